From an optimization exercise on the open Yosys and OpenROAD flow, aimed at small area; shortcuts taken in it are not production practice. The RTL was checked by simulation tests, not by an equivalence proof against the original design. Runs are listed by start time; runs that overlapped did not see each other's results, and the first one shown may already differ from the original design. Not every run is shown, and edits may drop behaviour that the tests do not exercise. Power and IR drop assume default switching activity.

[design/flow/design.v]
module LMC #(parameter pipe_width_gen1 = 8,
parameter pipe_width_gen2 = 16,
parameter pipe_width_gen3 = 16,
parameter pipe_width_gen4 = 32,
parameter pipe_width_gen5 = 32,
parameter number_of_lanes= 16
) (reset_n, pclk, generation, data_valid, data, d_k_in, MUXSyncHeader, PIPEWIDTH, data_valid_out_1, data_valid_out_2, data_valid_out_3, data_valid_out_4, data_valid_out_5, data_valid_out_6, data_valid_out_7, data_valid_out_8, data_valid_out_9, data_valid_out_10, data_valid_out_11, data_valid_out_12, data_valid_out_13, data_valid_out_14, data_valid_out_15, data_valid_out_16, d_k_out_1, d_k_out_2, d_k_out_3, d_k_out_4, d_k_out_5, d_k_out_6, d_k_out_7, d_k_out_8, d_k_out_9, d_k_out_10, d_k_out_11, d_k_out_12, d_k_out_13, d_k_out_14, d_k_out_15, d_k_out_16, dataout_1, dataout_2, dataout_3, dataout_4, dataout_5, dataout_6, dataout_7, dataout_8, dataout_9, dataout_10, dataout_11, dataout_12, dataout_13, dataout_14, dataout_15, dataout_16, LMCSyncHeader_1, LMCSyncHeader_2, LMCSyncHeader_3, LMCSyncHeader_4, LMCSyncHeader_5, LMCSyncHeader_6, LMCSyncHeader_7, LMCSyncHeader_8, LMCSyncHeader_9, LMCSyncHeader_10, LMCSyncHeader_11, LMCSyncHeader_12, LMCSyncHeader_13, LMCSyncHeader_14, LMCSyncHeader_15, LMCSyncHeader_16);
input reset_n, pclk;
input [2:0] generation;
input [63:0] data_valid;
input [511 : 0] data;
input [63:0] d_k_in;
input MUXSyncHeader;
output reg data_valid_out_1, data_valid_out_2, data_valid_out_3, data_valid_out_4, data_valid_out_5, data_valid_out_6, data_valid_out_7, data_valid_out_8, data_valid_out_9, data_valid_out_10, data_valid_out_11, data_valid_out_12, data_valid_out_13, data_valid_out_14, data_valid_out_15, data_valid_out_16;
output reg [31 : 0] dataout_1, dataout_2, dataout_3, dataout_4, dataout_5, dataout_6, dataout_7, dataout_8, dataout_9, dataout_10, dataout_11, dataout_12, dataout_13, dataout_14, dataout_15, dataout_16;
output reg [3 : 0] d_k_out_1, d_k_out_2, d_k_out_3, d_k_out_4, d_k_out_5, d_k_out_6, d_k_out_7, d_k_out_8, d_k_out_9, d_k_out_10, d_k_out_11, d_k_out_12, d_k_out_13, d_k_out_14, d_k_out_15, d_k_out_16;
output reg [5:0] PIPEWIDTH;
output reg [1:0] LMCSyncHeader_1, LMCSyncHeader_2, LMCSyncHeader_3, LMCSyncHeader_4, LMCSyncHeader_5, LMCSyncHeader_6, LMCSyncHeader_7, LMCSyncHeader_8, LMCSyncHeader_9, LMCSyncHeader_10, LMCSyncHeader_11, LMCSyncHeader_12, LMCSyncHeader_13, LMCSyncHeader_14, LMCSyncHeader_15, LMCSyncHeader_16;
reg [5:0] pipe_width;
reg [4:0] count;
always@(generation) begin
    pipe_width = pipe_width_gen1;
    if(generation==1)
        pipe_width = pipe_width_gen1; 
    else if (generation==2)
        pipe_width = pipe_width_gen2; 
    else if (generation==3)
        pipe_width = pipe_width_gen3; 
    else if (generation==4)
        pipe_width = pipe_width_gen4;                 
    else if (generation==5)
        pipe_width = pipe_width_gen5;
    PIPEWIDTH= pipe_width; 
end
always @(posedge pclk or negedge reset_n) begin
  if (~reset_n) begin
    dataout_1=0;
    dataout_2=0; 
    dataout_3=0;
    dataout_4=0; 
    dataout_5=0;
    dataout_6=0;
    dataout_7=0;
    dataout_8=0;
    dataout_9=0;
    dataout_10=0;
    dataout_11=0;
    dataout_12=0;
    dataout_13=0;
    dataout_14=0;
    dataout_15=0;
    dataout_16=0;
    d_k_out_1=0;
    d_k_out_2=0;
    d_k_out_3=0;
    d_k_out_4=0;
    d_k_out_5=0;
    d_k_out_6=0;
    d_k_out_7=0;
    d_k_out_8=0;
    d_k_out_9=0;
    d_k_out_10=0;
    d_k_out_11=0;
    d_k_out_12=0;
    d_k_out_13=0;
    d_k_out_14=0;
    d_k_out_15=0;
    d_k_out_16=0;
    data_valid_out_1=0;
    data_valid_out_2=0;
    data_valid_out_3=0;
    data_valid_out_4=0;
    data_valid_out_5=0;
    data_valid_out_6=0;
    data_valid_out_7=0;
    data_valid_out_8=0;
    data_valid_out_9=0;
    data_valid_out_10=0;
    data_valid_out_11=0;
    data_valid_out_12=0;
    data_valid_out_13=0;
    data_valid_out_14=0;
    data_valid_out_15=0;
    data_valid_out_16=0;
    LMCSyncHeader_1 =0;
    LMCSyncHeader_2 =0;
    LMCSyncHeader_3 =0;
    LMCSyncHeader_4 =0;
    LMCSyncHeader_5 =0;
    LMCSyncHeader_6 =0;
    LMCSyncHeader_7 =0;
    LMCSyncHeader_8 =0;
    LMCSyncHeader_9 =0;
    LMCSyncHeader_10 =0;
    LMCSyncHeader_11 =0;
    LMCSyncHeader_12 =0;
    LMCSyncHeader_13 =0;
    LMCSyncHeader_14 =0;
    LMCSyncHeader_15 =0;
    LMCSyncHeader_16 =0;
    count =0;
    end
  else begin
  if(generation >= 3) begin
    if(MUXSyncHeader==1 && count==0) begin   
        LMCSyncHeader_1 =10;
        LMCSyncHeader_2 =10;
        LMCSyncHeader_3 =10;
        LMCSyncHeader_4 =10;
        LMCSyncHeader_5 =10;
        LMCSyncHeader_6 =10;
        LMCSyncHeader_7 =10;
        LMCSyncHeader_8 =10;
        LMCSyncHeader_9 =10;
        LMCSyncHeader_10 =10;
        LMCSyncHeader_11 =10;
        LMCSyncHeader_12 =10;
        LMCSyncHeader_13 =10;
        LMCSyncHeader_14 =10;
        LMCSyncHeader_15 =10;
        LMCSyncHeader_16 =10;
        count = count + 1;
    end
    else if(PIPEWIDTH==6'b001000 && MUXSyncHeader==1 && count>0) begin
            if(MUXSyncHeader==1 && count==16) begin
                LMCSyncHeader_1 =10;
                LMCSyncHeader_2 =10;
                LMCSyncHeader_3 =10;
                LMCSyncHeader_4 =10;
                LMCSyncHeader_5 =10;
                LMCSyncHeader_6 =10;
                LMCSyncHeader_7 =10;
                LMCSyncHeader_8 =10;
                LMCSyncHeader_9 =10;
                LMCSyncHeader_10 =10;
                LMCSyncHeader_11 =10;
                LMCSyncHeader_12 =10;
                LMCSyncHeader_13 =10;
                LMCSyncHeader_14 =10;
                LMCSyncHeader_15 =10;
                LMCSyncHeader_16 =10;
                count=1;
            end
            else begin
                LMCSyncHeader_1 =0;
                LMCSyncHeader_2 =0;
                LMCSyncHeader_3 =0;
                LMCSyncHeader_4 =0;
                LMCSyncHeader_5 =0;
                LMCSyncHeader_6 =0;
                LMCSyncHeader_7 =0;
                LMCSyncHeader_8 =0;
                LMCSyncHeader_9 =0;
                LMCSyncHeader_10 =0;
                LMCSyncHeader_11 =0;
                LMCSyncHeader_12 =0;
                LMCSyncHeader_13 =0;
                LMCSyncHeader_14 =0;
                LMCSyncHeader_15 =0;
                LMCSyncHeader_16 =0;
                count = count + 1;
            end
        end
    else if(PIPEWIDTH==6'b010000 && MUXSyncHeader==1 && count>0) begin
            if(MUXSyncHeader==1 && count==8) begin
                LMCSyncHeader_1 =10;
                LMCSyncHeader_2 =10;
                LMCSyncHeader_3 =10;
                LMCSyncHeader_4 =10;
                LMCSyncHeader_5 =10;
                LMCSyncHeader_6 =10;
                LMCSyncHeader_7 =10;
                LMCSyncHeader_8 =10;
                LMCSyncHeader_9 =10;
                LMCSyncHeader_10 =10;
                LMCSyncHeader_11 =10;
                LMCSyncHeader_12 =10;
                LMCSyncHeader_13 =10;
                LMCSyncHeader_14 =10;
                LMCSyncHeader_15 =10;
                LMCSyncHeader_16 =10;
                count=1;
            end
            else begin
                LMCSyncHeader_1 =0;
                LMCSyncHeader_2 =0;
                LMCSyncHeader_3 =0;
                LMCSyncHeader_4 =0;
                LMCSyncHeader_5 =0;
                LMCSyncHeader_6 =0;
                LMCSyncHeader_7 =0;
                LMCSyncHeader_8 =0;
                LMCSyncHeader_9 =0;
                LMCSyncHeader_10 =0;
                LMCSyncHeader_11 =0;
                LMCSyncHeader_12 =0;
                LMCSyncHeader_13 =0;
                LMCSyncHeader_14 =0;
                LMCSyncHeader_15 =0;
                LMCSyncHeader_16 =0;   
                count = count + 1;
            end
        end
    else if(PIPEWIDTH==6'b100000 && MUXSyncHeader==1 && count>0) begin
            if(MUXSyncHeader==1 && count==4) begin
                LMCSyncHeader_1 =10;
                LMCSyncHeader_2 =10;
                LMCSyncHeader_3 =10;
                LMCSyncHeader_4 =10;
                LMCSyncHeader_5 =10;
                LMCSyncHeader_6 =10;
                LMCSyncHeader_7 =10;
                LMCSyncHeader_8 =10;
                LMCSyncHeader_9 =10;
                LMCSyncHeader_10 =10;
                LMCSyncHeader_11 =10;
                LMCSyncHeader_12 =10;
                LMCSyncHeader_13 =10;
                LMCSyncHeader_14 =10;
                LMCSyncHeader_15 =10;
                LMCSyncHeader_16 =10;
                count=1;
            end
            else begin
                LMCSyncHeader_1 =0;
                LMCSyncHeader_2 =0;
                LMCSyncHeader_3 =0;
                LMCSyncHeader_4 =0;
                LMCSyncHeader_5 =0;
                LMCSyncHeader_6 =0;
                LMCSyncHeader_7 =0;
                LMCSyncHeader_8 =0;
                LMCSyncHeader_9 =0;
                LMCSyncHeader_10 =0;
                LMCSyncHeader_11 =0;
                LMCSyncHeader_12 =0;
                LMCSyncHeader_13 =0;
                LMCSyncHeader_14 =0;
                LMCSyncHeader_15 =0;
                LMCSyncHeader_16 =0;
                count = count + 1;
            end 
    end
    else if(MUXSyncHeader==0 && count==0) begin     
        LMCSyncHeader_1 =01;
        LMCSyncHeader_2 =01;
        LMCSyncHeader_3 =01;
        LMCSyncHeader_4 =01;
        LMCSyncHeader_5 =01;
        LMCSyncHeader_6 =01;
        LMCSyncHeader_7 =01;
        LMCSyncHeader_8 =01;
        LMCSyncHeader_9 =01;
        LMCSyncHeader_10 =01;
        LMCSyncHeader_11 =01;
        LMCSyncHeader_12 =01;
        LMCSyncHeader_13 =01;
        LMCSyncHeader_14 =01;
        LMCSyncHeader_15 =01;
        LMCSyncHeader_16 =01;
        count = count + 1;     
    end 
    else if(PIPEWIDTH==6'b001000 && MUXSyncHeader==0 && count>0) begin
            if(MUXSyncHeader==0 && count==16) begin
                LMCSyncHeader_1 =01;
                LMCSyncHeader_2 =01;
                LMCSyncHeader_3 =01;
                LMCSyncHeader_4 =01;
                LMCSyncHeader_5 =01;
                LMCSyncHeader_6 =01;
                LMCSyncHeader_7 =01;
                LMCSyncHeader_8 =01;
                LMCSyncHeader_9 =01;
                LMCSyncHeader_10 =01;
                LMCSyncHeader_11 =01;
                LMCSyncHeader_12 =01;
                LMCSyncHeader_13 =01;
                LMCSyncHeader_14 =01;
                LMCSyncHeader_15 =01;
                LMCSyncHeader_16 =01;
                count=1;
            end
            else begin
                LMCSyncHeader_1 =0;
                LMCSyncHeader_2 =0;
                LMCSyncHeader_3 =0;
                LMCSyncHeader_4 =0;
                LMCSyncHeader_5 =0;
                LMCSyncHeader_6 =0;
                LMCSyncHeader_7 =0;
                LMCSyncHeader_8 =0;
                LMCSyncHeader_9 =0;
                LMCSyncHeader_10 =0;
                LMCSyncHeader_11 =0;
                LMCSyncHeader_12 =0;
                LMCSyncHeader_13 =0;
                LMCSyncHeader_14 =0;
                LMCSyncHeader_15 =0;
                LMCSyncHeader_16 =0;
                count = count + 1;
            end
        end
        else if(PIPEWIDTH==6'b010000 && MUXSyncHeader==0 && count>0) begin
            if(MUXSyncHeader==0 && count==8) begin
                LMCSyncHeader_1 =01;
                LMCSyncHeader_2 =01;
                LMCSyncHeader_3 =01;
                LMCSyncHeader_4 =01;
                LMCSyncHeader_5 =01;
                LMCSyncHeader_6 =01;
                LMCSyncHeader_7 =01;
                LMCSyncHeader_8 =01;
                LMCSyncHeader_9 =01;
                LMCSyncHeader_10 =01;
                LMCSyncHeader_11 =01;
                LMCSyncHeader_12 =01;
                LMCSyncHeader_13 =01;
                LMCSyncHeader_14 =01;
                LMCSyncHeader_15 =01;
                LMCSyncHeader_16 =01;
                count=1;
            end
            else begin
                LMCSyncHeader_1 =0;
                LMCSyncHeader_2 =0;
                LMCSyncHeader_3 =0;
                LMCSyncHeader_4 =0;
                LMCSyncHeader_5 =0;
                LMCSyncHeader_6 =0;
                LMCSyncHeader_7 =0;
                LMCSyncHeader_8 =0;
                LMCSyncHeader_9 =0;
                LMCSyncHeader_10 =0;
                LMCSyncHeader_11 =0;
                LMCSyncHeader_12 =0;
                LMCSyncHeader_13 =0;
                LMCSyncHeader_14 =0;
                LMCSyncHeader_15 =0;
                LMCSyncHeader_16 =0;    
                count = count + 1;
            end
        end
        else if(PIPEWIDTH==6'b100000 && MUXSyncHeader==0 && count>0) begin
            if(MUXSyncHeader==1 && count==4) begin
                LMCSyncHeader_1 =01;
                LMCSyncHeader_2 =01;
                LMCSyncHeader_3 =01;
                LMCSyncHeader_4 =01;
                LMCSyncHeader_5 =01;
                LMCSyncHeader_6 =01;
                LMCSyncHeader_7 =01;
                LMCSyncHeader_8 =01;
                LMCSyncHeader_9 =01;
                LMCSyncHeader_10 =01;
                LMCSyncHeader_11 =01;
                LMCSyncHeader_12 =01;
                LMCSyncHeader_13 =01;
                LMCSyncHeader_14 =01;
                LMCSyncHeader_15 =01;
                LMCSyncHeader_16 =01;
                count=1;
            end
            else begin
                LMCSyncHeader_1 =0;
                LMCSyncHeader_2 =0;
                LMCSyncHeader_3 =0;
                LMCSyncHeader_4 =0;
                LMCSyncHeader_5 =0;
                LMCSyncHeader_6 =0;
                LMCSyncHeader_7 =0;
                LMCSyncHeader_8 =0;
                LMCSyncHeader_9 =0;
                LMCSyncHeader_10 =0;
                LMCSyncHeader_11 =0;
                LMCSyncHeader_12 =0;
                LMCSyncHeader_13 =0;
                LMCSyncHeader_14 =0;
                LMCSyncHeader_15 =0;
                LMCSyncHeader_16 =0;
                count = count + 1;
            end  
        end
        else
            count =0;
  end
  if (data_valid[0] == 0) begin
    dataout_1=0;
    dataout_2=0; 
    dataout_3=0;
    dataout_4=0; 
    dataout_5=0;
    dataout_6=0;
    dataout_7=0;
    dataout_8=0;
    dataout_9=0;
    dataout_10=0;
    dataout_11=0;
    dataout_12=0;
    dataout_13=0;
    dataout_14=0;
    dataout_15=0;
    dataout_16=0;
    d_k_out_1=0;
    d_k_out_2=0;
    d_k_out_3=0;
    d_k_out_4=0;
    d_k_out_5=0;
    d_k_out_6=0;
    d_k_out_7=0;
    d_k_out_8=0;
    d_k_out_9=0;
    d_k_out_10=0;
    d_k_out_11=0;
    d_k_out_12=0;
    d_k_out_13=0;
    d_k_out_14=0;
    d_k_out_15=0;
    d_k_out_16=0;
    data_valid_out_1=0;
    data_valid_out_2=0;
    data_valid_out_3=0;
    data_valid_out_4=0;
    data_valid_out_5=0;
    data_valid_out_6=0;
    data_valid_out_7=0;
    data_valid_out_8=0;
    data_valid_out_9=0;
    data_valid_out_10=0;
    data_valid_out_11=0;
    data_valid_out_12=0;
    data_valid_out_13=0;
    data_valid_out_14=0;
    data_valid_out_15=0;
    data_valid_out_16=0;
    LMCSyncHeader_1 =0;
    LMCSyncHeader_2 =0;
    LMCSyncHeader_3 =0;
    LMCSyncHeader_4 =0;
    LMCSyncHeader_5 =0;
    LMCSyncHeader_6 =0;
    LMCSyncHeader_7 =0;
    LMCSyncHeader_8 =0;
    LMCSyncHeader_9 =0;
    LMCSyncHeader_10 =0;
    LMCSyncHeader_11 =0;
    LMCSyncHeader_12 =0;
    LMCSyncHeader_13 =0;
    LMCSyncHeader_14 =0;
    LMCSyncHeader_15 =0;
    LMCSyncHeader_16 =0;
    count =0;
  end
  else if (pipe_width == 8 && number_of_lanes == 1) begin
            if (data_valid[0] == 1) begin
                dataout_1= data[7:0];
                d_k_out_1= d_k_in;
                data_valid_out_1= 1'b1;
            end
  end
  else if (pipe_width == 16 && number_of_lanes == 1) begin
            if (data_valid[1] == 1 && data_valid[0] == 1) begin
                dataout_1= {data[7:0] , data[15:8]};
                d_k_out_1= {d_k_in[0] , d_k_in[1]};
                data_valid_out_1= 1'b1;                
            end
  end
  else if (pipe_width == 32 && number_of_lanes == 1) begin
            data_valid_out_1= 1'b1; 
            if(data_valid[3] == 1 && data_valid[0] == 1) begin
                dataout_1= {data[7:0] , data[15:8] , data[23:16] , data[31:24]};
                d_k_out_1= {d_k_in[0] , d_k_in[1] , d_k_in[2] , d_k_in[3]};                               
            end
            else if (data_valid[1] == 0 && data_valid[0] == 1) begin
                 if(generation >= 3)
                     dataout_1= {data[7:0] , 24'b0};
                 else
                     dataout_1= {data[7:0] , 24'hf7f7f7};
                d_k_out_1= {d_k_in[0] , 3'b111 };
            end
            else if (data_valid[2] == 0 && data_valid[0] == 1) begin
                  if(generation >= 3)
                      dataout_1= {data[7:0] , data[15:8] , 16'b0};
                  else
                      dataout_1= {data[7:0] , data[15:8] , 16'hf7f7};
                d_k_out_1= {d_k_in[0] , d_k_in[1] , 2'b11};
            end
            else if (data_valid[3] == 0 && data_valid[0] == 1) begin
                    if(generation >= 3)
                      dataout_1= {data[7:0] , data[15:8] , data[23:16] , 8'b0};
                    else 
                      dataout_1= {data[7:0] , data[15:8] , data[23:16] , 8'hf7};
                d_k_out_1= {d_k_in[0] , d_k_in[1] , d_k_in[2] , 1'b1};
            end
  end    
  else if (pipe_width == 8 && number_of_lanes == 4) begin
                data_valid_out_1= 1'b1;
                data_valid_out_2= 1'b1;
                data_valid_out_3= 1'b1;
                data_valid_out_4= 1'b1;
            if( data_valid[3] == 1 && data_valid[0] == 1) begin
                dataout_1= data[7:0];
                dataout_2= data[15:8]; 
                dataout_3= data[23:16];
                dataout_4= data[32:24];
                d_k_out_1= d_k_in[0];
                d_k_out_2= d_k_in[1];
                d_k_out_3= d_k_in[2];
                d_k_out_4= d_k_in[3];
            end            
  end
  else if (pipe_width == 16 && number_of_lanes == 4) begin
                data_valid_out_1= 1'b1;
                data_valid_out_2= 1'b1;
                data_valid_out_3= 1'b1;
                data_valid_out_4= 1'b1;
            if( data_valid[7] == 1 && data_valid[0] == 1) begin
                dataout_1= {data[7:0] , data[39:32]};
                dataout_2= {data[15:8] , data[47:40]}; 
                dataout_3= {data[23:16] , data[55:48]};
                dataout_4= {data[31:24] , data[63:56]};
                d_k_out_1= {d_k_in[0] , d_k_in[4]};
                d_k_out_2= {d_k_in[1] , d_k_in[5]};
                d_k_out_3= {d_k_in[2] , d_k_in[6]};
                d_k_out_4= {d_k_in[3] , d_k_in[7]};
            end
            else if( data_valid[4] == 0 && data_valid[0] == 1) begin
                if (generation>=3) begin
                        dataout_1= {data[7:0] , 8'b0};
                        dataout_2= {data[15:8] , 8'b0}; 
                        dataout_3= {data[23:16] , 8'b0};
                        dataout_4= {data[31:24] , 8'b0};
                end
                else begin
                        dataout_1= {data[7:0] , 8'hf7};
                        dataout_2= {data[15:8] , 8'hf7}; 
                        dataout_3= {data[23:16] , 8'hf7};
                        dataout_4= {data[31:24] , 8'hf7};
                end
                d_k_out_1= {d_k_in[0] , 1'b1};
                d_k_out_2= {d_k_in[1] , 1'b1};
                d_k_out_3= {d_k_in[2] , 1'b1};
                d_k_out_4= {d_k_in[3] , 1'b1};
            end
  end
  else if (pipe_width == 32 && number_of_lanes == 4) begin
                data_valid_out_1= 1'b1;
                data_valid_out_2= 1'b1;
                data_valid_out_3= 1'b1;
                data_valid_out_4= 1'b1;
            if( data_valid[15] == 1 && data_valid[0] == 1) begin
                dataout_1= {data[7:0] , data[39:32] , data[71:64] , data[103:96]};
                dataout_2= {data[15:8] , data[47:40] , data[79:72] , data[111:104]}; 
                dataout_3= {data[23:16] , data[55:48] , data[87:80] , data[119:112]};
                dataout_4= {data[31:24] , data[63:56] , data[95:88] , data[127:120]};
                d_k_out_1= {d_k_in[0] , d_k_in[4] , d_k_in[8] , d_k_in[12]};
                d_k_out_2= {d_k_in[1] , d_k_in[5] , d_k_in[9] , d_k_in[13]};
                d_k_out_3= {d_k_in[2] , d_k_in[6] , d_k_in[10] , d_k_in[14]};
                d_k_out_4= {d_k_in[3] , d_k_in[7] , d_k_in[11] , d_k_in[15]};
            end      
            else if( data_valid[4] == 0 && data_valid[0] == 1) begin
                    if(generation>=3) begin
                        dataout_1= {data[7:0] , 24'b0};
                        dataout_2= {data[15:8] , 24'b0}; 
                        dataout_3= {data[23:16] , 24'b0};
                        dataout_4= {data[31:24] , 24'b0};                         
                    end
                    else begin
                        dataout_1= {data[7:0] , 24'hf7f7f7};
                        dataout_2= {data[15:8] , 24'hf7f7f7}; 
                        dataout_3= {data[23:16] , 24'hf7f7f7};
                        dataout_4= {data[31:24] , 24'hf7f7f7}; 
                    end
                d_k_out_1= {d_k_in[0] , 3'b111};
                d_k_out_2= {d_k_in[1] , 3'b111};
                d_k_out_3= {d_k_in[2] , 3'b111};
                d_k_out_4= {d_k_in[3] , 3'b111};
            end 
            else if( data_valid[8] == 0 && data_valid[0] == 1) begin
                    if(generation>=3) begin
                        dataout_1= {data[7:0] , data[39:32] , 16'b0};
                        dataout_2= {data[15:8] , data[47:40] , 16'b0}; 
                        dataout_3= {data[23:16] , data[55:48] , 16'b0};
                        dataout_4= {data[31:24] , data[63:56] , 16'b0};
                    end
                    else begin
                        dataout_1= {data[7:0] , data[39:32] , 16'hf7f7};
                        dataout_2= {data[15:8] , data[47:40] , 16'hf7f7}; 
                        dataout_3= {data[23:16] , data[55:48] , 16'hf7f7};
                        dataout_4= {data[31:24] , data[63:56] , 16'hf7f7};                        
                    end
                d_k_out_1= {d_k_in[0] , d_k_in[4] , 2'b11};
                d_k_out_2= {d_k_in[1] , d_k_in[5] , 2'b11};
                d_k_out_3= {d_k_in[2] , d_k_in[6] , 2'b11};
                d_k_out_4= {d_k_in[3] , d_k_in[7] , 2'b11};
            end 
            else if( data_valid[12] == 0 && data_valid[0] == 1) begin
                    if(generation>=3) begin
                        dataout_1= {data[7:0] , data[39:32] , data[71:64] , 8'b0};
                        dataout_2= {data[15:8] , data[47:40] , data[79:72] , 8'b0}; 
                        dataout_3= {data[23:16] , data[55:48] , data[87:80] , 8'b0};
                        dataout_4= {data[31:24] , data[63:56] , data[95:88] , 8'b0};
                    end
                    else begin
                        dataout_1= {data[7:0] , data[39:32] , data[71:64] , 8'hf7};
                        dataout_2= {data[15:8] , data[47:40] , data[79:72] , 8'hf7}; 
                        dataout_3= {data[23:16] , data[55:48] , data[87:80] , 8'hf7};
                        dataout_4= {data[31:24] , data[63:56] , data[95:88] , 8'hf7};                        
                    end
                d_k_out_1= {d_k_in[0] , d_k_in[4] , d_k_in[8] , 1'b1};
                d_k_out_2= {d_k_in[1] , d_k_in[5] , d_k_in[9] , 1'b1};
                d_k_out_3= {d_k_in[2] , d_k_in[6] , d_k_in[10] , 1'b1};
                d_k_out_4= {d_k_in[3] , d_k_in[7] , d_k_in[11] , 1'b1};
            end     
  end
  else if (pipe_width == 8 && number_of_lanes == 8) begin
                data_valid_out_1= 1'b1;
                data_valid_out_2= 1'b1;
                data_valid_out_3= 1'b1;
                data_valid_out_4= 1'b1;
                data_valid_out_5= 1'b1;
                data_valid_out_6= 1'b1;
                data_valid_out_7= 1'b1;
                data_valid_out_8= 1'b1;
            if(data_valid[7] == 1 && data_valid[0] == 1) begin
                dataout_1= data[7:0];
                dataout_2= data[15:8]; 
                dataout_3= data[23:16];
                dataout_4= data[31:24];
                dataout_5= data[39:32];
                dataout_6= data[47:40]; 
                dataout_7= data[55:48];
                dataout_8= data[63:56];
                d_k_out_1= d_k_in[0];
                d_k_out_2= d_k_in[1];
                d_k_out_3= d_k_in[2];
                d_k_out_4= d_k_in[3];
                d_k_out_5= d_k_in[4];
                d_k_out_6= d_k_in[5];
                d_k_out_7= d_k_in[6];
                d_k_out_8= d_k_in[7]; 
            end
            else if(data_valid[4] == 0 && data_valid[0] == 1) begin
                    if(generation>=3) begin
                        dataout_1= data[7:0];
                        dataout_2= data[15:8]; 
                        dataout_3= data[23:16];
                        dataout_4= data[31:24];
                        dataout_5= 8'b0;
                        dataout_6= 8'b0; 
                        dataout_7= 8'b0;
                        dataout_8= 8'b0;  
                    end
                    else begin
                        dataout_1= data[7:0];
                        dataout_2= data[15:8]; 
                        dataout_3= data[23:16];
                        dataout_4= data[31:24];
                        dataout_5= 8'hf7;
                        dataout_6= 8'hf7; 
                        dataout_7= 8'hf7;
                        dataout_8= 8'hf7;                        
                    end
                d_k_out_1= d_k_in[0];
                d_k_out_2= d_k_in[1];
                d_k_out_3= d_k_in[2];
                d_k_out_4= d_k_in[3];
                d_k_out_5= 1;
                d_k_out_6= 1;
                d_k_out_7= 1;
                d_k_out_8= 1; 
            end
  end
  else if (pipe_width == 16 && number_of_lanes == 8) begin
                data_valid_out_1= 1'b1;
                data_valid_out_2= 1'b1;
                data_valid_out_3= 1'b1;
                data_valid_out_4= 1'b1;
                data_valid_out_5= 1'b1;
                data_valid_out_6= 1'b1;
                data_valid_out_7= 1'b1;
                data_valid_out_8= 1'b1;  
            if(data_valid[15] == 1 && data_valid[0] == 1) begin
                dataout_1= {data[7:0] , data[71:64]};
                dataout_2= {data[15:8] , data[79:72]}; 
                dataout_3= {data[23:16] , data[87:80]};
                dataout_4= {data[31:24] , data[95:88]};
                dataout_5= {data[39:32] , data[103:96]};
                dataout_6= {data[47:40] , data[111:104]}; 
                dataout_7= {data[55:48] , data[119:112]};
                dataout_8= {data[63:56] , data[127:120]};
                d_k_out_1= {d_k_in[0] , d_k_in[8]};
                d_k_out_2= {d_k_in[1] , d_k_in[9]};
                d_k_out_3= {d_k_in[2] , d_k_in[10]};
                d_k_out_4= {d_k_in[3] , d_k_in[11]};
                d_k_out_5= {d_k_in[4] , d_k_in[12]};
                d_k_out_6= {d_k_in[5] , d_k_in[13]};
                d_k_out_7= {d_k_in[6] , d_k_in[14]};
                d_k_out_8= {d_k_in[7] , d_k_in[15]};                
            end
            else if(data_valid[4] == 0 && data_valid[0] == 1) begin
                    if(generation>=3) begin
                        dataout_1= {data[7:0] , 8'b0};
                        dataout_2= {data[15:8] , 8'b0}; 
                        dataout_3= {data[23:16] , 8'b0};
                        dataout_4= {data[31:24] , 8'b0};
                        dataout_5= {16'b0};
                        dataout_6= {16'b0}; 
                        dataout_7= {16'b0};
                        dataout_8= {16'b0};             
                    end
                    else begin
                        dataout_1= {data[7:0] , 8'hf7};
                        dataout_2= {data[15:8] , 8'hf7}; 
                        dataout_3= {data[23:16] , 8'hf7};
                        dataout_4= {data[31:24] , 8'hf7};
                        dataout_5= {16'hf7f7};
                        dataout_6= {16'hf7f7}; 
                        dataout_7= {16'hf7f7};
                        dataout_8= {16'hf7f7};                        
                    end
                d_k_out_1= {d_k_in[0] , 1'b1};
                d_k_out_2= {d_k_in[1] , 1'b1};
                d_k_out_3= {d_k_in[2] , 1'b1};
                d_k_out_4= {d_k_in[3] , 1'b1};
                d_k_out_5= 2'b11;
                d_k_out_6= 2'b11;
                d_k_out_7= 2'b11;
                d_k_out_8= 2'b11;                
            end
            else if(data_valid[8] == 0 && data_valid[0] == 1) begin
                    if(generation>=3) begin
                        dataout_1= {data[7:0] , 8'b0};
                        dataout_2= {data[15:8] , 8'b0}; 
                        dataout_3= {data[23:16] , 8'b0};
                        dataout_4= {data[31:24] , 8'b0};
                        dataout_5= {data[39:32] , 8'b0};
                        dataout_6= {data[47:40] , 8'b0}; 
                        dataout_7= {data[55:48] , 8'b0};
                        dataout_8= {data[63:56] , 8'b0};
                    end
                    else begin
                        dataout_1= {data[7:0] , 8'hf7};
                        dataout_2= {data[15:8] , 8'hf7}; 
                        dataout_3= {data[23:16] , 8'hf7};
                        dataout_4= {data[31:24] , 8'hf7};
                        dataout_5= {data[39:32] , 8'hf7};
                        dataout_6= {data[47:40] , 8'hf7}; 
                        dataout_7= {data[55:48] , 8'hf7};
                        dataout_8= {data[63:56] , 8'hf7};                        
                    end
                d_k_out_1= {d_k_in[0] , 1'b1};
                d_k_out_2= {d_k_in[1] , 1'b1};
                d_k_out_3= {d_k_in[2] , 1'b1};
                d_k_out_4= {d_k_in[3] , 1'b1};
                d_k_out_5= {d_k_in[4] , 1'b1};
                d_k_out_6= {d_k_in[5] , 1'b1};
                d_k_out_7= {d_k_in[6] , 1'b1};
                d_k_out_8= {d_k_in[7] , 1'b1};                
            end
            else if(data_valid[12] == 0 && data_valid[0] == 1) begin
                    if(generation>=3) begin
                        dataout_1= {data[7:0] , data[71:64]};
                        dataout_2= {data[15:8] , data[79:72]}; 
                        dataout_3= {data[23:16] , data[87:80]};
                        dataout_4= {data[31:24] , data[95:88]};
                        dataout_5= {data[39:32] , 8'b0};
                        dataout_6= {data[47:40] , 8'b0}; 
                        dataout_7= {data[55:48] , 8'b0};
                        dataout_8= {data[63:56] , 8'b0};
                    end
                    else begin
                        dataout_1= {data[7:0] , data[71:64]};
                        dataout_2= {data[15:8] , data[79:72]}; 
                        dataout_3= {data[23:16] , data[87:80]};
                        dataout_4= {data[31:24] , data[95:88]};
                        dataout_5= {data[39:32] , 8'hf7};
                        dataout_6= {data[47:40] , 8'hf7}; 
                        dataout_7= {data[55:48] , 8'hf7};
                        dataout_8= {data[63:56] , 8'hf7};                        
                    end
                d_k_out_1= {d_k_in[0] , d_k_in[8]};
                d_k_out_2= {d_k_in[1] , d_k_in[9]};
                d_k_out_3= {d_k_in[2] , d_k_in[10]};
                d_k_out_4= {d_k_in[3] , d_k_in[11]};
                d_k_out_5= {d_k_in[4] , 1'b1};
                d_k_out_6= {d_k_in[5] , 1'b1};
                d_k_out_7= {d_k_in[6] , 1'b1};
                d_k_out_8= {d_k_in[7] , 1'b1};                
            end            
  end
  else if (pipe_width == 32 && number_of_lanes == 8) begin
                data_valid_out_1= 1'b1;
                data_valid_out_2= 1'b1;
                data_valid_out_3= 1'b1;
                data_valid_out_4= 1'b1;
                data_valid_out_5= 1'b1;
                data_valid_out_6= 1'b1;
                data_valid_out_7= 1'b1;
                data_valid_out_8= 1'b1;   
            if(data_valid[31] == 1 && data_valid[0] == 1) begin
                dataout_1= {data[7:0], data[71:64], data[135:128], data[199:192]};
                dataout_2= {data[15:8], data[79:72] , data[143:136] , data[207:200]}; 
                dataout_3= {data[23:16] , data[87:80] , data[151:144] , data[215:208]};
                dataout_4= {data[31:24] , data[95:88] , data[159:152] , data[223:216]};
                dataout_5= {data[39:32] , data[103:96] , data[167:160] , data[231:224]};
                dataout_6= {data[47:40] , data[111:104] , data[175:168] , data[239:232]}; 
                dataout_7= {data[55:48] , data[119:112] , data[183:176] , data[247:240]};
                dataout_8= {data[63:56] , data[127:120] , data[191:184] , data[255:248]};
                d_k_out_1= {d_k_in[0] , d_k_in[8] , d_k_in[16] , d_k_in[24]};
                d_k_out_2= {d_k_in[1] , d_k_in[9] , d_k_in[17] , d_k_in[25]};
                d_k_out_3= {d_k_in[2] , d_k_in[10] , d_k_in[18] , d_k_in[26]};
                d_k_out_4= {d_k_in[3] , d_k_in[11] , d_k_in[19] , d_k_in[27]};
                d_k_out_5= {d_k_in[4] , d_k_in[12] , d_k_in[20] , d_k_in[28]};
                d_k_out_6= {d_k_in[5] , d_k_in[13] , d_k_in[21] , d_k_in[29]};
                d_k_out_7= {d_k_in[6] , d_k_in[14] , d_k_in[22] , d_k_in[30]};
                d_k_out_8= {d_k_in[7] , d_k_in[15] , d_k_in[23] , d_k_in[31]};                 
            end
            else if(data_valid[4] == 0 && data_valid[0] == 1) begin
                    if(generation>=3) begin
                        dataout_1= {data[7:0] , 24'b0};
                        dataout_2= {data[15:8] , 24'b0}; 
                        dataout_3= {data[23:16] , 24'b0};
                        dataout_4= {data[31:24] , 24'b0};
                        dataout_5= {32'b0};
                        dataout_6= {32'b0}; 
                        dataout_7= {32'b0};
                        dataout_8= {32'b0}; 
                    end
                    else begin
                        dataout_1= {data[7:0] , 24'hf7f7f7};
                        dataout_2= {data[15:8] , 24'hf7f7f7}; 
                        dataout_3= {data[23:16] , 24'hf7f7f7};
                        dataout_4= {data[31:24] , 24'hf7f7f7};
                        dataout_5= {32'hf7f7f7f7};
                        dataout_6= {32'hf7f7f7f7}; 
                        dataout_7= {32'hf7f7f7f7};
                        dataout_8= {32'hf7f7f7f7};                        
                    end
                d_k_out_1= {d_k_in[0] , 3'b111};
                d_k_out_2= {d_k_in[1] , 3'b111};
                d_k_out_3= {d_k_in[2] , 3'b111};
                d_k_out_4= {d_k_in[3] , 3'b111};
                d_k_out_5= 4'b1111; 
                d_k_out_6= 4'b1111;
                d_k_out_7= 4'b1111;
                d_k_out_8= 4'b1111;                 
            end             
            else if(data_valid[8] == 0 && data_valid[0] == 1) begin
                    if(generation>=3) begin
                        dataout_1= {data[7:0] , 24'b0};
                        dataout_2= {data[15:8] , 24'b0}; 
                        dataout_3= {data[23:16] , 24'b0};
                        dataout_4= {data[31:24] , 24'b0};
                        dataout_5= {data[39:32] , 24'b0};
                        dataout_6= {data[47:40] , 24'b0}; 
                        dataout_7= {data[55:48] , 24'b0};
                        dataout_8= {data[63:56] , 24'b0}; 
                    end
                    else begin
                        dataout_1= {data[7:0] , 24'hf7f7f7};
                        dataout_2= {data[15:8] , 24'hf7f7f7}; 
                        dataout_3= {data[23:16] , 24'hf7f7f7};
                        dataout_4= {data[31:24] , 24'hf7f7f7};
                        dataout_5= {data[39:32] , 24'hf7f7f7};
                        dataout_6= {data[47:40] , 24'hf7f7f7}; 
                        dataout_7= {data[55:48] , 24'hf7f7f7};
                        dataout_8= {data[63:56] , 24'hf7f7f7};                        
                    end
                d_k_out_1= {d_k_in[0] , 3'b111};
                d_k_out_2= {d_k_in[1] , 3'b111};
                d_k_out_3= {d_k_in[2] , 3'b111};
                d_k_out_4= {d_k_in[3] , 3'b111};
                d_k_out_5= {d_k_in[4] , 3'b111};
                d_k_out_6= {d_k_in[5] , 3'b111};
                d_k_out_7= {d_k_in[6] , 3'b111};
                d_k_out_8= {d_k_in[7] , 3'b111};                 
            end
            else if(data_valid[12] == 0 && data_valid[0] == 1) begin
                    if(generation>=3) begin
                        dataout_1= {data[7:0] , data[71:64] , 16'b0};
                        dataout_2= {data[15:8] , data[79:72] , 16'b0}; 
                        dataout_3= {data[23:16] , data[87:80] , 16'b0};
                        dataout_4= {data[31:24] , data[95:88] , 16'b0};
                        dataout_5= {data[39:32] , 24'b0};
                        dataout_6= {data[47:40] , 24'b0}; 
                        dataout_7= {data[55:48] , 24'b0};
                        dataout_8= {data[63:56] , 24'b0};       
                    end
                    else begin
                        dataout_1= {data[7:0] , data[71:64] , 16'hf7f7};
                        dataout_2= {data[15:8] , data[79:72] , 16'hf7f7}; 
                        dataout_3= {data[23:16] , data[87:80] , 16'hf7f7};
                        dataout_4= {data[31:24] , data[95:88] , 16'hf7f7};
                        dataout_5= {data[39:32] , 24'hf7f7f7};
                        dataout_6= {data[47:40] , 24'hf7f7f7}; 
                        dataout_7= {data[55:48] , 24'hf7f7f7};
                        dataout_8= {data[63:56] , 24'hf7f7f7};                        
                    end
                d_k_out_1= {d_k_in[0] , d_k_in[8] , 2'b11};
                d_k_out_2= {d_k_in[1] , d_k_in[9] , 2'b11};
                d_k_out_3= {d_k_in[2] , d_k_in[10] , 2'b11};
                d_k_out_4= {d_k_in[3] , d_k_in[11] , 2'b11};
                d_k_out_5= {d_k_in[4] , 3'b111};
                d_k_out_6= {d_k_in[5] , 3'b111};
                d_k_out_7= {d_k_in[6] , 3'b111};
                d_k_out_8= {d_k_in[7] , 3'b111};                 
            end              
            else if(data_valid[16] == 0 && data_valid[0] == 1) begin
                        if(generation>=3) begin
                            dataout_1= {data[7:0] , data[71:64] , 16'b0};
                            dataout_2= {data[15:8] , data[79:72] , 16'b0}; 
                            dataout_3= {data[23:16] , data[87:80] , 16'b0};
                            dataout_4= {data[31:24] , data[95:88] , 16'b0};
                            dataout_5= {data[39:32] , data[103:96] , 16'b0};
                            dataout_6= {data[47:40] , data[111:104] , 16'b0}; 
                            dataout_7= {data[55:48] , data[119:112] , 16'b0};
                            dataout_8= {data[63:56] , data[127:120] , 16'b0};
                        end
                        else begin
                            dataout_1= {data[7:0] , data[71:64] , 16'hf7f7};
                            dataout_2= {data[15:8] , data[79:72] , 16'hf7f7}; 
                            dataout_3= {data[23:16] , data[87:80] , 16'hf7f7};
                            dataout_4= {data[31:24] , data[95:88] , 16'hf7f7};
                            dataout_5= {data[39:32] , data[103:96] , 16'hf7f7};
                            dataout_6= {data[47:40] , data[111:104] , 16'hf7f7}; 
                            dataout_7= {data[55:48] , data[119:112] , 16'hf7f7};
                            dataout_8= {data[63:56] , data[127:120] , 16'hf7f7};                            
                        end
                d_k_out_1= {d_k_in[0] , d_k_in[8] , 2'b11};
                d_k_out_2= {d_k_in[1] , d_k_in[9] , 2'b11};
                d_k_out_3= {d_k_in[2] , d_k_in[10] , 2'b11};
                d_k_out_4= {d_k_in[3] , d_k_in[11] , 2'b11};
                d_k_out_5= {d_k_in[4] , d_k_in[12] , 2'b11};
                d_k_out_6= {d_k_in[5] , d_k_in[13] , 2'b11};
                d_k_out_7= {d_k_in[6] , d_k_in[14] , 2'b11};
                d_k_out_8= {d_k_in[7] , d_k_in[15] , 2'b11};                 
            end
            else if(data_valid[20] == 0 && data_valid[0] == 1) begin
                    if(generation>=3) begin
                        dataout_1= {data[7:0] , data[71:64] , data[135:128] , 8'b0};
                        dataout_2= {data[15:8] , data[79:72] , data[143:136] , 8'b0}; 
                        dataout_3= {data[23:16] , data[87:80] , data[151:144] , 8'b0};
                        dataout_4= {data[31:24] , data[95:88] , data[159:152] , 8'b0};
                        dataout_5= {data[39:32] , data[103:96] , 16'b0};
                        dataout_6= {data[47:40] , data[111:104] , 16'b0}; 
                        dataout_7= {data[55:48] , data[119:112] , 16'b0};
                        dataout_8= {data[63:56] , data[127:120] , 16'b0};        
                    end
                    else begin
                        dataout_1= {data[7:0] , data[71:64] , data[135:128] , 8'hf7};
                        dataout_2= {data[15:8] , data[79:72] , data[143:136] , 8'hf7}; 
                        dataout_3= {data[23:16] , data[87:80] , data[151:144] , 8'hf7};
                        dataout_4= {data[31:24] , data[95:88] , data[159:152] , 8'hf7};
                        dataout_5= {data[39:32] , data[103:96] , 16'hf7f7};
                        dataout_6= {data[47:40] , data[111:104] , 16'hf7f7}; 
                        dataout_7= {data[55:48] , data[119:112] , 16'hf7f7};
                        dataout_8= {data[63:56] , data[127:120] , 16'hf7f7};                        
                    end
                d_k_out_1= {d_k_in[0] , d_k_in[8] , d_k_in[16] , 1'b1};
                d_k_out_2= {d_k_in[1] , d_k_in[9] , d_k_in[17] , 1'b1};
                d_k_out_3= {d_k_in[2] , d_k_in[10] , d_k_in[18] , 1'b1};
                d_k_out_4= {d_k_in[3] , d_k_in[11] , d_k_in[19] , 1'b1};
                d_k_out_5= {d_k_in[4] , d_k_in[12] , 2'b11};
                d_k_out_6= {d_k_in[5] , d_k_in[13] , 2'b11};
                d_k_out_7= {d_k_in[6] , d_k_in[14] , 2'b11};
                d_k_out_8= {d_k_in[7] , d_k_in[15] , 2'b11};                 
            end               
            else if(data_valid[24] == 0 && data_valid[0] == 1) begin
                    if(generation>=3) begin
                        dataout_1= {data[7:0] , data[71:64] , data[135:128] , 8'b0};
                        dataout_2= {data[15:8] , data[79:72] , data[143:136] , 8'b0}; 
                        dataout_3= {data[23:16] , data[87:80] , data[151:144] , 8'b0};
                        dataout_4= {data[31:24] , data[95:88] , data[159:152] , 8'b0};
                        dataout_5= {data[39:32] , data[103:96] , data[167:160] , 8'b0};
                        dataout_6= {data[47:40] , data[111:104] , data[175:168] , 8'b0}; 
                        dataout_7= {data[55:48] , data[119:112] , data[183:176] , 8'b0};
                        dataout_8= {data[63:56] , data[127:120] , data[191:184] , 8'b0};                       
                    end
                    else begin
                        dataout_1= {data[7:0] , data[71:64] , data[135:128] , 8'hf7};
                        dataout_2= {data[15:8] , data[79:72] , data[143:136] , 8'hf7}; 
                        dataout_3= {data[23:16] , data[87:80] , data[151:144] , 8'hf7};
                        dataout_4= {data[31:24] , data[95:88] , data[159:152] , 8'hf7};
                        dataout_5= {data[39:32] , data[103:96] , data[167:160] , 8'hf7};
                        dataout_6= {data[47:40] , data[111:104] , data[175:168] , 8'hf7}; 
                        dataout_7= {data[55:48] , data[119:112] , data[183:176] , 8'hf7};
                        dataout_8= {data[63:56] , data[127:120] , data[191:184] , 8'hf7};                        
                    end
                d_k_out_1= {d_k_in[0] , d_k_in[8] , d_k_in[16] , 1'b1};
                d_k_out_2= {d_k_in[1] , d_k_in[9] , d_k_in[17] , 1'b1};
                d_k_out_3= {d_k_in[2] , d_k_in[10] , d_k_in[18] , 1'b1};
                d_k_out_4= {d_k_in[3] , d_k_in[11] , d_k_in[19] , 1'b1};
                d_k_out_5= {d_k_in[4] , d_k_in[12] , d_k_in[20] , 1'b1};
                d_k_out_6= {d_k_in[5] , d_k_in[13] , d_k_in[21] , 1'b1};
                d_k_out_7= {d_k_in[6] , d_k_in[14] , d_k_in[22] , 1'b1};
                d_k_out_8= {d_k_in[7] , d_k_in[15] , d_k_in[23] , 1'b1};                 
            end 
            else if(data_valid[28] == 0 && data_valid[0] == 1) begin
                    if(generation>=3) begin
                        dataout_1= {data[7:0] , data[71:64] , data[135:128] , data[199:192]};
                        dataout_2= {data[15:8] , data[79:72] , data[143:136] , data[207:200]}; 
                        dataout_3= {data[23:16] , data[87:80] , data[151:144] , data[215:208]};
                        dataout_4= {data[31:24] , data[95:88] , data[159:152] , data[223:216]};
                        dataout_5= {data[39:32] , data[103:96] , data[167:160] , 8'b0};
                        dataout_6= {data[47:40] , data[111:104] , data[175:168] , 8'b0}; 
                        dataout_7= {data[55:48] , data[119:112] , data[183:176] , 8'b0};
                        dataout_8= {data[63:56] , data[127:120] , data[191:184] , 8'b0};             
                    end
                    else begin
                        dataout_1= {data[7:0] , data[71:64] , data[135:128] , data[199:192]};
                        dataout_2= {data[15:8] , data[79:72] , data[143:136] , data[207:200]}; 
                        dataout_3= {data[23:16] , data[87:80] , data[151:144] , data[215:208]};
                        dataout_4= {data[31:24] , data[95:88] , data[159:152] , data[223:216]};
                        dataout_5= {data[39:32] , data[103:96] , data[167:160] , 8'hf7};
                        dataout_6= {data[47:40] , data[111:104] , data[175:168] , 8'hf7}; 
                        dataout_7= {data[55:48] , data[119:112] , data[183:176] , 8'hf7};
                        dataout_8= {data[63:56] , data[127:120] , data[191:184] , 8'hf7};                        
                    end
                d_k_out_1= {d_k_in[0] , d_k_in[8] , d_k_in[16] , d_k_in[24]};
                d_k_out_2= {d_k_in[1] , d_k_in[9] , d_k_in[17] , d_k_in[25]};
                d_k_out_3= {d_k_in[2] , d_k_in[10] , d_k_in[18] , d_k_in[26]};
                d_k_out_4= {d_k_in[3] , d_k_in[11] , d_k_in[19] , d_k_in[27]};
                d_k_out_5= {d_k_in[4] , d_k_in[12] , d_k_in[20] , 1'b1};
                d_k_out_6= {d_k_in[5] , d_k_in[13] , d_k_in[21] , 1'b1};
                d_k_out_7= {d_k_in[6] , d_k_in[14] , d_k_in[22] , 1'b1};
                d_k_out_8= {d_k_in[7] , d_k_in[15] , d_k_in[23] , 1'b1};                 
            end 
  end
  else if (pipe_width == 8 && number_of_lanes == 16) begin
                data_valid_out_1= 1'b1;
                data_valid_out_2= 1'b1;
                data_valid_out_3= 1'b1;
                data_valid_out_4= 1'b1;
                data_valid_out_5= 1'b1;
                data_valid_out_6= 1'b1;
                data_valid_out_7= 1'b1;
                data_valid_out_8= 1'b1;
                data_valid_out_9= 1'b1;
                data_valid_out_10= 1'b1;
                data_valid_out_11= 1'b1;
                data_valid_out_12= 1'b1;
                data_valid_out_13= 1'b1;
                data_valid_out_14= 1'b1;
                data_valid_out_15= 1'b1;
                data_valid_out_16= 1'b1;
            if(data_valid[15] == 1 && data_valid[0] == 1) begin
                dataout_1= data[7:0];
                dataout_2= data[15:8]; 
                dataout_3= data[23:16];
                dataout_4= data[31:24];
                dataout_5= data[39:32];
                dataout_6= data[47:40]; 
                dataout_7= data[55:48];
                dataout_8= data[63:56];
                dataout_9= data[71:64];
                dataout_10= data[79:72]; 
                dataout_11= data[87:80];
                dataout_12= data[95:88];
                dataout_13= data[103:96];
                dataout_14= data[111:104]; 
                dataout_15= data[119:112];
                dataout_16= data[127:120];
                d_k_out_1= d_k_in[0];
                d_k_out_2= d_k_in[1];
                d_k_out_3= d_k_in[2];
                d_k_out_4= d_k_in[3];
                d_k_out_5= d_k_in[4];
                d_k_out_6= d_k_in[5];
                d_k_out_7= d_k_in[6];
                d_k_out_8= d_k_in[7];
                d_k_out_9= d_k_in[8];
                d_k_out_10= d_k_in[9];
                d_k_out_11= d_k_in[10];
                d_k_out_12= d_k_in[11];
                d_k_out_13= d_k_in[12];
                d_k_out_14= d_k_in[13];
                d_k_out_15= d_k_in[14];
                d_k_out_16= d_k_in[15];   
            end
            else if(data_valid[4] == 0 && data_valid[0] == 1) begin
                    if(generation>=3) begin
                        dataout_1= data[7:0];
                        dataout_2= data[15:8]; 
                        dataout_3= data[23:16];
                        dataout_4= data[31:24];
                        dataout_5= 8'b0;
                        dataout_6= 8'b0; 
                        dataout_7= 8'b0;
                        dataout_8= 8'b0;
                        dataout_9= 8'b0;
                        dataout_10= 8'b0; 
                        dataout_11= 8'b0;
                        dataout_12= 8'b0;
                        dataout_13= 8'b0;
                        dataout_14= 8'b0; 
                        dataout_15= 8'b0;
                        dataout_16= 8'b0;     
                    end
                    else begin
                        dataout_1= data[7:0];
                        dataout_2= data[15:8]; 
                        dataout_3= data[23:16];
                        dataout_4= data[31:24];
                        dataout_5= 8'hf7;
                        dataout_6= 8'hf7; 
                        dataout_7= 8'hf7;
                        dataout_8= 8'hf7;
                        dataout_9= 8'hf7;
                        dataout_10= 8'hf7; 
                        dataout_11= 8'hf7;
                        dataout_12= 8'hf7;
                        dataout_13= 8'hf7;
                        dataout_14= 8'hf7; 
                        dataout_15= 8'hf7;
                        dataout_16= 8'hf7;                        
                    end
                d_k_out_1= d_k_in[0];
                d_k_out_2= d_k_in[1];
                d_k_out_3= d_k_in[2];
                d_k_out_4= d_k_in[3];
                d_k_out_5= 1;
                d_k_out_6= 1;
                d_k_out_7= 1;
                d_k_out_8= 1;
                d_k_out_9= 1;
                d_k_out_10= 1;
                d_k_out_11= 1;
                d_k_out_12= 1;
                d_k_out_13= 1;
                d_k_out_14= 1;
                d_k_out_15= 1;
                d_k_out_16= 1;   
            end            
            else if(data_valid[8] == 0 && data_valid[0] == 1) begin
                    if(generation>=3) begin
                        dataout_1= data[7:0];
                        dataout_2= data[15:8]; 
                        dataout_3= data[23:16];
                        dataout_4= data[31:24];
                        dataout_5= data[39:32];
                        dataout_6= data[47:40]; 
                        dataout_7= data[55:48];
                        dataout_8= data[63:56];
                        dataout_9= 8'b0;
                        dataout_10= 8'b0; 
                        dataout_11= 8'b0;
                        dataout_12= 8'b0;
                        dataout_13= 8'b0;
                        dataout_14= 8'b0; 
                        dataout_15= 8'b0;
                        dataout_16= 8'b0;          
                    end
                    else begin
                        dataout_1= data[7:0];
                        dataout_2= data[15:8]; 
                        dataout_3= data[23:16];
                        dataout_4= data[31:24];
                        dataout_5= data[39:32];
                        dataout_6= data[47:40]; 
                        dataout_7= data[55:48];
                        dataout_8= data[63:56];
                        dataout_9= 8'hf7;
                        dataout_10= 8'hf7; 
                        dataout_11= 8'hf7;
                        dataout_12= 8'hf7;
                        dataout_13= 8'hf7;
                        dataout_14= 8'hf7; 
                        dataout_15= 8'hf7;
                        dataout_16= 8'hf7;                        
                    end
                d_k_out_1= d_k_in[0];
                d_k_out_2= d_k_in[1];
                d_k_out_3= d_k_in[2];
                d_k_out_4= d_k_in[3];
                d_k_out_5= d_k_in[4];
                d_k_out_6= d_k_in[5];
                d_k_out_7= d_k_in[6];
                d_k_out_8= d_k_in[7];
                d_k_out_9= 1;
                d_k_out_10= 1;
                d_k_out_11= 1;
                d_k_out_12= 1;
                d_k_out_13= 1;
                d_k_out_14= 1;
                d_k_out_15= 1;
                d_k_out_16= 1;   
            end
            else if(data_valid[12] == 0 && data_valid[0] == 1) begin
                    if(generation>=3) begin
                        dataout_1= data[7:0];
                        dataout_2= data[15:8]; 
                        dataout_3= data[23:16];
                        dataout_4= data[31:24];
                        dataout_5= data[39:32];
                        dataout_6= data[47:40]; 
                        dataout_7= data[55:48];
                        dataout_8= data[63:56];
                        dataout_9= data[71:64];
                        dataout_10= data[79:72]; 
                        dataout_11= data[87:80];
                        dataout_12= data[95:88];
                        dataout_13= 8'b0;
                        dataout_14= 8'b0; 
                        dataout_15= 8'b0;
                        dataout_16= 8'b0;       
                    end
                    else begin
                        dataout_1= data[7:0];
                        dataout_2= data[15:8]; 
                        dataout_3= data[23:16];
                        dataout_4= data[31:24];
                        dataout_5= data[39:32];
                        dataout_6= data[47:40]; 
                        dataout_7= data[55:48];
                        dataout_8= data[63:56];
                        dataout_9= data[71:64];
                        dataout_10= data[79:72]; 
                        dataout_11= data[87:80];
                        dataout_12= data[95:88];
                        dataout_13= 8'hf7;
                        dataout_14= 8'hf7; 
                        dataout_15= 8'hf7;
                        dataout_16= 8'hf7;                        
                    end
                d_k_out_1= d_k_in[0];
                d_k_out_2= d_k_in[1];
                d_k_out_3= d_k_in[2];
                d_k_out_4= d_k_in[3];
                d_k_out_5= d_k_in[4];
                d_k_out_6= d_k_in[5];
                d_k_out_7= d_k_in[6];
                d_k_out_8= d_k_in[7];
                d_k_out_9= d_k_in[8];
                d_k_out_10= d_k_in[9];
                d_k_out_11= d_k_in[10];
                d_k_out_12= d_k_in[11];
                d_k_out_13= 1;
                d_k_out_14= 1;
                d_k_out_15= 1;
                d_k_out_16= 1;   
            end
  end
  else if (pipe_width == 16 && number_of_lanes == 16) begin
                data_valid_out_1= 1'b1;
                data_valid_out_2= 1'b1;
                data_valid_out_3= 1'b1;
                data_valid_out_4= 1'b1;
                data_valid_out_5= 1'b1;
                data_valid_out_6= 1'b1;
                data_valid_out_7= 1'b1;
                data_valid_out_8= 1'b1;
                data_valid_out_9= 1'b1;
                data_valid_out_10= 1'b1;
                data_valid_out_11= 1'b1;
                data_valid_out_12= 1'b1;
                data_valid_out_13= 1'b1;
                data_valid_out_14= 1'b1;
                data_valid_out_15= 1'b1;
                data_valid_out_16= 1'b1; 
            if(data_valid[31] == 1 && data_valid[0] == 1) begin
                dataout_1= {data[7:0] , data[135:128]};
                dataout_2= {data[15:8] , data[143:136]}; 
                dataout_3= {data[23:16] , data[151:144]};
                dataout_4= {data[31:24] , data[159:152]};
                dataout_5= {data[39:32] , data[167:160]};
                dataout_6= {data[47:40] , data[175:168]}; 
                dataout_7= {data[55:48] , data[183:176]};
                dataout_8= {data[63:56] , data[191:184]};
                dataout_9= {data[71:64] , data[199:192]};
                dataout_10= {data[79:72] , data[207:200]}; 
                dataout_11= {data[87:80] , data[215:208]};
                dataout_12= {data[95:88] , data[223:216]};
                dataout_13= {data[103:96] , data[231:224]};
                dataout_14= {data[111:104] , data[239:232]};
                dataout_15= {data[119:112] , data[247:240]};
                dataout_16= {data[127:120] , data[255:248]};
                d_k_out_1= {d_k_in[0] , d_k_in[16]};
                d_k_out_2= {d_k_in[1] , d_k_in[17]};
                d_k_out_3= {d_k_in[2] , d_k_in[18]};
                d_k_out_4= {d_k_in[3] , d_k_in[19]};
                d_k_out_5= {d_k_in[4] , d_k_in[20]};
                d_k_out_6= {d_k_in[5] , d_k_in[21]};
                d_k_out_7= {d_k_in[6] , d_k_in[22]};
                d_k_out_8= {d_k_in[7] , d_k_in[23]};
                d_k_out_9= {d_k_in[8] , d_k_in[24]};
                d_k_out_10= {d_k_in[9] , d_k_in[25]};
                d_k_out_11= {d_k_in[10] , d_k_in[26]};
                d_k_out_12= {d_k_in[11] , d_k_in[27]};
                d_k_out_13= {d_k_in[12] , d_k_in[28]};
                d_k_out_14= {d_k_in[13] , d_k_in[29]};
                d_k_out_15= {d_k_in[14] , d_k_in[30]};
                d_k_out_16= {d_k_in[15] , d_k_in[31]};                
            end
           else if(data_valid[4] == 0 && data_valid[0] == 1) begin
                if(generation>=3) begin
                        dataout_1= {data[7:0] , 8'b0};
                        dataout_2= {data[15:8] , 8'b0}; 
                        dataout_3= {data[23:16] , 8'b0};
                        dataout_4= {data[31:24] , 8'b0};
                        dataout_5= {16'b0};
                        dataout_6= {16'b0}; 
                        dataout_7= {16'b0};
                        dataout_8= {16'b0};
                        dataout_9= {16'b0};
                        dataout_10= {16'b0}; 
                        dataout_11= {16'b0};
                        dataout_12= {16'b0};
                        dataout_13= {16'b0};
                        dataout_14= {16'b0};
                        dataout_15= {16'b0};
                        dataout_16= {16'b0};               
                end
                else begin
                        dataout_1= {data[7:0] , 8'hf7};
                        dataout_2= {data[15:8] , 8'hf7}; 
                        dataout_3= {data[23:16] , 8'hf7};
                        dataout_4= {data[31:24] , 8'hf7};
                        dataout_5= {16'hf7f7};
                        dataout_6= {16'hf7f7}; 
                        dataout_7= {16'hf7f7};
                        dataout_8= {16'hf7f7};
                        dataout_9= {16'hf7f7};
                        dataout_10= {16'hf7f7}; 
                        dataout_11= {16'hf7f7};
                        dataout_12= {16'hf7f7};
                        dataout_13= {16'hf7f7};
                        dataout_14= {16'hf7f7};
                        dataout_15= {16'hf7f7};
                        dataout_16= {16'hf7f7};                    
                end
                d_k_out_1= {d_k_in[0] , 1'b1};
                d_k_out_2= {d_k_in[1] , 1'b1};
                d_k_out_3= {d_k_in[2] , 1'b1};
                d_k_out_4= {d_k_in[3] , 1'b1};
                d_k_out_5= 2'b11;
                d_k_out_6= 2'b11;
                d_k_out_7= 2'b11;
                d_k_out_8= 2'b11;
                d_k_out_9= 2'b11;
                d_k_out_10= 2'b11;
                d_k_out_11= 2'b11;
                d_k_out_12= 2'b11;
                d_k_out_13= 2'b11;
                d_k_out_14= 2'b11;
                d_k_out_15= 2'b11;
                d_k_out_16= 2'b11;                
            end             
            else if(data_valid[8] == 0 && data_valid[0] == 1) begin
                    if(generation>=3) begin
                        dataout_1= {data[7:0] , 8'b0};
                        dataout_2= {data[15:8] , 8'b0}; 
                        dataout_3= {data[23:16] , 8'b0};
                        dataout_4= {data[31:24] , 8'b0};
                        dataout_5= {data[39:32] , 8'b0};
                        dataout_6= {data[47:40] , 8'b0}; 
                        dataout_7= {data[55:48] , 8'b0};
                        dataout_8= {data[63:56] , 8'b0};
                        dataout_9= {16'b0};
                        dataout_10=  {16'b0}; 
                        dataout_11=  {16'b0};
                        dataout_12=  {16'b0};
                        dataout_13=  {16'b0};
                        dataout_14=  {16'b0};
                        dataout_15=  {16'b0};
                        dataout_16=  {16'b0};     
                    end
                    else begin
                        dataout_1= {data[7:0] , 8'hf7};
                        dataout_2= {data[15:8] , 8'hf7}; 
                        dataout_3= {data[23:16] , 8'hf7};
                        dataout_4= {data[31:24] , 8'hf7};
                        dataout_5= {data[39:32] , 8'hf7};
                        dataout_6= {data[47:40] , 8'hf7}; 
                        dataout_7= {data[55:48] , 8'hf7};
                        dataout_8= {data[63:56] , 8'hf7};
                        dataout_9= {16'hf7f7};
                        dataout_10=  {16'hf7f7}; 
                        dataout_11=  {16'hf7f7};
                        dataout_12=  {16'hf7f7};
                        dataout_13=  {16'hf7f7};
                        dataout_14=  {16'hf7f7};
                        dataout_15=  {16'hf7f7};
                        dataout_16=  {16'hf7f7};                        
                    end
                d_k_out_1= {d_k_in[0] , 1'b1};
                d_k_out_2= {d_k_in[1] , 1'b1};
                d_k_out_3= {d_k_in[2] , 1'b1};
                d_k_out_4= {d_k_in[3] , 1'b1};
                d_k_out_5= {d_k_in[4] , 1'b1};
                d_k_out_6= {d_k_in[5] , 1'b1};
                d_k_out_7= {d_k_in[6] , 1'b1};
                d_k_out_8= {d_k_in[7] , 1'b1};
                d_k_out_9=  2'b11;
                d_k_out_10=  2'b11;
                d_k_out_11=  2'b11;
                d_k_out_12=  2'b11;
                d_k_out_13=  2'b11;
                d_k_out_14=  2'b11;
                d_k_out_15=  2'b11;
                d_k_out_16=  2'b11;                
            end             
            else if(data_valid[12] == 0 && data_valid[0] == 1) begin
                    if(generation>=3) begin
                        dataout_1= {data[7:0] , 8'b0};
                        dataout_2= {data[15:8] , 8'b0}; 
                        dataout_3= {data[23:16] , 8'b0};
                        dataout_4= {data[31:24] , 8'b0};
                        dataout_5= {data[39:32] , 8'b0};
                        dataout_6= {data[47:40] , 8'b0}; 
                        dataout_7= {data[55:48] , 8'b0};
                        dataout_8= {data[63:56] , 8'b0};
                        dataout_9= {data[71:64] , 8'b0};
                        dataout_10= {data[79:72] , 8'b0}; 
                        dataout_11= {data[87:80] , 8'b0};
                        dataout_12= {data[95:88] , 8'b0};
                        dataout_13=  {16'b0};
                        dataout_14=  {16'b0};
                        dataout_15=  {16'b0};
                        dataout_16=  {16'b0};   
                    end
                    else begin
                        dataout_1= {data[7:0] , 8'hf7};
                        dataout_2= {data[15:8] , 8'hf7}; 
                        dataout_3= {data[23:16] , 8'hf7};
                        dataout_4= {data[31:24] , 8'hf7};
                        dataout_5= {data[39:32] , 8'hf7};
                        dataout_6= {data[47:40] , 8'hf7}; 
                        dataout_7= {data[55:48] , 8'hf7};
                        dataout_8= {data[63:56] , 8'hf7};
                        dataout_9= {data[71:64] , 8'hf7};
                        dataout_10= {data[79:72] , 8'hf7}; 
                        dataout_11= {data[87:80] , 8'hf7};
                        dataout_12= {data[95:88] , 8'hf7};
                        dataout_13=  {16'hf7f7};
                        dataout_14=  {16'hf7f7};
                        dataout_15=  {16'hf7f7};
                        dataout_16=  {16'hf7f7};                        
                    end
                d_k_out_1= {d_k_in[0] , 1'b1};
                d_k_out_2= {d_k_in[1] , 1'b1};
                d_k_out_3= {d_k_in[2] , 1'b1};
                d_k_out_4= {d_k_in[3] , 1'b1};
                d_k_out_5= {d_k_in[4] , 1'b1};
                d_k_out_6= {d_k_in[5] , 1'b1};
                d_k_out_7= {d_k_in[6] , 1'b1};
                d_k_out_8= {d_k_in[7] , 1'b1};
                d_k_out_9= {d_k_in[8] , 1'b1};
                d_k_out_10= {d_k_in[9] , 1'b1};
                d_k_out_11= {d_k_in[10] , 1'b1};
                d_k_out_12= {d_k_in[11] , 1'b1};
                d_k_out_13=  2'b11;
                d_k_out_14=  2'b11;
                d_k_out_15=  2'b11;
                d_k_out_16=  2'b11;                
            end                        
            else if(data_valid[16] == 0 && data_valid[0] == 1) begin
                    if(generation>=3) begin
                        dataout_1= {data[7:0] , 8'b0};
                        dataout_2= {data[15:8] , 8'b0}; 
                        dataout_3= {data[23:16] ,8'b0};
                        dataout_4= {data[31:24] , 8'b0};
                        dataout_5= {data[39:32] , 8'b0};
                        dataout_6= {data[47:40] , 8'b0}; 
                        dataout_7= {data[55:48] , 8'b0};
                        dataout_8= {data[63:56] , 8'b0};
                        dataout_9= {data[71:64] , 8'b0};
                        dataout_10= {data[79:72] , 8'b0}; 
                        dataout_11= {data[87:80] , 8'b0};
                        dataout_12= {data[95:88] , 8'b0};
                        dataout_13= {data[103:96] , 8'b0};
                        dataout_14= {data[111:104] , 8'b0};
                        dataout_15= {data[119:112] , 8'b0};
                        dataout_16= {data[127:120] , 8'b0};
                    end
                    else begin
                        dataout_1= {data[7:0] , 8'hf7};
                        dataout_2= {data[15:8] , 8'hf7}; 
                        dataout_3= {data[23:16] ,8'hf7};
                        dataout_4= {data[31:24] , 8'hf7};
                        dataout_5= {data[39:32] , 8'hf7};
                        dataout_6= {data[47:40] , 8'hf7}; 
                        dataout_7= {data[55:48] , 8'hf7};
                        dataout_8= {data[63:56] , 8'hf7};
                        dataout_9= {data[71:64] , 8'hf7};
                        dataout_10= {data[79:72] , 8'hf7}; 
                        dataout_11= {data[87:80] , 8'hf7};
                        dataout_12= {data[95:88] , 8'hf7};
                        dataout_13= {data[103:96] , 8'hf7};
                        dataout_14= {data[111:104] , 8'hf7};
                        dataout_15= {data[119:112] , 8'hf7};
                        dataout_16= {data[127:120] , 8'hf7};                        
                    end
                d_k_out_1= {d_k_in[0] , 1'b1};
                d_k_out_2= {d_k_in[1] , 1'b1};
                d_k_out_3= {d_k_in[2] , 1'b1};
                d_k_out_4= {d_k_in[3] , 1'b1};
                d_k_out_5= {d_k_in[4] , 1'b1};
                d_k_out_6= {d_k_in[5] , 1'b1};
                d_k_out_7= {d_k_in[6] , 1'b1};
                d_k_out_8= {d_k_in[7] , 1'b1};
                d_k_out_9= {d_k_in[8] , 1'b1};
                d_k_out_10= {d_k_in[9] , 1'b1};
                d_k_out_11= {d_k_in[10] , 1'b1};
                d_k_out_12= {d_k_in[11] , 1'b1};
                d_k_out_13= {d_k_in[12] , 1'b1};
                d_k_out_14= {d_k_in[13] , 1'b1};
                d_k_out_15= {d_k_in[14] , 1'b1};
                d_k_out_16= {d_k_in[15] , 1'b1};                
            end            
            else if(data_valid[20] == 0 && data_valid[0] == 1) begin
                    if(generation>=3) begin
                        dataout_1= {data[7:0] , data[135:128]};
                        dataout_2= {data[15:8] , data[143:136]}; 
                        dataout_3= {data[23:16] , data[151:144]};
                        dataout_4= {data[31:24] , data[159:152]};
                        dataout_5= {data[39:32] , 8'b0};
                        dataout_6= {data[47:40] , 8'b0}; 
                        dataout_7= {data[55:48] , 8'b0};
                        dataout_8= {data[63:56] , 8'b0};
                        dataout_9= {data[71:64] , 8'b0};
                        dataout_10= {data[79:72] , 8'b0}; 
                        dataout_11= {data[87:80] , 8'b0};
                        dataout_12= {data[95:88] , 8'b0};
                        dataout_13= {data[103:96] , 8'b0};
                        dataout_14= {data[111:104] , 8'b0};
                        dataout_15= {data[119:112] , 8'b0};
                        dataout_16= {data[127:120] , 8'b0};         
                    end
                    else begin
                        dataout_1= {data[7:0] , data[135:128]};
                        dataout_2= {data[15:8] , data[143:136]}; 
                        dataout_3= {data[23:16] , data[151:144]};
                        dataout_4= {data[31:24] , data[159:152]};
                        dataout_5= {data[39:32] , 8'hf7};
                        dataout_6= {data[47:40] , 8'hf7}; 
                        dataout_7= {data[55:48] , 8'hf7};
                        dataout_8= {data[63:56] , 8'hf7};
                        dataout_9= {data[71:64] , 8'hf7};
                        dataout_10= {data[79:72] , 8'hf7}; 
                        dataout_11= {data[87:80] , 8'hf7};
                        dataout_12= {data[95:88] , 8'hf7};
                        dataout_13= {data[103:96] , 8'hf7};
                        dataout_14= {data[111:104] , 8'hf7};
                        dataout_15= {data[119:112] , 8'hf7};
                        dataout_16= {data[127:120] , 8'hf7};                        
                    end
                d_k_out_1= {d_k_in[0] , d_k_in[16]};
                d_k_out_2= {d_k_in[1] , d_k_in[17]};
                d_k_out_3= {d_k_in[2] , d_k_in[18]};
                d_k_out_4= {d_k_in[3] , d_k_in[19]};
                d_k_out_5= {d_k_in[4] , 1'b1};
                d_k_out_6= {d_k_in[5] , 1'b1};
                d_k_out_7= {d_k_in[6] , 1'b1};
                d_k_out_8= {d_k_in[7] , 1'b1};
                d_k_out_9= {d_k_in[8] , 1'b1};
                d_k_out_10= {d_k_in[9] , 1'b1};
                d_k_out_11= {d_k_in[10] , 1'b1};
                d_k_out_12= {d_k_in[11] , 1'b1};
                d_k_out_13= {d_k_in[12] , 1'b1};
                d_k_out_14= {d_k_in[13] , 1'b1};
                d_k_out_15= {d_k_in[14] , 1'b1};
                d_k_out_16= {d_k_in[15] , 1'b1};                
            end                        
            else if(data_valid[24] == 0 && data_valid[0] == 1) begin
                    if(generation>=3) begin
                        dataout_1= {data[7:0] , data[135:128]};
                        dataout_2= {data[15:8] , data[143:136]}; 
                        dataout_3= {data[23:16] , data[151:144]};
                        dataout_4= {data[31:24] , data[159:152]};
                        dataout_5= {data[39:32] , data[167:160]};
                        dataout_6= {data[47:40] , data[175:168]}; 
                        dataout_7= {data[55:48] , data[183:176]};
                        dataout_8= {data[63:56] , data[191:184]};
                        dataout_9= {data[71:64] , 8'b0};
                        dataout_10= {data[79:72] , 8'b0}; 
                        dataout_11= {data[87:80] , 8'b0};
                        dataout_12= {data[95:88] , 8'b0};
                        dataout_13= {data[103:96] , 8'b0};
                        dataout_14= {data[111:104] , 8'b0};
                        dataout_15= {data[119:112] , 8'b0};
                        dataout_16= {data[127:120] , 8'b0};
                    end
                    else begin
                        dataout_1= {data[7:0] , data[135:128]};
                        dataout_2= {data[15:8] , data[143:136]}; 
                        dataout_3= {data[23:16] , data[151:144]};
                        dataout_4= {data[31:24] , data[159:152]};
                        dataout_5= {data[39:32] , data[167:160]};
                        dataout_6= {data[47:40] , data[175:168]}; 
                        dataout_7= {data[55:48] , data[183:176]};
                        dataout_8= {data[63:56] , data[191:184]};
                        dataout_9= {data[71:64] , 8'hf7};
                        dataout_10= {data[79:72] , 8'hf7}; 
                        dataout_11= {data[87:80] , 8'hf7};
                        dataout_12= {data[95:88] , 8'hf7};
                        dataout_13= {data[103:96] , 8'hf7};
                        dataout_14= {data[111:104] , 8'hf7};
                        dataout_15= {data[119:112] , 8'hf7};
                        dataout_16= {data[127:120] , 8'hf7};                        
                    end
                d_k_out_1= {d_k_in[0] , d_k_in[16]};
                d_k_out_2= {d_k_in[1] , d_k_in[17]};
                d_k_out_3= {d_k_in[2] , d_k_in[18]};
                d_k_out_4= {d_k_in[3] , d_k_in[19]};
                d_k_out_5= {d_k_in[4] , d_k_in[20]};
                d_k_out_6= {d_k_in[5] , d_k_in[21]};
                d_k_out_7= {d_k_in[6] , d_k_in[22]};
                d_k_out_8= {d_k_in[7] , d_k_in[23]};
                d_k_out_9= {d_k_in[8] , 1'b1};
                d_k_out_10= {d_k_in[9] , 1'b1};
                d_k_out_11= {d_k_in[10] , 1'b1};
                d_k_out_12= {d_k_in[11] , 1'b1};
                d_k_out_13= {d_k_in[12] , 1'b1};
                d_k_out_14= {d_k_in[13] , 1'b1};
                d_k_out_15= {d_k_in[14] , 1'b1};
                d_k_out_16= {d_k_in[15] , 1'b1};                
            end            
            else if(data_valid[28] == 0 && data_valid[0] == 1) begin
                    if(generation>=3) begin
                        dataout_1= {data[7:0] , data[135:128]};
                        dataout_2= {data[15:8] , data[143:136]}; 
                        dataout_3= {data[23:16] , data[151:144]};
                        dataout_4= {data[31:24] , data[159:152]};
                        dataout_5= {data[39:32] , data[167:160]};
                        dataout_6= {data[47:40] , data[175:168]}; 
                        dataout_7= {data[55:48] , data[183:176]};
                        dataout_8= {data[63:56] , data[191:184]};
                        dataout_9= {data[71:64] , data[199:192]};
                        dataout_10= {data[79:72] , data[207:200]}; 
                        dataout_11= {data[87:80] , data[215:208]};
                        dataout_12= {data[95:88] , data[223:216]};
                        dataout_13= {data[103:96] , 8'b0};
                        dataout_14= {data[111:104] , 8'b0};
                        dataout_15= {data[119:112] , 8'b0};
                        dataout_16= {data[127:120] , 8'b0};
                    end
                    else begin
                        dataout_1= {data[7:0] , data[135:128]};
                        dataout_2= {data[15:8] , data[143:136]}; 
                        dataout_3= {data[23:16] , data[151:144]};
                        dataout_4= {data[31:24] , data[159:152]};
                        dataout_5= {data[39:32] , data[167:160]};
                        dataout_6= {data[47:40] , data[175:168]}; 
                        dataout_7= {data[55:48] , data[183:176]};
                        dataout_8= {data[63:56] , data[191:184]};
                        dataout_9= {data[71:64] , data[199:192]};
                        dataout_10= {data[79:72] , data[207:200]}; 
                        dataout_11= {data[87:80] , data[215:208]};
                        dataout_12= {data[95:88] , data[223:216]};
                        dataout_13= {data[103:96] , 8'hf7};
                        dataout_14= {data[111:104] , 8'hf7};
                        dataout_15= {data[119:112] , 8'hf7};
                        dataout_16= {data[127:120] , 8'hf7};                        
                    end
                d_k_out_1= {d_k_in[0] , d_k_in[16]};
                d_k_out_2= {d_k_in[1] , d_k_in[17]};
                d_k_out_3= {d_k_in[2] , d_k_in[18]};
                d_k_out_4= {d_k_in[3] , d_k_in[19]};
                d_k_out_5= {d_k_in[4] , d_k_in[20]};
                d_k_out_6= {d_k_in[5] , d_k_in[21]};
                d_k_out_7= {d_k_in[6] , d_k_in[22]};
                d_k_out_8= {d_k_in[7] , d_k_in[23]};
                d_k_out_9= {d_k_in[8] , d_k_in[24]};
                d_k_out_10= {d_k_in[9] , d_k_in[25]};
                d_k_out_11= {d_k_in[10] , d_k_in[26]};
                d_k_out_12= {d_k_in[11] , d_k_in[27]};
                d_k_out_13= {d_k_in[12] , 1'b1};
                d_k_out_14= {d_k_in[13] , 1'b1};
                d_k_out_15= {d_k_in[14] , 1'b1};
                d_k_out_16= {d_k_in[15] , 1'b1};                
            end
  end
  else if (pipe_width == 32 && number_of_lanes == 16) begin
                data_valid_out_1= 1'b1;
                data_valid_out_2= 1'b1;
                data_valid_out_3= 1'b1;
                data_valid_out_4= 1'b1;
                data_valid_out_5= 1'b1;
                data_valid_out_6= 1'b1;
                data_valid_out_7= 1'b1;
                data_valid_out_8= 1'b1;
                data_valid_out_9= 1'b1;
                data_valid_out_10= 1'b1;
                data_valid_out_11= 1'b1;
                data_valid_out_12= 1'b1;
                data_valid_out_13= 1'b1;
                data_valid_out_14= 1'b1;
                data_valid_out_15= 1'b1;
                data_valid_out_16= 1'b1;
            if(data_valid[63] == 1 && data_valid[0] == 1) begin
                dataout_1= {data[7:0] , data[135:128] , data[263:256] , data[391:384]};
                dataout_2= {data[15:8] , data[143:136] , data[271:264] , data[399:392]}; 
                dataout_3= {data[23:16] , data[151:144] , data[279:272] , data[407:400]};
                dataout_4= {data[31:24] , data[159:152] , data[287:280] , data[415:408]};
                dataout_5= {data[39:32] , data[167:160] , data[295:288] , data[423:416]};
                dataout_6= {data[47:40] , data[175:168] , data[303:296] , data[431:424]}; 
                dataout_7= {data[55:48] , data[183:176] , data[311:304] , data[439:432]};
                dataout_8= {data[63:56] , data[191:184] , data[319:312] , data[447:440]};
                dataout_9= {data[71:64] , data[199:192] , data[327:320] , data[455:448]};
                dataout_10= {data[79:72] , data[207:200] , data[335:328] , data[463:456]}; 
                dataout_11= {data[87:80] , data[215:208] , data[343:336] , data[471:464]};
                dataout_12= {data[95:88] , data[223:216] , data[351:344] , data[479:472]};
                dataout_13= {data[103:96] , data[231:224] , data[359:352] , data[487:480]};
                dataout_14= {data[111:104] , data[239:232] , data[367:360] , data[495:488]}; 
                dataout_15= {data[119:112] , data[247:240] , data[375:368] , data[503:496]};
                dataout_16= {data[127:120] , data[255:248] , data[383:376] , data[511:504]};
                d_k_out_1= {d_k_in[0] , d_k_in[16] , d_k_in[32] , d_k_in[48]};
                d_k_out_2= {d_k_in[1] , d_k_in[17] , d_k_in[33] , d_k_in[49]};
                d_k_out_3= {d_k_in[2] , d_k_in[18] , d_k_in[34] , d_k_in[50]};
                d_k_out_4= {d_k_in[3] , d_k_in[19] , d_k_in[35] , d_k_in[51]};
                d_k_out_5= {d_k_in[4] , d_k_in[20] , d_k_in[36] , d_k_in[52]};
                d_k_out_6= {d_k_in[5] , d_k_in[21] , d_k_in[37] , d_k_in[53]};
                d_k_out_7= {d_k_in[6] , d_k_in[22] , d_k_in[38] , d_k_in[54]};
                d_k_out_8= {d_k_in[7] , d_k_in[23] , d_k_in[39] , d_k_in[55]};
                d_k_out_9= {d_k_in[8] , d_k_in[24] , d_k_in[40] , d_k_in[56]};
                d_k_out_10= {d_k_in[9] , d_k_in[25] , d_k_in[41] , d_k_in[57]};
                d_k_out_11= {d_k_in[10] , d_k_in[26] , d_k_in[42] , d_k_in[58]};
                d_k_out_12= {d_k_in[11] , d_k_in[27] , d_k_in[43] , d_k_in[59]};
                d_k_out_13= {d_k_in[12] , d_k_in[28] , d_k_in[44] , d_k_in[60]};
                d_k_out_14= {d_k_in[13] , d_k_in[29] , d_k_in[45] , d_k_in[61]};
                d_k_out_15= {d_k_in[14] , d_k_in[30] , d_k_in[46] , d_k_in[62]};
                d_k_out_16= {d_k_in[15] , d_k_in[31] , d_k_in[47] , d_k_in[63]};
            end
            else if(data_valid[4] == 0 && data_valid[0] == 1) begin
                    if(generation>=3) begin
                        dataout_1= {data[7:0] , 24'b0};
                        dataout_2= {data[15:8] , 24'b0}; 
                        dataout_3= {data[23:16] , 24'b0};
                        dataout_4= {data[31:24] , 24'b0};
                        dataout_5= {32'b0};
                        dataout_6= {32'b0}; 
                        dataout_7= {32'b0};
                        dataout_8= {32'b0};
                        dataout_9= {32'b0};
                        dataout_10= {32'b0};
                        dataout_11= {32'b0};
                        dataout_12= {32'b0};
                        dataout_13= {32'b0};
                        dataout_14= {32'b0};
                        dataout_15= {32'b0};
                        dataout_16= {32'b0};
                    end
                    else begin
                        dataout_1= {data[7:0] , 24'hf7f7f7};
                        dataout_2= {data[15:8] , 24'hf7f7f7}; 
                        dataout_3= {data[23:16] , 24'hf7f7f7};
                        dataout_4= {data[31:24] , 24'hf7f7f7};
                        dataout_5= {32'hf7f7f7f7};
                        dataout_6= {32'hf7f7f7f7}; 
                        dataout_7= {32'hf7f7f7f7};
                        dataout_8= {32'hf7f7f7f7};
                        dataout_9= {32'hf7f7f7f7};
                        dataout_10= {32'hf7f7f7f7};
                        dataout_11= {32'hf7f7f7f7};
                        dataout_12= {32'hf7f7f7f7};
                        dataout_13= {32'hf7f7f7f7};
                        dataout_14= {32'hf7f7f7f7};
                        dataout_15= {32'hf7f7f7f7};
                        dataout_16= {32'hf7f7f7f7};                        
                    end
                d_k_out_1= {d_k_in[0] , 3'b111};
                d_k_out_2= {d_k_in[1] , 3'b111};
                d_k_out_3= {d_k_in[2] , 3'b111};
                d_k_out_4= {d_k_in[3] , 3'b111};
                d_k_out_5=  4'b1111;
                d_k_out_6=  4'b1111;
                d_k_out_7=  4'b1111;
                d_k_out_8=  4'b1111;
                d_k_out_9=  4'b1111;
                d_k_out_10=  4'b1111;
                d_k_out_11=  4'b1111;
                d_k_out_12=  4'b1111;
                d_k_out_13=  4'b1111;
                d_k_out_14=  4'b1111;
                d_k_out_15=  4'b1111;
                d_k_out_16=  4'b1111;
            end
            else if(data_valid[8] == 0 && data_valid[0] == 1) begin
                    if(generation>=3) begin
                        dataout_1= {data[7:0] , 24'b0};
                        dataout_2= {data[15:8] , 24'b0}; 
                        dataout_3= {data[23:16] , 24'b0};
                        dataout_4= {data[31:24] , 24'b0};
                        dataout_5= {data[39:32] , 24'b0};
                        dataout_6= {data[47:40] , 24'b0}; 
                        dataout_7= {data[55:48] , 24'b0};
                        dataout_8= {data[63:56] , 24'b0};
                        dataout_9= {32'b0};
                        dataout_10=  {32'b0}; 
                        dataout_11=  {32'b0};
                        dataout_12=  {32'b0};
                        dataout_13=  {32'b0};
                        dataout_14=  {32'b0}; 
                        dataout_15=  {32'b0};
                        dataout_16=  {32'b0};            
                    end
                    else begin
                        dataout_1= {data[7:0] , 24'hf7f7f7};
                        dataout_2= {data[15:8] , 24'hf7f7f7}; 
                        dataout_3= {data[23:16] , 24'hf7f7f7};
                        dataout_4= {data[31:24] , 24'hf7f7f7};
                        dataout_5= {data[39:32] , 24'hf7f7f7};
                        dataout_6= {data[47:40] , 24'hf7f7f7}; 
                        dataout_7= {data[55:48] , 24'hf7f7f7};
                        dataout_8= {data[63:56] , 24'hf7f7f7};
                        dataout_9= {32'hf7f7f7f7};
                        dataout_10=  {32'hf7f7f7f7}; 
                        dataout_11=  {32'hf7f7f7f7};
                        dataout_12=  {32'hf7f7f7f7};
                        dataout_13=  {32'hf7f7f7f7};
                        dataout_14=  {32'hf7f7f7f7}; 
                        dataout_15=  {32'hf7f7f7f7};
                        dataout_16=  {32'hf7f7f7f7};                        
                    end
                d_k_out_1= {d_k_in[0] , 3'b111};
                d_k_out_2= {d_k_in[1] , 3'b111};
                d_k_out_3= {d_k_in[2] , 3'b111};
                d_k_out_4= {d_k_in[3] , 3'b111};
                d_k_out_5= {d_k_in[4] , 3'b111};
                d_k_out_6= {d_k_in[5] , 3'b111};
                d_k_out_7= {d_k_in[6] , 3'b111};
                d_k_out_8= {d_k_in[7] , 3'b111};
                d_k_out_9=  4'b1111;
                d_k_out_10=  4'b1111;
                d_k_out_11=  4'b1111;
                d_k_out_12=  4'b1111;
                d_k_out_13=  4'b1111;
                d_k_out_14=  4'b1111;
                d_k_out_15=  4'b1111;
                d_k_out_16=  4'b1111;
            end
            else if(data_valid[12] == 0 && data_valid[0] == 1) begin
                    if(generation>=3) begin
                        dataout_1= {data[7:0] , 24'b0};
                        dataout_2= {data[15:8] , 24'b0}; 
                        dataout_3= {data[23:16] , 24'b0};
                        dataout_4= {data[31:24] , 24'b0};
                        dataout_5= {data[39:32] , 24'b0};
                        dataout_6= {data[47:40] , 24'b0}; 
                        dataout_7= {data[55:48] , 24'b0};
                        dataout_8= {data[63:56] , 24'b0};
                        dataout_9= {data[71:64] , 24'b0};
                        dataout_10= {data[79:72] , 24'b0}; 
                        dataout_11= {data[87:80] , 24'b0};
                        dataout_12= {data[95:88] , 24'b0};
                        dataout_13= {32'b0};
                        dataout_14= {32'b0}; 
                        dataout_15= {32'b0};
                        dataout_16= {32'b0}; 
                    end
                    else begin
                        dataout_1= {data[7:0] , 24'hf7f7f7};
                        dataout_2= {data[15:8] , 24'hf7f7f7}; 
                        dataout_3= {data[23:16] , 24'hf7f7f7};
                        dataout_4= {data[31:24] , 24'hf7f7f7};
                        dataout_5= {data[39:32] , 24'hf7f7f7};
                        dataout_6= {data[47:40] , 24'hf7f7f7}; 
                        dataout_7= {data[55:48] , 24'hf7f7f7};
                        dataout_8= {data[63:56] , 24'hf7f7f7};
                        dataout_9= {data[71:64] , 24'hf7f7f7};
                        dataout_10= {data[79:72] , 24'hf7f7f7}; 
                        dataout_11= {data[87:80] , 24'hf7f7f7};
                        dataout_12= {data[95:88] , 24'hf7f7f7};
                        dataout_13= {32'hf7f7f7f7};
                        dataout_14= {32'hf7f7f7f7}; 
                        dataout_15= {32'hf7f7f7f7};
                        dataout_16= {32'hf7f7f7f7};                        
                    end
                d_k_out_1= {d_k_in[0] , 3'b111};
                d_k_out_2= {d_k_in[1] , 3'b111};
                d_k_out_3= {d_k_in[2] , 3'b111};
                d_k_out_4= {d_k_in[3] , 3'b111};
                d_k_out_5= {d_k_in[4] , 3'b111};
                d_k_out_6= {d_k_in[5] , 3'b111};
                d_k_out_7= {d_k_in[6] , 3'b111};
                d_k_out_8= {d_k_in[7] , 3'b111};
                d_k_out_9= {d_k_in[8] , 3'b111};
                d_k_out_10= {d_k_in[9] , 3'b111};
                d_k_out_11= {d_k_in[10] , 3'b111};
                d_k_out_12= {d_k_in[11] , 3'b111};
                d_k_out_13=  4'b1111;
                d_k_out_14=  4'b1111;
                d_k_out_15=  4'b1111;
                d_k_out_16=  4'b1111;
            end
            else if(data_valid[16] == 0 && data_valid[0] == 1) begin
                    if(generation>=3) begin
                        dataout_1= {data[7:0] , 24'b0};
                        dataout_2= {data[15:8] , 24'b0}; 
                        dataout_3= {data[23:16] , 24'b0};
                        dataout_4= {data[31:24] , 24'b0};
                        dataout_5= {data[39:32] , 24'b0};
                        dataout_6= {data[47:40] , 24'b0}; 
                        dataout_7= {data[55:48] , 24'b0};
                        dataout_8= {data[63:56] , 24'b0};
                        dataout_9= {data[71:64] , 24'b0};
                        dataout_10= {data[79:72] , 24'b0}; 
                        dataout_11= {data[87:80] , 24'b0};
                        dataout_12= {data[95:88] , 24'b0};
                        dataout_13= {data[103:96] , 24'b0};
                        dataout_14= {data[111:104] ,24'b0}; 
                        dataout_15= {data[119:112] , 24'b0};
                        dataout_16= {data[127:120] , 24'b0};
                    end
                    else begin
                        dataout_1= {data[7:0] , 24'hf7f7f7};
                        dataout_2= {data[15:8] , 24'hf7f7f7}; 
                        dataout_3= {data[23:16] , 24'hf7f7f7};
                        dataout_4= {data[31:24] , 24'hf7f7f7};
                        dataout_5= {data[39:32] , 24'hf7f7f7};
                        dataout_6= {data[47:40] , 24'hf7f7f7}; 
                        dataout_7= {data[55:48] , 24'hf7f7f7};
                        dataout_8= {data[63:56] , 24'hf7f7f7};
                        dataout_9= {data[71:64] , 24'hf7f7f7};
                        dataout_10= {data[79:72] , 24'hf7f7f7}; 
                        dataout_11= {data[87:80] , 24'hf7f7f7};
                        dataout_12= {data[95:88] , 24'hf7f7f7};
                        dataout_13= {data[103:96] , 24'hf7f7f7};
                        dataout_14= {data[111:104] , 24'hf7f7f7}; 
                        dataout_15= {data[119:112] , 24'hf7f7f7};
                        dataout_16= {data[127:120] , 24'hf7f7f7};                        
                    end
                d_k_out_1= {d_k_in[0] , 3'b111};
                d_k_out_2= {d_k_in[1] , 3'b111};
                d_k_out_3= {d_k_in[2] , 3'b111};
                d_k_out_4= {d_k_in[3] , 3'b111};
                d_k_out_5= {d_k_in[4] , 3'b111};
                d_k_out_6= {d_k_in[5] , 3'b111};
                d_k_out_7= {d_k_in[6] , 3'b111};
                d_k_out_8= {d_k_in[7] , 3'b111};
                d_k_out_9= {d_k_in[8] , 3'b111};
                d_k_out_10= {d_k_in[9] , 3'b111};
                d_k_out_11= {d_k_in[10] , 3'b111};
                d_k_out_12= {d_k_in[11] , 3'b111};
                d_k_out_13= {d_k_in[12] , 3'b111};
                d_k_out_14= {d_k_in[13] , 3'b111};
                d_k_out_15= {d_k_in[14] , 3'b111};
                d_k_out_16= {d_k_in[15] , 3'b111};
            end
            else if(data_valid[20] == 0 && data_valid[0] == 1) begin
                    if(generation>=3) begin
                        dataout_1= {data[7:0] , data[135:128] , 16'b0};
                        dataout_2= {data[15:8] , data[143:136] ,16'b0}; 
                        dataout_3= {data[23:16] , data[151:144] , 16'b0};
                        dataout_4= {data[31:24] , data[159:152] , 16'b0};
                        dataout_5= {data[39:32] , 24'b0};
                        dataout_6= {data[47:40] , 24'b0}; 
                        dataout_7= {data[55:48] , 24'b0};
                        dataout_8= {data[63:56] , 24'b0};
                        dataout_9= {data[71:64] , 24'b0};
                        dataout_10= {data[79:72] , 24'b0}; 
                        dataout_11= {data[87:80] , 24'b0};
                        dataout_12= {data[95:88] , 24'b0};
                        dataout_13= {data[103:96] , 24'b0};
                        dataout_14= {data[111:104] , 24'b0}; 
                        dataout_15= {data[119:112] , 24'b0};
                        dataout_16= {data[127:120] , 24'b0};
                    end
                    else begin
                        dataout_1= {data[7:0] , data[135:128] , 16'hf7f7};
                        dataout_2= {data[15:8] , data[143:136] ,16'hf7f7}; 
                        dataout_3= {data[23:16] , data[151:144] , 16'hf7f7};
                        dataout_4= {data[31:24] , data[159:152] , 16'hf7f7};
                        dataout_5= {data[39:32] , 24'hf7f7f7};
                        dataout_6= {data[47:40] , 24'hf7f7f7}; 
                        dataout_7= {data[55:48] , 24'hf7f7f7};
                        dataout_8= {data[63:56] , 24'hf7f7f7};
                        dataout_9= {data[71:64] , 24'hf7f7f7};
                        dataout_10= {data[79:72] , 24'hf7f7f7}; 
                        dataout_11= {data[87:80] , 24'hf7f7f7};
                        dataout_12= {data[95:88] , 24'hf7f7f7};
                        dataout_13= {data[103:96] , 24'hf7f7f7};
                        dataout_14= {data[111:104] , 24'hf7f7f7}; 
                        dataout_15= {data[119:112] , 24'hf7f7f7};
                        dataout_16= {data[127:120] , 24'hf7f7f7};                        
                    end
                d_k_out_1= {d_k_in[0] , d_k_in[16] , 2'b11};
                d_k_out_2= {d_k_in[1] , d_k_in[17] , 2'b11};
                d_k_out_3= {d_k_in[2] , d_k_in[18] , 2'b11};
                d_k_out_4= {d_k_in[3] , d_k_in[19] , 2'b11};
                d_k_out_5= {d_k_in[4] , 3'b111};
                d_k_out_6= {d_k_in[5] , 3'b111};
                d_k_out_7= {d_k_in[6] , 3'b111};
                d_k_out_8= {d_k_in[7] , 3'b111};
                d_k_out_9= {d_k_in[8] , 3'b111};
                d_k_out_10= {d_k_in[9] , 3'b111};
                d_k_out_11= {d_k_in[10] , 3'b111};
                d_k_out_12= {d_k_in[11] , 3'b111};
                d_k_out_13= {d_k_in[12] , 3'b111};
                d_k_out_14= {d_k_in[13] , 3'b111};
                d_k_out_15= {d_k_in[14] , 3'b111};
                d_k_out_16= {d_k_in[15] , 3'b111};
            end
            else if(data_valid[24] == 0 && data_valid[0] == 1) begin
                    if(generation>=3) begin
                        dataout_1= {data[7:0] , data[135:128] , 16'b0};
                        dataout_2= {data[15:8] , data[143:136] , 16'b0}; 
                        dataout_3= {data[23:16] , data[151:144] , 16'b0};
                        dataout_4= {data[31:24] , data[159:152] , 16'b0};
                        dataout_5= {data[39:32] , data[167:160] , 16'b0};
                        dataout_6= {data[47:40] , data[175:168] , 16'b0}; 
                        dataout_7= {data[55:48] , data[183:176] , 16'b0};
                        dataout_8= {data[63:56] , data[191:184] , 16'b0};
                        dataout_9= {data[71:64] , 24'b0};
                        dataout_10= {data[79:72] , 24'b0}; 
                        dataout_11= {data[87:80] , 24'b0};
                        dataout_12= {data[95:88] , 24'b0};
                        dataout_13= {data[103:96] , 24'b0};
                        dataout_14= {data[111:104] , 24'b0}; 
                        dataout_15= {data[119:112] , 24'b0};
                        dataout_16= {data[127:120] , 24'b0};
                    end
                    else begin
                        dataout_1= {data[7:0] , data[135:128] , 16'hf7f7};
                        dataout_2= {data[15:8] , data[143:136] , 16'hf7f7}; 
                        dataout_3= {data[23:16] , data[151:144] , 16'hf7f7};
                        dataout_4= {data[31:24] , data[159:152] , 16'hf7f7};
                        dataout_5= {data[39:32] , data[167:160] , 16'hf7f7};
                        dataout_6= {data[47:40] , data[175:168] , 16'hf7f7}; 
                        dataout_7= {data[55:48] , data[183:176] , 16'hf7f7};
                        dataout_8= {data[63:56] , data[191:184] , 16'hf7f7};
                        dataout_9= {data[71:64] , 24'hf7f7f7};
                        dataout_10= {data[79:72] , 24'hf7f7f7}; 
                        dataout_11= {data[87:80] , 24'hf7f7f7};
                        dataout_12= {data[95:88] , 24'hf7f7f7};
                        dataout_13= {data[103:96] , 24'hf7f7f7};
                        dataout_14= {data[111:104] , 24'hf7f7f7}; 
                        dataout_15= {data[119:112] , 24'hf7f7f7};
                        dataout_16= {data[127:120] , 24'hf7f7f7};                        
                    end
                d_k_out_1= {d_k_in[0] , d_k_in[16] , 2'b11};
                d_k_out_2= {d_k_in[1] , d_k_in[17] , 2'b11};
                d_k_out_3= {d_k_in[2] , d_k_in[18] , 2'b11};
                d_k_out_4= {d_k_in[3] , d_k_in[19] , 2'b11};
                d_k_out_5= {d_k_in[4] , d_k_in[20] , 2'b11};
                d_k_out_6= {d_k_in[5] , d_k_in[21] , 2'b11};
                d_k_out_7= {d_k_in[6] , d_k_in[22] , 2'b11};
                d_k_out_8= {d_k_in[7] , d_k_in[23] , 2'b11};
                d_k_out_9= {d_k_in[8] , 3'b111};
                d_k_out_10= {d_k_in[9] , 3'b111};
                d_k_out_11= {d_k_in[10] , 3'b111};
                d_k_out_12= {d_k_in[11] , 3'b111};
                d_k_out_13= {d_k_in[12] , 3'b111};
                d_k_out_14= {d_k_in[13] , 3'b111};
                d_k_out_15= {d_k_in[14] , 3'b111};
                d_k_out_16= {d_k_in[15] , 3'b111};
            end
            else if(data_valid[28] == 0 && data_valid[0] == 1) begin
                    if(generation>=3) begin
                        dataout_1= {data[7:0] , data[135:128] , 16'b0};
                        dataout_2= {data[15:8] , data[143:136] , 16'b0}; 
                        dataout_3= {data[23:16] , data[151:144] , 16'b0};
                        dataout_4= {data[31:24] , data[159:152] , 16'b0};
                        dataout_5= {data[39:32] , data[167:160] , 16'b0};
                        dataout_6= {data[47:40] , data[175:168] , 16'b0}; 
                        dataout_7= {data[55:48] , data[183:176] , 16'b0};
                        dataout_8= {data[63:56] , data[191:184] , 16'b0};
                        dataout_9= {data[71:64] , data[199:192] , 16'b0};
                        dataout_10= {data[79:72] , data[207:200] , 16'b0}; 
                        dataout_11= {data[87:80] , data[215:208] , 16'b0};
                        dataout_12= {data[95:88] , data[223:216] , 16'b0};
                        dataout_13= {data[103:96] , 24'b0};
                        dataout_14= {data[111:104] , 24'b0}; 
                        dataout_15= {data[119:112] , 24'b0};
                        dataout_16= {data[127:120] , 24'b0};  
                    end
                    else begin
                        dataout_1= {data[7:0] , data[135:128] , 16'hf7f7};
                        dataout_2= {data[15:8] , data[143:136] , 16'hf7f7}; 
                        dataout_3= {data[23:16] , data[151:144] , 16'hf7f7};
                        dataout_4= {data[31:24] , data[159:152] , 16'hf7f7};
                        dataout_5= {data[39:32] , data[167:160] , 16'hf7f7};
                        dataout_6= {data[47:40] , data[175:168] , 16'hf7f7}; 
                        dataout_7= {data[55:48] , data[183:176] , 16'hf7f7};
                        dataout_8= {data[63:56] , data[191:184] , 16'hf7f7};
                        dataout_9= {data[71:64] , data[199:192] , 16'hf7f7};
                        dataout_10= {data[79:72] , data[207:200] , 16'hf7f7}; 
                        dataout_11= {data[87:80] , data[215:208] , 16'hf7f7};
                        dataout_12= {data[95:88] , data[223:216] , 16'hf7f7};
                        dataout_13= {data[103:96] , 24'hf7f7f7};
                        dataout_14= {data[111:104] , 24'hf7f7f7}; 
                        dataout_15= {data[119:112] , 24'hf7f7f7};
                        dataout_16= {data[127:120] , 24'hf7f7f7};                        
                    end
                d_k_out_1= {d_k_in[0] , d_k_in[16] , 2'b11};
                d_k_out_2= {d_k_in[1] , d_k_in[17] , 2'b11};
                d_k_out_3= {d_k_in[2] , d_k_in[18] , 2'b11};
                d_k_out_4= {d_k_in[3] , d_k_in[19] , 2'b11};
                d_k_out_5= {d_k_in[4] , d_k_in[20] , 2'b11};
                d_k_out_6= {d_k_in[5] , d_k_in[21] , 2'b11};
                d_k_out_7= {d_k_in[6] , d_k_in[22] , 2'b11};
                d_k_out_8= {d_k_in[7] , d_k_in[23] , 2'b11};
                d_k_out_9= {d_k_in[8] , d_k_in[24] , 2'b11};
                d_k_out_10= {d_k_in[9] , d_k_in[25] , 2'b11};
                d_k_out_11= {d_k_in[10] , d_k_in[26] , 2'b11};
                d_k_out_12= {d_k_in[11] , d_k_in[27] , 2'b11};
                d_k_out_13= {d_k_in[12] , 3'b111};
                d_k_out_14= {d_k_in[13] , 3'b111};
                d_k_out_15= {d_k_in[14] , 3'b111};
                d_k_out_16= {d_k_in[15] , 3'b111};
            end
            else if(data_valid[32] == 0 && data_valid[0] == 1) begin
                    if(generation>=3) begin
                        dataout_1= {data[7:0] , data[135:128] , 16'b0};
                        dataout_2= {data[15:8] , data[143:136] , 16'b0}; 
                        dataout_3= {data[23:16] , data[151:144] , 16'b0};
                        dataout_4= {data[31:24] , data[159:152] , 16'b0};
                        dataout_5= {data[39:32] , data[167:160] , 16'b0};
                        dataout_6= {data[47:40] , data[175:168] , 16'b0}; 
                        dataout_7= {data[55:48] , data[183:176] , 16'b0};
                        dataout_8= {data[63:56] , data[191:184] , 16'b0};
                        dataout_9= {data[71:64] , data[199:192] , 16'b0};
                        dataout_10= {data[79:72] , data[207:200] , 16'b0}; 
                        dataout_11= {data[87:80] , data[215:208] , 16'b0};
                        dataout_12= {data[95:88] , data[223:216] , 16'b0};
                        dataout_13= {data[103:96] , data[231:224] , 16'b0};
                        dataout_14= {data[111:104] , data[239:232] , 16'b0}; 
                        dataout_15= {data[119:112] , data[247:240] , 16'b0};
                        dataout_16= {data[127:120] , data[255:248] , 16'b0};
                    end
                    else begin
                        dataout_1= {data[7:0] , data[135:128] , 16'hf7f7};
                        dataout_2= {data[15:8] , data[143:136] , 16'hf7f7}; 
                        dataout_3= {data[23:16] , data[151:144] , 16'hf7f7};
                        dataout_4= {data[31:24] , data[159:152] , 16'hf7f7};
                        dataout_5= {data[39:32] , data[167:160] , 16'hf7f7};
                        dataout_6= {data[47:40] , data[175:168] , 16'hf7f7}; 
                        dataout_7= {data[55:48] , data[183:176] , 16'hf7f7};
                        dataout_8= {data[63:56] , data[191:184] , 16'hf7f7};
                        dataout_9= {data[71:64] , data[199:192] , 16'hf7f7};
                        dataout_10= {data[79:72] , data[207:200] , 16'hf7f7}; 
                        dataout_11= {data[87:80] , data[215:208] , 16'hf7f7};
                        dataout_12= {data[95:88] , data[223:216] , 16'hf7f7};
                        dataout_13= {data[103:96] , data[231:224] , 16'hf7f7};
                        dataout_14= {data[111:104] , data[239:232] , 16'hf7f7}; 
                        dataout_15= {data[119:112] , data[247:240] , 16'hf7f7};
                        dataout_16= {data[127:120] , data[255:248] , 16'hf7f7};                        
                    end
                d_k_out_1= {d_k_in[0] , d_k_in[16] , 2'b11};
                d_k_out_2= {d_k_in[1] , d_k_in[17] , 2'b11};
                d_k_out_3= {d_k_in[2] , d_k_in[18] , 2'b11};
                d_k_out_4= {d_k_in[3] , d_k_in[19] , 2'b11};
                d_k_out_5= {d_k_in[4] , d_k_in[20] , 2'b11};
                d_k_out_6= {d_k_in[5] , d_k_in[21] , 2'b11};
                d_k_out_7= {d_k_in[6] , d_k_in[22] , 2'b11};
                d_k_out_8= {d_k_in[7] , d_k_in[23] , 2'b11};
                d_k_out_9= {d_k_in[8] , d_k_in[24] , 2'b11};
                d_k_out_10= {d_k_in[9] , d_k_in[25] , 2'b11};
                d_k_out_11= {d_k_in[10] , d_k_in[26] , 2'b11};
                d_k_out_12= {d_k_in[11] , d_k_in[27] , 2'b11};
                d_k_out_13= {d_k_in[12] , d_k_in[28] , 2'b11};
                d_k_out_14= {d_k_in[13] , d_k_in[29] , 2'b11};
                d_k_out_15= {d_k_in[14] , d_k_in[30] , 2'b11};
                d_k_out_16= {d_k_in[15] , d_k_in[31] , 2'b11};
            end 
            else if(data_valid[36] == 0 && data_valid[0] == 1) begin
                    if(generation>=3) begin
                        dataout_1= {data[7:0] , data[135:128] , data[263:256] , 8'b0};
                        dataout_2= {data[15:8] , data[143:136] , data[271:264] , 8'b0}; 
                        dataout_3= {data[23:16] , data[151:144] , data[279:272] , 8'b0};
                        dataout_4= {data[31:24] , data[159:152] , data[287:280] , 8'b0};
                        dataout_5= {data[39:32] , data[167:160] , 16'b0};
                        dataout_6= {data[47:40] , data[175:168] , 16'b0}; 
                        dataout_7= {data[55:48] , data[183:176] , 16'b0};
                        dataout_8= {data[63:56] , data[191:184] , 16'b0};
                        dataout_9= {data[71:64] , data[199:192] , 16'b0};
                        dataout_10= {data[79:72] , data[207:200] , 16'b0}; 
                        dataout_11= {data[87:80] , data[215:208] , 16'b0};
                        dataout_12= {data[95:88] , data[223:216] , 16'b0};
                        dataout_13= {data[103:96] , data[231:224] , 16'b0};
                        dataout_14= {data[111:104] , data[239:232] , 16'b0}; 
                        dataout_15= {data[119:112] , data[247:240] , 16'b0};
                        dataout_16= {data[127:120] , data[255:248] , 16'b0};
                    end
                    else begin
                        dataout_1= {data[7:0] , data[135:128] , data[263:256] , 8'hf7};
                        dataout_2= {data[15:8] , data[143:136] , data[271:264] , 8'hf7}; 
                        dataout_3= {data[23:16] , data[151:144] , data[279:272] , 8'hf7};
                        dataout_4= {data[31:24] , data[159:152] , data[287:280] , 8'hf7};
                        dataout_5= {data[39:32] , data[167:160] , 16'hf7f7};
                        dataout_6= {data[47:40] , data[175:168] , 16'hf7f7}; 
                        dataout_7= {data[55:48] , data[183:176] , 16'hf7f7};
                        dataout_8= {data[63:56] , data[191:184] , 16'hf7f7};
                        dataout_9= {data[71:64] , data[199:192] , 16'hf7f7};
                        dataout_10= {data[79:72] , data[207:200] , 16'hf7f7}; 
                        dataout_11= {data[87:80] , data[215:208] , 16'hf7f7};
                        dataout_12= {data[95:88] , data[223:216] , 16'hf7f7};
                        dataout_13= {data[103:96] , data[231:224] , 16'hf7f7};
                        dataout_14= {data[111:104] , data[239:232] , 16'hf7f7}; 
                        dataout_15= {data[119:112] , data[247:240] , 16'hf7f7};
                        dataout_16= {data[127:120] , data[255:248] , 16'hf7f7};                        
                    end
                d_k_out_1= {d_k_in[0] , d_k_in[16] , d_k_in[32] , 1'b1};
                d_k_out_2= {d_k_in[1] , d_k_in[17] , d_k_in[33] , 1'b1};
                d_k_out_3= {d_k_in[2] , d_k_in[18] , d_k_in[34] , 1'b1};
                d_k_out_4= {d_k_in[3] , d_k_in[19] , d_k_in[35] , 1'b1};
                d_k_out_5= {d_k_in[4] , d_k_in[20] , 2'b11};
                d_k_out_6= {d_k_in[5] , d_k_in[21] , 2'b11};
                d_k_out_7= {d_k_in[6] , d_k_in[22] , 2'b11};
                d_k_out_8= {d_k_in[7] , d_k_in[23] , 2'b11};
                d_k_out_9= {d_k_in[8] , d_k_in[24] , 2'b11};
                d_k_out_10= {d_k_in[9] , d_k_in[25] , 2'b11};
                d_k_out_11= {d_k_in[10] , d_k_in[26] , 2'b11};
                d_k_out_12= {d_k_in[11] , d_k_in[27] , 2'b11};
                d_k_out_13= {d_k_in[12] , d_k_in[28] , 2'b11};
                d_k_out_14= {d_k_in[13] , d_k_in[29] , 2'b11};
                d_k_out_15= {d_k_in[14] , d_k_in[30] , 2'b11};
                d_k_out_16= {d_k_in[15] , d_k_in[31] , 2'b11};
            end            
            else if(data_valid[40] == 0 && data_valid[0] == 1) begin
                    if(generation>=3) begin
                        dataout_1= {data[7:0] , data[135:128] , data[263:256] , 8'b0};
                        dataout_2= {data[15:8] , data[143:136] , data[271:264] , 8'b0}; 
                        dataout_3= {data[23:16] , data[151:144] , data[279:272] , 8'b0};
                        dataout_4= {data[31:24] , data[159:152] , data[287:280] , 8'b0};
                        dataout_5= {data[39:32] , data[167:160] , data[295:288] , 8'b0};
                        dataout_6= {data[47:40] , data[175:168] , data[303:296] , 8'b0}; 
                        dataout_7= {data[55:48] , data[183:176] , data[311:304] , 8'b0};
                        dataout_8= {data[63:56] , data[191:184] , data[319:312] , 8'b0};
                        dataout_9= {data[71:64] , data[199:192] , 16'b0};
                        dataout_10= {data[79:72] , data[207:200] , 16'b0}; 
                        dataout_11= {data[87:80] , data[215:208] , 16'b0};
                        dataout_12= {data[95:88] , data[223:216] , 16'b0};
                        dataout_13= {data[103:96] , data[231:224] , 16'b0};
                        dataout_14= {data[111:104] , data[239:232] , 16'b0}; 
                        dataout_15= {data[119:112] , data[247:240] , 16'b0};
                        dataout_16= {data[127:120] , data[255:248] , 16'b0};
                    end
                    else begin
                        dataout_1= {data[7:0] , data[135:128] , data[263:256] , 8'hf7};
                        dataout_2= {data[15:8] , data[143:136] , data[271:264] , 8'hf7}; 
                        dataout_3= {data[23:16] , data[151:144] , data[279:272] , 8'hf7};
                        dataout_4= {data[31:24] , data[159:152] , data[287:280] , 8'hf7};
                        dataout_5= {data[39:32] , data[167:160] , data[295:288] , 8'hf7};
                        dataout_6= {data[47:40] , data[175:168] , data[303:296] , 8'hf7}; 
                        dataout_7= {data[55:48] , data[183:176] , data[311:304] , 8'hf7};
                        dataout_8= {data[63:56] , data[191:184] , data[319:312] , 8'hf7};
                        dataout_9= {data[71:64] , data[199:192] , 16'hf7f7};
                        dataout_10= {data[79:72] , data[207:200] , 16'hf7f7}; 
                        dataout_11= {data[87:80] , data[215:208] , 16'hf7f7};
                        dataout_12= {data[95:88] , data[223:216] , 16'hf7f7};
                        dataout_13= {data[103:96] , data[231:224] , 16'hf7f7};
                        dataout_14= {data[111:104] , data[239:232] , 16'hf7f7}; 
                        dataout_15= {data[119:112] , data[247:240] , 16'hf7f7};
                        dataout_16= {data[127:120] , data[255:248] , 16'hf7f7};                        
                    end
                d_k_out_1= {d_k_in[0] , d_k_in[16] , d_k_in[32] , 1'b1};
                d_k_out_2= {d_k_in[1] , d_k_in[17] , d_k_in[33] , 1'b1};
                d_k_out_3= {d_k_in[2] , d_k_in[18] , d_k_in[34] , 1'b1};
                d_k_out_4= {d_k_in[3] , d_k_in[19] , d_k_in[35] , 1'b1};
                d_k_out_5= {d_k_in[4] , d_k_in[20] , d_k_in[36] , 1'b1};
                d_k_out_6= {d_k_in[5] , d_k_in[21] , d_k_in[37] , 1'b1};
                d_k_out_7= {d_k_in[6] , d_k_in[22] , d_k_in[38] , 1'b1};
                d_k_out_8= {d_k_in[7] , d_k_in[23] , d_k_in[39] , 1'b1};
                d_k_out_9= {d_k_in[8] , d_k_in[24] , 2'b11};
                d_k_out_10= {d_k_in[9] , d_k_in[25] , 2'b11};
                d_k_out_11= {d_k_in[10] , d_k_in[26] , 2'b11};
                d_k_out_12= {d_k_in[11] , d_k_in[27] , 2'b11};
                d_k_out_13= {d_k_in[12] , d_k_in[28] , 2'b11};
                d_k_out_14= {d_k_in[13] , d_k_in[29] , 2'b11};
                d_k_out_15= {d_k_in[14] , d_k_in[30] , 2'b11};
                d_k_out_16= {d_k_in[15] , d_k_in[31] , 2'b11};
            end
            else if(data_valid[44] == 0 && data_valid[0] == 1) begin
                    if(generation>=3) begin
                        dataout_1= {data[7:0] , data[135:128] , data[263:256] , 8'b0};
                        dataout_2= {data[15:8] , data[143:136] , data[271:264] , 8'b0}; 
                        dataout_3= {data[23:16] , data[151:144] , data[279:272] , 8'b0};
                        dataout_4= {data[31:24] , data[159:152] , data[287:280] , 8'b0};
                        dataout_5= {data[39:32] , data[167:160] , data[295:288] , 8'b0};
                        dataout_6= {data[47:40] , data[175:168] , data[303:296] , 8'b0}; 
                        dataout_7= {data[55:48] , data[183:176] , data[311:304] , 8'b0};
                        dataout_8= {data[63:56] , data[191:184] , data[319:312] , 8'b0};
                        dataout_9= {data[71:64] , data[199:192] , data[327:320] , 8'b0};
                        dataout_10= {data[79:72] , data[207:200] , data[335:328] , 8'b0}; 
                        dataout_11= {data[87:80] , data[215:208] , data[343:336] , 8'b0};
                        dataout_12= {data[95:88] , data[223:216] , data[351:344] , 8'b0};
                        dataout_13= {data[103:96] , data[231:224] , 16'b0};
                        dataout_14= {data[111:104] , data[239:232] , 16'b0}; 
                        dataout_15= {data[119:112] , data[247:240] , 16'b0};
                        dataout_16= {data[127:120] , data[255:248] , 16'b0};
                    end
                    else begin
                        dataout_1= {data[7:0] , data[135:128] , data[263:256] , 8'hf7};
                        dataout_2= {data[15:8] , data[143:136] , data[271:264] , 8'hf7}; 
                        dataout_3= {data[23:16] , data[151:144] , data[279:272] , 8'hf7};
                        dataout_4= {data[31:24] , data[159:152] , data[287:280] , 8'hf7};
                        dataout_5= {data[39:32] , data[167:160] , data[295:288] , 8'hf7};
                        dataout_6= {data[47:40] , data[175:168] , data[303:296] , 8'hf7}; 
                        dataout_7= {data[55:48] , data[183:176] , data[311:304] , 8'hf7};
                        dataout_8= {data[63:56] , data[191:184] , data[319:312] , 8'hf7};
                        dataout_9= {data[71:64] , data[199:192] , data[327:320] , 8'hf7};
                        dataout_10= {data[79:72] , data[207:200] , data[335:328] , 8'hf7}; 
                        dataout_11= {data[87:80] , data[215:208] , data[343:336] , 8'hf7};
                        dataout_12= {data[95:88] , data[223:216] , data[351:344] , 8'hf7};
                        dataout_13= {data[103:96] , data[231:224] , 16'hf7f7};
                        dataout_14= {data[111:104] , data[239:232] , 16'hf7f7}; 
                        dataout_15= {data[119:112] , data[247:240] , 16'hf7f7};
                        dataout_16= {data[127:120] , data[255:248] , 16'hf7f7};                        
                    end
                d_k_out_1= {d_k_in[0] , d_k_in[16] , d_k_in[32] , 1'b1};
                d_k_out_2= {d_k_in[1] , d_k_in[17] , d_k_in[33] , 1'b1};
                d_k_out_3= {d_k_in[2] , d_k_in[18] , d_k_in[34] , 1'b1};
                d_k_out_4= {d_k_in[3] , d_k_in[19] , d_k_in[35] , 1'b1};
                d_k_out_5= {d_k_in[4] , d_k_in[20] , d_k_in[36] , 1'b1};
                d_k_out_6= {d_k_in[5] , d_k_in[21] , d_k_in[37] , 1'b1};
                d_k_out_7= {d_k_in[6] , d_k_in[22] , d_k_in[38] , 1'b1};
                d_k_out_8= {d_k_in[7] , d_k_in[23] , d_k_in[39] , 1'b1};
                d_k_out_9= {d_k_in[8] , d_k_in[24] , d_k_in[40] , 1'b1};
                d_k_out_10= {d_k_in[9] , d_k_in[25] , d_k_in[41] , 1'b1};
                d_k_out_11= {d_k_in[10] , d_k_in[26] , d_k_in[42] , 1'b1};
                d_k_out_12= {d_k_in[11] , d_k_in[27] , d_k_in[43] , 1'b1};
                d_k_out_13= {d_k_in[12] , d_k_in[28] , 2'b11};
                d_k_out_14= {d_k_in[13] , d_k_in[29] , 2'b11};
                d_k_out_15= {d_k_in[14] , d_k_in[30] , 2'b11};
                d_k_out_16= {d_k_in[15] , d_k_in[31] , 2'b11};
            end
            else if(data_valid[48] == 0 && data_valid[0] == 1) begin
                    if(generation>=3) begin
                        dataout_1= {data[7:0] , data[135:128] , data[263:256] , 8'b0};
                        dataout_2= {data[15:8] , data[143:136] , data[271:264] , 8'b0}; 
                        dataout_3= {data[23:16] , data[151:144] , data[279:272] , 8'b0};
                        dataout_4= {data[31:24] , data[159:152] , data[287:280] , 8'b0};
                        dataout_5= {data[39:32] , data[167:160] , data[295:288] , 8'b0};
                        dataout_6= {data[47:40] , data[175:168] , data[303:296] , 8'b0}; 
                        dataout_7= {data[55:48] , data[183:176] , data[311:304] , 8'b0};
                        dataout_8= {data[63:56] , data[191:184] , data[319:312] , 8'b0};
                        dataout_9= {data[71:64] , data[199:192] , data[327:320] , 8'b0};
                        dataout_10= {data[79:72] , data[207:200] , data[335:328] , 8'b0}; 
                        dataout_11= {data[87:80] , data[215:208] , data[343:336] , 8'b0};
                        dataout_12= {data[95:88] , data[223:216] , data[351:344] , 8'b0};
                        dataout_13= {data[103:96] , data[231:224] , data[359:352] , 8'b0};
                        dataout_14= {data[111:104] , data[239:232] , data[367:360] , 8'b0}; 
                        dataout_15= {data[119:112] , data[247:240] , data[375:368] , 8'b0};
                        dataout_16= {data[127:120] , data[255:248] , data[383:376] , 8'b0};   
                    end
                    else begin
                        dataout_1= {data[7:0] , data[135:128] , data[263:256] , 8'hf7};
                        dataout_2= {data[15:8] , data[143:136] , data[271:264] , 8'hf7}; 
                        dataout_3= {data[23:16] , data[151:144] , data[279:272] , 8'hf7};
                        dataout_4= {data[31:24] , data[159:152] , data[287:280] , 8'hf7};
                        dataout_5= {data[39:32] , data[167:160] , data[295:288] , 8'hf7};
                        dataout_6= {data[47:40] , data[175:168] , data[303:296] , 8'hf7}; 
                        dataout_7= {data[55:48] , data[183:176] , data[311:304] , 8'hf7};
                        dataout_8= {data[63:56] , data[191:184] , data[319:312] , 8'hf7};
                        dataout_9= {data[71:64] , data[199:192] , data[327:320] , 8'hf7};
                        dataout_10= {data[79:72] , data[207:200] , data[335:328] , 8'hf7}; 
                        dataout_11= {data[87:80] , data[215:208] , data[343:336] , 8'hf7};
                        dataout_12= {data[95:88] , data[223:216] , data[351:344] , 8'hf7};
                        dataout_13= {data[103:96] , data[231:224] , data[359:352] , 8'hf7};
                        dataout_14= {data[111:104] , data[239:232] , data[367:360] , 8'hf7}; 
                        dataout_15= {data[119:112] , data[247:240] , data[375:368] , 8'hf7};
                        dataout_16= {data[127:120] , data[255:248] , data[383:376] , 8'hf7};                        
                    end
                d_k_out_1= {d_k_in[0] , d_k_in[16] , d_k_in[32] , 1'b1};
                d_k_out_2= {d_k_in[1] , d_k_in[17] , d_k_in[33] , 1'b1};
                d_k_out_3= {d_k_in[2] , d_k_in[18] , d_k_in[34] , 1'b1};
                d_k_out_4= {d_k_in[3] , d_k_in[19] , d_k_in[35] , 1'b1};
                d_k_out_5= {d_k_in[4] , d_k_in[20] , d_k_in[36] , 1'b1};
                d_k_out_6= {d_k_in[5] , d_k_in[21] , d_k_in[37] , 1'b1};
                d_k_out_7= {d_k_in[6] , d_k_in[22] , d_k_in[38] , 1'b1};
                d_k_out_8= {d_k_in[7] , d_k_in[23] , d_k_in[39] , 1'b1};
                d_k_out_9= {d_k_in[8] , d_k_in[24] , d_k_in[40] , 1'b1};
                d_k_out_10= {d_k_in[9] , d_k_in[25] , d_k_in[41] , 1'b1};
                d_k_out_11= {d_k_in[10] , d_k_in[26] , d_k_in[42] , 1'b1};
                d_k_out_12= {d_k_in[11] , d_k_in[27] , d_k_in[43] , 1'b1};
                d_k_out_13= {d_k_in[12] , d_k_in[28] , d_k_in[44] , 1'b1};
                d_k_out_14= {d_k_in[13] , d_k_in[29] , d_k_in[45] , 1'b1};
                d_k_out_15= {d_k_in[14] , d_k_in[30] , d_k_in[46] , 1'b1};
                d_k_out_16= {d_k_in[15] , d_k_in[31] , d_k_in[47] , 1'b1};
            end            
            else if(data_valid[52] == 0 && data_valid[0] == 1) begin
                    if(generation>=3) begin
                        dataout_1= {data[7:0] , data[135:128] , data[263:256] , data[391:384]};
                        dataout_2= {data[15:8] , data[143:136] , data[271:264] , data[399:392]}; 
                        dataout_3= {data[23:16] , data[151:144] , data[279:272] , data[407:400]};
                        dataout_4= {data[31:24] , data[159:152] , data[287:280] , data[415:408]};
                        dataout_5= {data[39:32] , data[167:160] , data[295:288] , 8'b0};
                        dataout_6= {data[47:40] , data[175:168] , data[303:296] , 8'b0}; 
                        dataout_7= {data[55:48] , data[183:176] , data[311:304] , 8'b0};
                        dataout_8= {data[63:56] , data[191:184] , data[319:312] , 8'b0};
                        dataout_9= {data[71:64] , data[199:192] , data[327:320] , 8'b0};
                        dataout_10= {data[79:72] , data[207:200] , data[335:328] , 8'b0}; 
                        dataout_11= {data[87:80] , data[215:208] , data[343:336] , 8'b0};
                        dataout_12= {data[95:88] , data[223:216] , data[351:344] , 8'b0};
                        dataout_13= {data[103:96] , data[231:224] , data[359:352] , 8'b0};
                        dataout_14= {data[111:104] , data[239:232] , data[367:360] , 8'b0}; 
                        dataout_15= {data[119:112] , data[247:240] , data[375:368] , 8'b0};
                        dataout_16= {data[127:120] , data[255:248] , data[383:376] , 8'b0};
                    end
                    else begin
                        dataout_1= {data[7:0] , data[135:128] , data[263:256] , data[391:384]};
                        dataout_2= {data[15:8] , data[143:136] , data[271:264] , data[399:392]}; 
                        dataout_3= {data[23:16] , data[151:144] , data[279:272] , data[407:400]};
                        dataout_4= {data[31:24] , data[159:152] , data[287:280] , data[415:408]};
                        dataout_5= {data[39:32] , data[167:160] , data[295:288] , 8'hf7};
                        dataout_6= {data[47:40] , data[175:168] , data[303:296] , 8'hf7}; 
                        dataout_7= {data[55:48] , data[183:176] , data[311:304] , 8'hf7};
                        dataout_8= {data[63:56] , data[191:184] , data[319:312] , 8'hf7};
                        dataout_9= {data[71:64] , data[199:192] , data[327:320] , 8'hf7};
                        dataout_10= {data[79:72] , data[207:200] , data[335:328] , 8'hf7}; 
                        dataout_11= {data[87:80] , data[215:208] , data[343:336] , 8'hf7};
                        dataout_12= {data[95:88] , data[223:216] , data[351:344] , 8'hf7};
                        dataout_13= {data[103:96] , data[231:224] , data[359:352] , 8'hf7};
                        dataout_14= {data[111:104] , data[239:232] , data[367:360] , 8'hf7}; 
                        dataout_15= {data[119:112] , data[247:240] , data[375:368] , 8'hf7};
                        dataout_16= {data[127:120] , data[255:248] , data[383:376] , 8'hf7};                        
                    end
                d_k_out_1= {d_k_in[0] , d_k_in[16] , d_k_in[32] , d_k_in[48]};
                d_k_out_2= {d_k_in[1] , d_k_in[17] , d_k_in[33] , d_k_in[49]};
                d_k_out_3= {d_k_in[2] , d_k_in[18] , d_k_in[34] , d_k_in[50]};
                d_k_out_4= {d_k_in[3] , d_k_in[19] , d_k_in[35] , d_k_in[51]};
                d_k_out_5= {d_k_in[4] , d_k_in[20] , d_k_in[36] , 1'b1};
                d_k_out_6= {d_k_in[5] , d_k_in[21] , d_k_in[37] , 1'b1};
                d_k_out_7= {d_k_in[6] , d_k_in[22] , d_k_in[38] , 1'b1};
                d_k_out_8= {d_k_in[7] , d_k_in[23] , d_k_in[39] , 1'b1};
                d_k_out_9= {d_k_in[8] , d_k_in[24] , d_k_in[40] , 1'b1};
                d_k_out_10= {d_k_in[9] , d_k_in[25] , d_k_in[41] , 1'b1};
                d_k_out_11= {d_k_in[10] , d_k_in[26] , d_k_in[42] , 1'b1};
                d_k_out_12= {d_k_in[11] , d_k_in[27] , d_k_in[43] , 1'b1};
                d_k_out_13= {d_k_in[12] , d_k_in[28] , d_k_in[44] , 1'b1};
                d_k_out_14= {d_k_in[13] , d_k_in[29] , d_k_in[45] , 1'b1};
                d_k_out_15= {d_k_in[14] , d_k_in[30] , d_k_in[46] , 1'b1};
                d_k_out_16= {d_k_in[15] , d_k_in[31] , d_k_in[47] , 1'b1};
            end                          
            else if(data_valid[56] == 0 && data_valid[0] == 1) begin
                    if(generation>=3) begin
                        dataout_1= {data[7:0] , data[135:128] , data[263:256] , data[391:384]};
                        dataout_2= {data[15:8] , data[143:136] , data[271:264] , data[399:392]}; 
                        dataout_3= {data[23:16] , data[151:144] , data[279:272] , data[407:400]};
                        dataout_4= {data[31:24] , data[159:152] , data[287:280] , data[415:408]};
                        dataout_5= {data[39:32] , data[167:160] , data[295:288] , data[423:416]};
                        dataout_6= {data[47:40] , data[175:168] , data[303:296] , data[431:424]}; 
                        dataout_7= {data[55:48] , data[183:176] , data[311:304] , data[439:432]};
                        dataout_8= {data[63:56] , data[191:184] , data[319:312] , data[447:440]};
                        dataout_9= {data[71:64] , data[199:192] , data[327:320] , 8'b0};
                        dataout_10= {data[79:72] , data[207:200] , data[335:328] , 8'b0}; 
                        dataout_11= {data[87:80] , data[215:208] , data[343:336] , 8'b0};
                        dataout_12= {data[95:88] , data[223:216] , data[351:344] , 8'b0};
                        dataout_13= {data[103:96] , data[231:224] , data[359:352] , 8'b0};
                        dataout_14= {data[111:104] , data[239:232] , data[367:360] , 8'b0}; 
                        dataout_15= {data[119:112] , data[247:240] , data[375:368] , 8'b0};
                        dataout_16= {data[127:120] , data[255:248] , data[383:376] , 8'b0}; 
                    end
                    else begin
                        dataout_1= {data[7:0] , data[135:128] , data[263:256] , data[391:384]};
                        dataout_2= {data[15:8] , data[143:136] , data[271:264] , data[399:392]}; 
                        dataout_3= {data[23:16] , data[151:144] , data[279:272] , data[407:400]};
                        dataout_4= {data[31:24] , data[159:152] , data[287:280] , data[415:408]};
                        dataout_5= {data[39:32] , data[167:160] , data[295:288] , data[423:416]};
                        dataout_6= {data[47:40] , data[175:168] , data[303:296] , data[431:424]}; 
                        dataout_7= {data[55:48] , data[183:176] , data[311:304] , data[439:432]};
                        dataout_8= {data[63:56] , data[191:184] , data[319:312] , data[447:440]};
                        dataout_9= {data[71:64] , data[199:192] , data[327:320] , 8'hf7};
                        dataout_10= {data[79:72] , data[207:200] , data[335:328] , 8'hf7}; 
                        dataout_11= {data[87:80] , data[215:208] , data[343:336] , 8'hf7};
                        dataout_12= {data[95:88] , data[223:216] , data[351:344] , 8'hf7};
                        dataout_13= {data[103:96] , data[231:224] , data[359:352] , 8'hf7};
                        dataout_14= {data[111:104] , data[239:232] , data[367:360] , 8'hf7}; 
                        dataout_15= {data[119:112] , data[247:240] , data[375:368] , 8'hf7};
                        dataout_16= {data[127:120] , data[255:248] , data[383:376] , 8'hf7};                        
                    end
                d_k_out_1= {d_k_in[0] , d_k_in[16] , d_k_in[32] , d_k_in[48]};
                d_k_out_2= {d_k_in[1] , d_k_in[17] , d_k_in[33] , d_k_in[49]};
                d_k_out_3= {d_k_in[2] , d_k_in[18] , d_k_in[34] , d_k_in[50]};
                d_k_out_4= {d_k_in[3] , d_k_in[19] , d_k_in[35] , d_k_in[51]};
                d_k_out_5= {d_k_in[4] , d_k_in[20] , d_k_in[36] , d_k_in[52]};
                d_k_out_6= {d_k_in[5] , d_k_in[21] , d_k_in[37] , d_k_in[53]};
                d_k_out_7= {d_k_in[6] , d_k_in[22] , d_k_in[38] , d_k_in[54]};
                d_k_out_8= {d_k_in[7] , d_k_in[23] , d_k_in[39] , d_k_in[55]};
                d_k_out_9= {d_k_in[8] , d_k_in[24] , d_k_in[40] , 1'b1};
                d_k_out_10= {d_k_in[9] , d_k_in[25] , d_k_in[41] , 1'b1};
                d_k_out_11= {d_k_in[10] , d_k_in[26] , d_k_in[42] , 1'b1};
                d_k_out_12= {d_k_in[11] , d_k_in[27] , d_k_in[43] , 1'b1};
                d_k_out_13= {d_k_in[12] , d_k_in[28] , d_k_in[44] , 1'b1};
                d_k_out_14= {d_k_in[13] , d_k_in[29] , d_k_in[45] , 1'b1};
                d_k_out_15= {d_k_in[14] , d_k_in[30] , d_k_in[46] , 1'b1};
                d_k_out_16= {d_k_in[15] , d_k_in[31] , d_k_in[47] , 1'b1};
            end              
            else if(data_valid[60] == 0 && data_valid[0] == 1) begin
                    if(generation>=3) begin
                        dataout_1= {data[7:0] , data[135:128] , data[263:256] , data[391:384]};
                        dataout_2= {data[15:8] , data[143:136] , data[271:264] , data[399:392]}; 
                        dataout_3= {data[23:16] , data[151:144] , data[279:272] , data[407:400]};
                        dataout_4= {data[31:24] , data[159:152] , data[287:280] , data[415:408]};
                        dataout_5= {data[39:32] , data[167:160] , data[295:288] , data[423:416]};
                        dataout_6= {data[47:40] , data[175:168] , data[303:296] , data[431:424]}; 
                        dataout_7= {data[55:48] , data[183:176] , data[311:304] , data[439:432]};
                        dataout_8= {data[63:56] , data[191:184] , data[319:312] , data[447:440]};
                        dataout_9= {data[71:64] , data[199:192] , data[327:320] , data[455:448]};
                        dataout_10= {data[79:72] , data[207:200] , data[335:328] , data[463:456]}; 
                        dataout_11= {data[87:80] , data[215:208] , data[343:336] , data[471:464]};
                        dataout_12= {data[95:88] , data[223:216] , data[351:344] , data[479:472]};
                        dataout_13= {data[103:96] , data[231:224] , data[359:352] , 8'b0};
                        dataout_14= {data[111:104] , data[239:232] , data[367:360] , 8'b0}; 
                        dataout_15= {data[119:112] , data[247:240] , data[375:368] , 8'b0};
                        dataout_16= {data[127:120] , data[255:248] , data[383:376] , 8'b0};
                    end
                    else begin
                        dataout_1= {data[7:0] , data[135:128] , data[263:256] , data[391:384]};
                        dataout_2= {data[15:8] , data[143:136] , data[271:264] , data[399:392]}; 
                        dataout_3= {data[23:16] , data[151:144] , data[279:272] , data[407:400]};
                        dataout_4= {data[31:24] , data[159:152] , data[287:280] , data[415:408]};
                        dataout_5= {data[39:32] , data[167:160] , data[295:288] , data[423:416]};
                        dataout_6= {data[47:40] , data[175:168] , data[303:296] , data[431:424]}; 
                        dataout_7= {data[55:48] , data[183:176] , data[311:304] , data[439:432]};
                        dataout_8= {data[63:56] , data[191:184] , data[319:312] , data[447:440]};
                        dataout_9= {data[71:64] , data[199:192] , data[327:320] , data[455:448]};
                        dataout_10= {data[79:72] , data[207:200] , data[335:328] , data[463:456]}; 
                        dataout_11= {data[87:80] , data[215:208] , data[343:336] , data[471:464]};
                        dataout_12= {data[95:88] , data[223:216] , data[351:344] , data[479:472]};
                        dataout_13= {data[103:96] , data[231:224] , data[359:352] , 8'hf7};
                        dataout_14= {data[111:104] , data[239:232] , data[367:360] , 8'hf7}; 
                        dataout_15= {data[119:112] , data[247:240] , data[375:368] , 8'hf7};
                        dataout_16= {data[127:120] , data[255:248] , data[383:376] , 8'hf7};                        
                    end
                d_k_out_1= {d_k_in[0] , d_k_in[16] , d_k_in[32] , d_k_in[48]};
                d_k_out_2= {d_k_in[1] , d_k_in[17] , d_k_in[33] , d_k_in[49]};
                d_k_out_3= {d_k_in[2] , d_k_in[18] , d_k_in[34] , d_k_in[50]};
                d_k_out_4= {d_k_in[3] , d_k_in[19] , d_k_in[35] , d_k_in[51]};
                d_k_out_5= {d_k_in[4] , d_k_in[20] , d_k_in[36] , d_k_in[52]};
                d_k_out_6= {d_k_in[5] , d_k_in[21] , d_k_in[37] , d_k_in[53]};
                d_k_out_7= {d_k_in[6] , d_k_in[22] , d_k_in[38] , d_k_in[54]};
                d_k_out_8= {d_k_in[7] , d_k_in[23] , d_k_in[39] , d_k_in[55]};
                d_k_out_9= {d_k_in[8] , d_k_in[24] , d_k_in[40] , d_k_in[56]};
                d_k_out_10= {d_k_in[9] , d_k_in[25] , d_k_in[41] , d_k_in[57]};
                d_k_out_11= {d_k_in[10] , d_k_in[26] , d_k_in[42] , d_k_in[58]};
                d_k_out_12= {d_k_in[11] , d_k_in[27] , d_k_in[43] , d_k_in[59]};
                d_k_out_13= {d_k_in[12] , d_k_in[28] , d_k_in[44] , 1'b1};
                d_k_out_14= {d_k_in[13] , d_k_in[29] , d_k_in[45] , 1'b1};
                d_k_out_15= {d_k_in[14] , d_k_in[30] , d_k_in[46] , 1'b1};
                d_k_out_16= {d_k_in[15] , d_k_in[31] , d_k_in[47] , 1'b1};
            end            
  end
  end
end
endmodule
[design/flow/run.sh]
#!/bin/bash
# synth_recipe.tcl (not shown) runs the flow's synth.tcl, then flattens the netlist and writes it again
# the make line also repeats each setting of config.mk as NAME=value (left out here)
make -C /OpenROAD-flow-scripts/flow DESIGN_CONFIG=/design/flow/config.mk WORK_HOME=/design/flow/orfs CLKGATE_MAP_FILE= SYNTH_SCRIPT=/design/flow/synth_recipe.tcl finish
[design/flow/config.mk]
export PLATFORM = sky130hd
export DESIGN_NAME = LMC
export DESIGN_NICKNAME = LMC
export VERILOG_FILES = /design/flow/design.v
export SDC_FILE = /design/flow/constraint.sdc
export NUM_CORES = 4
export LEC_CHECK = 0
export CAP_MARGIN = 20
export CORE_AREA = 10 10 440 440
export DIE_AREA = 0 0 450 450
export SLEW_MARGIN = 20
[design/flow/constraint.sdc]
create_clock -name core_clock -period 5.0 [get_ports {pclk}]
set_input_delay 1.0000 -clock core_clock [delete_from_list [all_inputs] [get_ports {pclk}]]
set_output_delay 1.0000 -clock core_clock [all_outputs]
set_load 0.01 [all_outputs]
==> results of run 1 <==
[per-layer routing]
layer,global-route usage [%],part of all wire (%),wire length (um)
met5,0,0.018,45
met4,13.95,7.0,17820
met3,7.705,9.4,24100
met2,38.69,46,118400
met1,27.42,37,94760
[power groups by stage]
stage | sequential [mW] | combinational, mW | clock (mW)
floorplan | 5.31 | 0.930 | 0
global placement | 5.24 | 3.19 | 0
detailed placement | 5.25 | 3.20 | 0
global route | 5.20 | 3.37 | 6.38
finish | 5.17 | 3.22 | 6.09
CTS | 5.17 | 3.21 | 6.21
[critical path, delay by kind of cell]
kind	cells	cell delay (ns)
buf+inv	4	1.59
simple gates	1	0.25
[state kept, by name (all words and copies together) (netlist names), 5 cells and up]
signal and flops:
count 5, dataout_1 32, dataout_10 32, dataout_11 32, dataout_12 32, dataout_13 32
dataout_14 32, dataout_15 32, dataout_16 32, dataout_2 32, dataout_3 32, dataout_4 32
dataout_5 32, dataout_6 32, dataout_7 32, dataout_8 32, dataout_9 32
[worst min path at each step]
stage / slack [ns] / end / startpoint / cells after the start
finish: 0.33 / dataout_15[30] / reset_n / 1
global route: 0.34 / dataout_15[30] / reset_n / 1
CTS: 0.32 / dataout_15[30] / reset_n / 1
detailed placement: 0.46 / d_k_out_8[3] / d_k_out_8[3] / 2
global placement: 0.45 / d_k_out_9[3] / d_k_out_9[3] / 2
floorplan: 0.48 / count[0] / count[0] / 1
[placed cells by master, fill, tap and decap left out, types with 10 or more instances in the layout]
cell type / synthesis / final
clkdlybuf4s50_1: 0 / 1221
nand2_1: 676 / 668
dfrtp_1: 584 / 584
a21oi_1: 471 / 466
o21ai_0: 434 / 430
nor2_1: 284 / 278
buf_4: 60 / 158
a22o_1: 106 / 106
o22ai_1: 86 / 86
clkbuf_16: 0 / 77
nand3_1: 71 / 70
o221ai_1: 49 / 49
o211ai_1: 48 / 48
o31ai_1: 48 / 47
nor3_1: 39 / 37
a221o_1: 35 / 35
diode_2: 0 / 34
a31oi_1: 34 / 33
a22oi_1: 25 / 25
a211oi_1: 25 / 25
buf_12: 0 / 25
o21a_1: 20 / 20
a221oi_1: 17 / 17
clkbuf_8: 0 / 15
and3_1: 14 / 14
clkinv_2: 0 / 14
inv_1: 14 / 13
o21ai_1: 14 / 12
nand4_1: 11 / 11
a21o_1: 12 / 11
clkbuf_1: 182 / 10
[area by class of cell]
cell class              count  area (sq um)  share of cell area, %
repair buffers           1408         13940                  28.49
well taps                2464          3083                  6.301
multi-input cells        2676         14440                  29.50
flip-flops and latches    584         14610                  29.87
diodes                     34         85.08                 0.1739
clock inverters            34         545.5                  1.115
clock buffers             102          2171                  4.436
inverters                  15         58.81                 0.1202
[kinds of logic after synthesis]
group / after synthesis / synth area share (%)
simple gates: 1164 / 15.73
other cells: 1 / 0.01226
fa+ha+maj: 2 / 0.08181
mux: 1 / 0.03273
compound gates: 1506 / 30.41
buf+inv: 382 / 5.953
flops: 584 / 47.78
[per-stage QoR]
step / power, mW / hold slack (ns)
3_5_place_dp: 8.447 / 0.4553
2_1_floorplan: 6.242 / 0.4823
6_report: 14.48 / 0.3306
3_3_place_gp: 8.433 / 0.4517
5_1_grt: 14.95 / 0.3365
4_1_cts: 14.59 / 0.3236
==> results.sh, run 1 <==
export IMPL_place_area_sq_um=46130
export IMPL_hpwl_um=203100
export IMPL_cts_sinks=584
export IMPL_drcViolationCount=0
export IMPL_finalHoldViolations=0
export IMPL_synth_edff_count=0
export IMPL_fillers=19850
export IMPL_cp_end_kind="output pin"
export IMPL_core_sq_um=183500
export IMPL_min_period_over_period_pct=77.35
export IMPL_cts_hold_buf=0
export IMPL_synth_top_area_share_pct=47.78
export IMPL_yosysWarnings=1
export IMPL_switching_share_pct=32.16
export IMPL_dp_cells=7147
export IMPL_fin_util_pct=26.67
export IMPL_grt_ovfl_total=0
export IMPL_crit_end="PIPEWIDTH[5]"
export IMPL_cts_setup_buffers=0
export IMPL_cts_root_buf="clkbuf_16"
export IMPL_drive_above_1_share_pct=7.968
export IMPL_clk_latency_ns=0.71
export IMPL_fmax_ghz=0.2586
export IMPL_cp_arrival_ns=2.87
export IMPL_setup_viol=0
export IMPL_p_int_mw=9.820
export IMPL_vdd_drop_max_uv=273.9
export IMPL_worst_slack_ns=1.132
export IMPL_yosys_top_cells_count="nand2_1 (676), dfrtp_1 (584), a21oi_1 (471), o21ai_0 (434), nor2_1 (284)"
export IMPL_fin_nets=5410
export IMPL_synth_top_area_cell="dfrtp_1"
export IMPL_ys_flop_type="dfrtp_1"
export IMPL_fin_area_sq_um=48930
export IMPL_clockBufferDepth=3
export IMPL_routed_via_count=36350
export IMPL_timing_rr_start="count[4]"
export IMPL_r2r_end="count[4]"
export IMPL_antenna_left=0
export IMPL_place_congestion=0.9647
export IMPL_die_x_um=450
export IMPL_netlist_area_sq_um=30580
export IMPL_clkTransAtPathRegs_ns=0.06
export IMPL_synth_top_cells_by_area="dfrtp_1 (48%), nand2_1 (8.3%), a21oi_1 (7.7%)"
export IMPL_track_usage_pct=23.84
export IMPL_tightest_slew_ns=1.093
export IMPL_synth_seq_cells=584
export IMPL_synth_area_per_cell_sq_um=8.402
export IMPL_cts_resized_gates=0
export IMPL_drtPass1Iterations=6
export IMPL_die_area_sq_um=202500
export IMPL_io_buffers=1227
export IMPL_grt_pass1_wl_um=336300
export IMPL_setup_worst_path_start="generation[2]"
export IMPL_grt_pass1_vias=35750
export IMPL_synth_most_common_cell="nand2_1"
export IMPL_initial_core_util_pct=16.67
export IMPL_layout_min_cycle_time_ns=3.868
export IMPL_pwr_share_seq_pct=35.7
export IMPL_power_density_nw_per_um2=295.8
export IMPL_r2r_slack_ns=3.07
export IMPL_cts_buffers=77
export IMPL_areaGrowthSynthToFinish_pct=60.00
export IMPL_p_leak_nw=19.62
export IMPL_cp_start_kind="input pin"
export IMPL_htreeDepth=3
export IMPL_async_flop_share_pct=100.0
export IMPL_cts_tree="built"
export IMPL_hold_class="in -> async"
export IMPL_power_switching_mw=4.655
export IMPL_slowest_stage="clkdlybuf4s50_1"
export IMPL_path_cells="buf_2, nand2b_1, inv_1, buf_4, clkdlybuf4s50_1"
export IMPL_die_h_um=450
export IMPL_skew_ns=0.01317
export IMPL_fp_row_count=157
export IMPL_cp_max_fo=10
export IMPL_yosysSeqAreaShare_pct=47.78
export IMPL_drt_iter0_markers=4061
export IMPL_ys_types=77
export IMPL_wl_per_cell_um=34.87
export IMPL_grt_setup_unrepaired="no"
export IMPL_tns_ns=0
export IMPL_combPwrFrac_pct=22.2
export IMPL_grt_max_degree=110
export IMPL_power_frac_clock_pct=42.0
export IMPL_status="complete, no violations"
export IMPL_reg2regPathDepth=6
export IMPL_io_pins=1276
export IMPL_syn_inst=3640
export IMPL_finalNonFillerCells=7317
export IMPL_critPathRequiredTime_ns=4.00
export IMPL_worstSetupPathType="in -> out"
export IMPL_antenna_found_initial=73
export IMPL_wirelength_um=255100
export IMPL_drv_cap=0
export IMPL_place_ws_ns=0.5183
export IMPL_slew_violations=0
export IMPL_viasPerCell=4.968
export IMPL_max_slew_margin_pct=26.38
export IMPL_critPathMaxStageDelay_ns=0.65
==> inputs of run 2 (changes only) <==
==> design/flow/design.v (replaced) <==
module LMC (reset_n, pclk, generation, data_valid, data, d_k_in, MUXSyncHeader, PIPEWIDTH, data_valid_out_1, data_valid_out_2, data_valid_out_3, data_valid_out_4, data_valid_out_5, data_valid_out_6, data_valid_out_7, data_valid_out_8, data_valid_out_9, data_valid_out_10, data_valid_out_11, data_valid_out_12, data_valid_out_13, data_valid_out_14, data_valid_out_15, data_valid_out_16, d_k_out_1, d_k_out_2, d_k_out_3, d_k_out_4, d_k_out_5, d_k_out_6, d_k_out_7, d_k_out_8, d_k_out_9, d_k_out_10, d_k_out_11, d_k_out_12, d_k_out_13, d_k_out_14, d_k_out_15, d_k_out_16, dataout_1, dataout_2, dataout_3, dataout_4, dataout_5, dataout_6, dataout_7, dataout_8, dataout_9, dataout_10, dataout_11, dataout_12, dataout_13, dataout_14, dataout_15, dataout_16, LMCSyncHeader_1, LMCSyncHeader_2, LMCSyncHeader_3, LMCSyncHeader_4, LMCSyncHeader_5, LMCSyncHeader_6, LMCSyncHeader_7, LMCSyncHeader_8, LMCSyncHeader_9, LMCSyncHeader_10, LMCSyncHeader_11, LMCSyncHeader_12, LMCSyncHeader_13, LMCSyncHeader_14, LMCSyncHeader_15, LMCSyncHeader_16);
input reset_n, pclk;
input [2:0] generation;
input [63:0] data_valid;
input [511:0] data;
input [63:0] d_k_in;
input MUXSyncHeader;
output data_valid_out_1, data_valid_out_2, data_valid_out_3, data_valid_out_4, data_valid_out_5, data_valid_out_6, data_valid_out_7, data_valid_out_8, data_valid_out_9, data_valid_out_10, data_valid_out_11, data_valid_out_12, data_valid_out_13, data_valid_out_14, data_valid_out_15, data_valid_out_16;
output [31:0] dataout_1, dataout_2, dataout_3, dataout_4, dataout_5, dataout_6, dataout_7, dataout_8, dataout_9, dataout_10, dataout_11, dataout_12, dataout_13, dataout_14, dataout_15, dataout_16;
output [3:0] d_k_out_1, d_k_out_2, d_k_out_3, d_k_out_4, d_k_out_5, d_k_out_6, d_k_out_7, d_k_out_8, d_k_out_9, d_k_out_10, d_k_out_11, d_k_out_12, d_k_out_13, d_k_out_14, d_k_out_15, d_k_out_16;
output [5:0] PIPEWIDTH;
output [1:0] LMCSyncHeader_1, LMCSyncHeader_2, LMCSyncHeader_3, LMCSyncHeader_4, LMCSyncHeader_5, LMCSyncHeader_6, LMCSyncHeader_7, LMCSyncHeader_8, LMCSyncHeader_9, LMCSyncHeader_10, LMCSyncHeader_11, LMCSyncHeader_12, LMCSyncHeader_13, LMCSyncHeader_14, LMCSyncHeader_15, LMCSyncHeader_16;
wire w16 = ~generation[2] & generation[1];
wire w32 = generation[2] & ~generation[1];
wire w8  = ~w16 & ~w32;
assign PIPEWIDTH = {w32, w16, w8, 3'b000};
wire g3 = generation[2] | (generation[1] & generation[0]);
wire dv0 = data_valid[0];
wire [15:0] pre;
assign pre[0] = 1'b1;
genvar g;
generate
  for (g = 1; g < 16; g = g + 1) begin : gpre
    assign pre[g] = pre[g-1] & data_valid[4*g];
  end
endgenerate
wire full = w8 ? data_valid[15] : w16 ? data_valid[31] : data_valid[63];
wire part = w8 ? ~pre[3] : w16 ? ~pre[7] : ~pre[15];
wire load = dv0 & (full | part);
wire hold = dv0 & ~load;
wire [15:0] vg = pre | {16{full}};
reg [4:0] count;
reg [1:0] hdr;
wire [4:0] lim = w8 ? 5'd16 : w16 ? 5'd8 : 5'd4;
wire wrap = (count == 5'd0) | ((count == lim) & (MUXSyncHeader | ~w32));
always @(posedge pclk or negedge reset_n) begin
  if (~reset_n) begin
    count <= 5'd0;
    hdr <= 2'b00;
  end else if (~dv0) begin
    count <= 5'd0;
    hdr <= 2'b00;
  end else if (g3) begin
    if (wrap) begin
      count <= 5'd1;
      hdr <= {MUXSyncHeader, ~MUXSyncHeader};
    end else begin
      count <= count + 5'd1;
      hdr <= 2'b00;
    end
  end
end
reg dvo;
always @(posedge pclk or negedge reset_n) begin
  if (~reset_n) dvo <= 1'b0;
  else dvo <= dv0;
end
wire [7:0] pad = g3 ? 8'h00 : 8'hF7;
reg [511:0] dout;
reg [63:0] dk;
genvar n, p;
generate
  for (n = 0; n < 16; n = n + 1) begin : glane
    for (p = 0; p < 4; p = p + 1) begin : gpos
      localparam integer J8  = (p == 0) ? n : -1;
      localparam integer J16 = (p == 0) ? n + 16 : (p == 1) ? n : -1;
      localparam integer J32 = n + 16 * (3 - p);
      wire [7:0] nd;
      wire nk;
      if (p == 0) begin : gp0
        assign nd = w8  ? (vg[J8/4]  ? data[8*J8  +: 8] : pad) :
                    w16 ? (vg[J16/4] ? data[8*J16 +: 8] : pad) :
                          (vg[J32/4] ? data[8*J32 +: 8] : pad);
        assign nk = w8  ? (vg[J8/4]  ? d_k_in[J8]  : 1'b1) :
                    w16 ? (vg[J16/4] ? d_k_in[J16] : 1'b1) :
                          (vg[J32/4] ? d_k_in[J32] : 1'b1);
      end else if (p == 1) begin : gp1
        assign nd = w8  ? 8'h00 :
                    w16 ? (vg[J16/4] ? data[8*J16 +: 8] : pad) :
                          (vg[J32/4] ? data[8*J32 +: 8] : pad);
        assign nk = w8  ? 1'b0 :
                    w16 ? (vg[J16/4] ? d_k_in[J16] : 1'b1) :
                          (vg[J32/4] ? d_k_in[J32] : 1'b1);
      end else begin : gp23
        assign nd = ~w32 ? 8'h00 : (vg[J32/4] ? data[8*J32 +: 8] : pad);
        assign nk = ~w32 ? 1'b0 : (vg[J32/4] ? d_k_in[J32] : 1'b1);
      end
      always @(posedge pclk or negedge reset_n) begin
        if (~reset_n) begin
          dout[32*n + 8*p +: 8] <= 8'h00;
          dk[4*n + p] <= 1'b0;
        end else if (~dv0) begin
          dout[32*n + 8*p +: 8] <= 8'h00;
          dk[4*n + p] <= 1'b0;
        end else if (load) begin
          dout[32*n + 8*p +: 8] <= nd;
          dk[4*n + p] <= nk;
        end
      end
    end
  end
endgenerate
assign dataout_1 = dout[31:0];
assign dataout_2 = dout[63:32];
assign dataout_3 = dout[95:64];
assign dataout_4 = dout[127:96];
assign dataout_5 = dout[159:128];
assign dataout_6 = dout[191:160];
assign dataout_7 = dout[223:192];
assign dataout_8 = dout[255:224];
assign dataout_9 = dout[287:256];
assign dataout_10 = dout[319:288];
assign dataout_11 = dout[351:320];
assign dataout_12 = dout[383:352];
assign dataout_13 = dout[415:384];
assign dataout_14 = dout[447:416];
assign dataout_15 = dout[479:448];
assign dataout_16 = dout[511:480];
assign d_k_out_1 = dk[3:0];
assign d_k_out_2 = dk[7:4];
assign d_k_out_3 = dk[11:8];
assign d_k_out_4 = dk[15:12];
assign d_k_out_5 = dk[19:16];
assign d_k_out_6 = dk[23:20];
assign d_k_out_7 = dk[27:24];
assign d_k_out_8 = dk[31:28];
assign d_k_out_9 = dk[35:32];
assign d_k_out_10 = dk[39:36];
assign d_k_out_11 = dk[43:40];
assign d_k_out_12 = dk[47:44];
assign d_k_out_13 = dk[51:48];
assign d_k_out_14 = dk[55:52];
assign d_k_out_15 = dk[59:56];
assign d_k_out_16 = dk[63:60];
assign data_valid_out_1 = dvo;
assign data_valid_out_2 = dvo;
assign data_valid_out_3 = dvo;
assign data_valid_out_4 = dvo;
assign data_valid_out_5 = dvo;
assign data_valid_out_6 = dvo;
assign data_valid_out_7 = dvo;
assign data_valid_out_8 = dvo;
assign data_valid_out_9 = dvo;
assign data_valid_out_10 = dvo;
assign data_valid_out_11 = dvo;
assign data_valid_out_12 = dvo;
assign data_valid_out_13 = dvo;
assign data_valid_out_14 = dvo;
assign data_valid_out_15 = dvo;
assign data_valid_out_16 = dvo;
assign LMCSyncHeader_1 = hdr;
assign LMCSyncHeader_2 = hdr;
assign LMCSyncHeader_3 = hdr;
assign LMCSyncHeader_4 = hdr;
assign LMCSyncHeader_5 = hdr;
assign LMCSyncHeader_6 = hdr;
assign LMCSyncHeader_7 = hdr;
assign LMCSyncHeader_8 = hdr;
assign LMCSyncHeader_9 = hdr;
assign LMCSyncHeader_10 = hdr;
assign LMCSyncHeader_11 = hdr;
assign LMCSyncHeader_12 = hdr;
assign LMCSyncHeader_13 = hdr;
assign LMCSyncHeader_14 = hdr;
assign LMCSyncHeader_15 = hdr;
assign LMCSyncHeader_16 = hdr;
endmodule
==> results.sh, run 2 <==
export IMPL_cp_max_fo=13
export IMPL_grt_ovfl_total=0
export IMPL_synth_top_cells_by_area="dfrtp_1 (51%), o21ai_0 (6.9%), nand2_1 (6.8%)"
export IMPL_yosysSeqAreaShare_pct=50.78
export IMPL_synth_top_area_share_pct=50.78
export IMPL_cts_buffers=80
export IMPL_initial_core_util_pct=15.68
export IMPL_total_power_mw=15.50
export IMPL_synth_top_area_cell="dfrtp_1"
export IMPL_cts_resized_gates=0
export IMPL_drive_above_1_share_pct=8.906
export IMPL_p_leak_nw=18.35
export IMPL_place_congestion=0.9633
export IMPL_largest_reg_flops=512
export IMPL_syn_inst=3073
export IMPL_fp_row_count=157
export IMPL_fmax_ghz=0.2402
export IMPL_worstSetupPathType="in -> out"
export IMPL_ys_flop_type="dfrtp_1"
export IMPL_synth_seq_cells=584
export IMPL_drv_cap=0
export IMPL_layout_common_cells="clkdlybuf4s50_1 (1225), dfrtp_1 (584), nand2_1 (522)"
export IMPL_status="complete, no violations"
export IMPL_cts_tree="built"
export IMPL_grt_pass1_vias=31730
export IMPL_hold_class="in -> async"
export IMPL_die_h_um=450
export IMPL_setup_viol=0
export IMPL_skew_ns=0.008769
export IMPL_cts_setup_buffers=0
export IMPL_tightest_slew_ns=1.113
export IMPL_viasPerCell=4.740
export IMPL_io_buffers=1227
export IMPL_grt_setup_unrepaired="no"
export IMPL_grt_max_degree=95
export IMPL_hpwl_um=199500
export IMPL_largest_register="dout"
export IMPL_die_x_um=450
export IMPL_antenna_left=0
export IMPL_antenna_found_initial=82
export IMPL_reg2regPathDepth=5
export IMPL_max_slew_margin_pct=25.83
export IMPL_layout_min_cycle_time_ns=4.164
export IMPL_drtPass1Iterations=6
export IMPL_io_pins=1276
export IMPL_grt_pass1_wl_um=321600
export IMPL_die_area_sq_um=202500
export IMPL_cts_hold_buf=0
export IMPL_min_period_over_period_pct=83.28
export IMPL_synth_most_common_cell="dfrtp_1"
export IMPL_routed_via_count=31840
export IMPL_clockBufferDepth=3
export IMPL_synth_area_per_cell_sq_um=9.364
export IMPL_drt_iter0_markers=3275
export IMPL_cts_sinks=584
export IMPL_slew_violations=0
export IMPL_synth_edff_count=0
export IMPL_track_usage_pct=23.25
export IMPL_cp_end_kind="output pin"
export IMPL_reg_top3="dout (512), dk (64), count (5)"
export IMPL_clk_latency_ns=0.70
export IMPL_finalHoldViolations=0
export IMPL_power_density_nw_per_um2=331.3
export IMPL_core_sq_um=183500
export IMPL_fillers=19830
export IMPL_final_common_cell="clkdlybuf4s50_1"
export IMPL_fin_nets=4813
export IMPL_areaGrowthSynthToFinish_pct=62.56
export IMPL_tns_ns=0
export IMPL_clkTransAtPathRegs_ns=0.06
export IMPL_drcViolationCount=0
export IMPL_netlist_area_sq_um=28780
export IMPL_vdd_drop_max_uv=228.3
export IMPL_yosys_top_cells_count="dfrtp_1 (584), nand2_1 (525), o21ai_0 (397), a21oi_1 (259), clkbuf_1 (172)"
export IMPL_wl_per_cell_um=36.91
export IMPL_htreeDepth=3
export IMPL_async_flop_share_pct=100.0
export IMPL_ys_types=67
export IMPL_critPathRequiredTime_ns=4.00
export IMPL_cp_start_kind="input pin"
export IMPL_wirelength_um=247900
export IMPL_cts_root_buf="clkbuf_16"
export IMPL_yosysWarnings=1
export IMPL_cp_arrival_ns=3.16
## run 2: final cells by class
| class | instances | area [sq um] | share of cell area (%) |
|---|---|---|---|
| Inverter | 27 | 106.4 | 0.2273 |
| Tap cell | 2464 | 3083 | 6.590 |
| Multi-Input combinational cell | 2109 | 12580 | 26.90 |
| Sequential cell | 584 | 14610 | 31.24 |
| Clock buffer | 108 | 2291 | 4.897 |
| Clock inverter | 33 | 420.4 | 0.8987 |
| Timing Repair Buffer | 1361 | 13600 | 29.07 |
| Antenna cell | 32 | 80.08 | 0.1712 |
## run 2: kinds of logic (layout without fill, tap and decap cells)
| logic type | count (synthesis) | count (layout) | share of synthesized area, % |
|---|---|---|---|
| buf+inv | 382 | 1529 | 6.622 |
| fa+ha+maj | 4 | 4 | 0.1739 |
| mux | 37 | 37 | 1.339 |
| flops | 584 | 584 | 50.78 |
| other cells | 1 | 35 | 0.01303 |
| simple gates | 794 | 794 | 11.97 |
| xor+xnor | 2 | 2 | 0.06088 |
| compound gates | 1269 | 1269 | 29.04 |
## run 2: metrics by stage
step / std cells / util, % / cell area [sq um] / hold WS, ns / setup slack, ns
global route: 6711 / 25.49 / 46760 / 0.3626 / 0.7784
finish: 6718 / 25.50 / 46780 / 0.3551 / 0.8362
detailed placement: 6545 / 23.97 / 43980 / 0.4547 / 0.4207
CTS: 6686 / 25.45 / 46690 / 0.3303 / 0.8369
floorplan: 3075 / - / 28780 / 0.4924 / 1.661
global placement: 6545 / 23.97 / 43980 / 0.4537 / 0.4298
## run 2: worst max-delay path, cell delays in order
cell and delay, ns:
clkdlybuf4s50_1 0.64, inv_1 0.13, ha_4 0.38, buf_4 0.37
clkdlybuf4s50_1 0.63
## run 2: where the power goes
part	total [mW]	switching (mW)	internal, mW
logic	4.06	2.42	1.64
clock network	6.14	2.51	3.62
registers	5.30	0.237	5.06
## run 2: path summary, 6_finish.rpt
path | start | to | slack [ns]
max reg2reg | count[2] | hdr[0] | 3.14
min reg2reg | dout[30] | dout[30] | 0.47
min | reset_n | dout[266] | 0.36
max in group asynchronous | reset_n | dout[476] | 3.39
min in group core_clock | dout[30] | dout[30] | 0.47
max | generation[1] | PIPEWIDTH[3] | 0.84
## run 2: routing by layer
metal	global-route usage, %	vias to the layer above	part of all wire (%)
met5	0	-	0.066
met4	8.658	24	4.0
met3	7.572	317	8.5
met2	38.65	1684	48
met1	27.84	16360	40
li1	-	13460	-
==> inputs of run 3 (changes only) <==
--- a/design/flow/design.v
+++ b/design/flow/design.v
@@ -28,7 +28,19 @@
 wire part = w8 ? ~pre[3] : w16 ? ~pre[7] : ~pre[15];
 wire load = dv0 & (full | part);
 wire hold = dv0 & ~load;
+wire l8 = load & w8;
+wire l16 = load & w16;
+wire l32 = load & w32;
 wire [15:0] vg = pre | {16{full}};
+wire [15:0] iv8 = {16{l8}} & vg;
+wire [15:0] ip8 = {16{l8}} & ~vg;
+wire [15:0] iv16 = {16{l16}} & vg;
+wire [15:0] ip16 = {16{l16}} & ~vg;
+wire [15:0] iv32 = {16{l32}} & vg;
+wire [15:0] ip32 = {16{l32}} & ~vg;
+wire [15:0] dp8 = ip8 & {16{~g3}};
+wire [15:0] dp16 = ip16 & {16{~g3}};
+wire [15:0] dp32 = ip32 & {16{~g3}};
 reg [4:0] count;
 reg [1:0] hdr;
 wire [4:0] lim = w8 ? 5'd16 : w16 ? 5'd8 : 5'd4;
@@ -55,51 +67,595 @@
   if (~reset_n) dvo <= 1'b0;
   else dvo <= dv0;
 end
-wire [7:0] pad = g3 ? 8'h00 : 8'hF7;
 reg [511:0] dout;
 reg [63:0] dk;
-genvar n, p;
-generate
-  for (n = 0; n < 16; n = n + 1) begin : glane
-    for (p = 0; p < 4; p = p + 1) begin : gpos
-      localparam integer J8  = (p == 0) ? n : -1;
-      localparam integer J16 = (p == 0) ? n + 16 : (p == 1) ? n : -1;
-      localparam integer J32 = n + 16 * (3 - p);
-      wire [7:0] nd;
-      wire nk;
-      if (p == 0) begin : gp0
-        assign nd = w8  ? (vg[J8/4]  ? data[8*J8  +: 8] : pad) :
-                    w16 ? (vg[J16/4] ? data[8*J16 +: 8] : pad) :
-                          (vg[J32/4] ? data[8*J32 +: 8] : pad);
-        assign nk = w8  ? (vg[J8/4]  ? d_k_in[J8]  : 1'b1) :
-                    w16 ? (vg[J16/4] ? d_k_in[J16] : 1'b1) :
-                          (vg[J32/4] ? d_k_in[J32] : 1'b1);
-      end else if (p == 1) begin : gp1
-        assign nd = w8  ? 8'h00 :
-                    w16 ? (vg[J16/4] ? data[8*J16 +: 8] : pad) :
-                          (vg[J32/4] ? data[8*J32 +: 8] : pad);
-        assign nk = w8  ? 1'b0 :
-                    w16 ? (vg[J16/4] ? d_k_in[J16] : 1'b1) :
-                          (vg[J32/4] ? d_k_in[J32] : 1'b1);
-      end else begin : gp23
-        assign nd = ~w32 ? 8'h00 : (vg[J32/4] ? data[8*J32 +: 8] : pad);
-        assign nk = ~w32 ? 1'b0 : (vg[J32/4] ? d_k_in[J32] : 1'b1);
-      end
-      always @(posedge pclk or negedge reset_n) begin
-        if (~reset_n) begin
-          dout[32*n + 8*p +: 8] <= 8'h00;
-          dk[4*n + p] <= 1'b0;
-        end else if (~dv0) begin
-          dout[32*n + 8*p +: 8] <= 8'h00;
-          dk[4*n + p] <= 1'b0;
-        end else if (load) begin
-          dout[32*n + 8*p +: 8] <= nd;
-          dk[4*n + p] <= nk;
-        end
-      end
-    end
+wire [511:0] dout_n;
+wire [63:0] dk_n;
+always @(posedge pclk or negedge reset_n) begin
+  if (~reset_n) begin
+    dout <= 512'd0;
+    dk <= 64'd0;
+  end else begin
+    dout <= dout_n;
+    dk <= dk_n;
   end
-endgenerate
+end
+sel3p u0_0_0 (dout_n[0], hold, dout[0], iv8[0], data[0], iv16[4], data[128], iv32[12], data[384], (dp8[0] | dp16[4] | dp32[12]));
+sel3p u0_0_1 (dout_n[1], hold, dout[1], iv8[0], data[1], iv16[4], data[129], iv32[12], data[385], (dp8[0] | dp16[4] | dp32[12]));
+sel3p u0_0_2 (dout_n[2], hold, dout[2], iv8[0], data[2], iv16[4], data[130], iv32[12], data[386], (dp8[0] | dp16[4] | dp32[12]));
+sel3 u0_0_3 (dout_n[3], hold, dout[3], iv8[0], data[3], iv16[4], data[131], iv32[12], data[387]);
+sel3p u0_0_4 (dout_n[4], hold, dout[4], iv8[0], data[4], iv16[4], data[132], iv32[12], data[388], (dp8[0] | dp16[4] | dp32[12]));
+sel3p u0_0_5 (dout_n[5], hold, dout[5], iv8[0], data[5], iv16[4], data[133], iv32[12], data[389], (dp8[0] | dp16[4] | dp32[12]));
+sel3p u0_0_6 (dout_n[6], hold, dout[6], iv8[0], data[6], iv16[4], data[134], iv32[12], data[390], (dp8[0] | dp16[4] | dp32[12]));
+sel3p u0_0_7 (dout_n[7], hold, dout[7], iv8[0], data[7], iv16[4], data[135], iv32[12], data[391], (dp8[0] | dp16[4] | dp32[12]));
+sel3p u0_0_8 (dk_n[0], hold, dk[0], iv8[0], d_k_in[0], iv16[4], d_k_in[16], iv32[12], d_k_in[48], (ip8[0] | ip16[4] | ip32[12]));
+sel2p u0_1_0 (dout_n[8], hold, dout[8], iv16[0], data[0], iv32[8], data[256], ~(dp16[0] | dp32[8]));
+sel2p u0_1_1 (dout_n[9], hold, dout[9], iv16[0], data[1], iv32[8], data[257], ~(dp16[0] | dp32[8]));
+sel2p u0_1_2 (dout_n[10], hold, dout[10], iv16[0], data[2], iv32[8], data[258], ~(dp16[0] | dp32[8]));
+sel2 u0_1_3 (dout_n[11], hold, dout[11], iv16[0], data[3], iv32[8], data[259]);
+sel2p u0_1_4 (dout_n[12], hold, dout[12], iv16[0], data[4], iv32[8], data[260], ~(dp16[0] | dp32[8]));
+sel2p u0_1_5 (dout_n[13], hold, dout[13], iv16[0], data[5], iv32[8], data[261], ~(dp16[0] | dp32[8]));
+sel2p u0_1_6 (dout_n[14], hold, dout[14], iv16[0], data[6], iv32[8], data[262], ~(dp16[0] | dp32[8]));
+sel2p u0_1_7 (dout_n[15], hold, dout[15], iv16[0], data[7], iv32[8], data[263], ~(dp16[0] | dp32[8]));
+sel2p u0_1_8 (dk_n[1], hold, dk[1], iv16[0], d_k_in[0], iv32[8], d_k_in[32], ~(ip16[0] | ip32[8]));
+sel1p u0_2_0 (dout_n[16], hold, dout[16], iv32[4], data[128], dp32[4]);
+sel1p u0_2_1 (dout_n[17], hold, dout[17], iv32[4], data[129], dp32[4]);
+sel1p u0_2_2 (dout_n[18], hold, dout[18], iv32[4], data[130], dp32[4]);
+sel1 u0_2_3 (dout_n[19], hold, dout[19], iv32[4], data[131]);
+sel1p u0_2_4 (dout_n[20], hold, dout[20], iv32[4], data[132], dp32[4]);
+sel1p u0_2_5 (dout_n[21], hold, dout[21], iv32[4], data[133], dp32[4]);
+sel1p u0_2_6 (dout_n[22], hold, dout[22], iv32[4], data[134], dp32[4]);
+sel1p u0_2_7 (dout_n[23], hold, dout[23], iv32[4], data[135], dp32[4]);
+sel1p u0_2_8 (dk_n[2], hold, dk[2], iv32[4], d_k_in[16], ip32[4]);
+sel1p u0_3_0 (dout_n[24], hold, dout[24], iv32[0], data[0], dp32[0]);
+sel1p u0_3_1 (dout_n[25], hold, dout[25], iv32[0], data[1], dp32[0]);
+sel1p u0_3_2 (dout_n[26], hold, dout[26], iv32[0], data[2], dp32[0]);
+sel1 u0_3_3 (dout_n[27], hold, dout[27], iv32[0], data[3]);
+sel1p u0_3_4 (dout_n[28], hold, dout[28], iv32[0], data[4], dp32[0]);
+sel1p u0_3_5 (dout_n[29], hold, dout[29], iv32[0], data[5], dp32[0]);
+sel1p u0_3_6 (dout_n[30], hold, dout[30], iv32[0], data[6], dp32[0]);
+sel1p u0_3_7 (dout_n[31], hold, dout[31], iv32[0], data[7], dp32[0]);
+sel1p u0_3_8 (dk_n[3], hold, dk[3], iv32[0], d_k_in[0], ip32[0]);
+sel3p u1_0_0 (dout_n[32], hold, dout[32], iv8[0], data[8], iv16[4], data[136], iv32[12], data[392], (dp8[0] | dp16[4] | dp32[12]));
+sel3p u1_0_1 (dout_n[33], hold, dout[33], iv8[0], data[9], iv16[4], data[137], iv32[12], data[393], (dp8[0] | dp16[4] | dp32[12]));
+sel3p u1_0_2 (dout_n[34], hold, dout[34], iv8[0], data[10], iv16[4], data[138], iv32[12], data[394], (dp8[0] | dp16[4] | dp32[12]));
+sel3 u1_0_3 (dout_n[35], hold, dout[35], iv8[0], data[11], iv16[4], data[139], iv32[12], data[395]);
+sel3p u1_0_4 (dout_n[36], hold, dout[36], iv8[0], data[12], iv16[4], data[140], iv32[12], data[396], (dp8[0] | dp16[4] | dp32[12]));
+sel3p u1_0_5 (dout_n[37], hold, dout[37], iv8[0], data[13], iv16[4], data[141], iv32[12], data[397], (dp8[0] | dp16[4] | dp32[12]));
+sel3p u1_0_6 (dout_n[38], hold, dout[38], iv8[0], data[14], iv16[4], data[142], iv32[12], data[398], (dp8[0] | dp16[4] | dp32[12]));
+sel3p u1_0_7 (dout_n[39], hold, dout[39], iv8[0], data[15], iv16[4], data[143], iv32[12], data[399], (dp8[0] | dp16[4] | dp32[12]));
+sel3p u1_0_8 (dk_n[4], hold, dk[4], iv8[0], d_k_in[1], iv16[4], d_k_in[17], iv32[12], d_k_in[49], (ip8[0] | ip16[4] | ip32[12]));
+sel2p u1_1_0 (dout_n[40], hold, dout[40], iv16[0], data[8], iv32[8], data[264], ~(dp16[0] | dp32[8]));
+sel2p u1_1_1 (dout_n[41], hold, dout[41], iv16[0], data[9], iv32[8], data[265], ~(dp16[0] | dp32[8]));
+sel2p u1_1_2 (dout_n[42], hold, dout[42], iv16[0], data[10], iv32[8], data[266], ~(dp16[0] | dp32[8]));
+sel2 u1_1_3 (dout_n[43], hold, dout[43], iv16[0], data[11], iv32[8], data[267]);
+sel2p u1_1_4 (dout_n[44], hold, dout[44], iv16[0], data[12], iv32[8], data[268], ~(dp16[0] | dp32[8]));
+sel2p u1_1_5 (dout_n[45], hold, dout[45], iv16[0], data[13], iv32[8], data[269], ~(dp16[0] | dp32[8]));
+sel2p u1_1_6 (dout_n[46], hold, dout[46], iv16[0], data[14], iv32[8], data[270], ~(dp16[0] | dp32[8]));
+sel2p u1_1_7 (dout_n[47], hold, dout[47], iv16[0], data[15], iv32[8], data[271], ~(dp16[0] | dp32[8]));
+sel2p u1_1_8 (dk_n[5], hold, dk[5], iv16[0], d_k_in[1], iv32[8], d_k_in[33], ~(ip16[0] | ip32[8]));
+sel1p u1_2_0 (dout_n[48], hold, dout[48], iv32[4], data[136], dp32[4]);
+sel1p u1_2_1 (dout_n[49], hold, dout[49], iv32[4], data[137], dp32[4]);
+sel1p u1_2_2 (dout_n[50], hold, dout[50], iv32[4], data[138], dp32[4]);
+sel1 u1_2_3 (dout_n[51], hold, dout[51], iv32[4], data[139]);
+sel1p u1_2_4 (dout_n[52], hold, dout[52], iv32[4], data[140], dp32[4]);
+sel1p u1_2_5 (dout_n[53], hold, dout[53], iv32[4], data[141], dp32[4]);
+sel1p u1_2_6 (dout_n[54], hold, dout[54], iv32[4], data[142], dp32[4]);
+sel1p u1_2_7 (dout_n[55], hold, dout[55], iv32[4], data[143], dp32[4]);
+sel1p u1_2_8 (dk_n[6], hold, dk[6], iv32[4], d_k_in[17], ip32[4]);
+sel1p u1_3_0 (dout_n[56], hold, dout[56], iv32[0], data[8], dp32[0]);
+sel1p u1_3_1 (dout_n[57], hold, dout[57], iv32[0], data[9], dp32[0]);
+sel1p u1_3_2 (dout_n[58], hold, dout[58], iv32[0], data[10], dp32[0]);
+sel1 u1_3_3 (dout_n[59], hold, dout[59], iv32[0], data[11]);
+sel1p u1_3_4 (dout_n[60], hold, dout[60], iv32[0], data[12], dp32[0]);
+sel1p u1_3_5 (dout_n[61], hold, dout[61], iv32[0], data[13], dp32[0]);
+sel1p u1_3_6 (dout_n[62], hold, dout[62], iv32[0], data[14], dp32[0]);
+sel1p u1_3_7 (dout_n[63], hold, dout[63], iv32[0], data[15], dp32[0]);
+sel1p u1_3_8 (dk_n[7], hold, dk[7], iv32[0], d_k_in[1], ip32[0]);
+sel3p u2_0_0 (dout_n[64], hold, dout[64], iv8[0], data[16], iv16[4], data[144], iv32[12], data[400], (dp8[0] | dp16[4] | dp32[12]));
+sel3p u2_0_1 (dout_n[65], hold, dout[65], iv8[0], data[17], iv16[4], data[145], iv32[12], data[401], (dp8[0] | dp16[4] | dp32[12]));
+sel3p u2_0_2 (dout_n[66], hold, dout[66], iv8[0], data[18], iv16[4], data[146], iv32[12], data[402], (dp8[0] | dp16[4] | dp32[12]));
+sel3 u2_0_3 (dout_n[67], hold, dout[67], iv8[0], data[19], iv16[4], data[147], iv32[12], data[403]);
+sel3p u2_0_4 (dout_n[68], hold, dout[68], iv8[0], data[20], iv16[4], data[148], iv32[12], data[404], (dp8[0] | dp16[4] | dp32[12]));
+sel3p u2_0_5 (dout_n[69], hold, dout[69], iv8[0], data[21], iv16[4], data[149], iv32[12], data[405], (dp8[0] | dp16[4] | dp32[12]));
+sel3p u2_0_6 (dout_n[70], hold, dout[70], iv8[0], data[22], iv16[4], data[150], iv32[12], data[406], (dp8[0] | dp16[4] | dp32[12]));
+sel3p u2_0_7 (dout_n[71], hold, dout[71], iv8[0], data[23], iv16[4], data[151], iv32[12], data[407], (dp8[0] | dp16[4] | dp32[12]));
+sel3p u2_0_8 (dk_n[8], hold, dk[8], iv8[0], d_k_in[2], iv16[4], d_k_in[18], iv32[12], d_k_in[50], (ip8[0] | ip16[4] | ip32[12]));
+sel2p u2_1_0 (dout_n[72], hold, dout[72], iv16[0], data[16], iv32[8], data[272], ~(dp16[0] | dp32[8]));
+sel2p u2_1_1 (dout_n[73], hold, dout[73], iv16[0], data[17], iv32[8], data[273], ~(dp16[0] | dp32[8]));
+sel2p u2_1_2 (dout_n[74], hold, dout[74], iv16[0], data[18], iv32[8], data[274], ~(dp16[0] | dp32[8]));
+sel2 u2_1_3 (dout_n[75], hold, dout[75], iv16[0], data[19], iv32[8], data[275]);
+sel2p u2_1_4 (dout_n[76], hold, dout[76], iv16[0], data[20], iv32[8], data[276], ~(dp16[0] | dp32[8]));
+sel2p u2_1_5 (dout_n[77], hold, dout[77], iv16[0], data[21], iv32[8], data[277], ~(dp16[0] | dp32[8]));
+sel2p u2_1_6 (dout_n[78], hold, dout[78], iv16[0], data[22], iv32[8], data[278], ~(dp16[0] | dp32[8]));
+sel2p u2_1_7 (dout_n[79], hold, dout[79], iv16[0], data[23], iv32[8], data[279], ~(dp16[0] | dp32[8]));
+sel2p u2_1_8 (dk_n[9], hold, dk[9], iv16[0], d_k_in[2], iv32[8], d_k_in[34], ~(ip16[0] | ip32[8]));
+sel1p u2_2_0 (dout_n[80], hold, dout[80], iv32[4], data[144], dp32[4]);
+sel1p u2_2_1 (dout_n[81], hold, dout[81], iv32[4], data[145], dp32[4]);
+sel1p u2_2_2 (dout_n[82], hold, dout[82], iv32[4], data[146], dp32[4]);
+sel1 u2_2_3 (dout_n[83], hold, dout[83], iv32[4], data[147]);
+sel1p u2_2_4 (dout_n[84], hold, dout[84], iv32[4], data[148], dp32[4]);
+sel1p u2_2_5 (dout_n[85], hold, dout[85], iv32[4], data[149], dp32[4]);
+sel1p u2_2_6 (dout_n[86], hold, dout[86], iv32[4], data[150], dp32[4]);
+sel1p u2_2_7 (dout_n[87], hold, dout[87], iv32[4], data[151], dp32[4]);
+sel1p u2_2_8 (dk_n[10], hold, dk[10], iv32[4], d_k_in[18], ip32[4]);
+sel1p u2_3_0 (dout_n[88], hold, dout[88], iv32[0], data[16], dp32[0]);
+sel1p u2_3_1 (dout_n[89], hold, dout[89], iv32[0], data[17], dp32[0]);
+sel1p u2_3_2 (dout_n[90], hold, dout[90], iv32[0], data[18], dp32[0]);
+sel1 u2_3_3 (dout_n[91], hold, dout[91], iv32[0], data[19]);
+sel1p u2_3_4 (dout_n[92], hold, dout[92], iv32[0], data[20], dp32[0]);
+sel1p u2_3_5 (dout_n[93], hold, dout[93], iv32[0], data[21], dp32[0]);
+sel1p u2_3_6 (dout_n[94], hold, dout[94], iv32[0], data[22], dp32[0]);
+sel1p u2_3_7 (dout_n[95], hold, dout[95], iv32[0], data[23], dp32[0]);
+sel1p u2_3_8 (dk_n[11], hold, dk[11], iv32[0], d_k_in[2], ip32[0]);
+sel3p u3_0_0 (dout_n[96], hold, dout[96], iv8[0], data[24], iv16[4], data[152], iv32[12], data[408], (dp8[0] | dp16[4] | dp32[12]));
+sel3p u3_0_1 (dout_n[97], hold, dout[97], iv8[0], data[25], iv16[4], data[153], iv32[12], data[409], (dp8[0] | dp16[4] | dp32[12]));
+sel3p u3_0_2 (dout_n[98], hold, dout[98], iv8[0], data[26], iv16[4], data[154], iv32[12], data[410], (dp8[0] | dp16[4] | dp32[12]));
+sel3 u3_0_3 (dout_n[99], hold, dout[99], iv8[0], data[27], iv16[4], data[155], iv32[12], data[411]);
+sel3p u3_0_4 (dout_n[100], hold, dout[100], iv8[0], data[28], iv16[4], data[156], iv32[12], data[412], (dp8[0] | dp16[4] | dp32[12]));
+sel3p u3_0_5 (dout_n[101], hold, dout[101], iv8[0], data[29], iv16[4], data[157], iv32[12], data[413], (dp8[0] | dp16[4] | dp32[12]));
+sel3p u3_0_6 (dout_n[102], hold, dout[102], iv8[0], data[30], iv16[4], data[158], iv32[12], data[414], (dp8[0] | dp16[4] | dp32[12]));
+sel3p u3_0_7 (dout_n[103], hold, dout[103], iv8[0], data[31], iv16[4], data[159], iv32[12], data[415], (dp8[0] | dp16[4] | dp32[12]));
+sel3p u3_0_8 (dk_n[12], hold, dk[12], iv8[0], d_k_in[3], iv16[4], d_k_in[19], iv32[12], d_k_in[51], (ip8[0] | ip16[4] | ip32[12]));
+sel2p u3_1_0 (dout_n[104], hold, dout[104], iv16[0], data[24], iv32[8], data[280], ~(dp16[0] | dp32[8]));
+sel2p u3_1_1 (dout_n[105], hold, dout[105], iv16[0], data[25], iv32[8], data[281], ~(dp16[0] | dp32[8]));
+sel2p u3_1_2 (dout_n[106], hold, dout[106], iv16[0], data[26], iv32[8], data[282], ~(dp16[0] | dp32[8]));
+sel2 u3_1_3 (dout_n[107], hold, dout[107], iv16[0], data[27], iv32[8], data[283]);
+sel2p u3_1_4 (dout_n[108], hold, dout[108], iv16[0], data[28], iv32[8], data[284], ~(dp16[0] | dp32[8]));
+sel2p u3_1_5 (dout_n[109], hold, dout[109], iv16[0], data[29], iv32[8], data[285], ~(dp16[0] | dp32[8]));
+sel2p u3_1_6 (dout_n[110], hold, dout[110], iv16[0], data[30], iv32[8], data[286], ~(dp16[0] | dp32[8]));
+sel2p u3_1_7 (dout_n[111], hold, dout[111], iv16[0], data[31], iv32[8], data[287], ~(dp16[0] | dp32[8]));
+sel2p u3_1_8 (dk_n[13], hold, dk[13], iv16[0], d_k_in[3], iv32[8], d_k_in[35], ~(ip16[0] | ip32[8]));
+sel1p u3_2_0 (dout_n[112], hold, dout[112], iv32[4], data[152], dp32[4]);
+sel1p u3_2_1 (dout_n[113], hold, dout[113], iv32[4], data[153], dp32[4]);
+sel1p u3_2_2 (dout_n[114], hold, dout[114], iv32[4], data[154], dp32[4]);
+sel1 u3_2_3 (dout_n[115], hold, dout[115], iv32[4], data[155]);
+sel1p u3_2_4 (dout_n[116], hold, dout[116], iv32[4], data[156], dp32[4]);
+sel1p u3_2_5 (dout_n[117], hold, dout[117], iv32[4], data[157], dp32[4]);
+sel1p u3_2_6 (dout_n[118], hold, dout[118], iv32[4], data[158], dp32[4]);
+sel1p u3_2_7 (dout_n[119], hold, dout[119], iv32[4], data[159], dp32[4]);
+sel1p u3_2_8 (dk_n[14], hold, dk[14], iv32[4], d_k_in[19], ip32[4]);
+sel1p u3_3_0 (dout_n[120], hold, dout[120], iv32[0], data[24], dp32[0]);
+sel1p u3_3_1 (dout_n[121], hold, dout[121], iv32[0], data[25], dp32[0]);
+sel1p u3_3_2 (dout_n[122], hold, dout[122], iv32[0], data[26], dp32[0]);
+sel1 u3_3_3 (dout_n[123], hold, dout[123], iv32[0], data[27]);
+sel1p u3_3_4 (dout_n[124], hold, dout[124], iv32[0], data[28], dp32[0]);
+sel1p u3_3_5 (dout_n[125], hold, dout[125], iv32[0], data[29], dp32[0]);
+sel1p u3_3_6 (dout_n[126], hold, dout[126], iv32[0], data[30], dp32[0]);
+sel1p u3_3_7 (dout_n[127], hold, dout[127], iv32[0], data[31], dp32[0]);
+sel1p u3_3_8 (dk_n[15], hold, dk[15], iv32[0], d_k_in[3], ip32[0]);
+sel3p u4_0_0 (dout_n[128], hold, dout[128], iv8[1], data[32], iv16[5], data[160], iv32[13], data[416], (dp8[1] | dp16[5] | dp32[13]));
+sel3p u4_0_1 (dout_n[129], hold, dout[129], iv8[1], data[33], iv16[5], data[161], iv32[13], data[417], (dp8[1] | dp16[5] | dp32[13]));
+sel3p u4_0_2 (dout_n[130], hold, dout[130], iv8[1], data[34], iv16[5], data[162], iv32[13], data[418], (dp8[1] | dp16[5] | dp32[13]));
+sel3 u4_0_3 (dout_n[131], hold, dout[131], iv8[1], data[35], iv16[5], data[163], iv32[13], data[419]);
+sel3p u4_0_4 (dout_n[132], hold, dout[132], iv8[1], data[36], iv16[5], data[164], iv32[13], data[420], (dp8[1] | dp16[5] | dp32[13]));
+sel3p u4_0_5 (dout_n[133], hold, dout[133], iv8[1], data[37], iv16[5], data[165], iv32[13], data[421], (dp8[1] | dp16[5] | dp32[13]));
+sel3p u4_0_6 (dout_n[134], hold, dout[134], iv8[1], data[38], iv16[5], data[166], iv32[13], data[422], (dp8[1] | dp16[5] | dp32[13]));
+sel3p u4_0_7 (dout_n[135], hold, dout[135], iv8[1], data[39], iv16[5], data[167], iv32[13], data[423], (dp8[1] | dp16[5] | dp32[13]));
+sel3p u4_0_8 (dk_n[16], hold, dk[16], iv8[1], d_k_in[4], iv16[5], d_k_in[20], iv32[13], d_k_in[52], (ip8[1] | ip16[5] | ip32[13]));
+sel2p u4_1_0 (dout_n[136], hold, dout[136], iv16[1], data[32], iv32[9], data[288], ~(dp16[1] | dp32[9]));
+sel2p u4_1_1 (dout_n[137], hold, dout[137], iv16[1], data[33], iv32[9], data[289], ~(dp16[1] | dp32[9]));
+sel2p u4_1_2 (dout_n[138], hold, dout[138], iv16[1], data[34], iv32[9], data[290], ~(dp16[1] | dp32[9]));
+sel2 u4_1_3 (dout_n[139], hold, dout[139], iv16[1], data[35], iv32[9], data[291]);
+sel2p u4_1_4 (dout_n[140], hold, dout[140], iv16[1], data[36], iv32[9], data[292], ~(dp16[1] | dp32[9]));
+sel2p u4_1_5 (dout_n[141], hold, dout[141], iv16[1], data[37], iv32[9], data[293], ~(dp16[1] | dp32[9]));
+sel2p u4_1_6 (dout_n[142], hold, dout[142], iv16[1], data[38], iv32[9], data[294], ~(dp16[1] | dp32[9]));
+sel2p u4_1_7 (dout_n[143], hold, dout[143], iv16[1], data[39], iv32[9], data[295], ~(dp16[1] | dp32[9]));
+sel2p u4_1_8 (dk_n[17], hold, dk[17], iv16[1], d_k_in[4], iv32[9], d_k_in[36], ~(ip16[1] | ip32[9]));
+sel1p u4_2_0 (dout_n[144], hold, dout[144], iv32[5], data[160], dp32[5]);
+sel1p u4_2_1 (dout_n[145], hold, dout[145], iv32[5], data[161], dp32[5]);
+sel1p u4_2_2 (dout_n[146], hold, dout[146], iv32[5], data[162], dp32[5]);
+sel1 u4_2_3 (dout_n[147], hold, dout[147], iv32[5], data[163]);
+sel1p u4_2_4 (dout_n[148], hold, dout[148], iv32[5], data[164], dp32[5]);
+sel1p u4_2_5 (dout_n[149], hold, dout[149], iv32[5], data[165], dp32[5]);
+sel1p u4_2_6 (dout_n[150], hold, dout[150], iv32[5], data[166], dp32[5]);
+sel1p u4_2_7 (dout_n[151], hold, dout[151], iv32[5], data[167], dp32[5]);
+sel1p u4_2_8 (dk_n[18], hold, dk[18], iv32[5], d_k_in[20], ip32[5]);
+sel1p u4_3_0 (dout_n[152], hold, dout[152], iv32[1], data[32], dp32[1]);
+sel1p u4_3_1 (dout_n[153], hold, dout[153], iv32[1], data[33], dp32[1]);
+sel1p u4_3_2 (dout_n[154], hold, dout[154], iv32[1], data[34], dp32[1]);
+sel1 u4_3_3 (dout_n[155], hold, dout[155], iv32[1], data[35]);
+sel1p u4_3_4 (dout_n[156], hold, dout[156], iv32[1], data[36], dp32[1]);
+sel1p u4_3_5 (dout_n[157], hold, dout[157], iv32[1], data[37], dp32[1]);
+sel1p u4_3_6 (dout_n[158], hold, dout[158], iv32[1], data[38], dp32[1]);
+sel1p u4_3_7 (dout_n[159], hold, dout[159], iv32[1], data[39], dp32[1]);
+sel1p u4_3_8 (dk_n[19], hold, dk[19], iv32[1], d_k_in[4], ip32[1]);
+sel3p u5_0_0 (dout_n[160], hold, dout[160], iv8[1], data[40], iv16[5], data[168], iv32[13], data[424], (dp8[1] | dp16[5] | dp32[13]));
+sel3p u5_0_1 (dout_n[161], hold, dout[161], iv8[1], data[41], iv16[5], data[169], iv32[13], data[425], (dp8[1] | dp16[5] | dp32[13]));
+sel3p u5_0_2 (dout_n[162], hold, dout[162], iv8[1], data[42], iv16[5], data[170], iv32[13], data[426], (dp8[1] | dp16[5] | dp32[13]));
+sel3 u5_0_3 (dout_n[163], hold, dout[163], iv8[1], data[43], iv16[5], data[171], iv32[13], data[427]);
+sel3p u5_0_4 (dout_n[164], hold, dout[164], iv8[1], data[44], iv16[5], data[172], iv32[13], data[428], (dp8[1] | dp16[5] | dp32[13]));
+sel3p u5_0_5 (dout_n[165], hold, dout[165], iv8[1], data[45], iv16[5], data[173], iv32[13], data[429], (dp8[1] | dp16[5] | dp32[13]));
+sel3p u5_0_6 (dout_n[166], hold, dout[166], iv8[1], data[46], iv16[5], data[174], iv32[13], data[430], (dp8[1] | dp16[5] | dp32[13]));
+sel3p u5_0_7 (dout_n[167], hold, dout[167], iv8[1], data[47], iv16[5], data[175], iv32[13], data[431], (dp8[1] | dp16[5] | dp32[13]));
+sel3p u5_0_8 (dk_n[20], hold, dk[20], iv8[1], d_k_in[5], iv16[5], d_k_in[21], iv32[13], d_k_in[53], (ip8[1] | ip16[5] | ip32[13]));
+sel2p u5_1_0 (dout_n[168], hold, dout[168], iv16[1], data[40], iv32[9], data[296], ~(dp16[1] | dp32[9]));
+sel2p u5_1_1 (dout_n[169], hold, dout[169], iv16[1], data[41], iv32[9], data[297], ~(dp16[1] | dp32[9]));
+sel2p u5_1_2 (dout_n[170], hold, dout[170], iv16[1], data[42], iv32[9], data[298], ~(dp16[1] | dp32[9]));
+sel2 u5_1_3 (dout_n[171], hold, dout[171], iv16[1], data[43], iv32[9], data[299]);
+sel2p u5_1_4 (dout_n[172], hold, dout[172], iv16[1], data[44], iv32[9], data[300], ~(dp16[1] | dp32[9]));
+sel2p u5_1_5 (dout_n[173], hold, dout[173], iv16[1], data[45], iv32[9], data[301], ~(dp16[1] | dp32[9]));
+sel2p u5_1_6 (dout_n[174], hold, dout[174], iv16[1], data[46], iv32[9], data[302], ~(dp16[1] | dp32[9]));
+sel2p u5_1_7 (dout_n[175], hold, dout[175], iv16[1], data[47], iv32[9], data[303], ~(dp16[1] | dp32[9]));
+sel2p u5_1_8 (dk_n[21], hold, dk[21], iv16[1], d_k_in[5], iv32[9], d_k_in[37], ~(ip16[1] | ip32[9]));
+sel1p u5_2_0 (dout_n[176], hold, dout[176], iv32[5], data[168], dp32[5]);
+sel1p u5_2_1 (dout_n[177], hold, dout[177], iv32[5], data[169], dp32[5]);
+sel1p u5_2_2 (dout_n[178], hold, dout[178], iv32[5], data[170], dp32[5]);
+sel1 u5_2_3 (dout_n[179], hold, dout[179], iv32[5], data[171]);
+sel1p u5_2_4 (dout_n[180], hold, dout[180], iv32[5], data[172], dp32[5]);
+sel1p u5_2_5 (dout_n[181], hold, dout[181], iv32[5], data[173], dp32[5]);
+sel1p u5_2_6 (dout_n[182], hold, dout[182], iv32[5], data[174], dp32[5]);
+sel1p u5_2_7 (dout_n[183], hold, dout[183], iv32[5], data[175], dp32[5]);
+sel1p u5_2_8 (dk_n[22], hold, dk[22], iv32[5], d_k_in[21], ip32[5]);
+sel1p u5_3_0 (dout_n[184], hold, dout[184], iv32[1], data[40], dp32[1]);
+sel1p u5_3_1 (dout_n[185], hold, dout[185], iv32[1], data[41], dp32[1]);
+sel1p u5_3_2 (dout_n[186], hold, dout[186], iv32[1], data[42], dp32[1]);
+sel1 u5_3_3 (dout_n[187], hold, dout[187], iv32[1], data[43]);
+sel1p u5_3_4 (dout_n[188], hold, dout[188], iv32[1], data[44], dp32[1]);
+sel1p u5_3_5 (dout_n[189], hold, dout[189], iv32[1], data[45], dp32[1]);
+sel1p u5_3_6 (dout_n[190], hold, dout[190], iv32[1], data[46], dp32[1]);
+sel1p u5_3_7 (dout_n[191], hold, dout[191], iv32[1], data[47], dp32[1]);
+sel1p u5_3_8 (dk_n[23], hold, dk[23], iv32[1], d_k_in[5], ip32[1]);
+sel3p u6_0_0 (dout_n[192], hold, dout[192], iv8[1], data[48], iv16[5], data[176], iv32[13], data[432], (dp8[1] | dp16[5] | dp32[13]));
+sel3p u6_0_1 (dout_n[193], hold, dout[193], iv8[1], data[49], iv16[5], data[177], iv32[13], data[433], (dp8[1] | dp16[5] | dp32[13]));
+sel3p u6_0_2 (dout_n[194], hold, dout[194], iv8[1], data[50], iv16[5], data[178], iv32[13], data[434], (dp8[1] | dp16[5] | dp32[13]));
+sel3 u6_0_3 (dout_n[195], hold, dout[195], iv8[1], data[51], iv16[5], data[179], iv32[13], data[435]);
+sel3p u6_0_4 (dout_n[196], hold, dout[196], iv8[1], data[52], iv16[5], data[180], iv32[13], data[436], (dp8[1] | dp16[5] | dp32[13]));
+sel3p u6_0_5 (dout_n[197], hold, dout[197], iv8[1], data[53], iv16[5], data[181], iv32[13], data[437], (dp8[1] | dp16[5] | dp32[13]));
+sel3p u6_0_6 (dout_n[198], hold, dout[198], iv8[1], data[54], iv16[5], data[182], iv32[13], data[438], (dp8[1] | dp16[5] | dp32[13]));
+sel3p u6_0_7 (dout_n[199], hold, dout[199], iv8[1], data[55], iv16[5], data[183], iv32[13], data[439], (dp8[1] | dp16[5] | dp32[13]));
+sel3p u6_0_8 (dk_n[24], hold, dk[24], iv8[1], d_k_in[6], iv16[5], d_k_in[22], iv32[13], d_k_in[54], (ip8[1] | ip16[5] | ip32[13]));
+sel2p u6_1_0 (dout_n[200], hold, dout[200], iv16[1], data[48], iv32[9], data[304], ~(dp16[1] | dp32[9]));
+sel2p u6_1_1 (dout_n[201], hold, dout[201], iv16[1], data[49], iv32[9], data[305], ~(dp16[1] | dp32[9]));
+sel2p u6_1_2 (dout_n[202], hold, dout[202], iv16[1], data[50], iv32[9], data[306], ~(dp16[1] | dp32[9]));
+sel2 u6_1_3 (dout_n[203], hold, dout[203], iv16[1], data[51], iv32[9], data[307]);
+sel2p u6_1_4 (dout_n[204], hold, dout[204], iv16[1], data[52], iv32[9], data[308], ~(dp16[1] | dp32[9]));
+sel2p u6_1_5 (dout_n[205], hold, dout[205], iv16[1], data[53], iv32[9], data[309], ~(dp16[1] | dp32[9]));
+sel2p u6_1_6 (dout_n[206], hold, dout[206], iv16[1], data[54], iv32[9], data[310], ~(dp16[1] | dp32[9]));
+sel2p u6_1_7 (dout_n[207], hold, dout[207], iv16[1], data[55], iv32[9], data[311], ~(dp16[1] | dp32[9]));
+sel2p u6_1_8 (dk_n[25], hold, dk[25], iv16[1], d_k_in[6], iv32[9], d_k_in[38], ~(ip16[1] | ip32[9]));
+sel1p u6_2_0 (dout_n[208], hold, dout[208], iv32[5], data[176], dp32[5]);
+sel1p u6_2_1 (dout_n[209], hold, dout[209], iv32[5], data[177], dp32[5]);
+sel1p u6_2_2 (dout_n[210], hold, dout[210], iv32[5], data[178], dp32[5]);
+sel1 u6_2_3 (dout_n[211], hold, dout[211], iv32[5], data[179]);
+sel1p u6_2_4 (dout_n[212], hold, dout[212], iv32[5], data[180], dp32[5]);
+sel1p u6_2_5 (dout_n[213], hold, dout[213], iv32[5], data[181], dp32[5]);
+sel1p u6_2_6 (dout_n[214], hold, dout[214], iv32[5], data[182], dp32[5]);
+sel1p u6_2_7 (dout_n[215], hold, dout[215], iv32[5], data[183], dp32[5]);
+sel1p u6_2_8 (dk_n[26], hold, dk[26], iv32[5], d_k_in[22], ip32[5]);
+sel1p u6_3_0 (dout_n[216], hold, dout[216], iv32[1], data[48], dp32[1]);
+sel1p u6_3_1 (dout_n[217], hold, dout[217], iv32[1], data[49], dp32[1]);
+sel1p u6_3_2 (dout_n[218], hold, dout[218], iv32[1], data[50], dp32[1]);
+sel1 u6_3_3 (dout_n[219], hold, dout[219], iv32[1], data[51]);
+sel1p u6_3_4 (dout_n[220], hold, dout[220], iv32[1], data[52], dp32[1]);
+sel1p u6_3_5 (dout_n[221], hold, dout[221], iv32[1], data[53], dp32[1]);
+sel1p u6_3_6 (dout_n[222], hold, dout[222], iv32[1], data[54], dp32[1]);
+sel1p u6_3_7 (dout_n[223], hold, dout[223], iv32[1], data[55], dp32[1]);
+sel1p u6_3_8 (dk_n[27], hold, dk[27], iv32[1], d_k_in[6], ip32[1]);
+sel3p u7_0_0 (dout_n[224], hold, dout[224], iv8[1], data[56], iv16[5], data[184], iv32[13], data[440], (dp8[1] | dp16[5] | dp32[13]));
+sel3p u7_0_1 (dout_n[225], hold, dout[225], iv8[1], data[57], iv16[5], data[185], iv32[13], data[441], (dp8[1] | dp16[5] | dp32[13]));
+sel3p u7_0_2 (dout_n[226], hold, dout[226], iv8[1], data[58], iv16[5], data[186], iv32[13], data[442], (dp8[1] | dp16[5] | dp32[13]));
+sel3 u7_0_3 (dout_n[227], hold, dout[227], iv8[1], data[59], iv16[5], data[187], iv32[13], data[443]);
+sel3p u7_0_4 (dout_n[228], hold, dout[228], iv8[1], data[60], iv16[5], data[188], iv32[13], data[444], (dp8[1] | dp16[5] | dp32[13]));
+sel3p u7_0_5 (dout_n[229], hold, dout[229], iv8[1], data[61], iv16[5], data[189], iv32[13], data[445], (dp8[1] | dp16[5] | dp32[13]));
+sel3p u7_0_6 (dout_n[230], hold, dout[230], iv8[1], data[62], iv16[5], data[190], iv32[13], data[446], (dp8[1] | dp16[5] | dp32[13]));
+sel3p u7_0_7 (dout_n[231], hold, dout[231], iv8[1], data[63], iv16[5], data[191], iv32[13], data[447], (dp8[1] | dp16[5] | dp32[13]));
+sel3p u7_0_8 (dk_n[28], hold, dk[28], iv8[1], d_k_in[7], iv16[5], d_k_in[23], iv32[13], d_k_in[55], (ip8[1] | ip16[5] | ip32[13]));
+sel2p u7_1_0 (dout_n[232], hold, dout[232], iv16[1], data[56], iv32[9], data[312], ~(dp16[1] | dp32[9]));
+sel2p u7_1_1 (dout_n[233], hold, dout[233], iv16[1], data[57], iv32[9], data[313], ~(dp16[1] | dp32[9]));
+sel2p u7_1_2 (dout_n[234], hold, dout[234], iv16[1], data[58], iv32[9], data[314], ~(dp16[1] | dp32[9]));
+sel2 u7_1_3 (dout_n[235], hold, dout[235], iv16[1], data[59], iv32[9], data[315]);
+sel2p u7_1_4 (dout_n[236], hold, dout[236], iv16[1], data[60], iv32[9], data[316], ~(dp16[1] | dp32[9]));
+sel2p u7_1_5 (dout_n[237], hold, dout[237], iv16[1], data[61], iv32[9], data[317], ~(dp16[1] | dp32[9]));
+sel2p u7_1_6 (dout_n[238], hold, dout[238], iv16[1], data[62], iv32[9], data[318], ~(dp16[1] | dp32[9]));
+sel2p u7_1_7 (dout_n[239], hold, dout[239], iv16[1], data[63], iv32[9], data[319], ~(dp16[1] | dp32[9]));
+sel2p u7_1_8 (dk_n[29], hold, dk[29], iv16[1], d_k_in[7], iv32[9], d_k_in[39], ~(ip16[1] | ip32[9]));
+sel1p u7_2_0 (dout_n[240], hold, dout[240], iv32[5], data[184], dp32[5]);
+sel1p u7_2_1 (dout_n[241], hold, dout[241], iv32[5], data[185], dp32[5]);
+sel1p u7_2_2 (dout_n[242], hold, dout[242], iv32[5], data[186], dp32[5]);
+sel1 u7_2_3 (dout_n[243], hold, dout[243], iv32[5], data[187]);
+sel1p u7_2_4 (dout_n[244], hold, dout[244], iv32[5], data[188], dp32[5]);
+sel1p u7_2_5 (dout_n[245], hold, dout[245], iv32[5], data[189], dp32[5]);
+sel1p u7_2_6 (dout_n[246], hold, dout[246], iv32[5], data[190], dp32[5]);
+sel1p u7_2_7 (dout_n[247], hold, dout[247], iv32[5], data[191], dp32[5]);
+sel1p u7_2_8 (dk_n[30], hold, dk[30], iv32[5], d_k_in[23], ip32[5]);
+sel1p u7_3_0 (dout_n[248], hold, dout[248], iv32[1], data[56], dp32[1]);
+sel1p u7_3_1 (dout_n[249], hold, dout[249], iv32[1], data[57], dp32[1]);
+sel1p u7_3_2 (dout_n[250], hold, dout[250], iv32[1], data[58], dp32[1]);
+sel1 u7_3_3 (dout_n[251], hold, dout[251], iv32[1], data[59]);
+sel1p u7_3_4 (dout_n[252], hold, dout[252], iv32[1], data[60], dp32[1]);
+sel1p u7_3_5 (dout_n[253], hold, dout[253], iv32[1], data[61], dp32[1]);
+sel1p u7_3_6 (dout_n[254], hold, dout[254], iv32[1], data[62], dp32[1]);
+sel1p u7_3_7 (dout_n[255], hold, dout[255], iv32[1], data[63], dp32[1]);
+sel1p u7_3_8 (dk_n[31], hold, dk[31], iv32[1], d_k_in[7], ip32[1]);
+sel3p u8_0_0 (dout_n[256], hold, dout[256], iv8[2], data[64], iv16[6], data[192], iv32[14], data[448], (dp8[2] | dp16[6] | dp32[14]));
+sel3p u8_0_1 (dout_n[257], hold, dout[257], iv8[2], data[65], iv16[6], data[193], iv32[14], data[449], (dp8[2] | dp16[6] | dp32[14]));
+sel3p u8_0_2 (dout_n[258], hold, dout[258], iv8[2], data[66], iv16[6], data[194], iv32[14], data[450], (dp8[2] | dp16[6] | dp32[14]));
+sel3 u8_0_3 (dout_n[259], hold, dout[259], iv8[2], data[67], iv16[6], data[195], iv32[14], data[451]);
+sel3p u8_0_4 (dout_n[260], hold, dout[260], iv8[2], data[68], iv16[6], data[196], iv32[14], data[452], (dp8[2] | dp16[6] | dp32[14]));
+sel3p u8_0_5 (dout_n[261], hold, dout[261], iv8[2], data[69], iv16[6], data[197], iv32[14], data[453], (dp8[2] | dp16[6] | dp32[14]));
+sel3p u8_0_6 (dout_n[262], hold, dout[262], iv8[2], data[70], iv16[6], data[198], iv32[14], data[454], (dp8[2] | dp16[6] | dp32[14]));
+sel3p u8_0_7 (dout_n[263], hold, dout[263], iv8[2], data[71], iv16[6], data[199], iv32[14], data[455], (dp8[2] | dp16[6] | dp32[14]));
+sel3p u8_0_8 (dk_n[32], hold, dk[32], iv8[2], d_k_in[8], iv16[6], d_k_in[24], iv32[14], d_k_in[56], (ip8[2] | ip16[6] | ip32[14]));
+sel2p u8_1_0 (dout_n[264], hold, dout[264], iv16[2], data[64], iv32[10], data[320], ~(dp16[2] | dp32[10]));
+sel2p u8_1_1 (dout_n[265], hold, dout[265], iv16[2], data[65], iv32[10], data[321], ~(dp16[2] | dp32[10]));
+sel2p u8_1_2 (dout_n[266], hold, dout[266], iv16[2], data[66], iv32[10], data[322], ~(dp16[2] | dp32[10]));
+sel2 u8_1_3 (dout_n[267], hold, dout[267], iv16[2], data[67], iv32[10], data[323]);
+sel2p u8_1_4 (dout_n[268], hold, dout[268], iv16[2], data[68], iv32[10], data[324], ~(dp16[2] | dp32[10]));
+sel2p u8_1_5 (dout_n[269], hold, dout[269], iv16[2], data[69], iv32[10], data[325], ~(dp16[2] | dp32[10]));
+sel2p u8_1_6 (dout_n[270], hold, dout[270], iv16[2], data[70], iv32[10], data[326], ~(dp16[2] | dp32[10]));
+sel2p u8_1_7 (dout_n[271], hold, dout[271], iv16[2], data[71], iv32[10], data[327], ~(dp16[2] | dp32[10]));
+sel2p u8_1_8 (dk_n[33], hold, dk[33], iv16[2], d_k_in[8], iv32[10], d_k_in[40], ~(ip16[2] | ip32[10]));
+sel1p u8_2_0 (dout_n[272], hold, dout[272], iv32[6], data[192], dp32[6]);
+sel1p u8_2_1 (dout_n[273], hold, dout[273], iv32[6], data[193], dp32[6]);
+sel1p u8_2_2 (dout_n[274], hold, dout[274], iv32[6], data[194], dp32[6]);
+sel1 u8_2_3 (dout_n[275], hold, dout[275], iv32[6], data[195]);
+sel1p u8_2_4 (dout_n[276], hold, dout[276], iv32[6], data[196], dp32[6]);
+sel1p u8_2_5 (dout_n[277], hold, dout[277], iv32[6], data[197], dp32[6]);
+sel1p u8_2_6 (dout_n[278], hold, dout[278], iv32[6], data[198], dp32[6]);
+sel1p u8_2_7 (dout_n[279], hold, dout[279], iv32[6], data[199], dp32[6]);
+sel1p u8_2_8 (dk_n[34], hold, dk[34], iv32[6], d_k_in[24], ip32[6]);
+sel1p u8_3_0 (dout_n[280], hold, dout[280], iv32[2], data[64], dp32[2]);
+sel1p u8_3_1 (dout_n[281], hold, dout[281], iv32[2], data[65], dp32[2]);
+sel1p u8_3_2 (dout_n[282], hold, dout[282], iv32[2], data[66], dp32[2]);
+sel1 u8_3_3 (dout_n[283], hold, dout[283], iv32[2], data[67]);
+sel1p u8_3_4 (dout_n[284], hold, dout[284], iv32[2], data[68], dp32[2]);
+sel1p u8_3_5 (dout_n[285], hold, dout[285], iv32[2], data[69], dp32[2]);
+sel1p u8_3_6 (dout_n[286], hold, dout[286], iv32[2], data[70], dp32[2]);
+sel1p u8_3_7 (dout_n[287], hold, dout[287], iv32[2], data[71], dp32[2]);
+sel1p u8_3_8 (dk_n[35], hold, dk[35], iv32[2], d_k_in[8], ip32[2]);
+sel3p u9_0_0 (dout_n[288], hold, dout[288], iv8[2], data[72], iv16[6], data[200], iv32[14], data[456], (dp8[2] | dp16[6] | dp32[14]));
+sel3p u9_0_1 (dout_n[289], hold, dout[289], iv8[2], data[73], iv16[6], data[201], iv32[14], data[457], (dp8[2] | dp16[6] | dp32[14]));
+sel3p u9_0_2 (dout_n[290], hold, dout[290], iv8[2], data[74], iv16[6], data[202], iv32[14], data[458], (dp8[2] | dp16[6] | dp32[14]));
+sel3 u9_0_3 (dout_n[291], hold, dout[291], iv8[2], data[75], iv16[6], data[203], iv32[14], data[459]);
+sel3p u9_0_4 (dout_n[292], hold, dout[292], iv8[2], data[76], iv16[6], data[204], iv32[14], data[460], (dp8[2] | dp16[6] | dp32[14]));
+sel3p u9_0_5 (dout_n[293], hold, dout[293], iv8[2], data[77], iv16[6], data[205], iv32[14], data[461], (dp8[2] | dp16[6] | dp32[14]));
+sel3p u9_0_6 (dout_n[294], hold, dout[294], iv8[2], data[78], iv16[6], data[206], iv32[14], data[462], (dp8[2] | dp16[6] | dp32[14]));
+sel3p u9_0_7 (dout_n[295], hold, dout[295], iv8[2], data[79], iv16[6], data[207], iv32[14], data[463], (dp8[2] | dp16[6] | dp32[14]));
+sel3p u9_0_8 (dk_n[36], hold, dk[36], iv8[2], d_k_in[9], iv16[6], d_k_in[25], iv32[14], d_k_in[57], (ip8[2] | ip16[6] | ip32[14]));
+sel2p u9_1_0 (dout_n[296], hold, dout[296], iv16[2], data[72], iv32[10], data[328], ~(dp16[2] | dp32[10]));
+sel2p u9_1_1 (dout_n[297], hold, dout[297], iv16[2], data[73], iv32[10], data[329], ~(dp16[2] | dp32[10]));
+sel2p u9_1_2 (dout_n[298], hold, dout[298], iv16[2], data[74], iv32[10], data[330], ~(dp16[2] | dp32[10]));
+sel2 u9_1_3 (dout_n[299], hold, dout[299], iv16[2], data[75], iv32[10], data[331]);
+sel2p u9_1_4 (dout_n[300], hold, dout[300], iv16[2], data[76], iv32[10], data[332], ~(dp16[2] | dp32[10]));
+sel2p u9_1_5 (dout_n[301], hold, dout[301], iv16[2], data[77], iv32[10], data[333], ~(dp16[2] | dp32[10]));
+sel2p u9_1_6 (dout_n[302], hold, dout[302], iv16[2], data[78], iv32[10], data[334], ~(dp16[2] | dp32[10]));
+sel2p u9_1_7 (dout_n[303], hold, dout[303], iv16[2], data[79], iv32[10], data[335], ~(dp16[2] | dp32[10]));
+sel2p u9_1_8 (dk_n[37], hold, dk[37], iv16[2], d_k_in[9], iv32[10], d_k_in[41], ~(ip16[2] | ip32[10]));
+sel1p u9_2_0 (dout_n[304], hold, dout[304], iv32[6], data[200], dp32[6]);
+sel1p u9_2_1 (dout_n[305], hold, dout[305], iv32[6], data[201], dp32[6]);
+sel1p u9_2_2 (dout_n[306], hold, dout[306], iv32[6], data[202], dp32[6]);
+sel1 u9_2_3 (dout_n[307], hold, dout[307], iv32[6], data[203]);
+sel1p u9_2_4 (dout_n[308], hold, dout[308], iv32[6], data[204], dp32[6]);
+sel1p u9_2_5 (dout_n[309], hold, dout[309], iv32[6], data[205], dp32[6]);
+sel1p u9_2_6 (dout_n[310], hold, dout[310], iv32[6], data[206], dp32[6]);
+sel1p u9_2_7 (dout_n[311], hold, dout[311], iv32[6], data[207], dp32[6]);
+sel1p u9_2_8 (dk_n[38], hold, dk[38], iv32[6], d_k_in[25], ip32[6]);
+sel1p u9_3_0 (dout_n[312], hold, dout[312], iv32[2], data[72], dp32[2]);
+sel1p u9_3_1 (dout_n[313], hold, dout[313], iv32[2], data[73], dp32[2]);
+sel1p u9_3_2 (dout_n[314], hold, dout[314], iv32[2], data[74], dp32[2]);
+sel1 u9_3_3 (dout_n[315], hold, dout[315], iv32[2], data[75]);
+sel1p u9_3_4 (dout_n[316], hold, dout[316], iv32[2], data[76], dp32[2]);
+sel1p u9_3_5 (dout_n[317], hold, dout[317], iv32[2], data[77], dp32[2]);
+sel1p u9_3_6 (dout_n[318], hold, dout[318], iv32[2], data[78], dp32[2]);
+sel1p u9_3_7 (dout_n[319], hold, dout[319], iv32[2], data[79], dp32[2]);
+sel1p u9_3_8 (dk_n[39], hold, dk[39], iv32[2], d_k_in[9], ip32[2]);
+sel3p u10_0_0 (dout_n[320], hold, dout[320], iv8[2], data[80], iv16[6], data[208], iv32[14], data[464], (dp8[2] | dp16[6] | dp32[14]));
+sel3p u10_0_1 (dout_n[321], hold, dout[321], iv8[2], data[81], iv16[6], data[209], iv32[14], data[465], (dp8[2] | dp16[6] | dp32[14]));
+sel3p u10_0_2 (dout_n[322], hold, dout[322], iv8[2], data[82], iv16[6], data[210], iv32[14], data[466], (dp8[2] | dp16[6] | dp32[14]));
+sel3 u10_0_3 (dout_n[323], hold, dout[323], iv8[2], data[83], iv16[6], data[211], iv32[14], data[467]);
+sel3p u10_0_4 (dout_n[324], hold, dout[324], iv8[2], data[84], iv16[6], data[212], iv32[14], data[468], (dp8[2] | dp16[6] | dp32[14]));
+sel3p u10_0_5 (dout_n[325], hold, dout[325], iv8[2], data[85], iv16[6], data[213], iv32[14], data[469], (dp8[2] | dp16[6] | dp32[14]));
+sel3p u10_0_6 (dout_n[326], hold, dout[326], iv8[2], data[86], iv16[6], data[214], iv32[14], data[470], (dp8[2] | dp16[6] | dp32[14]));
+sel3p u10_0_7 (dout_n[327], hold, dout[327], iv8[2], data[87], iv16[6], data[215], iv32[14], data[471], (dp8[2] | dp16[6] | dp32[14]));
+sel3p u10_0_8 (dk_n[40], hold, dk[40], iv8[2], d_k_in[10], iv16[6], d_k_in[26], iv32[14], d_k_in[58], (ip8[2] | ip16[6] | ip32[14]));
+sel2p u10_1_0 (dout_n[328], hold, dout[328], iv16[2], data[80], iv32[10], data[336], ~(dp16[2] | dp32[10]));
+sel2p u10_1_1 (dout_n[329], hold, dout[329], iv16[2], data[81], iv32[10], data[337], ~(dp16[2] | dp32[10]));
+sel2p u10_1_2 (dout_n[330], hold, dout[330], iv16[2], data[82], iv32[10], data[338], ~(dp16[2] | dp32[10]));
+sel2 u10_1_3 (dout_n[331], hold, dout[331], iv16[2], data[83], iv32[10], data[339]);
+sel2p u10_1_4 (dout_n[332], hold, dout[332], iv16[2], data[84], iv32[10], data[340], ~(dp16[2] | dp32[10]));
+sel2p u10_1_5 (dout_n[333], hold, dout[333], iv16[2], data[85], iv32[10], data[341], ~(dp16[2] | dp32[10]));
+sel2p u10_1_6 (dout_n[334], hold, dout[334], iv16[2], data[86], iv32[10], data[342], ~(dp16[2] | dp32[10]));
+sel2p u10_1_7 (dout_n[335], hold, dout[335], iv16[2], data[87], iv32[10], data[343], ~(dp16[2] | dp32[10]));
+sel2p u10_1_8 (dk_n[41], hold, dk[41], iv16[2], d_k_in[10], iv32[10], d_k_in[42], ~(ip16[2] | ip32[10]));
+sel1p u10_2_0 (dout_n[336], hold, dout[336], iv32[6], data[208], dp32[6]);
+sel1p u10_2_1 (dout_n[337], hold, dout[337], iv32[6], data[209], dp32[6]);
+sel1p u10_2_2 (dout_n[338], hold, dout[338], iv32[6], data[210], dp32[6]);
+sel1 u10_2_3 (dout_n[339], hold, dout[339], iv32[6], data[211]);
+sel1p u10_2_4 (dout_n[340], hold, dout[340], iv32[6], data[212], dp32[6]);
+sel1p u10_2_5 (dout_n[341], hold, dout[341], iv32[6], data[213], dp32[6]);
+sel1p u10_2_6 (dout_n[342], hold, dout[342], iv32[6], data[214], dp32[6]);
+sel1p u10_2_7 (dout_n[343], hold, dout[343], iv32[6], data[215], dp32[6]);
+sel1p u10_2_8 (dk_n[42], hold, dk[42], iv32[6], d_k_in[26], ip32[6]);
+sel1p u10_3_0 (dout_n[344], hold, dout[344], iv32[2], data[80], dp32[2]);
+sel1p u10_3_1 (dout_n[345], hold, dout[345], iv32[2], data[81], dp32[2]);
+sel1p u10_3_2 (dout_n[346], hold, dout[346], iv32[2], data[82], dp32[2]);
+sel1 u10_3_3 (dout_n[347], hold, dout[347], iv32[2], data[83]);
+sel1p u10_3_4 (dout_n[348], hold, dout[348], iv32[2], data[84], dp32[2]);
+sel1p u10_3_5 (dout_n[349], hold, dout[349], iv32[2], data[85], dp32[2]);
+sel1p u10_3_6 (dout_n[350], hold, dout[350], iv32[2], data[86], dp32[2]);
+sel1p u10_3_7 (dout_n[351], hold, dout[351], iv32[2], data[87], dp32[2]);
+sel1p u10_3_8 (dk_n[43], hold, dk[43], iv32[2], d_k_in[10], ip32[2]);
+sel3p u11_0_0 (dout_n[352], hold, dout[352], iv8[2], data[88], iv16[6], data[216], iv32[14], data[472], (dp8[2] | dp16[6] | dp32[14]));
+sel3p u11_0_1 (dout_n[353], hold, dout[353], iv8[2], data[89], iv16[6], data[217], iv32[14], data[473], (dp8[2] | dp16[6] | dp32[14]));
+sel3p u11_0_2 (dout_n[354], hold, dout[354], iv8[2], data[90], iv16[6], data[218], iv32[14], data[474], (dp8[2] | dp16[6] | dp32[14]));
+sel3 u11_0_3 (dout_n[355], hold, dout[355], iv8[2], data[91], iv16[6], data[219], iv32[14], data[475]);
+sel3p u11_0_4 (dout_n[356], hold, dout[356], iv8[2], data[92], iv16[6], data[220], iv32[14], data[476], (dp8[2] | dp16[6] | dp32[14]));
+sel3p u11_0_5 (dout_n[357], hold, dout[357], iv8[2], data[93], iv16[6], data[221], iv32[14], data[477], (dp8[2] | dp16[6] | dp32[14]));
+sel3p u11_0_6 (dout_n[358], hold, dout[358], iv8[2], data[94], iv16[6], data[222], iv32[14], data[478], (dp8[2] | dp16[6] | dp32[14]));
+sel3p u11_0_7 (dout_n[359], hold, dout[359], iv8[2], data[95], iv16[6], data[223], iv32[14], data[479], (dp8[2] | dp16[6] | dp32[14]));
+sel3p u11_0_8 (dk_n[44], hold, dk[44], iv8[2], d_k_in[11], iv16[6], d_k_in[27], iv32[14], d_k_in[59], (ip8[2] | ip16[6] | ip32[14]));
+sel2p u11_1_0 (dout_n[360], hold, dout[360], iv16[2], data[88], iv32[10], data[344], ~(dp16[2] | dp32[10]));
+sel2p u11_1_1 (dout_n[361], hold, dout[361], iv16[2], data[89], iv32[10], data[345], ~(dp16[2] | dp32[10]));
+sel2p u11_1_2 (dout_n[362], hold, dout[362], iv16[2], data[90], iv32[10], data[346], ~(dp16[2] | dp32[10]));
+sel2 u11_1_3 (dout_n[363], hold, dout[363], iv16[2], data[91], iv32[10], data[347]);
+sel2p u11_1_4 (dout_n[364], hold, dout[364], iv16[2], data[92], iv32[10], data[348], ~(dp16[2] | dp32[10]));
+sel2p u11_1_5 (dout_n[365], hold, dout[365], iv16[2], data[93], iv32[10], data[349], ~(dp16[2] | dp32[10]));
+sel2p u11_1_6 (dout_n[366], hold, dout[366], iv16[2], data[94], iv32[10], data[350], ~(dp16[2] | dp32[10]));
+sel2p u11_1_7 (dout_n[367], hold, dout[367], iv16[2], data[95], iv32[10], data[351], ~(dp16[2] | dp32[10]));
+sel2p u11_1_8 (dk_n[45], hold, dk[45], iv16[2], d_k_in[11], iv32[10], d_k_in[43], ~(ip16[2] | ip32[10]));
+sel1p u11_2_0 (dout_n[368], hold, dout[368], iv32[6], data[216], dp32[6]);
+sel1p u11_2_1 (dout_n[369], hold, dout[369], iv32[6], data[217], dp32[6]);
+sel1p u11_2_2 (dout_n[370], hold, dout[370], iv32[6], data[218], dp32[6]);
+sel1 u11_2_3 (dout_n[371], hold, dout[371], iv32[6], data[219]);
+sel1p u11_2_4 (dout_n[372], hold, dout[372], iv32[6], data[220], dp32[6]);
+sel1p u11_2_5 (dout_n[373], hold, dout[373], iv32[6], data[221], dp32[6]);
+sel1p u11_2_6 (dout_n[374], hold, dout[374], iv32[6], data[222], dp32[6]);
+sel1p u11_2_7 (dout_n[375], hold, dout[375], iv32[6], data[223], dp32[6]);
+sel1p u11_2_8 (dk_n[46], hold, dk[46], iv32[6], d_k_in[27], ip32[6]);
+sel1p u11_3_0 (dout_n[376], hold, dout[376], iv32[2], data[88], dp32[2]);
+sel1p u11_3_1 (dout_n[377], hold, dout[377], iv32[2], data[89], dp32[2]);
+sel1p u11_3_2 (dout_n[378], hold, dout[378], iv32[2], data[90], dp32[2]);
+sel1 u11_3_3 (dout_n[379], hold, dout[379], iv32[2], data[91]);
+sel1p u11_3_4 (dout_n[380], hold, dout[380], iv32[2], data[92], dp32[2]);
+sel1p u11_3_5 (dout_n[381], hold, dout[381], iv32[2], data[93], dp32[2]);
+sel1p u11_3_6 (dout_n[382], hold, dout[382], iv32[2], data[94], dp32[2]);
+sel1p u11_3_7 (dout_n[383], hold, dout[383], iv32[2], data[95], dp32[2]);
+sel1p u11_3_8 (dk_n[47], hold, dk[47], iv32[2], d_k_in[11], ip32[2]);
+sel3p u12_0_0 (dout_n[384], hold, dout[384], iv8[3], data[96], iv16[7], data[224], iv32[15], data[480], (dp8[3] | dp16[7] | dp32[15]));
+sel3p u12_0_1 (dout_n[385], hold, dout[385], iv8[3], data[97], iv16[7], data[225], iv32[15], data[481], (dp8[3] | dp16[7] | dp32[15]));
+sel3p u12_0_2 (dout_n[386], hold, dout[386], iv8[3], data[98], iv16[7], data[226], iv32[15], data[482], (dp8[3] | dp16[7] | dp32[15]));
+sel3 u12_0_3 (dout_n[387], hold, dout[387], iv8[3], data[99], iv16[7], data[227], iv32[15], data[483]);
+sel3p u12_0_4 (dout_n[388], hold, dout[388], iv8[3], data[100], iv16[7], data[228], iv32[15], data[484], (dp8[3] | dp16[7] | dp32[15]));
+sel3p u12_0_5 (dout_n[389], hold, dout[389], iv8[3], data[101], iv16[7], data[229], iv32[15], data[485], (dp8[3] | dp16[7] | dp32[15]));
+sel3p u12_0_6 (dout_n[390], hold, dout[390], iv8[3], data[102], iv16[7], data[230], iv32[15], data[486], (dp8[3] | dp16[7] | dp32[15]));
+sel3p u12_0_7 (dout_n[391], hold, dout[391], iv8[3], data[103], iv16[7], data[231], iv32[15], data[487], (dp8[3] | dp16[7] | dp32[15]));
+sel3p u12_0_8 (dk_n[48], hold, dk[48], iv8[3], d_k_in[12], iv16[7], d_k_in[28], iv32[15], d_k_in[60], (ip8[3] | ip16[7] | ip32[15]));
+sel2p u12_1_0 (dout_n[392], hold, dout[392], iv16[3], data[96], iv32[11], data[352], ~(dp16[3] | dp32[11]));
+sel2p u12_1_1 (dout_n[393], hold, dout[393], iv16[3], data[97], iv32[11], data[353], ~(dp16[3] | dp32[11]));
+sel2p u12_1_2 (dout_n[394], hold, dout[394], iv16[3], data[98], iv32[11], data[354], ~(dp16[3] | dp32[11]));
+sel2 u12_1_3 (dout_n[395], hold, dout[395], iv16[3], data[99], iv32[11], data[355]);
+sel2p u12_1_4 (dout_n[396], hold, dout[396], iv16[3], data[100], iv32[11], data[356], ~(dp16[3] | dp32[11]));
+sel2p u12_1_5 (dout_n[397], hold, dout[397], iv16[3], data[101], iv32[11], data[357], ~(dp16[3] | dp32[11]));
+sel2p u12_1_6 (dout_n[398], hold, dout[398], iv16[3], data[102], iv32[11], data[358], ~(dp16[3] | dp32[11]));
+sel2p u12_1_7 (dout_n[399], hold, dout[399], iv16[3], data[103], iv32[11], data[359], ~(dp16[3] | dp32[11]));
+sel2p u12_1_8 (dk_n[49], hold, dk[49], iv16[3], d_k_in[12], iv32[11], d_k_in[44], ~(ip16[3] | ip32[11]));
+sel1p u12_2_0 (dout_n[400], hold, dout[400], iv32[7], data[224], dp32[7]);
+sel1p u12_2_1 (dout_n[401], hold, dout[401], iv32[7], data[225], dp32[7]);
+sel1p u12_2_2 (dout_n[402], hold, dout[402], iv32[7], data[226], dp32[7]);
+sel1 u12_2_3 (dout_n[403], hold, dout[403], iv32[7], data[227]);
+sel1p u12_2_4 (dout_n[404], hold, dout[404], iv32[7], data[228], dp32[7]);
+sel1p u12_2_5 (dout_n[405], hold, dout[405], iv32[7], data[229], dp32[7]);
+sel1p u12_2_6 (dout_n[406], hold, dout[406], iv32[7], data[230], dp32[7]);
+sel1p u12_2_7 (dout_n[407], hold, dout[407], iv32[7], data[231], dp32[7]);
+sel1p u12_2_8 (dk_n[50], hold, dk[50], iv32[7], d_k_in[28], ip32[7]);
+sel1p u12_3_0 (dout_n[408], hold, dout[408], iv32[3], data[96], dp32[3]);
+sel1p u12_3_1 (dout_n[409], hold, dout[409], iv32[3], data[97], dp32[3]);
+sel1p u12_3_2 (dout_n[410], hold, dout[410], iv32[3], data[98], dp32[3]);
+sel1 u12_3_3 (dout_n[411], hold, dout[411], iv32[3], data[99]);
+sel1p u12_3_4 (dout_n[412], hold, dout[412], iv32[3], data[100], dp32[3]);
+sel1p u12_3_5 (dout_n[413], hold, dout[413], iv32[3], data[101], dp32[3]);
+sel1p u12_3_6 (dout_n[414], hold, dout[414], iv32[3], data[102], dp32[3]);
+sel1p u12_3_7 (dout_n[415], hold, dout[415], iv32[3], data[103], dp32[3]);
+sel1p u12_3_8 (dk_n[51], hold, dk[51], iv32[3], d_k_in[12], ip32[3]);
+sel3p u13_0_0 (dout_n[416], hold, dout[416], iv8[3], data[104], iv16[7], data[232], iv32[15], data[488], (dp8[3] | dp16[7] | dp32[15]));
+sel3p u13_0_1 (dout_n[417], hold, dout[417], iv8[3], data[105], iv16[7], data[233], iv32[15], data[489], (dp8[3] | dp16[7] | dp32[15]));
+sel3p u13_0_2 (dout_n[418], hold, dout[418], iv8[3], data[106], iv16[7], data[234], iv32[15], data[490], (dp8[3] | dp16[7] | dp32[15]));
+sel3 u13_0_3 (dout_n[419], hold, dout[419], iv8[3], data[107], iv16[7], data[235], iv32[15], data[491]);
+sel3p u13_0_4 (dout_n[420], hold, dout[420], iv8[3], data[108], iv16[7], data[236], iv32[15], data[492], (dp8[3] | dp16[7] | dp32[15]));
+sel3p u13_0_5 (dout_n[421], hold, dout[421], iv8[3], data[109], iv16[7], data[237], iv32[15], data[493], (dp8[3] | dp16[7] | dp32[15]));
+sel3p u13_0_6 (dout_n[422], hold, dout[422], iv8[3], data[110], iv16[7], data[238], iv32[15], data[494], (dp8[3] | dp16[7] | dp32[15]));
+sel3p u13_0_7 (dout_n[423], hold, dout[423], iv8[3], data[111], iv16[7], data[239], iv32[15], data[495], (dp8[3] | dp16[7] | dp32[15]));
+sel3p u13_0_8 (dk_n[52], hold, dk[52], iv8[3], d_k_in[13], iv16[7], d_k_in[29], iv32[15], d_k_in[61], (ip8[3] | ip16[7] | ip32[15]));
+sel2p u13_1_0 (dout_n[424], hold, dout[424], iv16[3], data[104], iv32[11], data[360], ~(dp16[3] | dp32[11]));
+sel2p u13_1_1 (dout_n[425], hold, dout[425], iv16[3], data[105], iv32[11], data[361], ~(dp16[3] | dp32[11]));
+sel2p u13_1_2 (dout_n[426], hold, dout[426], iv16[3], data[106], iv32[11], data[362], ~(dp16[3] | dp32[11]));
+sel2 u13_1_3 (dout_n[427], hold, dout[427], iv16[3], data[107], iv32[11], data[363]);
+sel2p u13_1_4 (dout_n[428], hold, dout[428], iv16[3], data[108], iv32[11], data[364], ~(dp16[3] | dp32[11]));
+sel2p u13_1_5 (dout_n[429], hold, dout[429], iv16[3], data[109], iv32[11], data[365], ~(dp16[3] | dp32[11]));
+sel2p u13_1_6 (dout_n[430], hold, dout[430], iv16[3], data[110], iv32[11], data[366], ~(dp16[3] | dp32[11]));
+sel2p u13_1_7 (dout_n[431], hold, dout[431], iv16[3], data[111], iv32[11], data[367], ~(dp16[3] | dp32[11]));
+sel2p u13_1_8 (dk_n[53], hold, dk[53], iv16[3], d_k_in[13], iv32[11], d_k_in[45], ~(ip16[3] | ip32[11]));
+sel1p u13_2_0 (dout_n[432], hold, dout[432], iv32[7], data[232], dp32[7]);
+sel1p u13_2_1 (dout_n[433], hold, dout[433], iv32[7], data[233], dp32[7]);
+sel1p u13_2_2 (dout_n[434], hold, dout[434], iv32[7], data[234], dp32[7]);
+sel1 u13_2_3 (dout_n[435], hold, dout[435], iv32[7], data[235]);
+sel1p u13_2_4 (dout_n[436], hold, dout[436], iv32[7], data[236], dp32[7]);
+sel1p u13_2_5 (dout_n[437], hold, dout[437], iv32[7], data[237], dp32[7]);
+sel1p u13_2_6 (dout_n[438], hold, dout[438], iv32[7], data[238], dp32[7]);
+sel1p u13_2_7 (dout_n[439], hold, dout[439], iv32[7], data[239], dp32[7]);
+sel1p u13_2_8 (dk_n[54], hold, dk[54], iv32[7], d_k_in[29], ip32[7]);
+sel1p u13_3_0 (dout_n[440], hold, dout[440], iv32[3], data[104], dp32[3]);
+sel1p u13_3_1 (dout_n[441], hold, dout[441], iv32[3], data[105], dp32[3]);
+sel1p u13_3_2 (dout_n[442], hold, dout[442], iv32[3], data[106], dp32[3]);
+sel1 u13_3_3 (dout_n[443], hold, dout[443], iv32[3], data[107]);
+sel1p u13_3_4 (dout_n[444], hold, dout[444], iv32[3], data[108], dp32[3]);
+sel1p u13_3_5 (dout_n[445], hold, dout[445], iv32[3], data[109], dp32[3]);
+sel1p u13_3_6 (dout_n[446], hold, dout[446], iv32[3], data[110], dp32[3]);
+sel1p u13_3_7 (dout_n[447], hold, dout[447], iv32[3], data[111], dp32[3]);
+sel1p u13_3_8 (dk_n[55], hold, dk[55], iv32[3], d_k_in[13], ip32[3]);
+sel3p u14_0_0 (dout_n[448], hold, dout[448], iv8[3], data[112], iv16[7], data[240], iv32[15], data[496], (dp8[3] | dp16[7] | dp32[15]));
+sel3p u14_0_1 (dout_n[449], hold, dout[449], iv8[3], data[113], iv16[7], data[241], iv32[15], data[497], (dp8[3] | dp16[7] | dp32[15]));
+sel3p u14_0_2 (dout_n[450], hold, dout[450], iv8[3], data[114], iv16[7], data[242], iv32[15], data[498], (dp8[3] | dp16[7] | dp32[15]));
+sel3 u14_0_3 (dout_n[451], hold, dout[451], iv8[3], data[115], iv16[7], data[243], iv32[15], data[499]);
+sel3p u14_0_4 (dout_n[452], hold, dout[452], iv8[3], data[116], iv16[7], data[244], iv32[15], data[500], (dp8[3] | dp16[7] | dp32[15]));
+sel3p u14_0_5 (dout_n[453], hold, dout[453], iv8[3], data[117], iv16[7], data[245], iv32[15], data[501], (dp8[3] | dp16[7] | dp32[15]));
+sel3p u14_0_6 (dout_n[454], hold, dout[454], iv8[3], data[118], iv16[7], data[246], iv32[15], data[502], (dp8[3] | dp16[7] | dp32[15]));
+sel3p u14_0_7 (dout_n[455], hold, dout[455], iv8[3], data[119], iv16[7], data[247], iv32[15], data[503], (dp8[3] | dp16[7] | dp32[15]));
+sel3p u14_0_8 (dk_n[56], hold, dk[56], iv8[3], d_k_in[14], iv16[7], d_k_in[30], iv32[15], d_k_in[62], (ip8[3] | ip16[7] | ip32[15]));
+sel2p u14_1_0 (dout_n[456], hold, dout[456], iv16[3], data[112], iv32[11], data[368], ~(dp16[3] | dp32[11]));
+sel2p u14_1_1 (dout_n[457], hold, dout[457], iv16[3], data[113], iv32[11], data[369], ~(dp16[3] | dp32[11]));
+sel2p u14_1_2 (dout_n[458], hold, dout[458], iv16[3], data[114], iv32[11], data[370], ~(dp16[3] | dp32[11]));
+sel2 u14_1_3 (dout_n[459], hold, dout[459], iv16[3], data[115], iv32[11], data[371]);
+sel2p u14_1_4 (dout_n[460], hold, dout[460], iv16[3], data[116], iv32[11], data[372], ~(dp16[3] | dp32[11]));
+sel2p u14_1_5 (dout_n[461], hold, dout[461], iv16[3], data[117], iv32[11], data[373], ~(dp16[3] | dp32[11]));
+sel2p u14_1_6 (dout_n[462], hold, dout[462], iv16[3], data[118], iv32[11], data[374], ~(dp16[3] | dp32[11]));
+sel2p u14_1_7 (dout_n[463], hold, dout[463], iv16[3], data[119], iv32[11], data[375], ~(dp16[3] | dp32[11]));
+sel2p u14_1_8 (dk_n[57], hold, dk[57], iv16[3], d_k_in[14], iv32[11], d_k_in[46], ~(ip16[3] | ip32[11]));
+sel1p u14_2_0 (dout_n[464], hold, dout[464], iv32[7], data[240], dp32[7]);
+sel1p u14_2_1 (dout_n[465], hold, dout[465], iv32[7], data[241], dp32[7]);
+sel1p u14_2_2 (dout_n[466], hold, dout[466], iv32[7], data[242], dp32[7]);
+sel1 u14_2_3 (dout_n[467], hold, dout[467], iv32[7], data[243]);
+sel1p u14_2_4 (dout_n[468], hold, dout[468], iv32[7], data[244], dp32[7]);
+sel1p u14_2_5 (dout_n[469], hold, dout[469], iv32[7], data[245], dp32[7]);
+sel1p u14_2_6 (dout_n[470], hold, dout[470], iv32[7], data[246], dp32[7]);
+sel1p u14_2_7 (dout_n[471], hold, dout[471], iv32[7], data[247], dp32[7]);
+sel1p u14_2_8 (dk_n[58], hold, dk[58], iv32[7], d_k_in[30], ip32[7]);
+sel1p u14_3_0 (dout_n[472], hold, dout[472], iv32[3], data[112], dp32[3]);
+sel1p u14_3_1 (dout_n[473], hold, dout[473], iv32[3], data[113], dp32[3]);
+sel1p u14_3_2 (dout_n[474], hold, dout[474], iv32[3], data[114], dp32[3]);
+sel1 u14_3_3 (dout_n[475], hold, dout[475], iv32[3], data[115]);
+sel1p u14_3_4 (dout_n[476], hold, dout[476], iv32[3], data[116], dp32[3]);
+sel1p u14_3_5 (dout_n[477], hold, dout[477], iv32[3], data[117], dp32[3]);
+sel1p u14_3_6 (dout_n[478], hold, dout[478], iv32[3], data[118], dp32[3]);
+sel1p u14_3_7 (dout_n[479], hold, dout[479], iv32[3], data[119], dp32[3]);
+sel1p u14_3_8 (dk_n[59], hold, dk[59], iv32[3], d_k_in[14], ip32[3]);
+sel3p u15_0_0 (dout_n[480], hold, dout[480], iv8[3], data[120], iv16[7], data[248], iv32[15], data[504], (dp8[3] | dp16[7] | dp32[15]));
+sel3p u15_0_1 (dout_n[481], hold, dout[481], iv8[3], data[121], iv16[7], data[249], iv32[15], data[505], (dp8[3] | dp16[7] | dp32[15]));
+sel3p u15_0_2 (dout_n[482], hold, dout[482], iv8[3], data[122], iv16[7], data[250], iv32[15], data[506], (dp8[3] | dp16[7] | dp32[15]));
+sel3 u15_0_3 (dout_n[483], hold, dout[483], iv8[3], data[123], iv16[7], data[251], iv32[15], data[507]);
+sel3p u15_0_4 (dout_n[484], hold, dout[484], iv8[3], data[124], iv16[7], data[252], iv32[15], data[508], (dp8[3] | dp16[7] | dp32[15]));
+sel3p u15_0_5 (dout_n[485], hold, dout[485], iv8[3], data[125], iv16[7], data[253], iv32[15], data[509], (dp8[3] | dp16[7] | dp32[15]));
+sel3p u15_0_6 (dout_n[486], hold, dout[486], iv8[3], data[126], iv16[7], data[254], iv32[15], data[510], (dp8[3] | dp16[7] | dp32[15]));
+sel3p u15_0_7 (dout_n[487], hold, dout[487], iv8[3], data[127], iv16[7], data[255], iv32[15], data[511], (dp8[3] | dp16[7] | dp32[15]));
+sel3p u15_0_8 (dk_n[60], hold, dk[60], iv8[3], d_k_in[15], iv16[7], d_k_in[31], iv32[15], d_k_in[63], (ip8[3] | ip16[7] | ip32[15]));
+sel2p u15_1_0 (dout_n[488], hold, dout[488], iv16[3], data[120], iv32[11], data[376], ~(dp16[3] | dp32[11]));
+sel2p u15_1_1 (dout_n[489], hold, dout[489], iv16[3], data[121], iv32[11], data[377], ~(dp16[3] | dp32[11]));
+sel2p u15_1_2 (dout_n[490], hold, dout[490], iv16[3], data[122], iv32[11], data[378], ~(dp16[3] | dp32[11]));
+sel2 u15_1_3 (dout_n[491], hold, dout[491], iv16[3], data[123], iv32[11], data[379]);
+sel2p u15_1_4 (dout_n[492], hold, dout[492], iv16[3], data[124], iv32[11], data[380], ~(dp16[3] | dp32[11]));
+sel2p u15_1_5 (dout_n[493], hold, dout[493], iv16[3], data[125], iv32[11], data[381], ~(dp16[3] | dp32[11]));
+sel2p u15_1_6 (dout_n[494], hold, dout[494], iv16[3], data[126], iv32[11], data[382], ~(dp16[3] | dp32[11]));
+sel2p u15_1_7 (dout_n[495], hold, dout[495], iv16[3], data[127], iv32[11], data[383], ~(dp16[3] | dp32[11]));
+sel2p u15_1_8 (dk_n[61], hold, dk[61], iv16[3], d_k_in[15], iv32[11], d_k_in[47], ~(ip16[3] | ip32[11]));
+sel1p u15_2_0 (dout_n[496], hold, dout[496], iv32[7], data[248], dp32[7]);
+sel1p u15_2_1 (dout_n[497], hold, dout[497], iv32[7], data[249], dp32[7]);
+sel1p u15_2_2 (dout_n[498], hold, dout[498], iv32[7], data[250], dp32[7]);
+sel1 u15_2_3 (dout_n[499], hold, dout[499], iv32[7], data[251]);
+sel1p u15_2_4 (dout_n[500], hold, dout[500], iv32[7], data[252], dp32[7]);
+sel1p u15_2_5 (dout_n[501], hold, dout[501], iv32[7], data[253], dp32[7]);
+sel1p u15_2_6 (dout_n[502], hold, dout[502], iv32[7], data[254], dp32[7]);
+sel1p u15_2_7 (dout_n[503], hold, dout[503], iv32[7], data[255], dp32[7]);
+sel1p u15_2_8 (dk_n[62], hold, dk[62], iv32[7], d_k_in[31], ip32[7]);
+sel1p u15_3_0 (dout_n[504], hold, dout[504], iv32[3], data[120], dp32[3]);
+sel1p u15_3_1 (dout_n[505], hold, dout[505], iv32[3], data[121], dp32[3]);
+sel1p u15_3_2 (dout_n[506], hold, dout[506], iv32[3], data[122], dp32[3]);
+sel1 u15_3_3 (dout_n[507], hold, dout[507], iv32[3], data[123]);
+sel1p u15_3_4 (dout_n[508], hold, dout[508], iv32[3], data[124], dp32[3]);
+sel1p u15_3_5 (dout_n[509], hold, dout[509], iv32[3], data[125], dp32[3]);
+sel1p u15_3_6 (dout_n[510], hold, dout[510], iv32[3], data[126], dp32[3]);
+sel1p u15_3_7 (dout_n[511], hold, dout[511], iv32[3], data[127], dp32[3]);
+sel1p u15_3_8 (dk_n[63], hold, dk[63], iv32[3], d_k_in[15], ip32[3]);
 assign dataout_1 = dout[31:0];
 assign dataout_2 = dout[63:32];
 assign dataout_3 = dout[95:64];
@@ -165,3 +721,45 @@
 assign LMCSyncHeader_15 = hdr;
 assign LMCSyncHeader_16 = hdr;
 endmodule
+module aoi222 (y, a0, a1, b0, b1, c0, c1);
+output y;
+input a0, a1, b0, b1, c0, c1;
+assign y = ~((a0 & a1) | (b0 & b1) | (c0 & c1));
+endmodule
+module nand2 (y, a, b);
+output y;
+input a, b;
+assign y = ~(a & b);
+endmodule
+module sel1 (y, h, q, s0, d0);
+output y;
+input h, q, s0, d0;
+assign y = (h & q) | (s0 & d0);
+endmodule
+module sel1p (y, h, q, s0, d0, c);
+output y;
+input h, q, s0, d0, c;
+assign y = (h & q) | (s0 & d0) | c;
+endmodule
+module sel2 (y, h, q, s0, d0, s1, d1);
+output y;
+input h, q, s0, d0, s1, d1;
+assign y = (h & q) | (s0 & d0) | (s1 & d1);
+endmodule
+module sel2p (y, h, q, s0, d0, s1, d1, c);
+output y;
+input h, q, s0, d0, s1, d1, c;
+wire t;
+aoi222 g0 (t, h, q, s0, d0, s1, d1);
+nand2 g1 (y, t, c);
+endmodule
+module sel3 (y, h, q, s0, d0, s1, d1, s2, d2);
+output y;
+input h, q, s0, d0, s1, d1, s2, d2;
+assign y = (h & q) | (s0 & d0) | (s1 & d1) | (s2 & d2);
+endmodule
+module sel3p (y, h, q, s0, d0, s1, d1, s2, d2, c);
+output y;
+input h, q, s0, d0, s1, d1, s2, d2, c;
+assign y = (h & q) | (s0 & d0) | (s1 & d1) | (s2 & d2) | c;
+endmodule
--- a/design/flow/config.mk
+++ b/design/flow/config.mk
@@ -9,3 +9,4 @@
 export CORE_AREA = 10 10 440 440
 export DIE_AREA = 0 0 450 450
 export SLEW_MARGIN = 20
+export SYNTH_HIERARCHICAL = 1
==> results.sh, run 3 <==
export IMPL_cts_root_buf="clkbuf_16"
export IMPL_wirelength_um=211700
export IMPL_netlist_area_sq_um=23520
export IMPL_clockBufferDepth=3
export IMPL_layout_min_cycle_time_ns=4.199
export IMPL_worst_path_stages=10
export IMPL_grt_pass1_wl_um=273500
export IMPL_cts_hold_buf=0
export IMPL_largest_register="dout"
export IMPL_place_congestion=0.9796
export IMPL_die_x_um=450
export IMPL_drive_above_1_share_pct=8.760
export IMPL_reg2regPathDepth=5
export IMPL_drtPass1Iterations=9
export IMPL_fin_area_sq_um=42680
export IMPL_min_period_over_period_pct=83.99
export IMPL_drcViolationCount=0
export IMPL_yosysWarnings=7
export IMPL_tightest_slew_ns=1.136
export IMPL_grt_setup_unrepaired="no"
export IMPL_worst_slack_ns=0.8006
export IMPL_max_slew_margin_pct=24.26
export IMPL_slew_violations=0
export IMPL_antenna_found_initial=94
export IMPL_synth_seq_cells=584
export IMPL_vdd_drop_max_uv=227.3
export IMPL_fp_row_count=157
export IMPL_viasPerCell=4.590
export IMPL_htreeDepth=3
export IMPL_setup_viol=0
export IMPL_cp_max_fo=18
export IMPL_synth_top_area_cell="dfrtp_1"
export IMPL_die_h_um=450
export IMPL_cts_setup_buffers=0
export IMPL_synth_most_common_cell="dfrtp_1"
export IMPL_finalHoldViolations=0
export IMPL_cts_buffers=78
export IMPL_place_area_sq_um=39950
export IMPL_layout_common_cells="clkdlybuf4s50_1 (1226), dfrtp_1 (584), nand2_1 (296)"
export IMPL_cp_top_family="compound AO/OA/AOI/OAI gates"
export IMPL_place_ws_ns=0.2494
export IMPL_synth_edff_count=0
export IMPL_areaGrowthSynthToFinish_pct=81.47
export IMPL_slowest_stage="a222oi_1"
export IMPL_largest_reg_flops=512
export IMPL_yosys_top_cells_count="dfrtp_1 (584), nand2_1 (296), a222oi_1 (272), a221o_1 (257), a21oi_1 (149)"
export IMPL_drt_iter0_markers=4367
export IMPL_cts_tree="built"
export IMPL_antenna_left=0
export IMPL_reg_top3="dout (512), dk (64), count (5)"
export IMPL_critPathRequiredTime_ns=5.52
export IMPL_synth_top_area_share_pct=62.14
export IMPL_ys_flop_type="dfrtp_1"
export IMPL_p_leak_nw=18.18
export IMPL_hpwl_um=167500
export IMPL_grt_ovfl_total=0
export IMPL_cp_arrival_ns=4.72
export IMPL_fmax_ghz=0.2381
export IMPL_die_area_sq_um=202500
export IMPL_hold_class="in -> async"
export IMPL_grt_max_degree=131
export IMPL_critical_path_buf_inv_count=3
export IMPL_syn_inst=1825
export IMPL_fin_nets=3855
export IMPL_synth_top_cells_by_area="dfrtp_1 (62%), a222oi_1 (12%), a221o_1 (11%)"
export IMPL_core_sq_um=183500
export IMPL_cts_sinks=584
export IMPL_io_pins=1276
export IMPL_status="complete, no violations"
export IMPL_critPathMostFrequentCell="buf_4"
export IMPL_routed_via_count=26390
export IMPL_clk_latency_ns=0.71
export IMPL_wl_per_cell_um=36.83
export IMPL_critPathMaxStageDelay_ns=0.97
export IMPL_path_cells="clkdlybuf4s50_1, ha_1, buf_4, nand4b_1, o22a_4, a211oi_4, buf_4, a21oi_4, a222oi_1, nand2_1"
export IMPL_ys_types=47
export IMPL_worstSetupPathType="in -> reg"
export IMPL_synth_area_per_cell_sq_um=12.89
export IMPL_finalHoldWorstSlack_ns=0.3780
export IMPL_io_buffers=1227
export IMPL_drv_cap=0
export IMPL_cts_resized_gates=0
export IMPL_skew_ns=0.02374
export IMPL_grt_pass1_vias=26200
export IMPL_cp_end_kind="register"
export IMPL_yosysSeqAreaShare_pct=62.14
export IMPL_power_density_nw_per_um2=353.4
export IMPL_final_common_cell="clkdlybuf4s50_1"
export IMPL_clkTransAtPathRegs_ns=0.06
export IMPL_cp_start_kind="input pin"
export IMPL_async_flop_share_pct=100.0
export IMPL_track_usage_pct=19.79
export IMPL_initial_core_util_pct=12.82
## run 3: cell types whose count changed in the layout (fill, tap and decap cells not counted), sizes merged, moves of 57 or more
cell    before  now
nand2      527  296
o31ai      122    0
a221o       62  257
a221oi      66    0
a21oi      259  149
o21ai      401    2
a222oi       0  272
a32o        73    0
o22ai       59    2
## run 3: cell families (layout without fill, tap and decap cells)
group,after synthesis,count (layout),synth area share [%]
flops,584,584,62.14
simple gates,378,378,6.401
buf+inv,88,1494,2.277
compound gates,765,765,28.74
fa+ha+maj,4,4,0.2128
xor+xnor,4,4,0.1490
mux,1,1,0.06383
other cells,1,55,0.01595
## run 3: metal layers
metal | vias up | routed length (um) | part of all wire (%) | GRT usage, %
li1 | 10530 | - | - | -
met1 | 13640 | 78290 | 37 | 22.82
met2 | 1872 | 101500 | 48 | 32.80
met3 | 348 | 25310 | 12 | 8.908
met4 | 10 | 6486 | 3.1 | 5.971
met5 | - | 69 | 0.033 | 0
## run 3: final timing paths
| check | slack [ns] | start | to |
|---|---|---|---|
| max | 0.80 | generation[2] | dout[484] |
| min | 0.38 | reset_n | dout[339] |
| max reg2reg | 3.22 | count[3] | hdr[0] |
| min reg2reg | 0.48 | dout[2] | dout[2] |
| max in group asynchronous | 3.44 | reset_n | dout[244] |
| min in group core_clock | 0.48 | dout[2] | dout[2] |
## run 3: worst register-to-register path: stages, from the launching register on
cell and delay (ns):
dfrtp_1 0.43, or2_2 0.32, a21oi_1 0.18, o21bai_1 0.16, or4b_1 0.49, a21oi_1 0.15
## run 3: power by group
part	internal, mW	switching [mW]
Combinational	1.61	1.95
Clock	3.53	2.52
Sequential	5.17	0.304
Total	10.3	4.78
## run 3: layout make-up
class	count	area, sq um
Antenna cell	20	50.05
Clock buffer	107	2243
Clock inverter	33	427.9
Fill cell	19680	140800
Inverter	25	106.4
Multi-Input combinational cell	1187	8823
Sequential cell	584	14610
Tap cell	2464	3083
Timing Repair Buffer	1329	13330
## run 3: metrics by stage
stage	power, mW	utilization (%)	cells	setup TNS, ns
6_report	15.08	23.26	5749	0
5_1_grt	15.65	23.25	5742	0
4_1_cts	15.30	23.23	5729	0
3_5_place_dp	9.128	21.78	5589	0
3_3_place_gp	9.098	21.78	5589	0
2_1_floorplan	6.422	-	1859	-4157.78
## run 3: modules after synthesis (local to each module, per instance), excerpt
module  flops+latches  cell area [sq um]
aoi222              0              10.01
sel1                0              8.758
sel2                0              13.76
sel3                0              18.77
sel3p               0              18.77
nand2               0              3.754
sel1p               0              10.01
LMC               584              15990
==> inputs of run 4 (changes only) <==
==> design/flow/flow/run.sh (new file) <==
#!/bin/bash
# Layout: the standard flow (standard synthesis included), with smaller port
# buffers, a clock tree without dummy loads, and power (area) recovery after routing.
set -euo pipefail
export BUFFER_PORTS_ARGS="-buffer_cell sky130_fd_sc_hd__buf_1"
export CTS_ARGS="-sink_clustering_enable -repair_clock_nets -dont_use_dummy_load"
export RECOVER_POWER=100
bash standard.sh > standard_flow.log 2>&1
==> design/flow/standard.sh (new file) <==
#!/bin/bash
# synth_recipe.tcl (not shown) runs the flow's synth.tcl, then flattens the netlist and writes it again
# the make line also repeats each setting of config.mk as NAME=value (left out here)
make -C /OpenROAD-flow-scripts/flow DESIGN_CONFIG=/design/flow/config.mk WORK_HOME=/design/flow/orfs CLKGATE_MAP_FILE= SYNTH_SCRIPT=/design/flow/synth_recipe.tcl "${@:-finish}"
removed: design/flow/run.sh
==> results.sh, run 4 <==
export IMPL_synth_seq_cells=584
export IMPL_grt_setup_unrepaired="no"
export IMPL_drv_cap=5
export IMPL_cp_end_kind="register"
export IMPL_async_flop_share_pct=100.0
export IMPL_layout_common_cells="buf_1 (983), dfrtp_1 (584), nand2_1 (296)"
export IMPL_clkTransAtPathRegs_ns=0.06
export IMPL_cp_top_family="buffers and inverters"
export IMPL_grt_ovfl_total=0
export IMPL_tns_ns=0
export IMPL_critPathRequiredTime_ns=5.56
export IMPL_cts_tree="built"
export IMPL_drive_above_1_share_pct=6.134
export IMPL_cts_setup_buffers=0
export IMPL_netlist_area_sq_um=23520
export IMPL_power_density_nw_per_um2=379.1
export IMPL_vdd_drop_max_uv=203.3
export IMPL_slowest_stage="clkbuf_1"
export IMPL_fp_row_count=157
export IMPL_cp_max_fo=36
export IMPL_cts_root_buf="clkbuf_16"
export IMPL_synth_edff_count=0
export IMPL_initial_core_util_pct=12.82
export IMPL_hold_class="reg -> reg"
export IMPL_place_congestion=1.004
export IMPL_synth_top_area_share_pct=62.14
export IMPL_io_pins=1276
export IMPL_status="finished with violations"
export IMPL_tightest_slew_ns=2.814
export IMPL_cp_start_kind="input pin"
export IMPL_r2r_end="hdr[0]"
export IMPL_die_x_um=450
export IMPL_fillers=20510
export IMPL_clockBufferDepth=3
export IMPL_cp_arrival_ns=5.11
export IMPL_critical_path_buf_inv_count=6
export IMPL_clk_latency_ns=0.66
export IMPL_critPathMostFrequentCell="clkbuf_1"
export IMPL_slew_violations=194
export IMPL_skew_ns=0.03466
export IMPL_ys_flop_type="dfrtp_1"
export IMPL_track_usage_pct=18.94
export IMPL_finalHoldWorstSlack_ns=0.4856
export IMPL_syn_inst=1825
export IMPL_p_leak_nw=14.45
export IMPL_max_slew_margin_pct=-87.60
export IMPL_critPathMaxStageDelay_ns=0.65
export IMPL_grt_max_degree=173
export IMPL_grt_pass1_vias=25740
export IMPL_wirelength_um=203700
export IMPL_cts_hold_buf=0
export IMPL_yosysWarnings=7
export IMPL_reg2regPathDepth=5
export IMPL_min_path_cells=2
export IMPL_worstHoldEndpoint="dout[100]"
export IMPL_routed_via_count=26590
export IMPL_reg_top3="dout (512), dk (64), count (5)"
export IMPL_multiInputGateArea_sq_um=8787
export IMPL_finalNonFillerCells=5672
export IMPL_min_from="dout[100]"
export IMPL_hpwl_um=161800
export IMPL_yosysSeqAreaShare_pct=62.14
export IMPL_min_period_over_period_pct=90.97
export IMPL_antenna_left=0
export IMPL_timing_rr_start="count[3]"
export IMPL_r2r_slack_ns=3.15
export IMPL_antenna_found_initial=94
export IMPL_grt_pass1_wl_um=262000
export IMPL_cts_resized_gates=0
export IMPL_finalHoldViolations=0
export IMPL_dp_cells=5569
export IMPL_viasPerCell=4.687
export IMPL_core_sq_um=183500
export IMPL_largest_reg_flops=512
export IMPL_fin_util_pct=18.43
export IMPL_largest_register="dout"
export IMPL_setup_viol=0
export IMPL_final_common_cell="buf_1"
export IMPL_failed_checks="capacitance limit, slew limit"
export IMPL_io_buffers=1227
export IMPL_layout_min_cycle_time_ns=4.549
export IMPL_ys_types=47
export IMPL_cts_sinks=584
export IMPL_fin_nets=3831
export IMPL_areaGrowthSynthToFinish_pct=43.77
export IMPL_yosys_top_cells_count="dfrtp_1 (584), nand2_1 (296), a222oi_1 (272), a221o_1 (257), a21oi_1 (149)"
export IMPL_synth_area_per_cell_sq_um=12.89
export IMPL_wl_per_cell_um=35.91
export IMPL_synth_most_common_cell="dfrtp_1"
export IMPL_htreeDepth=3
export IMPL_ff_latch_area_sq_um=14610
export IMPL_synth_top_cells_by_area="dfrtp_1 (62%), a222oi_1 (12%), a221o_1 (11%)"
export IMPL_drt_iter0_markers=5143
export IMPL_total_power_mw=12.82
export IMPL_drtPass1Iterations=14
export IMPL_drcViolationCount=0
export IMPL_path_cells="clkbuf_1, inv_1, ha_1, clkbuf_1, nor2_1, o2111a_1, a211oi_1, buf_4, clkbuf_1, nor2_4, clkbuf_2, a221o_1"
export IMPL_cts_buffers=74
export IMPL_worstSetupPathType="in -> reg"
export IMPL_die_h_um=450
export IMPL_synth_top_area_cell="dfrtp_1"
export IMPL_fmax_ghz=0.2198
export IMPL_die_area_sq_um=202500
run 4: cell counts after synthesis:
No cell type changed its count.
run 4: worst max path at each step:
stage                  start   endpoint  slack (ns)  cells past startpoint
2_1_floorplan  generation[2]     dk[13]       -7.49                      8
3_3_place_gp   generation[1]  dout[288]        0.46                     11
3_5_place_dp   data_valid[8]  dout[320]        0.30                      9
4_1_cts        data_valid[8]  dout[320]        1.06                      9
5_1_grt        generation[1]  dout[362]        0.37                     10
6_report       generation[1]  dout[249]        0.45                     12
run 4: report_power, final:
part / total [mW] / switching, mW / internal (mW) / leakage [nW]
clock network: 4.71 / 2.13 / 2.58 / 0.912
registers: 5.47 / 0.295 / 5.18 / 7.74
logic: 2.63 / 1.95 / 0.684 / 5.80
run 4: metal layers:
metal	GRT usage [%]	part of all wire, %	routed length (um)
met1	21.61	36	72720
met2	29.94	46	93510
met3	9.536	14	28360
met4	7.747	4.4	8984
met5	0	0.059	120
run 4: metrics by stage:
step / instance area (sq um) / setup slack [ns]
6_report: 33810 / 0.4514
3_3_place_gp: 32030 / 0.4577
3_5_place_dp: 32030 / 0.3049
2_1_floorplan: 23690 / -7.490
5_1_grt: 33790 / 0.3666
4_1_cts: 33880 / 1.060
run 4: tightest hold or removal path, stage by stage (launching register included):
cell and delay (ns):
dfrtp_1 0.34, a21oi_1 0.06, nand2_1 0.06
run 4: final cells by class:
class	instances	area share [%]
clock buffers	74	5.477
inverters	25	0.3146
repair buffers	1309	15.66
diodes	29	0.2146
flip-flops and latches	584	43.23
multi-input cells	1187	25.99
well taps	2464	9.119
run 4: cell families after synthesis:
group                    Yosys count  share of synthesized area [%]
AO/OA/AOI/OAI                    765                          28.74
XOR/XNOR                           4                         0.1490
adder cells (fa/ha/maj)            4                         0.2128
buffers and inverters             88                          2.277
flip-flops                       584                          62.14
multiplexers                       1                        0.06383
other                              1                        0.01595
AND/OR/NAND/NOR                  378                          6.401
run 4: modules after synthesis, one instance, submodules excluded, excerpt:
module / cells inside / cell area [sq um]
LMC: 817 / 15990
aoi222: 1 / 10.01
nand2: 1 / 3.754
sel1: 1 / 8.758
sel1p: 1 / 10.01
sel2: 2 / 13.76
sel3: 3 / 18.77
sel3p: 3 / 18.77
==> inputs of run 5 (changes only) <==
--- a/design/flow/design.v
+++ b/design/flow/design.v
@@ -80,24 +80,24 @@
     dk <= dk_n;
   end
 end
-sel3p u0_0_0 (dout_n[0], hold, dout[0], iv8[0], data[0], iv16[4], data[128], iv32[12], data[384], (dp8[0] | dp16[4] | dp32[12]));
-sel3p u0_0_1 (dout_n[1], hold, dout[1], iv8[0], data[1], iv16[4], data[129], iv32[12], data[385], (dp8[0] | dp16[4] | dp32[12]));
-sel3p u0_0_2 (dout_n[2], hold, dout[2], iv8[0], data[2], iv16[4], data[130], iv32[12], data[386], (dp8[0] | dp16[4] | dp32[12]));
+sel3p u0_0_0 (dout_n[0], hold, dout[0], iv8[0], data[0], iv16[4], data[128], iv32[12], data[384], (dp16[4] | dp32[12]));
+sel3p u0_0_1 (dout_n[1], hold, dout[1], iv8[0], data[1], iv16[4], data[129], iv32[12], data[385], (dp16[4] | dp32[12]));
+sel3p u0_0_2 (dout_n[2], hold, dout[2], iv8[0], data[2], iv16[4], data[130], iv32[12], data[386], (dp16[4] | dp32[12]));
 sel3 u0_0_3 (dout_n[3], hold, dout[3], iv8[0], data[3], iv16[4], data[131], iv32[12], data[387]);
-sel3p u0_0_4 (dout_n[4], hold, dout[4], iv8[0], data[4], iv16[4], data[132], iv32[12], data[388], (dp8[0] | dp16[4] | dp32[12]));
-sel3p u0_0_5 (dout_n[5], hold, dout[5], iv8[0], data[5], iv16[4], data[133], iv32[12], data[389], (dp8[0] | dp16[4] | dp32[12]));
-sel3p u0_0_6 (dout_n[6], hold, dout[6], iv8[0], data[6], iv16[4], data[134], iv32[12], data[390], (dp8[0] | dp16[4] | dp32[12]));
-sel3p u0_0_7 (dout_n[7], hold, dout[7], iv8[0], data[7], iv16[4], data[135], iv32[12], data[391], (dp8[0] | dp16[4] | dp32[12]));
-sel3p u0_0_8 (dk_n[0], hold, dk[0], iv8[0], d_k_in[0], iv16[4], d_k_in[16], iv32[12], d_k_in[48], (ip8[0] | ip16[4] | ip32[12]));
-sel2p u0_1_0 (dout_n[8], hold, dout[8], iv16[0], data[0], iv32[8], data[256], ~(dp16[0] | dp32[8]));
-sel2p u0_1_1 (dout_n[9], hold, dout[9], iv16[0], data[1], iv32[8], data[257], ~(dp16[0] | dp32[8]));
-sel2p u0_1_2 (dout_n[10], hold, dout[10], iv16[0], data[2], iv32[8], data[258], ~(dp16[0] | dp32[8]));
+sel3p u0_0_4 (dout_n[4], hold, dout[4], iv8[0], data[4], iv16[4], data[132], iv32[12], data[388], (dp16[4] | dp32[12]));
+sel3p u0_0_5 (dout_n[5], hold, dout[5], iv8[0], data[5], iv16[4], data[133], iv32[12], data[389], (dp16[4] | dp32[12]));
+sel3p u0_0_6 (dout_n[6], hold, dout[6], iv8[0], data[6], iv16[4], data[134], iv32[12], data[390], (dp16[4] | dp32[12]));
+sel3p u0_0_7 (dout_n[7], hold, dout[7], iv8[0], data[7], iv16[4], data[135], iv32[12], data[391], (dp16[4] | dp32[12]));
+sel3p u0_0_8 (dk_n[0], hold, dk[0], iv8[0], d_k_in[0], iv16[4], d_k_in[16], iv32[12], d_k_in[48], (ip16[4] | ip32[12]));
+sel2p u0_1_0 (dout_n[8], hold, dout[8], iv16[0], data[0], iv32[8], data[256], ~dp32[8]);
+sel2p u0_1_1 (dout_n[9], hold, dout[9], iv16[0], data[1], iv32[8], data[257], ~dp32[8]);
+sel2p u0_1_2 (dout_n[10], hold, dout[10], iv16[0], data[2], iv32[8], data[258], ~dp32[8]);
 sel2 u0_1_3 (dout_n[11], hold, dout[11], iv16[0], data[3], iv32[8], data[259]);
-sel2p u0_1_4 (dout_n[12], hold, dout[12], iv16[0], data[4], iv32[8], data[260], ~(dp16[0] | dp32[8]));
-sel2p u0_1_5 (dout_n[13], hold, dout[13], iv16[0], data[5], iv32[8], data[261], ~(dp16[0] | dp32[8]));
-sel2p u0_1_6 (dout_n[14], hold, dout[14], iv16[0], data[6], iv32[8], data[262], ~(dp16[0] | dp32[8]));
-sel2p u0_1_7 (dout_n[15], hold, dout[15], iv16[0], data[7], iv32[8], data[263], ~(dp16[0] | dp32[8]));
-sel2p u0_1_8 (dk_n[1], hold, dk[1], iv16[0], d_k_in[0], iv32[8], d_k_in[32], ~(ip16[0] | ip32[8]));
+sel2p u0_1_4 (dout_n[12], hold, dout[12], iv16[0], data[4], iv32[8], data[260], ~dp32[8]);
+sel2p u0_1_5 (dout_n[13], hold, dout[13], iv16[0], data[5], iv32[8], data[261], ~dp32[8]);
+sel2p u0_1_6 (dout_n[14], hold, dout[14], iv16[0], data[6], iv32[8], data[262], ~dp32[8]);
+sel2p u0_1_7 (dout_n[15], hold, dout[15], iv16[0], data[7], iv32[8], data[263], ~dp32[8]);
+sel2p u0_1_8 (dk_n[1], hold, dk[1], iv16[0], d_k_in[0], iv32[8], d_k_in[32], ~ip32[8]);
 sel1p u0_2_0 (dout_n[16], hold, dout[16], iv32[4], data[128], dp32[4]);
 sel1p u0_2_1 (dout_n[17], hold, dout[17], iv32[4], data[129], dp32[4]);
 sel1p u0_2_2 (dout_n[18], hold, dout[18], iv32[4], data[130], dp32[4]);
@@ -107,33 +107,33 @@
 sel1p u0_2_6 (dout_n[22], hold, dout[22], iv32[4], data[134], dp32[4]);
 sel1p u0_2_7 (dout_n[23], hold, dout[23], iv32[4], data[135], dp32[4]);
 sel1p u0_2_8 (dk_n[2], hold, dk[2], iv32[4], d_k_in[16], ip32[4]);
-sel1p u0_3_0 (dout_n[24], hold, dout[24], iv32[0], data[0], dp32[0]);
-sel1p u0_3_1 (dout_n[25], hold, dout[25], iv32[0], data[1], dp32[0]);
-sel1p u0_3_2 (dout_n[26], hold, dout[26], iv32[0], data[2], dp32[0]);
+sel1 u0_3_0 (dout_n[24], hold, dout[24], iv32[0], data[0]);
+sel1 u0_3_1 (dout_n[25], hold, dout[25], iv32[0], data[1]);
+sel1 u0_3_2 (dout_n[26], hold, dout[26], iv32[0], data[2]);
 sel1 u0_3_3 (dout_n[27], hold, dout[27], iv32[0], data[3]);
-sel1p u0_3_4 (dout_n[28], hold, dout[28], iv32[0], data[4], dp32[0]);
-sel1p u0_3_5 (dout_n[29], hold, dout[29], iv32[0], data[5], dp32[0]);
-sel1p u0_3_6 (dout_n[30], hold, dout[30], iv32[0], data[6], dp32[0]);
-sel1p u0_3_7 (dout_n[31], hold, dout[31], iv32[0], data[7], dp32[0]);
-sel1p u0_3_8 (dk_n[3], hold, dk[3], iv32[0], d_k_in[0], ip32[0]);
-sel3p u1_0_0 (dout_n[32], hold, dout[32], iv8[0], data[8], iv16[4], data[136], iv32[12], data[392], (dp8[0] | dp16[4] | dp32[12]));
-sel3p u1_0_1 (dout_n[33], hold, dout[33], iv8[0], data[9], iv16[4], data[137], iv32[12], data[393], (dp8[0] | dp16[4] | dp32[12]));
-sel3p u1_0_2 (dout_n[34], hold, dout[34], iv8[0], data[10], iv16[4], data[138], iv32[12], data[394], (dp8[0] | dp16[4] | dp32[12]));
+sel1 u0_3_4 (dout_n[28], hold, dout[28], iv32[0], data[4]);
+sel1 u0_3_5 (dout_n[29], hold, dout[29], iv32[0], data[5]);
+sel1 u0_3_6 (dout_n[30], hold, dout[30], iv32[0], data[6]);
+sel1 u0_3_7 (dout_n[31], hold, dout[31], iv32[0], data[7]);
+sel1 u0_3_8 (dk_n[3], hold, dk[3], iv32[0], d_k_in[0]);
+sel3p u1_0_0 (dout_n[32], hold, dout[32], iv8[0], data[8], iv16[4], data[136], iv32[12], data[392], (dp16[4] | dp32[12]));
+sel3p u1_0_1 (dout_n[33], hold, dout[33], iv8[0], data[9], iv16[4], data[137], iv32[12], data[393], (dp16[4] | dp32[12]));
+sel3p u1_0_2 (dout_n[34], hold, dout[34], iv8[0], data[10], iv16[4], data[138], iv32[12], data[394], (dp16[4] | dp32[12]));
 sel3 u1_0_3 (dout_n[35], hold, dout[35], iv8[0], data[11], iv16[4], data[139], iv32[12], data[395]);
-sel3p u1_0_4 (dout_n[36], hold, dout[36], iv8[0], data[12], iv16[4], data[140], iv32[12], data[396], (dp8[0] | dp16[4] | dp32[12]));
-sel3p u1_0_5 (dout_n[37], hold, dout[37], iv8[0], data[13], iv16[4], data[141], iv32[12], data[397], (dp8[0] | dp16[4] | dp32[12]));
-sel3p u1_0_6 (dout_n[38], hold, dout[38], iv8[0], data[14], iv16[4], data[142], iv32[12], data[398], (dp8[0] | dp16[4] | dp32[12]));
-sel3p u1_0_7 (dout_n[39], hold, dout[39], iv8[0], data[15], iv16[4], data[143], iv32[12], data[399], (dp8[0] | dp16[4] | dp32[12]));
-sel3p u1_0_8 (dk_n[4], hold, dk[4], iv8[0], d_k_in[1], iv16[4], d_k_in[17], iv32[12], d_k_in[49], (ip8[0] | ip16[4] | ip32[12]));
-sel2p u1_1_0 (dout_n[40], hold, dout[40], iv16[0], data[8], iv32[8], data[264], ~(dp16[0] | dp32[8]));
-sel2p u1_1_1 (dout_n[41], hold, dout[41], iv16[0], data[9], iv32[8], data[265], ~(dp16[0] | dp32[8]));
-sel2p u1_1_2 (dout_n[42], hold, dout[42], iv16[0], data[10], iv32[8], data[266], ~(dp16[0] | dp32[8]));
+sel3p u1_0_4 (dout_n[36], hold, dout[36], iv8[0], data[12], iv16[4], data[140], iv32[12], data[396], (dp16[4] | dp32[12]));
+sel3p u1_0_5 (dout_n[37], hold, dout[37], iv8[0], data[13], iv16[4], data[141], iv32[12], data[397], (dp16[4] | dp32[12]));
+sel3p u1_0_6 (dout_n[38], hold, dout[38], iv8[0], data[14], iv16[4], data[142], iv32[12], data[398], (dp16[4] | dp32[12]));
+sel3p u1_0_7 (dout_n[39], hold, dout[39], iv8[0], data[15], iv16[4], data[143], iv32[12], data[399], (dp16[4] | dp32[12]));
+sel3p u1_0_8 (dk_n[4], hold, dk[4], iv8[0], d_k_in[1], iv16[4], d_k_in[17], iv32[12], d_k_in[49], (ip16[4] | ip32[12]));
+sel2p u1_1_0 (dout_n[40], hold, dout[40], iv16[0], data[8], iv32[8], data[264], ~dp32[8]);
+sel2p u1_1_1 (dout_n[41], hold, dout[41], iv16[0], data[9], iv32[8], data[265], ~dp32[8]);
+sel2p u1_1_2 (dout_n[42], hold, dout[42], iv16[0], data[10], iv32[8], data[266], ~dp32[8]);
 sel2 u1_1_3 (dout_n[43], hold, dout[43], iv16[0], data[11], iv32[8], data[267]);
-sel2p u1_1_4 (dout_n[44], hold, dout[44], iv16[0], data[12], iv32[8], data[268], ~(dp16[0] | dp32[8]));
-sel2p u1_1_5 (dout_n[45], hold, dout[45], iv16[0], data[13], iv32[8], data[269], ~(dp16[0] | dp32[8]));
-sel2p u1_1_6 (dout_n[46], hold, dout[46], iv16[0], data[14], iv32[8], data[270], ~(dp16[0] | dp32[8]));
-sel2p u1_1_7 (dout_n[47], hold, dout[47], iv16[0], data[15], iv32[8], data[271], ~(dp16[0] | dp32[8]));
-sel2p u1_1_8 (dk_n[5], hold, dk[5], iv16[0], d_k_in[1], iv32[8], d_k_in[33], ~(ip16[0] | ip32[8]));
+sel2p u1_1_4 (dout_n[44], hold, dout[44], iv16[0], data[12], iv32[8], data[268], ~dp32[8]);
+sel2p u1_1_5 (dout_n[45], hold, dout[45], iv16[0], data[13], iv32[8], data[269], ~dp32[8]);
+sel2p u1_1_6 (dout_n[46], hold, dout[46], iv16[0], data[14], iv32[8], data[270], ~dp32[8]);
+sel2p u1_1_7 (dout_n[47], hold, dout[47], iv16[0], data[15], iv32[8], data[271], ~dp32[8]);
+sel2p u1_1_8 (dk_n[5], hold, dk[5], iv16[0], d_k_in[1], iv32[8], d_k_in[33], ~ip32[8]);
 sel1p u1_2_0 (dout_n[48], hold, dout[48], iv32[4], data[136], dp32[4]);
 sel1p u1_2_1 (dout_n[49], hold, dout[49], iv32[4], data[137], dp32[4]);
 sel1p u1_2_2 (dout_n[50], hold, dout[50], iv32[4], data[138], dp32[4]);
@@ -143,33 +143,33 @@
 sel1p u1_2_6 (dout_n[54], hold, dout[54], iv32[4], data[142], dp32[4]);
 sel1p u1_2_7 (dout_n[55], hold, dout[55], iv32[4], data[143], dp32[4]);
 sel1p u1_2_8 (dk_n[6], hold, dk[6], iv32[4], d_k_in[17], ip32[4]);
-sel1p u1_3_0 (dout_n[56], hold, dout[56], iv32[0], data[8], dp32[0]);
-sel1p u1_3_1 (dout_n[57], hold, dout[57], iv32[0], data[9], dp32[0]);
-sel1p u1_3_2 (dout_n[58], hold, dout[58], iv32[0], data[10], dp32[0]);
+sel1 u1_3_0 (dout_n[56], hold, dout[56], iv32[0], data[8]);
+sel1 u1_3_1 (dout_n[57], hold, dout[57], iv32[0], data[9]);
+sel1 u1_3_2 (dout_n[58], hold, dout[58], iv32[0], data[10]);
 sel1 u1_3_3 (dout_n[59], hold, dout[59], iv32[0], data[11]);
-sel1p u1_3_4 (dout_n[60], hold, dout[60], iv32[0], data[12], dp32[0]);
-sel1p u1_3_5 (dout_n[61], hold, dout[61], iv32[0], data[13], dp32[0]);
-sel1p u1_3_6 (dout_n[62], hold, dout[62], iv32[0], data[14], dp32[0]);
-sel1p u1_3_7 (dout_n[63], hold, dout[63], iv32[0], data[15], dp32[0]);
-sel1p u1_3_8 (dk_n[7], hold, dk[7], iv32[0], d_k_in[1], ip32[0]);
-sel3p u2_0_0 (dout_n[64], hold, dout[64], iv8[0], data[16], iv16[4], data[144], iv32[12], data[400], (dp8[0] | dp16[4] | dp32[12]));
-sel3p u2_0_1 (dout_n[65], hold, dout[65], iv8[0], data[17], iv16[4], data[145], iv32[12], data[401], (dp8[0] | dp16[4] | dp32[12]));
-sel3p u2_0_2 (dout_n[66], hold, dout[66], iv8[0], data[18], iv16[4], data[146], iv32[12], data[402], (dp8[0] | dp16[4] | dp32[12]));
+sel1 u1_3_4 (dout_n[60], hold, dout[60], iv32[0], data[12]);
+sel1 u1_3_5 (dout_n[61], hold, dout[61], iv32[0], data[13]);
+sel1 u1_3_6 (dout_n[62], hold, dout[62], iv32[0], data[14]);
+sel1 u1_3_7 (dout_n[63], hold, dout[63], iv32[0], data[15]);
+sel1 u1_3_8 (dk_n[7], hold, dk[7], iv32[0], d_k_in[1]);
+sel3p u2_0_0 (dout_n[64], hold, dout[64], iv8[0], data[16], iv16[4], data[144], iv32[12], data[400], (dp16[4] | dp32[12]));
+sel3p u2_0_1 (dout_n[65], hold, dout[65], iv8[0], data[17], iv16[4], data[145], iv32[12], data[401], (dp16[4] | dp32[12]));
+sel3p u2_0_2 (dout_n[66], hold, dout[66], iv8[0], data[18], iv16[4], data[146], iv32[12], data[402], (dp16[4] | dp32[12]));
 sel3 u2_0_3 (dout_n[67], hold, dout[67], iv8[0], data[19], iv16[4], data[147], iv32[12], data[403]);
-sel3p u2_0_4 (dout_n[68], hold, dout[68], iv8[0], data[20], iv16[4], data[148], iv32[12], data[404], (dp8[0] | dp16[4] | dp32[12]));
-sel3p u2_0_5 (dout_n[69], hold, dout[69], iv8[0], data[21], iv16[4], data[149], iv32[12], data[405], (dp8[0] | dp16[4] | dp32[12]));
-sel3p u2_0_6 (dout_n[70], hold, dout[70], iv8[0], data[22], iv16[4], data[150], iv32[12], data[406], (dp8[0] | dp16[4] | dp32[12]));
-sel3p u2_0_7 (dout_n[71], hold, dout[71], iv8[0], data[23], iv16[4], data[151], iv32[12], data[407], (dp8[0] | dp16[4] | dp32[12]));
-sel3p u2_0_8 (dk_n[8], hold, dk[8], iv8[0], d_k_in[2], iv16[4], d_k_in[18], iv32[12], d_k_in[50], (ip8[0] | ip16[4] | ip32[12]));
-sel2p u2_1_0 (dout_n[72], hold, dout[72], iv16[0], data[16], iv32[8], data[272], ~(dp16[0] | dp32[8]));
-sel2p u2_1_1 (dout_n[73], hold, dout[73], iv16[0], data[17], iv32[8], data[273], ~(dp16[0] | dp32[8]));
-sel2p u2_1_2 (dout_n[74], hold, dout[74], iv16[0], data[18], iv32[8], data[274], ~(dp16[0] | dp32[8]));
+sel3p u2_0_4 (dout_n[68], hold, dout[68], iv8[0], data[20], iv16[4], data[148], iv32[12], data[404], (dp16[4] | dp32[12]));
+sel3p u2_0_5 (dout_n[69], hold, dout[69], iv8[0], data[21], iv16[4], data[149], iv32[12], data[405], (dp16[4] | dp32[12]));
+sel3p u2_0_6 (dout_n[70], hold, dout[70], iv8[0], data[22], iv16[4], data[150], iv32[12], data[406], (dp16[4] | dp32[12]));
+sel3p u2_0_7 (dout_n[71], hold, dout[71], iv8[0], data[23], iv16[4], data[151], iv32[12], data[407], (dp16[4] | dp32[12]));
+sel3p u2_0_8 (dk_n[8], hold, dk[8], iv8[0], d_k_in[2], iv16[4], d_k_in[18], iv32[12], d_k_in[50], (ip16[4] | ip32[12]));
+sel2p u2_1_0 (dout_n[72], hold, dout[72], iv16[0], data[16], iv32[8], data[272], ~dp32[8]);
+sel2p u2_1_1 (dout_n[73], hold, dout[73], iv16[0], data[17], iv32[8], data[273], ~dp32[8]);
+sel2p u2_1_2 (dout_n[74], hold, dout[74], iv16[0], data[18], iv32[8], data[274], ~dp32[8]);
 sel2 u2_1_3 (dout_n[75], hold, dout[75], iv16[0], data[19], iv32[8], data[275]);
-sel2p u2_1_4 (dout_n[76], hold, dout[76], iv16[0], data[20], iv32[8], data[276], ~(dp16[0] | dp32[8]));
-sel2p u2_1_5 (dout_n[77], hold, dout[77], iv16[0], data[21], iv32[8], data[277], ~(dp16[0] | dp32[8]));
-sel2p u2_1_6 (dout_n[78], hold, dout[78], iv16[0], data[22], iv32[8], data[278], ~(dp16[0] | dp32[8]));
-sel2p u2_1_7 (dout_n[79], hold, dout[79], iv16[0], data[23], iv32[8], data[279], ~(dp16[0] | dp32[8]));
-sel2p u2_1_8 (dk_n[9], hold, dk[9], iv16[0], d_k_in[2], iv32[8], d_k_in[34], ~(ip16[0] | ip32[8]));
+sel2p u2_1_4 (dout_n[76], hold, dout[76], iv16[0], data[20], iv32[8], data[276], ~dp32[8]);
+sel2p u2_1_5 (dout_n[77], hold, dout[77], iv16[0], data[21], iv32[8], data[277], ~dp32[8]);
+sel2p u2_1_6 (dout_n[78], hold, dout[78], iv16[0], data[22], iv32[8], data[278], ~dp32[8]);
+sel2p u2_1_7 (dout_n[79], hold, dout[79], iv16[0], data[23], iv32[8], data[279], ~dp32[8]);
+sel2p u2_1_8 (dk_n[9], hold, dk[9], iv16[0], d_k_in[2], iv32[8], d_k_in[34], ~ip32[8]);
 sel1p u2_2_0 (dout_n[80], hold, dout[80], iv32[4], data[144], dp32[4]);
 sel1p u2_2_1 (dout_n[81], hold, dout[81], iv32[4], data[145], dp32[4]);
 sel1p u2_2_2 (dout_n[82], hold, dout[82], iv32[4], data[146], dp32[4]);
@@ -179,33 +179,33 @@
 sel1p u2_2_6 (dout_n[86], hold, dout[86], iv32[4], data[150], dp32[4]);
 sel1p u2_2_7 (dout_n[87], hold, dout[87], iv32[4], data[151], dp32[4]);
 sel1p u2_2_8 (dk_n[10], hold, dk[10], iv32[4], d_k_in[18], ip32[4]);
-sel1p u2_3_0 (dout_n[88], hold, dout[88], iv32[0], data[16], dp32[0]);
-sel1p u2_3_1 (dout_n[89], hold, dout[89], iv32[0], data[17], dp32[0]);
-sel1p u2_3_2 (dout_n[90], hold, dout[90], iv32[0], data[18], dp32[0]);
+sel1 u2_3_0 (dout_n[88], hold, dout[88], iv32[0], data[16]);
+sel1 u2_3_1 (dout_n[89], hold, dout[89], iv32[0], data[17]);
+sel1 u2_3_2 (dout_n[90], hold, dout[90], iv32[0], data[18]);
 sel1 u2_3_3 (dout_n[91], hold, dout[91], iv32[0], data[19]);
-sel1p u2_3_4 (dout_n[92], hold, dout[92], iv32[0], data[20], dp32[0]);
-sel1p u2_3_5 (dout_n[93], hold, dout[93], iv32[0], data[21], dp32[0]);
-sel1p u2_3_6 (dout_n[94], hold, dout[94], iv32[0], data[22], dp32[0]);
-sel1p u2_3_7 (dout_n[95], hold, dout[95], iv32[0], data[23], dp32[0]);
-sel1p u2_3_8 (dk_n[11], hold, dk[11], iv32[0], d_k_in[2], ip32[0]);
-sel3p u3_0_0 (dout_n[96], hold, dout[96], iv8[0], data[24], iv16[4], data[152], iv32[12], data[408], (dp8[0] | dp16[4] | dp32[12]));
-sel3p u3_0_1 (dout_n[97], hold, dout[97], iv8[0], data[25], iv16[4], data[153], iv32[12], data[409], (dp8[0] | dp16[4] | dp32[12]));
-sel3p u3_0_2 (dout_n[98], hold, dout[98], iv8[0], data[26], iv16[4], data[154], iv32[12], data[410], (dp8[0] | dp16[4] | dp32[12]));
+sel1 u2_3_4 (dout_n[92], hold, dout[92], iv32[0], data[20]);
+sel1 u2_3_5 (dout_n[93], hold, dout[93], iv32[0], data[21]);
+sel1 u2_3_6 (dout_n[94], hold, dout[94], iv32[0], data[22]);
+sel1 u2_3_7 (dout_n[95], hold, dout[95], iv32[0], data[23]);
+sel1 u2_3_8 (dk_n[11], hold, dk[11], iv32[0], d_k_in[2]);
+sel3p u3_0_0 (dout_n[96], hold, dout[96], iv8[0], data[24], iv16[4], data[152], iv32[12], data[408], (dp16[4] | dp32[12]));
+sel3p u3_0_1 (dout_n[97], hold, dout[97], iv8[0], data[25], iv16[4], data[153], iv32[12], data[409], (dp16[4] | dp32[12]));
+sel3p u3_0_2 (dout_n[98], hold, dout[98], iv8[0], data[26], iv16[4], data[154], iv32[12], data[410], (dp16[4] | dp32[12]));
 sel3 u3_0_3 (dout_n[99], hold, dout[99], iv8[0], data[27], iv16[4], data[155], iv32[12], data[411]);
-sel3p u3_0_4 (dout_n[100], hold, dout[100], iv8[0], data[28], iv16[4], data[156], iv32[12], data[412], (dp8[0] | dp16[4] | dp32[12]));
-sel3p u3_0_5 (dout_n[101], hold, dout[101], iv8[0], data[29], iv16[4], data[157], iv32[12], data[413], (dp8[0] | dp16[4] | dp32[12]));
-sel3p u3_0_6 (dout_n[102], hold, dout[102], iv8[0], data[30], iv16[4], data[158], iv32[12], data[414], (dp8[0] | dp16[4] | dp32[12]));
-sel3p u3_0_7 (dout_n[103], hold, dout[103], iv8[0], data[31], iv16[4], data[159], iv32[12], data[415], (dp8[0] | dp16[4] | dp32[12]));
-sel3p u3_0_8 (dk_n[12], hold, dk[12], iv8[0], d_k_in[3], iv16[4], d_k_in[19], iv32[12], d_k_in[51], (ip8[0] | ip16[4] | ip32[12]));
-sel2p u3_1_0 (dout_n[104], hold, dout[104], iv16[0], data[24], iv32[8], data[280], ~(dp16[0] | dp32[8]));
-sel2p u3_1_1 (dout_n[105], hold, dout[105], iv16[0], data[25], iv32[8], data[281], ~(dp16[0] | dp32[8]));
-sel2p u3_1_2 (dout_n[106], hold, dout[106], iv16[0], data[26], iv32[8], data[282], ~(dp16[0] | dp32[8]));
+sel3p u3_0_4 (dout_n[100], hold, dout[100], iv8[0], data[28], iv16[4], data[156], iv32[12], data[412], (dp16[4] | dp32[12]));
+sel3p u3_0_5 (dout_n[101], hold, dout[101], iv8[0], data[29], iv16[4], data[157], iv32[12], data[413], (dp16[4] | dp32[12]));
+sel3p u3_0_6 (dout_n[102], hold, dout[102], iv8[0], data[30], iv16[4], data[158], iv32[12], data[414], (dp16[4] | dp32[12]));
+sel3p u3_0_7 (dout_n[103], hold, dout[103], iv8[0], data[31], iv16[4], data[159], iv32[12], data[415], (dp16[4] | dp32[12]));
+sel3p u3_0_8 (dk_n[12], hold, dk[12], iv8[0], d_k_in[3], iv16[4], d_k_in[19], iv32[12], d_k_in[51], (ip16[4] | ip32[12]));
+sel2p u3_1_0 (dout_n[104], hold, dout[104], iv16[0], data[24], iv32[8], data[280], ~dp32[8]);
+sel2p u3_1_1 (dout_n[105], hold, dout[105], iv16[0], data[25], iv32[8], data[281], ~dp32[8]);
+sel2p u3_1_2 (dout_n[106], hold, dout[106], iv16[0], data[26], iv32[8], data[282], ~dp32[8]);
 sel2 u3_1_3 (dout_n[107], hold, dout[107], iv16[0], data[27], iv32[8], data[283]);
-sel2p u3_1_4 (dout_n[108], hold, dout[108], iv16[0], data[28], iv32[8], data[284], ~(dp16[0] | dp32[8]));
-sel2p u3_1_5 (dout_n[109], hold, dout[109], iv16[0], data[29], iv32[8], data[285], ~(dp16[0] | dp32[8]));
-sel2p u3_1_6 (dout_n[110], hold, dout[110], iv16[0], data[30], iv32[8], data[286], ~(dp16[0] | dp32[8]));
-sel2p u3_1_7 (dout_n[111], hold, dout[111], iv16[0], data[31], iv32[8], data[287], ~(dp16[0] | dp32[8]));
-sel2p u3_1_8 (dk_n[13], hold, dk[13], iv16[0], d_k_in[3], iv32[8], d_k_in[35], ~(ip16[0] | ip32[8]));
+sel2p u3_1_4 (dout_n[108], hold, dout[108], iv16[0], data[28], iv32[8], data[284], ~dp32[8]);
+sel2p u3_1_5 (dout_n[109], hold, dout[109], iv16[0], data[29], iv32[8], data[285], ~dp32[8]);
+sel2p u3_1_6 (dout_n[110], hold, dout[110], iv16[0], data[30], iv32[8], data[286], ~dp32[8]);
+sel2p u3_1_7 (dout_n[111], hold, dout[111], iv16[0], data[31], iv32[8], data[287], ~dp32[8]);
+sel2p u3_1_8 (dk_n[13], hold, dk[13], iv16[0], d_k_in[3], iv32[8], d_k_in[35], ~ip32[8]);
 sel1p u3_2_0 (dout_n[112], hold, dout[112], iv32[4], data[152], dp32[4]);
 sel1p u3_2_1 (dout_n[113], hold, dout[113], iv32[4], data[153], dp32[4]);
 sel1p u3_2_2 (dout_n[114], hold, dout[114], iv32[4], data[154], dp32[4]);
@@ -215,15 +215,15 @@
 sel1p u3_2_6 (dout_n[118], hold, dout[118], iv32[4], data[158], dp32[4]);
 sel1p u3_2_7 (dout_n[119], hold, dout[119], iv32[4], data[159], dp32[4]);
 sel1p u3_2_8 (dk_n[14], hold, dk[14], iv32[4], d_k_in[19], ip32[4]);
-sel1p u3_3_0 (dout_n[120], hold, dout[120], iv32[0], data[24], dp32[0]);
-sel1p u3_3_1 (dout_n[121], hold, dout[121], iv32[0], data[25], dp32[0]);
-sel1p u3_3_2 (dout_n[122], hold, dout[122], iv32[0], data[26], dp32[0]);
+sel1 u3_3_0 (dout_n[120], hold, dout[120], iv32[0], data[24]);
+sel1 u3_3_1 (dout_n[121], hold, dout[121], iv32[0], data[25]);
+sel1 u3_3_2 (dout_n[122], hold, dout[122], iv32[0], data[26]);
 sel1 u3_3_3 (dout_n[123], hold, dout[123], iv32[0], data[27]);
-sel1p u3_3_4 (dout_n[124], hold, dout[124], iv32[0], data[28], dp32[0]);
-sel1p u3_3_5 (dout_n[125], hold, dout[125], iv32[0], data[29], dp32[0]);
-sel1p u3_3_6 (dout_n[126], hold, dout[126], iv32[0], data[30], dp32[0]);
-sel1p u3_3_7 (dout_n[127], hold, dout[127], iv32[0], data[31], dp32[0]);
-sel1p u3_3_8 (dk_n[15], hold, dk[15], iv32[0], d_k_in[3], ip32[0]);
+sel1 u3_3_4 (dout_n[124], hold, dout[124], iv32[0], data[28]);
+sel1 u3_3_5 (dout_n[125], hold, dout[125], iv32[0], data[29]);
+sel1 u3_3_6 (dout_n[126], hold, dout[126], iv32[0], data[30]);
+sel1 u3_3_7 (dout_n[127], hold, dout[127], iv32[0], data[31]);
+sel1 u3_3_8 (dk_n[15], hold, dk[15], iv32[0], d_k_in[3]);
 sel3p u4_0_0 (dout_n[128], hold, dout[128], iv8[1], data[32], iv16[5], data[160], iv32[13], data[416], (dp8[1] | dp16[5] | dp32[13]));
 sel3p u4_0_1 (dout_n[129], hold, dout[129], iv8[1], data[33], iv16[5], data[161], iv32[13], data[417], (dp8[1] | dp16[5] | dp32[13]));
 sel3p u4_0_2 (dout_n[130], hold, dout[130], iv8[1], data[34], iv16[5], data[162], iv32[13], data[418], (dp8[1] | dp16[5] | dp32[13]));
==> design/flow/flow/run.sh (replaced) <==
#!/bin/bash
# Layout: the standard flow (standard synthesis included), with the smallest
# buffer on each port and a clock tree without dummy loads.
set -euo pipefail
export BUFFER_PORTS_ARGS="-buffer_cell sky130_fd_sc_hd__buf_1"
export CTS_ARGS="-sink_clustering_enable -repair_clock_nets -dont_use_dummy_load"
bash standard.sh > standard_flow.log 2>&1
==> results.sh, run 5 <==
export IMPL_io_pins=1276
export IMPL_final_common_cell="buf_1"
export IMPL_total_power_mw=12.83
export IMPL_largest_register="dout"
export IMPL_setup_viol=0
export IMPL_synth_most_common_cell="dfrtp_1"
export IMPL_areaGrowthSynthToFinish_pct=44.69
export IMPL_status="complete, no violations"
export IMPL_r2r_slack_ns=3.07
export IMPL_fin_nets=3808
export IMPL_grt_max_degree=130
export IMPL_yosysWarnings=7
export IMPL_wl_per_cell_um=35.43
export IMPL_drt_iter0_markers=5326
export IMPL_clockBufferDepth=3
export IMPL_grt_setup_unrepaired="no"
export IMPL_routed_via_count=26390
export IMPL_viasPerCell=4.660
export IMPL_cts_hold_buf=0
export IMPL_synthMuxAreaShare_pct=0.06396
export IMPL_crit_end="dout[453]"
export IMPL_max_slew_margin_pct=19.15
export IMPL_finalHoldViolations=0
export IMPL_cts_root_buf="clkbuf_16"
export IMPL_clk_latency_ns=0.66
export IMPL_layout_min_cycle_time_ns=3.893
export IMPL_syn_inst=1825
export IMPL_grt_ovfl_total=0
export IMPL_cp_arrival_ns=4.48
export IMPL_hpwl_um=162500
export IMPL_die_area_sq_um=202500
export IMPL_cts_sinks=584
export IMPL_initial_core_util_pct=12.80
export IMPL_min_period_over_period_pct=77.86
export IMPL_synth_top_area_share_pct=62.25
export IMPL_antenna_left=0
export IMPL_cts_setup_buffers=0
export IMPL_largest_reg_flops=512
export IMPL_cp_start_kind="input pin"
export IMPL_finalHoldWorstSlack_ns=0.3930
export IMPL_hold_class="in -> async"
export IMPL_ys_flop_type="dfrtp_1"
export IMPL_fp_row_count=157
export IMPL_async_flop_share_pct=100.0
export IMPL_synth_top_area_cell="dfrtp_1"
export IMPL_clkTransAtPathRegs_ns=0.05
export IMPL_yosysSeqAreaShare_pct=62.25
export IMPL_p_leak_nw=14.57
export IMPL_synth_fa_ha_area_share_pct=0.2132
export IMPL_synth_seq_cells=584
export IMPL_htreeDepth=3
export IMPL_worstSetupPathType="in -> reg"
export IMPL_setup_worst_path_start="generation[2]"
export IMPL_grt_pass1_wl_um=259500
export IMPL_timing_rr_start="count[3]"
export IMPL_antenna_found_initial=96
export IMPL_vdd_drop_max_uv=204.1
export IMPL_critPathRequiredTime_ns=5.59
export IMPL_power_density_nw_per_um2=377.7
export IMPL_track_usage_pct=18.69
export IMPL_die_x_um=450
export IMPL_synth_top_cells_by_area="dfrtp_1 (62%), a222oi_1 (12%), a221o_1 (9.6%)"
export IMPL_cts_buffers=76
export IMPL_fmax_ghz=0.2569
export IMPL_drtPass1Iterations=12
export IMPL_fillers=20490
export IMPL_reg_top3="dout (512), dk (64), count (5)"
export IMPL_synthSimpleGateAreaFrac_pct=6.412
export IMPL_drive_above_1_share_pct=7.003
export IMPL_ff_latch_area_sq_um=14610
export IMPL_grt_pass1_vias=25880
export IMPL_cts_tree="built"
export IMPL_skew_ns=0.02319
export IMPL_wirelength_um=200600
export IMPL_io_buffers=1227
export IMPL_multiInputGateArea_sq_um=8658
export IMPL_drcViolationCount=0
export IMPL_place_congestion=1.046
export IMPL_reg2regPathDepth=4
export IMPL_core_sq_um=183500
export IMPL_synth_top_family_by_area="compound AO/OA/AOI/OAI gates"
export IMPL_cts_resized_gates=0
export IMPL_cp_max_fo=36
export IMPL_layout_common_cells="buf_1 (1226), dfrtp_1 (584), nand2_1 (296)"
export IMPL_synthXorXnorAreaFrac_pct=0.1492
export IMPL_synth_compound_area_share_pct=28.61
export IMPL_drv_cap=0
export IMPL_cp_end_kind="register"
export IMPL_r2r_end="hdr[1]"
export IMPL_synth_edff_count=0
export IMPL_ys_types=47
export IMPL_die_h_um=450
export IMPL_slew_violations=0
export IMPL_netlist_area_sq_um=23480
export IMPL_yosys_top_cells_count="dfrtp_1 (584), nand2_1 (296), a222oi_1 (272), a221o_1 (225), a21oi_1 (149)"
export IMPL_synth_area_per_cell_sq_um=12.86
export IMPL_tightest_slew_ns=1.213
run 5: cells by family (layout without fill, tap and decap cells):
kind of cell,count (synthesis),after routing
multiplexers,1,1
XOR/XNOR,4,4
buffers and inverters,88,1417
adder cells (fa/ha/maj),4,4
flip-flops,584,584
AO/OA/AOI/OAI,765,765
AND/OR/NAND/NOR,378,378
other,1,46
run 5: where the power goes:
group | internal (mW) | switching, mW | total [mW]
combinational | 0.694 | 1.92 | 2.62
sequential | 5.17 | 0.293 | 5.47
clock | 2.65 | 2.10 | 4.75
run 5: worst max-delay path, cell delays in order:
cell      delay, ns
buf_1          0.35
ha_1           0.45
nand2b_1       0.25
o21a_1         0.45
buf_4          0.29
nor2_1         0.12
nor2_4         0.89
a222oi_1       0.49
nand2_1        0.14
run 5: metrics by stage:
| stage | setup TNS (ns) | cell area, sq um | utilization (%) | std cells | setup WS [ns] |
|---|---|---|---|---|---|
| floorplan | -4150.66 | 23530 | - | 1827 | -7.488 |
| CTS | 0 | 33840 | 18.44 | 5619 | 1.256 |
| global route | 0 | 33950 | 18.51 | 5657 | 1.083 |
| finish | 0 | 33970 | 18.51 | 5663 | 1.107 |
| detailed placement | 0 | 31940 | 17.41 | 5543 | 0.4965 |
| global placement | 0 | 31910 | 17.39 | 5542 | 0.5534 |
run 5: final cells by class:
class | count | share of cell area (%)
clock buffer | 76 | 5.599
tap | 2464 | 9.076
sequential | 584 | 43.02
timing repair buffer | 1316 | 16.18
multi-input combinational | 1155 | 25.49
inverter | 25 | 0.3131
antenna | 43 | 0.3168
run 5: per-layer routing:
layer	GRT usage [%]	wire length, um	vias to the layer above
met2	29.54	93210	2097
met5	0.4259	223	-
met3	8.634	25390	361
li1	-	-	10390
met4	8.187	8180	16
met1	21.56	73640	13520
run 5: per-module statistics from Yosys, one instance, submodules excluded, a selection:
module,copies in the design,cells inside
sel1p,224,1
sel3,16,3
nand2,128,1
sel3p,128,3
sel1,64,1
sel2,16,2
aoi222,128,1
LMC,1,817
run 5: how the worst min path moves through the flow:
stage	from	endpoint	slack, ns	depth (start not counted)
final	reset_n	dk[49]	0.39	1
after global routing	reset_n	dk[49]	0.41	1
after CTS	reset_n	dk[49]	0.36	1
after detailed placement	dout[102]	dout[102]	0.47	2
after global placement	dout[480]	dout[480]	0.47	2
after floorplan	dk[0]	dk[0]	0.53	2
==> inputs of run 6 (changes only) <==
==> design/flow/flow/run.sh (replaced) <==
#!/bin/bash
# Layout: the standard flow (standard synthesis included), with the smallest
# buffer on each port and a clock tree of smaller buffers without dummy loads.
set -euo pipefail
export BUFFER_PORTS_ARGS="-buffer_cell sky130_fd_sc_hd__buf_1"
export CTS_ARGS="-sink_clustering_enable -repair_clock_nets -dont_use_dummy_load -buf_list {sky130_fd_sc_hd__clkbuf_4 sky130_fd_sc_hd__clkbuf_8}"
bash standard.sh > standard_flow.log 2>&1
==> results.sh, run 6 <==
export IMPL_status="complete, no violations"
export IMPL_async_flop_share_pct=100.0
export IMPL_yosys_top_cells_count="dfrtp_1 (584), nand2_1 (296), a222oi_1 (272), a221o_1 (225), a21oi_1 (149)"
export IMPL_layout_min_cycle_time_ns=3.688
export IMPL_multiInputGateArea_sq_um=8658
export IMPL_ff_latch_area_sq_um=14610
export IMPL_total_power_mw=12.04
export IMPL_setup_viol=0
export IMPL_wirelength_um=200900
export IMPL_drcViolationCount=0
export IMPL_track_usage_pct=18.70
export IMPL_drv_cap=0
export IMPL_place_congestion=1.046
export IMPL_largest_register="dout"
export IMPL_die_x_um=450
export IMPL_p_int_mw=7.777
export IMPL_synth_top_cells_by_area="dfrtp_1 (62%), a222oi_1 (12%), a221o_1 (9.6%)"
export IMPL_routed_via_count=26620
export IMPL_synth_most_common_cell="dfrtp_1"
export IMPL_clockBufferDepth=3
export IMPL_netlist_area_sq_um=23480
export IMPL_synth_area_per_cell_sq_um=12.86
export IMPL_htreeDepth=3
export IMPL_cts_hold_buf=0
export IMPL_slew_violations=0
export IMPL_skew_ns=0.03143
export IMPL_synth_top_area_share_pct=62.25
export IMPL_die_area_sq_um=202500
export IMPL_cts_resized_gates=0
export IMPL_yosysSeqAreaShare_pct=62.25
export IMPL_grt_setup_unrepaired="no"
export IMPL_cp_arrival_ns=4.44
export IMPL_fin_nets=3842
export IMPL_cp_end_kind="register"
export IMPL_wl_per_cell_um=35.26
export IMPL_cp_start_kind="input pin"
export IMPL_min_period_over_period_pct=73.76
export IMPL_combPwrFrac_pct=21.8
export IMPL_cts_setup_buffers=0
export IMPL_layout_common_cells="buf_1 (1226), dfrtp_1 (584), nand2_1 (296)"
export IMPL_viasPerCell=4.673
export IMPL_hpwl_um=162500
export IMPL_io_pins=1276
export IMPL_critPathRequiredTime_ns=5.76
export IMPL_areaGrowthSynthToFinish_pct=43.05
export IMPL_drt_iter0_markers=4917
export IMPL_grt_pass1_vias=26100
export IMPL_fillers=20570
export IMPL_clkTransAtPathRegs_ns=0.06
export IMPL_cts_tree="built"
export IMPL_fin_util_pct=18.30
export IMPL_ys_types=47
export IMPL_fp_row_count=157
export IMPL_syn_inst=1825
export IMPL_cp_max_fo=36
export IMPL_die_h_um=450
export IMPL_ys_flop_type="dfrtp_1"
export IMPL_yosysWarnings=7
export IMPL_power_density_nw_per_um2=358.6
export IMPL_synth_seq_cells=584
export IMPL_fmax_ghz=0.2712
export IMPL_synth_top_area_cell="dfrtp_1"
export IMPL_largest_reg_flops=512
export IMPL_pwr_share_seq_pct=45.4
export IMPL_reg_top3="dout (512), dk (64), count (5)"
export IMPL_drive_above_1_share_pct=7.994
export IMPL_core_sq_um=183500
export IMPL_antenna_left=0
export IMPL_cts_sinks=584
export IMPL_switching_share_pct=35.43
export IMPL_initial_core_util_pct=12.80
export IMPL_worstSetupPathType="in -> reg"
export IMPL_cts_buffers=110
export IMPL_vdd_drop_max_uv=189.7
export IMPL_p_leak_nw=14.42
export IMPL_drtPass1Iterations=14
export IMPL_max_slew_margin_pct=20.39
export IMPL_antenna_found_initial=94
export IMPL_grt_pass1_wl_um=259900
export IMPL_finalHoldViolations=0
export IMPL_final_common_cell="buf_1"
export IMPL_clk_latency_ns=0.83
export IMPL_power_frac_clock_pct=32.9
export IMPL_cts_root_buf="clkbuf_8"
export IMPL_grt_max_degree=130
export IMPL_tightest_slew_ns=1.194
export IMPL_synth_edff_count=0
export IMPL_grt_ovfl_total=0
export IMPL_hold_class="in -> async"
export IMPL_power_switching_mw=4.267
export IMPL_io_buffers=1227
-- run 6: cell counts after synthesis --
No cell type changed its count.
-- run 6: routing by layer --
| layer | up-vias | GRT usage, % | part of all wire [%] |
|---|---|---|---|
| met5 | - | 0.4259 | 0.096 |
| met4 | 12 | 8.091 | 4.2 |
| met3 | 383 | 8.890 | 13 |
| met1 | 13670 | 21.33 | 36 |
| li1 | 10440 | - | - |
| met2 | 2123 | 29.70 | 46 |
-- run 6: path summary, 6_finish.rpt --
kind                            depth (start not counted)          start  slack, ns         to
worst min register to register                          2      dout[353]       0.49  dout[353]
min in group core_clock                                 3      data[395]       0.39   dout[35]
worst max-delay path                                    9  generation[2]       1.31  dout[453]
worst min-delay path                                    1        reset_n       0.22     dk[49]
max in group asynchronous                               2        reset_n       3.34  dout[335]
worst max register to register                          4       count[3]       3.02     hdr[1]
-- run 6: through the flow --
stage	cell area [sq um]	setup TNS (ns)	cells	hold slack (ns)	worst slack, ns
2_1_floorplan	23530	-4150.66	1827	0.5273	-7.488
3_3_place_gp	31910	0	5542	0.4731	0.5534
3_5_place_dp	31940	0	5543	0.4745	0.4965
4_1_cts	33450	0	5653	0.1676	1.420
5_1_grt	33570	0	5692	0.2159	1.250
6_report	33580	0	5698	0.2235	1.312
-- run 6: cells by family after synthesis --
family                     after synthesis  synth area share, %
AOI/OAI and AO/OA                      765                28.61
xor gates and xnor gates                 4               0.1493
adders and majority gates                4               0.2132
buffers and inverters                   88                2.281
DFF                                    584                62.25
muxes                                    1              0.06394
other                                    1              0.01597
and+or+nand+nor                        378                6.412
-- run 6: power by group through the flow --
| stage | sequential, mW | combinational (mW) | clock [mW] |
|---|---|---|---|
| final | 5.47 | 2.62 | 3.96 |
| after global routing | 5.50 | 2.79 | 4.28 |
| after CTS | 5.45 | 2.65 | 4.12 |
| after detailed placement | 5.53 | 2.64 | 0 |
| after global placement | 5.50 | 2.62 | 0 |
| after floorplan | 5.69 | 0.710 | 0 |
-- run 6: modules after synthesis, one instance, submodules excluded, excerpt --
module	flip-flops and latches	cells
sel1p	0	1
nand2	0	1
sel2	0	2
sel3p	0	3
LMC	584	817
sel3	0	3
sel1	0	1
aoi222	0	1
-- run 6: layout make-up --
cell class	instances	share of cell area [%]
multi-input cells	1155	25.78
repair buffers	1316	16.37
well taps	2464	9.180
clock buffers	110	4.508
flip-flops and latches	584	43.52
inverters	25	0.3167
diodes	44	0.3279
-- run 6: critical path: stages --
cell and delay (ns):
buf_1 0.35, ha_1 0.44, nand2b_1 0.25, o21a_1 0.45, buf_4 0.28, nor2_1 0.12, nor2_4 0.87, a222oi_1 0.48
nand2_1 0.15
==> inputs of run 7 (changes only) <==
==> design/flow/flow/run.sh (replaced) <==
#!/bin/bash
# Layout: the standard flow (standard synthesis included), with the smallest
# buffer on each port and a clock tree of smaller buffers without dummy loads.
set -euo pipefail
export BUFFER_PORTS_ARGS="-buffer_cell sky130_fd_sc_hd__buf_1"
export CTS_ARGS="-sink_clustering_enable -repair_clock_nets -dont_use_dummy_load -buf_list {sky130_fd_sc_hd__clkbuf_2 sky130_fd_sc_hd__clkbuf_4}"
bash standard.sh > standard_flow.log 2>&1
==> results.sh, run 7 <==
export IMPL_status="complete, no violations"
export IMPL_layout_common_cells="buf_1 (1226), dlygate4sd3_1 (603), dfrtp_1 (584)"
export IMPL_clockBufferDepth=3
export IMPL_vdd_drop_max_uv=202.3
export IMPL_grt_max_degree=130
export IMPL_skew_ns=0.04599
export IMPL_fin_util_pct=21.51
export IMPL_critPathRequiredTime_ns=6.10
export IMPL_drive_above_1_share_pct=8.223
export IMPL_clkTransAtPathRegs_ns=0.06
export IMPL_syn_inst=1825
export IMPL_combPwrFrac_pct=25.6
export IMPL_fmax_ghz=0.2317
export IMPL_switching_share_pct=36.64
export IMPL_ff_latch_area_sq_um=14610
export IMPL_drt_iter0_markers=5620
export IMPL_cts_sinks=584
export IMPL_dp_cells=5543
export IMPL_synth_seq_cells=584
export IMPL_io_pins=1276
export IMPL_fillers=19950
export IMPL_yosys_top_cells_count="dfrtp_1 (584), nand2_1 (296), a222oi_1 (272), a221o_1 (225), a21oi_1 (149)"
export IMPL_p_int_mw=7.769
export IMPL_drv_cap=0
export IMPL_min_period_over_period_pct=86.33
export IMPL_worst_slack_ns=0.6837
export IMPL_routed_via_count=30250
export IMPL_hpwl_um=162500
export IMPL_synth_area_per_cell_sq_um=12.86
export IMPL_cts_setup_buffers=0
export IMPL_io_buffers=1227
export IMPL_grt_pass1_wl_um=275600
export IMPL_pwr_share_seq_pct=44.6
export IMPL_max_slew_margin_pct=17.77
export IMPL_largest_reg_flops=512
export IMPL_cts_tree="built"
export IMPL_synth_edff_count=0
export IMPL_clk_latency_ns=1.21
export IMPL_fp_row_count=157
export IMPL_cp_start_kind="input pin"
export IMPL_finalHoldViolations=0
export IMPL_slew_violations=0
export IMPL_tightest_slew_ns=1.233
export IMPL_cp_max_fo=36
export IMPL_ys_flop_type="dfrtp_1"
export IMPL_p_leak_nw=16.66
export IMPL_die_h_um=450
export IMPL_layout_min_cycle_time_ns=4.316
export IMPL_fin_nets=4507
export IMPL_htreeDepth=4
export IMPL_place_ws_ns=0.4965
export IMPL_largest_register="dout"
export IMPL_setup_viol=0
export IMPL_grt_setup_unrepaired="no"
export IMPL_power_switching_mw=4.493
export IMPL_grt_pass1_vias=30520
export IMPL_wirelength_um=209700
export IMPL_final_common_cell="buf_1"
export IMPL_synth_most_common_cell="dfrtp_1"
export IMPL_areaGrowthSynthToFinish_pct=68.12
export IMPL_tns_ns=0
export IMPL_place_congestion=1.046
export IMPL_worstSetupPathType="in -> reg"
export IMPL_synth_top_area_share_pct=62.25
export IMPL_cts_hold_buf=603
export IMPL_antenna_left=0
export IMPL_netlist_area_sq_um=23480
export IMPL_yosysSeqAreaShare_pct=62.25
export IMPL_cts_resized_gates=0
export IMPL_yosysWarnings=7
export IMPL_async_flop_share_pct=100.0
export IMPL_die_x_um=450
export IMPL_finalNonFillerCells=6389
export IMPL_drcViolationCount=0
export IMPL_wl_per_cell_um=32.82
export IMPL_cp_arrival_ns=5.41
export IMPL_hold_class="in -> reg"
export IMPL_reg_top3="dout (512), dk (64), count (5)"
export IMPL_die_area_sq_um=202500
export IMPL_multiInputGateArea_sq_um=8658
export IMPL_synth_top_area_cell="dfrtp_1"
export IMPL_drtPass1Iterations=11
export IMPL_antenna_found_initial=94
export IMPL_ys_types=47
export IMPL_cts_root_buf="clkbuf_4"
export IMPL_core_sq_um=183500
export IMPL_viasPerCell=4.734
export IMPL_initial_core_util_pct=12.80
export IMPL_total_power_mw=12.26
export IMPL_grt_ovfl_total=0
export IMPL_cp_end_kind="register"
export IMPL_cts_buffers=172
export IMPL_synth_top_cells_by_area="dfrtp_1 (62%), a222oi_1 (12%), a221o_1 (9.6%)"
export IMPL_power_density_nw_per_um2=310.7
export IMPL_power_frac_clock_pct=29.8
export IMPL_track_usage_pct=19.55
run 7: cell counts after synthesis:
Identical to the previous run, type by type.
run 7: power groups by stage:
stage	sequential, mW	clock (mW)	combinational, mW
detailed placement	5.53	0	2.64
finish	5.47	3.66	3.14
global route	5.50	4.00	3.32
global placement	5.50	0	2.62
CTS	5.45	3.82	3.12
floorplan	5.69	0	0.710
run 7: path summary, 6_finish.rpt:
path	start	end	slack, ns	depth (start not counted)
max in group asynchronous	reset_n	dout[353]	3.12	3
min in group asynchronous	reset_n	dk[51]	0.45	2
worst max register to register	count[3]	hdr[1]	2.96	4
worst min-delay path	data[108]	dout[428]	0.20	3
worst max-delay path	data_valid[0]	dout[387]	0.68	11
worst min register to register	dout[353]	dout[353]	0.48	2
run 7: Yosys stat by module, one instance, submodules excluded, excerpt:
module	flip-flops and latches	copies in the design	area, sq um
LMC	584	1	15990
aoi222	0	128	10.01
nand2	0	128	3.754
sel1	0	64	8.758
sel1p	0	224	10.01
sel2	0	16	13.76
sel3	0	16	18.77
sel3p	0	128	18.77
run 7: metal layers:
layer	GRT usage [%]	vias up	part of all wire (%)
li1	-	11840	-
met5	1.585	-	0.24
met2	30.14	2730	45
met3	9.970	683	14
met4	11.06	12	6.4
met1	21.54	14980	35
run 7: logic make-up (layout without fill, tap and decap cells):
logic type	Yosys count	count (layout)	synth area share, %
AND/OR/NAND/NOR	378	378	6.412
XOR/XNOR	4	4	0.1493
AO/OA/AOI/OAI	765	765	28.61
adder cells (fa/ha/maj)	4	4	0.2132
other	1	73	0.01597
multiplexers	1	1	0.06394
flip-flops	584	584	62.25
buffers and inverters	88	2116	2.281
run 7: final cells by class:
class                   count  area share (%)
diodes                     70          0.4438
clock buffers             172           3.272
inverters                  25          0.2695
multi-input cells        1155           21.94
flip-flops and latches    584           37.03
well taps                2464           7.811
repair buffers           1919           29.24
run 7: critical path, stage by stage:
cell	delay, ns
dlygate4sd3_1	0.55
buf_1	0.23
buf_4	0.27
nand2_1	0.12
a211o_1	0.50
buf_12	0.25
nor2_4	0.90
a22oi_1	0.22
dlygate4sd3_1	0.63
nand2_1	0.10
dlygate4sd3_1	0.57
run 7: metrics by stage:
stage	hold slack (ns)	cell area, sq um
finish	0.2001	39470
global route	0.03688	39430
floorplan	0.5273	23530
CTS	0.0006102	39270
global placement	0.4731	31910
detailed placement	0.4745	31940
==> inputs of run 8 (changes only) <==
==> design/flow/flow/run.sh (replaced) <==
#!/bin/bash
# Layout: the standard flow (standard synthesis included), with the smallest
# buffer on each port and a clock tree of smaller buffers without dummy loads.
set -euo pipefail
export BUFFER_PORTS_ARGS="-buffer_cell sky130_fd_sc_hd__buf_1"
export CTS_ARGS="-sink_clustering_enable -repair_clock_nets -dont_use_dummy_load -buf_list {sky130_fd_sc_hd__clkbuf_4 sky130_fd_sc_hd__clkbuf_8}"
bash standard.sh > standard_flow.log 2>&1
--- a/design/flow/config.mk
+++ b/design/flow/config.mk
@@ -6,7 +6,7 @@
 export NUM_CORES = 4
 export LEC_CHECK = 0
 export CAP_MARGIN = 20
-export CORE_AREA = 10 10 440 440
-export DIE_AREA = 0 0 450 450
+export CORE_AREA = 5 5 375 375
+export DIE_AREA = 0 0 380 380
 export SLEW_MARGIN = 20
 export SYNTH_HIERARCHICAL = 1
==> results.sh, run 8 <==
export IMPL_critPathRequiredTime_ns=5.59
export IMPL_largest_register="dout"
export IMPL_synth_top_area_cell="dfrtp_1"
export IMPL_min_period_over_period_pct=79.03
export IMPL_synth_seq_cells=584
export IMPL_yosys_top_cells_count="dfrtp_1 (584), nand2_1 (296), a222oi_1 (272), a221o_1 (225), a21oi_1 (149)"
export IMPL_synth_area_per_cell_sq_um=12.86
export IMPL_reg_top3="dout (512), dk (64), count (5)"
export IMPL_drtPass1Iterations=14
export IMPL_synth_most_common_cell="dfrtp_1"
export IMPL_synth_top_cells_by_area="dfrtp_1 (62%), a222oi_1 (12%), a221o_1 (9.6%)"
export IMPL_syn_inst=1825
export IMPL_power_switching_mw=3.895
export IMPL_async_flop_share_pct=100.0
export IMPL_cp_arrival_ns=4.54
export IMPL_yosysWarnings=7
export IMPL_combPwrFrac_pct=20.8
export IMPL_drt_iter0_markers=4264
export IMPL_power_density_nw_per_um2=353.9
export IMPL_drcViolationCount=0
export IMPL_hold_class="in -> async"
export IMPL_p_int_mw=7.653
export IMPL_layout_min_cycle_time_ns=3.951
export IMPL_grt_pass1_wl_um=219500
export IMPL_grt_max_degree=133
export IMPL_die_h_um=380
export IMPL_place_congestion=1.000
export IMPL_cts_tree="built"
export IMPL_skew_ns=0.007196
export IMPL_grt_setup_unrepaired="no"
export IMPL_cp_max_fo=28
export IMPL_io_buffers=1227
export IMPL_routed_via_count=26090
export IMPL_vdd_drop_max_uv=218.1
export IMPL_clockBufferDepth=3
export IMPL_clkTransAtPathRegs_ns=0.06
export IMPL_layout_common_cells="buf_1 (1226), dfrtp_1 (584), nand2_1 (296)"
export IMPL_drive_above_1_share_pct=8.109
export IMPL_setup_viol=0
export IMPL_cts_hold_buf=0
export IMPL_largest_reg_flops=512
export IMPL_timing_rr_start="count[3]"
export IMPL_htreeDepth=3
export IMPL_fin_nets=3846
export IMPL_io_pins=1276
export IMPL_cts_sinks=584
export IMPL_r2r_end="hdr[0]"
export IMPL_wl_per_cell_um=32.58
export IMPL_ys_flop_type="dfrtp_1"
export IMPL_areaGrowthSynthToFinish_pct=39.01
export IMPL_critPathMaxStageDelay_ns=0.65
export IMPL_viasPerCell=5.221
export IMPL_grt_pass1_vias=25740
export IMPL_total_power_mw=11.55
export IMPL_drv_cap=0
export IMPL_initial_core_util_pct=17.29
export IMPL_grt_ovfl_total=0
export IMPL_netlist_area_sq_um=23480
export IMPL_status="complete, no violations"
export IMPL_ys_types=47
export IMPL_reg2regPathDepth=5
export IMPL_r2r_slack_ns=3.21
export IMPL_finalNonFillerCells=4997
export IMPL_wirelength_um=162800
export IMPL_cts_buffers=102
export IMPL_max_slew_margin_pct=29.05
export IMPL_cp_start_kind="input pin"
export IMPL_fp_row_count=135
export IMPL_die_x_um=380
export IMPL_slew_violations=0
export IMPL_core_sq_um=135800
export IMPL_antenna_left=0
export IMPL_yosysSeqAreaShare_pct=62.25
export IMPL_fin_util_pct=24.03
export IMPL_dp_cells=4873
export IMPL_synth_top_area_share_pct=62.25
export IMPL_tightest_slew_ns=1.064
export IMPL_cts_resized_gates=0
export IMPL_hpwl_um=126700
export IMPL_p_leak_nw=14.42
export IMPL_switching_share_pct=33.73
export IMPL_path_cells="buf_1, ha_1, nand2b_1, o21a_1, nor2_1, a221o_1, and2_2, a21oi_1, nand2_1"
export IMPL_die_area_sq_um=144400
export IMPL_worstSetupPathType="in -> reg"
export IMPL_finalHoldViolations=0
export IMPL_finalHoldWorstSlack_ns=0.3944
export IMPL_slowest_stage="a221o_1"
export IMPL_final_common_cell="buf_1"
export IMPL_synth_edff_count=0
export IMPL_track_usage_pct=21.32
export IMPL_cts_root_buf="clkbuf_8"
export IMPL_cts_setup_buffers=0
export IMPL_power_frac_clock_pct=31.9
export IMPL_antenna_found_initial=71
export IMPL_fmax_ghz=0.2531
export IMPL_clk_latency_ns=0.72
export IMPL_cp_end_kind="register"
export IMPL_pwr_share_seq_pct=47.3
==> run 8: cell counts after synthesis <==
No cell type changed its count.
==> run 8: critical path, delay by kind of cell <==
kind                     cells  cell delay [ns]
buffers and inverters        1             0.34
adder cells (fa/ha/maj)      1             0.45
AO/OA/AOI/OAI                3             1.53
AND/OR/NAND/NOR              4             1.18
==> run 8: power by group through the flow <==
stage	clock network (mW)	registers [mW]	logic (mW)
after floorplan	0	5.69	0.710
after global placement	0	5.50	2.40
after detailed placement	0	5.52	2.41
after CTS	3.82	5.44	2.42
after global routing	3.97	5.50	2.55
final	3.69	5.46	2.40
==> run 8: how the worst max path moves through the flow <==
stage / to / from / cells past startpoint / slack (ns)
2_1_floorplan: dk[13] / generation[2] / 8 / -7.49
3_3_place_gp: dout[167] / data_valid[4] / 10 / 0.41
3_5_place_dp: dout[192] / generation[2] / 9 / 0.36
4_1_cts: dout[192] / generation[2] / 9 / 1.22
5_1_grt: dout[192] / generation[2] / 9 / 1.0
6_report: dout[192] / generation[2] / 9 / 1.05
==> run 8: area by class of cell <==
cell class              instances  area, sq um
well taps                    1781         2228
inverters                      25        106.4
flip-flops and latches        584        14610
multi-input cells            1155         8658
clock buffers                 102         1404
repair buffers               1328         5568
diodes                         22        55.05
fillers                     14820       103200
==> run 8: through the flow <==
step	setup TNS, ns	cell area, sq um	worst slack, ns
after floorplan	-4150.66	23530	-7.488
after global placement	0	31170	0.4071
after detailed placement	0	31170	0.3619
after CTS	0	32580	1.220
after global routing	0	32600	0.9956
final	0	32630	1.049
==> run 8: metal layers <==
metal / vias up / share of wire [%] / global-route usage [%]
met2: 2064 / 43 / 31.77
met5: - / 0.20 / 0
li1: 10420 / - / -
met3: 369 / 14 / 10.33
met1: 13190 / 37 / 25.68
met4: 50 / 5.5 / 10.47
==> run 8: Yosys stat by module (local to each module, per instance), a selection <==
module,copies in the design,cells inside,cell area [sq um]
LMC,1,817,15990
sel3,16,3,18.77
sel3p,128,3,18.77
sel2,16,2,13.76
aoi222,128,1,10.01
sel1,64,1,8.758
==> run 8: cell families after synthesis <==
family                     Yosys count  share of synthesized area (%)
DFF                                584                          62.25
AOI/OAI and AO/OA                  765                          28.61
muxes                                1                        0.06394
and+or+nand+nor                    378                          6.412
other                                1                        0.01597
adders and majority gates            4                         0.2132
buffers and inverters               88                          2.281
xor gates and xnor gates             4                         0.1493
==> inputs of run 9 (changes only) <==
==> design/flow/flow/run.sh (replaced) <==
#!/bin/bash
# Layout: the standard flow (standard synthesis included), with the smallest
# buffer on each port and a clock tree of smaller buffers without dummy loads.
set -euo pipefail
export BUFFER_PORTS_ARGS="-buffer_cell sky130_fd_sc_hd__buf_1"
export CTS_ARGS="-sink_clustering_enable -repair_clock_nets -dont_use_dummy_load -sink_clustering_size 12 -sink_clustering_max_diameter 80 -buf_list {sky130_fd_sc_hd__clkbuf_8}"
bash standard.sh > standard_flow.log 2>&1
==> results.sh, run 9 <==
export IMPL_ys_flop_type="dfrtp_1"
export IMPL_place_congestion=1.000
export IMPL_die_x_um=380
export IMPL_synth_most_common_cell="dfrtp_1"
export IMPL_routed_via_count=26030
export IMPL_reg2regPathDepth=5
export IMPL_areaGrowthSynthToFinish_pct=36.54
export IMPL_finalHoldViolations=0
export IMPL_die_h_um=380
export IMPL_r2r_slack_ns=3.18
export IMPL_layout_min_cycle_time_ns=3.897
export IMPL_largest_register="dout"
export IMPL_worstSetupPathType="in -> reg"
export IMPL_tightest_slew_ns=1.078
export IMPL_synth_area_per_cell_sq_um=12.86
export IMPL_synth_top_cells_by_area="dfrtp_1 (62%), a222oi_1 (12%), a221o_1 (9.6%)"
export IMPL_drive_above_1_share_pct=6.914
export IMPL_fp_row_count=135
export IMPL_grt_ovfl_total=0
export IMPL_yosysSeqAreaShare_pct=62.25
export IMPL_cts_resized_gates=0
export IMPL_place_area_sq_um=31170
export IMPL_drt_iter0_markers=4660
export IMPL_p_leak_nw=14.13
export IMPL_status="complete, no violations"
export IMPL_antenna_found_initial=73
export IMPL_drtPass1Iterations=13
export IMPL_r2r_end="hdr[0]"
export IMPL_io_pins=1276
export IMPL_power_density_nw_per_um2=332.6
export IMPL_clkTransAtPathRegs_ns=0.09
export IMPL_fin_nets=3805
export IMPL_drv_cap=0
export IMPL_cp_end_kind="register"
export IMPL_grt_pass1_wl_um=218700
export IMPL_synth_edff_count=0
export IMPL_track_usage_pct=21.15
export IMPL_wirelength_um=162600
export IMPL_grt_max_degree=133
export IMPL_largest_reg_flops=512
export IMPL_cp_start_kind="input pin"
export IMPL_io_buffers=1227
export IMPL_critPathRequiredTime_ns=5.64
export IMPL_netlist_area_sq_um=23480
export IMPL_final_common_cell="buf_1"
export IMPL_cp_max_fo=28
export IMPL_core_sq_um=135800
export IMPL_max_slew_margin_pct=28.15
export IMPL_cp_arrival_ns=4.54
export IMPL_cts_buffers=61
export IMPL_timing_rr_start="count[3]"
export IMPL_yosysWarnings=7
export IMPL_fmax_ghz=0.2566
export IMPL_drcViolationCount=0
export IMPL_cts_tree="built"
export IMPL_cts_sinks=584
export IMPL_synth_seq_cells=584
export IMPL_grt_setup_unrepaired="no"
export IMPL_die_area_sq_um=144400
export IMPL_htreeDepth=2
export IMPL_skew_ns=0.02156
export IMPL_multiInputGateArea_sq_um=8658
export IMPL_yosys_top_cells_count="dfrtp_1 (584), nand2_1 (296), a222oi_1 (272), a221o_1 (225), a21oi_1 (149)"
export IMPL_ys_types=47
export IMPL_setup_viol=0
export IMPL_async_flop_share_pct=100.0
export IMPL_ff_latch_area_sq_um=14610
export IMPL_hold_class="in -> async"
export IMPL_viasPerCell=5.259
export IMPL_hpwl_um=126700
export IMPL_synth_top_area_share_pct=62.25
export IMPL_layout_common_cells="buf_1 (1226), dfrtp_1 (584), nand2_1 (296)"
export IMPL_synth_top_area_cell="dfrtp_1"
export IMPL_cts_hold_buf=0
export IMPL_clk_latency_ns=0.72
export IMPL_clockBufferDepth=3
export IMPL_vdd_drop_max_uv=165.2
export IMPL_grt_pass1_vias=25250
export IMPL_min_period_over_period_pct=77.94
export IMPL_fin_area_sq_um=32050
export IMPL_fillers=14870
export IMPL_antenna_left=0
export IMPL_cts_setup_buffers=0
export IMPL_slew_violations=0
export IMPL_syn_inst=1825
export IMPL_tns_ns=0
export IMPL_wl_per_cell_um=32.85
export IMPL_cts_root_buf="clkbuf_8"
export IMPL_initial_core_util_pct=17.29
export IMPL_reg_top3="dout (512), dk (64), count (5)"
==> run 9: cell counts after synthesis <==
No cell type changed its count.
==> run 9: worst max path at each step <==
stage | start | end | slack [ns] | depth (start not counted)
floorplan | generation[2] | dk[13] | -7.49 | 8
detailed placement | generation[2] | dout[192] | 0.36 | 9
global route | data_valid[4] | dk[32] | 1.00 | 11
finish | generation[2] | dout[192] | 1.10 | 9
global placement | data_valid[4] | dout[167] | 0.41 | 10
CTS | generation[2] | dout[192] | 1.21 | 9
==> run 9: power by group <==
part	switching (mW)	internal (mW)	total, mW
Clock	1.74	1.08	2.81
Combinational	1.70	0.698	2.40
Sequential	0.287	5.16	5.45
Total	3.73	6.93	10.7
==> run 9: modules after synthesis, one instance, submodules excluded, a selection <==
module,cells inside,flip-flops and latches,copies in the design,cell area (sq um)
LMC,817,584,1,15990
aoi222,1,0,128,10.01
sel1,1,0,64,8.758
sel3p,3,0,128,18.77
nand2,1,0,128,3.754
sel3,3,0,16,18.77
sel1p,1,0,224,10.01
sel2,2,0,16,13.76
==> run 9: logic make-up (layout without fill, tap and decap cells) <==
| logic type | after synthesis | in the layout | synth area share (%) |
|---|---|---|---|
| buffers and inverters | 88 | 1414 | 2.281 |
| muxes | 1 | 1 | 0.06394 |
| and+or+nand+nor | 378 | 378 | 6.412 |
| DFF | 584 | 584 | 62.25 |
| adders and majority gates | 4 | 4 | 0.2132 |
| other | 1 | 19 | 0.01597 |
| xor gates and xnor gates | 4 | 4 | 0.1493 |
| AOI/OAI and AO/OA | 765 | 765 | 28.61 |
==> run 9: per-stage QoR <==
stage	utilization (%)	instances	worst slack [ns]	power, mW	hold WS [ns]
after floorplan	-	1827	-7.488	6.403	0.5273
after global placement	22.96	4873	0.4071	7.903	0.4750
after detailed placement	22.96	4873	0.3619	7.931	0.4756
after CTS	23.57	4934	1.213	10.77	0.3189
after global routing	23.59	4942	1.001	11.08	0.3537
final	23.60	4950	1.103	10.66	0.4240
==> run 9: layout make-up <==
cell class,instances,share of cell area (%)
Antenna cell,16,0.1249
Clock buffer,61,2.619
Inverter,25,0.3318
Multi-Input combinational cell,1155,27.01
Sequential cell,584,45.59
Tap cell,1781,6.952
Timing Repair Buffer,1328,17.37
==> run 9: worst max-delay path, stage by stage <==
cell and delay, ns:
buf_1 0.34, ha_1 0.45, nand2b_1 0.26, o21a_1 0.60, nor2_1 0.27, a221o_1 0.64
and2_2 0.55, a21oi_1 0.28, nand2_1 0.09
==> run 9: routing by layer <==
metal / GRT usage (%) / part of all wire (%)
met1: 25.81 / 37
met2: 31.64 / 43
met3: 9.698 / 14
met4: 10.21 / 5.7
met5: 0 / 0.22
==> inputs of run 10 (changes only) <==
==> design/flow/flow/run.sh (replaced) <==
#!/bin/bash
# Layout: the standard flow (standard synthesis included), with the smallest
# buffer on each port and a clock tree of smaller buffers without dummy loads.
set -euo pipefail
export BUFFER_PORTS_ARGS="-buffer_cell sky130_fd_sc_hd__buf_1"
export CTS_ARGS="-sink_clustering_enable -repair_clock_nets -dont_use_dummy_load -sink_clustering_size 20 -sink_clustering_max_diameter 100 -buf_list {sky130_fd_sc_hd__clkbuf_16}"
bash standard.sh > standard_flow.log 2>&1
==> results.sh, run 10 <==
export IMPL_status="complete, no violations"
export IMPL_routed_via_count=25790
export IMPL_worstSetupPathType="in -> reg"
export IMPL_vdd_drop_max_uv=223.5
export IMPL_fin_util_pct=23.69
export IMPL_htreeDepth=2
export IMPL_power_density_nw_per_um2=339.3
export IMPL_finalHoldViolations=0
export IMPL_ys_types=47
export IMPL_max_slew_margin_pct=30.67
export IMPL_fin_area_sq_um=32180
export IMPL_synth_most_common_cell="dfrtp_1"
export IMPL_multiInputGateArea_sq_um=8658
export IMPL_wl_per_cell_um=32.89
export IMPL_dp_cells=4873
export IMPL_slowest_stage="a221o_1"
export IMPL_total_power_mw=10.92
export IMPL_synth_top_cells_by_area="dfrtp_1 (62%), a222oi_1 (12%), a221o_1 (9.6%)"
export IMPL_hold_class="reg -> reg"
export IMPL_ys_flop_type="dfrtp_1"
export IMPL_fp_row_count=135
export IMPL_cp_start_kind="input pin"
export IMPL_die_x_um=380
export IMPL_drive_above_1_share_pct=6.230
export IMPL_reg_top3="dout (512), dk (64), count (5)"
export IMPL_slew_violations=0
export IMPL_antenna_left=0
export IMPL_maxUsedRoutingLayer="met5"
export IMPL_viasPerCell=5.230
export IMPL_critPathMaxStageDelay_ns=0.64
export IMPL_clk_latency_ns=0.61
export IMPL_track_usage_pct=21.10
export IMPL_wirelength_um=162200
export IMPL_final_common_cell="buf_1"
export IMPL_cts_sinks=584
export IMPL_synthSimpleGateAreaFrac_pct=6.412
export IMPL_fmax_ghz=0.2461
export IMPL_cts_hold_buf=0
export IMPL_critPathRequiredTime_ns=5.49
export IMPL_clkTransAtPathRegs_ns=0.09
export IMPL_initial_core_util_pct=17.29
export IMPL_synth_seq_cells=584
export IMPL_skew_ns=0.02273
export IMPL_place_area_sq_um=31170
export IMPL_synth_edff_count=0
export IMPL_grt_max_degree=133
export IMPL_fillers=14840
export IMPL_grt_setup_unrepaired="no"
export IMPL_fin_nets=3782
export IMPL_synth_compound_area_share_pct=28.61
export IMPL_synthMuxAreaShare_pct=0.06396
export IMPL_tightest_slew_ns=1.040
export IMPL_ff_latch_area_sq_um=14610
export IMPL_wl_met2_um=70460
export IMPL_die_h_um=380
export IMPL_cp_top_family="compound AO/OA/AOI/OAI gates"
export IMPL_cts_root_buf="clkbuf_16"
export IMPL_hpwl_um=126700
export IMPL_die_area_sq_um=144400
export IMPL_grt_pass1_wl_um=217800
export IMPL_cp_max_fo=28
export IMPL_drt_iter0_markers=4717
export IMPL_finalHoldWorstSlack_ns=0.4934
export IMPL_p_leak_nw=14.16
export IMPL_io_pins=1276
export IMPL_largest_reg_flops=512
export IMPL_cts_resized_gates=0
export IMPL_areaGrowthSynthToFinish_pct=37.06
export IMPL_yosysWarnings=7
export IMPL_synth_top_area_cell="dfrtp_1"
export IMPL_grt_ovfl_total=0
export IMPL_netlist_area_sq_um=23480
export IMPL_synth_top_area_share_pct=62.25
export IMPL_r2r_slack_ns=3.19
export IMPL_critical_path_buf_inv_count=1
export IMPL_setup_viol=0
export IMPL_synth_area_per_cell_sq_um=12.86
export IMPL_clockBufferDepth=3
export IMPL_synthXorXnorAreaFrac_pct=0.1492
export IMPL_min_period_over_period_pct=81.26
export IMPL_largest_register="dout"
export IMPL_drt_met1_wl_um=59610
export IMPL_cts_buffers=38
export IMPL_async_flop_share_pct=100.0
export IMPL_io_buffers=1227
export IMPL_synth_fa_ha_area_share_pct=0.2132
export IMPL_cp_end_kind="register"
export IMPL_wl_met3_um=23290
export IMPL_layout_min_cycle_time_ns=4.063
export IMPL_core_sq_um=135800
export IMPL_syn_inst=1825
export IMPL_layout_common_cells="buf_1 (1226), dfrtp_1 (584), nand2_1 (296)"
export IMPL_path_cells="buf_1, ha_1, nand2b_1, o21a_1, nor2_1, a221o_1, and2_2, a21oi_1, nand2_1"
export IMPL_cts_tree="built"
export IMPL_cp_arrival_ns=4.56
export IMPL_drv_cap=0
export IMPL_grt_pass1_vias=25050
export IMPL_synth_top_family_by_area="compound AO/OA/AOI/OAI gates"
export IMPL_place_congestion=1.000
export IMPL_antenna_found_initial=67
export IMPL_cts_setup_buffers=0
export IMPL_drtPass1Iterations=10
export IMPL_yosysSeqAreaShare_pct=62.25
export IMPL_drcViolationCount=0
export IMPL_yosys_top_cells_count="dfrtp_1 (584), nand2_1 (296), a222oi_1 (272), a221o_1 (225), a21oi_1 (149)"
export IMPL_finalNonFillerCells=4931
[run 10: per-layer routing]
layer,GRT usage [%],up-vias
li1,-,10300
met1,25.89,13080
met2,31.72,2028
met3,9.636,331
met4,9.549,54
met5,0,-
[run 10: modules after synthesis (local to each module, per instance), a selection]
module | times used | flops+latches | cells
LMC | 1 | 584 | 817
sel3 | 16 | 0 | 3
sel3p | 128 | 0 | 3
sel2 | 16 | 0 | 2
aoi222 | 128 | 0 | 1
sel1p | 224 | 0 | 1
sel1 | 64 | 0 | 1
nand2 | 128 | 0 | 1
[run 10: logic make-up (layout without fill, tap and decap cells)]
| kind of cell | after synthesis | in the layout |
|---|---|---|
| flip-flops | 584 | 584 |
| AND/OR/NAND/NOR | 378 | 378 |
| multiplexers | 1 | 1 |
| buffers and inverters | 88 | 1391 |
| XOR/XNOR | 4 | 4 |
| adder cells (fa/ha/maj) | 4 | 4 |
| other | 1 | 23 |
| AO/OA/AOI/OAI | 765 | 765 |
[run 10: through the flow]
stage | TNS [ns] | setup slack, ns
6_report | 0 | 0.9369
5_1_grt | 0 | 0.8595
4_1_cts | 0 | 1.040
3_5_place_dp | 0 | 0.3619
3_3_place_gp | 0 | 0.4071
2_1_floorplan | -4150.66 | -7.488
[run 10: worst min-delay path: stages (launching register included)]
cell and delay, ns:
dfrtp_1 0.35, a21oi_1 0.06, nand2_1 0.06
[run 10: cell type report]
class                      count  area share, %
sequential                   584          45.42
multi-input combinational   1155          26.91
timing repair buffer        1328          17.30
tap                         1781          6.926
clock buffer                  38          2.955
inverter                      25         0.3305
antenna                       20         0.1555
[run 10: worst paths after layout]
path	to	from	depth (start not counted)
setup reg to reg	hdr[0]	count[3]	5
setup / recovery	dout[192]	generation[2]	9
max in group asynchronous	dout[6]	reset_n	2
hold / removal	dout[420]	dout[420]	2
min in group asynchronous	dout[344]	reset_n	1
hold reg to reg	dout[420]	dout[420]	2
[run 10: report_power, final]
| part | leakage, nW | internal, mW | switching, mW |
|---|---|---|---|
| sequential | 7.81 | 5.16 | 0.287 |
| combinational | 5.88 | 0.698 | 1.71 |
| clock | 0.468 | 1.35 | 1.72 |
| total | 14.2 | 7.21 | 3.71 |
==> inputs of run 11 (changes only) <==
==> design/flow/design.v (replaced) <==
module LMC (reset_n, pclk, generation, data_valid, data, d_k_in, MUXSyncHeader, PIPEWIDTH, data_valid_out_1, data_valid_out_2, data_valid_out_3, data_valid_out_4, data_valid_out_5, data_valid_out_6, data_valid_out_7, data_valid_out_8, data_valid_out_9, data_valid_out_10, data_valid_out_11, data_valid_out_12, data_valid_out_13, data_valid_out_14, data_valid_out_15, data_valid_out_16, d_k_out_1, d_k_out_2, d_k_out_3, d_k_out_4, d_k_out_5, d_k_out_6, d_k_out_7, d_k_out_8, d_k_out_9, d_k_out_10, d_k_out_11, d_k_out_12, d_k_out_13, d_k_out_14, d_k_out_15, d_k_out_16, dataout_1, dataout_2, dataout_3, dataout_4, dataout_5, dataout_6, dataout_7, dataout_8, dataout_9, dataout_10, dataout_11, dataout_12, dataout_13, dataout_14, dataout_15, dataout_16, LMCSyncHeader_1, LMCSyncHeader_2, LMCSyncHeader_3, LMCSyncHeader_4, LMCSyncHeader_5, LMCSyncHeader_6, LMCSyncHeader_7, LMCSyncHeader_8, LMCSyncHeader_9, LMCSyncHeader_10, LMCSyncHeader_11, LMCSyncHeader_12, LMCSyncHeader_13, LMCSyncHeader_14, LMCSyncHeader_15, LMCSyncHeader_16);
input reset_n, pclk;
input [2:0] generation;
input [63:0] data_valid;
input [511:0] data;
input [63:0] d_k_in;
input MUXSyncHeader;
output data_valid_out_1, data_valid_out_2, data_valid_out_3, data_valid_out_4, data_valid_out_5, data_valid_out_6, data_valid_out_7, data_valid_out_8, data_valid_out_9, data_valid_out_10, data_valid_out_11, data_valid_out_12, data_valid_out_13, data_valid_out_14, data_valid_out_15, data_valid_out_16;
output [31:0] dataout_1, dataout_2, dataout_3, dataout_4, dataout_5, dataout_6, dataout_7, dataout_8, dataout_9, dataout_10, dataout_11, dataout_12, dataout_13, dataout_14, dataout_15, dataout_16;
output [3:0] d_k_out_1, d_k_out_2, d_k_out_3, d_k_out_4, d_k_out_5, d_k_out_6, d_k_out_7, d_k_out_8, d_k_out_9, d_k_out_10, d_k_out_11, d_k_out_12, d_k_out_13, d_k_out_14, d_k_out_15, d_k_out_16;
output [5:0] PIPEWIDTH;
output [1:0] LMCSyncHeader_1, LMCSyncHeader_2, LMCSyncHeader_3, LMCSyncHeader_4, LMCSyncHeader_5, LMCSyncHeader_6, LMCSyncHeader_7, LMCSyncHeader_8, LMCSyncHeader_9, LMCSyncHeader_10, LMCSyncHeader_11, LMCSyncHeader_12, LMCSyncHeader_13, LMCSyncHeader_14, LMCSyncHeader_15, LMCSyncHeader_16;
wire w16 = ~generation[2] & generation[1];
wire w32 = generation[2] & ~generation[1];
wire w8  = ~w16 & ~w32;
assign PIPEWIDTH = {w32, w16, w8, 3'b000};
wire g3 = generation[2] | (generation[1] & generation[0]);
wire dv0 = data_valid[0];
wire [15:0] pre;
assign pre[0] = 1'b1;
genvar g;
generate
  for (g = 1; g < 16; g = g + 1) begin : gpre
    assign pre[g] = pre[g-1] & data_valid[4*g];
  end
endgenerate
wire full = w8 ? data_valid[15] : w16 ? data_valid[31] : data_valid[63];
wire part = w8 ? ~pre[3] : w16 ? ~pre[7] : ~pre[15];
wire load = dv0 & (full | part);
wire hold = dv0 & ~load;
wire l8 = load & w8;
wire l16 = load & w16;
wire l32 = load & w32;
wire [15:0] vg = pre | {16{full}};
wire [15:0] iv8 = {16{l8}} & vg;
wire [15:0] ip8 = {16{l8}} & ~vg;
wire [15:0] iv16 = {16{l16}} & vg;
wire [15:0] ip16 = {16{l16}} & ~vg;
wire [15:0] iv32 = {16{l32}} & vg;
wire [15:0] ip32 = {16{l32}} & ~vg;
wire [15:0] dp8 = ip8 & {16{~g3}};
wire [15:0] dp16 = ip16 & {16{~g3}};
reg [4:0] count;
reg [1:0] hdr;
wire [4:0] lim = w8 ? 5'd16 : w16 ? 5'd8 : 5'd4;
wire wrap = (count == 5'd0) | ((count == lim) & (MUXSyncHeader | ~w32));
always @(posedge pclk or negedge reset_n) begin
  if (~reset_n) begin
    count <= 5'd0;
    hdr <= 2'b00;
  end else if (~dv0) begin
    count <= 5'd0;
    hdr <= 2'b00;
  end else if (g3) begin
    if (wrap) begin
      count <= 5'd1;
      hdr <= {MUXSyncHeader, ~MUXSyncHeader};
    end else begin
      count <= count + 5'd1;
      hdr <= 2'b00;
    end
  end
end
reg dvo;
always @(posedge pclk or negedge reset_n) begin
  if (~reset_n) dvo <= 1'b0;
  else dvo <= dv0;
end
reg [511:0] dout;
reg [63:0] dk;
wire [511:0] dout_n;
wire [63:0] dk_n;
always @(posedge pclk or negedge reset_n) begin
  if (~reset_n) begin
    dout <= 512'd0;
    dk <= 64'd0;
  end else begin
    dout <= dout_n;
    dk <= dk_n;
  end
end
sel3p u0_0_0 (dout_n[0], hold, dout[0], iv8[0], data[0], iv16[4], data[128], iv32[12], data[384], dp16[4]);
sel3p u0_0_1 (dout_n[1], hold, dout[1], iv8[0], data[1], iv16[4], data[129], iv32[12], data[385], dp16[4]);
sel3p u0_0_2 (dout_n[2], hold, dout[2], iv8[0], data[2], iv16[4], data[130], iv32[12], data[386], dp16[4]);
sel3 u0_0_3 (dout_n[3], hold, dout[3], iv8[0], data[3], iv16[4], data[131], iv32[12], data[387]);
sel3p u0_0_4 (dout_n[4], hold, dout[4], iv8[0], data[4], iv16[4], data[132], iv32[12], data[388], dp16[4]);
sel3p u0_0_5 (dout_n[5], hold, dout[5], iv8[0], data[5], iv16[4], data[133], iv32[12], data[389], dp16[4]);
sel3p u0_0_6 (dout_n[6], hold, dout[6], iv8[0], data[6], iv16[4], data[134], iv32[12], data[390], dp16[4]);
sel3p u0_0_7 (dout_n[7], hold, dout[7], iv8[0], data[7], iv16[4], data[135], iv32[12], data[391], dp16[4]);
sel3p u0_0_8 (dk_n[0], hold, dk[0], iv8[0], d_k_in[0], iv16[4], d_k_in[16], iv32[12], d_k_in[48], (ip16[4] | ip32[12]));
sel2 u0_1_0 (dout_n[8], hold, dout[8], iv16[0], data[0], iv32[8], data[256]);
sel2 u0_1_1 (dout_n[9], hold, dout[9], iv16[0], data[1], iv32[8], data[257]);
sel2 u0_1_2 (dout_n[10], hold, dout[10], iv16[0], data[2], iv32[8], data[258]);
sel2 u0_1_3 (dout_n[11], hold, dout[11], iv16[0], data[3], iv32[8], data[259]);
sel2 u0_1_4 (dout_n[12], hold, dout[12], iv16[0], data[4], iv32[8], data[260]);
sel2 u0_1_5 (dout_n[13], hold, dout[13], iv16[0], data[5], iv32[8], data[261]);
sel2 u0_1_6 (dout_n[14], hold, dout[14], iv16[0], data[6], iv32[8], data[262]);
sel2 u0_1_7 (dout_n[15], hold, dout[15], iv16[0], data[7], iv32[8], data[263]);
sel2p u0_1_8 (dk_n[1], hold, dk[1], iv16[0], d_k_in[0], iv32[8], d_k_in[32], ~ip32[8]);
sel1 u0_2_0 (dout_n[16], hold, dout[16], iv32[4], data[128]);
sel1 u0_2_1 (dout_n[17], hold, dout[17], iv32[4], data[129]);
sel1 u0_2_2 (dout_n[18], hold, dout[18], iv32[4], data[130]);
sel1 u0_2_3 (dout_n[19], hold, dout[19], iv32[4], data[131]);
sel1 u0_2_4 (dout_n[20], hold, dout[20], iv32[4], data[132]);
sel1 u0_2_5 (dout_n[21], hold, dout[21], iv32[4], data[133]);
sel1 u0_2_6 (dout_n[22], hold, dout[22], iv32[4], data[134]);
sel1 u0_2_7 (dout_n[23], hold, dout[23], iv32[4], data[135]);
sel1p u0_2_8 (dk_n[2], hold, dk[2], iv32[4], d_k_in[16], ip32[4]);
sel1 u0_3_0 (dout_n[24], hold, dout[24], iv32[0], data[0]);
sel1 u0_3_1 (dout_n[25], hold, dout[25], iv32[0], data[1]);
sel1 u0_3_2 (dout_n[26], hold, dout[26], iv32[0], data[2]);
sel1 u0_3_3 (dout_n[27], hold, dout[27], iv32[0], data[3]);
sel1 u0_3_4 (dout_n[28], hold, dout[28], iv32[0], data[4]);
sel1 u0_3_5 (dout_n[29], hold, dout[29], iv32[0], data[5]);
sel1 u0_3_6 (dout_n[30], hold, dout[30], iv32[0], data[6]);
sel1 u0_3_7 (dout_n[31], hold, dout[31], iv32[0], data[7]);
sel1 u0_3_8 (dk_n[3], hold, dk[3], iv32[0], d_k_in[0]);
sel3p u1_0_0 (dout_n[32], hold, dout[32], iv8[0], data[8], iv16[4], data[136], iv32[12], data[392], dp16[4]);
sel3p u1_0_1 (dout_n[33], hold, dout[33], iv8[0], data[9], iv16[4], data[137], iv32[12], data[393], dp16[4]);
sel3p u1_0_2 (dout_n[34], hold, dout[34], iv8[0], data[10], iv16[4], data[138], iv32[12], data[394], dp16[4]);
sel3 u1_0_3 (dout_n[35], hold, dout[35], iv8[0], data[11], iv16[4], data[139], iv32[12], data[395]);
sel3p u1_0_4 (dout_n[36], hold, dout[36], iv8[0], data[12], iv16[4], data[140], iv32[12], data[396], dp16[4]);
sel3p u1_0_5 (dout_n[37], hold, dout[37], iv8[0], data[13], iv16[4], data[141], iv32[12], data[397], dp16[4]);
sel3p u1_0_6 (dout_n[38], hold, dout[38], iv8[0], data[14], iv16[4], data[142], iv32[12], data[398], dp16[4]);
sel3p u1_0_7 (dout_n[39], hold, dout[39], iv8[0], data[15], iv16[4], data[143], iv32[12], data[399], dp16[4]);
sel3p u1_0_8 (dk_n[4], hold, dk[4], iv8[0], d_k_in[1], iv16[4], d_k_in[17], iv32[12], d_k_in[49], (ip16[4] | ip32[12]));
sel2 u1_1_0 (dout_n[40], hold, dout[40], iv16[0], data[8], iv32[8], data[264]);
sel2 u1_1_1 (dout_n[41], hold, dout[41], iv16[0], data[9], iv32[8], data[265]);
sel2 u1_1_2 (dout_n[42], hold, dout[42], iv16[0], data[10], iv32[8], data[266]);
sel2 u1_1_3 (dout_n[43], hold, dout[43], iv16[0], data[11], iv32[8], data[267]);
sel2 u1_1_4 (dout_n[44], hold, dout[44], iv16[0], data[12], iv32[8], data[268]);
sel2 u1_1_5 (dout_n[45], hold, dout[45], iv16[0], data[13], iv32[8], data[269]);
sel2 u1_1_6 (dout_n[46], hold, dout[46], iv16[0], data[14], iv32[8], data[270]);
sel2 u1_1_7 (dout_n[47], hold, dout[47], iv16[0], data[15], iv32[8], data[271]);
sel2p u1_1_8 (dk_n[5], hold, dk[5], iv16[0], d_k_in[1], iv32[8], d_k_in[33], ~ip32[8]);
sel1 u1_2_0 (dout_n[48], hold, dout[48], iv32[4], data[136]);
sel1 u1_2_1 (dout_n[49], hold, dout[49], iv32[4], data[137]);
sel1 u1_2_2 (dout_n[50], hold, dout[50], iv32[4], data[138]);
sel1 u1_2_3 (dout_n[51], hold, dout[51], iv32[4], data[139]);
sel1 u1_2_4 (dout_n[52], hold, dout[52], iv32[4], data[140]);
sel1 u1_2_5 (dout_n[53], hold, dout[53], iv32[4], data[141]);
sel1 u1_2_6 (dout_n[54], hold, dout[54], iv32[4], data[142]);
sel1 u1_2_7 (dout_n[55], hold, dout[55], iv32[4], data[143]);
sel1p u1_2_8 (dk_n[6], hold, dk[6], iv32[4], d_k_in[17], ip32[4]);
sel1 u1_3_0 (dout_n[56], hold, dout[56], iv32[0], data[8]);
sel1 u1_3_1 (dout_n[57], hold, dout[57], iv32[0], data[9]);
sel1 u1_3_2 (dout_n[58], hold, dout[58], iv32[0], data[10]);
sel1 u1_3_3 (dout_n[59], hold, dout[59], iv32[0], data[11]);
sel1 u1_3_4 (dout_n[60], hold, dout[60], iv32[0], data[12]);
sel1 u1_3_5 (dout_n[61], hold, dout[61], iv32[0], data[13]);
sel1 u1_3_6 (dout_n[62], hold, dout[62], iv32[0], data[14]);
sel1 u1_3_7 (dout_n[63], hold, dout[63], iv32[0], data[15]);
sel1 u1_3_8 (dk_n[7], hold, dk[7], iv32[0], d_k_in[1]);
sel3p u2_0_0 (dout_n[64], hold, dout[64], iv8[0], data[16], iv16[4], data[144], iv32[12], data[400], dp16[4]);
sel3p u2_0_1 (dout_n[65], hold, dout[65], iv8[0], data[17], iv16[4], data[145], iv32[12], data[401], dp16[4]);
sel3p u2_0_2 (dout_n[66], hold, dout[66], iv8[0], data[18], iv16[4], data[146], iv32[12], data[402], dp16[4]);
sel3 u2_0_3 (dout_n[67], hold, dout[67], iv8[0], data[19], iv16[4], data[147], iv32[12], data[403]);
sel3p u2_0_4 (dout_n[68], hold, dout[68], iv8[0], data[20], iv16[4], data[148], iv32[12], data[404], dp16[4]);
sel3p u2_0_5 (dout_n[69], hold, dout[69], iv8[0], data[21], iv16[4], data[149], iv32[12], data[405], dp16[4]);
sel3p u2_0_6 (dout_n[70], hold, dout[70], iv8[0], data[22], iv16[4], data[150], iv32[12], data[406], dp16[4]);
sel3p u2_0_7 (dout_n[71], hold, dout[71], iv8[0], data[23], iv16[4], data[151], iv32[12], data[407], dp16[4]);
sel3p u2_0_8 (dk_n[8], hold, dk[8], iv8[0], d_k_in[2], iv16[4], d_k_in[18], iv32[12], d_k_in[50], (ip16[4] | ip32[12]));
sel2 u2_1_0 (dout_n[72], hold, dout[72], iv16[0], data[16], iv32[8], data[272]);
sel2 u2_1_1 (dout_n[73], hold, dout[73], iv16[0], data[17], iv32[8], data[273]);
sel2 u2_1_2 (dout_n[74], hold, dout[74], iv16[0], data[18], iv32[8], data[274]);
sel2 u2_1_3 (dout_n[75], hold, dout[75], iv16[0], data[19], iv32[8], data[275]);
sel2 u2_1_4 (dout_n[76], hold, dout[76], iv16[0], data[20], iv32[8], data[276]);
sel2 u2_1_5 (dout_n[77], hold, dout[77], iv16[0], data[21], iv32[8], data[277]);
sel2 u2_1_6 (dout_n[78], hold, dout[78], iv16[0], data[22], iv32[8], data[278]);
sel2 u2_1_7 (dout_n[79], hold, dout[79], iv16[0], data[23], iv32[8], data[279]);
sel2p u2_1_8 (dk_n[9], hold, dk[9], iv16[0], d_k_in[2], iv32[8], d_k_in[34], ~ip32[8]);
sel1 u2_2_0 (dout_n[80], hold, dout[80], iv32[4], data[144]);
sel1 u2_2_1 (dout_n[81], hold, dout[81], iv32[4], data[145]);
sel1 u2_2_2 (dout_n[82], hold, dout[82], iv32[4], data[146]);
sel1 u2_2_3 (dout_n[83], hold, dout[83], iv32[4], data[147]);
sel1 u2_2_4 (dout_n[84], hold, dout[84], iv32[4], data[148]);
sel1 u2_2_5 (dout_n[85], hold, dout[85], iv32[4], data[149]);
sel1 u2_2_6 (dout_n[86], hold, dout[86], iv32[4], data[150]);
sel1 u2_2_7 (dout_n[87], hold, dout[87], iv32[4], data[151]);
sel1p u2_2_8 (dk_n[10], hold, dk[10], iv32[4], d_k_in[18], ip32[4]);
sel1 u2_3_0 (dout_n[88], hold, dout[88], iv32[0], data[16]);
sel1 u2_3_1 (dout_n[89], hold, dout[89], iv32[0], data[17]);
sel1 u2_3_2 (dout_n[90], hold, dout[90], iv32[0], data[18]);
sel1 u2_3_3 (dout_n[91], hold, dout[91], iv32[0], data[19]);
sel1 u2_3_4 (dout_n[92], hold, dout[92], iv32[0], data[20]);
sel1 u2_3_5 (dout_n[93], hold, dout[93], iv32[0], data[21]);
sel1 u2_3_6 (dout_n[94], hold, dout[94], iv32[0], data[22]);
sel1 u2_3_7 (dout_n[95], hold, dout[95], iv32[0], data[23]);
sel1 u2_3_8 (dk_n[11], hold, dk[11], iv32[0], d_k_in[2]);
sel3p u3_0_0 (dout_n[96], hold, dout[96], iv8[0], data[24], iv16[4], data[152], iv32[12], data[408], dp16[4]);
sel3p u3_0_1 (dout_n[97], hold, dout[97], iv8[0], data[25], iv16[4], data[153], iv32[12], data[409], dp16[4]);
sel3p u3_0_2 (dout_n[98], hold, dout[98], iv8[0], data[26], iv16[4], data[154], iv32[12], data[410], dp16[4]);
sel3 u3_0_3 (dout_n[99], hold, dout[99], iv8[0], data[27], iv16[4], data[155], iv32[12], data[411]);
sel3p u3_0_4 (dout_n[100], hold, dout[100], iv8[0], data[28], iv16[4], data[156], iv32[12], data[412], dp16[4]);
sel3p u3_0_5 (dout_n[101], hold, dout[101], iv8[0], data[29], iv16[4], data[157], iv32[12], data[413], dp16[4]);
sel3p u3_0_6 (dout_n[102], hold, dout[102], iv8[0], data[30], iv16[4], data[158], iv32[12], data[414], dp16[4]);
sel3p u3_0_7 (dout_n[103], hold, dout[103], iv8[0], data[31], iv16[4], data[159], iv32[12], data[415], dp16[4]);
sel3p u3_0_8 (dk_n[12], hold, dk[12], iv8[0], d_k_in[3], iv16[4], d_k_in[19], iv32[12], d_k_in[51], (ip16[4] | ip32[12]));
sel2 u3_1_0 (dout_n[104], hold, dout[104], iv16[0], data[24], iv32[8], data[280]);
sel2 u3_1_1 (dout_n[105], hold, dout[105], iv16[0], data[25], iv32[8], data[281]);
sel2 u3_1_2 (dout_n[106], hold, dout[106], iv16[0], data[26], iv32[8], data[282]);
sel2 u3_1_3 (dout_n[107], hold, dout[107], iv16[0], data[27], iv32[8], data[283]);
sel2 u3_1_4 (dout_n[108], hold, dout[108], iv16[0], data[28], iv32[8], data[284]);
sel2 u3_1_5 (dout_n[109], hold, dout[109], iv16[0], data[29], iv32[8], data[285]);
sel2 u3_1_6 (dout_n[110], hold, dout[110], iv16[0], data[30], iv32[8], data[286]);
sel2 u3_1_7 (dout_n[111], hold, dout[111], iv16[0], data[31], iv32[8], data[287]);
sel2p u3_1_8 (dk_n[13], hold, dk[13], iv16[0], d_k_in[3], iv32[8], d_k_in[35], ~ip32[8]);
sel1 u3_2_0 (dout_n[112], hold, dout[112], iv32[4], data[152]);
sel1 u3_2_1 (dout_n[113], hold, dout[113], iv32[4], data[153]);
sel1 u3_2_2 (dout_n[114], hold, dout[114], iv32[4], data[154]);
sel1 u3_2_3 (dout_n[115], hold, dout[115], iv32[4], data[155]);
sel1 u3_2_4 (dout_n[116], hold, dout[116], iv32[4], data[156]);
sel1 u3_2_5 (dout_n[117], hold, dout[117], iv32[4], data[157]);
sel1 u3_2_6 (dout_n[118], hold, dout[118], iv32[4], data[158]);
sel1 u3_2_7 (dout_n[119], hold, dout[119], iv32[4], data[159]);
sel1p u3_2_8 (dk_n[14], hold, dk[14], iv32[4], d_k_in[19], ip32[4]);
sel1 u3_3_0 (dout_n[120], hold, dout[120], iv32[0], data[24]);
sel1 u3_3_1 (dout_n[121], hold, dout[121], iv32[0], data[25]);
sel1 u3_3_2 (dout_n[122], hold, dout[122], iv32[0], data[26]);
sel1 u3_3_3 (dout_n[123], hold, dout[123], iv32[0], data[27]);
sel1 u3_3_4 (dout_n[124], hold, dout[124], iv32[0], data[28]);
sel1 u3_3_5 (dout_n[125], hold, dout[125], iv32[0], data[29]);
sel1 u3_3_6 (dout_n[126], hold, dout[126], iv32[0], data[30]);
sel1 u3_3_7 (dout_n[127], hold, dout[127], iv32[0], data[31]);
sel1 u3_3_8 (dk_n[15], hold, dk[15], iv32[0], d_k_in[3]);
sel3p u4_0_0 (dout_n[128], hold, dout[128], iv8[1], data[32], iv16[5], data[160], iv32[13], data[416], (dp8[1] | dp16[5]));
sel3p u4_0_1 (dout_n[129], hold, dout[129], iv8[1], data[33], iv16[5], data[161], iv32[13], data[417], (dp8[1] | dp16[5]));
sel3p u4_0_2 (dout_n[130], hold, dout[130], iv8[1], data[34], iv16[5], data[162], iv32[13], data[418], (dp8[1] | dp16[5]));
sel3 u4_0_3 (dout_n[131], hold, dout[131], iv8[1], data[35], iv16[5], data[163], iv32[13], data[419]);
sel3p u4_0_4 (dout_n[132], hold, dout[132], iv8[1], data[36], iv16[5], data[164], iv32[13], data[420], (dp8[1] | dp16[5]));
sel3p u4_0_5 (dout_n[133], hold, dout[133], iv8[1], data[37], iv16[5], data[165], iv32[13], data[421], (dp8[1] | dp16[5]));
sel3p u4_0_6 (dout_n[134], hold, dout[134], iv8[1], data[38], iv16[5], data[166], iv32[13], data[422], (dp8[1] | dp16[5]));
sel3p u4_0_7 (dout_n[135], hold, dout[135], iv8[1], data[39], iv16[5], data[167], iv32[13], data[423], (dp8[1] | dp16[5]));
sel3p u4_0_8 (dk_n[16], hold, dk[16], iv8[1], d_k_in[4], iv16[5], d_k_in[20], iv32[13], d_k_in[52], (ip8[1] | ip16[5] | ip32[13]));
sel2p u4_1_0 (dout_n[136], hold, dout[136], iv16[1], data[32], iv32[9], data[288], ~dp16[1]);
sel2p u4_1_1 (dout_n[137], hold, dout[137], iv16[1], data[33], iv32[9], data[289], ~dp16[1]);
sel2p u4_1_2 (dout_n[138], hold, dout[138], iv16[1], data[34], iv32[9], data[290], ~dp16[1]);
sel2 u4_1_3 (dout_n[139], hold, dout[139], iv16[1], data[35], iv32[9], data[291]);
sel2p u4_1_4 (dout_n[140], hold, dout[140], iv16[1], data[36], iv32[9], data[292], ~dp16[1]);
sel2p u4_1_5 (dout_n[141], hold, dout[141], iv16[1], data[37], iv32[9], data[293], ~dp16[1]);
sel2p u4_1_6 (dout_n[142], hold, dout[142], iv16[1], data[38], iv32[9], data[294], ~dp16[1]);
sel2p u4_1_7 (dout_n[143], hold, dout[143], iv16[1], data[39], iv32[9], data[295], ~dp16[1]);
sel2p u4_1_8 (dk_n[17], hold, dk[17], iv16[1], d_k_in[4], iv32[9], d_k_in[36], ~(ip16[1] | ip32[9]));
sel1 u4_2_0 (dout_n[144], hold, dout[144], iv32[5], data[160]);
sel1 u4_2_1 (dout_n[145], hold, dout[145], iv32[5], data[161]);
sel1 u4_2_2 (dout_n[146], hold, dout[146], iv32[5], data[162]);
sel1 u4_2_3 (dout_n[147], hold, dout[147], iv32[5], data[163]);
sel1 u4_2_4 (dout_n[148], hold, dout[148], iv32[5], data[164]);
sel1 u4_2_5 (dout_n[149], hold, dout[149], iv32[5], data[165]);
sel1 u4_2_6 (dout_n[150], hold, dout[150], iv32[5], data[166]);
sel1 u4_2_7 (dout_n[151], hold, dout[151], iv32[5], data[167]);
sel1p u4_2_8 (dk_n[18], hold, dk[18], iv32[5], d_k_in[20], ip32[5]);
sel1 u4_3_0 (dout_n[152], hold, dout[152], iv32[1], data[32]);
sel1 u4_3_1 (dout_n[153], hold, dout[153], iv32[1], data[33]);
sel1 u4_3_2 (dout_n[154], hold, dout[154], iv32[1], data[34]);
sel1 u4_3_3 (dout_n[155], hold, dout[155], iv32[1], data[35]);
sel1 u4_3_4 (dout_n[156], hold, dout[156], iv32[1], data[36]);
sel1 u4_3_5 (dout_n[157], hold, dout[157], iv32[1], data[37]);
sel1 u4_3_6 (dout_n[158], hold, dout[158], iv32[1], data[38]);
sel1 u4_3_7 (dout_n[159], hold, dout[159], iv32[1], data[39]);
sel1p u4_3_8 (dk_n[19], hold, dk[19], iv32[1], d_k_in[4], ip32[1]);
sel3p u5_0_0 (dout_n[160], hold, dout[160], iv8[1], data[40], iv16[5], data[168], iv32[13], data[424], (dp8[1] | dp16[5]));
sel3p u5_0_1 (dout_n[161], hold, dout[161], iv8[1], data[41], iv16[5], data[169], iv32[13], data[425], (dp8[1] | dp16[5]));
sel3p u5_0_2 (dout_n[162], hold, dout[162], iv8[1], data[42], iv16[5], data[170], iv32[13], data[426], (dp8[1] | dp16[5]));
sel3 u5_0_3 (dout_n[163], hold, dout[163], iv8[1], data[43], iv16[5], data[171], iv32[13], data[427]);
sel3p u5_0_4 (dout_n[164], hold, dout[164], iv8[1], data[44], iv16[5], data[172], iv32[13], data[428], (dp8[1] | dp16[5]));
sel3p u5_0_5 (dout_n[165], hold, dout[165], iv8[1], data[45], iv16[5], data[173], iv32[13], data[429], (dp8[1] | dp16[5]));
sel3p u5_0_6 (dout_n[166], hold, dout[166], iv8[1], data[46], iv16[5], data[174], iv32[13], data[430], (dp8[1] | dp16[5]));
sel3p u5_0_7 (dout_n[167], hold, dout[167], iv8[1], data[47], iv16[5], data[175], iv32[13], data[431], (dp8[1] | dp16[5]));
sel3p u5_0_8 (dk_n[20], hold, dk[20], iv8[1], d_k_in[5], iv16[5], d_k_in[21], iv32[13], d_k_in[53], (ip8[1] | ip16[5] | ip32[13]));
sel2p u5_1_0 (dout_n[168], hold, dout[168], iv16[1], data[40], iv32[9], data[296], ~dp16[1]);
sel2p u5_1_1 (dout_n[169], hold, dout[169], iv16[1], data[41], iv32[9], data[297], ~dp16[1]);
sel2p u5_1_2 (dout_n[170], hold, dout[170], iv16[1], data[42], iv32[9], data[298], ~dp16[1]);
sel2 u5_1_3 (dout_n[171], hold, dout[171], iv16[1], data[43], iv32[9], data[299]);
sel2p u5_1_4 (dout_n[172], hold, dout[172], iv16[1], data[44], iv32[9], data[300], ~dp16[1]);
sel2p u5_1_5 (dout_n[173], hold, dout[173], iv16[1], data[45], iv32[9], data[301], ~dp16[1]);
sel2p u5_1_6 (dout_n[174], hold, dout[174], iv16[1], data[46], iv32[9], data[302], ~dp16[1]);
sel2p u5_1_7 (dout_n[175], hold, dout[175], iv16[1], data[47], iv32[9], data[303], ~dp16[1]);
sel2p u5_1_8 (dk_n[21], hold, dk[21], iv16[1], d_k_in[5], iv32[9], d_k_in[37], ~(ip16[1] | ip32[9]));
sel1 u5_2_0 (dout_n[176], hold, dout[176], iv32[5], data[168]);
sel1 u5_2_1 (dout_n[177], hold, dout[177], iv32[5], data[169]);
sel1 u5_2_2 (dout_n[178], hold, dout[178], iv32[5], data[170]);
sel1 u5_2_3 (dout_n[179], hold, dout[179], iv32[5], data[171]);
sel1 u5_2_4 (dout_n[180], hold, dout[180], iv32[5], data[172]);
sel1 u5_2_5 (dout_n[181], hold, dout[181], iv32[5], data[173]);
sel1 u5_2_6 (dout_n[182], hold, dout[182], iv32[5], data[174]);
sel1 u5_2_7 (dout_n[183], hold, dout[183], iv32[5], data[175]);
sel1p u5_2_8 (dk_n[22], hold, dk[22], iv32[5], d_k_in[21], ip32[5]);
sel1 u5_3_0 (dout_n[184], hold, dout[184], iv32[1], data[40]);
sel1 u5_3_1 (dout_n[185], hold, dout[185], iv32[1], data[41]);
sel1 u5_3_2 (dout_n[186], hold, dout[186], iv32[1], data[42]);
sel1 u5_3_3 (dout_n[187], hold, dout[187], iv32[1], data[43]);
sel1 u5_3_4 (dout_n[188], hold, dout[188], iv32[1], data[44]);
sel1 u5_3_5 (dout_n[189], hold, dout[189], iv32[1], data[45]);
sel1 u5_3_6 (dout_n[190], hold, dout[190], iv32[1], data[46]);
sel1 u5_3_7 (dout_n[191], hold, dout[191], iv32[1], data[47]);
sel1p u5_3_8 (dk_n[23], hold, dk[23], iv32[1], d_k_in[5], ip32[1]);
sel3p u6_0_0 (dout_n[192], hold, dout[192], iv8[1], data[48], iv16[5], data[176], iv32[13], data[432], (dp8[1] | dp16[5]));
sel3p u6_0_1 (dout_n[193], hold, dout[193], iv8[1], data[49], iv16[5], data[177], iv32[13], data[433], (dp8[1] | dp16[5]));
sel3p u6_0_2 (dout_n[194], hold, dout[194], iv8[1], data[50], iv16[5], data[178], iv32[13], data[434], (dp8[1] | dp16[5]));
sel3 u6_0_3 (dout_n[195], hold, dout[195], iv8[1], data[51], iv16[5], data[179], iv32[13], data[435]);
sel3p u6_0_4 (dout_n[196], hold, dout[196], iv8[1], data[52], iv16[5], data[180], iv32[13], data[436], (dp8[1] | dp16[5]));
sel3p u6_0_5 (dout_n[197], hold, dout[197], iv8[1], data[53], iv16[5], data[181], iv32[13], data[437], (dp8[1] | dp16[5]));
sel3p u6_0_6 (dout_n[198], hold, dout[198], iv8[1], data[54], iv16[5], data[182], iv32[13], data[438], (dp8[1] | dp16[5]));
sel3p u6_0_7 (dout_n[199], hold, dout[199], iv8[1], data[55], iv16[5], data[183], iv32[13], data[439], (dp8[1] | dp16[5]));
sel3p u6_0_8 (dk_n[24], hold, dk[24], iv8[1], d_k_in[6], iv16[5], d_k_in[22], iv32[13], d_k_in[54], (ip8[1] | ip16[5] | ip32[13]));
sel2p u6_1_0 (dout_n[200], hold, dout[200], iv16[1], data[48], iv32[9], data[304], ~dp16[1]);
sel2p u6_1_1 (dout_n[201], hold, dout[201], iv16[1], data[49], iv32[9], data[305], ~dp16[1]);
sel2p u6_1_2 (dout_n[202], hold, dout[202], iv16[1], data[50], iv32[9], data[306], ~dp16[1]);
sel2 u6_1_3 (dout_n[203], hold, dout[203], iv16[1], data[51], iv32[9], data[307]);
sel2p u6_1_4 (dout_n[204], hold, dout[204], iv16[1], data[52], iv32[9], data[308], ~dp16[1]);
sel2p u6_1_5 (dout_n[205], hold, dout[205], iv16[1], data[53], iv32[9], data[309], ~dp16[1]);
sel2p u6_1_6 (dout_n[206], hold, dout[206], iv16[1], data[54], iv32[9], data[310], ~dp16[1]);
sel2p u6_1_7 (dout_n[207], hold, dout[207], iv16[1], data[55], iv32[9], data[311], ~dp16[1]);
sel2p u6_1_8 (dk_n[25], hold, dk[25], iv16[1], d_k_in[6], iv32[9], d_k_in[38], ~(ip16[1] | ip32[9]));
sel1 u6_2_0 (dout_n[208], hold, dout[208], iv32[5], data[176]);
sel1 u6_2_1 (dout_n[209], hold, dout[209], iv32[5], data[177]);
sel1 u6_2_2 (dout_n[210], hold, dout[210], iv32[5], data[178]);
sel1 u6_2_3 (dout_n[211], hold, dout[211], iv32[5], data[179]);
sel1 u6_2_4 (dout_n[212], hold, dout[212], iv32[5], data[180]);
sel1 u6_2_5 (dout_n[213], hold, dout[213], iv32[5], data[181]);
sel1 u6_2_6 (dout_n[214], hold, dout[214], iv32[5], data[182]);
sel1 u6_2_7 (dout_n[215], hold, dout[215], iv32[5], data[183]);
sel1p u6_2_8 (dk_n[26], hold, dk[26], iv32[5], d_k_in[22], ip32[5]);
sel1 u6_3_0 (dout_n[216], hold, dout[216], iv32[1], data[48]);
sel1 u6_3_1 (dout_n[217], hold, dout[217], iv32[1], data[49]);
sel1 u6_3_2 (dout_n[218], hold, dout[218], iv32[1], data[50]);
sel1 u6_3_3 (dout_n[219], hold, dout[219], iv32[1], data[51]);
sel1 u6_3_4 (dout_n[220], hold, dout[220], iv32[1], data[52]);
sel1 u6_3_5 (dout_n[221], hold, dout[221], iv32[1], data[53]);
sel1 u6_3_6 (dout_n[222], hold, dout[222], iv32[1], data[54]);
sel1 u6_3_7 (dout_n[223], hold, dout[223], iv32[1], data[55]);
sel1p u6_3_8 (dk_n[27], hold, dk[27], iv32[1], d_k_in[6], ip32[1]);
sel3p u7_0_0 (dout_n[224], hold, dout[224], iv8[1], data[56], iv16[5], data[184], iv32[13], data[440], (dp8[1] | dp16[5]));
sel3p u7_0_1 (dout_n[225], hold, dout[225], iv8[1], data[57], iv16[5], data[185], iv32[13], data[441], (dp8[1] | dp16[5]));
sel3p u7_0_2 (dout_n[226], hold, dout[226], iv8[1], data[58], iv16[5], data[186], iv32[13], data[442], (dp8[1] | dp16[5]));
sel3 u7_0_3 (dout_n[227], hold, dout[227], iv8[1], data[59], iv16[5], data[187], iv32[13], data[443]);
sel3p u7_0_4 (dout_n[228], hold, dout[228], iv8[1], data[60], iv16[5], data[188], iv32[13], data[444], (dp8[1] | dp16[5]));
sel3p u7_0_5 (dout_n[229], hold, dout[229], iv8[1], data[61], iv16[5], data[189], iv32[13], data[445], (dp8[1] | dp16[5]));
sel3p u7_0_6 (dout_n[230], hold, dout[230], iv8[1], data[62], iv16[5], data[190], iv32[13], data[446], (dp8[1] | dp16[5]));
sel3p u7_0_7 (dout_n[231], hold, dout[231], iv8[1], data[63], iv16[5], data[191], iv32[13], data[447], (dp8[1] | dp16[5]));
sel3p u7_0_8 (dk_n[28], hold, dk[28], iv8[1], d_k_in[7], iv16[5], d_k_in[23], iv32[13], d_k_in[55], (ip8[1] | ip16[5] | ip32[13]));
sel2p u7_1_0 (dout_n[232], hold, dout[232], iv16[1], data[56], iv32[9], data[312], ~dp16[1]);
sel2p u7_1_1 (dout_n[233], hold, dout[233], iv16[1], data[57], iv32[9], data[313], ~dp16[1]);
sel2p u7_1_2 (dout_n[234], hold, dout[234], iv16[1], data[58], iv32[9], data[314], ~dp16[1]);
sel2 u7_1_3 (dout_n[235], hold, dout[235], iv16[1], data[59], iv32[9], data[315]);
sel2p u7_1_4 (dout_n[236], hold, dout[236], iv16[1], data[60], iv32[9], data[316], ~dp16[1]);
sel2p u7_1_5 (dout_n[237], hold, dout[237], iv16[1], data[61], iv32[9], data[317], ~dp16[1]);
sel2p u7_1_6 (dout_n[238], hold, dout[238], iv16[1], data[62], iv32[9], data[318], ~dp16[1]);
sel2p u7_1_7 (dout_n[239], hold, dout[239], iv16[1], data[63], iv32[9], data[319], ~dp16[1]);
sel2p u7_1_8 (dk_n[29], hold, dk[29], iv16[1], d_k_in[7], iv32[9], d_k_in[39], ~(ip16[1] | ip32[9]));
sel1 u7_2_0 (dout_n[240], hold, dout[240], iv32[5], data[184]);
sel1 u7_2_1 (dout_n[241], hold, dout[241], iv32[5], data[185]);
sel1 u7_2_2 (dout_n[242], hold, dout[242], iv32[5], data[186]);
sel1 u7_2_3 (dout_n[243], hold, dout[243], iv32[5], data[187]);
sel1 u7_2_4 (dout_n[244], hold, dout[244], iv32[5], data[188]);
sel1 u7_2_5 (dout_n[245], hold, dout[245], iv32[5], data[189]);
sel1 u7_2_6 (dout_n[246], hold, dout[246], iv32[5], data[190]);
sel1 u7_2_7 (dout_n[247], hold, dout[247], iv32[5], data[191]);
sel1p u7_2_8 (dk_n[30], hold, dk[30], iv32[5], d_k_in[23], ip32[5]);
sel1 u7_3_0 (dout_n[248], hold, dout[248], iv32[1], data[56]);
sel1 u7_3_1 (dout_n[249], hold, dout[249], iv32[1], data[57]);
sel1 u7_3_2 (dout_n[250], hold, dout[250], iv32[1], data[58]);
sel1 u7_3_3 (dout_n[251], hold, dout[251], iv32[1], data[59]);
sel1 u7_3_4 (dout_n[252], hold, dout[252], iv32[1], data[60]);
sel1 u7_3_5 (dout_n[253], hold, dout[253], iv32[1], data[61]);
sel1 u7_3_6 (dout_n[254], hold, dout[254], iv32[1], data[62]);
sel1 u7_3_7 (dout_n[255], hold, dout[255], iv32[1], data[63]);
sel1p u7_3_8 (dk_n[31], hold, dk[31], iv32[1], d_k_in[7], ip32[1]);
sel3p u8_0_0 (dout_n[256], hold, dout[256], iv8[2], data[64], iv16[6], data[192], iv32[14], data[448], (dp8[2] | dp16[6]));
sel3p u8_0_1 (dout_n[257], hold, dout[257], iv8[2], data[65], iv16[6], data[193], iv32[14], data[449], (dp8[2] | dp16[6]));
sel3p u8_0_2 (dout_n[258], hold, dout[258], iv8[2], data[66], iv16[6], data[194], iv32[14], data[450], (dp8[2] | dp16[6]));
sel3 u8_0_3 (dout_n[259], hold, dout[259], iv8[2], data[67], iv16[6], data[195], iv32[14], data[451]);
sel3p u8_0_4 (dout_n[260], hold, dout[260], iv8[2], data[68], iv16[6], data[196], iv32[14], data[452], (dp8[2] | dp16[6]));
sel3p u8_0_5 (dout_n[261], hold, dout[261], iv8[2], data[69], iv16[6], data[197], iv32[14], data[453], (dp8[2] | dp16[6]));
sel3p u8_0_6 (dout_n[262], hold, dout[262], iv8[2], data[70], iv16[6], data[198], iv32[14], data[454], (dp8[2] | dp16[6]));
sel3p u8_0_7 (dout_n[263], hold, dout[263], iv8[2], data[71], iv16[6], data[199], iv32[14], data[455], (dp8[2] | dp16[6]));
sel3p u8_0_8 (dk_n[32], hold, dk[32], iv8[2], d_k_in[8], iv16[6], d_k_in[24], iv32[14], d_k_in[56], (ip8[2] | ip16[6] | ip32[14]));
sel2p u8_1_0 (dout_n[264], hold, dout[264], iv16[2], data[64], iv32[10], data[320], ~dp16[2]);
sel2p u8_1_1 (dout_n[265], hold, dout[265], iv16[2], data[65], iv32[10], data[321], ~dp16[2]);
sel2p u8_1_2 (dout_n[266], hold, dout[266], iv16[2], data[66], iv32[10], data[322], ~dp16[2]);
sel2 u8_1_3 (dout_n[267], hold, dout[267], iv16[2], data[67], iv32[10], data[323]);
sel2p u8_1_4 (dout_n[268], hold, dout[268], iv16[2], data[68], iv32[10], data[324], ~dp16[2]);
sel2p u8_1_5 (dout_n[269], hold, dout[269], iv16[2], data[69], iv32[10], data[325], ~dp16[2]);
sel2p u8_1_6 (dout_n[270], hold, dout[270], iv16[2], data[70], iv32[10], data[326], ~dp16[2]);
sel2p u8_1_7 (dout_n[271], hold, dout[271], iv16[2], data[71], iv32[10], data[327], ~dp16[2]);
sel2p u8_1_8 (dk_n[33], hold, dk[33], iv16[2], d_k_in[8], iv32[10], d_k_in[40], ~(ip16[2] | ip32[10]));
sel1 u8_2_0 (dout_n[272], hold, dout[272], iv32[6], data[192]);
sel1 u8_2_1 (dout_n[273], hold, dout[273], iv32[6], data[193]);
sel1 u8_2_2 (dout_n[274], hold, dout[274], iv32[6], data[194]);
sel1 u8_2_3 (dout_n[275], hold, dout[275], iv32[6], data[195]);
sel1 u8_2_4 (dout_n[276], hold, dout[276], iv32[6], data[196]);
sel1 u8_2_5 (dout_n[277], hold, dout[277], iv32[6], data[197]);
sel1 u8_2_6 (dout_n[278], hold, dout[278], iv32[6], data[198]);
sel1 u8_2_7 (dout_n[279], hold, dout[279], iv32[6], data[199]);
sel1p u8_2_8 (dk_n[34], hold, dk[34], iv32[6], d_k_in[24], ip32[6]);
sel1 u8_3_0 (dout_n[280], hold, dout[280], iv32[2], data[64]);
sel1 u8_3_1 (dout_n[281], hold, dout[281], iv32[2], data[65]);
sel1 u8_3_2 (dout_n[282], hold, dout[282], iv32[2], data[66]);
sel1 u8_3_3 (dout_n[283], hold, dout[283], iv32[2], data[67]);
sel1 u8_3_4 (dout_n[284], hold, dout[284], iv32[2], data[68]);
sel1 u8_3_5 (dout_n[285], hold, dout[285], iv32[2], data[69]);
sel1 u8_3_6 (dout_n[286], hold, dout[286], iv32[2], data[70]);
sel1 u8_3_7 (dout_n[287], hold, dout[287], iv32[2], data[71]);
sel1p u8_3_8 (dk_n[35], hold, dk[35], iv32[2], d_k_in[8], ip32[2]);
sel3p u9_0_0 (dout_n[288], hold, dout[288], iv8[2], data[72], iv16[6], data[200], iv32[14], data[456], (dp8[2] | dp16[6]));
sel3p u9_0_1 (dout_n[289], hold, dout[289], iv8[2], data[73], iv16[6], data[201], iv32[14], data[457], (dp8[2] | dp16[6]));
sel3p u9_0_2 (dout_n[290], hold, dout[290], iv8[2], data[74], iv16[6], data[202], iv32[14], data[458], (dp8[2] | dp16[6]));
sel3 u9_0_3 (dout_n[291], hold, dout[291], iv8[2], data[75], iv16[6], data[203], iv32[14], data[459]);
sel3p u9_0_4 (dout_n[292], hold, dout[292], iv8[2], data[76], iv16[6], data[204], iv32[14], data[460], (dp8[2] | dp16[6]));
sel3p u9_0_5 (dout_n[293], hold, dout[293], iv8[2], data[77], iv16[6], data[205], iv32[14], data[461], (dp8[2] | dp16[6]));
sel3p u9_0_6 (dout_n[294], hold, dout[294], iv8[2], data[78], iv16[6], data[206], iv32[14], data[462], (dp8[2] | dp16[6]));
sel3p u9_0_7 (dout_n[295], hold, dout[295], iv8[2], data[79], iv16[6], data[207], iv32[14], data[463], (dp8[2] | dp16[6]));
sel3p u9_0_8 (dk_n[36], hold, dk[36], iv8[2], d_k_in[9], iv16[6], d_k_in[25], iv32[14], d_k_in[57], (ip8[2] | ip16[6] | ip32[14]));
sel2p u9_1_0 (dout_n[296], hold, dout[296], iv16[2], data[72], iv32[10], data[328], ~dp16[2]);
sel2p u9_1_1 (dout_n[297], hold, dout[297], iv16[2], data[73], iv32[10], data[329], ~dp16[2]);
sel2p u9_1_2 (dout_n[298], hold, dout[298], iv16[2], data[74], iv32[10], data[330], ~dp16[2]);
sel2 u9_1_3 (dout_n[299], hold, dout[299], iv16[2], data[75], iv32[10], data[331]);
sel2p u9_1_4 (dout_n[300], hold, dout[300], iv16[2], data[76], iv32[10], data[332], ~dp16[2]);
sel2p u9_1_5 (dout_n[301], hold, dout[301], iv16[2], data[77], iv32[10], data[333], ~dp16[2]);
sel2p u9_1_6 (dout_n[302], hold, dout[302], iv16[2], data[78], iv32[10], data[334], ~dp16[2]);
sel2p u9_1_7 (dout_n[303], hold, dout[303], iv16[2], data[79], iv32[10], data[335], ~dp16[2]);
sel2p u9_1_8 (dk_n[37], hold, dk[37], iv16[2], d_k_in[9], iv32[10], d_k_in[41], ~(ip16[2] | ip32[10]));
sel1 u9_2_0 (dout_n[304], hold, dout[304], iv32[6], data[200]);
sel1 u9_2_1 (dout_n[305], hold, dout[305], iv32[6], data[201]);
sel1 u9_2_2 (dout_n[306], hold, dout[306], iv32[6], data[202]);
sel1 u9_2_3 (dout_n[307], hold, dout[307], iv32[6], data[203]);
sel1 u9_2_4 (dout_n[308], hold, dout[308], iv32[6], data[204]);
sel1 u9_2_5 (dout_n[309], hold, dout[309], iv32[6], data[205]);
sel1 u9_2_6 (dout_n[310], hold, dout[310], iv32[6], data[206]);
sel1 u9_2_7 (dout_n[311], hold, dout[311], iv32[6], data[207]);
sel1p u9_2_8 (dk_n[38], hold, dk[38], iv32[6], d_k_in[25], ip32[6]);
sel1 u9_3_0 (dout_n[312], hold, dout[312], iv32[2], data[72]);
sel1 u9_3_1 (dout_n[313], hold, dout[313], iv32[2], data[73]);
sel1 u9_3_2 (dout_n[314], hold, dout[314], iv32[2], data[74]);
sel1 u9_3_3 (dout_n[315], hold, dout[315], iv32[2], data[75]);
sel1 u9_3_4 (dout_n[316], hold, dout[316], iv32[2], data[76]);
sel1 u9_3_5 (dout_n[317], hold, dout[317], iv32[2], data[77]);
sel1 u9_3_6 (dout_n[318], hold, dout[318], iv32[2], data[78]);
sel1 u9_3_7 (dout_n[319], hold, dout[319], iv32[2], data[79]);
sel1p u9_3_8 (dk_n[39], hold, dk[39], iv32[2], d_k_in[9], ip32[2]);
sel3p u10_0_0 (dout_n[320], hold, dout[320], iv8[2], data[80], iv16[6], data[208], iv32[14], data[464], (dp8[2] | dp16[6]));
sel3p u10_0_1 (dout_n[321], hold, dout[321], iv8[2], data[81], iv16[6], data[209], iv32[14], data[465], (dp8[2] | dp16[6]));
sel3p u10_0_2 (dout_n[322], hold, dout[322], iv8[2], data[82], iv16[6], data[210], iv32[14], data[466], (dp8[2] | dp16[6]));
sel3 u10_0_3 (dout_n[323], hold, dout[323], iv8[2], data[83], iv16[6], data[211], iv32[14], data[467]);
sel3p u10_0_4 (dout_n[324], hold, dout[324], iv8[2], data[84], iv16[6], data[212], iv32[14], data[468], (dp8[2] | dp16[6]));
sel3p u10_0_5 (dout_n[325], hold, dout[325], iv8[2], data[85], iv16[6], data[213], iv32[14], data[469], (dp8[2] | dp16[6]));
sel3p u10_0_6 (dout_n[326], hold, dout[326], iv8[2], data[86], iv16[6], data[214], iv32[14], data[470], (dp8[2] | dp16[6]));
sel3p u10_0_7 (dout_n[327], hold, dout[327], iv8[2], data[87], iv16[6], data[215], iv32[14], data[471], (dp8[2] | dp16[6]));
sel3p u10_0_8 (dk_n[40], hold, dk[40], iv8[2], d_k_in[10], iv16[6], d_k_in[26], iv32[14], d_k_in[58], (ip8[2] | ip16[6] | ip32[14]));
sel2p u10_1_0 (dout_n[328], hold, dout[328], iv16[2], data[80], iv32[10], data[336], ~dp16[2]);
sel2p u10_1_1 (dout_n[329], hold, dout[329], iv16[2], data[81], iv32[10], data[337], ~dp16[2]);
sel2p u10_1_2 (dout_n[330], hold, dout[330], iv16[2], data[82], iv32[10], data[338], ~dp16[2]);
sel2 u10_1_3 (dout_n[331], hold, dout[331], iv16[2], data[83], iv32[10], data[339]);
sel2p u10_1_4 (dout_n[332], hold, dout[332], iv16[2], data[84], iv32[10], data[340], ~dp16[2]);
sel2p u10_1_5 (dout_n[333], hold, dout[333], iv16[2], data[85], iv32[10], data[341], ~dp16[2]);
sel2p u10_1_6 (dout_n[334], hold, dout[334], iv16[2], data[86], iv32[10], data[342], ~dp16[2]);
sel2p u10_1_7 (dout_n[335], hold, dout[335], iv16[2], data[87], iv32[10], data[343], ~dp16[2]);
sel2p u10_1_8 (dk_n[41], hold, dk[41], iv16[2], d_k_in[10], iv32[10], d_k_in[42], ~(ip16[2] | ip32[10]));
sel1 u10_2_0 (dout_n[336], hold, dout[336], iv32[6], data[208]);
sel1 u10_2_1 (dout_n[337], hold, dout[337], iv32[6], data[209]);
sel1 u10_2_2 (dout_n[338], hold, dout[338], iv32[6], data[210]);
sel1 u10_2_3 (dout_n[339], hold, dout[339], iv32[6], data[211]);
sel1 u10_2_4 (dout_n[340], hold, dout[340], iv32[6], data[212]);
sel1 u10_2_5 (dout_n[341], hold, dout[341], iv32[6], data[213]);
sel1 u10_2_6 (dout_n[342], hold, dout[342], iv32[6], data[214]);
sel1 u10_2_7 (dout_n[343], hold, dout[343], iv32[6], data[215]);
sel1p u10_2_8 (dk_n[42], hold, dk[42], iv32[6], d_k_in[26], ip32[6]);
sel1 u10_3_0 (dout_n[344], hold, dout[344], iv32[2], data[80]);
sel1 u10_3_1 (dout_n[345], hold, dout[345], iv32[2], data[81]);
sel1 u10_3_2 (dout_n[346], hold, dout[346], iv32[2], data[82]);
sel1 u10_3_3 (dout_n[347], hold, dout[347], iv32[2], data[83]);
sel1 u10_3_4 (dout_n[348], hold, dout[348], iv32[2], data[84]);
sel1 u10_3_5 (dout_n[349], hold, dout[349], iv32[2], data[85]);
sel1 u10_3_6 (dout_n[350], hold, dout[350], iv32[2], data[86]);
sel1 u10_3_7 (dout_n[351], hold, dout[351], iv32[2], data[87]);
sel1p u10_3_8 (dk_n[43], hold, dk[43], iv32[2], d_k_in[10], ip32[2]);
sel3p u11_0_0 (dout_n[352], hold, dout[352], iv8[2], data[88], iv16[6], data[216], iv32[14], data[472], (dp8[2] | dp16[6]));
sel3p u11_0_1 (dout_n[353], hold, dout[353], iv8[2], data[89], iv16[6], data[217], iv32[14], data[473], (dp8[2] | dp16[6]));
sel3p u11_0_2 (dout_n[354], hold, dout[354], iv8[2], data[90], iv16[6], data[218], iv32[14], data[474], (dp8[2] | dp16[6]));
sel3 u11_0_3 (dout_n[355], hold, dout[355], iv8[2], data[91], iv16[6], data[219], iv32[14], data[475]);
sel3p u11_0_4 (dout_n[356], hold, dout[356], iv8[2], data[92], iv16[6], data[220], iv32[14], data[476], (dp8[2] | dp16[6]));
sel3p u11_0_5 (dout_n[357], hold, dout[357], iv8[2], data[93], iv16[6], data[221], iv32[14], data[477], (dp8[2] | dp16[6]));
sel3p u11_0_6 (dout_n[358], hold, dout[358], iv8[2], data[94], iv16[6], data[222], iv32[14], data[478], (dp8[2] | dp16[6]));
sel3p u11_0_7 (dout_n[359], hold, dout[359], iv8[2], data[95], iv16[6], data[223], iv32[14], data[479], (dp8[2] | dp16[6]));
sel3p u11_0_8 (dk_n[44], hold, dk[44], iv8[2], d_k_in[11], iv16[6], d_k_in[27], iv32[14], d_k_in[59], (ip8[2] | ip16[6] | ip32[14]));
sel2p u11_1_0 (dout_n[360], hold, dout[360], iv16[2], data[88], iv32[10], data[344], ~dp16[2]);
sel2p u11_1_1 (dout_n[361], hold, dout[361], iv16[2], data[89], iv32[10], data[345], ~dp16[2]);
sel2p u11_1_2 (dout_n[362], hold, dout[362], iv16[2], data[90], iv32[10], data[346], ~dp16[2]);
sel2 u11_1_3 (dout_n[363], hold, dout[363], iv16[2], data[91], iv32[10], data[347]);
sel2p u11_1_4 (dout_n[364], hold, dout[364], iv16[2], data[92], iv32[10], data[348], ~dp16[2]);
sel2p u11_1_5 (dout_n[365], hold, dout[365], iv16[2], data[93], iv32[10], data[349], ~dp16[2]);
sel2p u11_1_6 (dout_n[366], hold, dout[366], iv16[2], data[94], iv32[10], data[350], ~dp16[2]);
sel2p u11_1_7 (dout_n[367], hold, dout[367], iv16[2], data[95], iv32[10], data[351], ~dp16[2]);
sel2p u11_1_8 (dk_n[45], hold, dk[45], iv16[2], d_k_in[11], iv32[10], d_k_in[43], ~(ip16[2] | ip32[10]));
sel1 u11_2_0 (dout_n[368], hold, dout[368], iv32[6], data[216]);
sel1 u11_2_1 (dout_n[369], hold, dout[369], iv32[6], data[217]);
sel1 u11_2_2 (dout_n[370], hold, dout[370], iv32[6], data[218]);
sel1 u11_2_3 (dout_n[371], hold, dout[371], iv32[6], data[219]);
sel1 u11_2_4 (dout_n[372], hold, dout[372], iv32[6], data[220]);
sel1 u11_2_5 (dout_n[373], hold, dout[373], iv32[6], data[221]);
sel1 u11_2_6 (dout_n[374], hold, dout[374], iv32[6], data[222]);
sel1 u11_2_7 (dout_n[375], hold, dout[375], iv32[6], data[223]);
sel1p u11_2_8 (dk_n[46], hold, dk[46], iv32[6], d_k_in[27], ip32[6]);
sel1 u11_3_0 (dout_n[376], hold, dout[376], iv32[2], data[88]);
sel1 u11_3_1 (dout_n[377], hold, dout[377], iv32[2], data[89]);
sel1 u11_3_2 (dout_n[378], hold, dout[378], iv32[2], data[90]);
sel1 u11_3_3 (dout_n[379], hold, dout[379], iv32[2], data[91]);
sel1 u11_3_4 (dout_n[380], hold, dout[380], iv32[2], data[92]);
sel1 u11_3_5 (dout_n[381], hold, dout[381], iv32[2], data[93]);
sel1 u11_3_6 (dout_n[382], hold, dout[382], iv32[2], data[94]);
sel1 u11_3_7 (dout_n[383], hold, dout[383], iv32[2], data[95]);
sel1p u11_3_8 (dk_n[47], hold, dk[47], iv32[2], d_k_in[11], ip32[2]);
sel3p u12_0_0 (dout_n[384], hold, dout[384], iv8[3], data[96], iv16[7], data[224], iv32[15], data[480], (dp8[3] | dp16[7]));
sel3p u12_0_1 (dout_n[385], hold, dout[385], iv8[3], data[97], iv16[7], data[225], iv32[15], data[481], (dp8[3] | dp16[7]));
sel3p u12_0_2 (dout_n[386], hold, dout[386], iv8[3], data[98], iv16[7], data[226], iv32[15], data[482], (dp8[3] | dp16[7]));
sel3 u12_0_3 (dout_n[387], hold, dout[387], iv8[3], data[99], iv16[7], data[227], iv32[15], data[483]);
sel3p u12_0_4 (dout_n[388], hold, dout[388], iv8[3], data[100], iv16[7], data[228], iv32[15], data[484], (dp8[3] | dp16[7]));
sel3p u12_0_5 (dout_n[389], hold, dout[389], iv8[3], data[101], iv16[7], data[229], iv32[15], data[485], (dp8[3] | dp16[7]));
sel3p u12_0_6 (dout_n[390], hold, dout[390], iv8[3], data[102], iv16[7], data[230], iv32[15], data[486], (dp8[3] | dp16[7]));
sel3p u12_0_7 (dout_n[391], hold, dout[391], iv8[3], data[103], iv16[7], data[231], iv32[15], data[487], (dp8[3] | dp16[7]));
sel3p u12_0_8 (dk_n[48], hold, dk[48], iv8[3], d_k_in[12], iv16[7], d_k_in[28], iv32[15], d_k_in[60], (ip8[3] | ip16[7] | ip32[15]));
sel2p u12_1_0 (dout_n[392], hold, dout[392], iv16[3], data[96], iv32[11], data[352], ~dp16[3]);
sel2p u12_1_1 (dout_n[393], hold, dout[393], iv16[3], data[97], iv32[11], data[353], ~dp16[3]);
sel2p u12_1_2 (dout_n[394], hold, dout[394], iv16[3], data[98], iv32[11], data[354], ~dp16[3]);
sel2 u12_1_3 (dout_n[395], hold, dout[395], iv16[3], data[99], iv32[11], data[355]);
sel2p u12_1_4 (dout_n[396], hold, dout[396], iv16[3], data[100], iv32[11], data[356], ~dp16[3]);
sel2p u12_1_5 (dout_n[397], hold, dout[397], iv16[3], data[101], iv32[11], data[357], ~dp16[3]);
sel2p u12_1_6 (dout_n[398], hold, dout[398], iv16[3], data[102], iv32[11], data[358], ~dp16[3]);
sel2p u12_1_7 (dout_n[399], hold, dout[399], iv16[3], data[103], iv32[11], data[359], ~dp16[3]);
sel2p u12_1_8 (dk_n[49], hold, dk[49], iv16[3], d_k_in[12], iv32[11], d_k_in[44], ~(ip16[3] | ip32[11]));
sel1 u12_2_0 (dout_n[400], hold, dout[400], iv32[7], data[224]);
sel1 u12_2_1 (dout_n[401], hold, dout[401], iv32[7], data[225]);
sel1 u12_2_2 (dout_n[402], hold, dout[402], iv32[7], data[226]);
sel1 u12_2_3 (dout_n[403], hold, dout[403], iv32[7], data[227]);
sel1 u12_2_4 (dout_n[404], hold, dout[404], iv32[7], data[228]);
sel1 u12_2_5 (dout_n[405], hold, dout[405], iv32[7], data[229]);
sel1 u12_2_6 (dout_n[406], hold, dout[406], iv32[7], data[230]);
sel1 u12_2_7 (dout_n[407], hold, dout[407], iv32[7], data[231]);
sel1p u12_2_8 (dk_n[50], hold, dk[50], iv32[7], d_k_in[28], ip32[7]);
sel1 u12_3_0 (dout_n[408], hold, dout[408], iv32[3], data[96]);
sel1 u12_3_1 (dout_n[409], hold, dout[409], iv32[3], data[97]);
sel1 u12_3_2 (dout_n[410], hold, dout[410], iv32[3], data[98]);
sel1 u12_3_3 (dout_n[411], hold, dout[411], iv32[3], data[99]);
sel1 u12_3_4 (dout_n[412], hold, dout[412], iv32[3], data[100]);
sel1 u12_3_5 (dout_n[413], hold, dout[413], iv32[3], data[101]);
sel1 u12_3_6 (dout_n[414], hold, dout[414], iv32[3], data[102]);
sel1 u12_3_7 (dout_n[415], hold, dout[415], iv32[3], data[103]);
sel1p u12_3_8 (dk_n[51], hold, dk[51], iv32[3], d_k_in[12], ip32[3]);
sel3p u13_0_0 (dout_n[416], hold, dout[416], iv8[3], data[104], iv16[7], data[232], iv32[15], data[488], (dp8[3] | dp16[7]));
sel3p u13_0_1 (dout_n[417], hold, dout[417], iv8[3], data[105], iv16[7], data[233], iv32[15], data[489], (dp8[3] | dp16[7]));
sel3p u13_0_2 (dout_n[418], hold, dout[418], iv8[3], data[106], iv16[7], data[234], iv32[15], data[490], (dp8[3] | dp16[7]));
sel3 u13_0_3 (dout_n[419], hold, dout[419], iv8[3], data[107], iv16[7], data[235], iv32[15], data[491]);
sel3p u13_0_4 (dout_n[420], hold, dout[420], iv8[3], data[108], iv16[7], data[236], iv32[15], data[492], (dp8[3] | dp16[7]));
sel3p u13_0_5 (dout_n[421], hold, dout[421], iv8[3], data[109], iv16[7], data[237], iv32[15], data[493], (dp8[3] | dp16[7]));
sel3p u13_0_6 (dout_n[422], hold, dout[422], iv8[3], data[110], iv16[7], data[238], iv32[15], data[494], (dp8[3] | dp16[7]));
sel3p u13_0_7 (dout_n[423], hold, dout[423], iv8[3], data[111], iv16[7], data[239], iv32[15], data[495], (dp8[3] | dp16[7]));
sel3p u13_0_8 (dk_n[52], hold, dk[52], iv8[3], d_k_in[13], iv16[7], d_k_in[29], iv32[15], d_k_in[61], (ip8[3] | ip16[7] | ip32[15]));
sel2p u13_1_0 (dout_n[424], hold, dout[424], iv16[3], data[104], iv32[11], data[360], ~dp16[3]);
sel2p u13_1_1 (dout_n[425], hold, dout[425], iv16[3], data[105], iv32[11], data[361], ~dp16[3]);
sel2p u13_1_2 (dout_n[426], hold, dout[426], iv16[3], data[106], iv32[11], data[362], ~dp16[3]);
sel2 u13_1_3 (dout_n[427], hold, dout[427], iv16[3], data[107], iv32[11], data[363]);
sel2p u13_1_4 (dout_n[428], hold, dout[428], iv16[3], data[108], iv32[11], data[364], ~dp16[3]);
sel2p u13_1_5 (dout_n[429], hold, dout[429], iv16[3], data[109], iv32[11], data[365], ~dp16[3]);
sel2p u13_1_6 (dout_n[430], hold, dout[430], iv16[3], data[110], iv32[11], data[366], ~dp16[3]);
sel2p u13_1_7 (dout_n[431], hold, dout[431], iv16[3], data[111], iv32[11], data[367], ~dp16[3]);
sel2p u13_1_8 (dk_n[53], hold, dk[53], iv16[3], d_k_in[13], iv32[11], d_k_in[45], ~(ip16[3] | ip32[11]));
sel1 u13_2_0 (dout_n[432], hold, dout[432], iv32[7], data[232]);
sel1 u13_2_1 (dout_n[433], hold, dout[433], iv32[7], data[233]);
sel1 u13_2_2 (dout_n[434], hold, dout[434], iv32[7], data[234]);
sel1 u13_2_3 (dout_n[435], hold, dout[435], iv32[7], data[235]);
sel1 u13_2_4 (dout_n[436], hold, dout[436], iv32[7], data[236]);
sel1 u13_2_5 (dout_n[437], hold, dout[437], iv32[7], data[237]);
sel1 u13_2_6 (dout_n[438], hold, dout[438], iv32[7], data[238]);
sel1 u13_2_7 (dout_n[439], hold, dout[439], iv32[7], data[239]);
sel1p u13_2_8 (dk_n[54], hold, dk[54], iv32[7], d_k_in[29], ip32[7]);
sel1 u13_3_0 (dout_n[440], hold, dout[440], iv32[3], data[104]);
sel1 u13_3_1 (dout_n[441], hold, dout[441], iv32[3], data[105]);
sel1 u13_3_2 (dout_n[442], hold, dout[442], iv32[3], data[106]);
sel1 u13_3_3 (dout_n[443], hold, dout[443], iv32[3], data[107]);
sel1 u13_3_4 (dout_n[444], hold, dout[444], iv32[3], data[108]);
sel1 u13_3_5 (dout_n[445], hold, dout[445], iv32[3], data[109]);
sel1 u13_3_6 (dout_n[446], hold, dout[446], iv32[3], data[110]);
sel1 u13_3_7 (dout_n[447], hold, dout[447], iv32[3], data[111]);
sel1p u13_3_8 (dk_n[55], hold, dk[55], iv32[3], d_k_in[13], ip32[3]);
sel3p u14_0_0 (dout_n[448], hold, dout[448], iv8[3], data[112], iv16[7], data[240], iv32[15], data[496], (dp8[3] | dp16[7]));
sel3p u14_0_1 (dout_n[449], hold, dout[449], iv8[3], data[113], iv16[7], data[241], iv32[15], data[497], (dp8[3] | dp16[7]));
sel3p u14_0_2 (dout_n[450], hold, dout[450], iv8[3], data[114], iv16[7], data[242], iv32[15], data[498], (dp8[3] | dp16[7]));
sel3 u14_0_3 (dout_n[451], hold, dout[451], iv8[3], data[115], iv16[7], data[243], iv32[15], data[499]);
sel3p u14_0_4 (dout_n[452], hold, dout[452], iv8[3], data[116], iv16[7], data[244], iv32[15], data[500], (dp8[3] | dp16[7]));
sel3p u14_0_5 (dout_n[453], hold, dout[453], iv8[3], data[117], iv16[7], data[245], iv32[15], data[501], (dp8[3] | dp16[7]));
sel3p u14_0_6 (dout_n[454], hold, dout[454], iv8[3], data[118], iv16[7], data[246], iv32[15], data[502], (dp8[3] | dp16[7]));
sel3p u14_0_7 (dout_n[455], hold, dout[455], iv8[3], data[119], iv16[7], data[247], iv32[15], data[503], (dp8[3] | dp16[7]));
sel3p u14_0_8 (dk_n[56], hold, dk[56], iv8[3], d_k_in[14], iv16[7], d_k_in[30], iv32[15], d_k_in[62], (ip8[3] | ip16[7] | ip32[15]));
sel2p u14_1_0 (dout_n[456], hold, dout[456], iv16[3], data[112], iv32[11], data[368], ~dp16[3]);
sel2p u14_1_1 (dout_n[457], hold, dout[457], iv16[3], data[113], iv32[11], data[369], ~dp16[3]);
sel2p u14_1_2 (dout_n[458], hold, dout[458], iv16[3], data[114], iv32[11], data[370], ~dp16[3]);
sel2 u14_1_3 (dout_n[459], hold, dout[459], iv16[3], data[115], iv32[11], data[371]);
sel2p u14_1_4 (dout_n[460], hold, dout[460], iv16[3], data[116], iv32[11], data[372], ~dp16[3]);
sel2p u14_1_5 (dout_n[461], hold, dout[461], iv16[3], data[117], iv32[11], data[373], ~dp16[3]);
sel2p u14_1_6 (dout_n[462], hold, dout[462], iv16[3], data[118], iv32[11], data[374], ~dp16[3]);
sel2p u14_1_7 (dout_n[463], hold, dout[463], iv16[3], data[119], iv32[11], data[375], ~dp16[3]);
sel2p u14_1_8 (dk_n[57], hold, dk[57], iv16[3], d_k_in[14], iv32[11], d_k_in[46], ~(ip16[3] | ip32[11]));
sel1 u14_2_0 (dout_n[464], hold, dout[464], iv32[7], data[240]);
sel1 u14_2_1 (dout_n[465], hold, dout[465], iv32[7], data[241]);
sel1 u14_2_2 (dout_n[466], hold, dout[466], iv32[7], data[242]);
sel1 u14_2_3 (dout_n[467], hold, dout[467], iv32[7], data[243]);
sel1 u14_2_4 (dout_n[468], hold, dout[468], iv32[7], data[244]);
sel1 u14_2_5 (dout_n[469], hold, dout[469], iv32[7], data[245]);
sel1 u14_2_6 (dout_n[470], hold, dout[470], iv32[7], data[246]);
sel1 u14_2_7 (dout_n[471], hold, dout[471], iv32[7], data[247]);
sel1p u14_2_8 (dk_n[58], hold, dk[58], iv32[7], d_k_in[30], ip32[7]);
sel1 u14_3_0 (dout_n[472], hold, dout[472], iv32[3], data[112]);
sel1 u14_3_1 (dout_n[473], hold, dout[473], iv32[3], data[113]);
sel1 u14_3_2 (dout_n[474], hold, dout[474], iv32[3], data[114]);
sel1 u14_3_3 (dout_n[475], hold, dout[475], iv32[3], data[115]);
sel1 u14_3_4 (dout_n[476], hold, dout[476], iv32[3], data[116]);
sel1 u14_3_5 (dout_n[477], hold, dout[477], iv32[3], data[117]);
sel1 u14_3_6 (dout_n[478], hold, dout[478], iv32[3], data[118]);
sel1 u14_3_7 (dout_n[479], hold, dout[479], iv32[3], data[119]);
sel1p u14_3_8 (dk_n[59], hold, dk[59], iv32[3], d_k_in[14], ip32[3]);
sel3p u15_0_0 (dout_n[480], hold, dout[480], iv8[3], data[120], iv16[7], data[248], iv32[15], data[504], (dp8[3] | dp16[7]));
sel3p u15_0_1 (dout_n[481], hold, dout[481], iv8[3], data[121], iv16[7], data[249], iv32[15], data[505], (dp8[3] | dp16[7]));
sel3p u15_0_2 (dout_n[482], hold, dout[482], iv8[3], data[122], iv16[7], data[250], iv32[15], data[506], (dp8[3] | dp16[7]));
sel3 u15_0_3 (dout_n[483], hold, dout[483], iv8[3], data[123], iv16[7], data[251], iv32[15], data[507]);
sel3p u15_0_4 (dout_n[484], hold, dout[484], iv8[3], data[124], iv16[7], data[252], iv32[15], data[508], (dp8[3] | dp16[7]));
sel3p u15_0_5 (dout_n[485], hold, dout[485], iv8[3], data[125], iv16[7], data[253], iv32[15], data[509], (dp8[3] | dp16[7]));
sel3p u15_0_6 (dout_n[486], hold, dout[486], iv8[3], data[126], iv16[7], data[254], iv32[15], data[510], (dp8[3] | dp16[7]));
sel3p u15_0_7 (dout_n[487], hold, dout[487], iv8[3], data[127], iv16[7], data[255], iv32[15], data[511], (dp8[3] | dp16[7]));
sel3p u15_0_8 (dk_n[60], hold, dk[60], iv8[3], d_k_in[15], iv16[7], d_k_in[31], iv32[15], d_k_in[63], (ip8[3] | ip16[7] | ip32[15]));
sel2p u15_1_0 (dout_n[488], hold, dout[488], iv16[3], data[120], iv32[11], data[376], ~dp16[3]);
sel2p u15_1_1 (dout_n[489], hold, dout[489], iv16[3], data[121], iv32[11], data[377], ~dp16[3]);
sel2p u15_1_2 (dout_n[490], hold, dout[490], iv16[3], data[122], iv32[11], data[378], ~dp16[3]);
sel2 u15_1_3 (dout_n[491], hold, dout[491], iv16[3], data[123], iv32[11], data[379]);
sel2p u15_1_4 (dout_n[492], hold, dout[492], iv16[3], data[124], iv32[11], data[380], ~dp16[3]);
sel2p u15_1_5 (dout_n[493], hold, dout[493], iv16[3], data[125], iv32[11], data[381], ~dp16[3]);
sel2p u15_1_6 (dout_n[494], hold, dout[494], iv16[3], data[126], iv32[11], data[382], ~dp16[3]);
sel2p u15_1_7 (dout_n[495], hold, dout[495], iv16[3], data[127], iv32[11], data[383], ~dp16[3]);
sel2p u15_1_8 (dk_n[61], hold, dk[61], iv16[3], d_k_in[15], iv32[11], d_k_in[47], ~(ip16[3] | ip32[11]));
sel1 u15_2_0 (dout_n[496], hold, dout[496], iv32[7], data[248]);
sel1 u15_2_1 (dout_n[497], hold, dout[497], iv32[7], data[249]);
sel1 u15_2_2 (dout_n[498], hold, dout[498], iv32[7], data[250]);
sel1 u15_2_3 (dout_n[499], hold, dout[499], iv32[7], data[251]);
sel1 u15_2_4 (dout_n[500], hold, dout[500], iv32[7], data[252]);
sel1 u15_2_5 (dout_n[501], hold, dout[501], iv32[7], data[253]);
sel1 u15_2_6 (dout_n[502], hold, dout[502], iv32[7], data[254]);
sel1 u15_2_7 (dout_n[503], hold, dout[503], iv32[7], data[255]);
sel1p u15_2_8 (dk_n[62], hold, dk[62], iv32[7], d_k_in[31], ip32[7]);
sel1 u15_3_0 (dout_n[504], hold, dout[504], iv32[3], data[120]);
sel1 u15_3_1 (dout_n[505], hold, dout[505], iv32[3], data[121]);
sel1 u15_3_2 (dout_n[506], hold, dout[506], iv32[3], data[122]);
sel1 u15_3_3 (dout_n[507], hold, dout[507], iv32[3], data[123]);
sel1 u15_3_4 (dout_n[508], hold, dout[508], iv32[3], data[124]);
sel1 u15_3_5 (dout_n[509], hold, dout[509], iv32[3], data[125]);
sel1 u15_3_6 (dout_n[510], hold, dout[510], iv32[3], data[126]);
sel1 u15_3_7 (dout_n[511], hold, dout[511], iv32[3], data[127]);
sel1p u15_3_8 (dk_n[63], hold, dk[63], iv32[3], d_k_in[15], ip32[3]);
assign dataout_1 = dout[31:0];
assign dataout_2 = dout[63:32];
assign dataout_3 = dout[95:64];
assign dataout_4 = dout[127:96];
assign dataout_5 = dout[159:128];
assign dataout_6 = dout[191:160];
assign dataout_7 = dout[223:192];
assign dataout_8 = dout[255:224];
assign dataout_9 = dout[287:256];
assign dataout_10 = dout[319:288];
assign dataout_11 = dout[351:320];
assign dataout_12 = dout[383:352];
assign dataout_13 = dout[415:384];
assign dataout_14 = dout[447:416];
assign dataout_15 = dout[479:448];
assign dataout_16 = dout[511:480];
assign d_k_out_1 = dk[3:0];
assign d_k_out_2 = dk[7:4];
assign d_k_out_3 = dk[11:8];
assign d_k_out_4 = dk[15:12];
assign d_k_out_5 = dk[19:16];
assign d_k_out_6 = dk[23:20];
assign d_k_out_7 = dk[27:24];
assign d_k_out_8 = dk[31:28];
assign d_k_out_9 = dk[35:32];
assign d_k_out_10 = dk[39:36];
assign d_k_out_11 = dk[43:40];
assign d_k_out_12 = dk[47:44];
assign d_k_out_13 = dk[51:48];
assign d_k_out_14 = dk[55:52];
assign d_k_out_15 = dk[59:56];
assign d_k_out_16 = dk[63:60];
assign data_valid_out_1 = dvo;
assign data_valid_out_2 = dvo;
assign data_valid_out_3 = dvo;
assign data_valid_out_4 = dvo;
assign data_valid_out_5 = dvo;
assign data_valid_out_6 = dvo;
assign data_valid_out_7 = dvo;
assign data_valid_out_8 = dvo;
assign data_valid_out_9 = dvo;
assign data_valid_out_10 = dvo;
assign data_valid_out_11 = dvo;
assign data_valid_out_12 = dvo;
assign data_valid_out_13 = dvo;
assign data_valid_out_14 = dvo;
assign data_valid_out_15 = dvo;
assign data_valid_out_16 = dvo;
assign LMCSyncHeader_1 = hdr;
assign LMCSyncHeader_2 = hdr;
assign LMCSyncHeader_3 = hdr;
assign LMCSyncHeader_4 = hdr;
assign LMCSyncHeader_5 = hdr;
assign LMCSyncHeader_6 = hdr;
assign LMCSyncHeader_7 = hdr;
assign LMCSyncHeader_8 = hdr;
assign LMCSyncHeader_9 = hdr;
assign LMCSyncHeader_10 = hdr;
assign LMCSyncHeader_11 = hdr;
assign LMCSyncHeader_12 = hdr;
assign LMCSyncHeader_13 = hdr;
assign LMCSyncHeader_14 = hdr;
assign LMCSyncHeader_15 = hdr;
assign LMCSyncHeader_16 = hdr;
endmodule
module aoi222 (y, a0, a1, b0, b1, c0, c1);
output y;
input a0, a1, b0, b1, c0, c1;
assign y = ~((a0 & a1) | (b0 & b1) | (c0 & c1));
endmodule
module nand2 (y, a, b);
output y;
input a, b;
assign y = ~(a & b);
endmodule
module sel1 (y, h, q, s0, d0);
output y;
input h, q, s0, d0;
assign y = (h & q) | (s0 & d0);
endmodule
module sel1p (y, h, q, s0, d0, c);
output y;
input h, q, s0, d0, c;
assign y = (h & q) | (s0 & d0) | c;
endmodule
module sel2 (y, h, q, s0, d0, s1, d1);
output y;
input h, q, s0, d0, s1, d1;
assign y = (h & q) | (s0 & d0) | (s1 & d1);
endmodule
module sel2p (y, h, q, s0, d0, s1, d1, c);
output y;
input h, q, s0, d0, s1, d1, c;
wire t;
aoi222 g0 (t, h, q, s0, d0, s1, d1);
nand2 g1 (y, t, c);
endmodule
module sel3 (y, h, q, s0, d0, s1, d1, s2, d2);
output y;
input h, q, s0, d0, s1, d1, s2, d2;
assign y = (h & q) | (s0 & d0) | (s1 & d1) | (s2 & d2);
endmodule
module sel3p (y, h, q, s0, d0, s1, d1, s2, d2, c);
output y;
input h, q, s0, d0, s1, d1, s2, d2, c;
assign y = (h & q) | (s0 & d0) | (s1 & d1) | (s2 & d2) | c;
endmodule
==> design/flow/flow/run.sh (replaced) <==
#!/bin/bash
# Layout: the standard flow (standard synthesis included), with the smallest
# buffer on each port and a clock tree of smaller buffers without dummy loads.
set -euo pipefail
export BUFFER_PORTS_ARGS="-buffer_cell sky130_fd_sc_hd__buf_1"
export CTS_ARGS="-sink_clustering_enable -repair_clock_nets -dont_use_dummy_load -sink_clustering_size 12 -sink_clustering_max_diameter 80 -buf_list {sky130_fd_sc_hd__clkbuf_8}"
bash standard.sh > standard_flow.log 2>&1
==> results.sh, run 11 <==
export IMPL_path_cells="buf_1, ha_1, nand2b_1, o21a_1, a21oi_1, nor2_4, buf_4, a222oi_1, nand2_1"
export IMPL_tightest_slew_ns=1.059
export IMPL_clockBufferDepth=3
export IMPL_async_flop_share_pct=100.0
export IMPL_grt_setup_unrepaired="no"
export IMPL_synth_most_common_cell="dfrtp_1"
export IMPL_die_x_um=380
export IMPL_drcViolationCount=0
export IMPL_final_common_cell="buf_1"
export IMPL_cts_setup_buffers=0
export IMPL_setup_viol=0
export IMPL_clk_latency_ns=0.73
export IMPL_synthSimpleGateAreaFrac_pct=5.782
export IMPL_hold_class="in -> async"
export IMPL_routed_via_count=24980
export IMPL_antenna_left=0
export IMPL_grt_pass1_vias=24310
export IMPL_synth_area_per_cell_sq_um=12.83
export IMPL_netlist_area_sq_um=23260
export IMPL_cp_top_family="simple AND/OR/NAND/NOR gates"
export IMPL_setup_worst_path_start="generation[2]"
export IMPL_cts_sinks=584
export IMPL_drive_above_1_share_pct=6.783
export IMPL_layout_common_cells="buf_1 (1226), dfrtp_1 (583), a222oi_1 (272)"
export IMPL_synth_compound_area_share_pct=28.14
export IMPL_grt_ovfl_total=0
export IMPL_critPathRequiredTime_ns=5.64
export IMPL_cp_end_kind="register"
export IMPL_cp_arrival_ns=4.39
export IMPL_critical_path_buf_inv_count=2
export IMPL_drtPass1Iterations=10
export IMPL_htreeDepth=2
export IMPL_fin_nets=3792
export IMPL_tns_ns=0
export IMPL_synth_edff_count=0
export IMPL_synth_top_area_share_pct=62.82
export IMPL_cts_root_buf="clkbuf_8"
export IMPL_areaGrowthSynthToFinish_pct=36.75
export IMPL_synth_top_cells_by_area="dfrtp_1 (63%), a222oi_1 (12%), a22o_1 (9.8%)"
export IMPL_yosysWarnings=7
export IMPL_power_density_nw_per_um2=328.4
export IMPL_synth_top_family_by_area="compound AO/OA/AOI/OAI gates"
export IMPL_total_power_mw=10.45
export IMPL_worstSetupPathType="in -> reg"
export IMPL_grt_max_degree=119
export IMPL_layout_min_cycle_time_ns=3.744
export IMPL_core_sq_um=135800
export IMPL_synth_fa_ha_area_share_pct=0.2151
export IMPL_ys_flop_type="dfrtp_1"
export IMPL_antenna_found_initial=63
export IMPL_place_area_sq_um=30970
export IMPL_slew_violations=0
export IMPL_fmax_ghz=0.2671
export IMPL_hpwl_um=132600
export IMPL_skew_ns=0.002259
export IMPL_io_buffers=1227
export IMPL_ff_latch_area_sq_um=14620
export IMPL_die_h_um=380
export IMPL_multiInputGateArea_sq_um=8285
export IMPL_cts_resized_gates=0
export IMPL_grt_pass1_wl_um=221700
export IMPL_worst_slack_ns=1.256
export IMPL_cp_max_fo=22
export IMPL_finalHoldViolations=0
export IMPL_critPathMaxStageDelay_ns=0.70
export IMPL_status="complete, no violations"
export IMPL_yosysSeqAreaShare_pct=62.82
export IMPL_place_ws_ns=0.4732
export IMPL_initial_core_util_pct=17.13
export IMPL_synth_seq_cells=584
export IMPL_synthMuxAreaShare_pct=0.06454
export IMPL_cts_hold_buf=0
export IMPL_largest_reg_flops=512
export IMPL_wirelength_um=166400
export IMPL_fillers=14860
export IMPL_synthXorXnorAreaFrac_pct=0.1882
export IMPL_slowest_stage="nor2_4"
export IMPL_max_slew_margin_pct=29.40
export IMPL_fin_util_pct=23.42
export IMPL_die_area_sq_um=144400
export IMPL_track_usage_pct=21.75
export IMPL_io_pins=1276
export IMPL_min_period_over_period_pct=74.88
export IMPL_cts_buffers=57
export IMPL_syn_inst=1813
export IMPL_synth_top_area_cell="dfrtp_1"
export IMPL_clkTransAtPathRegs_ns=0.10
export IMPL_yosys_top_cells_count="dfrtp_1 (584), a222oi_1 (272), a22o_1 (260), nand2_1 (254), a21oi_1 (143)"
export IMPL_drt_iter0_markers=3865
export IMPL_largest_register="dout"
export IMPL_ys_types=47
export IMPL_wl_per_cell_um=33.66
export IMPL_viasPerCell=5.052
export IMPL_cts_tree="built"
export IMPL_reg_top3="dout (512), dk (64), count (5)"
export IMPL_drv_cap=0
export IMPL_timing_rr_start="count[3]"
export IMPL_fp_row_count=135
export IMPL_p_leak_nw=14.23
export IMPL_place_congestion=0.9346
export IMPL_cp_start_kind="input pin"
export IMPL_fin_area_sq_um=31810
export IMPL_vdd_drop_max_uv=207.7
## run 11: cell count changes after synthesis, sizes merged, moves of 4 or more
| cell | change |
|---|---|
| a21o | +4 |
| a21oi | -6 |
| a221o | -197 |
| a22o | +196 |
| and2 | +4 |
| clkbuf | -5 |
| inv | +29 |
| nand2 | -42 |
| nor2 | -7 |
| nor3 | -5 |
| o21ai | +7 |
## run 11: metrics by stage
step | hold slack, ns | std cells
finish | 0.4208 | 4944
CTS | 0.3413 | 4921
floorplan | 0.5268 | 1815
detailed placement | 0.4745 | 4864
global route | 0.3943 | 4930
global placement | 0.4749 | 4862
## run 11: worst paths after layout
| kind | endpoint | slack, ns | cells past startpoint |
|---|---|---|---|
| worst max-delay path | dout[262] | 1.26 | 9 |
| worst min-delay path | dk[4] | 0.42 | 1 |
| worst max register to register | count[4] | 3.26 | 4 |
| worst min register to register | dk[60] | 0.49 | 2 |
| max in group asynchronous | dout[213] | 3.42 | 2 |
| min in group core_clock | dout[398] | 0.45 | 3 |
## run 11: Yosys stat by module, one instance, submodules excluded, excerpt
module	area, sq um	copies in the design	cells	flops+latches
LMC	16020	1	805	584
sel3	18.77	16	3	0
sel3p	18.77	128	3	0
sel2	13.76	44	2	0
aoi222	10.01	100	1	0
sel1p	10.01	28	1	0
sel1	8.758	260	1	0
nand2	3.754	100	1	0
## run 11: kinds of logic (layout without fill, tap and decap cells)
group	Yosys count	in the layout
other	1	26
DFF	584	584
buffers and inverters	115	1440
xor gates and xnor gates	5	5
and+or+nand+nor	331	331
adders and majority gates	4	4
AOI/OAI and AO/OA	772	772
muxes	1	1
## run 11: where the power goes
group          internal (mW)  switching [mW]  leakage [nW]
combinational          0.672            1.66          5.96
sequential              5.11           0.259          7.86
clock                   1.01            1.74         0.410
total                   6.79            3.66          14.2
## run 11: worst reg2reg max path: cells and delay by family (launching register included)
kind | cells | cell delay, ns
and+or+nand+nor | 1 | 0.29
DFF | 1 | 0.46
AOI/OAI and AO/OA | 3 | 0.89
## run 11: final cells by class
class	instances	share of cell area, %
clock buffers	57	2.466
multi-input cells	1116	26.05
well taps	1781	7.005
flip-flops and latches	584	45.94
inverters	54	0.6765
repair buffers	1329	17.68
diodes	23	0.1809
## run 11: per-layer routing
| layer | global-route usage (%) | part of all wire [%] | vias up |
|---|---|---|---|
| li1 | - | - | 10100 |
| met4 | 8.505 | 4.7 | 66 |
| met3 | 9.640 | 13 | 276 |
| met2 | 34.78 | 46 | 1664 |
| met1 | 25.68 | 37 | 12880 |
| met5 | 0 | 0.26 | - |
==> inputs of run 12 (changes only) <==
==> design/flow/flow/run.sh (replaced) <==
#!/bin/bash
# Layout: the standard flow (standard synthesis included), with the smallest
# buffer on each port and a clock tree of smaller buffers without dummy loads.
set -euo pipefail
export BUFFER_PORTS_ARGS="-buffer_cell sky130_fd_sc_hd__buf_1"
export CTS_ARGS="-sink_clustering_enable -repair_clock_nets -dont_use_dummy_load -sink_clustering_size 15 -sink_clustering_max_diameter 80 -buf_list {sky130_fd_sc_hd__clkbuf_8}"
bash standard.sh > standard_flow.log 2>&1
==> results.sh, run 12 <==
export IMPL_slew_violations=0
export IMPL_clkTransAtPathRegs_ns=0.10
export IMPL_cts_setup_buffers=0
export IMPL_cp_start_kind="input pin"
export IMPL_setup_worst_path_start="generation[1]"
export IMPL_final_common_cell="buf_1"
export IMPL_cts_buffers=51
export IMPL_max_slew_margin_pct=27.61
export IMPL_antenna_found_initial=65
export IMPL_syn_inst=1813
export IMPL_path_cells="buf_1, inv_1, ha_1, nand2b_1, o221ai_1, and3_2, buf_4, nor2_4, buf_4, a222oi_1, nand2_1"
export IMPL_critPathMostFrequentCell="buf_4"
export IMPL_grt_setup_unrepaired="no"
export IMPL_synth_top_area_share_pct=62.82
export IMPL_cts_sinks=584
export IMPL_ys_types=47
export IMPL_met1_usage_pct=25.67
export IMPL_antenna_left=0
export IMPL_htreeDepth=2
export IMPL_fmax_ghz=0.2647
export IMPL_cts_tree="built"
export IMPL_cp_max_fo=36
export IMPL_io_buffers=1227
export IMPL_hold_class="in -> async"
export IMPL_grt_pass1_vias=24230
export IMPL_wirelength_um=166400
export IMPL_grt_max_degree=119
export IMPL_cts_hold_buf=0
export IMPL_clk_latency_ns=0.71
export IMPL_slowest_stage="a222oi_1"
export IMPL_reg_top3="dout (512), dk (64), count (5)"
export IMPL_vdd_drop_max_uv=194.6
export IMPL_setup_viol=0
export IMPL_cts_resized_gates=0
export IMPL_cts_root_buf="clkbuf_8"
export IMPL_tightest_slew_ns=1.086
export IMPL_track_usage_pct=21.71
export IMPL_cp_arrival_ns=4.34
export IMPL_ys_flop_type="dfrtp_1"
export IMPL_tns_ns=0
export IMPL_async_flop_share_pct=100.0
export IMPL_p_leak_nw=14.19
export IMPL_place_congestion=0.9346
export IMPL_routed_via_count=24920
export IMPL_areaGrowthSynthToFinish_pct=36.42
export IMPL_critPathMaxStageDelay_ns=0.68
export IMPL_place_area_sq_um=30970
export IMPL_fin_nets=3786
export IMPL_drv_cap=0
export IMPL_largest_reg_flops=512
export IMPL_crit_end="dk[16]"
export IMPL_finalHoldViolations=0
export IMPL_layout_min_cycle_time_ns=3.778
export IMPL_worstSetupPathType="in -> reg"
export IMPL_synth_seq_cells=584
export IMPL_met2_usage_pct=34.59
export IMPL_die_h_um=380
export IMPL_use_met3_pct=9.569
export IMPL_power_density_nw_per_um2=325.9
export IMPL_synth_top_cells_by_area="dfrtp_1 (63%), a222oi_1 (12%), a22o_1 (9.8%)"
export IMPL_critPathRequiredTime_ns=5.56
export IMPL_largest_register="dout"
export IMPL_synth_most_common_cell="dfrtp_1"
export IMPL_drcViolationCount=0
export IMPL_synth_top_area_cell="dfrtp_1"
export IMPL_io_pins=1276
export IMPL_skew_ns=0.002232
export IMPL_wl_per_cell_um=33.67
export IMPL_cp_end_kind="register"
export IMPL_r2r_end="count[4]"
export IMPL_grt_busiest_layer="met2"
export IMPL_reg2regPathDepth=4
export IMPL_r2r_slack_ns=3.26
export IMPL_hpwl_um=132600
export IMPL_netlist_area_sq_um=23260
export IMPL_synth_area_per_cell_sq_um=12.83
export IMPL_core_sq_um=135800
export IMPL_yosysSeqAreaShare_pct=62.82
export IMPL_total_power_mw=10.34
export IMPL_drtPass1Iterations=14
export IMPL_clockBufferDepth=3
export IMPL_fin_area_sq_um=31740
export IMPL_drt_iter0_markers=3740
export IMPL_fp_row_count=135
export IMPL_grt_ovfl_total=0
export IMPL_drive_above_1_share_pct=6.605
export IMPL_yosysWarnings=7
export IMPL_status="complete, no violations"
export IMPL_die_area_sq_um=144400
export IMPL_synth_edff_count=0
export IMPL_layout_common_cells="buf_1 (1226), dfrtp_1 (583), a222oi_1 (272)"
export IMPL_die_x_um=380
export IMPL_yosys_top_cells_count="dfrtp_1 (584), a222oi_1 (272), a22o_1 (260), nand2_1 (254), a21oi_1 (143)"
export IMPL_initial_core_util_pct=17.13
export IMPL_timing_rr_start="count[3]"
export IMPL_min_period_over_period_pct=75.56
export IMPL_viasPerCell=5.044
export IMPL_grt_pass1_wl_um=221200
[run 12: kinds of logic (layout without fill, tap and decap cells)]
| group | after synthesis | after routing | share of synthesized area, % |
|---|---|---|---|
| flip-flops | 584 | 584 | 62.82 |
| AND/OR/NAND/NOR | 331 | 331 | 5.782 |
| adder cells (fa/ha/maj) | 4 | 4 | 0.2151 |
| multiplexers | 1 | 1 | 0.06452 |
| buffers and inverters | 115 | 1434 | 2.775 |
| AO/OA/AOI/OAI | 772 | 772 | 28.14 |
| XOR/XNOR | 5 | 5 | 0.1882 |
| other | 1 | 29 | 0.01612 |
[run 12: area by class of cell]
class / count / area (sq um)
sequential: 584 / 14620
multi-input combinational: 1116 / 8285
timing repair buffer: 1329 / 5625
tap: 1781 / 2228
fill: 14870 / 104100
clock buffer: 51 / 701.9
antenna: 26 / 65.06
inverter: 54 / 215.2
[run 12: modules after synthesis, one instance, submodules excluded, a selection]
module  flip-flops and latches  cell area, sq um
LMC                        584             16020
sel3                         0             18.77
sel3p                        0             18.77
sel2                         0             13.76
aoi222                       0             10.01
sel1p                        0             10.01
sel1                         0             8.758
nand2                        0             3.754
[run 12: worst min path at each step]
stage	to	depth (start not counted)
6_report	count[2]	1
5_1_grt	dout[452]	3
4_1_cts	dout[456]	3
3_5_place_dp	dout[135]	2
3_3_place_gp	dout[320]	2
2_1_floorplan	dk[16]	2
[run 12: metal layers]
layer  up-vias  wire [um]
li1      10080          -
met1     12800      61430
met2      1685      75520
met3       286      20780
met4        64       8224
met5         -        404
[run 12: stage by stage]
stage	util (%)	worst slack, ns	hold slack [ns]	cells
2_1_floorplan	-	-4.319	0.5268	1815
3_3_place_gp	22.78	0.5413	0.4749	4862
3_5_place_dp	22.80	0.4732	0.4745	4864
4_1_cts	23.32	1.345	0.3368	4915
5_1_grt	23.34	1.065	0.3962	4926
6_report	23.37	1.222	0.4143	4941
[run 12: critical path: cells and delay by family]
kind | cells | cell delay (ns)
AOI/OAI and AO/OA | 2 | 0.89
adders and majority gates | 1 | 0.60
buffers and inverters | 4 | 0.83
and+or+nand+nor | 4 | 0.96
[run 12: report_power, final]
part / switching (mW) / internal (mW) / total [mW]
registers: 0.260 / 5.11 / 5.37
clock network: 1.73 / 0.907 / 2.64
logic: 1.66 / 0.672 / 2.33
total: 3.66 / 6.69 / 10.3
==> inputs of run 13 (changes only) <==
--- a/design/flow/config.mk
+++ b/design/flow/config.mk
@@ -8,5 +8,6 @@
 export CAP_MARGIN = 20
 export CORE_AREA = 5 5 375 375
 export DIE_AREA = 0 0 380 380
+export PLACE_DENSITY = 0.75
 export SLEW_MARGIN = 20
 export SYNTH_HIERARCHICAL = 1
==> results.sh, run 13 <==
export IMPL_grt_pass1_wl_um=224300
export IMPL_max_slew_margin_pct=18.47
export IMPL_io_pins=1276
export IMPL_ys_flop_type="dfrtp_1"
export IMPL_drive_above_1_share_pct=5.997
export IMPL_cts_resized_gates=0
export IMPL_cts_root_buf="clkbuf_8"
export IMPL_worst_slack_ns=0.9680
export IMPL_hold_class="in -> async"
export IMPL_critPathRequiredTime_ns=5.56
export IMPL_place_congestion=0.9857
export IMPL_r2r_slack_ns=3.26
export IMPL_grt_setup_unrepaired="no"
export IMPL_drcViolationCount=0
export IMPL_wirelength_um=170300
export IMPL_layout_min_cycle_time_ns=4.032
export IMPL_final_common_cell="buf_1"
export IMPL_fin_area_sq_um=31690
export IMPL_vdd_drop_max_uv=160.6
export IMPL_skew_ns=0.0008215
export IMPL_clkTransAtPathRegs_ns=0.10
export IMPL_reg_top3="dout (512), dk (64), count (5)"
export IMPL_die_h_um=380
export IMPL_slowest_stage="ha_1"
export IMPL_clk_latency_ns=0.71
export IMPL_synth_top_cells_by_area="dfrtp_1 (63%), a222oi_1 (12%), a22o_1 (9.8%)"
export IMPL_synth_seq_cells=584
export IMPL_viasPerCell=5.151
export IMPL_synth_top_area_cell="dfrtp_1"
export IMPL_cp_start_kind="input pin"
export IMPL_track_usage_pct=22.23
export IMPL_cts_buffers=52
export IMPL_cts_sinks=584
export IMPL_synth_area_per_cell_sq_um=12.83
export IMPL_place_area_sq_um=30770
export IMPL_reg2regPathDepth=4
export IMPL_fin_nets=3770
export IMPL_fillers=14790
export IMPL_grt_max_degree=144
export IMPL_syn_inst=1813
export IMPL_async_flop_share_pct=100.0
export IMPL_layout_common_cells="buf_1 (1226), dfrtp_1 (584), a222oi_1 (272)"
export IMPL_finalHoldWorstSlack_ns=0.3557
export IMPL_fp_row_count=135
export IMPL_initial_core_util_pct=17.13
export IMPL_antenna_found_initial=120
export IMPL_largest_reg_flops=512
export IMPL_hpwl_um=136800
export IMPL_grt_ovfl_total=0
export IMPL_tns_ns=0
export IMPL_timing_rr_start="count[3]"
export IMPL_cp_arrival_ns=4.59
export IMPL_routed_via_count=25490
export IMPL_cp_end_kind="register"
export IMPL_status="complete, no violations"
export IMPL_cts_setup_buffers=0
export IMPL_ys_types=47
export IMPL_wl_met2_um=73750
export IMPL_wl_per_cell_um=34.41
export IMPL_critPathMaxStageDelay_ns=0.66
export IMPL_yosysWarnings=7
export IMPL_slew_violations=0
export IMPL_largest_register="dout"
export IMPL_netlist_area_sq_um=23260
export IMPL_fmax_ghz=0.2480
export IMPL_wl_met3_um=26820
export IMPL_setup_viol=0
export IMPL_min_period_over_period_pct=80.64
export IMPL_clockBufferDepth=3
export IMPL_drt_met1_wl_um=59880
export IMPL_drv_cap=0
export IMPL_core_sq_um=135800
export IMPL_maxUsedRoutingLayer="met5"
export IMPL_grt_pass1_vias=24410
export IMPL_worstSetupPathType="in -> reg"
export IMPL_p_leak_nw=14.12
export IMPL_power_density_nw_per_um2=325.0
export IMPL_htreeDepth=2
export IMPL_place_ws_ns=0.1530
export IMPL_io_buffers=1227
export IMPL_fin_util_pct=23.33
export IMPL_r2r_end="count[2]"
export IMPL_synth_top_area_share_pct=62.82
export IMPL_yosysSeqAreaShare_pct=62.82
export IMPL_drt_iter0_markers=4151
export IMPL_die_x_um=380
export IMPL_drtPass1Iterations=12
export IMPL_cts_tree="built"
export IMPL_antenna_left=0
export IMPL_areaGrowthSynthToFinish_pct=36.20
export IMPL_path_cells="buf_1, ha_1, nand2b_1, o21a_1, nor2_1, nor2_4, buf_4, a222oi_1, nand2_1"
export IMPL_tightest_slew_ns=1.223
export IMPL_synth_most_common_cell="dfrtp_1"
export IMPL_synth_edff_count=0
export IMPL_yosys_top_cells_count="dfrtp_1 (584), a222oi_1 (272), a22o_1 (260), nand2_1 (254), a21oi_1 (143)"
export IMPL_finalHoldViolations=0
export IMPL_cp_max_fo=27
export IMPL_die_area_sq_um=144400
export IMPL_cts_hold_buf=0
[run 13: cell types whose count changed in the layout (fill, tap and decap cells not counted), moves of 2 or more]
cell and change:
buf_4 -17, diode_2 +24, buf_16 +2, buf_12 -2
[run 13: cells by family (layout without fill, tap and decap cells)]
| kind of cell | Yosys count | in the layout | synth area share, % |
|---|---|---|---|
| AOI/OAI and AO/OA | 772 | 772 | 28.14 |
| adders and majority gates | 4 | 4 | 0.2151 |
| DFF | 584 | 584 | 62.82 |
| buffers and inverters | 115 | 1418 | 2.775 |
| muxes | 1 | 1 | 0.06452 |
| other | 1 | 53 | 0.01612 |
| and+or+nand+nor | 331 | 331 | 5.782 |
| xor gates and xnor gates | 5 | 5 | 0.1882 |
[run 13: worst max path at each step]
stage	startpoint	endpoint	slack [ns]	cells after the start
2_1_floorplan	generation[2]	dk[13]	-4.32	9
3_3_place_gp	generation[2]	dk[56]	0.23	9
3_5_place_dp	generation[1]	dk[56]	0.15	10
4_1_cts	generation[1]	dk[56]	0.98	10
5_1_grt	generation[1]	dk[56]	0.66	10
6_report	generation[2]	dk[56]	0.97	9
[run 13: critical path, delay by kind of cell]
family                   cells  cell delay (ns)
adder cells (fa/ha/maj)      1             0.66
AND/OR/NAND/NOR              4             1.35
AO/OA/AOI/OAI                2             0.99
buffers and inverters        2             0.54
[run 13: power breakdown]
| group | internal (mW) | total [mW] | switching (mW) |
|---|---|---|---|
| clock | 0.922 | 2.61 | 1.69 |
| combinational | 0.665 | 2.32 | 1.65 |
| sequential | 5.11 | 5.37 | 0.256 |
| total | 6.70 | 10.3 | 3.60 |
[run 13: cell type report]
cell class | count | area, sq um | area share, %
diodes | 50 | 125.1 | 0.3949
clock buffers | 52 | 715.7 | 2.259
inverters | 54 | 215.2 | 0.6792
multi-input cells | 1116 | 8274 | 26.11
flip-flops and latches | 584 | 14610 | 46.12
well taps | 1781 | 2228 | 7.033
repair buffers | 1312 | 5513 | 17.40
[run 13: per-module statistics from Yosys, one instance, submodules excluded, a selection]
module,area (sq um),cells,copies in the design
LMC,16020,805,1
aoi222,10.01,1,100
nand2,3.754,1,100
sel1,8.758,1,260
sel1p,10.01,1,28
sel2,13.76,2,44
sel3,18.77,3,16
sel3p,18.77,3,128
[run 13: through the flow]
stage / instances / power [mW]
2_1_floorplan: 1815 / 6.292
3_5_place_dp: 4844 / 7.768
5_1_grt: 4910 / 10.69
4_1_cts: 4896 / 10.40
6_report: 4949 / 10.30
3_3_place_gp: 4842 / 7.725
[run 13: routing by layer]
layer  GRT usage, %  up-vias
met5              0        -
met2          33.72     2030
li1               -    10080
met4          9.808      102
met3          13.05      391
met1          25.30    12890
==> inputs of run 14 (changes only) <==
--- a/design/flow/config.mk
+++ b/design/flow/config.mk
@@ -8,6 +8,6 @@
 export CAP_MARGIN = 20
 export CORE_AREA = 5 5 375 375
 export DIE_AREA = 0 0 380 380
-export PLACE_DENSITY = 0.75
+export PLACE_DENSITY = 0.45
 export SLEW_MARGIN = 20
 export SYNTH_HIERARCHICAL = 1
==> results.sh, run 14 <==
export IMPL_pwr_share_seq_pct=52.5
export IMPL_met1_usage_pct=25.64
export IMPL_io_buffers=1227
export IMPL_yosysSeqAreaShare_pct=62.82
export IMPL_synth_top_area_share_pct=62.82
export IMPL_hpwl_um=119600
export IMPL_drive_above_1_share_pct=6.154
export IMPL_power_frac_clock_pct=25.5
export IMPL_grt_busiest_layer="met2"
export IMPL_largest_reg_flops=512
export IMPL_synth_seq_cells=584
export IMPL_yosysWarnings=7
export IMPL_cts_resized_gates=0
export IMPL_antenna_left=0
export IMPL_setup_worst_path_start="generation[2]"
export IMPL_cts_sinks=584
export IMPL_tightest_slew_ns=1.084
export IMPL_grt_setup_unrepaired="no"
export IMPL_grt_pass1_vias=24290
export IMPL_status="complete, no violations"
export IMPL_fmax_ghz=0.2416
export IMPL_combPwrFrac_pct=22.1
export IMPL_synth_most_common_cell="dfrtp_1"
export IMPL_min_period_over_period_pct=82.78
export IMPL_wirelength_um=155600
export IMPL_cts_setup_buffers=0
export IMPL_cts_buffers=50
export IMPL_ys_flop_type="dfrtp_1"
export IMPL_antenna_found_initial=36
export IMPL_power_density_nw_per_um2=323.8
export IMPL_areaGrowthSynthToFinish_pct=35.75
export IMPL_core_sq_um=135800
export IMPL_timing_rr_start="count[3]"
export IMPL_cts_tree="built"
export IMPL_ff_latch_area_sq_um=14610
export IMPL_viasPerCell=4.913
export IMPL_met2_usage_pct=33.53
export IMPL_cts_root_buf="clkbuf_8"
export IMPL_clk_latency_ns=0.70
export IMPL_grt_pass1_wl_um=211100
export IMPL_syn_inst=1813
export IMPL_fin_util_pct=23.25
export IMPL_slew_violations=0
export IMPL_clkTransAtPathRegs_ns=0.11
export IMPL_dp_cells=4850
export IMPL_largest_register="dout"
export IMPL_p_leak_nw=14.11
export IMPL_hold_class="in -> async"
export IMPL_fin_nets=3772
export IMPL_power_switching_mw=3.563
export IMPL_yosys_top_cells_count="dfrtp_1 (584), a222oi_1 (272), a22o_1 (260), nand2_1 (254), a21oi_1 (143)"
export IMPL_reg_top3="dout (512), dk (64), count (5)"
export IMPL_drt_iter0_markers=3105
export IMPL_ys_types=47
export IMPL_cp_start_kind="input pin"
export IMPL_fillers=15060
export IMPL_die_h_um=380
export IMPL_final_common_cell="buf_1"
export IMPL_fp_row_count=135
export IMPL_p_int_mw=6.663
export IMPL_max_slew_margin_pct=27.76
export IMPL_drv_cap=0
export IMPL_async_flop_share_pct=100.0
export IMPL_io_pins=1276
export IMPL_switching_share_pct=34.84
export IMPL_die_area_sq_um=144400
export IMPL_drtPass1Iterations=10
export IMPL_wl_per_cell_um=31.65
export IMPL_die_x_um=380
export IMPL_synth_area_per_cell_sq_um=12.83
export IMPL_cp_max_fo=28
export IMPL_synth_top_cells_by_area="dfrtp_1 (63%), a222oi_1 (12%), a22o_1 (9.8%)"
export IMPL_routed_via_count=24160
export IMPL_synth_edff_count=0
export IMPL_cp_end_kind="register"
export IMPL_cts_hold_buf=0
export IMPL_multiInputGateArea_sq_um=8284
export IMPL_fin_area_sq_um=31580
export IMPL_setup_viol=0
export IMPL_worstSetupPathType="in -> reg"
export IMPL_drcViolationCount=0
export IMPL_track_usage_pct=20.37
export IMPL_initial_core_util_pct=17.13
export IMPL_clockBufferDepth=3
export IMPL_place_area_sq_um=30850
export IMPL_layout_common_cells="buf_1 (1226), dfrtp_1 (584), a222oi_1 (272)"
export IMPL_netlist_area_sq_um=23260
export IMPL_vdd_drop_max_uv=137.9
export IMPL_finalNonFillerCells=4917
export IMPL_finalHoldViolations=0
export IMPL_htreeDepth=2
export IMPL_layout_min_cycle_time_ns=4.139
export IMPL_grt_ovfl_total=0
export IMPL_synth_top_area_cell="dfrtp_1"
export IMPL_place_congestion=0.8793
export IMPL_use_met3_pct=6.844
export IMPL_grt_max_degree=111
export IMPL_critPathRequiredTime_ns=5.65
export IMPL_cp_arrival_ns=4.79
export IMPL_skew_ns=0.002467
run 14: cell counts after synthesis:
No cell type changed its count.
run 14: layout make-up:
class                   instances  share of cell area [%]
inverters                      54                  0.6815
repair buffers               1316                   17.45
multi-input cells            1116                   26.23
well taps                    1781                   7.056
diodes                         16                  0.1268
flip-flops and latches        584                   46.28
clock buffers                  50                   2.179
run 14: logic make-up after synthesis:
kind of cell	share of synthesized area (%)
AOI/OAI and AO/OA	28.14
other	0.01612
muxes	0.06452
buffers and inverters	2.775
DFF	62.82
xor gates and xnor gates	0.1882
and+or+nand+nor	5.782
adders and majority gates	0.2151
run 14: power by group through the flow:
stage               registers (mW)  logic (mW)  clock network [mW]
global route                  5.41        2.42                2.87
detailed placement            5.44        2.31                   0
floorplan                     5.60       0.696                   0
global placement              5.44        2.30                   0
finish                        5.36        2.26                2.60
CTS                           5.36        2.31                2.74
run 14: layer usage:
| metal | share of wire [%] | vias up |
|---|---|---|
| met2 | 47 | 1375 |
| met1 | 40 | 12540 |
| li1 | - | 10040 |
| met5 | 0.082 | - |
| met3 | 10 | 174 |
| met4 | 3.0 | 22 |
run 14: critical path: stages:
cell and delay (ns):
buf_1 0.43, ha_1 0.66, nand2b_1 0.30, o21a_1 0.41
nor2_1 0.64, nand3_2 0.94, nand2_1 0.33
run 14: worst paths after layout:
path	to	slack (ns)	cells past startpoint
min in group core_clock	dout[235]	0.48	3
setup / recovery	dout[140]	0.86	7
setup reg to reg	count[4]	3.24	4
max in group asynchronous	dout[495]	3.44	2
hold / removal	dout[306]	0.44	1
hold reg to reg	dk[24]	0.49	2
run 14: modules after synthesis (local to each module, per instance), a selection:
module,cells,times used,cell area (sq um),flops+latches
LMC,805,1,16020,584
sel2,2,44,13.76,0
sel1,1,260,8.758,0
sel1p,1,28,10.01,0
aoi222,1,100,10.01,0
sel3p,3,128,18.77,0
sel3,3,16,18.77,0
run 14: per-stage QoR:
| stage | hold slack, ns | total power [mW] | setup slack (ns) | TNS, ns |
|---|---|---|---|---|
| after CTS | 0.3668 | 10.41 | 0.9982 | 0 |
| final | 0.4440 | 10.23 | 0.8611 | 0 |
| after floorplan | 0.5268 | 6.292 | -4.319 | -2331.80 |
| after global routing | 0.4105 | 10.70 | 0.7317 | 0 |
| after global placement | 0.4741 | 7.740 | 0.1355 | 0 |
| after detailed placement | 0.4755 | 7.752 | 0.1318 | 0 |
==> inputs of run 15 (changes only) <==
--- a/design/flow/config.mk
+++ b/design/flow/config.mk
@@ -8,6 +8,6 @@
 export CAP_MARGIN = 20
 export CORE_AREA = 5 5 375 375
 export DIE_AREA = 0 0 380 380
-export PLACE_DENSITY = 0.45
+export PLACE_DENSITY = 0.3
 export SLEW_MARGIN = 20
 export SYNTH_HIERARCHICAL = 1
==> results.sh, run 15 <==
export IMPL_antenna_left=0
export IMPL_fmax_ghz=0.2543
export IMPL_syn_inst=1813
export IMPL_max_slew_margin_pct=31.24
export IMPL_core_sq_um=135800
export IMPL_status="complete, no violations"
export IMPL_cts_setup_buffers=0
export IMPL_multiInputGateArea_sq_um=8268
export IMPL_cts_tree="built"
export IMPL_drive_above_1_share_pct=5.962
export IMPL_synth_most_common_cell="dfrtp_1"
export IMPL_wirelength_um=158600
export IMPL_critical_path_buf_inv_count=4
export IMPL_skew_ns=0.03347
export IMPL_fin_util_pct=23.19
export IMPL_fin_nets=3772
export IMPL_io_buffers=1227
export IMPL_drcViolationCount=0
export IMPL_vdd_drop_max_uv=176.5
export IMPL_synth_area_per_cell_sq_um=12.83
export IMPL_fillers=15100
export IMPL_antenna_found_initial=52
export IMPL_routed_via_count=23690
export IMPL_synth_edff_count=0
export IMPL_largest_register="dout"
export IMPL_yosys_top_cells_count="dfrtp_1 (584), a222oi_1 (272), a22o_1 (260), nand2_1 (254), a21oi_1 (143)"
export IMPL_final_common_cell="buf_1"
export IMPL_tns_ns=0
export IMPL_yosysWarnings=7
export IMPL_p_leak_nw=14.09
export IMPL_track_usage_pct=20.84
export IMPL_initial_core_util_pct=17.13
export IMPL_finalNonFillerCells=4920
export IMPL_place_area_sq_um=30670
export IMPL_drtPass1Iterations=7
export IMPL_ys_types=47
export IMPL_grt_setup_unrepaired="no"
export IMPL_cp_arrival_ns=4.53
export IMPL_worstSetupPathType="in -> reg"
export IMPL_worst_slack_ns=1.068
export IMPL_clkTransAtPathRegs_ns=0.10
export IMPL_place_congestion=0.8236
export IMPL_io_pins=1276
export IMPL_cts_hold_buf=0
export IMPL_slew_violations=0
export IMPL_die_area_sq_um=144400
export IMPL_hpwl_um=119000
export IMPL_power_density_nw_per_um2=328.4
export IMPL_wl_per_cell_um=32.23
export IMPL_layout_common_cells="buf_1 (1226), dfrtp_1 (584), a222oi_1 (272)"
export IMPL_htreeDepth=2
export IMPL_cts_root_buf="clkbuf_8"
export IMPL_grt_max_degree=112
export IMPL_ff_latch_area_sq_um=14610
export IMPL_grt_pass1_wl_um=214900
export IMPL_tightest_slew_ns=1.031
export IMPL_total_power_mw=10.34
export IMPL_largest_reg_flops=512
export IMPL_die_x_um=380
export IMPL_grt_pass1_vias=24170
export IMPL_viasPerCell=4.815
export IMPL_cp_end_kind="register"
export IMPL_grt_ovfl_total=0
export IMPL_drt_iter0_markers=2511
export IMPL_drv_cap=0
export IMPL_critPathRequiredTime_ns=5.59
export IMPL_place_ws_ns=0.2513
export IMPL_synth_top_area_share_pct=62.82
export IMPL_cts_resized_gates=0
export IMPL_setup_viol=0
export IMPL_synth_top_area_cell="dfrtp_1"
export IMPL_ys_flop_type="dfrtp_1"
export IMPL_die_h_um=380
export IMPL_clockBufferDepth=3
export IMPL_hold_class="in -> async"
export IMPL_slowest_stage="and2_2"
export IMPL_path_cells="buf_1, inv_1, ha_1, buf_4, nor4bb_1, o21ai_0, and3_2, inv_2, and2_2, a222oi_1, nand2_1"
export IMPL_synth_top_cells_by_area="dfrtp_1 (63%), a222oi_1 (12%), a22o_1 (9.8%)"
export IMPL_netlist_area_sq_um=23260
export IMPL_synth_seq_cells=584
export IMPL_cp_top_family="simple AND/OR/NAND/NOR gates"
export IMPL_areaGrowthSynthToFinish_pct=35.36
export IMPL_fp_row_count=135
export IMPL_cp_start_kind="input pin"
export IMPL_cts_buffers=56
export IMPL_layout_min_cycle_time_ns=3.932
export IMPL_async_flop_share_pct=100.0
export IMPL_yosysSeqAreaShare_pct=62.82
export IMPL_fin_area_sq_um=31490
export IMPL_finalHoldViolations=0
export IMPL_min_period_over_period_pct=78.64
export IMPL_dp_cells=4845
export IMPL_critPathMaxStageDelay_ns=0.93
export IMPL_reg_top3="dout (512), dk (64), count (5)"
export IMPL_cts_sinks=584
export IMPL_finalHoldWorstSlack_ns=0.3577
export IMPL_clk_latency_ns=0.73
export IMPL_cp_max_fo=36
-- run 15: cell types whose count changed in the layout (fill, tap and decap cells not counted), moves of 3 or more --
cell	before	now
clkbuf_8	50	56
diode_2	16	19
buf_4	68	74
nand3_2	4	1
buf_12	19	9
nand3_1	4	7
-- run 15: worst paths after layout --
path / depth (start not counted) / slack (ns) / to / startpoint
hold / removal: 1 / 0.36 / dout[331] / reset_n
setup reg to reg: 4 / 3.15 / count[4] / count[3]
min in group core_clock: 3 / 0.46 / dout[235] / data[315]
max in group asynchronous: 2 / 3.24 / dk[47] / reset_n
hold reg to reg: 2 / 0.49 / dout[423] / dout[423]
setup / recovery: 11 / 1.07 / dout[295] / generation[1]
-- run 15: area by class of cell --
class	count	area share, %
Antenna cell	19	0.1510
Clock buffer	56	2.448
Inverter	54	0.6834
Multi-Input combinational cell	1116	26.26
Sequential cell	584	46.41
Tap cell	1781	7.077
Timing Repair Buffer	1310	16.97
-- run 15: kinds of logic (layout without fill, tap and decap cells) --
| family | count (synthesis) | after routing | synth area share [%] |
|---|---|---|---|
| AO/OA/AOI/OAI | 772 | 772 | 28.14 |
| XOR/XNOR | 5 | 5 | 0.1882 |
| adder cells (fa/ha/maj) | 4 | 4 | 0.2151 |
| buffers and inverters | 115 | 1420 | 2.775 |
| flip-flops | 584 | 584 | 62.82 |
| multiplexers | 1 | 1 | 0.06452 |
| other | 1 | 22 | 0.01612 |
| AND/OR/NAND/NOR | 331 | 331 | 5.782 |
-- run 15: metal layers --
layer | share of wire [%] | track usage [%] | vias to the layer above
met5 | 0.11 | 0 | -
met4 | 2.6 | 5.065 | 26
met3 | 7.6 | 5.761 | 181
met2 | 51 | 37.18 | 1096
met1 | 39 | 24.83 | 12340
li1 | - | - | 10050
-- run 15: Yosys stat by module, one instance, submodules excluded, a selection --
| module | flip-flops and latches | copies in the design |
|---|---|---|
| LMC | 584 | 1 |
| aoi222 | 0 | 100 |
| nand2 | 0 | 100 |
| sel1 | 0 | 260 |
| sel1p | 0 | 28 |
| sel2 | 0 | 44 |
| sel3 | 0 | 16 |
| sel3p | 0 | 128 |
-- run 15: power by group --
group          total [mW]  switching, mW  internal, mW  leakage [nW]
clock                2.80           1.80         0.993         0.403
sequential           5.35          0.245          5.11          7.86
combinational        2.19           1.54         0.646          5.83

## separate check: timing with driven ports
The results above use ideal ports. As a check the final layouts listed here were re-extracted and re-timed, cells and wires unchanged.
Step 1: set_driving_cell puts a clkbuf_16 on pclk and a buf_2 on each other input, an assumption about the parent block.
Step 2 adds t to the input delays and takes it off the output delays; t is the mean of the earliest and latest rising clock arrival at the registers after step 1. Input paths then give back, and output paths get back, about the clock's delay inside the block.
a / b / c = no drivers / after step 1 / after step 2; a / b = the first two.
run | t, ns | setup WS [ns] | latest minus earliest clock arrival (ns) | worst data-port slew with drivers (ns)
run 1 | 0.746 | 1.132 / 0.984 / 0.402 | 0.071 / 0.071 | 0.25
run 2 | 0.779 | 0.836 / 0.651 / 0.239 | 0.031 / 0.030 | 0.32
run 3 | 0.782 | 0.801 / 0.759 / -0.023 | 0.031 / 0.032 | 0.30
run 4 | 0.740 | 0.451 / 0.423 / -0.317 | 0.062 / 0.062 | 0.27
run 5 | 0.737 | 1.107 / 1.103 / 0.366 | 0.047 / 0.046 | 0.33
run 6 | 0.878 | 1.312 / 1.272 / 0.394 | 0.094 / 0.094 | 0.38
run 7 | 1.214 | 0.684 / 0.682 / -0.532 | 0.186 / 0.186 | 0.32
run 8 | 0.801 | 1.049 / 0.979 / 0.177 | 0.090 / 0.089 | 0.28
run 9 | 0.779 | 1.103 / 1.105 / 0.326 | 0.108 / 0.108 | 0.28
run 10 | 0.666 | 0.937 / 0.955 / 0.289 | 0.054 / 0.054 | 0.32
run 11 | 0.769 | 1.256 / 1.162 / 0.393 | 0.111 / 0.112 | 0.23
run 12 | 0.781 | 1.222 / 1.105 / 0.324 | 0.112 / 0.112 | 0.22
run 13 | 0.743 | 0.968 / 0.923 / 0.181 | 0.125 / 0.125 | 0.24
run 14 | 0.756 | 0.861 / 0.877 / 0.121 | 0.075 / 0.074 | 0.22
run 15 | 0.793 | 1.068 / 1.030 / 0.236 | 0.101 / 0.101 | 0.25
The setup slack of run 7, which loses most, moves by -0.002 ns with the drivers and by -1.216 ns with both steps.
